Source: an optimization exercise on an open RTL-to-GDS flow (aim: small area and a short achievable clock period). Production flows keep margins and buffers that such runs may drop. RTL that was checked went through simulation tests only; none was proved equivalent to the original. Runs are listed by start time; runs that overlapped did not see each other's results, and the first one shown may already differ from the original design. Some runs may be left out. An edit can pass the tests and still lose a function that they never use. The RTL of runs 3 to 15, 19 to 23, 30 and 31 was laid out without a check of its function. Power is estimated from default activity; no workload was simulated.

==> flow/config.mk <==
export PLATFORM = sky130hd
export DESIGN_NAME = gb_apu
export DESIGN_NICKNAME = gb_apu
export VERILOG_FILES = /design/flow/design.v
export SDC_FILE = /design/flow/constraint.sdc
export NUM_CORES = 4
export LEC_CHECK = 0
export CAP_MARGIN = 20
export CORE_MARGIN = 2
export CORE_UTILIZATION = 40
export SLEW_MARGIN = 20
==> flow/constraint.sdc <==
create_clock -name core_clock -period 11.0 [get_ports {clk}]
set_input_delay 2.2000 -clock core_clock [delete_from_list [all_inputs] [get_ports {clk}]]
set_output_delay 2.2000 -clock core_clock [all_outputs]
set_load 0.01 [all_outputs]
==> flow/design.v <==
module edgeDetector (
    input  logic clk,
    input  logic i,
    output logic o
);
    logic last_i;
    always_ff @(posedge clk) begin
        last_i <= i;
    end
    assign o = (!last_i) && i;
endmodule
module gb_apu_function_envelope (
    input logic clk,
    input logic clk_vol_env,
    input logic start,
    input logic [3:0] initial_volume,
    input logic envelope_increasing,
    input logic [2:0] num_envelope_sweeps,
    output logic [3:0] target_vol
);
    logic [2:0] enve_left;   
    logic enve_enabled;
    assign enve_enabled = (num_envelope_sweeps == 3'd0) ? 0 : 1;
    always_ff @(posedge clk) begin
        if (start) begin
            target_vol <= initial_volume;
            enve_left  <= num_envelope_sweeps;
        end else if (clk_vol_env) begin
            if (enve_left != 3'b0) enve_left <= enve_left - 1'b1;
            else begin
                if (enve_enabled) begin
                    if (envelope_increasing)
                        if (target_vol != 4'b1111) target_vol <= target_vol + 1;
                        else if (target_vol != 4'b0000) target_vol <= target_vol - 1;
                    enve_left <= num_envelope_sweeps;
                end
            end
        end
    end
endmodule
module gb_apu_function_length #(
    parameter WIDTH = 6
) (
    input logic clk,
    input logic reset,
    input logic clk_length_ctr,
    input logic start,
    input logic single,
    input logic [WIDTH-1:0] length,
    output logic enable
);
    logic [WIDTH-1:0] length_left;
    always_ff @(posedge clk) begin
        if (reset) begin
            enable <= 1'b0;
            length_left <= 0;
        end else begin
            if (start) begin
                enable <= 1'b1;
                length_left <= (length == 0) ? ({WIDTH{1'b1}}) : (length);
            end else if (clk_length_ctr) begin
                if (single) begin
                    if (length_left != {WIDTH{1'b1}}) length_left <= length_left + 1;
                    else enable <= 1'b0;
                end
            end
        end
    end
endmodule
module gb_apu_function_sweep (
    input logic clk,
    input logic clk_sweep,
    input logic trigger,
    input logic [2:0] sweep_pace,
    input logic sweep_decreasing,
    input logic [2:0] num_sweep_shifts,
    input logic [10:0] frequency,
    output logic overflow,
    output logic [10:0] shadow_frequency
);
    logic sweep_enabled;
    logic [3:0] sweep_timer;   
    logic [10:0] new_frequency;
    assign new_frequency = shadow_frequency >> num_sweep_shifts;
    always_ff @(posedge clk) begin
        if (trigger) begin
            shadow_frequency <= frequency;
            sweep_timer <= (sweep_pace == 3'b000) ? 4'b1000 : {1'b0, sweep_pace};
            sweep_enabled <= ((sweep_pace != 0) && (num_sweep_shifts != 0)) ? 1'b1 : 1'b0;
            overflow <= 1'b0;
        end else if (clk_sweep) begin
            if (sweep_timer != 4'b0000) begin
                sweep_timer <= sweep_timer - 1;
            end else begin
                sweep_timer <= (sweep_pace == 3'b000) ? 4'b1000 : {1'b0, sweep_pace};
                if (sweep_enabled) begin
                    if (sweep_decreasing) shadow_frequency <= shadow_frequency - new_frequency;
                    else begin
                        if (~overflow) {overflow, shadow_frequency} <= {1'b0, shadow_frequency} + {1'b0, new_frequency};
                    end
                end
            end
        end
    end
endmodule
module gb_apu_channel_pulse (
    input logic reset,
    input logic clk,
    input logic clk_length_ctr,
    input logic clk_vol_env,
    input logic clk_sweep,
    input logic [2:0] sweep_time,
    input logic sweep_decreasing,
    input logic [2:0] num_sweep_shifts,
    input logic [1:0] wave_duty,
    input logic [5:0] length,
    input logic [3:0] initial_volume,
    input logic envelope_increasing,
    input logic [2:0] num_envelope_sweeps,
    input logic start,
    input logic single,
    input logic [10:0] frequency,
    output logic [3:0] level,
    output logic enable
);
    logic start_posedge;
    edgeDetector start_edgeDetection (
        .clk(clk),
        .i  (start),
        .o  (start_posedge)
    );
    logic overflow;
    logic [10:0] pulse_frequency;
    gb_apu_function_sweep sweepFunction (
        .clk(clk),
        .clk_sweep(clk_sweep),
        .trigger(start_posedge),
        .sweep_pace(sweep_time),
        .sweep_decreasing(sweep_decreasing),
        .num_sweep_shifts(num_sweep_shifts),
        .frequency(frequency),
        .overflow(overflow),
        .shadow_frequency(pulse_frequency)
    );
    logic [3:0] target_vol;
    gb_apu_function_envelope envelopeFunction (
        .clk(clk),
        .clk_vol_env(clk_vol_env),
        .start(start_posedge),
        .initial_volume(initial_volume),
        .envelope_increasing(envelope_increasing),
        .num_envelope_sweeps(num_envelope_sweeps),
        .target_vol(target_vol)
    );
    logic enable_length;
    gb_apu_function_length #(6) lengthFunction (
        .clk(clk),
        .reset(reset),
        .clk_length_ctr(clk_length_ctr),
        .start(start_posedge),
        .single(single),
        .length(length),
        .enable(enable_length)
    );
    logic [ 2:0] waveIndex;
    logic [10:0] periodDivider;   
    logic [ 1:0] periodDividerClock;   
    always_ff @(posedge clk) begin
        if (start_posedge) begin
            waveIndex <= 3'b000;
            periodDivider <= frequency;
            periodDividerClock <= 2'b11;
        end else begin
            if (periodDividerClock == 2'b00) begin
                if (periodDivider == 11'd2047) begin
                    waveIndex <= waveIndex + 1;
                    periodDivider <= pulse_frequency;   
                end else periodDivider <= periodDivider + 1;
            end
            periodDividerClock <= periodDividerClock - 1;
        end
    end
    logic waveValue;
    always_comb begin
        case (wave_duty)
            2'b00:   waveValue = (waveIndex != 3'b111) ? 1'b0 : 1'b1;
            2'b01:   waveValue = (waveIndex[2:1] != 2'b11) ? 1'b0 : 1'b1;
            2'b10:   waveValue = (waveIndex[2]) ? 1'b1 : 1'b0;
            2'b11:   waveValue = (waveIndex[2:1] == 2'b00) ? 1'b0 : 1'b1;
            default: waveValue = 1'b0;
        endcase
    end
    assign enable = enable_length & ~overflow;
    assign level  = (enable & waveValue) ? target_vol : 4'b0000;
endmodule
module gb_apu_channel_custom (
    input logic reset,
    input logic clk,
    input logic clk_length_ctr,
    input logic [7:0] length,
    input logic [1:0] volume,
    input logic on,
    input logic single,
    input logic start,
    input logic [10:0] frequency,
    input logic [7:0] wave_data,
    output logic [3:0] wave_addr,
    output logic [3:0] level,
    output logic enable
);
    logic start_posedge;
    edgeDetector start_edgeDetection (
        .clk(clk),
        .i  (start),
        .o  (start_posedge)
    );
    logic [4:0] current_pointer;
    logic [3:0] current_sample;
    assign wave_addr[3:0] = current_pointer[4:1];
    assign current_sample[3:0] = (current_pointer[0]) ? (wave_data[3:0]) : (wave_data[7:4]);
    logic [11:0] divider;
    always_ff @(posedge clk) begin
        if (start_posedge) begin
            divider <= {frequency, 1'b0};   
            current_pointer <= 5'd0;
        end else begin
            if (divider == 12'd4095) begin
                if (on) current_pointer <= current_pointer + 1'b1;
                divider <= {frequency, 1'b0};
            end else divider <= divider + 1'b1;
        end
    end
    gb_apu_function_length #(8) lengthFunction (
        .clk(clk),
        .reset(reset),
        .clk_length_ctr(clk_length_ctr),
        .start(start),
        .single(single),
        .length(length),
        .enable(enable)
    );
    always_comb begin
        if (on) begin
            case (volume)
                2'b00:   level = 4'b0000;
                2'b01:   level = current_sample[3:0];
                2'b10:   level = {1'b0, current_sample[3:1]};   
                2'b11:   level = {2'b00, current_sample[3:2]};   
                default: level = 4'b0000;
            endcase
        end else begin
            level = 4'b0000;   
        end
    end
endmodule
module gb_apu_channel_noise (
    input logic reset,
    input logic clk,
    input logic clk_length_ctr,
    input logic clk_vol_env,
    input logic [5:0] length,
    input logic [3:0] initial_volume,
    input logic envelope_increasing,
    input logic [2:0] num_envelope_sweeps,
    input logic [3:0] shift_clock_freq,
    input logic counter_width,
    input logic [2:0] freq_dividing_ratio,
    input logic start,
    input logic single,
    output logic [3:0] level,
    output logic enable
);
    logic start_posedge;
    edgeDetector start_edgeDetection (
        .clk(clk),
        .i  (start),
        .o  (start_posedge)
    );
    logic [6:0] polynomialDivisor;
    always_comb begin
        if (freq_dividing_ratio == 3'b000) polynomialDivisor = 7'd8;
        else polynomialDivisor = {freq_dividing_ratio, 4'b0000};
    end
    logic [21:0] frequencyTimer;
    logic [21:0] calcFrequencyTimer;
    assign calcFrequencyTimer = ({{15{1'b0}}, polynomialDivisor} << shift_clock_freq);
    logic [14:0] lfsr;
    logic target_freq_out;
    assign target_freq_out = ~lfsr[0];
    logic [14:0] lfsr_next;
    always_comb begin
        case (counter_width)
            0: lfsr_next = {(lfsr[0] ^ lfsr[1]), lfsr[14:1]};
            1: lfsr_next = {(lfsr[0] ^ lfsr[1]), lfsr[14:8], (lfsr[0] ^ lfsr[1]), lfsr[6:1]};
            default: lfsr_next = lfsr;
        endcase
    end
    always_ff @(posedge clk) begin
        if (start_posedge) begin
            frequencyTimer <= calcFrequencyTimer;
            lfsr <= {15{1'b1}};
        end else begin
            if (frequencyTimer == 38'd0) begin
                frequencyTimer <= calcFrequencyTimer;
                lfsr <= lfsr_next;
            end else frequencyTimer <= frequencyTimer - 1;
        end
    end
    logic [3:0] target_vol;   
    gb_apu_function_envelope envelopeFunction (
        .clk(clk),
        .clk_vol_env(clk_vol_env),
        .start(start_posedge),
        .initial_volume(initial_volume),
        .envelope_increasing(envelope_increasing),
        .num_envelope_sweeps(num_envelope_sweeps),
        .target_vol(target_vol)
    );
    gb_apu_function_length #(6) lengthFunction (
        .clk(clk),
        .reset(reset),
        .clk_length_ctr(clk_length_ctr),
        .start(start_posedge),
        .single(single),
        .length(length),
        .enable(enable)
    );
    assign level = (enable & target_freq_out) ? target_vol : 4'b0000;
endmodule
module gb_apu_frameSequencer (
    input  logic clk,
    input  logic reset,
    output logic length_clk,
    output logic envelope_clk,
    output logic sweep_clk
);
    logic [15:0] div;
    always_ff @(posedge clk) begin
        if (reset) div <= 16'd0;
        else div <= div + 16'd1;
    end
    assign length_clk   = (div[13:0] == {14{1'b1}});   
    assign envelope_clk = (div[15:0] == {16{1'b1}});   
    assign sweep_clk    = (div[14:0] == {15{1'b1}});   
endmodule
module gb_apu (
    input logic clk,
    input logic reset,
    input logic [15:0] addr_i,
    input logic [7:0] data_i,
    input logic wren,
    output logic [7:0] data_o,
    output logic [15:0] left,
    output logic [15:0] right
);
    logic [7:0] regs[32];
    logic [7:0] reg_nr10, reg_nr11, reg_nr12, reg_nr13, reg_nr14;
    logic [7:0] reg_nr21, reg_nr22, reg_nr23, reg_nr24;
    logic [7:0] reg_nr30, reg_nr31, reg_nr32, reg_nr33, reg_nr34;
    logic [7:0] reg_nr41, reg_nr42, reg_nr43, reg_nr44;
    logic [7:0] reg_nr50, reg_nr51, reg_nr52;
    assign reg_nr10 = regs[00];   
    assign reg_nr11 = regs[01];   
    assign reg_nr12 = regs[02];   
    assign reg_nr13 = regs[03];   
    assign reg_nr14 = regs[04];   
    assign reg_nr21 = regs[06];   
    assign reg_nr22 = regs[07];   
    assign reg_nr23 = regs[08];   
    assign reg_nr24 = regs[09];   
    assign reg_nr30 = regs[10];   
    assign reg_nr31 = regs[11];   
    assign reg_nr32 = regs[12];   
    assign reg_nr33 = regs[13];   
    assign reg_nr34 = regs[14];   
    assign reg_nr41 = regs[16];   
    assign reg_nr42 = regs[17];   
    assign reg_nr43 = regs[18];   
    assign reg_nr44 = regs[19];   
    assign reg_nr50 = regs[20];   
    assign reg_nr51 = regs[21];   
    assign reg_nr52 = regs[22];   
    logic [ 2:0] ch1_sweep_time;
    logic        ch1_sweep_decreasing;
    logic [ 2:0] ch1_num_sweep_shifts;
    logic [ 1:0] ch1_wave_duty;
    logic [ 5:0] ch1_length;   
    logic [ 3:0] ch1_initial_volume;
    logic        ch1_envelope_increasing;
    logic [ 2:0] ch1_num_envelope_sweeps;
    logic [10:0] ch1_frequency;
    logic        ch1_start;   
    logic        ch1_single;
    assign ch1_sweep_time = reg_nr10[6:4];
    assign ch1_sweep_decreasing = reg_nr10[3];
    assign ch1_num_sweep_shifts = reg_nr10[2:0];
    assign ch1_wave_duty = reg_nr11[7:6];
    assign ch1_length = reg_nr11[5:0];
    assign ch1_initial_volume = reg_nr12[7:4];
    assign ch1_envelope_increasing = reg_nr12[3];
    assign ch1_num_envelope_sweeps = reg_nr12[2:0];
    assign ch1_frequency = {reg_nr14[2:0], reg_nr13[7:0]};
    assign ch1_single = reg_nr14[6];
    logic [ 1:0] ch2_wave_duty;
    logic [ 5:0] ch2_length;
    logic [ 3:0] ch2_initial_volume;
    logic        ch2_envelope_increasing;
    logic [ 2:0] ch2_num_envelope_sweeps;
    logic [10:0] ch2_frequency;
    logic        ch2_start;   
    logic        ch2_single;
    assign ch2_wave_duty = reg_nr21[7:6];
    assign ch2_length = reg_nr21[5:0];
    assign ch2_initial_volume = reg_nr22[7:4];
    assign ch2_envelope_increasing = reg_nr22[3];
    assign ch2_num_envelope_sweeps = reg_nr22[2:0];
    assign ch2_frequency = {reg_nr24[2:0], reg_nr23[7:0]};
    assign ch2_single = reg_nr24[6];
    logic        ch3_on;
    logic [ 7:0] ch3_length;   
    logic [ 1:0] ch3_volume;   
    logic [10:0] ch3_frequency;
    logic        ch3_start;   
    logic        ch3_single;
    assign ch3_on = reg_nr30[7];
    assign ch3_length = reg_nr31[7:0];
    assign ch3_volume = reg_nr32[6:5];
    assign ch3_frequency = {reg_nr34[2:0], reg_nr33[7:0]};
    assign ch3_single = reg_nr34[6];
    logic [5:0] ch4_length;   
    logic [3:0] ch4_initial_volume;
    logic       ch4_envelope_increasing;
    logic [2:0] ch4_num_envelope_sweeps;
    logic [3:0] ch4_shift_clock_freq;
    logic       ch4_counter_width;   
    logic [2:0] ch4_freq_dividing_ratio;
    logic       ch4_start;   
    logic       ch4_single;   
    assign ch4_length = reg_nr41[5:0];
    assign ch4_initial_volume = reg_nr42[7:4];
    assign ch4_envelope_increasing = reg_nr42[3];
    assign ch4_num_envelope_sweeps = reg_nr42[2:0];
    assign ch4_shift_clock_freq = reg_nr43[7:4];
    assign ch4_counter_width = reg_nr43[3];
    assign ch4_freq_dividing_ratio = reg_nr43[2:0];
    assign ch4_single = reg_nr44[6];   
    logic [2:0] left_output_level, right_output_level;
    logic left_ch4_enable, left_ch3_enable, left_ch2_enable, left_ch1_enable;
    logic right_ch4_enable, right_ch3_enable, right_ch2_enable, right_ch1_enable;
    logic sound_enable;   
    assign left_output_level = reg_nr50[6:4];
    assign right_output_level = reg_nr50[2:0];
    assign left_ch4_enable = reg_nr51[7];
    assign left_ch3_enable = reg_nr51[6];
    assign left_ch2_enable = reg_nr51[5];
    assign left_ch1_enable = reg_nr51[4];
    assign right_ch4_enable = reg_nr51[3];
    assign right_ch3_enable = reg_nr51[2];
    assign right_ch2_enable = reg_nr51[1];
    assign right_ch1_enable = reg_nr51[0];
    assign sound_enable = reg_nr52[7];
    logic ch4_on_flag, ch3_on_flag, ch2_on_flag, ch1_on_flag;
    logic [7:0] wave[16];
    logic [3:0] wave_addr_ext;   
    logic [3:0] wave_addr_int;   
    logic [3:0] wave_addr;
    logic [7:0] wave_data;
    always_comb begin
        wave_addr_ext = addr_i[3:0];
        wave_addr = (ch3_on) ? (wave_addr_int) : (wave_addr_ext);
        wave_data = wave[wave_addr];
    end
    logic addr_in_regs;
    logic addr_in_wave;
    assign addr_in_regs = (addr_i >= 16'hFF10 && addr_i <= 16'hFF2F);
    assign addr_in_wave = (addr_i >= 16'hFF30 && addr_i <= 16'hFF3F);
    logic [4:0] reg_addr;
    assign reg_addr = {~addr_i[4], addr_i[3:0]};
    always_comb begin
        if (addr_in_regs) begin
            if (addr_i == 16'hFF26) data_o = {sound_enable, 3'b000, ch4_on_flag, ch3_on_flag, ch2_on_flag, ch1_on_flag};
            else data_o = regs[reg_addr];
        end else if (addr_in_wave) begin
            data_o = wave[wave_addr];
        end else begin
            data_o = 8'hFF;   
        end
    end
    integer i;
    always_ff @(posedge clk) begin
        if (reset) begin
            for (i = 0; i < 32; i = i + 1) begin : resetAudioRegisters
                regs[i] <= 8'h00;
            end
        end else begin
            if (wren) begin
                if (addr_in_regs) begin
                    if ((addr_i == 16'hFF26) && (data_i[7] == 1'b0)) begin
                        for (i = 0; i < 32; i = i + 1) begin : masterResetAudio
                            regs[i] <= 8'h00;
                        end
                    end else if (sound_enable || ((addr_i == 16'hFF26) && (data_i[7] == 1'b1)))
                        regs[reg_addr] <= data_i;
                end else if (addr_in_wave) begin
                    wave[wave_addr] <= data_i;
                end
            end
            if ((wren) && (addr_i == 16'hFF14)) ch1_start <= data_i[7];
            else ch1_start <= 0;
            if ((wren) && (addr_i == 16'hFF19)) ch2_start <= data_i[7];
            else ch2_start <= 0;
            if ((wren) && (addr_i == 16'hFF1E)) ch3_start <= data_i[7];
            else ch3_start <= 0;
            if ((wren) && (addr_i == 16'hFF23)) ch4_start <= data_i[7];
            else ch4_start <= 0;
        end
    end
    logic clk_length_ctr;   
    logic clk_vol_env;   
    logic clk_sweep;   
    gb_apu_frameSequencer APUclockDivider (
        .clk(clk),
        .reset(reset),
        .length_clk(clk_length_ctr),
        .envelope_clk(clk_vol_env),
        .sweep_clk(clk_sweep)
    );
    logic [3:0] ch1;
    logic [3:0] ch2;
    logic [3:0] ch3;
    logic [3:0] ch4;
    gb_apu_channel_pulse channel_1 (
        .reset(~sound_enable),
        .clk(clk),
        .clk_length_ctr(clk_length_ctr),
        .clk_vol_env(clk_vol_env),
        .clk_sweep(clk_sweep),
        .sweep_time(ch1_sweep_time),
        .sweep_decreasing(ch1_sweep_decreasing),
        .num_sweep_shifts(ch1_num_sweep_shifts),
        .wave_duty(ch1_wave_duty),
        .length(ch1_length),
        .initial_volume(ch1_initial_volume),
        .envelope_increasing(ch1_envelope_increasing),
        .num_envelope_sweeps(ch1_num_envelope_sweeps),
        .start(ch1_start),
        .single(ch1_single),
        .frequency(ch1_frequency),
        .level(ch1),
        .enable(ch1_on_flag)
    );
    gb_apu_channel_pulse channel_2 (
        .reset(~sound_enable),
        .clk(clk),
        .clk_length_ctr(clk_length_ctr),
        .clk_vol_env(clk_vol_env),
        .clk_sweep(clk_sweep),
        .sweep_time(3'b000),
        .sweep_decreasing(1'b0),
        .num_sweep_shifts(3'b000),
        .wave_duty(ch2_wave_duty),
        .length(ch2_length),
        .initial_volume(ch2_initial_volume),
        .envelope_increasing(ch2_envelope_increasing),
        .num_envelope_sweeps(ch2_num_envelope_sweeps),
        .start(ch2_start),
        .single(ch2_single),
        .frequency(ch2_frequency),
        .level(ch2),
        .enable(ch2_on_flag)
    );
    gb_apu_channel_custom channel_3 (
        .reset(~sound_enable),
        .clk(clk),
        .clk_length_ctr(clk_length_ctr),
        .length(ch3_length),
        .volume(ch3_volume),
        .on(ch3_on),
        .single(ch3_single),
        .start(ch3_start),
        .frequency(ch3_frequency),
        .wave_addr(wave_addr_int),
        .wave_data(wave_data),
        .level(ch3),
        .enable(ch3_on_flag)
    );
    gb_apu_channel_noise channel_4 (
        .reset(~sound_enable),
        .clk(clk),
        .clk_length_ctr(clk_length_ctr),
        .clk_vol_env(clk_vol_env),
        .length(ch4_length),
        .initial_volume(ch4_initial_volume),
        .envelope_increasing(ch4_envelope_increasing),
        .num_envelope_sweeps(ch4_num_envelope_sweeps),
        .shift_clock_freq(ch4_shift_clock_freq),
        .counter_width(ch4_counter_width),
        .freq_dividing_ratio(ch4_freq_dividing_ratio),
        .start(ch4_start),
        .single(ch4_single),
        .level(ch4),
        .enable(ch4_on_flag)
    );
    logic [5:0] DAC_sum_left;
    logic [5:0] DAC_sum_right;
    always_comb begin
        DAC_sum_left  = 6'd0;
        DAC_sum_right = 6'd0;
        if (left_ch1_enable) DAC_sum_left = DAC_sum_left + {2'b00, ch1};
        if (left_ch2_enable) DAC_sum_left = DAC_sum_left + {2'b00, ch2};
        if (left_ch3_enable) DAC_sum_left = DAC_sum_left + {2'b00, ch3};
        if (left_ch4_enable) DAC_sum_left = DAC_sum_left + {2'b00, ch4};
        if (right_ch1_enable) DAC_sum_right = DAC_sum_right + {2'b00, ch1};
        if (right_ch2_enable) DAC_sum_right = DAC_sum_right + {2'b00, ch2};
        if (right_ch3_enable) DAC_sum_right = DAC_sum_right + {2'b00, ch3};
        if (right_ch4_enable) DAC_sum_right = DAC_sum_right + {2'b00, ch4};
    end
    logic [8:0] mixer_sum_left;
    logic [8:0] mixer_sum_right;
    assign mixer_sum_left = DAC_sum_left * left_output_level;
    assign mixer_sum_right = DAC_sum_right * right_output_level;
    assign left = (sound_enable) ? {1'b0, mixer_sum_left[8:0], 6'b0} : 16'b0;
    assign right = (sound_enable) ? {1'b0, mixer_sum_right[8:0], 6'b0} : 16'b0;
endmodule
==> flow/run.sh <==
#!/bin/bash
# synth_recipe.tcl (not shown) runs the flow's synth.tcl, then flattens the netlist and writes it again
# the make line also repeats each setting of config.mk as NAME=value (left out here)
make -C /OpenROAD-flow-scripts/flow DESIGN_CONFIG=/design/flow/config.mk WORK_HOME=/design/flow/orfs CLKGATE_MAP_FILE= SYNTH_SCRIPT=/design/flow/synth_recipe.tcl finish
==> results of run 1 <==
what timing repair did:
item	CTS	global route
cloned	0	0
gates resized for setup	5	29
hold buffers	0	0
setup buffers	1	3
setup endpoints to repair	6	10
pin swaps	0	8
layout make-up:
| type | instances | area, um^2 |
|---|---|---|
| antenna | 4 | 10.01 |
| clock inverter | 27 | 414.1 |
| multi-input combinational | 1823 | 13560 |
| tap | 978 | 1224 |
| timing repair buffer | 142 | 1196 |
| clock buffer | 87 | 1695 |
| fill | 6774 | 41230 |
| inverter | 84 | 315.3 |
| sequential | 573 | 16060 |
layer usage:
layer  track usage, %  share of wire (%)  vias to the layer above
met5                0              0.048                        -
met4            6.143                2.6                        6
met3            3.264                7.0                      129
met2            32.37                 47                      651
met1            26.62                 43                    10290
li1                 -                  -                     9633
final timing paths:
check | to | slack [ns]
max reg2reg | channel_1.sweepFunction.shadow_frequency[10] | 7.13
min reg2reg | channel_1.periodDividerClock[0] | 0.38
max | right[11] | 0.39
min | channel_1.periodDividerClock[0] | 0.38
cells by family (layout without fill, tap and decap cells):
family,after synthesis,count (layout),share of synthesized area [%]
AND/OR/NAND/NOR,1009,1009,17.52
flip-flops,573,573,52.70
AO/OA/AOI/OAI,408,408,7.968
buffers and inverters,231,340,3.327
multiplexers,164,164,10.12
XOR/XNOR,118,118,3.392
adder cells (fa/ha/maj),110,110,4.961
other,1,18,0.01231
power breakdown:
group          leakage (nW)  internal [mW]  switching (mW)
sequential             5.44           2.48           0.115
combinational          6.57          0.277           0.356
clock                  1.01           1.31           0.870
layout by cell type, fill, tap and decap left out, drive strengths merged, types with 20 or more instances in the layout:
cell           netlist  layout
mux2                22      22
o21ai              147     147
nand2              193     193
mux4               107     107
mux2i               35      35
and3                26      26
xor2                54      54
xnor2               64      64
a21o                27      27
ha                  92      92
dfxtp              115     115
edfxtp             458     458
o22ai               20      20
buf                 60     100
nor3                32      32
nor2               217     217
nand4               24      24
nand3               72      72
clkbuf              87      87
and2               287     287
nor2b               44      44
nand2b              32      32
inv                 84      85
a21oi              117     117
nor4                22      22
clkdlybuf4s50        0      35
sequential cells by signal, indices dropped and copies added, names as in the netlist, 4 cells and up:
signal	count
channel_4.envelopeFunction.target_vol	4
channel_1.envelopeFunction.target_vol	4
APUclockDivider.div	16
channel_1.lengthFunction.length_left	6
channel_4.lfsr	15
channel_2.lengthFunction.length_left	6
channel_2.envelopeFunction.target_vol	4
regs	256
channel_3.current_pointer	5
channel_1.sweepFunction.shadow_frequency	11
channel_3.divider	12
channel_2.sweepFunction.shadow_frequency	11
wave	128
channel_2.periodDivider	11
channel_1.periodDivider	11
channel_1.sweepFunction.sweep_timer	4
channel_3.lengthFunction.length_left	8
channel_4.lengthFunction.length_left	6
channel_4.frequencyTimer	22
cells in the mapped netlist, types with 20 or more instances:
| library cell | count |
|---|---|
| edfxtp_1 | 458 |
| buf_4 | 21 |
| mux4_2 | 87 |
| and2_1 | 287 |
| o21ai_0 | 143 |
| mux4_1 | 20 |
| mux2_2 | 22 |
| xnor2_1 | 64 |
| nand3_1 | 71 |
| buf_2 | 27 |
| a21oi_1 | 116 |
| nand4_1 | 24 |
| mux2i_1 | 35 |
| o22ai_1 | 20 |
| nor2b_1 | 44 |
| and3_1 | 26 |
| dfxtp_1 | 115 |
| nor2_1 | 210 |
| xor2_1 | 54 |
| inv_1 | 84 |
| nand2b_1 | 32 |
| nor3_1 | 32 |
| a21o_1 | 27 |
| nand2_1 | 191 |
| ha_1 | 92 |
| clkbuf_1 | 87 |
through the flow:
step	utilization [%]	hold WS [ns]
floorplan	-	0.3491
global placement	42.49	0.3571
detailed placement	42.52	0.3704
CTS	45.35	0.3838
global route	45.52	0.3979
finish	45.54	0.3833
==> impl.org, run 1 <==
** STA
- Static timing analysis puts the maximum clock frequency at 0.09426 GHz.
- Setup skew after layout :: approximately 0.018 ns
- Setup repair after global routing left no endpoint under its margin.
- In this run the tightest slew margin relative to its limit is 22.27%.
- The worst path in the final design needs a cycle of between 10 and 15 ns, including I/O delays and setup.
- The final critical path takes up 96.44% of the cycle.
- Post-route worst setup slack :: 0.3912 ns
- Final slew viol count :: 0
- At the pin with the least slew margin, the transition time is roughly 1.2 ns.
- For the final routed database, the setup TNS stands at 0 ns.
- Setup violations remaining at the end of the flow were counted as 0.
- The count of final hold-check violations was 0.

** Cells and area
- Nets :: 2822
- The area growth from synthesis to layout is 13.15%.
- Layout Cells excl Fill :: between 3000 and 4000
- Finished layout cell area :: between 30000 and 40000 um^2
- Cells with a size suffix above 1 make up 12.79% of the layout.

** Power
- Overall power after layout :: 5.402 mW
- Peak VDD IR :: 0.1227 mV
- Static Leak :: 13.02 nW
- Power density normalized to cell area :: 156.7 nW/um^2

** GRT
- Global route total overflow :: 0
- Overall routing resource usage :: between 10% and 20%
- Number of antenna violations at the first check in global routing :: 8
- First-pass GRT wire length :: 118800 um
- Maximum number of pins on one net before global-route repair :: 50
- Via count of the first global-routing pass :: 20370

** Placed design
- Detailed placement ended at an HPWL of 54650 um.
- Buffers added on ports :: 52
- Pre-CTS worst setup slack :: -0.1661 ns
- Routability congestion estimate :: 0.8472
- Placed instance count :: 3595
- Placed instance area :: 32190 um^2

** Drt
- Antenna violation net count after detailed routing :: 0
- Number of iterations in the first detailed-routing pass :: 6
- Total via count in the routed design :: 20710
- In the routed layout, each cell is associated on average with a via count of about 5.6.
- Final routed DRC violation total :: 0
- After detailed routing, the total wire length is between 70000 and 80000 um.
- Iter 0 DRT Violations :: 1628
- Dividing the detail-routed wire length by the instance count gives 20.87 um.

** Setup path
- Tracing the worst setup path back leads to its startpoint at addr_i[0].
- Count of buffering cells on the critical path with inverters included :: 8
- Worst setup path category :: primary input to output pin
- Cell mode on critical path :: buf_4
- Counting cells, the worst reg-to-reg path comes to 13.
- Slowest stage delay, CP :: 0.53 ns
- Kind of start point of the critical path :: primary input
- Data on the critical path is required at its endpoint by ~8.8 ns.
- Cell with the largest stage delay on the worst path :: clkdlybuf4s50_1
- Along the worst path, the maximum fanout reaches 19.
- Data on the critical path arrives at its endpoint at 8.41 ns.
- Cell depth of the worst setup path :: 31
- Sort of element at the end of the critical path :: output pin
- The cell family contributing the most delay on the critical path is adder cells.
- In this run the critical register-to-register path is launched from regs[0][1].

** Synth
- Synthesized area divided by synthesized cell count :: around 12 um^2
- Primary flip-flop cell chosen by synthesis mapping :: edfxtp_1
- Proportion of synthesized flip-flops having asynchronous set or reset :: 0%
- The cell area that synthesis handed to floorplanning was just over 30000 um^2.
- Distinct cell type count after synthesis :: between 70 and 80
- Post-synth EDFFs :: roughly 460
- Sorting the synthesized cells by area gives the leading types as edfxtp_1 (45%), dfxtp_1 (7.6%), mux4_2 (6.4%).
- After synthesis, flip-flops and latches occupy 52.70% of the total area.
- Top cell type by total area after synthesis :: edfxtp_1
- Share of the synthesized area in the top cell type :: about 45%
- Synthesis inferred 573 register bits.
- Number of standard cells after synthesis :: approximately 2600
- During synthesis, Yosys emitted a total of 10 warnings.

** Clock network
- Total CTS buffers :: 61
- TritonCTS built the clock tree.
- After clock tree synthesis, the clock-pin slew on the worst setup and hold paths is 0.06 ns.
- Counting along the longest clock path gives a buffer depth of 3.
- Root Buffer Master :: clkbuf_16
- CTS Sinks :: ~570
- Number of levels the H-tree was split into :: 2
- Clk Latency, worst-skew pair :: 0.65 ns

** Min path
- Along the worst hold path, the cell count comes to 1.
- The min-delay analysis places its worst path in the category flip-flop to flip-flop.
- Hold path start :: channel_1.periodDividerClock[0]

** Die
- Cell Rows :: 101
- The die is approximately 280 um tall.
- Measured along the x axis, the die boundary spans 280.0 um.
- The floorplan step defined a die boundary enclosing 78380 um^2.
- I/O pins :: 67
- Area of the core :: approximately 76000 um^2
- The initial utilization of the core area, before any placement, comes to 40.25%.

** Run
- Max capacitance violation total :: 0

** Outcome
- Run status :: finished clean
==> inputs of run 2 (changes only) <==
==> flow/design.v (replaced) <==
module gbx_len #(
    parameter W = 6
) (
    input  logic         clk,
    input  logic         rst,
    input  logic         tick,
    input  logic         start,
    input  logic         single,
    input  logic [W-1:0] length,
    output logic         en
);
    logic [W-1:0] cnt;
    logic step;
    assign step = tick & single;
    always_ff @(posedge clk) begin
        if (rst) en <= 1'b0;
        else if (start) en <= 1'b1;
        else if (step & (&cnt)) en <= 1'b0;
    end
    always_ff @(posedge clk) begin
        if (start) cnt <= length | {W{~|length}};
        else if (step) cnt <= cnt + 1'b1;
    end
endmodule
module gbx_env (
    input  logic       clk,
    input  logic       tick,
    input  logic       start,
    input  logic [3:0] init,
    input  logic       inc,
    input  logic [2:0] n,
    output logic [3:0] vol
);
    logic [2:0] cnt;
    always_ff @(posedge clk) begin
        if (start) cnt <= n;
        else if (tick) cnt <= (cnt != 3'd0) ? cnt - 1'b1 : n;
    end
    always_ff @(posedge clk) begin
        if (start) vol <= init;
        else if (tick & (cnt == 3'd0) & (n != 3'd0) & inc)
            vol <= (&vol) ? 4'd14 : vol + 1'b1;
    end
endmodule
module gbx_pulse #(
    parameter SWEEP = 1
) (
    input  logic        clk,
    input  logic        len_rst,
    input  logic        len_clk,
    input  logic        env_clk,
    input  logic        sw_clk,
    input  logic        sp,
    input  logic [ 2:0] pace,
    input  logic        dec,
    input  logic [ 2:0] nsh,
    input  logic [ 1:0] duty,
    input  logic [ 5:0] length,
    input  logic [ 3:0] init,
    input  logic        inc,
    input  logic [ 2:0] nenv,
    input  logic        single,
    input  logic [10:0] freq,
    output logic [ 3:0] level,
    output logic        on
);
    logic [10:0] shadow;
    logic        ovf;
    generate
        if (SWEEP) begin : g_sweep
            logic [3:0] stimer;
            logic sen;
            logic [10:0] delta;
            logic [3:0] reload;
            assign delta  = shadow >> nsh;
            assign reload = (pace == 3'd0) ? 4'd8 : {1'b0, pace};
            always_ff @(posedge clk) begin
                if (sp) begin
                    shadow <= freq;
                    stimer <= reload;
                    sen    <= (pace != 3'd0) && (nsh != 3'd0);
                    ovf    <= 1'b0;
                end else if (sw_clk) begin
                    if (stimer != 4'd0) stimer <= stimer - 1'b1;
                    else begin
                        stimer <= reload;
                        if (sen) begin
                            if (dec) shadow <= shadow - delta;
                            else if (~ovf) {ovf, shadow} <= {1'b0, shadow} + {1'b0, delta};
                        end
                    end
                end
            end
        end else begin : g_nosweep
            always_ff @(posedge clk) begin
                if (sp) shadow <= freq;
            end
            assign ovf = 1'b0;
        end
    endgenerate
    logic [3:0] vol;
    gbx_env envelope (
        .clk  (clk),
        .tick (env_clk),
        .start(sp),
        .init (init),
        .inc  (inc),
        .n    (nenv),
        .vol  (vol)
    );
    logic len_en;
    gbx_len #(6) len (
        .clk   (clk),
        .rst   (len_rst),
        .tick  (len_clk),
        .start (sp),
        .single(single),
        .length(length),
        .en    (len_en)
    );
    logic [ 2:0] widx;
    logic [10:0] pd;
    logic [ 1:0] pdc;
    always_ff @(posedge clk) begin
        if (sp) pdc <= 2'b11;
        else pdc <= pdc - 1'b1;
    end
    always_ff @(posedge clk) begin
        if (sp) begin
            widx <= 3'd0;
            pd   <= freq;
        end else if (pdc == 2'b00) begin
            if (&pd) begin
                widx <= widx + 1'b1;
                pd   <= shadow;
            end else pd <= pd + 1'b1;
        end
    end
    logic wv;
    always_comb begin
        case (duty)
            2'b00:   wv = &widx;
            2'b01:   wv = &widx[2:1];
            2'b10:   wv = widx[2];
            default: wv = |widx[2:1];
        endcase
    end
    assign on    = len_en & ~ovf;
    assign level = (on & wv) ? vol : 4'b0000;
endmodule
module gbx_wave (
    input  logic        clk,
    input  logic        len_rst,
    input  logic        len_clk,
    input  logic        start,
    input  logic        sp,
    input  logic [ 7:0] length,
    input  logic [ 1:0] vol,
    input  logic        on,
    input  logic        single,
    input  logic [10:0] freq,
    input  logic [ 7:0] wdata,
    output logic [ 3:0] waddr,
    output logic [ 3:0] level,
    output logic        en
);
    logic [11:0] div;
    logic [ 4:0] ptr;
    always_ff @(posedge clk) begin
        if (sp) begin
            div <= {freq, 1'b0};
            ptr <= 5'd0;
        end else if (&div) begin
            if (on) ptr <= ptr + 1'b1;
            div <= {freq, 1'b0};
        end else div <= div + 1'b1;
    end
    assign waddr = ptr[4:1];
    logic [3:0] sample;
    assign sample = ptr[0] ? wdata[3:0] : wdata[7:4];
    always_comb begin
        if (on) begin
            case (vol)
                2'b00:   level = 4'b0000;
                2'b01:   level = sample;
                2'b10:   level = {1'b0, sample[3:1]};
                default: level = {2'b00, sample[3:2]};
            endcase
        end else level = 4'b0000;
    end
    gbx_len #(8) len (
        .clk   (clk),
        .rst   (len_rst),
        .tick  (len_clk),
        .start (start),
        .single(single),
        .length(length),
        .en    (en)
    );
endmodule
module gbx_noise (
    input  logic       clk,
    input  logic       len_rst,
    input  logic       len_clk,
    input  logic       env_clk,
    input  logic       sp,
    input  logic [5:0] length,
    input  logic [3:0] init,
    input  logic       inc,
    input  logic [2:0] nenv,
    input  logic [3:0] shift,
    input  logic       width7,
    input  logic [2:0] ratio,
    input  logic       single,
    output logic [3:0] level,
    output logic       en
);
    logic [ 6:0] pdiv;
    logic [21:0] calc;
    assign pdiv = (ratio == 3'd0) ? 7'd8 : {ratio, 4'b0000};
    assign calc = {15'd0, pdiv} << shift;
    logic [21:0] ft;
    logic [14:0] lfsr;
    logic        fb;
    assign fb = lfsr[0] ^ lfsr[1];
    always_ff @(posedge clk) begin
        if (sp) begin
            ft   <= calc;
            lfsr <= {15{1'b1}};
        end else if (ft == 22'd0) begin
            ft <= calc;
            lfsr <= width7 ? {fb, lfsr[14:8], fb, lfsr[6:1]} : {fb, lfsr[14:1]};
        end else ft <= ft - 1'b1;
    end
    logic [3:0] vol;
    gbx_env envelope (
        .clk  (clk),
        .tick (env_clk),
        .start(sp),
        .init (init),
        .inc  (inc),
        .n    (nenv),
        .vol  (vol)
    );
    gbx_len #(6) len (
        .clk   (clk),
        .rst   (len_rst),
        .tick  (len_clk),
        .start (sp),
        .single(single),
        .length(length),
        .en    (en)
    );
    assign level = (en & ~lfsr[0]) ? vol : 4'b0000;
endmodule
module gb_apu (
    input  logic        clk,
    input  logic        reset,
    input  logic [15:0] addr_i,
    input  logic [ 7:0] data_i,
    input  logic        wren,
    output logic [ 7:0] data_o,
    output logic [15:0] left,
    output logic [15:0] right
);
    logic       hi_ok, in_regs, in_wave, is26;
    logic [4:0] ridx;
    assign hi_ok   = (addr_i[15:6] == 10'b1111111100);
    assign in_regs = hi_ok & (addr_i[5] ^ addr_i[4]);
    assign in_wave = hi_ok & addr_i[5] & addr_i[4];
    assign ridx    = {~addr_i[4], addr_i[3:0]};
    assign is26    = in_regs & (ridx == 5'd22);
    logic [7:0] regs[32];
    logic       se;
    assign se = regs[22][7];
    logic       clr, wr_ok;
    logic [7:0] dcol;
    assign clr   = reset | (wren & is26 & ~data_i[7]);
    assign wr_ok = wren & in_regs & (se | (is26 & data_i[7]));
    assign dcol  = data_i & {8{~clr}};
    integer i;
    always_ff @(posedge clk) begin
        for (i = 0; i < 32; i = i + 1) begin
            if (clr | (wr_ok & (ridx == i[4:0]))) regs[i] <= dcol;
        end
    end
    logic [7:0] wave[16];
    logic [3:0] wave_addr_int, wave_addr;
    logic [7:0] wave_data;
    logic       ch3_dac;
    assign ch3_dac   = regs[10][7];
    assign wave_addr = ch3_dac ? wave_addr_int : addr_i[3:0];
    assign wave_data = wave[wave_addr];
    always_ff @(posedge clk) begin
        if (~reset & wren & in_wave) wave[wave_addr] <= data_i;
    end
    logic [3:0] trig_w, start, sp;
    assign trig_w[0] = wren & data_i[7] & (addr_i == 16'hFF14);
    assign trig_w[1] = wren & data_i[7] & (addr_i == 16'hFF19);
    assign trig_w[2] = wren & data_i[7] & (addr_i == 16'hFF1E);
    assign trig_w[3] = wren & data_i[7] & (addr_i == 16'hFF23);
    always_ff @(posedge clk) begin
        if (~reset) start <= trig_w;
        sp <= reset ? 4'b0000 : (trig_w & ~start);
    end
    logic [15:0] fdiv;
    always_ff @(posedge clk) begin
        if (reset) fdiv <= 16'd0;
        else fdiv <= fdiv + 1'b1;
    end
    logic len_clk, sw_clk, env_clk;
    assign len_clk = &fdiv[13:0];
    assign sw_clk  = &fdiv[14:0];
    assign env_clk = &fdiv[15:0];
    logic [3:0] ch1, ch2, ch3, ch4;
    logic ch1_on, ch2_on, ch3_on, ch4_on;
    gbx_pulse #(1) channel_1 (
        .clk    (clk),
        .len_rst(~se),
        .len_clk(len_clk),
        .env_clk(env_clk),
        .sw_clk (sw_clk),
        .sp     (sp[0]),
        .pace   (regs[0][6:4]),
        .dec    (regs[0][3]),
        .nsh    (regs[0][2:0]),
        .duty   (regs[1][7:6]),
        .length (regs[1][5:0]),
        .init   (regs[2][7:4]),
        .inc    (regs[2][3]),
        .nenv   (regs[2][2:0]),
        .single (regs[4][6]),
        .freq   ({regs[4][2:0], regs[3]}),
        .level  (ch1),
        .on     (ch1_on)
    );
    gbx_pulse #(0) channel_2 (
        .clk    (clk),
        .len_rst(~se),
        .len_clk(len_clk),
        .env_clk(env_clk),
        .sw_clk (sw_clk),
        .sp     (sp[1]),
        .pace   (3'd0),
        .dec    (1'b0),
        .nsh    (3'd0),
        .duty   (regs[6][7:6]),
        .length (regs[6][5:0]),
        .init   (regs[7][7:4]),
        .inc    (regs[7][3]),
        .nenv   (regs[7][2:0]),
        .single (regs[9][6]),
        .freq   ({regs[9][2:0], regs[8]}),
        .level  (ch2),
        .on     (ch2_on)
    );
    gbx_wave channel_3 (
        .clk    (clk),
        .len_rst(~se),
        .len_clk(len_clk),
        .start  (start[2]),
        .sp     (sp[2]),
        .length (regs[11]),
        .vol    (regs[12][6:5]),
        .on     (ch3_dac),
        .single (regs[14][6]),
        .freq   ({regs[14][2:0], regs[13]}),
        .wdata  (wave_data),
        .waddr  (wave_addr_int),
        .level  (ch3),
        .en     (ch3_on)
    );
    gbx_noise channel_4 (
        .clk    (clk),
        .len_rst(~se),
        .len_clk(len_clk),
        .env_clk(env_clk),
        .sp     (sp[3]),
        .length (regs[16][5:0]),
        .init   (regs[17][7:4]),
        .inc    (regs[17][3]),
        .nenv   (regs[17][2:0]),
        .shift  (regs[18][7:4]),
        .width7 (regs[18][3]),
        .ratio  (regs[18][2:0]),
        .single (regs[19][6]),
        .level  (ch4),
        .en     (ch4_on)
    );
    always_comb begin
        if (in_regs) begin
            if (ridx == 5'd22) data_o = {se, 3'b000, ch4_on, ch3_on, ch2_on, ch1_on};
            else data_o = regs[ridx];
        end else if (in_wave) data_o = wave_data;
        else data_o = 8'hFF;
    end
    logic [7:0] pan;
    assign pan = regs[21];
    logic [5:0] sum_l, sum_r;
    assign sum_l = (pan[4] ? {2'b00, ch1} : 6'd0) + (pan[5] ? {2'b00, ch2} : 6'd0)
                 + (pan[6] ? {2'b00, ch3} : 6'd0) + (pan[7] ? {2'b00, ch4} : 6'd0);
    assign sum_r = (pan[0] ? {2'b00, ch1} : 6'd0) + (pan[1] ? {2'b00, ch2} : 6'd0)
                 + (pan[2] ? {2'b00, ch3} : 6'd0) + (pan[3] ? {2'b00, ch4} : 6'd0);
    logic [8:0] mix_l, mix_r;
    assign mix_l = sum_l * regs[20][6:4];
    assign mix_r = sum_r * regs[20][2:0];
    assign left  = se ? {1'b0, mix_l, 6'b0} : 16'b0;
    assign right = se ? {1'b0, mix_r, 6'b0} : 16'b0;
endmodule
==> impl.org, run 2 <==
** Die
- Area of the core :: 68350 um^2
- Once the floorplan was initialized, standard cells occupied 40.28% of the core.
- Height of the die :: 266.3 um
- 67 I/O pins were placed.
- Die outline width :: 266.3 um
- Cell Rows :: 96
- The die covers 70930 um^2.

** Setup path
- In this run the worst path has a maximum fanout of 6.
- In this run the critical register-to-register path is launched from regs[0][1].
- STA classifies the critical path startpoint as a primary input.
- The worst setup path is of the primary input to output pin kind.
- STA puts the critical path data required time at 8.80 ns.
- Data arrival time of the critical path :: 8.56 ns
- Slowest stage delay, CP :: 0.54 ns
- Sort of element at the end of the critical path :: output pin
- Cell with the largest stage delay on the worst path :: fa_1
- Capturing point of the worst reg2reg path :: channel_1.shadow[9]
- Counting cells, the worst reg-to-reg path comes to 12.
- Minimum setup slack among reg-to-reg paths :: 7.14 ns

** Clock network
- Clock tree synthesis found a total of 566 sinks.
- TritonCTS built the clock tree.
- Clk Latency, worst-skew pair :: 0.66 ns
- Root Buffer Master :: clkbuf_16
- Hold bufs inserted after CTS :: 0
- The H-tree generated during clock tree synthesis spans 2 levels.
- Total CTS buffers :: 61
- Counting along the longest clock path gives a buffer depth of 3.
- After clock tree synthesis, the clock-pin slew on the worst setup and hold paths is 0.06 ns.

** GRT
- Maximum number of pins on one net before global-route repair :: 73
- Number of antenna violations at the first check in global routing :: 2
- The number of global-route vias before repair was 18800.
- The total overflow left after global routing is 0.
- First-pass GRT wire length :: approximately 120000 um
- Global routing used 21.67% of the available tracks across all layers.

** Drt
- In this run, the number of DRC markers left after iteration 0 of detailed routing was 2419.
- Ratio of routed vias to standard cells :: 5.813
- Dividing the detail-routed wire length by the instance count gives between 20 and 25 um.
- The routed design has approximately 78000 um of wire.
- Number of iterations in the first detailed-routing pass :: 5
- Antenna violation net count after detailed routing :: 0
- Total via count in the routed design :: 19560
- Final routed DRC violation total :: 0

** STA
- For the pin with the worst max-slew slack, the measured transition is 1.178 ns.
- Final worst path period need :: 10.76 ns
- Post-route worst setup slack :: around 0.24 ns
- The final critical path takes up 97.80% of the cycle.
- Worst-case hold slack :: 0.3905 ns
- Number of failing hold endpoints at the final stage :: 0
- Worst max-slew margin expressed relative to the limit :: 21.29%
- Peak Freq :: 0.09295 GHz
- Final slew viol count :: 0
- Number of setup violations in the final report :: 0
- Setup skew after layout :: 0.05206 ns
- Setup repair after global routing left no endpoint under its margin.

** Synth
- Synthesis instantiated 75 different standard cells from the library.
- In this run the cell area of the synthesized design comes to 27530 um^2.
- Share of synthesized cell area in and, or, nand and nor gates :: 14.23%
- Most frequent cells after synthesis :: edfxtp_1 (477), nor2_1 (220), nand2_1 (181)
- After synthesis, the share of cell area in mux cells is 3.904%.
- Counting flops with a built-in enable in the synthesized netlist gives 477.
- Number of warnings printed during yosys synthesis :: 10
- Yosys instantiated no cell more often than edfxtp_1.
- Flip-flop and latch count after synthesis :: 566
- Summing the areas of all compound-gate instances in the mapped netlist gives 11.65% of the synthesized area.
- Number of standard cells after synthesis :: ~2300
- The biggest area contributor in the post-synthesis netlist is edfxtp_1.
- Of the total synthesized cell area, the portion taken by full adders, half adders and majority gates is roughly 5.5%.
- Among all flip-flop cells after synthesis, the most frequent one is edfxtp_1.
- After synthesis, the largest family of logic cells by area is simple AND/OR/NAND/NOR gates.
- Each instance of the synthesized netlist takes up on average 11.89 um^2.
- Share of synthesized area occupied by flip-flops and latches :: between 50% and 60%
- Xor/xnor share of the synthesized area :: 3.054%
- Main area contributors after synthesis :: edfxtp_1 (52%), dfxtp_1 (6.5%), ha_1 (3.5%)
- Proportion of synthesized flip-flops having asynchronous set or reset :: 0%
- Share of the synthesized area in the top cell type :: a little over half

** Placed design
- OpenSTA, run right after detailed placement, puts the worst setup slack at -0.4030 ns.
- Counting tap cells, the placed design contains a total of between 3000 and 4000 instances.
- Routability-driven placement finished with a final weighted congestion of 0.9644.
- Summed over all nets, the half-perimeter wirelength after detailed placement is approximately 55000 um.
- Buffers added on ports :: 52

** Cells and area
- The repair_antennas step left the layout with diodes totalling 0.
- Count of filler cells inserted in the layout :: between 6000 and 7000
- The net count of the finished layout is about 2600.
- Commonest cells after routing, fill and taps aside :: edfxtp_1 (477), nor2_1 (215), nand2_1 (181)
- The finished layout holds 3365 standard cells, fillers aside.
- From synthesis to final layout, the design area changed by 15.31%.
- The register with the most flip-flops in the final layout is regs.
- The library cell used most frequently in the layout, excluding fill and tap cells, is edfxtp_1.
- The post-route netlist has 12.00% of its cells at a drive strength greater than 1.
- Largest registers ranked by flip-flop count :: regs (249), wave (128), channel_4.ft (22)
- Max reg flops :: 249

** Power
- Static Leak :: approximately 11 nW
- The completed layout was analyzed and its total power is 5.040 mW.
- Power density normalized to cell area :: around 160 nW/um^2
- Peak VDD IR :: roughly 0.13 mV

** Min path
- The path class of the tightest hold or removal check is flip-flop to flip-flop.
- Hold path start :: channel_2.pdc[0]
- Worst hold endpoint :: channel_2.pdc[0]
- Along the worst hold path, the cell count comes to 1.

** Outcome
- Run status :: finished clean

** Run
- Max capacitance violation total :: 0
run 2: cell families after synthesis:
group           count (synthesis)
simple gates                  782
fa+ha+maj                     105
compound gates                489
xor+xnor                       96
other cells                     1
buf+inv                       204
flops                         566
mux                            72
run 2: stage by stage:
step	util, %	setup TNS (ns)	area, um^2
after global routing	46.44	0	31740
final	46.44	0	31740
after global placement	43.21	-1.848	29530
after floorplan	-	0	27580
after CTS	46.27	0	31620
after detailed placement	43.23	-2.502	29550
run 2: timing repair:
| action | in CTS | in global routing |
|---|---|---|
| gates resized for setup | 15 | 32 |
| setup buffers | 1 | 0 |
| setup endpoints to repair | 9 | 10 |
| pin swaps | 2 | 1 |
run 2: worst max-delay path by stage:
stage / slack, ns / start / to / depth (start not counted)
after global placement: -0.32 / addr_i[0] / right[13] / 29
final: 0.24 / addr_i[0] / left[10] / 26
after floorplan: 0.58 / addr_i[0] / left[13] / 25
after detailed placement: -0.40 / addr_i[0] / left[13] / 29
after CTS: 0.04 / addr_i[0] / left[11] / 29
after global routing: 0.006 / addr_i[0] / left[10] / 25
run 2: routing by layer:
| layer | track usage (%) | wire [um] | part of all wire [%] |
|---|---|---|---|
| met4 | 8.397 | 2995 | 3.9 |
| met1 | 29.58 | 32310 | 42 |
| met5 | 0 | 15 | 0.019 |
| met2 | 33.79 | 35440 | 46 |
| met3 | 4.649 | 6984 | 9.0 |
run 2: report_power, final:
group / internal (mW) / total, mW / switching [mW]
Clock: 1.21 / 2.10 / 0.885
Sequential: 2.44 / 2.55 / 0.108
Combinational: 0.159 / 0.394 / 0.235
run 2: cell type report:
cell class,count,area [um^2],share of cell area (%)
clock inverter,41,455.4,1.435
multi-input combinational,1558,10840,34.14
tap,882,1104,3.477
clock buffer,75,1607,5.061
sequential,566,16110,50.74
inverter,93,349.1,1.100
timing repair buffer,150,1284,4.044
run 2: critical path: cells and delay by family:
kind	cells	cell delay, ns
buf+inv	10	1.72
xor+xnor	1	0.16
compound gates	1	0.11
simple gates	5	0.51
mux	3	1.21
fa+ha+maj	6	2.64
==> inputs of run 3 (changes only) <==
==> flow/design.v (replaced) <==
module gbx_len #(
    parameter W = 6
) (
    input  logic         clk,
    input  logic         rst,
    input  logic         tick,
    input  logic         start,
    input  logic         single,
    input  logic [W-1:0] length,
    output logic         en,
    output logic         en_n
);
    logic [W-1:0] cnt;
    logic step;
    assign step = tick & single;
    always_comb begin
        if (rst) en_n = 1'b0;
        else if (start) en_n = 1'b1;
        else if (step & (&cnt)) en_n = 1'b0;
        else en_n = en;
    end
    always_ff @(posedge clk) begin
        en <= en_n;
        if (start) cnt <= length | {W{~|length}};
        else if (step) cnt <= cnt + 1'b1;
    end
endmodule
module gbx_env (
    input  logic       clk,
    input  logic       tick,
    input  logic       start,
    input  logic [3:0] init,
    input  logic       inc,
    input  logic [2:0] n,
    output logic [3:0] vol_n
);
    logic [2:0] cnt;
    logic [3:0] vol;
    always_comb begin
        if (start) vol_n = init;
        else if (tick & (cnt == 3'd0) & (n != 3'd0) & inc) vol_n = (&vol) ? 4'd14 : vol + 1'b1;
        else vol_n = vol;
    end
    always_ff @(posedge clk) begin
        vol <= vol_n;
        if (start) cnt <= n;
        else if (tick) cnt <= (cnt != 3'd0) ? cnt - 1'b1 : n;
    end
endmodule
module gbx_pulse #(
    parameter SWEEP = 1
) (
    input  logic        clk,
    input  logic        len_rst,
    input  logic        len_clk,
    input  logic        env_clk,
    input  logic        sw_clk,
    input  logic        sp,
    input  logic [ 2:0] pace,
    input  logic        dec,
    input  logic [ 2:0] nsh,
    input  logic [ 1:0] duty_n,
    input  logic [ 5:0] length,
    input  logic [ 3:0] init,
    input  logic        inc,
    input  logic [ 2:0] nenv,
    input  logic        single,
    input  logic [10:0] freq,
    output logic [ 3:0] level_n,
    output logic        on
);
    logic [10:0] shadow;
    logic        ovf, ovf_n;
    generate
        if (SWEEP) begin : g_sweep
            logic [3:0] stimer;
            logic sen;
            logic [10:0] delta;
            logic [3:0] reload;
            logic step;
            assign delta  = shadow >> nsh;
            assign reload = (pace == 3'd0) ? 4'd8 : {1'b0, pace};
            assign step   = sw_clk & (stimer == 4'd0) & sen;
            always_comb begin
                if (sp) ovf_n = 1'b0;
                else if (step & ~dec & ~ovf) ovf_n = ({1'b0, shadow} + {1'b0, delta}) > 12'd2047;
                else ovf_n = ovf;
            end
            always_ff @(posedge clk) begin
                ovf <= ovf_n;
                if (sp) begin
                    shadow <= freq;
                    stimer <= reload;
                    sen    <= (pace != 3'd0) && (nsh != 3'd0);
                end else if (sw_clk) begin
                    if (stimer != 4'd0) stimer <= stimer - 1'b1;
                    else begin
                        stimer <= reload;
                        if (sen) begin
                            if (dec) shadow <= shadow - delta;
                            else if (~ovf) shadow <= shadow + delta;
                        end
                    end
                end
            end
        end else begin : g_nosweep
            always_ff @(posedge clk) begin
                if (sp) shadow <= freq;
            end
            assign ovf   = 1'b0;
            assign ovf_n = 1'b0;
        end
    endgenerate
    logic [3:0] vol_n;
    gbx_env envelope (
        .clk  (clk),
        .tick (env_clk),
        .start(sp),
        .init (init),
        .inc  (inc),
        .n    (nenv),
        .vol_n(vol_n)
    );
    logic len_en, len_en_n;
    gbx_len #(6) len (
        .clk   (clk),
        .rst   (len_rst),
        .tick  (len_clk),
        .start (sp),
        .single(single),
        .length(length),
        .en    (len_en),
        .en_n  (len_en_n)
    );
    logic [ 2:0] widx, widx_n;
    logic [10:0] pd;
    logic [ 1:0] pdc;
    logic        wrap;
    assign wrap = (pdc == 2'b00) & (&pd);
    always_comb begin
        if (sp) widx_n = 3'd0;
        else if (wrap) widx_n = widx + 1'b1;
        else widx_n = widx;
    end
    always_ff @(posedge clk) begin
        widx <= widx_n;
        if (sp) pdc <= 2'b11;
        else pdc <= pdc - 1'b1;
        if (sp) pd <= freq;
        else if (pdc == 2'b00) pd <= (&pd) ? shadow : pd + 1'b1;
    end
    logic wv_n;
    always_comb begin
        case (duty_n)
            2'b00:   wv_n = &widx_n;
            2'b01:   wv_n = &widx_n[2:1];
            2'b10:   wv_n = widx_n[2];
            default: wv_n = |widx_n[2:1];
        endcase
    end
    assign on      = len_en & ~ovf;
    assign level_n = (len_en_n & ~ovf_n & wv_n) ? vol_n : 4'b0000;
endmodule
module gbx_wave (
    input  logic        clk,
    input  logic        len_rst,
    input  logic        len_clk,
    input  logic        start,
    input  logic        sp,
    input  logic [ 7:0] length,
    input  logic [ 1:0] vol_n,
    input  logic        on,
    input  logic        on_n,
    input  logic        single,
    input  logic [10:0] freq,
    input  logic [ 7:0] byte_n,
    output logic [ 4:0] ptr,
    output logic [ 4:0] ptr_next,
    output logic [ 3:0] level_n,
    output logic        en
);
    logic [11:0] div;
    logic        wrap;
    assign wrap = &div;
    always_comb begin
        if (sp) ptr_next = 5'd0;
        else if (wrap & on) ptr_next = ptr + 1'b1;
        else ptr_next = ptr;
    end
    always_ff @(posedge clk) begin
        ptr <= ptr_next;
        if (sp | wrap) div <= {freq, 1'b0};
        else div <= div + 1'b1;
    end
    logic [3:0] sample_n;
    assign sample_n = ptr_next[0] ? byte_n[3:0] : byte_n[7:4];
    always_comb begin
        if (on_n) begin
            case (vol_n)
                2'b00:   level_n = 4'b0000;
                2'b01:   level_n = sample_n;
                2'b10:   level_n = {1'b0, sample_n[3:1]};
                default: level_n = {2'b00, sample_n[3:2]};
            endcase
        end else level_n = 4'b0000;
    end
    logic en_n;
    gbx_len #(8) len (
        .clk   (clk),
        .rst   (len_rst),
        .tick  (len_clk),
        .start (start),
        .single(single),
        .length(length),
        .en    (en),
        .en_n  (en_n)
    );
endmodule
module gbx_noise (
    input  logic       clk,
    input  logic       len_rst,
    input  logic       len_clk,
    input  logic       env_clk,
    input  logic       sp,
    input  logic [5:0] length,
    input  logic [3:0] init,
    input  logic       inc,
    input  logic [2:0] nenv,
    input  logic [3:0] shift,
    input  logic       width7,
    input  logic [2:0] ratio,
    input  logic       single,
    output logic [3:0] level_n,
    output logic       en
);
    logic [ 6:0] pdiv;
    logic [21:0] calc;
    assign pdiv = (ratio == 3'd0) ? 7'd8 : {ratio, 4'b0000};
    assign calc = {15'd0, pdiv} << shift;
    logic [21:0] ft;
    logic [14:0] lfsr, lfsr_n;
    logic        fb, fire;
    assign fb   = lfsr[0] ^ lfsr[1];
    assign fire = (ft == 22'd0);
    always_comb begin
        if (sp) lfsr_n = {15{1'b1}};
        else if (fire) lfsr_n = width7 ? {fb, lfsr[14:8], fb, lfsr[6:1]} : {fb, lfsr[14:1]};
        else lfsr_n = lfsr;
    end
    always_ff @(posedge clk) begin
        lfsr <= lfsr_n;
        if (sp | fire) ft <= calc;
        else ft <= ft - 1'b1;
    end
    logic [3:0] vol_n;
    gbx_env envelope (
        .clk  (clk),
        .tick (env_clk),
        .start(sp),
        .init (init),
        .inc  (inc),
        .n    (nenv),
        .vol_n(vol_n)
    );
    logic en_n;
    gbx_len #(6) len (
        .clk   (clk),
        .rst   (len_rst),
        .tick  (len_clk),
        .start (sp),
        .single(single),
        .length(length),
        .en    (en),
        .en_n  (en_n)
    );
    assign level_n = (en_n & ~lfsr_n[0]) ? vol_n : 4'b0000;
endmodule
module gb_apu (
    input  logic        clk,
    input  logic        reset,
    input  logic [15:0] addr_i,
    input  logic [ 7:0] data_i,
    input  logic        wren,
    output logic [ 7:0] data_o,
    output logic [15:0] left,
    output logic [15:0] right
);
    logic       hi_ok, in_regs, in_wave, is26;
    logic [4:0] ridx;
    assign hi_ok   = (addr_i[15:6] == 10'b1111111100);
    assign in_regs = hi_ok & (addr_i[5] ^ addr_i[4]);
    assign in_wave = hi_ok & addr_i[5] & addr_i[4];
    assign ridx    = {~addr_i[4], addr_i[3:0]};
    assign is26    = in_regs & (ridx == 5'd22);
    logic [31:0][7:0] regs, regs_n;
    logic             se;
    assign se = regs[22][7];
    logic       clr, wr_ok;
    logic [7:0] dcol;
    assign clr   = reset | (wren & is26 & ~data_i[7]);
    assign wr_ok = wren & in_regs & (se | (is26 & data_i[7]));
    assign dcol  = data_i & {8{~clr}};
    integer i;
    always_comb begin
        for (i = 0; i < 32; i = i + 1) begin
            regs_n[i] = (clr | (wr_ok & (ridx == i[4:0]))) ? dcol : regs[i];
        end
    end
    always_ff @(posedge clk) regs <= regs_n;
    logic [15:0][7:0] wave;
    logic [7:0] cur_byte, byte_n;
    logic [4:0] ptr, ptr_next;
    logic [3:0] wave_waddr;
    logic       wave_we, ch3_dac;
    assign ch3_dac    = regs[10][7];
    assign wave_waddr = ch3_dac ? ptr[4:1] : addr_i[3:0];
    assign wave_we    = ~reset & wren & in_wave;
    integer k;
    always_ff @(posedge clk) begin
        for (k = 0; k < 16; k = k + 1) begin
            if (wave_we & (wave_waddr == k[3:0])) wave[k] <= data_i;
        end
    end
    assign byte_n = (wave_we && (wave_waddr == ptr_next[4:1])) ? data_i : wave[ptr_next[4:1]];
    always_ff @(posedge clk) cur_byte <= byte_n;
    logic [3:0] trig_w, start, sp;
    assign trig_w[0] = wren & data_i[7] & (addr_i == 16'hFF14);
    assign trig_w[1] = wren & data_i[7] & (addr_i == 16'hFF19);
    assign trig_w[2] = wren & data_i[7] & (addr_i == 16'hFF1E);
    assign trig_w[3] = wren & data_i[7] & (addr_i == 16'hFF23);
    always_ff @(posedge clk) begin
        if (~reset) start <= trig_w;
        sp <= reset ? 4'b0000 : (trig_w & ~start);
    end
    logic [15:0] fdiv;
    always_ff @(posedge clk) begin
        if (reset) fdiv <= 16'd0;
        else fdiv <= fdiv + 1'b1;
    end
    logic len_clk, sw_clk, env_clk;
    assign len_clk = &fdiv[13:0];
    assign sw_clk  = &fdiv[14:0];
    assign env_clk = &fdiv[15:0];
    logic [3:0] lv1_n, lv2_n, lv3_n, lv4_n;
    logic ch1_on, ch2_on, ch3_on, ch4_on;
    gbx_pulse #(1) channel_1 (
        .clk    (clk),
        .len_rst(~se),
        .len_clk(len_clk),
        .env_clk(env_clk),
        .sw_clk (sw_clk),
        .sp     (sp[0]),
        .pace   (regs[0][6:4]),
        .dec    (regs[0][3]),
        .nsh    (regs[0][2:0]),
        .duty_n (regs_n[1][7:6]),
        .length (regs[1][5:0]),
        .init   (regs[2][7:4]),
        .inc    (regs[2][3]),
        .nenv   (regs[2][2:0]),
        .single (regs[4][6]),
        .freq   ({regs[4][2:0], regs[3]}),
        .level_n(lv1_n),
        .on     (ch1_on)
    );
    gbx_pulse #(0) channel_2 (
        .clk    (clk),
        .len_rst(~se),
        .len_clk(len_clk),
        .env_clk(env_clk),
        .sw_clk (sw_clk),
        .sp     (sp[1]),
        .pace   (3'd0),
        .dec    (1'b0),
        .nsh    (3'd0),
        .duty_n (regs_n[6][7:6]),
        .length (regs[6][5:0]),
        .init   (regs[7][7:4]),
        .inc    (regs[7][3]),
        .nenv   (regs[7][2:0]),
        .single (regs[9][6]),
        .freq   ({regs[9][2:0], regs[8]}),
        .level_n(lv2_n),
        .on     (ch2_on)
    );
    gbx_wave channel_3 (
        .clk     (clk),
        .len_rst (~se),
        .len_clk (len_clk),
        .start   (start[2]),
        .sp      (sp[2]),
        .length  (regs[11]),
        .vol_n   (regs_n[12][6:5]),
        .on      (ch3_dac),
        .on_n    (regs_n[10][7]),
        .single  (regs[14][6]),
        .freq    ({regs[14][2:0], regs[13]}),
        .byte_n  (byte_n),
        .ptr     (ptr),
        .ptr_next(ptr_next),
        .level_n (lv3_n),
        .en      (ch3_on)
    );
    gbx_noise channel_4 (
        .clk    (clk),
        .len_rst(~se),
        .len_clk(len_clk),
        .env_clk(env_clk),
        .sp     (sp[3]),
        .length (regs[16][5:0]),
        .init   (regs[17][7:4]),
        .inc    (regs[17][3]),
        .nenv   (regs[17][2:0]),
        .shift  (regs[18][7:4]),
        .width7 (regs[18][3]),
        .ratio  (regs[18][2:0]),
        .single (regs[19][6]),
        .level_n(lv4_n),
        .en     (ch4_on)
    );
    always_comb begin
        if (in_regs) begin
            if (ridx == 5'd22) data_o = {se, 3'b000, ch4_on, ch3_on, ch2_on, ch1_on};
            else data_o = regs[ridx];
        end else if (in_wave) data_o = ch3_dac ? cur_byte : wave[addr_i[3:0]];
        else data_o = 8'hFF;
    end
    logic [7:0] pan_n;
    assign pan_n = regs_n[21];
    logic [5:0] sum_l, sum_r;
    always_ff @(posedge clk) begin
        sum_l <= (pan_n[4] ? {2'b00, lv1_n} : 6'd0) + (pan_n[5] ? {2'b00, lv2_n} : 6'd0)
               + (pan_n[6] ? {2'b00, lv3_n} : 6'd0) + (pan_n[7] ? {2'b00, lv4_n} : 6'd0);
        sum_r <= (pan_n[0] ? {2'b00, lv1_n} : 6'd0) + (pan_n[1] ? {2'b00, lv2_n} : 6'd0)
               + (pan_n[2] ? {2'b00, lv3_n} : 6'd0) + (pan_n[3] ? {2'b00, lv4_n} : 6'd0);
    end
    logic [2:0] vl, vr;
    assign vl = regs[20][6:4] & {3{se}};
    assign vr = regs[20][2:0] & {3{se}};
    logic [8:0] mix_l, mix_r;
    assign mix_l = (vl[0] ? {3'd0, sum_l} : 9'd0) + (vl[1] ? {2'd0, sum_l, 1'b0} : 9'd0)
                 + (vl[2] ? {1'd0, sum_l, 2'b0} : 9'd0);
    assign mix_r = (vr[0] ? {3'd0, sum_r} : 9'd0) + (vr[1] ? {2'd0, sum_r, 1'b0} : 9'd0)
                 + (vr[2] ? {1'd0, sum_r, 2'b0} : 9'd0);
    assign left  = {1'b0, mix_l, 6'b0};
    assign right = {1'b0, mix_r, 6'b0};
endmodule
==> impl.org, run 3 <==
** Synth
- Yosys attributes the largest share of cell area to edfxtp_1 (46%), mux4_2 (9.3%), dfxtp_1 (9.1%).
- The synthesized netlist devotes 4.877% of its cell area to adder and majority cells.
- The largest total area in the synthesized netlist belongs to edfxtp_1.
- The Yosys step of the flow raised 8 warnings.
- Summing the areas of all compound-gate instances in the mapped netlist gives a little under a tenth of the synthesized area.
- Post-synth EDFFs :: 457
- Post-synthesis mux area share :: 11.26%
- The synthesized netlist occupies a cell area of 30070 um^2.
- After Yosys synthesis, and, or, nand and nor cells account for 12.93% of the synthesized area.
- Of the total synthesized cell area, the portion taken by XOR and XNOR cells is 3.283%.
- In the synthesized netlist the async set-or-reset flop fraction comes to 0%.
- Synthesis produced 2449 cells.
- Averaged over all synthesized cells, the footprint is about 12 um^2.
- Flip-flop and latch count after synthesis :: 593
- Primary flip-flop cell chosen by synthesis mapping :: edfxtp_1
- For this run, the register share of the synthesized area comes to 54.70%.
- Summed over its instances, the top area cell type makes up 45.64% of the synthesized netlist area.
- Sorting the synthesized cells by how often they occur yields edfxtp_1 (457), nor2_1 (204), nand2_1 (194).
- Dominant combinational cell family by area after synthesis :: simple AND/OR/NAND/NOR gates
- In this run, distinct cell masters in the synthesized netlist total 96.
- Most common cell in the synthesized netlist :: edfxtp_1

** Cells and area
- The largest registers in the layout are regs (256), wave (128), channel_4.ft (22).
- From synthesis to final layout, the design area changed by 11.91%.
- End-of-flow core utilization :: between 40% and 50%
- The final layout contains 2628 nets.
- Finished layout cell area :: about 34000 um^2
- Max reg flops :: about 260
- Ranked by flip-flop count, first place goes to regs.
- Antenna cell count :: 0
- Most frequent standard cell in the layout excluding fill and tap cells :: edfxtp_1
- For this run, the number of standard cells in the final layout without fillers is 3521.
- Commonest cells after routing, fill and taps aside :: edfxtp_1 (457), nor2_1 (196), nand2_1 (194)
- Fraction of layout cells with a size suffix above 1 :: 13.44%

** STA
- At the pin with the least slew margin, the transition time is 1.133 ns.
- Tcrit/Tclk final :: 76.24%
- Post-Route Setup TNS :: 0 ns
- Setup skew after layout :: 0.01801 ns
- After layout, the worst setup slack is 2.614 ns.
- Final slew viol count :: 0
- Number of setup violations in the final report :: 0
- Number of failing hold endpoints at the final stage :: 0
- RSZ-0062 raised after global routing :: false
- For the finished layout, the period the worst path requires is about 8.4 ns.
- In this run the tightest slew margin relative to its limit is between 20% and 30%.
- Hold timing on the final database bottoms out at a slack of 0.3955 ns.
- Peak Freq :: 0.1192 GHz

** Setup path
- Cell with the largest stage delay on the worst path :: clkdlybuf4s50_1
- Counting both buffers and inverters, the worst setup path holds a total of 3.
- In this run the worst path has a maximum fanout of 17.
- For this run, the slowest stage of the critical path takes 0.88 ns.
- Crit-path cells :: clkdlybuf4s50_1 > clkinv_1 > ha_1 > nor4_1 > nand2_1 > nor3_1 > nand3_1 > mux2i_1 > nor3_1 > nand3_1 > fa_1 > inv_1 > fa_1 > ha_1 > fa_1 > a21o_1 > a21o_1
- Data required time of the critical path :: approximately 11 ns
- Data arrives at the worst endpoint at 8.88 ns.
- By instance count, the cell type seen most on the critical path is fa_1.
- Cell family contributing the most delay on the critical path :: simple AND/OR/NAND/NOR gates
- Worst setup path category :: primary input to flip-flop
- STA classifies the critical path startpoint as a primary input.
- Sort of element at the end of the critical path :: flip-flop

** Clock network
- For this design, the CTS-stage hold fixing added 0 buffers.
- Total setup buffers inserted after CTS :: 0
- No sink is reached through more buffers than the 3 on the longest clock path.
- The cell sitting at the root of the clock tree is a clkbuf_16.
- Total CTS buffers :: 66
- Clock-pin slew was measured on the worst setup and hold paths at around 0.060 ns.
- Clk Latency, worst-skew pair :: 0.61 ns
- The number of gates resized after CTS was 0.
- CTS Sinks :: 593
- TritonCTS clock tree :: done
- Number of levels the H-tree was split into :: 3

** Placed design
- Buffers added on ports :: 52
- Pre-CTS worst setup slack :: 2.172 ns
- Once detailed placement completed, the half-perimeter wirelength came to 57210 um.
- Placed instance area :: 31600 um^2
- Placed instance count :: 3399
- At the end of routability-driven placement, the weighted congestion stood at approximately 0.92.

** Die
- Area of the die :: 77380 um^2
- Cell Rows :: 100
- During I/O placement, the number of pins put on the boundary was 67.
- In this run the horizontal extent of the chip is approximately 280 um.
- Height of the die :: 278.2 um
- Area of the core :: 74450 um^2
- The initial utilization of the core area, before any placement, comes to between 40% and 50%.

** Drt
- Total via count in the routed design :: 20510
- Routed wire length :: 81280 um
- Antenna violation net count after detailed routing :: 0
- Average wire per cell in the routed design :: 23.09 um
- Ratio of routed vias to standard cells :: 5.825
- Final routed DRC violation total :: 0
- Number of iterations in the first detailed-routing pass :: 6
- After the first detailed-routing iteration, the DRC count stood at 1856.

** GRT
- Via count of the first global-routing pass :: 20700
- The number of antenna violations at the first check in global routing is 3.
- Global route total overflow :: 0
- Overall routing resource usage :: 20.92%
- Entering global routing, the biggest net connects 78 pins.
- First-pass GRT wire length :: 124300 um

** Power
- The worst-case IR drop observed on VDD is roughly 0.13 mV.
- Overall power after layout :: 5.122 mW
- In this run the power density over the cells is 152.2 nW/um^2.
- In this run the static leakage power is 12.14 nW.

** Outcome
- Run status :: finished clean

** Min path
- The tightest min-delay check is of the flip-flop to flip-flop type.

** Run
- Max capacitance violation total :: 0
## run 3: cell count changes in the layout (fill, tap and decap cells not counted), moves of 17 or more
cell	previous run	this run
mux4_2	27	124
a22oi_1	98	8
dfxtp_1	87	134
buf_4	94	51
a21oi_1	96	124
nand3_1	60	86
a211o_1	1	22
edfxtp_1	477	457
nor2_1	215	196
a211oi_1	4	21
## run 3: worst paths after layout
path              depth (start not counted)  slack, ns             start          endpoint
setup reg to reg                         23       4.29           regs[0]          sum_l[5]
hold / removal                            1       0.40  channel_1.pdc[0]  channel_1.pdc[0]
setup / recovery                         17       2.61         addr_i[4]          sum_l[5]
hold reg to reg                           1       0.40  channel_1.pdc[0]  channel_1.pdc[0]
## run 3: power by group
part | leakage [nW] | internal [mW] | switching [mW]
clock | 0.994 | 1.19 | 0.916
combinational | 5.81 | 0.177 | 0.238
sequential | 5.34 | 2.52 | 0.0844
total | 12.1 | 3.88 | 1.24
## run 3: final cells by class
class / count / area, um^2
Fill cell: 6605 / 40800
Timing Repair Buffer: 104 / 900.9
Tap cell: 969 / 1212
Multi-Input combinational cell: 1633 / 12670
Clock inverter: 31 / 231.5
Sequential cell: 593 / 16450
Clock buffer: 89 / 1800
Inverter: 102 / 382.9
## run 3: kinds of logic after synthesis
family	Yosys count
compound gates	444
xor+xnor	111
fa+ha+maj	101
buf+inv	236
flops	593
mux	181
other cells	1
simple gates	782
## run 3: worst reg2reg max path, cell delays in order (launching register included)
cell and delay, ns:
edfxtp_1 0.84, mux2_2 0.43, mux2i_1 0.24, nor2_1 0.07, a21oi_1 0.29, inv_1 0.08
ha_1 0.27, a21o_1 0.18, a21o_1 0.17, a21o_1 0.18, a21o_1 0.17, a21oi_1 0.13
nor2b_1 0.06, o211ai_1 0.16, a211oi_1 0.25, a31oi_1 0.69, nand3_1 0.25, fa_1 0.60
inv_1 0.06, fa_1 0.48, ha_1 0.24, fa_1 0.40, a21o_1 0.19, a21o_1 0.17
## run 3: metal layers
layer	vias up	global-route usage, %	wire (um)
met4	2	8.080	3055
met2	788	35.07	39610
met3	187	3.702	5437
li1	9292	-	-
met1	10240	27.03	33160
met5	-	0	13
==> inputs of run 4 (changes only) <==
--- a/flow/config.mk
+++ b/flow/config.mk
@@ -8,4 +8,5 @@
 export CAP_MARGIN = 20
 export CORE_MARGIN = 2
 export CORE_UTILIZATION = 40
+export SETUP_SLACK_MARGIN = 5
 export SLEW_MARGIN = 20
==> impl.org, run 4 <==
** Drt
- For this run, the detailed router's first-pass iteration total came to 5.
- The count of nets left with antenna violations once routing finished came out at 0.
- The first routing iteration left 2369 violations.
- In the routed layout, each cell is associated on average with a via count of 5.882.
- After detailed routing, the average wire length per cell comes to between 20 and 25 um.
- Total via count in the routed design :: around 21000
- Summed over all layers, the routed wires come to 87350 um.
- In the routed design, unresolved DRC markers number 0.

** Cells and area
- In the final layout, the registers with the most flip-flops are regs (256), wave (128), channel_4.ft (22).
- Commonest cells after routing, fill and taps aside :: edfxtp_1 (457), nor2_1 (196), nand2_1 (182)
- Max reg flops :: 256
- Compared with the post-synthesis result, the final layout area differs by 20.10%.
- The final layout contains 2758 nets.
- Most flops, register :: regs
- End-of-flow core utilization :: 48.50%
- Most frequent standard cell in the layout excluding fill and tap cells :: edfxtp_1
- Antenna cell count :: 0
- Finished layout cell area :: 36110 um^2
- After the flow finishes, the layout carries non-filler instances totaling 3654.
- Cells with a size suffix above 1 make up 21.82% of the layout.

** Synth
- Flip-flop and latch count after synthesis :: 593
- Number of standard cells after synthesis :: 2449
- Number of warnings printed during yosys synthesis :: 8
- Share of synthesized area occupied by flip-flops and latches :: between 50% and 60%
- In this run, distinct cell masters in the synthesized netlist total 96.
- Sorting the synthesized cells by how often they occur yields edfxtp_1 (457), nor2_1 (204), nand2_1 (194).
- In the post-synthesis netlist, the cell with the most instances is edfxtp_1.
- Post-synthesis instance area :: 30070 um^2
- The top cell type by area accounts for 45.64% of the synthesized area.
- Averaged over all synthesized cells, the footprint is 12.28 um^2.
- Post-synth EDFFs :: 457
- Top cell type by total area after synthesis :: edfxtp_1
- In the synthesized netlist the dominant register cell turns out to be edfxtp_1.
- Main area contributors after synthesis :: edfxtp_1 (46%), mux4_2 (9.3%), dfxtp_1 (9.1%)
- Proportion of synthesized flip-flops having asynchronous set or reset :: 0%

** Die
- Initial Util :: 40.39%
- Cell Rows :: 100
- Area of the die :: 77380 um^2
- Pin placement for this block handled 67 I/O pins.
- The core region is 74450 um^2.
- In this run the vertical extent of the chip is around 280 um.
- Die outline width :: around 280 um

** Clock network
- Root Buffer Master :: clkbuf_16
- Clk Latency, worst-skew pair :: around 0.62 ns
- The clock tree synthesis step divided the H-tree into 3 levels.
- TritonCTS built the clock tree.
- Clock slew at reported path FFs :: 0.06 ns
- Buffers inserted during clock tree synthesis total 67.
- Counting every sink on the clock net gives 593.
- Hold bufs inserted after CTS :: 0
- Maximum buffer depth of the clock tree :: 3

** Setup path
- Capturing point of the worst reg2reg path :: sum_l[5]
- For the worst setup path, the data arrival time is 4.30 ns.
- Source of the worst register-to-register timing path :: regs[87]
- Among all stages on the critical path, the largest delay is contributed by mux4_2.
- STA puts the critical path data required time at 8.80 ns.
- The cell family contributing the most delay on the critical path is multiplexers.
- In this run the worst path has a maximum fanout of 8.
- Sort of element at the end of the critical path :: output pin
- Crit-path cells :: buf_16 > clkbuf_16 > buf_4 > mux4_2 > mux4_2 > nor2_2 > a31oi_1 > nor2_1 > a31oi_2 > buf_2
- By startpoint and endpoint, the worst setup path is classified as primary input to output pin.
- Slowest stage delay, CP :: about 0.54 ns
- Count of buffering cells on the critical path with inverters included :: 4
- Kind of start point of the critical path :: primary input
- Across all register-to-register paths, the minimum setup slack is a little over 5 ns.
- Cells on worst reg2reg path :: 18
- Cell mode on critical path :: mux4_2

** GRT
- Maximum number of pins on one net before global-route repair :: 71
- The number of global-route vias before repair was 21230.
- GR Util met3 :: ~4.5%
- First-pass GRT wire length :: approximately 130000 um
- Global routing finished with a remaining overflow of 0.
- Overall routing resource usage :: 22.18%
- GR Util met1 :: 29.48%
- Gr busiest metal :: met2
- For met2 alone, demand over resource in global routing was 35.72%.
- The number of antenna violations at the first check in global routing is 1.

** Placed design
- Routability congestion estimate :: 0.9270
- After legalization and detailed placement, the total HPWL measured 57320 um.
- Placed instance count :: between 3000 and 4000
- Buffers placed on the I/O ports in this run total 52.
- Pre-CTS worst setup slack :: 2.892 ns
- Placed instance area :: approximately 32000 um^2

** Run
- Max capacitance violation total :: 0

** STA
- The max-slew violation count is 0.
- Tcrit/Tclk final :: 59.08%
- Worst max-slew margin expressed relative to the limit :: between 20% and 30%
- Post-Route Setup TNS :: 0 ns
- Subtracting the final worst setup slack from the clock period gives 6.499 ns.
- RSZ-0062 raised after global routing :: true
- Setup violations remaining at the end of the flow were counted as 0.
- For this run, the top clock speed supported by timing is 0.1539 GHz.
- Clock skew on the completed layout was measured at 0.03533 ns.
- Slew @ Worst Pin :: ~1.2 ns
- Post-route worst setup slack :: 4.501 ns
- The count of final hold-check violations came to 0.

** Min path
- Hold path start :: channel_2.pdc[0]
- Worst hold endpoint :: channel_2.pdc[0]
- Along the worst hold path, the cell count comes to 1.
- Kind of path behind the tightest hold check :: flip-flop to flip-flop

** Power
- Summed over all cells, the static leakage comes to 13.39 nW.
- Power density normalized to cell area :: 150.0 nW/um^2
- Peak VDD IR :: 0.1522 mV

** Outcome
- The run finished with no timing, DRC or antenna violations.
==> run 4: cell counts after synthesis <==
No cell type changed its count.
==> run 4: logic make-up after synthesis <==
logic type      count (synthesis)  share of synthesized area (%)
flops                         593                          54.70
xor+xnor                      111                          3.283
fa+ha+maj                     101                          4.877
compound gates                444                          9.497
buf+inv                       236                          3.450
simple gates                  782                          12.93
mux                           181                          11.26
other cells                     1                        0.01247
==> run 4: per-stage QoR <==
step,hold WS (ns),power (mW)
after floorplan,0.3702,2.925
after global placement,0.3784,3.054
after detailed placement,0.3829,3.067
after CTS,0.3976,5.418
after global routing,0.4224,5.576
final,0.3913,5.415
==> run 4: layout make-up <==
class                   instances  area, um^2
fillers                      6352       38340
flip-flops and latches        593       16450
multi-input cells            1635       13260
repair buffers                230        2482
clock buffers                  82        1836
well taps                     969        1212
clock inverters                42       452.9
inverters                     102       406.6
repair inverters                1       7.507
==> run 4: routing by layer <==
| layer | routed length [um] | vias up |
|---|---|---|
| met3 | 8183 | 212 |
| met1 | 34960 | 10640 |
| met5 | 0 | - |
| li1 | - | 9583 |
| met4 | 3387 | 0 |
| met2 | 40820 | 1062 |
==> run 4: how the worst max path moves through the flow <==
stage | from | end | cells past startpoint
finish | addr_i[0] | data_o[2] | 10
CTS | addr_i[0] | data_o[6] | 8
global placement | addr_i[1] | data_o[0] | 9
floorplan | addr_i[3] | sum_l[5] | 18
detailed placement | addr_i[1] | data_o[0] | 9
global route | addr_i[0] | data_o[4] | 8
==> run 4: report_power, final <==
part / internal (mW) / switching [mW]
Sequential: 2.52 / 0.0881
Combinational: 0.226 / 0.266
Clock: 1.35 / 0.965
==> run 4: worst register-to-register path, stage by stage, from the launching register on <==
cell	delay, ns
dfxtp_1	0.58
buf_4	0.36
nand4_1	0.20
or4_1	0.61
o32a_2	0.54
a311oi_1	0.62
and4b_2	0.34
nor4_2	0.26
a31oi_4	0.06
nand2_2	0.09
buf_4	0.10
nand3b_1	0.09
fa_1	0.52
inv_1	0.05
fa_1	0.45
ha_2	0.21
fa_2	0.35
a21o_1	0.16
a21o_1	0.15
==> run 4: repair_timing <==
action | CTS | global route
setup buffers | 70 | 38
gates resized for setup | 139 | 70
setup endpoints to repair | 28 | 22
pin swaps | 39 | 42
gates cloned | 14 | 5
==> inputs of run 5 (changes only) <==
--- a/flow/config.mk
+++ b/flow/config.mk
@@ -8,5 +8,5 @@
 export CAP_MARGIN = 20
 export CORE_MARGIN = 2
 export CORE_UTILIZATION = 40
-export SETUP_SLACK_MARGIN = 5
+export SETUP_SLACK_MARGIN = 4
 export SLEW_MARGIN = 20
==> impl.org, run 5 <==
** Outcome
- The run finished with no timing, DRC or antenna violations.

** Setup path
- The endpoint identified for the worst register-to-register timing path is sum_r[5].
- The worst setup path is captured at an output pin.
- Minimum setup slack among reg-to-reg paths :: 4.39 ns
- Data arrival time of the critical path :: around 4.9 ns
- Maximum fanout along the worst path :: 32
- In this run the critical register-to-register path is launched from channel_3.div[0].
- The worst setup path is of the primary input to output pin kind.
- For the worst flop-to-flop path, the logic depth is 20.
- STA puts the critical path data required time at 8.80 ns.
- STA classifies the critical path startpoint as a primary input.

** Drt
- The detailed router finished its first iteration with between 2000 and 2500 violations.
- Average wire per cell in the routed design :: 23.28 um
- For this run, design rule violations remaining after detail routing come to 0.
- The detail route stage leaves a number of antenna-violating nets equal to 0.
- Routed wire length :: 82270 um
- In the routed layout, each cell is associated on average with a via count of 5.852.
- Summing over every cut layer, the via total after detailed routing is 20680.
- Number of iterations in the first detailed-routing pass :: 6

** Placed design
- The HPWL after detailed placement is 57160 um.
- At the end of routability-driven placement, the weighted congestion stood at 0.9604.
- Buffers added on ports :: 52
- Pre-CTS worst setup slack :: 2.869 ns

** Synth
- Most frequent cells after synthesis :: edfxtp_1 (457), nor2_1 (204), nand2_1 (194)
- After synthesis, the share of flip-flops with an asynchronous set or reset is 0%.
- Distinct cell type count after synthesis :: between 90 and 100
- After synthesis the cells add up to 30070 um^2.
- After synthesis the netlist holds a flip-flop and latch count of just under 600.
- By instance count, the leading cell after synthesis is edfxtp_1.
- During synthesis, Yosys emitted a total of 8 warnings.
- In this run the biggest area consumer among cell types represents 45.64% of the synthesized area.
- The largest total area in the synthesized netlist belongs to edfxtp_1.
- After technology mapping, the gate count stands at 2449.
- Sequential cells were found to cover 54.70% of the synthesized design area.
- Post-synth EDFFs :: 457
- By area the synthesized netlist is led by edfxtp_1 (46%), mux4_2 (9.3%), dfxtp_1 (9.1%).
- Primary flip-flop cell chosen by synthesis mapping :: edfxtp_1
- Synthesized area divided by synthesized cell count :: 12.28 um^2

** GRT
- Number of antenna violations at the first check in global routing :: 3
- First-pass GRT wire length :: 124800 um
- Global route total overflow :: 0
- Global routing used 21.09% of the available tracks across all layers.
- Entering global routing, the biggest net connects 71 pins.
- The number of global-route vias before repair is 20520.

** STA
- Across the routed clock network, the largest skew measured is 0.02906 ns.
- Counting I/O delays and the setup requirement, the final critical path takes 7.115 ns.
- Setup violations remaining at the end of the flow were counted as 0.
- Tcrit/Tclk final :: 64.68%
- The count of final hold-check violations was 0.
- Final slew viol count :: 0
- Post-Route Setup TNS :: 0 ns
- Derived from the worst setup path, the maximum achievable clock frequency is ~0.14 GHz.
- Once routing completed, OpenROAD measured the worst setup slack at 3.885 ns.
- At the pin with the least slew margin, the transition time is around 1.2 ns.
- Measured against its own limit, the worst slew margin works out to 20.24%.
- Setup repair after global routing could not meet its margin everywhere.

** Die
- Area of the die :: 77380 um^2
- The floorplan step defined a core boundary enclosing 74450 um^2.
- Height of the die :: 278.2 um
- Once the floorplan was initialized, standard cells occupied between 40% and 50% of the core.
- In this run the horizontal extent of the chip is 278.2 um.
- I/O pins :: 67
- Row generation in the floorplan step produced 100 rows.

** Cells and area
- Cells fill 46.08% of the core in the end.
- The largest registers in the layout are regs (256), wave (128), channel_4.ft (22).
- Fraction of layout cells with a size suffix above 1 :: 14.70%
- 0 antenna diodes ended up in the layout.
- Multi-input combinational cell area :: 12830 um^2
- The library cell used most frequently in the layout, excluding fill and tap cells, is edfxtp_1.
- In the final design database the tool counted 2641 nets.
- Max reg flops :: 256
- Area Growth Syn to Fin :: 14.10%
- regs holds more flip-flops than any other register.
- The filler cells instantiated in the layout total 6589.
- In the final layout, flip-flops and latches occupy 16450 um^2.
- Commonest cells after routing, fill and taps aside :: edfxtp_1 (457), nor2_1 (200), nand2_1 (193)

** Min path
- Counting instances, the worst hold path has a depth of 1.
- Kind of path behind the tightest hold check :: flip-flop to flip-flop
- Worst hold endpoint :: channel_1.pdc[0]
- In this run the most critical hold path is launched from channel_1.pdc[0].

** Clock network
- CTS Sinks :: 593
- Number of levels the H-tree was split into :: 3
- Root Buffer Master :: clkbuf_16
- TritonCTS built the clock tree.
- Counting the buffers created by CTS gives 66.
- Hold repair after CTS inserted 0 buffers.
- Maximum buffer depth of the clock tree :: 3
- After clock tree synthesis, the clock-pin slew on the worst setup and hold paths is 0.06 ns.
- Clk Latency, worst-skew pair :: 0.62 ns

** Power
- In this run the static leakage power is 12.43 nW.
- Across the VDD grid, the largest voltage drop is ~0.13 mV.
- Power density normalized to cell area :: 153.2 nW/um^2
- Power comes to between 5 and 6 mW.

** Run
- Across the run, the number of max-cap violations was 0.
-- run 5: cell counts after synthesis --
Identical to the previous run, type by type.
-- run 5: critical path, stage by stage --
cell and delay, ns:
buf_16 0.15, buf_12 0.24, mux4_2 0.60, mux4_2 0.53
a211oi_2 0.45, a31oi_1 0.15, clkdlybuf4s50_1 0.53
-- run 5: final cells by class --
class	count	area share [%]
sequential	593	47.94
multi-input combinational	1633	37.39
clock buffer	87	5.438
timing repair buffer	117	3.687
tap	969	3.534
inverter	102	1.131
clock inverter	33	0.8790
-- run 5: worst max path at each step --
stage / start / end / slack [ns]
2_1_floorplan: addr_i[4] / sum_l[5] / 4.03
3_3_place_gp: addr_i[1] / data_o[0] / 2.88
3_5_place_dp: addr_i[4] / sum_l[5] / 2.87
4_1_cts: addr_i[0] / data_o[2] / 3.98
5_1_grt: addr_i[0] / data_o[7] / 3.91
6_report: addr_i[1] / data_o[0] / 3.88
-- run 5: report_power, final --
group / internal, mW / total [mW] / switching [mW]
Clock: 1.30 / 2.21 / 0.918
Combinational: 0.191 / 0.433 / 0.242
Sequential: 2.52 / 2.61 / 0.0868
-- run 5: kinds of logic after synthesis --
kind of cell | Yosys count | synth area share (%)
xor gates and xnor gates | 111 | 3.283
and+or+nand+nor | 782 | 12.93
adders and majority gates | 101 | 4.877
buffers and inverters | 236 | 3.450
muxes | 181 | 11.26
AOI/OAI and AO/OA | 444 | 9.497
other | 1 | 0.01247
DFF | 593 | 54.70
-- run 5: layer usage --
layer	GRT usage (%)	up-vias	wire, um
li1	-	9321	-
met1	27.27	10320	33040
met2	35.94	849	40270
met3	3.660	192	6094
met4	7.041	4	2847
met5	0	-	25
-- run 5: what timing repair did --
action	CTS	global route
hold endpoints to repair	0	0
resized for setup	43	27
endpoints found under the setup margin	16	16
pin swaps	2	7
setup buffers	0	10
cloned	5	0
-- run 5: per-stage QoR --
stage / hold WS [ns] / std cells / area (um^2)
2_1_floorplan: 0.3702 / 2462 / 30150
3_3_place_gp: 0.3778 / 3396 / 31590
3_5_place_dp: 0.3900 / 3397 / 31600
4_1_cts: 0.4025 / 3522 / 34120
5_1_grt: 0.4174 / 3534 / 34310
6_report: 0.3982 / 3534 / 34310
==> inputs of run 6 (changes only) <==
--- a/flow/design.v
+++ b/flow/design.v
@@ -78,12 +78,14 @@
             logic [10:0] delta;
             logic [3:0] reload;
             logic step;
+            logic [11:0] res;
             assign delta  = shadow >> nsh;
             assign reload = (pace == 3'd0) ? 4'd8 : {1'b0, pace};
             assign step   = sw_clk & (stimer == 4'd0) & sen;
+            assign res    = {1'b0, shadow} + {1'b0, delta ^ {11{dec}}} + {11'd0, dec};
             always_comb begin
                 if (sp) ovf_n = 1'b0;
-                else if (step & ~dec & ~ovf) ovf_n = ({1'b0, shadow} + {1'b0, delta}) > 12'd2047;
+                else if (step & ~dec & ~ovf) ovf_n = res[11];
                 else ovf_n = ovf;
             end
             always_ff @(posedge clk) begin
@@ -96,10 +98,7 @@
                     if (stimer != 4'd0) stimer <= stimer - 1'b1;
                     else begin
                         stimer <= reload;
-                        if (sen) begin
-                            if (dec) shadow <= shadow - delta;
-                            else if (~ovf) shadow <= shadow + delta;
-                        end
+                        if (sen & (dec | ~ovf)) shadow <= res[10:0];
                     end
                 end
             end
@@ -418,12 +417,19 @@
         .level_n(lv4_n),
         .en     (ch4_on)
     );
+    logic [47:0] rsel;
+    logic [ 7:0] rd;
+    integer m;
     always_comb begin
-        if (in_regs) begin
-            if (ridx == 5'd22) data_o = {se, 3'b000, ch4_on, ch3_on, ch2_on, ch1_on};
-            else data_o = regs[ridx];
-        end else if (in_wave) data_o = ch3_dac ? cur_byte : wave[addr_i[3:0]];
-        else data_o = 8'hFF;
+        for (m = 0; m < 48; m = m + 1) rsel[m] = hi_ok & (addr_i[5:0] == m[5:0] + 6'd16);
+        rd = 8'h00;
+        for (m = 0; m < 32; m = m + 1) begin
+            if (m == 22) rd = rd | ({8{rsel[m]}} & {se, 3'b000, ch4_on, ch3_on, ch2_on, ch1_on});
+            else rd = rd | ({8{rsel[m]}} & regs[m]);
+        end
+        for (m = 0; m < 16; m = m + 1) rd = rd | ({8{rsel[32+m] & ~ch3_dac}} & wave[m]);
+        rd = rd | ({8{in_wave & ch3_dac}} & cur_byte);
+        data_o = rd | {8{~(in_regs | in_wave)}};
     end
     logic [7:0] pan_n;
     assign pan_n = regs_n[21];
--- a/flow/config.mk
+++ b/flow/config.mk
@@ -8,5 +8,6 @@
 export CAP_MARGIN = 20
 export CORE_MARGIN = 2
 export CORE_UTILIZATION = 40
-export SETUP_SLACK_MARGIN = 4
+export CTS_BUF_LIST = sky130_fd_sc_hd__clkbuf_4
+export SETUP_SLACK_MARGIN = 5
 export SLEW_MARGIN = 20
==> impl.org, run 6 <==
** Run
- Max capacitance violation total :: 0

** Drt
- Final routed DRC violation total :: 0
- M1 WL :: 47410 um
- Iter 0 DRT Violations :: around 3200
- Routed signal wires occupy layers up through met4.
- Number of iterations in the first detailed-routing pass :: 9
- Across all layers, the routed design uses 24420 vias.
- Wire length on met2 :: 52740 um
- Met3 Routed Length :: 12760 um
- After detailed routing, the number of vias per cell comes to between 6 and 7.
- Average wire per cell in the routed design :: ~31 um
- Antenna violation net count after detailed routing :: 0
- For this block, the routed nets add up to 120600 um of wire.

** Placed design
- The count of buffers added on input and output ports is 52.
- The wire-length estimate of the detail-placed layout is 86020 um.
- Routability congestion estimate :: 1.100

** Synth
- Summing the areas of all compound-gate instances in the mapped netlist gives 15.62% of the synthesized area.
- Synthesized area divided by synthesized cell count :: 11.45 um^2
- The portion of synthesized area spent on multiplexers is 3.392%.
- Post-synthesis instance area :: 29030 um^2
- Yosys printed 8 warnings.
- For this run, asynchronously set or reset flops after synthesis account for 0%.
- Distinct cell type count after synthesis :: 100
- Main area contributors after synthesis :: edfxtp_1 (47%), dfxtp_1 (9.4%), nor2_1 (3.1%)
- Primary flip-flop cell chosen by synthesis mapping :: edfxtp_1
- Share of synthesized area occupied by flip-flops and latches :: between 50% and 60%
- Most frequent cells after synthesis :: edfxtp_1 (450), nor2_1 (241), nand2_1 (142)
- In this run the biggest area consumer among cell types represents 46.55% of the synthesized area.
- Dominant combinational cell family by area after synthesis :: compound AO/OA/AOI/OAI gates
- The synthesized design contains 586 register bits.
- Most common cell in the synthesized netlist :: edfxtp_1
- Share of synthesized cell area in and, or, nand and nor gates :: 13.72%
- The synthesized design spends more area on one cell type than any other, namely edfxtp_1.
- Number of standard cells after synthesis :: approximately 2500
- Post-synth EDFFs :: 450
- Xor/xnor share of the synthesized area :: ~3.3%
- After Yosys synthesis, full adders, half adders and majority gates account for ~4.6% of the synthesized area.

** Setup path
- Kind of start point of the critical path :: primary input
- The setup path with the least slack is of type primary input to output pin.
- Maximum fanout along the worst path :: 18
- Sort of element at the end of the critical path :: output pin
- STA puts the critical path data arrival time at 4.71 ns.
- Cells on worst reg2reg path :: 19
- STA puts the critical path data required time at 8.80 ns.

** Clock network
- TritonCTS built the clock tree.
- In this run the clock root is driven by a clkbuf_4.
- Clk Latency, worst-skew pair :: 1.06 ns
- The longest clock path from root to sink contains 3 buffers.
- Clock-pin slew was measured on the worst setup and hold paths at 0.06 ns.
- In this run, post-CTS hold repair placed 0 buffers.
- The number of clock buffers added by TritonCTS is 161.
- Number of levels the H-tree was split into :: 4
- Clock tree synthesis found a total of 586 sinks.

** STA
- Summed over all failing endpoints, the final setup total negative slack is 0 ns.
- Between clock sinks in the finished design, the worst skew comes to 0.07955 ns.
- Setup repair after global routing could not meet its margin everywhere.
- Final slew viol count :: 0
- After layout, the worst path uses 62.77% of the clock period.
- Worst max-slew margin expressed relative to the limit :: 21.40%
- For the finished layout, the period the worst path requires is roughly 6.9 ns.
- For this run, the top clock speed supported by timing is 0.1448 GHz.
- At the pin with the least slew margin, the transition time is about 1.2 ns.
- Number of failing hold endpoints at the final stage :: 0
- Number of setup violations in the final report :: 0

** Cells and area
- regs holds more flip-flops than any other register.
- The library cell used most frequently in the layout, excluding fill and tap cells, is edfxtp_1.
- Area Growth Syn to Fin :: 22.70%
- Of the cells placed in the final design, the portion with a size suffix greater than 1 is 24.99%.
- Commonest cells after routing, fill and taps aside :: edfxtp_1 (450), clkbuf_4 (230), nor2_1 (192)
- Nets :: 2920
- Count of filler cells inserted in the layout :: between 6000 and 7000
- The register with the most flip-flops in the layout has 249 of them.
- Largest registers ranked by flip-flop count :: regs (249), wave (128), channel_4.ft (22)

** Die
- The floorplan has 98 rows.
- I/O pins :: 67
- The region available for standard cell placement spans 71730 um^2.
- Once the floorplan was initialized, standard cells occupied 40.47% of the core.
- The die is ~270 um wide.
- The die covers 74750 um^2.
- Height of the die :: 273.4 um

** Outcome
- Run status :: finished clean

** GRT
- Maximum number of pins on one net before global-route repair :: 78
- The first global-routing pass estimated approximately 170000 um of wire.
- For this run, the total global-route usage over all layers was measured as 31.94%.
- Via count of the first global-routing pass :: around 24000
- The number of antenna violations at the first check in global routing came to 6.
- The total overflow left after global routing is 0.

** Min path
- The tightest min-delay check is of the flip-flop to flip-flop type.
- Counting instances, the worst hold path has a depth of 1.

** Power
- Static Leak :: 13.29 nW
- Power density normalized to cell area :: 148.6 nW/um^2
- The design draws around 5.3 mW.
- Across the VDD grid, the largest voltage drop is 0.08446 mV.
## run 6: cell count changes after synthesis, moves of 14 or more
cell / previous run / this run
a221oi_1: 9 / 75
nand2_1: 194 / 142
nand4_1: 20 / 42
a22o_1: 2 / 72
nor4_1: 14 / 29
a31oi_1: 25 / 11
a22oi_1: 8 / 47
nor2_1: 204 / 241
mux4_2: 124 / 1
mux2i_1: 40 / 86
## run 6: area by class of cell
cell class | instances | area, um^2 | area share (%)
inverters | 113 | 432.9 | 1.215
well taps | 950 | 1189 | 3.337
flip-flops and latches | 586 | 16240 | 45.59
clock inverters | 67 | 445.4 | 1.250
diodes | 5 | 12.51 | 0.03512
multi-input cells | 1730 | 13510 | 37.93
repair buffers | 211 | 2064 | 5.796
clock buffers | 230 | 1727 | 4.847
## run 6: through the flow
step | worst slack [ns] | std cells | util (%) | hold WS (ns) | cell area [um^2]
floorplan | 4.775 | 2548 | - | 0.3703 | 29640
global placement | 2.276 | 3481 | 43.30 | 0.3780 | 31060
detailed placement | 2.376 | 3481 | 43.34 | 0.3815 | 31090
CTS | 4.189 | 3859 | 48.71 | 0.3960 | 34940
global route | 4.130 | 3890 | 49.65 | 0.4046 | 35620
finish | 4.095 | 3892 | 49.66 | 0.3945 | 35620
## run 6: path summary, 6_finish.rpt
path / from / end / slack, ns
worst min register to register: channel_1.pdc[0] / channel_1.pdc[0] / 0.39
worst max-delay path: addr_i[2] / data_o[4] / 4.09
worst max register to register: regs[87] / sum_l[5] / 5.13
worst min-delay path: channel_1.pdc[0] / channel_1.pdc[0] / 0.39
## run 6: worst max-delay path, stage by stage
cell and delay (ns):
buf_6 0.15, and4bb_4 0.24, a222oi_1 0.58, nor2_1 0.15, a21oi_2 0.18, o2111ai_4 0.18, a21oi_2 0.15, nand4_1 0.15
or4_4 0.55, buf_6 0.14
## run 6: kinds of logic (layout without fill, tap and decap cells)
group | after synthesis | in the layout
DFF | 586 | 586
AOI/OAI and AO/OA | 631 | 631
buffers and inverters | 234 | 621
muxes | 96 | 96
and+or+nand+nor | 786 | 788
adders and majority gates | 90 | 90
other | 1 | 19
xor gates and xnor gates | 111 | 111
## run 6: layer usage
layer	track usage [%]	vias up
met3	8.921	417
met5	0	-
li1	-	10360
met4	17.01	0
met1	41.06	12050
met2	48.96	1592
## run 6: what timing repair did
action / CTS / global route
setup endpoints to repair: 31 / 26
resized for setup: 324 / 83
endpoints found under the hold margin: 0 / 0
cloned: 8 / 2
buffers inserted: 73 / 26
pin swaps: 70 / 46
## run 6: power by group
part / internal [mW] / leakage, nW / switching [mW]
logic: 0.192 / 6.73 / 0.299
registers: 2.53 / 5.28 / 0.163
clock network: 1.11 / 1.29 / 0.994
==> inputs of run 7 (changes only) <==
--- a/flow/config.mk
+++ b/flow/config.mk
@@ -8,6 +8,5 @@
 export CAP_MARGIN = 20
 export CORE_MARGIN = 2
 export CORE_UTILIZATION = 40
-export CTS_BUF_LIST = sky130_fd_sc_hd__clkbuf_4
 export SETUP_SLACK_MARGIN = 5
 export SLEW_MARGIN = 20
==> impl.org, run 7 <==
** Outcome
- The run finished with no timing, DRC or antenna violations.

** GRT
- Number of antenna violations at the first check in global routing :: 6
- Entering global routing, the biggest net connects 78 pins.
- Via count of the first global-routing pass :: approximately 23000
- First-pass GRT wire length :: 166300 um
- Overall routing resource usage :: 31.29%
- Global route total overflow :: 0

** Placed design
- Buffers added on ports :: 52
- Post-DP HPWL :: about 86000 um
- The congestion estimate from routability-driven global placement came to ~1.1.

** Synth
- Counting flops and latches in the post-synthesis netlist gives 586.
- Share of synthesized area occupied by flip-flops and latches :: 55.92%
- Yosys mapped a number of flops with a built-in enable equal to 450.
- Distinct cell type count after synthesis :: 100
- The synthesized netlist occupies a cell area of 29030 um^2.
- Number of warnings printed during yosys synthesis :: 8
- The most used flip-flop cell after synthesis is edfxtp_1.
- Share of the synthesized area in the top cell type :: approximately 47%
- Most frequent cells after synthesis :: edfxtp_1 (450), nor2_1 (241), nand2_1 (142)
- Proportion of synthesized flip-flops having asynchronous set or reset :: 0%
- Most common cell in the synthesized netlist :: edfxtp_1
- Synthesized area divided by synthesized cell count :: 11.45 um^2
- Counting every instance in the synthesized netlist gives 2535.
- Main area contributors after synthesis :: edfxtp_1 (47%), dfxtp_1 (9.4%), nor2_1 (3.1%)
- Summed over all instances, the cell type with the most area after synthesis is edfxtp_1.

** Cells and area
- In the final layout, the registers with the most flip-flops are regs (249), wave (128), channel_4.ft (22).
- Area Growth Syn to Fin :: 22.84%
- The net count of the finished layout is 2833.
- Cells fill between 40% and 50% of the core in the end.
- Count of filler cells inserted in the layout :: 6351
- Max reg flops :: ~250
- The post-route netlist has 20.41% of its cells at a drive strength greater than 1.
- Most flops, register :: regs
- Commonest cells after routing, fill and taps aside :: edfxtp_1 (450), nor2_1 (190), dfxtp_1 (133)
- Most frequent standard cell in the layout excluding fill and tap cells :: edfxtp_1

** Die
- Area of the core :: 71730 um^2
- The die covers 74750 um^2.
- In this run the vertical extent of the chip is 273.4 um.
- Measured along the x axis, the die boundary spans 273.4 um.
- In this run the count of I/O pins placed on the die edge is 67.
- Initial Util :: 40.47%
- Cell Rows :: 98

** Setup path
- The worst setup path is captured at an output pin.
- Minimum setup slack among reg-to-reg paths :: 4.93 ns
- The worst setup path is of the primary input to output pin kind.
- CP endpoint :: data_o[4]
- Data arrival time of the critical path :: 4.75 ns
- Along the worst path, the maximum fanout reaches 5.
- For the worst flop-to-flop path, the logic depth is 21.
- The startpoint identified for the worst register-to-register timing path is channel_3.div[0].
- Data on the critical path is required at its endpoint by roughly 9 ns.
- Capturing point of the worst reg2reg path :: sum_l[5]
- The most critical setup path has its startpoint at addr_i[2].
- STA classifies the critical path startpoint as a primary input.

** Drt
- For this run, design rule violations remaining after detail routing come to 0.
- Average wire per cell in the routed design :: about 32 um
- Iter 0 DRT Violations :: 3293
- Across all layers, the routed design uses about 24000 vias.
- Dividing the detail-routed via count by the number of cells gives roughly 6.4.
- The first TritonRoute pass finished after 5 iterations.
- Routed wire length :: 119500 um
- Antenna violation net count after detailed routing :: 0

** Power
- IR analysis of the VDD net gives a maximum drop of 0.1024 mV.
- Summed over all cells, the static leakage comes to 13.16 nW.
- For this design the ratio of total power to cell area is 155.0 nW/um^2.
- Power comes to between 5 and 6 mW.

** Clock network
- Hold bufs inserted after CTS :: 0
- Maximum buffer depth of the clock tree :: 3
- CTS Sinks :: 586
- Number of levels the H-tree was split into :: 3
- Clock tree synthesis selected as its root buffer the cell clkbuf_16.
- TritonCTS clock tree :: done
- Clock slew at reported path FFs :: 0.06 ns
- Clk Latency, worst-skew pair :: between 0.6 and 0.7 ns
- Total CTS buffers :: 67

** STA
- Static timing analysis puts the maximum clock frequency at 0.1439 GHz.
- Worst max-slew margin expressed relative to the limit :: a little over a fifth
- Setup skew after layout :: 0.02740 ns
- Final slew viol count :: 0
- Tcrit/Tclk final :: 63.16%
- The count of final hold-check violations was 0.
- At the pin with the least slew margin, the transition time is 1.179 ns.
- For the final routed database, the setup TNS stands at 0 ns.
- Number of setup violations in the final report :: 0
- The worst path needs 6.947 ns of the cycle, external delays included.
- Across all hold checks on the routed design, the worst slack comes to just under 0.4 ns.
- RSZ-0062 raised after global routing :: true

** Run
- The tool flagged a number of max-cap violations equal to 0.

** Min path
- Kind of path behind the tightest hold check :: flip-flop to flip-flop
## run 7: metrics by stage
stage	cell area, um^2	instances	setup WS (ns)
floorplan	29640	2548	4.775
global placement	31060	3481	2.276
detailed placement	31090	3481	2.376
CTS	34810	3664	4.141
global route	35660	3719	4.032
finish	35660	3720	4.053
## run 7: worst min path at each step
stage                     start                to  slack, ns  cells after the start
6_report       channel_1.pdc[0]  channel_1.pdc[0]       0.40                      1
2_1_floorplan  channel_1.pdc[0]  channel_1.pdc[0]       0.37                      1
3_3_place_gp   channel_2.pdc[0]  channel_2.pdc[0]       0.38                      1
4_1_cts        channel_1.pdc[0]  channel_1.pdc[0]       0.40                      1
5_1_grt                start[3]             sp[3]       0.42                      1
3_5_place_dp   channel_1.pdc[0]  channel_1.pdc[0]       0.38                      1
## run 7: area by class of cell
type                            instances  area (um^2)  share of cell area (%)
Clock inverter                         45        529.3                   1.484
Timing Repair Buffer                  217         2175                   6.098
Clock buffer                           76         1742                   4.884
Multi-Input combinational cell       1731        13350                   37.44
Sequential cell                       586        16240                   45.54
Inverter                              113        432.9                   1.214
Tap cell                              950         1189                   3.333
Antenna cell                            2        5.005                 0.01403
## run 7: kinds of logic (layout without fill, tap and decap cells)
family / after synthesis / count (layout) / synth area share (%)
fa+ha+maj: 90 / 90 / 4.577
flops: 586 / 586 / 55.92
other cells: 1 / 16 / 0.01292
compound gates: 631 / 631 / 15.62
mux: 96 / 96 / 3.392
simple gates: 786 / 789 / 13.72
buf+inv: 234 / 451 / 3.400
xor+xnor: 111 / 111 / 3.349
## run 7: where the power goes
| group | switching [mW] | internal [mW] |
|---|---|---|
| Sequential | 0.162 | 2.53 |
| Clock | 0.967 | 1.38 |
| Combinational | 0.294 | 0.191 |
## run 7: timing repair
action                     in CTS  in global routing
setup endpoints to repair      26                 22
gates resized for setup       286                 72
pin swaps                      55                 30
cloned                          6                  6
buffers inserted               56                 48
## run 7: worst max-delay path, cell delays in order
cell and delay, ns:
buf_16 0.12, and4bb_4 0.22, a222oi_1 0.55, nor2_1 0.16, a21oi_2 0.18, o2111ai_4 0.24
a21oi_2 0.18, nand4_1 0.15, or4_4 0.59, buf_6 0.15
## run 7: routing by layer
| metal | global-route usage (%) | vias up | routed length [um] |
|---|---|---|---|
| met5 | 0 | - | 17 |
| met4 | 15.57 | 2 | 6952 |
| met3 | 8.605 | 339 | 12770 |
| met2 | 48.01 | 1501 | 52760 |
| met1 | 40.72 | 11820 | 47040 |
| li1 | - | 10070 | - |
==> inputs of run 8 (changes only) <==
--- a/flow/design.v
+++ b/flow/design.v
@@ -417,19 +417,15 @@
         .level_n(lv4_n),
         .en     (ch4_on)
     );
-    logic [47:0] rsel;
-    logic [ 7:0] rd;
-    integer m;
+    logic [31:0][7:0] rdarr;
     always_comb begin
-        for (m = 0; m < 48; m = m + 1) rsel[m] = hi_ok & (addr_i[5:0] == m[5:0] + 6'd16);
-        rd = 8'h00;
-        for (m = 0; m < 32; m = m + 1) begin
-            if (m == 22) rd = rd | ({8{rsel[m]}} & {se, 3'b000, ch4_on, ch3_on, ch2_on, ch1_on});
-            else rd = rd | ({8{rsel[m]}} & regs[m]);
-        end
-        for (m = 0; m < 16; m = m + 1) rd = rd | ({8{rsel[32+m] & ~ch3_dac}} & wave[m]);
-        rd = rd | ({8{in_wave & ch3_dac}} & cur_byte);
-        data_o = rd | {8{~(in_regs | in_wave)}};
+        rdarr     = regs;
+        rdarr[22] = {se, 3'b000, ch4_on, ch3_on, ch2_on, ch1_on};
+    end
+    always_comb begin
+        if (in_regs) data_o = rdarr[ridx];
+        else if (in_wave) data_o = ch3_dac ? cur_byte : wave[addr_i[3:0]];
+        else data_o = 8'hFF;
     end
     logic [7:0] pan_n;
     assign pan_n = regs_n[21];
==> impl.org, run 8 <==
** STA
- The max-slew violation count is 0.
- Peak Freq :: 0.1535 GHz
- Slew @ Worst Pin :: 1.106 ns
- Setup violations remaining at the end of the flow were counted as 0.
- Number of failing hold endpoints at the final stage :: 0
- In this run the tightest slew margin relative to its limit is 26.00%.
- The worst path needs ~6.5 ns of the cycle, external delays included.
- Tcrit/Tclk final :: ~59%
- After routing, the total negative slack on setup checks comes to 0 ns.
- On the final layout, the worst clock skew is 0.01736 ns.
- RSZ-0062 raised after global routing :: true

** Outcome
- The flow ran to the end and the layout has no timing, DRC or antenna violations.

** Cells and area
- Leaving out fill and tap cells, the most frequent cells in the layout are edfxtp_1 (450), nor2_1 (173), nand2_1 (164).
- Fraction of layout cells with a size suffix above 1 :: 21.63%
- Most frequent standard cell in the layout excluding fill and tap cells :: edfxtp_1
- The net count of the finished layout is 2632.
- Most flops, register :: regs
- Largest registers ranked by flip-flop count :: regs (249), wave (128), channel_4.ft (22)
- Compared with the post-synthesis result, the final layout area differs by 19.43%.
- The number of antenna diodes in the final layout is 0.
- Max reg flops :: 249

** Setup path
- The worst setup path is launched from a primary input.
- Data arrival time of the critical path :: 4.31 ns
- Sort of element at the end of the critical path :: output pin
- Maximum fanout along the worst path :: 7
- The worst register-to-register path begins at channel_3.div[0].
- The worst setup path is of the primary input to output pin kind.
- The most critical setup path has its startpoint at addr_i[1].
- Data required time of the critical path :: around 9 ns
- Counting cells, the worst reg-to-reg path comes to 17.

** Clock network
- Root Buffer Master :: clkbuf_16
- Hold bufs inserted after CTS :: 0
- TritonCTS clock tree :: done
- Clock slew at reported path FFs :: 0.05 ns
- The longest clock path from root to sink contains 3 buffers.
- The clock reaches the later pin of the worst-skew pair after 0.62 ns.
- Number of levels the H-tree was split into :: 3
- The number of clock buffers added by TritonCTS is 66.
- CTS Sinks :: between 500 and 600

** Run
- Max capacitance violation total :: 0

** Synth
- Share of the synthesized area in the top cell type :: 45.88%
- Among all flip-flop cells after synthesis, the most frequent one is edfxtp_1.
- Distinct cell type count after synthesis :: between 90 and 100
- Top cell type by total area after synthesis :: edfxtp_1
- Among all cell types in the netlist, the one instantiated most often is edfxtp_1.
- Proportion of synthesized flip-flops having asynchronous set or reset :: 0%
- Yosys printed 8 warnings.
- The synthesized design contains 450 enable-type register cells.
- Most frequent cells after synthesis :: edfxtp_1 (450), nor2_1 (194), nand2_1 (167)
- Sequential elements use 55.12% of the synthesized area.
- Flip-flop and latch count after synthesis :: 586
- Each instance of the synthesized netlist takes up on average 12.43 um^2.
- Counting every instance in the synthesized netlist gives between 2000 and 2500.
- Post-synthesis instance area :: 29450 um^2
- Main area contributors after synthesis :: edfxtp_1 (46%), mux4_2 (9.3%), dfxtp_1 (9.2%)

** Placed design
- Post-DP HPWL :: roughly 57000 um
- Buffers added on ports :: between 50 and 60
- Routability congestion estimate :: 0.8970

** Power
- Total power for the finished layout comes to 5.273 mW.
- Static Leak :: approximately 13 nW
- IR analysis of the VDD net gives a maximum drop of 0.1387 mV.
- Power density normalized to cell area :: 149.9 nW/um^2

** GRT
- The first global-routing pass estimated 128600 um of wire.
- The total overflow left after global routing is 0.
- For this run, the total global-route usage over all layers was measured as 22.70%.
- The number of global-route vias before repair was ~20000.
- Number of antenna violations at the first check in global routing :: 0
- Entering global routing, the biggest net connects 64 pins.

** Die
- The core region is 72960 um^2.
- 67 I/O pins were placed.
- Cell Rows :: 99
- Initial Util :: 40.37%
- The die covers 75820 um^2.
- Die outline width :: 275.4 um
- Height of the die :: 275.4 um

** Drt
- Antenna violation net count after detailed routing :: 0
- Number of iterations in the first detailed-routing pass :: 5
- Iter 0 DRT Violations :: 2355
- Routed wire length :: slightly below 90000 um
- Average wire per cell in the routed design :: roughly 25 um
- Final routed DRC violation total :: 0
- Dividing the detail-routed via count by the number of cells gives 5.916.
- The final route contains 20880 vias.

** Min path
- Kind of path behind the tightest hold check :: flip-flop to flip-flop
- Counting instances, the worst hold path has a depth of 1.
- Hold path start :: channel_1.pdc[0]
-- run 8: through the flow --
stage	utilization [%]	area (um^2)	hold slack, ns	instances	worst slack, ns
floorplan	-	29810	0.3663	2382	4.173
global placement	42.67	31130	0.3733	3311	2.867
detailed placement	42.73	31170	0.3812	3313	2.803
CTS	47.33	34530	0.3937	3495	4.505
global route	48.21	35180	0.4037	3529	4.466
finish	48.21	35180	0.3916	3529	4.486
-- run 8: what timing repair did --
item	4_1_cts	5_1_grt
buffers inserted	48	31
pin swaps	35	42
gates resized for setup	178	78
cloned	12	2
setup endpoints to repair	26	23
-- run 8: layout make-up --
class,instances,area (um^2)
Clock inverter,35,380.4
Timing Repair Buffer,198,2162
Tap cell,959,1200
Clock buffer,87,1760
Inverter,107,431.7
Multi-Input combinational cell,1557,13000
Sequential cell,586,16240
Fill cell,6341,37780
-- run 8: path summary, 6_finish.rpt --
check / end / slack, ns
setup / recovery: data_o[6] / 4.49
hold / removal: channel_1.pdc[0] / 0.39
setup reg to reg: sum_r[5] / 4.80
hold reg to reg: channel_1.pdc[0] / 0.39
-- run 8: cells by family (layout without fill, tap and decap cells) --
group	count (synthesis)	count (layout)	share of synthesized area, %
fa+ha+maj	89	89	4.469
buf+inv	239	427	3.513
flops	586	586	55.12
simple gates	705	705	11.81
xor+xnor	118	118	3.573
mux	214	214	12.54
other cells	1	14	0.01273
compound gates	417	417	8.955
-- run 8: worst max-delay path, cell delays in order --
cell and delay, ns:
buf_16 0.16, buf_16 0.16, buf_8 0.11, mux4_2 0.53, mux4_2 0.58, mux2i_4 0.24, a22oi_2 0.14, buf_2 0.17
-- run 8: power by group --
part	internal [mW]	total [mW]	switching, mW
Clock	1.26	2.19	0.925
Sequential	2.50	2.59	0.0945
Combinational	0.229	0.492	0.263
-- run 8: routing by layer --
layer / vias to the layer above / global-route usage (%) / part of all wire [%]
met1: 10450 / 30.06 / 41
met4: 0 / 9.474 / 4.5
met5: - / 0 / 0
li1: 9218 / - / -
met2: 998 / 36.66 / 47
met3: 210 / 4.385 / 7.8
==> inputs of run 9 (changes only) <==
--- a/flow/config.mk
+++ b/flow/config.mk
@@ -8,5 +8,7 @@
 export CAP_MARGIN = 20
 export CORE_MARGIN = 2
 export CORE_UTILIZATION = 40
+export CTS_CLUSTER_DIAMETER = 80
+export CTS_CLUSTER_SIZE = 30
 export SETUP_SLACK_MARGIN = 5
 export SLEW_MARGIN = 20
==> impl.org, run 9 <==
** Outcome
- The flow ran to the end and the layout has no timing, DRC or antenna violations.

** Cells and area
- For this run, the number of standard cells in the final layout without fillers is 3467.
- Most flops, register :: regs
- The top cell types in the final layout, fill and taps aside, are edfxtp_1 (450), nor2_1 (170), nand2_1 (164).
- In the final design database the tool counted 2599 nets.
- Largest registers ranked by flip-flop count :: regs (249), wave (128), channel_4.ft (22)
- Max reg flops :: 249
- Leaving out fill and tap cells, the most frequent cell in the layout is edfxtp_1.
- Fraction of layout cells with a size suffix above 1 :: about 21%
- Antenna cell count :: 0
- The area growth from synthesis to layout is 16.45%.

** Synth
- The synthesized netlist devotes 8.955% of its cell area to compound gates.
- Xor/xnor share of the synthesized area :: 3.573%
- Of the total synthesized cell area, the portion taken by full adders, half adders and majority gates is about 4.5%.
- Dominant combinational cell family by area after synthesis :: multiplexers
- Number of standard cells after synthesis :: approximately 2400
- By instance count, the leading cell after synthesis is edfxtp_1.
- For this run, the leading register cell type out of synthesis is edfxtp_1.
- Proportion of synthesized flip-flops having asynchronous set or reset :: 0%
- The biggest area contributor in the post-synthesis netlist is edfxtp_1.
- By count the netlist is led by edfxtp_1 (450), nor2_1 (194), nand2_1 (167).
- The synthesized netlist contains 91 unique library cells.
- The mapped netlist covers 29450 um^2.
- Flip-flop and latch count after synthesis :: 586
- Main area contributors after synthesis :: edfxtp_1 (46%), mux4_2 (9.3%), dfxtp_1 (9.2%)
- Post-synth EDFFs :: 450
- Synthesized area divided by synthesized cell count :: 12.43 um^2
- Share of the synthesized area in the top cell type :: about 46%
- Share of synthesized cell area in and, or, nand and nor gates :: roughly an eighth
- Number of warnings printed during yosys synthesis :: 8
- Post-synthesis mux area share :: 12.54%
- Sequential cells were found to cover 55.12% of the synthesized design area.

** Clock network
- Total CTS buffers :: 34
- No sink is reached through more buffers than the 3 on the longest clock path.
- Number of levels the H-tree was split into :: 2
- Root Buffer Master :: clkbuf_16
- Clock-pin slew was measured on the worst setup and hold paths at roughly 0.10 ns.
- TritonCTS clock tree :: done
- Clk Latency, worst-skew pair :: around 0.59 ns
- For this design, the sink count on the clock tree is 586.
- In this run, post-CTS hold repair placed 0 buffers.

** Setup path
- Along the worst path, the maximum fanout reaches 7.
- The worst setup path is captured at an output pin.
- In this run the critical register-to-register path is captured at sum_r[5].
- Data on the critical path arrives at its endpoint at 4.33 ns.
- Source of the worst register-to-register timing path :: channel_3.div[0]
- STA puts the critical path data required time at a little under 9 ns.
- The worst setup path is launched from a primary input.
- The largest single stage delay on the critical path is 0.58 ns.
- The setup check on the worst reg-to-reg path leaves a slack of 4.83 ns.
- The critical path is of the primary input to output pin type.
- On the critical path, the stage with the largest delay is an instance of mux4_2.
- The critical path goes through buf_16 > buf_16 > buf_8 > mux4_2 > mux4_2 > mux2i_4 > a22oi_2 > buf_2.
- Measured in cells, the most critical reg-to-reg path has a length of 17.

** Drt
- After detailed routing, the average wire length per cell comes to 24.65 um.
- The final route contains 20600 vias.
- Routed wire length :: 85460 um
- Antenna violation net count after detailed routing :: 0
- Number of iterations in the first detailed-routing pass :: 6
- Ratio of routed vias to standard cells :: 5.942
- Final routed DRC violation total :: 0
- Iter 0 DRT Violations :: 2162

** Power
- The internal power of the cells totals 3.417 mW.
- Summed over all nets, the switching power comes to 1.190 mW.
- Clock share of power :: 33.3%
- Reg power frac :: 56.2%
- The analysis attributes to cell leakage a power of about 12 nW.
- Power density normalized to cell area :: 134.3 nW/um^2
- VDD sags by at most 0.1209 mV.
- Logic gate share of total power :: 10.6%
- Net switching is around 26% of the power.

** STA
- Setup violations remaining at the end of the flow were counted as 0.
- The final critical path takes up 59.38% of the cycle.
- Final worst path period need :: 6.532 ns
- RSZ-0062 raised after global routing :: true
- Post-Route Setup TNS :: 0 ns
- Slew @ Worst Pin :: 1.134 ns
- Derived from the worst setup path, the maximum achievable clock frequency is 0.1531 GHz.
- The max-slew violation count came to 0.
- The count of final hold-check violations is 0.
- Setup skew after layout :: 0.03592 ns
- In this run the tightest slew margin relative to its limit is 24.11%.

** GRT
- First-pass GRT wire length :: 126700 um
- Maximum number of pins on one net before global-route repair :: 64
- Global route total overflow :: 0
- Via count of the first global-routing pass :: 19990
- Overall routing resource usage :: 22.34%
- Number of antenna violations at the first check in global routing :: 0

** Die
- In this run the horizontal extent of the chip is ~280 um.
- I/O pins :: 67
- Area of the die :: 75820 um^2
- The region available for standard cell placement spans 72960 um^2.
- Height of the die :: 275.4 um
- After floorplanning, the core was divided into 99 placement rows.
- The initial utilization of the core area, before any placement, comes to 40.37%.

** Placed design
- Buffers added on ports :: 52
- Post-DP HPWL :: 56650 um
- Routability congestion estimate :: 0.8970
- After detailed placement, the design holds a cell count of between 3000 and 4000.

** Min path
- Min-Delay Path Depth :: 1
- The startpoint identified for the worst hold timing path is channel_1.pdc[0].
- Kind of path behind the tightest hold check :: flip-flop to flip-flop
- Worst hold endpoint :: channel_1.pdc[0]

** Run
- Max capacitance violation total :: 0
run 9: cell count changes in the layout (fill, tap and decap cells not counted), sizes merged:
cell and delta:
clkbuf -48, clkinv -13, inv +7, bufinv -3, dlygate4sd2 -2, buf -1
clkdlybuf4s15 -1, clkdlybuf4s50 +1, clkinvlp -1, dlymetal6s2s -1
run 9: worst max path at each step:
stage                         start         to
after floorplan           addr_i[4]   sum_r[5]
after global placement    addr_i[4]  data_o[5]
after detailed placement  addr_i[4]   sum_r[5]
after CTS                 addr_i[1]  data_o[6]
after global routing      addr_i[1]  data_o[6]
final                     addr_i[1]  data_o[6]
run 9: cell families (layout without fill, tap and decap cells):
logic type / after synthesis / after routing
AO/OA/AOI/OAI: 417 / 417
buffers and inverters: 239 / 365
XOR/XNOR: 118 / 118
flip-flops: 586 / 586
AND/OR/NAND/NOR: 705 / 705
adder cells (fa/ha/maj): 89 / 89
other: 1 / 14
multiplexers: 214 / 214
run 9: metal layers:
metal	routed length, um	share of wire [%]	up-vias	global-route usage, %
li1	-	-	9119	-
met1	34470	40	10280	29.58
met2	40140	47	991	36.15
met3	7027	8.2	209	3.976
met4	3826	4.5	0	9.716
met5	0	0	-	0
run 9: what timing repair did:
action / CTS / global route
pin swaps: 45 / 43
setup buffers: 56 / 21
gates cloned: 12 / 2
gates resized for setup: 194 / 68
setup endpoints to repair: 26 / 24
run 9: cell type report:
| class | count | area (um^2) |
|---|---|---|
| Clock inverter | 25 | 359.1 |
| Tap cell | 959 | 1200 |
| Multi-Input combinational cell | 1557 | 13000 |
| Sequential cell | 586 | 16240 |
| Fill cell | 6364 | 38660 |
| Inverter | 107 | 431.7 |
| Timing Repair Buffer | 197 | 2172 |
| Clock buffer | 36 | 900.9 |
run 9: worst max-delay path: cells and delay by family:
| family | cells | cell delay, ns |
|---|---|---|
| mux | 3 | 1.36 |
| buf+inv | 4 | 0.61 |
| compound gates | 1 | 0.14 |
run 9: power by group through the flow:
stage	Sequential [mW]	Combinational (mW)	Clock, mW
3_5_place_dp	2.64	0.406	0
3_3_place_gp	2.63	0.397	0
4_1_cts	2.59	0.466	1.56
5_1_grt	2.60	0.516	1.63
6_report	2.59	0.487	1.53
2_1_floorplan	2.59	0.295	0
run 9: stage by stage:
step	total power, mW	instance area, um^2	setup WS (ns)	hold WS, ns	utilization (%)
after floorplan	2.889	29810	4.173	0.3663	-
after global placement	3.030	31130	2.867	0.3733	42.67
after detailed placement	3.043	31170	2.803	0.3812	42.73
after CTS	4.611	33780	4.500	0.4045	46.30
after global routing	4.743	34300	4.461	0.4161	47.01
final	4.607	34300	4.468	0.4024	47.01
==> inputs of run 10 (changes only) <==
==> flow/flow/run.sh (new file) <==
#!/bin/bash
cp standard.sh standard_sh_copy.txt
cp config.mk config_mk_copy.txt
export BUFFER_PORTS_ARGS="-buffer_cell sky130_fd_sc_hd__buf_4"
bash standard.sh > standard_flow.log 2>&1
==> flow/standard.sh (new file) <==
#!/bin/bash
# synth_recipe.tcl (not shown) runs the flow's synth.tcl, then flattens the netlist and writes it again
# the make line also repeats each setting of config.mk as NAME=value (left out here)
make -C /OpenROAD-flow-scripts/flow DESIGN_CONFIG=/design/flow/config.mk WORK_HOME=/design/flow/orfs CLKGATE_MAP_FILE= SYNTH_SCRIPT=/design/flow/synth_recipe.tcl "${@:-finish}"
removed: flow/run.sh
==> impl.org, run 10 <==
** Clock network
- The longest clock path from root to sink contains 3 buffers.
- The clock reaches the later pin of the worst-skew pair after roughly 0.65 ns.
- Number of levels the H-tree was split into :: 1
- The tree built by TritonCTS fans out to about 590 sinks.
- Root Buffer Master :: clkbuf_16
- TritonCTS clock tree :: done
- After clock tree synthesis, the flow added hold-fix buffers numbering 0.
- Clock slew at reported path FFs :: roughly 0.1 ns
- The number of clock buffers added by TritonCTS is 31.

** Synth
- Counting flops with a built-in enable in the synthesized netlist gives between 400 and 500.
- Ranked by total cell area, the synthesized netlist is headed by edfxtp_1 (46%), mux4_2 (9.3%), dfxtp_1 (9.2%).
- In the synthesized netlist the async set-or-reset flop fraction comes to 0%.
- By count the netlist is led by edfxtp_1 (450), nor2_1 (194), nand2_1 (167).
- The synthesized netlist occupies a cell area of approximately 29000 um^2.
- Share of synthesized area occupied by flip-flops and latches :: 55.12%
- In the synthesized netlist, the number of instances is about 2400.
- The average instance in the mapped netlist occupies between 10 and 15 um^2.
- Primary flip-flop cell chosen by synthesis mapping :: edfxtp_1
- Share of the synthesized area in the top cell type :: 45.88%
- Among all cell types in the netlist, the one instantiated most often is edfxtp_1.
- In this run, distinct cell masters in the synthesized netlist total between 90 and 100.
- Yosys printed 8 warnings.
- edfxtp_1 takes more of the synthesized area than any other cell.
- After synthesis the netlist holds a flip-flop and latch count of 586.

** GRT
- Entering global routing, the biggest net connects 64 pins.
- Global route total overflow :: 0
- Via count of the first global-routing pass :: between 15000 and 20000
- In the global route stage, overall resource usage came out at 21.43%.
- The first global-routing pass estimated approximately 120000 um of wire.
- The number of antenna violations at the first check in global routing was 2.

** STA
- Number of setup violations in the final report :: 0
- The worst path uses 59.78% of the clock period.
- For the pin with the worst max-slew slack, the measured transition is 1.192 ns.
- Final worst path period need :: roughly 6.6 ns
- Post-Route Setup TNS :: 0 ns
- The count of final hold-check violations is 0.
- Measured against its own limit, the worst slew margin works out to 20.24%.
- Between clock sinks in the finished design, the worst skew comes to 0.04961 ns.
- The max-slew violation count came to 0.
- For this run, the top clock speed supported by timing is 0.1521 GHz.
- RSZ-0062 raised after global routing :: true

** Setup path
- STA classifies the critical path endpoint as an output pin.
- Maximum fanout along the worst path :: 28
- Slowest stage delay, CP :: 0.54 ns
- The number of cells on the worst reg-to-reg path is 20.
- Cell with the largest stage delay on the worst path :: mux4_2
- The critical path goes through buf_12 > buf_16 > buf_12 > buf_12 > buf_16 > mux4_2 > mux4_2 > mux2i_2 > a22oi_2 > buf_4.
- Cell mode on critical path :: buf_12
- Capturing point of the worst reg2reg path :: sum_l[4]
- Minimum setup slack among reg-to-reg paths :: 4.86 ns
- Kind of start point of the critical path :: primary input
- Source of the worst register-to-register timing path :: channel_3.div[0]
- Data arrival time of the critical path :: roughly 4.4 ns
- Data required time of the critical path :: 8.80 ns
- Worst setup path category :: primary input to output pin

** Die
- Area of the die :: 75820 um^2
- In this run the count of I/O pins placed on the die edge is 67.
- Measured along the x axis, the die boundary spans 275.4 um.
- The core region is 72960 um^2.
- Cell Rows :: 99
- Once the floorplan was initialized, standard cells occupied 40.37% of the core.
- In this run the vertical extent of the chip is 275.4 um.

** Cells and area
- The filler cells instantiated in the layout total 6417.
- Commonest cells after routing, fill and taps aside :: edfxtp_1 (450), nor2_1 (177), nand2_1 (166)
- The net count of the finished layout is 2545.
- In the final layout, the registers with the most flip-flops are regs (249), wave (128), channel_4.ft (22).
- The register with the most flip-flops in the layout has 249 of them.
- Most frequent standard cell in the layout excluding fill and tap cells :: edfxtp_1
- Ranked by flip-flop count, first place goes to regs.
- In the final layout, the share of cells above drive strength 1 is 18.91%.
- Antenna cell count :: 0
- Area Growth Syn to Fin :: 13.11%
- Once layout is done, the placed cells without fillers occupy 33310 um^2.

** Drt
- After detailed routing, the average wire length per cell comes to between 20 and 25 um.
- Iter 0 DRT Violations :: 2164
- The final route contains between 20000 and 25000 vias.
- The pre-antenna-repair detailed-routing pass consisted of 6 iterations.
- Final routed DRC violation total :: 0
- Ratio of routed vias to standard cells :: between 5 and 6
- The detail route stage leaves a number of antenna-violating nets equal to 0.
- Routed wire length :: ~82000 um

** Power
- Peak VDD IR :: between 0.1 and 0.15 mV
- The analysis attributes to cell leakage a power of 11.92 nW.
- Power density normalized to cell area :: 134.0 nW/um^2
- Summing internal, switching and leakage power gives around 4.5 mW.

** Min path
- Min-Delay Path Depth :: 1
- The worst hold path terminates at channel_1.pdc[0].
- Kind of path behind the tightest hold check :: flip-flop to flip-flop
- The startpoint identified for the worst hold timing path is channel_1.pdc[0].

** Placed design
- Routability congestion estimate :: 0.9144
- Placed instance area :: 31020 um^2
- The wire-length estimate of the detail-placed layout is ~56000 um.
- Buffers added on ports :: 52

** Run
- Max capacitance violation total :: 0

** Outcome
- Run status :: finished clean
run 10: cell types whose count changed in the layout (fill, tap and decap cells not counted), sizes merged, moves of 2 or more:
| cell | previous run | this run |
|---|---|---|
| buf | 156 | 141 |
| bufinv | 2 | 0 |
| clkbuf | 41 | 35 |
| clkdlybuf4s15 | 3 | 0 |
| clkdlybuf4s50 | 23 | 0 |
| clkinv | 11 | 8 |
| dlymetal6s2s | 4 | 0 |
| inv | 117 | 119 |
run 10: metrics by stage:
| stage | util, % | setup WS, ns | hold WS (ns) | std cells |
|---|---|---|---|---|
| after CTS | 45.15 | 4.465 | 0.4033 | 3395 |
| final | 45.66 | 4.424 | 0.4001 | 3413 |
| after floorplan | - | 4.173 | 0.3663 | 2382 |
| after global routing | 45.66 | 4.403 | 0.4220 | 3413 |
| after detailed placement | 42.52 | 2.966 | 0.3786 | 3312 |
| after global placement | 42.50 | 3.168 | 0.3751 | 3312 |
run 10: repair_timing:
action	4_1_cts	5_1_grt
gates cloned	11	2
buffers inserted	14	16
pin swaps	11	20
setup endpoints to repair	20	19
gates resized for setup	64	51
run 10: layout make-up:
class                      count  area [um^2]  share of cell area [%]
sequential                   586        16240                   48.74
multi-input combinational   1558        12800                   38.42
timing repair buffer         145         1529                   4.590
tap                          959         1200                   3.602
clock buffer                  35        812.0                   2.437
inverter                     107        425.4                   1.277
clock inverter                23        309.0                  0.9277
run 10: logic make-up (layout without fill, tap and decap cells):
kind of cell | after synthesis | in the layout | synth area share [%]
AND/OR/NAND/NOR | 705 | 706 | 11.81
AO/OA/AOI/OAI | 417 | 417 | 8.955
buffers and inverters | 239 | 310 | 3.513
flip-flops | 586 | 586 | 55.12
XOR/XNOR | 118 | 118 | 3.573
other | 1 | 14 | 0.01273
adder cells (fa/ha/maj) | 89 | 89 | 4.469
multiplexers | 214 | 214 | 12.54
run 10: routing by layer:
metal	routed length [um]	global-route usage, %
met1	33110	29.04
met2	39130	35.44
met3	6805	3.201
met4	3075	7.041
met5	0	0
run 10: worst max-delay path by stage:
stage,from,end,cells past startpoint,slack [ns]
after floorplan,addr_i[4],sum_r[5],19,4.17
after global placement,addr_i[1],data_o[3],8,3.17
after detailed placement,addr_i[1],sum_r[5],18,2.97
after CTS,addr_i[1],data_o[2],10,4.46
after global routing,addr_i[1],data_o[5],11,4.40
final,addr_i[1],data_o[5],10,4.42
run 10: worst max-delay path: cells and delay by family:
| kind | cells | cell delay (ns) |
|---|---|---|
| buf+inv | 6 | 0.89 |
| mux | 3 | 1.10 |
| compound gates | 1 | 0.17 |
run 10: power breakdown:
group	switching, mW	internal (mW)
combinational	0.250	0.210
clock	0.830	0.589
sequential	0.0923	2.49
total	1.17	3.29
==> inputs of run 11 (changes only) <==
==> flow/run.sh (new file) <==
#!/bin/bash
# synth_recipe.tcl (not shown) runs the flow's synth.tcl, then flattens the netlist and writes it again
# the make line also repeats each setting of config.mk as NAME=value (left out here)
make -C /OpenROAD-flow-scripts/flow DESIGN_CONFIG=/design/flow/config.mk WORK_HOME=/design/flow/orfs CLKGATE_MAP_FILE= SYNTH_SCRIPT=/design/flow/synth_recipe.tcl finish
--- a/flow/config.mk
+++ b/flow/config.mk
@@ -10,5 +10,5 @@
 export CORE_UTILIZATION = 40
 export CTS_CLUSTER_DIAMETER = 80
 export CTS_CLUSTER_SIZE = 30
-export SETUP_SLACK_MARGIN = 5
+export SETUP_SLACK_MARGIN = 4.6
 export SLEW_MARGIN = 20
removed: flow/flow/run.sh
removed: flow/standard.sh
==> impl.org, run 11 <==
** Setup path
- Sort of element at the end of the critical path :: output pin
- In this run the worst path has a maximum fanout of 6.
- STA classifies the critical path startpoint as a primary input.
- Data required time of the critical path :: just under 9 ns
- The critical path is of the primary input to output pin type.
- Data arrival time of the critical path :: 4.37 ns

** Power
- Reg power frac :: 57.6%
- The analysis attributes to net switching a power of 1.182 mW.
- Power density normalized to cell area :: 132.5 nW/um^2
- Peak VDD IR :: around 0.13 mV
- Clock share of power :: 31.6%
- Proportion of total power due to net switching :: approximately a quarter
- The analysis attributes to cell leakage a power of approximately 12 nW.
- Cell internal power was estimated by the tool at 3.299 mW.
- Overall power after layout :: between 4 and 5 mW
- Combinational cells account for 10.8% of the total power.

** Synth
- Number of standard cells after synthesis :: 2369
- After synthesis, flip-flops and latches occupy 55.12% of the total area.
- edfxtp_1 is the most common cell in the netlist.
- Synthesized area divided by synthesized cell count :: 12.43 um^2
- Post-synth EDFFs :: 450
- After synthesis, the share of flip-flops with an asynchronous set or reset is 0%.
- The cell area that synthesis handed to floorplanning was 29450 um^2.
- Synthesis instantiated 91 different standard cells from the library.
- Main area contributors after synthesis :: edfxtp_1 (46%), mux4_2 (9.3%), dfxtp_1 (9.2%)
- Top cell type by total area after synthesis :: edfxtp_1
- Counting instances in the post-synthesis netlist gives the leading cell types as edfxtp_1 (450), nor2_1 (194), nand2_1 (167).
- The Yosys step of the flow raised 8 warnings.
- Share of the synthesized area in the top cell type :: 45.88%
- For this run, the leading register cell type out of synthesis is edfxtp_1.
- After synthesis the netlist holds a flip-flop and latch count of 586.

** Die
- The die covers around 76000 um^2.
- 67 I/O pins were placed.
- Initial Util :: 40.37%
- In this run the standard cell core region covers between 70000 and 80000 um^2.
- The die is 275.4 um tall.
- Die outline width :: roughly 280 um
- Cell Rows :: between 90 and 100

** Cells and area
- Finished layout cell area :: 33810 um^2
- regs holds more flip-flops than any other register.
- In the final layout, the registers with the most flip-flops are regs (249), wave (128), channel_4.ft (22).
- Commonest cells after routing, fill and taps aside :: edfxtp_1 (450), nor2_1 (177), nand2_1 (163)
- End-of-flow core utilization :: between 40% and 50%
- Most frequent standard cell in the layout excluding fill and tap cells :: edfxtp_1
- 0 antenna diodes ended up in the layout.
- Count of filler cells inserted in the layout :: approximately 6400
- Fraction of layout cells with a size suffix above 1 :: 18.61%
- At the end of the flow, the number of nets in the layout was between 2000 and 3000.
- Excluding fillers, the count of instances in the completed layout stands at 3442.
- Max reg flops :: 249
- Area Growth Syn to Fin :: 14.80%

** GRT
- After global routing, the most crowded layer is met2.
- For met2 alone, demand over resource in global routing was 34.91%.
- Entering global routing, the biggest net connects 64 pins.
- Global routing used 29.61% of the available met1 tracks.
- Number of antenna violations at the first check in global routing :: 2
- The number of global-route vias before repair came to 19730.
- Global routing finished with a remaining overflow of 0.
- Overall routing resource usage :: around 22%
- For this run, global-route usage on met3 was measured as 3.088%.
- First-pass GRT wire length :: 123800 um

** Clock network
- Clk Latency, worst-skew pair :: 0.65 ns
- The clock passes through at most 3 buffers.
- Clock-pin slew was measured on the worst setup and hold paths at between 0.1 and 0.15 ns.
- TritonCTS clock tree :: done
- Total CTS buffers :: 31
- Root Buffer Master :: clkbuf_16
- Counting every sink on the clock net gives 586.
- Number of levels the H-tree was split into :: 1
- Hold bufs inserted after CTS :: 0

** Drt
- Once detail routing completed, the nets flagged for antenna violations numbered 0.
- Wires add up to 83530 um.
- Average wire per cell in the routed design :: 24.27 um
- Total via count in the routed design :: 20400
- The pre-antenna-repair detailed-routing pass consisted of 6 iterations.
- Dividing the detail-routed via count by the number of cells gives 5.925.
- Iter 0 DRT Violations :: 2073
- Final routed DRC violation total :: 0

** STA
- At the pin with the least slew margin, the transition time is 1.271 ns.
- Post-Route Setup TNS :: 0 ns
- Number of failing hold endpoints at the final stage :: 0
- The max-slew violation count came to 0.
- Worst-case hold slack :: around 0.41 ns
- Static timing analysis puts the maximum clock frequency at 0.1523 GHz.
- Of the available clock period, the critical path in the final layout requires about three fifths.
- Setup slack on the critical path of the routed design comes to 4.434 ns.
- Across the routed clock network, the largest skew measured is 0.03467 ns.
- Counting I/O delays and the setup requirement, the final critical path takes between 6 and 7 ns.
- Worst max-slew margin expressed relative to the limit :: 14.38%
- RSZ-0062 raised after global routing :: true
- Number of setup violations in the final report :: 0

** Placed design
- Pre-CTS worst setup slack :: 2.809 ns
- The number of placed instances, taps included, is 3313.
- At the end of routability-driven placement, the weighted congestion stood at 0.9115.
- Post-DP HPWL :: roughly 54000 um
- After detailed placement, the total cell area comes to 31150 um^2.
- In this run the tool buffered the top-level ports with 52 buffer cells.

** Min path
- Kind of path behind the tightest hold check :: flip-flop to flip-flop

** Outcome
- The run finished with no timing, DRC or antenna violations.

** Run
- Max-cap violations in this run came to 0.
run 11: worst paths after layout:
kind / cells after the start / to / slack [ns] / start
worst min-delay path: 1 / channel_2.pdc[0] / 0.41 / channel_2.pdc[0]
worst min register to register: 1 / channel_2.pdc[0] / 0.41 / channel_2.pdc[0]
worst max-delay path: 8 / data_o[2] / 4.43 / addr_i[1]
worst max register to register: 19 / sum_r[5] / 4.68 / channel_3.div[0]
run 11: final cells by class:
class | count | area, um^2 | share of cell area, %
multi-input cells | 1557 | 12840 | 37.98
well taps | 959 | 1200 | 3.549
flip-flops and latches | 586 | 16240 | 48.03
clock inverters | 22 | 311.5 | 0.9214
inverters | 107 | 425.4 | 1.258
repair buffers | 175 | 1989 | 5.884
clock buffers | 36 | 804.5 | 2.379
run 11: timing repair:
| action | CTS | global route |
|---|---|---|
| setup endpoints to repair | 18 | 17 |
| resized for setup | 143 | 59 |
| buffers inserted | 36 | 14 |
| pin swaps | 30 | 27 |
| gates cloned | 14 | 5 |
run 11: power by group through the flow:
stage                     clock [mW]  combinational (mW)  sequential [mW]
after floorplan                    0               0.289             2.59
after global placement             0               0.403             2.62
after detailed placement           0               0.410             2.63
after CTS                       1.44               0.463             2.58
after global routing            1.52               0.512             2.60
final                           1.42               0.482             2.58
run 11: metal layers:
layer  vias to the layer above  part of all wire, %
met3                       179                  7.2
li1                       9061                    -
met4                         4                  4.7
met2                       865                   47
met5                         -                0.031
met1                     10290                   42
run 11: logic make-up after synthesis:
family / after synthesis / synth area share [%]
AOI/OAI and AO/OA: 417 / 8.955
xor gates and xnor gates: 118 / 3.573
adders and majority gates: 89 / 4.469
buffers and inverters: 239 / 3.513
DFF: 586 / 55.12
muxes: 214 / 12.54
other: 1 / 0.01273
and+or+nand+nor: 705 / 11.81
run 11: worst max-delay path: stages:
cell and delay, ns:
buf_16 0.14, buf_16 0.17, buf_8 0.13, mux4_2 0.56, mux4_2 0.56, mux2i_2 0.23, a22oi_2 0.16, buf_2 0.18
==> inputs of run 12 (changes only) <==
==> flow/flow/run.sh (new file) <==
#!/bin/bash
cp standard.sh standard_sh_copy.txt
cp config.mk config_mk_copy.txt
export BUFFER_PORTS_ARGS="-buffer_cell sky130_fd_sc_hd__buf_2"
bash standard.sh > standard_flow.log 2>&1
==> flow/standard.sh (new file) <==
#!/bin/bash
# synth_recipe.tcl (not shown) runs the flow's synth.tcl, then flattens the netlist and writes it again
# the make line also repeats each setting of config.mk as NAME=value (left out here)
make -C /OpenROAD-flow-scripts/flow DESIGN_CONFIG=/design/flow/config.mk WORK_HOME=/design/flow/orfs CLKGATE_MAP_FILE= SYNTH_SCRIPT=/design/flow/synth_recipe.tcl "${@:-finish}"
--- a/flow/config.mk
+++ b/flow/config.mk
@@ -9,6 +9,6 @@
 export CORE_MARGIN = 2
 export CORE_UTILIZATION = 40
 export CTS_CLUSTER_DIAMETER = 80
-export CTS_CLUSTER_SIZE = 30
+export CTS_CLUSTER_SIZE = 20
 export SETUP_SLACK_MARGIN = 4.6
 export SLEW_MARGIN = 20
removed: flow/run.sh
==> impl.org, run 12 <==
** Setup path
- At the worst endpoint, the arrival time is 4.33 ns.
- Walking the worst path, the cells encountered are buf_16 > buf_12 > buf_4 > mux4_2 > mux4_2 > mux2i_4 > a22oi_2 > buf_2.
- In this design, the stage delay of the slowest critical-path cell is ~0.55 ns.
- STA classifies the critical path startpoint as a primary input.
- Of all nets on the critical path, the largest fanout is 8.
- Minimum setup slack among reg-to-reg paths :: 4.92 ns
- Cell mode on critical path :: mux4_2
- Counting both buffers and inverters, the worst setup path holds a total of 4.
- Worst setup path category :: primary input to output pin
- At the worst endpoint, the required time is a little under 9 ns.
- Grouping stages by cell kind, the critical path spends the most delay in multiplexers.
- Cell with the largest stage delay on the worst path :: mux4_2
- STA classifies the critical path endpoint as an output pin.

** STA
- Post-Route Setup TNS :: 0 ns
- The worst path uses 59.38% of the clock period.
- Final slew viol count :: 0
- Worst-case hold slack :: 0.4011 ns
- Clock skew on the completed layout was measured at 0.04077 ns.
- The worst pin sits at a relative slew slack of 22.71%.
- Slew @ Worst Pin :: 1.155 ns
- The count of final hold-check violations was 0.
- Peak Freq :: 0.1531 GHz
- RSZ-0062 raised after global routing :: true
- Final worst path period need :: 6.532 ns
- Setup violations remaining at the end of the flow were counted as 0.

** Clock network
- Root Buffer Master :: clkbuf_16
- Hold bufs inserted after CTS :: 0
- The clock net in this run drives a total of 586 sinks.
- In this run, CTS created clock tree buffers numbering 38.
- TritonCTS clock tree :: done
- At the later pin of the worst-skew pair, clock insertion delay measures roughly 0.6 ns.
- Number of levels the H-tree was split into :: 2
- The longest clock path from root to sink contains 3 buffers.
- Clock-pin slew was measured on the worst setup and hold paths at 0.08 ns.

** Drt
- Number of iterations in the first detailed-routing pass :: 5
- Routed wire length :: ~84000 um
- After detailed routing, the number of remaining DRC violations is 0.
- Iter 0 DRT Violations :: 1950
- The detail route stage leaves a number of antenna-violating nets equal to 0.
- Ratio of routed vias to standard cells :: 5.948
- Total via count in the routed design :: 20420
- Average wire per cell in the routed design :: 24.38 um

** Placed design
- In this run the cell area measured after placement is just over 30000 um^2.
- Routability congestion estimate :: between 0.9 and 1
- The count of buffers added on input and output ports is 52.
- Post-DP HPWL :: 55720 um

** Synth
- After synthesis, the most frequently instantiated cells are edfxtp_1 (450), nor2_1 (194), nand2_1 (167).
- Primary flip-flop cell chosen by synthesis mapping :: edfxtp_1
- Most common cell in the synthesized netlist :: edfxtp_1
- Main area contributors after synthesis :: edfxtp_1 (46%), mux4_2 (9.3%), dfxtp_1 (9.2%)
- Dividing the synthesized area by the synthesized cell count gives 12.43 um^2.
- Of all flip-flops after synthesis, the portion carrying an async set or reset was 0%.
- Share of synthesized area occupied by flip-flops and latches :: between 50% and 60%
- The top cell type by area accounts for 45.88% of the synthesized area.
- In this run, synthesis inferred 450 flip-flops with an integrated enable.
- The cell area that synthesis handed to floorplanning was 29450 um^2.
- Top cell type by total area after synthesis :: edfxtp_1
- Number of warnings printed during yosys synthesis :: 8
- Number of standard cells after synthesis :: 2369
- Distinct cell type count after synthesis :: 91
- Flip-flop and latch count after synthesis :: 586

** Power
- Peak VDD IR :: 0.1536 mV
- Dividing total power by cell area gives a power density of between 100 and 150 nW/um^2.
- For this design the static power due to leakage is 12.04 nW.

** Cells and area
- Antenna cell count :: 0
- Commonest cells after routing, fill and taps aside :: edfxtp_1 (450), nor2_1 (179), nand2_1 (166)
- Nets :: approximately 2600
- Fraction of layout cells with a size suffix above 1 :: 18.84%
- The register with the most flip-flops in the layout has 249 of them.
- End-of-flow core utilization :: a little under half
- From synthesis to final layout, the design area changed by 13.80%.
- The largest registers in the layout are regs (249), wave (128), channel_4.ft (22).
- Ranked by flip-flop count, first place goes to regs.
- After routing the design area is 33520 um^2.
- Most frequent standard cell in the layout excluding fill and tap cells :: edfxtp_1

** GRT
- The number of global-route vias before repair is 19890.
- Number of antenna violations at the first check in global routing :: 3
- For this run, the total global-route usage over all layers was measured as around 22%.
- The first global-routing pass estimated 125600 um of wire.
- Entering global routing, the biggest net connects 64 pins.
- Summed over all layers, the global routing overflow is 0.

** Outcome
- Run status :: finished clean

** Die
- Once the floorplan was initialized, standard cells occupied 40.37% of the core.
- Height of the die :: 275.4 um
- The floorplan step defined a core boundary enclosing 72960 um^2.
- In this run the count of I/O pins placed on the die edge is 67.
- The die is about 280 um wide.
- The die covers 75820 um^2.
- After floorplanning, the core was divided into 99 placement rows.

** Run
- The tool flagged a number of max-cap violations equal to 0.

** Min path
- The worst hold path belongs to the class flip-flop to flip-flop.
-- run 12: changes by cell type in the layout (fill, tap and decap cells not counted), moves of 4 or more --
cell,delta
buf_2,+36
buf_4,-14
clkbuf_1,+14
clkdlybuf4s50_1,-27
dlygate4sd2_1,-8
inv_12,-4
-- run 12: cell type report --
| class | count | area, um^2 |
|---|---|---|
| Clock buffer | 59 | 1071 |
| Clock inverter | 10 | 165.2 |
| Fill cell | 6436 | 39440 |
| Inverter | 107 | 427.9 |
| Multi-Input combinational cell | 1558 | 12800 |
| Sequential cell | 586 | 16240 |
| Tap cell | 959 | 1200 |
| Timing Repair Buffer | 154 | 1612 |
-- run 12: kinds of logic after synthesis --
logic type                 after synthesis  share of synthesized area, %
buffers and inverters                  239                         3.513
adders and majority gates               89                         4.469
DFF                                    586                         55.12
muxes                                  214                         12.54
other                                    1                       0.01273
xor gates and xnor gates               118                         3.573
and+or+nand+nor                        705                         11.81
AOI/OAI and AO/OA                      417                         8.955
-- run 12: worst paths after layout --
check,cells after the start,from,to
worst min-delay path,1,channel_2.pdc[0],channel_2.pdc[0]
worst max-delay path,8,addr_i[1],data_o[4]
worst min register to register,1,channel_2.pdc[0],channel_2.pdc[0]
worst max register to register,19,channel_3.div[0],sum_l[4]
-- run 12: metrics by stage --
step | setup WS [ns] | std cells | power, mW
3_3_place_gp | 3.314 | 3308 | 3.020
6_report | 4.468 | 3433 | 4.585
3_5_place_dp | 3.152 | 3308 | 3.035
4_1_cts | 4.531 | 3424 | 4.594
5_1_grt | 4.496 | 3433 | 4.730
2_1_floorplan | 4.173 | 2382 | 2.883
-- run 12: per-layer routing --
metal	vias to the layer above	GRT usage, %	share of wire [%]
met5	-	0	0.049
met4	6	8.279	3.6
met3	162	3.297	7.5
met2	900	36.19	48
met1	10300	29.71	41
li1	9050	-	-
-- run 12: report_power, final --
part | leakage [nW] | total, mW | switching, mW | internal, mW
Combinational | 6.17 | 0.473 | 0.257 | 0.216
Clock | 0.590 | 1.53 | 0.790 | 0.741
Sequential | 5.28 | 2.58 | 0.0886 | 2.49
-- run 12: timing repair --
item | in CTS | in global routing
gates cloned | 14 | 1
buffers inserted | 33 | 7
gates resized for setup | 97 | 30
pin swaps | 25 | 18
endpoints found under the setup margin | 18 | 16
==> inputs of run 13 (changes only) <==
--- a/flow/config.mk
+++ b/flow/config.mk
@@ -7,8 +7,8 @@
 export LEC_CHECK = 0
 export CAP_MARGIN = 20
 export CORE_MARGIN = 2
-export CORE_UTILIZATION = 40
+export CORE_UTILIZATION = 60
 export CTS_CLUSTER_DIAMETER = 80
-export CTS_CLUSTER_SIZE = 20
+export CTS_CLUSTER_SIZE = 30
 export SETUP_SLACK_MARGIN = 4.6
 export SLEW_MARGIN = 20
==> impl.org, run 13 <==
** Cells and area
- Finished layout cell area :: about 33000 um^2
- Max reg flops :: about 250
- For this run, the post-layout net count is 2546.
- Fraction of layout cells with a size suffix above 1 :: around 18%
- Count of filler cells inserted in the layout :: approximately 3600
- Commonest cells after routing, fill and taps aside :: edfxtp_1 (450), nor2_1 (184), nand2_1 (167)
- Leaving out fill and tap cells, the most frequent cell in the layout is edfxtp_1.
- The area growth from synthesis to layout is 11.08%.
- Layout Cells excl Fill :: 3120
- Most flops, register :: regs
- In the final layout, the registers with the most flip-flops are regs (249), wave (128), channel_4.ft (22).

** Placed design
- Summing all placed instances gives a cell area of between 30000 and 40000 um^2.
- Post-DP HPWL :: about 54000 um
- Routability congestion estimate :: 0.9073
- After detailed placement, the design holds a cell count of approximately 3000.
- In this run the tool buffered the top-level ports with 52 buffer cells.

** Setup path
- For the worst setup path, the data required time is 8.80 ns.
- Data on the critical path arrives at its endpoint at between 4 and 5 ns.
- The critical path goes through buf_16 > buf_4 > bufbuf_16 > mux4_2 > mux4_2 > mux2i_2 > a22oi_1 > buf_2.
- Worst setup path category :: primary input to output pin
- The critical path contains buffers and inverters numbering 4 combined.
- STA classifies the critical path endpoint as an output pin.
- On the worst path, the slowest cell contributes a delay of approximately 0.52 ns.
- The slowest stage of the critical path belongs to the cell mux4_2.
- The cell family contributing the most delay on the critical path is multiplexers.
- Kind of start point of the critical path :: primary input
- Along the worst path, the maximum fanout reaches 11.
- The most numerous cell type found on the critical path is mux4_2.

** Clock network
- Total CTS buffers :: 31
- At the later pin of the worst-skew pair, clock insertion delay measures 0.64 ns.
- Clock tree synthesis found a total of roughly 600 sinks.
- Clock tree synthesis selected as its root buffer the cell clkbuf_16.
- Hold bufs inserted after CTS :: 0
- TritonCTS clock tree :: done
- Clock slew at reported path FFs :: 0.09 ns
- Maximum buffer depth of the clock tree :: 3
- In this run the number of H-tree levels came out at 1.

** Synth
- Share of the synthesized area in the top cell type :: 45.88%
- Share of synthesized area occupied by flip-flops and latches :: a little under three fifths
- After synthesis, the most frequently instantiated cells are edfxtp_1 (450), nor2_1 (194), nand2_1 (167).
- Flip-flop and latch count after synthesis :: just under 600
- Synthesized area divided by synthesized cell count :: 12.43 um^2
- Among all cell types in the netlist, the one instantiated most often is edfxtp_1.
- Primary flip-flop cell chosen by synthesis mapping :: edfxtp_1
- Top cell type by total area after synthesis :: edfxtp_1
- Number of warnings printed during yosys synthesis :: 8
- Post-synth EDFFs :: 450
- Distinct cell type count after synthesis :: 91
- Main area contributors after synthesis :: edfxtp_1 (46%), mux4_2 (9.3%), dfxtp_1 (9.2%)
- Post-synthesis instance area :: roughly 29000 um^2
- Number of standard cells after synthesis :: 2369
- After synthesis, the share of flip-flops with an asynchronous set or reset is 0%.

** GRT
- The number of antenna violations at the first check in global routing came to 4.
- First-pass GRT wire length :: 119600 um
- Entering global routing, the biggest net connects 57 pins.
- The number of global-route vias before repair is 19360.
- Global route total overflow :: 0
- In the global route stage, overall resource usage came out at 31.55%.

** Power
- Dividing total power by cell area gives a power density of 135.3 nW/um^2.
- Internal power comes to about 3.3 mW.
- Across the VDD grid, the largest voltage drop is 0.1736 mV.
- For this design the static power due to leakage is 11.91 nW.
- Reg power frac :: 58.3%
- Proportion of total power due to net switching :: 25.93%
- The share of total power dissipated in the clock network is 31.6%.
- Net switching power of the design :: 1.148 mW
- Logic gate share of total power :: roughly 10%

** Drt
- Ratio of routed vias to standard cells :: between 6 and 7
- In this run the remaining antenna-violating nets after routing total 0.
- Final routed DRC violation total :: 0
- Total via count in the routed design :: 20290
- Dividing the detail-routed wire length by the instance count gives ~26 um.
- Iter 0 DRT Violations :: 2553
- Routed wire length :: about 80000 um
- The first detailed-routing pass ran for 6 iterations.

** Die
- Cell Rows :: 81
- Die outline width :: 225.6 um
- During I/O placement, the number of pins put on the boundary was 67.
- Area of the die :: slightly above 50000 um^2
- Height of the die :: 225.6 um
- After floorplanning, the core was sized to cover between 40000 and 50000 um^2.
- Initial Util :: 60.42%

** STA
- At the pin with the least slew margin, the transition time is 1.159 ns.
- Setup skew after layout :: roughly 0.023 ns
- The max-slew violation count was 0.
- Post-Route Setup TNS :: 0 ns
- The routed design could run at a clock period as short as 6.385 ns.
- Number of setup violations in the final report :: 0
- The worst pin sits at a relative slew slack of 22.48%.
- Static timing analysis puts the maximum clock frequency at 0.1566 GHz.
- Number of failing hold endpoints at the final stage :: 0
- Dividing the final minimum period by the clock period gives 58.04%.
- RSZ-0062 raised after global routing :: true
- Hold timing on the final database bottoms out at a slack of 0.3993 ns.

** Outcome
- Run status :: finished clean

** Run
- Across the run, the number of max-cap violations was 0.

** Min path
- The path class of the tightest hold or removal check is flip-flop to flip-flop.
==> run 13: cell counts after synthesis <==
Identical to the previous run, type by type.
==> run 13: cell type report <==
type	instances	area (um^2)	share of cell area, %
inverter	107	425.4	1.300
multi-input combinational	1558	12690	38.80
tap	664	830.8	2.539
clock inverter	23	324.1	0.9905
timing repair buffer	146	1400	4.279
antenna	1	2.502	0.007648
clock buffer	35	800.8	2.448
sequential	586	16240	49.63
==> run 13: path summary, 6_finish.rpt <==
| path | slack [ns] | endpoint | cells past startpoint | startpoint |
|---|---|---|---|---|
| setup / recovery | 4.62 | data_o[4] | 8 | addr_i[1] |
| hold / removal | 0.40 | channel_2.pdc[0] | 1 | channel_2.pdc[0] |
| setup reg to reg | 4.98 | sum_r[5] | 16 | sp[2] |
| hold reg to reg | 0.40 | channel_2.pdc[0] | 1 | channel_2.pdc[0] |
==> run 13: power groups by stage <==
stage,registers [mW],logic (mW),clock network (mW)
after floorplan,2.59,0.289,0
after global placement,2.63,0.385,0
after detailed placement,2.63,0.391,0
after CTS,2.58,0.423,1.41
after global routing,2.59,0.475,1.49
final,2.58,0.446,1.40
==> run 13: routing by layer <==
| layer | up-vias | global-route usage, % | part of all wire [%] |
|---|---|---|---|
| met5 | - | 0 | 0.027 |
| met2 | 1013 | 50.39 | 47 |
| li1 | 9012 | - | - |
| met1 | 10070 | 44.77 | 40 |
| met3 | 182 | 5.319 | 9.2 |
| met4 | 6 | 9.613 | 3.7 |
==> run 13: worst reg2reg max path, stage by stage, from the launching register on <==
cell and delay [ns]:
dfxtp_1 0.74, inv_1 0.32, nand2_1 0.57, o21a_1 0.32, buf_4 0.37, a21oi_1 0.12, a221oi_1 0.64, nor4_2 0.17
a211oi_2 0.40, nor2_1 0.15, o211ai_1 0.31, fa_1 0.50, fa_2 0.48, ha_4 0.19, fa_2 0.35, a21o_1 0.16
a21o_1 0.14
==> run 13: cell families after synthesis <==
group / share of synthesized area (%)
AND/OR/NAND/NOR: 11.81
flip-flops: 55.12
AO/OA/AOI/OAI: 8.955
buffers and inverters: 3.513
multiplexers: 12.54
XOR/XNOR: 3.573
adder cells (fa/ha/maj): 4.469
other: 0.01273
==> run 13: through the flow <==
stage / util, % / setup WS, ns / power [mW]
after CTS: 66.19 / 4.576 / 4.418
final: 67.12 / 4.615 / 4.427
after detailed placement: 62.50 / 3.240 / 3.026
after floorplan: - / 4.173 / 2.883
after global routing: 67.11 / 4.523 / 4.559
after global placement: 62.50 / 3.371 / 3.013
==> run 13: repair_timing <==
action / 4_1_cts / 5_1_grt
endpoints found under the setup margin: 18 / 16
cloned: 10 / 1
buffers inserted: 13 / 24
pin swaps: 13 / 16
resized for setup: 52 / 43
==> inputs of run 14 (changes only) <==
--- a/flow/config.mk
+++ b/flow/config.mk
@@ -7,8 +7,8 @@
 export LEC_CHECK = 0
 export CAP_MARGIN = 20
 export CORE_MARGIN = 2
-export CORE_UTILIZATION = 60
+export CORE_UTILIZATION = 75
 export CTS_CLUSTER_DIAMETER = 80
-export CTS_CLUSTER_SIZE = 30
-export SETUP_SLACK_MARGIN = 4.6
+export CTS_CLUSTER_SIZE = 20
+export SETUP_SLACK_MARGIN = 4.5
 export SLEW_MARGIN = 20
==> impl.org, run 14 <==
** Outcome
- Run status :: finished clean

** Setup path
- Data on the critical path is required at its endpoint by 8.80 ns.
- Of all nets on the critical path, the largest fanout is 25.
- Cells on worst reg2reg path :: 18
- The endpoint identified for the worst register-to-register timing path is sum_r[5].
- STA classifies the critical path startpoint as a primary input.
- The worst setup path is captured at an output pin.
- The worst setup path is of the primary input to output pin kind.
- STA puts the critical path data arrival time at 4.34 ns.
- Minimum setup slack among reg-to-reg paths :: ~4.7 ns
- The startpoint identified for the worst register-to-register timing path is regs[0].

** Synth
- Most common cell in the synthesized netlist :: edfxtp_1
- Number of standard cells after synthesis :: 2369
- Top cell type by total area after synthesis :: edfxtp_1
- Xor/xnor share of the synthesized area :: 3.573%
- In this run, distinct cell masters in the synthesized netlist total 91.
- Post-synthesis mux area share :: 12.54%
- Summing the areas of all fa, ha and maj instances in the mapped netlist gives 4.469% of the synthesized area.
- Number of warnings printed during yosys synthesis :: 8
- Post-synth EDFFs :: 450
- In the post-synthesis netlist, the biggest area contributors are edfxtp_1 (46%), mux4_2 (9.3%), dfxtp_1 (9.2%).
- Among all flip-flop cells after synthesis, the most frequent one is edfxtp_1.
- After synthesis, the most frequently instantiated cells are edfxtp_1 (450), nor2_1 (194), nand2_1 (167).
- The synthesized netlist occupies a cell area of 29450 um^2.
- After synthesis, the largest family of logic cells by area is multiplexers.
- Share of synthesized cell area in and, or, nand and nor gates :: 11.81%
- Synthesized area divided by synthesized cell count :: 12.43 um^2
- After synthesis the netlist holds a flip-flop and latch count of about 600.
- Share of synthesized area occupied by flip-flops and latches :: 55.12%
- Compound-gate portion of the synthesized area :: 8.955%
- In the synthesized netlist the async set-or-reset flop fraction comes to 0%.
- Share of the synthesized area in the top cell type :: 45.88%

** Min path
- Min-Delay Path Depth :: 1
- Worst hold endpoint :: channel_1.pdc[0]
- In this run the most critical hold path is launched from channel_1.pdc[0].
- The path class of the tightest hold or removal check is flip-flop to flip-flop.

** Cells and area
- Layout Cells excl Fill :: 2970
- The net count of the finished layout is approximately 2500.
- After routing the design area is 32250 um^2.
- The register with the most flip-flops in the layout has 249 of them.
- Commonest cells after routing, fill and taps aside :: edfxtp_1 (450), nor2_1 (185), nand2_1 (167)
- The largest registers in the layout are regs (249), wave (128), channel_4.ft (22).
- Of the cells placed in the final design, the portion with a size suffix greater than 1 is 16.80%.
- Count of filler cells inserted in the layout :: roughly 2000
- End-of-flow core utilization :: 83.26%
- The register with the most flip-flops in the final layout is regs.
- Most frequent standard cell in the layout excluding fill and tap cells :: edfxtp_1
- The repair_antennas step left the layout with diodes totalling 0.
- The area growth from synthesis to layout is 9.507%.

** Power
- Static Leak :: about 12 nW
- Overall power after layout :: 4.445 mW
- Power spread over the standard cell area amounts to 137.8 nW/um^2.
- Peak VDD IR :: 0.1459 mV

** Placed design
- Timing analysis after detailed placement gives a worst setup slack of slightly above 3 ns.
- Detailed placement ended at an HPWL of 52910 um.
- The number of placed instances, taps included, is 2865.
- Routability congestion estimate :: 0.9698
- Buffers added on ports :: 52
- The placed instances occupy a cell area of 30280 um^2.

** Run
- The tool flagged a number of max-cap violations equal to 0.

** STA
- RSZ-0062 raised after global routing :: true
- Number of setup violations in the final report :: 0
- Slew @ Worst Pin :: between 1 and 1.5 ns
- Final worst path period need :: 6.540 ns
- Post-Route Setup TNS :: 0 ns
- Tcrit/Tclk final :: 59.45%
- Peak Freq :: roughly 0.15 GHz
- Once routing completed, OpenROAD measured the worst setup slack at 4.460 ns.
- Hold timing on the final database bottoms out at a slack of 0.4014 ns.
- For the final database, setup skew stands at 0.02389 ns.
- The max-slew violation count came to 0.
- The count of final hold-check violations was 0.
- Worst max-slew margin expressed relative to the limit :: 13.69%

** GRT
- The first global-routing pass estimated 119700 um of wire.
- Global routing finished with a remaining overflow of 0.
- In the global route stage, overall resource usage came out at 39.04%.
- Maximum number of pins on one net before global-route repair :: 64
- The number of antenna violations at the first check in global routing is 2.
- Via count of the first global-routing pass :: slightly above 20000

** Die
- Initial Util :: 76.03%
- I/O pins :: 67
- Die outline width :: 202.2 um
- The core region is 38740 um^2.
- Cell Rows :: 72
- Area of the die :: 40870 um^2
- The floorplan step set the die height to slightly above 200 um.

** Clock network
- CTS Sinks :: between 500 and 600
- The H-tree was split into 2 levels.
- Root Buffer Master :: clkbuf_16
- Clock slew at reported path FFs :: 0.08 ns
- For the worst-skew pair, the clock arrives at the later sink with an insertion delay of 0.59 ns.
- No sink is reached through more buffers than the 3 on the longest clock path.
- Clock tree synthesis inserted a total of 36 buffers.
- TritonCTS clock tree :: done

** Drt
- Final routed DRC violation total :: 0
- Summing over every cut layer, the via total after detailed routing is 21280.
- Number of iterations in the first detailed-routing pass :: 6
- Routed wire length :: 81190 um
- Antenna violation net count after detailed routing :: 0
- Average wire per cell in the routed design :: 27.34 um
- Iter 0 DRT Violations :: ~3200
- Ratio of routed vias to standard cells :: approximately 7.2
run 14: cell counts after synthesis:
No cell type changed its count.
run 14: critical path: stages:
cell and delay (ns):
buf_16 0.13, buf_4 0.17, bufbuf_16 0.34, mux4_2 0.35, mux4_2 0.59, mux2i_1 0.20, a22oi_1 0.14, buf_2 0.19
run 14: area by class of cell:
| type | instances | area (um^2) | area share [%] |
|---|---|---|---|
| Clock buffer | 59 | 1018 | 3.158 |
| Sequential cell | 586 | 16240 | 50.35 |
| Timing Repair Buffer | 135 | 1251 | 3.879 |
| Multi-Input combinational cell | 1558 | 12590 | 39.02 |
| Inverter | 107 | 427.9 | 1.327 |
| Tap cell | 518 | 648.1 | 2.009 |
| Clock inverter | 7 | 83.83 | 0.2599 |
run 14: how the worst max path moves through the flow:
stage	startpoint	endpoint	slack (ns)
6_report	addr_i[1]	data_o[2]	4.46
5_1_grt	addr_i[5]	sum_l[5]	4.42
4_1_cts	addr_i[5]	sum_r[5]	4.50
3_5_place_dp	addr_i[0]	sum_r[5]	3.09
3_3_place_gp	addr_i[0]	sum_r[5]	3.23
2_1_floorplan	addr_i[4]	sum_r[5]	4.17
run 14: cell families after synthesis:
| group | after synthesis |
|---|---|
| compound gates | 417 |
| xor+xnor | 118 |
| fa+ha+maj | 89 |
| buf+inv | 239 |
| flops | 586 |
| mux | 214 |
| other cells | 1 |
| simple gates | 705 |
run 14: where the power goes:
group / total [mW] / internal (mW) / switching, mW
Sequential: 2.59 / 2.49 / 0.0966
Combinational: 0.440 / 0.197 / 0.243
Clock: 1.42 / 0.673 / 0.742
run 14: per-layer routing:
metal  vias up  global-route usage (%)  part of all wire [%]
met5         -                       0                 0.042
met4         4                   17.75                   5.7
met3       377                   8.433                    12
met2      1696                   63.94                    48
met1     10220                   50.77                    34
li1       8983                       -                     -
run 14: timing repair:
item / in CTS / in global routing
setup endpoints to repair: 18 / 16
setup buffers: 14 / 14
pin swaps: 7 / 15
hold buffers: 0 / 0
gates resized for setup: 42 / 32
gates cloned: 7 / 4
==> inputs of run 15 (changes only) <==
--- a/flow/config.mk
+++ b/flow/config.mk
@@ -5,9 +5,10 @@
 export SDC_FILE = /design/flow/constraint.sdc
 export NUM_CORES = 4
 export LEC_CHECK = 0
+export ABC_AREA = 1
 export CAP_MARGIN = 20
 export CORE_MARGIN = 2
-export CORE_UTILIZATION = 75
+export CORE_UTILIZATION = 60
 export CTS_CLUSTER_DIAMETER = 80
 export CTS_CLUSTER_SIZE = 20
 export SETUP_SLACK_MARGIN = 4.5
==> impl.org, run 15 <==
** Drt
- Summed over all layers, the routed wires come to 86170 um.
- Average wire per cell in the routed design :: 23.56 um
- Antenna violation net count after detailed routing :: 0
- After detailed routing, the number of vias per cell comes to 6.271.
- For this run, design rule violations remaining after detail routing come to 0.
- Number of iterations in the first detailed-routing pass :: 6
- For this block, the via count after detailed routing is around 23000.
- The first routing iteration left 2918 violations.

** Synth
- The synthesized design devotes to its leading area cell type 46.42% of total area.
- Primary flip-flop cell chosen by synthesis mapping :: edfxtp_1
- After synthesis, the share of flip-flops with an asynchronous set or reset is 0%.
- Synthesized area divided by synthesized cell count :: 9.814 um^2
- Sorting the synthesized cells by area gives the leading types as edfxtp_1 (46%), dfxtp_1 (9.4%), nand2_1 (6.3%).
- Yosys mapped a number of flops with a built-in enable equal to 450.
- Share of synthesized area occupied by flip-flops and latches :: between 50% and 60%
- After synthesis, the most frequently instantiated cells are nand2_1 (491), edfxtp_1 (450), inv_1 (314).
- Distinct cell type count after synthesis :: 70
- Flip-flop and latch count after synthesis :: 586
- Number of standard cells after synthesis :: 2966
- In this run the cell area of the synthesized design comes to 29110 um^2.
- Summed over all instances, the cell type with the most area after synthesis is edfxtp_1.
- Most common cell in the synthesized netlist :: nand2_1
- Number of warnings printed during yosys synthesis :: 8

** Die
- Area of the die :: a little over 50000 um^2
- The die is 224.3 um wide.
- Height of the die :: between 200 and 250 um
- In this run the count of I/O pins placed on the die edge is 67.
- Cell Rows :: 80
- The total area inside the core boundary comes to 47850 um^2.
- Initial Util :: roughly three fifths

** Placed design
- Port buffering added between 50 and 60 buffers.
- OpenSTA, run right after detailed placement, puts the worst setup slack at 3.464 ns.
- The congestion estimate from routability-driven global placement came to 0.9321.
- Detailed placement ended at an HPWL of 57260 um.
- Placed instance count :: 3561

** GRT
- Maximum number of pins on one net before global-route repair :: 48
- The first global-routing pass estimated 128500 um of wire.
- Number of antenna violations at the first check in global routing :: 1
- Global routing used 33.71% of the available tracks across all layers.
- Global route total overflow :: 0
- Via count of the first global-routing pass :: 21720

** Setup path
- Data required time of the critical path :: 8.80 ns
- Count of buffering cells on the critical path with inverters included :: 6
- STA classifies the critical path endpoint as an output pin.
- Maximum fanout along the worst path :: 46
- Minimum setup slack among reg-to-reg paths :: roughly 5.1 ns
- Data arrival time of the critical path :: roughly 4.4 ns
- In this design, the critical path's most frequently occurring cell is nand2_1.
- Slowest stage delay, CP :: roughly 0.48 ns
- Crit-path cells :: clkbuf_4 > inv_4 > nand2_4 > buf_12 > inv_12 > buf_16 > a22oi_1 > a21oi_1 > o41ai_4 > nand2_1 > o21ai_0 > nand2_1 > buf_2
- Cell with the largest stage delay on the worst path :: o41ai_4
- The kind of cell with the highest combined delay along the critical path is compound AO/OA/AOI/OAI gates.
- Worst setup path category :: primary input to output pin
- Kind of start point of the critical path :: primary input

** Cells and area
- Fill cells in the final layout number ~3800.
- The register with the most flip-flops in the layout has roughly 250 of them.
- Of the cells placed in the final design, the portion with a size suffix greater than 1 is 10.39%.
- Commonest cells after routing, fill and taps aside :: nand2_1 (489), edfxtp_1 (450), inv_1 (307)
- Counting flops per register, the top entry is regs.
- The multi-input combinational cells in the finished layout cover a total of 11290 um^2.
- Most frequent standard cell in the layout excluding fill and tap cells :: nand2_1
- Nets :: 3130
- The largest registers in the layout are regs (249), wave (128), channel_4.ft (22).
- In the final layout, flip-flops and latches occupy approximately 16000 um^2.
- After the flow finishes, the layout carries non-filler instances totaling roughly 3700.
- Compared with the post-synthesis result, the final layout area differs by 9.976%.

** Outcome
- The run finished with no timing, DRC or antenna violations.

** Min path
- Kind of path behind the tightest hold check :: flip-flop to flip-flop

** Power
- Proportion of total power due to net switching :: roughly a quarter
- Combinational logic burns about an eighth of the power.
- Clock share of power :: about a third
- Summed over all cells, the static leakage comes to about 12 nW.
- Net switching power of the design :: between 1 and 1.5 mW
- Power density normalized to cell area :: 147.1 nW/um^2
- Internal power contribution :: about 3.5 mW
- Peak VDD IR :: approximately 0.14 mV
- Reg power frac :: 55.8%

** STA
- Number of failing hold endpoints at the final stage :: 0
- Final slew viol count :: 0
- Peak Freq :: 0.1505 GHz
- After layout, the worst path uses 60.40% of the clock period.
- Across all setup checks in the final design, the least slack found is 4.356 ns.
- For the final routed database, the setup TNS stands at 0 ns.
- RSZ-0062 raised after global routing :: true
- Between clock sinks in the finished design, the worst skew comes to 0.03623 ns.
- Slew @ Worst Pin :: 1.171 ns
- Worst-case hold slack :: ~0.39 ns
- Measured against its own limit, the worst slew margin works out to a little over a fifth.
- Number of setup violations in the final report :: 0
- Final worst path period need :: 6.644 ns

** Clock network
- Hold bufs inserted after CTS :: 0
- The tree is rooted in a clkbuf_16.
- Clock-pin slew was measured on the worst setup and hold paths at approximately 0.080 ns.
- Maximum buffer depth of the clock tree :: 3
- Number of levels the H-tree was split into :: 2
- The later pin in the worst-skew pair is clocked with a latency of 0.60 ns.
- CTS Sinks :: roughly 590
- Total CTS buffers :: 37
- TritonCTS built the clock tree.

** Run
- Max-cap violations in this run came to 0.
## run 15: cell types whose count changed in the layout (fill, tap and decap cells not counted), sizes merged, moves of 29 or more
cell / change
inv: +222
and3: -36
nand2: +339
a22oi: +144
nand4: +33
mux4: -122
mux2i: -73
nand3: +180
o21ai: +95
xnor2: -47
nor3: -29
## run 15: per-layer routing
metal  share of wire, %  global-route usage [%]  wire length [um]  vias up
li1                   -                       -                 -    10470
met1                 40                   46.14             34200    10950
met2                 46                   53.72             39520     1285
met3                 10                   6.780              8765      224
met4                4.3                   12.37              3685        0
met5                  0                       0                 0        -
## run 15: path summary, 6_finish.rpt
kind | from | end | cells past startpoint
worst max-delay path | addr_i[0] | data_o[5] | 13
worst min-delay path | channel_1.pdc[0] | channel_1.pdc[0] | 1
worst max register to register | channel_3.div[0] | sum_r[3] | 22
worst min register to register | channel_1.pdc[0] | channel_1.pdc[0] | 1
## run 15: timing repair
action | CTS | global route
pin swaps | 8 | 14
cloned | 6 | 3
gates resized for setup | 62 | 40
endpoints found under the setup margin | 16 | 16
buffers inserted | 11 | 9
## run 15: logic make-up after synthesis
family	Yosys count	synth area share (%)
DFF	586	55.77
AOI/OAI and AO/OA	635	13.45
xor gates and xnor gates	86	2.588
and+or+nand+nor	1094	16.97
other	1	0.01288
buffers and inverters	473	6.624
adders and majority gates	89	4.522
muxes	2	0.06878
## run 15: power by group through the flow
stage	registers (mW)	logic [mW]	clock network (mW)
after floorplan	2.64	0.355	0
after global placement	2.67	0.490	0
after detailed placement	2.68	0.502	0
after CTS	2.63	0.532	1.53
after global routing	2.65	0.610	1.60
final	2.63	0.558	1.52
## run 15: final cells by class
| type | count | area share, % |
|---|---|---|
| repair buffers | 128 | 3.650 |
| flip-flops and latches | 586 | 50.72 |
| inverters | 340 | 4.162 |
| well taps | 615 | 2.404 |
| repair inverters | 1 | 0.02345 |
| clock buffers | 58 | 3.400 |
| clock inverters | 8 | 0.3752 |
| multi-input cells | 1920 | 35.26 |
| diodes | 1 | 0.007817 |
## run 15: metrics by stage
stage | area, um^2 | utilization [%] | power, mW
2_1_floorplan | 29160 | - | 2.997
3_3_place_gp | 29920 | 62.54 | 3.163
3_5_place_dp | 29960 | 62.61 | 3.177
4_1_cts | 31710 | 66.28 | 4.689
5_1_grt | 32010 | 66.91 | 4.857
6_report | 32010 | 66.91 | 4.708
==> inputs of run 16 (changes only) <==
--- a/flow/design.v
+++ b/flow/design.v
@@ -284,25 +284,31 @@
     output logic [15:0] left,
     output logic [15:0] right
 );
-    logic       hi_ok, in_regs, in_wave, is26;
+    logic       hi_ok, in_lo, in_hi, in_regs, in_wave, is26;
     logic [4:0] ridx;
     assign hi_ok   = (addr_i[15:6] == 10'b1111111100);
-    assign in_regs = hi_ok & (addr_i[5] ^ addr_i[4]);
+    assign in_lo   = hi_ok & ~addr_i[5] & addr_i[4];
+    assign in_hi   = hi_ok & addr_i[5] & ~addr_i[4];
+    assign in_regs = in_lo | in_hi;
     assign in_wave = hi_ok & addr_i[5] & addr_i[4];
     assign ridx    = {~addr_i[4], addr_i[3:0]};
-    assign is26    = in_regs & (ridx == 5'd22);
+    assign is26    = (addr_i == 16'hFF26);
     logic [31:0][7:0] regs, regs_n;
     logic             se;
     assign se = regs[22][7];
-    logic       clr, wr_ok;
+    logic       clr;
     logic [7:0] dcol;
-    assign clr   = reset | (wren & is26 & ~data_i[7]);
-    assign wr_ok = wren & in_regs & (se | (is26 & data_i[7]));
-    assign dcol  = data_i & {8{~clr}};
+    assign clr  = reset | (wren & is26 & ~data_i[7]);
+    assign dcol = data_i & {8{~clr}};
+    logic [31:0] wsel;
     integer i;
     always_comb begin
         for (i = 0; i < 32; i = i + 1) begin
-            regs_n[i] = (clr | (wr_ok & (ridx == i[4:0]))) ? dcol : regs[i];
+            if (i == 22) wsel[i] = wren & is26 & (se | data_i[7]);
+            else wsel[i] = wren & se & (addr_i == 16'hFF10 + i[15:0]);
+        end
+        for (i = 0; i < 32; i = i + 1) begin
+            regs_n[i] = (clr | wsel[i]) ? dcol : regs[i];
         end
     end
     always_ff @(posedge clk) regs <= regs_n;
--- a/flow/config.mk
+++ b/flow/config.mk
@@ -10,6 +10,6 @@
 export CORE_MARGIN = 2
 export CORE_UTILIZATION = 60
 export CTS_CLUSTER_DIAMETER = 80
-export CTS_CLUSTER_SIZE = 20
-export SETUP_SLACK_MARGIN = 4.5
+export CTS_CLUSTER_SIZE = 30
+export SETUP_SLACK_MARGIN = 4.6
 export SLEW_MARGIN = 20
==> impl.org, run 16 <==
** Clock network
- Clock slew at reported path FFs :: 0.08 ns
- CTS saw about 590 sinks.
- Maximum buffer depth of the clock tree :: 3
- TritonCTS built the clock tree.
- For this design, the CTS-stage hold fixing added 0 buffers.
- Number of levels the H-tree was split into :: 2
- Total CTS buffers :: 34
- The tree is rooted in a clkbuf_16.
- For the worst-skew pair, the clock arrives at the later sink with an insertion delay of 0.62 ns.

** Synth
- After synthesis, the largest area contributor takes up a little under half of total cell area.
- Distinct cell type count after synthesis :: 77
- After synthesis, the largest family of logic cells by area is simple AND/OR/NAND/NOR gates.
- For this run, the register share of the synthesized area comes to 56.18%.
- Proportion of synthesized flip-flops having asynchronous set or reset :: 0%
- Counting flops and latches in the post-synthesis netlist gives 586.
- Number of standard cells after synthesis :: 2955
- Main area contributors after synthesis :: edfxtp_1 (47%), dfxtp_1 (9.4%), nand2_1 (7.1%)
- Yosys instantiated no cell more often than nand2_1.
- Summing the areas of all fa, ha and maj instances in the mapped netlist gives 4.468% of the synthesized area.
- The synthesized design spends more area on one cell type than any other, namely edfxtp_1.
- The synthesized design contains 450 enable-type register cells.
- Number of warnings printed during yosys synthesis :: 8
- After synthesis the cells add up to 28900 um^2.
- Each instance of the synthesized netlist takes up on average 9.781 um^2.
- Measured against the total synthesized area, the mux share comes to 0.03463%.
- Of the total synthesized cell area, the portion taken by XOR and XNOR cells is 2.515%.
- Among all flip-flop cells after synthesis, the most frequent one is edfxtp_1.
- Compound-gate portion of the synthesized area :: 13.42%
- Share of synthesized cell area in and, or, nand and nor gates :: 17.00%
- Ranked by instance count, the synthesized netlist is headed by nand2_1 (549), edfxtp_1 (450), inv_1 (301).

** Cells and area
- Antenna cell count :: 0
- Finished layout cell area :: 31960 um^2
- Leaving out fill and tap cells, the most frequent cell in the layout is nand2_1.
- Ranked by flip-flop count, first place goes to regs.
- Fraction of layout cells with a size suffix above 1 :: 10.54%
- The register with the most flip-flops in the layout has ~250 of them.
- Nets :: 3134
- At the end of the flow the core is filled with cells to 67.08%.
- The library cells used most frequently in the layout, excluding fill and tap cells, are nand2_1 (548), edfxtp_1 (450), inv_1 (297).
- The largest registers in the layout are regs (249), wave (128), channel_4.ft (22).
- The count of cells in the finished layout, fillers not included, comes to 3661.
- Area Growth Syn to Fin :: 10.59%

** STA
- Number of failing hold endpoints at the final stage :: 0
- At the pin with the least slew margin, the transition time is 1.228 ns.
- Setup skew after layout :: 0.04879 ns
- Hold is met by 0.3982 ns.
- Peak Freq :: 0.1553 GHz
- Once routing completed, OpenROAD measured the worst setup slack at 4.560 ns.
- Setup violations remaining at the end of the flow were counted as 0.
- In this run the tightest slew margin relative to its limit is 17.85%.
- Final slew viol count :: 0
- RSZ-0062 raised after global routing :: true
- Post-Route Setup TNS :: 0 ns
- Of the available clock period, the critical path in the final layout requires 58.54%.
- Counting I/O delays and the setup requirement, the final critical path takes around 6.4 ns.

** Drt
- Iter 0 DRT Violations :: roughly 3200
- Before antenna repair, the detailed router went through 6 iterations.
- For this run, design rule violations remaining after detail routing come to 0.
- Antenna violation net count after detailed routing :: 0
- In the final routed layout, each cell accounts on average for about 24 um.
- Ratio of routed vias to standard cells :: around 6.3
- The routed layout has 23140 vias.
- Routed wire length :: 87050 um

** Setup path
- By instance count, the cell type seen most on the critical path is buf_12.
- The signal on the critical path passes through buf_12 > inv_8 > nor2_4 > buf_6 > buf_12 > a22oi_1 > a21oi_1 > o31ai_1 > a21oi_2 > buf_2.
- Slowest stage delay, CP :: 0.37 ns
- The worst setup path is captured at an output pin.
- STA classifies the critical path startpoint as a primary input.
- Count of buffering cells on the critical path with inverters included :: 5
- Cell family contributing the most delay on the critical path :: compound AO/OA/AOI/OAI gates
- Worst setup path category :: primary input to output pin
- For the worst setup path, the data arrival time is roughly 4.2 ns.
- Along the worst path, the maximum fanout reaches 8.
- Cell with the largest stage delay on the worst path :: nor2_4
- At the worst endpoint, the required time is approximately 8.8 ns.

** Placed design
- Summed over all nets, the half-perimeter wirelength after detailed placement is 58280 um.
- Routability congestion estimate :: 0.9353
- Buffers added on ports :: 52
- In this run, placement finished with an instance count of 3559.
- OpenSTA, run right after detailed placement, puts the worst setup slack at 3.291 ns.
- In this run the cell area measured after placement is 29750 um^2.

** GRT
- Entering global routing, the biggest net connects 68 pins.
- The first global-routing pass estimated 128700 um of wire.
- The number of antenna violations at the first check in global routing is 0.
- Global route total overflow :: 0
- The number of global-route vias before repair was 21820.
- In the global route stage, overall resource usage came out at 33.87%.

** Power
- Peak VDD IR :: around 0.16 mV
- Power spread over the standard cell area amounts to 146.9 nW/um^2.
- Static Leak :: 12.48 nW
- Total power for the finished layout comes to between 4 and 5 mW.

** Die
- Initial Util :: 60.66%
- During I/O placement, the number of pins put on the boundary was 67.
- Cell Rows :: 80
- Die outline width :: 223.5 um
- Area of the core :: 47650 um^2
- Area of the die :: 49940 um^2
- The die is 223.5 um tall.

** Run
- Max capacitance violation total :: 0

** Min path
- In this run the worst hold path is classified as flip-flop to flip-flop.

** Outcome
- Run status :: finished clean
run 16: worst paths after layout:
| kind | to | from | slack [ns] | depth (start not counted) |
|---|---|---|---|---|
| min | channel_1.pdc[0] | channel_1.pdc[0] | 0.40 | 1 |
| min reg2reg | channel_1.pdc[0] | channel_1.pdc[0] | 0.40 | 1 |
| max | data_o[7] | addr_i[0] | 4.56 | 10 |
| max reg2reg | sum_l[3] | channel_3.div[0] | 4.89 | 22 |
run 16: area by class of cell:
type	count	area (um^2)
flip-flops and latches	586	16240
fillers	3772	15680
multi-input cells	1937	11320
inverters	324	1262
repair buffers	137	1171
clock buffers	41	940.9
well taps	615	769.5
clock inverters	21	262.8
run 16: metal layers:
metal | track usage, % | wire length, um
met3 | 5.426 | 8406
met5 | 0 | 0
met1 | 46.58 | 34770
met2 | 53.37 | 39400
met4 | 15.35 | 4477
run 16: kinds of logic after synthesis:
family                     after synthesis
DFF                                    586
other                                    1
buffers and inverters                  448
AOI/OAI and AO/OA                      636
xor gates and xnor gates                83
and+or+nand+nor                       1113
muxes                                    1
adders and majority gates               87
run 16: repair_timing:
item                       4_1_cts  5_1_grt
setup endpoints to repair       18       16
buffers inserted                 8       20
gates resized for setup         51       77
gates cloned                     3        9
pin swaps                        3       21
run 16: report_power, final:
group / internal [mW] / switching (mW) / total, mW
combinational: 0.188 / 0.347 / 0.535
sequential: 2.53 / 0.113 / 2.64
clock: 0.686 / 0.832 / 1.52
==> inputs of run 17 (changes only) <==
--- a/flow/config.mk
+++ b/flow/config.mk
@@ -5,11 +5,10 @@
 export SDC_FILE = /design/flow/constraint.sdc
 export NUM_CORES = 4
 export LEC_CHECK = 0
-export ABC_AREA = 1
 export CAP_MARGIN = 20
 export CORE_MARGIN = 2
 export CORE_UTILIZATION = 60
 export CTS_CLUSTER_DIAMETER = 80
 export CTS_CLUSTER_SIZE = 30
-export SETUP_SLACK_MARGIN = 4.6
+export SETUP_SLACK_MARGIN = 4.9
 export SLEW_MARGIN = 20
==> impl.org, run 17 <==
** Die
- The die covers 50300 um^2.
- Height of the die :: about 220 um
- The floorplan has 80 rows.
- During I/O placement, the number of pins put on the boundary was 67.
- Die outline width :: 224.3 um
- The core region is 47850 um^2.
- Once the floorplan was initialized, standard cells occupied 60.84% of the core.

** Synth
- The mapped netlist covers approximately 29000 um^2.
- Post-synthesis mux area share :: 14.51%
- Adder and majority cell fraction of the synthesized area :: 4.435%
- Top cell type by total area after synthesis :: edfxtp_1
- Share of synthesized area occupied by flip-flops and latches :: 55.77%
- Number of warnings printed during yosys synthesis :: 8
- Most frequent cells after synthesis :: edfxtp_1 (450), nor2_1 (190), nand2_1 (164)
- The number of different library cells used by synthesis comes to 82.
- Summing the areas of all compound-gate instances in the mapped netlist gives 7.139% of the synthesized area.
- Main area contributors after synthesis :: edfxtp_1 (46%), mux4_2 (9.6%), dfxtp_1 (9.4%)
- The synthesized netlist devotes 3.425% of its cell area to XOR and XNOR gates.
- Post-synth EDFFs :: 450
- Share of synthesized cell area in and, or, nand and nor gates :: 11.56%
- Among all flip-flop cells after synthesis, the most frequent one is edfxtp_1.
- Proportion of synthesized flip-flops having asynchronous set or reset :: 0%
- After synthesis, the largest family of logic cells by area is multiplexers.
- Number of standard cells after synthesis :: around 2300
- Share of the synthesized area in the top cell type :: between 40% and 50%
- The average instance in the mapped netlist occupies roughly 13 um^2.
- By instance count, the leading cell after synthesis is edfxtp_1.
- After synthesis the netlist holds a flip-flop and latch count of 586.

** Clock network
- Maximum buffer depth of the clock tree :: 3
- Clock slew at reported path FFs :: around 0.090 ns
- Counting the buffers created by CTS gives 34.
- The H-tree generated during clock tree synthesis spans 2 levels.
- Hold bufs inserted after CTS :: 0
- TritonCTS clock tree :: done
- CTS Sinks :: 586
- Clk Latency, worst-skew pair :: 0.59 ns
- Root Buffer Master :: clkbuf_16

** GRT
- The number of global-route vias before repair came to 18770.
- Overall routing resource usage :: 31.57%
- Global route total overflow :: 0
- Number of antenna violations at the first check in global routing :: 0
- First-pass GRT wire length :: between 100000 and 150000 um
- Maximum number of pins on one net before global-route repair :: 63

** Cells and area
- The finished layout holds 3010 standard cells, fillers aside.
- Antenna cell count :: 0
- Commonest cells after routing, fill and taps aside :: edfxtp_1 (450), nor2_1 (187), nand2_1 (162)
- Fraction of layout cells with a size suffix above 1 :: 19.04%
- After the last flow step, the layout net total stands at 2483.
- Compared with the post-synthesis result, the final layout area differs by 12.01%.
- The register with the most flip-flops in the final layout is regs.
- Count of filler cells inserted in the layout :: 3502
- In the final layout, the registers with the most flip-flops are regs (249), wave (128), channel_4.ft (22).
- The register with the most flip-flops in the layout has about 250 of them.
- Most frequent standard cell in the layout excluding fill and tap cells :: edfxtp_1

** Power
- Power density normalized to cell area :: 139.1 nW/um^2
- Logic gate share of total power :: 9.6%
- In this run the power spent charging and discharging nets is 1.138 mW.
- Internal power contribution :: 3.398 mW
- Clock share of power :: 33.4%
- The analysis attributes to cell leakage a power of roughly 12 nW.
- Reg power frac :: 57.0%
- Net switching is 25.09% of the power.
- VDD sags by at most roughly 0.15 mV.

** Setup path
- In this run the worst path has a maximum fanout of 7.
- Sort of element at the end of the critical path :: output pin
- Data required time of the critical path :: 8.80 ns
- Data arrives at the worst endpoint at 4.17 ns.
- The critical path is of the primary input to output pin type.
- STA classifies the critical path startpoint as a primary input.

** Drt
- In the routed layout, each cell is associated on average with a via count of 6.467.
- The detail route stage leaves a number of antenna-violating nets equal to 0.
- After detailed routing, the average wire length per cell comes to 26.27 um.
- For this run, the detailed router's first-pass iteration total came to 6.
- The routed layout has 19470 vias.
- Wires add up to 79070 um.
- Final routed DRC violation total :: 0
- For this block, the initial DRC count from the detailed router was approximately 2200.

** Min path
- Kind of path behind the tightest hold check :: flip-flop to flip-flop

** Placed design
- During placement, the flow inserted port buffers numbering between 50 and 60.
- Placed instance count :: 2888
- Pre-CTS worst setup slack :: about 3.3 ns
- Routability-driven placement finished with a final weighted congestion of 0.8762.
- Detailed placement ended at an HPWL of 53930 um.

** STA
- Worst-case hold slack :: roughly 0.40 ns
- Slew @ Worst Pin :: 1.006 ns
- For this run, the top clock speed supported by timing is 0.1571 GHz.
- In the final timing run, aggregate negative setup slack is 0 ns.
- Final slew viol count :: 0
- Setup skew after layout :: 0.03246 ns
- Of the available clock period, the critical path in the final layout requires a little under 60%.
- Headroom to the max-slew limit came out at 32.71%.
- Number of setup violations in the final report :: 0
- Once routing completed, OpenROAD measured the worst setup slack at 4.633 ns.
- Setup repair after global routing could not meet its margin everywhere.
- For the finished layout, the period the worst path requires is 6.367 ns.
- The count of final hold-check violations is 0.

** Outcome
- The run finished with no timing, DRC or antenna violations.

** Run
- Max capacitance violation total :: 0
[run 17: routing by layer]
layer  GRT usage [%]  vias to the layer above  part of all wire [%]
li1                -                     8702                     -
met1           42.03                     9694                    39
met3           4.128                      189                   7.5
met5               0                        -                     0
met2           51.36                      880                    47
met4           16.53                        0                   6.0
[run 17: layout make-up]
cell class	count	area [um^2]	share of cell area (%)
sequential	586	16240	49.80
multi-input combinational	1494	12450	38.18
inverter	97	387.9	1.190
timing repair buffer	156	1519	4.658
clock buffer	41	972.2	2.981
clock inverter	21	272.8	0.8365
tap	615	769.5	2.360
[run 17: logic make-up (layout without fill, tap and decap cells)]
| kind of cell | after synthesis | in the layout |
|---|---|---|
| compound gates | 334 | 334 |
| xor+xnor | 113 | 113 |
| fa+ha+maj | 87 | 87 |
| buf+inv | 215 | 315 |
| flops | 586 | 586 |
| mux | 263 | 263 |
| other cells | 1 | 14 |
| simple gates | 683 | 683 |
[run 17: worst paths after layout]
check,start,to,slack (ns),cells past startpoint
setup reg to reg,channel_3.div[0],sum_r[5],5.03,19
hold reg to reg,channel_1.pdc[0],channel_1.pdc[0],0.40,1
hold / removal,channel_1.pdc[0],channel_1.pdc[0],0.40,1
setup / recovery,addr_i[1],data_o[7],4.63,8
[run 17: critical path, cell delays in order]
cell	delay (ns)
buf_16	0.14
buf_12	0.13
buf_16	0.15
mux4_2	0.54
mux4_2	0.46
mux2i_1	0.20
a22oi_2	0.13
buf_2	0.20
[run 17: metrics by stage]
| step | utilization [%] | cell area, um^2 | power, mW |
|---|---|---|---|
| floorplan | - | 29280 | 2.863 |
| global placement | 62.85 | 30070 | 2.995 |
| detailed placement | 62.86 | 30080 | 3.007 |
| CTS | 67.26 | 32180 | 4.535 |
| global route | 68.15 | 32610 | 4.664 |
| finish | 68.15 | 32610 | 4.536 |
[run 17: power by group through the flow]
stage / combinational, mW / clock, mW / sequential (mW)
final: 0.436 / 1.52 / 2.58
after global routing: 0.465 / 1.60 / 2.59
after CTS: 0.418 / 1.53 / 2.58
after detailed placement: 0.373 / 0 / 2.63
after global placement: 0.366 / 0 / 2.63
after floorplan: 0.275 / 0 / 2.59
[run 17: repair_timing]
action                                  in CTS  in global routing
endpoints found under the setup margin      18                 17
buffers inserted                            21                 26
cloned                                      11                  2
endpoints found under the hold margin        0                  0
pin swaps                                    6                 10
resized for setup                           76                 39
==> inputs of run 18 (changes only) <==
--- a/flow/config.mk
+++ b/flow/config.mk
@@ -10,5 +10,5 @@
 export CORE_UTILIZATION = 60
 export CTS_CLUSTER_DIAMETER = 80
 export CTS_CLUSTER_SIZE = 30
-export SETUP_SLACK_MARGIN = 4.9
+export SETUP_SLACK_MARGIN = 4.6
 export SLEW_MARGIN = 20
==> impl.org, run 18 <==
** GRT
- Maximum number of pins on one net before global-route repair :: 64
- Global-route track usage on met2 :: 50.03%
- Global route total overflow :: 0
- Number of antenna violations at the first check in global routing :: 2
- GR Util met3 :: 3.801%
- GR Util met1 :: 43.01%
- The number of global-route vias before repair is roughly 19000.
- met2 is the most crowded layer.
- First-pass GRT wire length :: 114000 um
- For this run, the total global-route usage over all layers was measured as 30.27%.

** Die
- From bottom edge to top edge, the die measures 224.3 um.
- Area of the die :: 50300 um^2
- Area of the core :: between 40000 and 50000 um^2
- Initial Util :: between 60% and 70%
- I/O pins :: 67
- Die outline width :: around 220 um
- Cell Rows :: 80

** Drt
- Final routed DRC violation total :: 0
- Once detail routing completed, the nets flagged for antenna violations numbered 0.
- Iter 0 DRT Violations :: 2045
- Average wire per cell in the routed design :: 25.37 um
- Total via count in the routed design :: 19220
- Ratio of routed vias to standard cells :: 6.431
- For this run, the detailed router's first-pass iteration total came to 5.
- The final layout contains routed wiring with a total length of between 70000 and 80000 um.

** Setup path
- Data required time of the critical path :: 8.80 ns
- The number of cells on the worst reg-to-reg path is 18.
- STA classifies the critical path startpoint as a primary input.
- The worst register-to-register path begins at channel_3.div[0].
- By startpoint and endpoint, the worst setup path is classified as primary input to output pin.
- Capturing point of the worst reg2reg path :: sum_r[5]
- Maximum fanout along the worst path :: 9
- The worst register-to-register path has a setup slack of 4.79 ns.
- Data on the critical path arrives at its endpoint at around 4.2 ns.
- Sort of element at the end of the critical path :: output pin

** Synth
- After synthesis, the largest family of logic cells by area is multiplexers.
- Compound-gate portion of the synthesized area :: between 7 and 8%
- Yosys mapped the design onto 82 distinct sky130hd cell types.
- Main area contributors after synthesis :: edfxtp_1 (46%), mux4_2 (9.6%), dfxtp_1 (9.4%)
- Number of warnings printed during yosys synthesis :: 8
- Post-synth EDFFs :: 450
- For this run, the register share of the synthesized area comes to 55.77%.
- The synthesized netlist devotes 4.435% of its cell area to adder and majority cells.
- The synthesized netlist devotes 11.56% of its cell area to simple gates.
- Counting flops with an async set or reset pin after synthesis yields a share of 0%.
- Post-synthesis instance area :: 29110 um^2
- Share of the synthesized area in the top cell type :: 46.42%
- Number of standard cells after synthesis :: approximately 2300
- By count the netlist is led by edfxtp_1 (450), nor2_1 (190), nand2_1 (164).
- Among all flip-flop cells after synthesis, the most frequent one is edfxtp_1.
- Of the post-synthesis cell area, the part taken by muxes is 14.51%.
- Flip-flop and latch count after synthesis :: ~590
- Most common cell in the synthesized netlist :: edfxtp_1
- Top cell type by total area after synthesis :: edfxtp_1
- After Yosys synthesis, XOR and XNOR cells account for 3.425% of the synthesized area.
- After synthesis, the mean cell area works out to 12.76 um^2.

** Clock network
- Clock-pin slew was measured on the worst setup and hold paths at 0.11 ns.
- Root Buffer Master :: clkbuf_16
- Number of levels the H-tree was split into :: 1
- The number of hold buffers added after CTS was 0.
- The longest clock path from root to sink contains 3 buffers.
- In this run, CTS created clock tree buffers numbering 31.
- Clock latency on the worst-skew pair, taken at its later pin, is between 0.6 and 0.7 ns.
- The clock drives around 590 sinks.
- TritonCTS built the clock tree.

** STA
- Of the available clock period, the critical path in the final layout requires 57.92%.
- Setup total negative slack on the finished layout was measured at 0 ns.
- Static timing analysis puts the maximum clock frequency at 0.1569 GHz.
- Final worst path period need :: 6.372 ns
- For the final database, setup skew stands at 0.02567 ns.
- Number of failing hold endpoints at the final stage :: 0
- RSZ-0062 raised after global routing :: true
- Number of setup violations in the final report :: 0
- On the final layout, the worst hold slack is 0.3930 ns.
- For the pin with the worst max-slew slack, the measured transition is 1.071 ns.
- The max-slew violation count was 0.
- Worst max-slew margin expressed relative to the limit :: 28.35%

** Power
- The internal power of the cells totals 3.263 mW.
- Of the total power, the share spent switching nets is 25.51%.
- Of the total power, the clock network draws between 30% and 40%.
- Peak VDD IR :: 0.2019 mV
- Combinational logic burns 9.4% of the power.
- Power density normalized to cell area :: 137.1 nW/um^2
- Static Leak :: 11.71 nW
- Reg power frac :: 58.9%
- Net switching power of the design :: between 1 and 1.5 mW
- The design draws 4.380 mW.

** Cells and area
- Counting flops per register, the top entry is regs.
- Count of filler cells inserted in the layout :: between 3000 and 4000
- Antenna cell count :: 0
- The multi-input combinational cells in the finished layout cover a total of between 10000 and 15000 um^2.
- The top cell types in the final layout, fill and taps aside, are edfxtp_1 (450), nor2_1 (187), nand2_1 (164).
- Of the cells placed in the final design, the portion with a size suffix greater than 1 is about 17%.
- Sequential cell area :: 16240 um^2
- The largest registers in the layout are regs (249), wave (128), channel_4.ft (22).
- The finished cells cover 31940 um^2.
- Most frequent standard cell in the layout excluding fill and tap cells :: edfxtp_1
- Max reg flops :: 249
- The net count of the finished layout is about 2500.
- Layout Cells excl Fill :: around 3000
- Area Growth Syn to Fin :: 9.705%

** Min path
- The path class of the tightest hold or removal check is flip-flop to flip-flop.
- In this run the most critical hold path is launched from start[0].
- The worst hold path terminates at sp[0].
- Counting instances, the worst hold path has a depth of 1.

** Outcome
- Run status :: finished clean

** Placed design
- Buffers placed on the I/O ports in this run total 52.
- Once placement completed, the tool counted placed cells totaling 2888.
- Post-DP HPWL :: 51710 um
- Routability congestion estimate :: 0.8786
- The placed instances occupy a cell area of 30030 um^2.

** Run
- Max capacitance violation total :: 0
==> run 18: cell counts after synthesis <==
No cell type changed its count.
==> run 18: cell type report <==
class	instances	area share, %
Tap cell	615	2.409
Inverter	97	1.187
Clock inverter	22	0.9833
Timing Repair Buffer	138	4.035
Multi-Input combinational cell	1494	38.02
Sequential cell	586	50.84
Clock buffer	36	2.519
==> run 18: power groups by stage <==
stage	sequential [mW]	clock, mW	combinational, mW
after floorplan	2.59	0	0.272
after global placement	2.63	0	0.362
after detailed placement	2.63	0	0.370
after CTS	2.58	1.40	0.393
final	2.58	1.39	0.411
after global routing	2.59	1.48	0.438
==> run 18: timing repair <==
item,4_1_cts,5_1_grt
pin swaps,2,1
endpoints found under the setup margin,16,15
gates cloned,7,1
setup buffers,11,22
gates resized for setup,28,24
==> run 18: worst max-delay path by stage <==
stage               from   endpoint  slack [ns]
2_1_floorplan  addr_i[1]  data_o[0]        4.60
3_3_place_gp   addr_i[0]  data_o[3]        3.49
3_5_place_dp   addr_i[1]   sum_l[5]        3.43
4_1_cts        addr_i[0]  data_o[2]        4.60
5_1_grt        addr_i[4]   sum_r[5]        4.58
6_report       addr_i[0]  data_o[2]        4.63
==> run 18: cells by family after synthesis <==
group / count (synthesis)
flip-flops: 586
adder cells (fa/ha/maj): 87
other: 1
multiplexers: 263
XOR/XNOR: 113
AO/OA/AOI/OAI: 334
buffers and inverters: 215
AND/OR/NAND/NOR: 683
==> run 18: worst max-delay path, stage by stage <==
cell and delay [ns]:
buf_16 0.14, buf_4 0.18, mux4_2 0.55, mux4_2 0.57, mux2i_1 0.21, a22oi_2 0.13
buf_2 0.18
==> run 18: per-stage QoR <==
stage / utilization (%) / setup slack [ns]
after CTS: 66.06 / 4.604
after floorplan: - / 4.603
after detailed placement: 62.75 / 3.433
after global routing: 66.75 / 4.575
final: 66.75 / 4.628
after global placement: 62.74 / 3.491
==> run 18: layer usage <==
metal  routed length, um  up-vias
met5                   0        -
met4                2193        0
met3                4622      134
met2               36630      699
met1               32350     9715
li1                    -     8667
==> inputs of run 19 (changes only) <==
--- a/flow/design.v
+++ b/flow/design.v
@@ -274,6 +274,26 @@
     );
     assign level_n = (en_n & ~lfsr_n[0]) ? vol_n : 4'b0000;
 endmodule
+module gbx_read (
+    input  logic [15:0]       addr_i,
+    input  logic [31:0][7:0]  regs,
+    input  logic [15:0][7:0]  wave,
+    input  logic [ 7:0]       cur_byte,
+    input  logic              ch3_dac,
+    output logic [ 7:0]       data_o
+);
+    logic       hi_ok, in_regs, in_wave;
+    logic [4:0] ridx;
+    assign hi_ok   = (addr_i[15:6] == 10'b1111111100);
+    assign in_regs = hi_ok & ((~addr_i[5] & addr_i[4]) | (addr_i[5] & ~addr_i[4]));
+    assign in_wave = hi_ok & addr_i[5] & addr_i[4];
+    assign ridx    = {~addr_i[4], addr_i[3:0]};
+    always_comb begin
+        if (in_regs) data_o = regs[ridx];
+        else if (in_wave) data_o = ch3_dac ? cur_byte : wave[addr_i[3:0]];
+        else data_o = 8'hFF;
+    end
+endmodule
 module gb_apu (
     input  logic        clk,
     input  logic        reset,
@@ -428,11 +448,14 @@
         rdarr     = regs;
         rdarr[22] = {se, 3'b000, ch4_on, ch3_on, ch2_on, ch1_on};
     end
-    always_comb begin
-        if (in_regs) data_o = rdarr[ridx];
-        else if (in_wave) data_o = ch3_dac ? cur_byte : wave[addr_i[3:0]];
-        else data_o = 8'hFF;
-    end
+    gbx_read read_mux (
+        .addr_i  (addr_i),
+        .regs    (rdarr),
+        .wave    (wave),
+        .cur_byte(cur_byte),
+        .ch3_dac (ch3_dac),
+        .data_o  (data_o)
+    );
     logic [7:0] pan_n;
     assign pan_n = regs_n[21];
     logic [5:0] sum_l, sum_r;
--- a/flow/config.mk
+++ b/flow/config.mk
@@ -12,3 +12,5 @@
 export CTS_CLUSTER_SIZE = 30
 export SETUP_SLACK_MARGIN = 4.6
 export SLEW_MARGIN = 20
+export SYNTH_HIERARCHICAL = 1
+export SYNTH_MINIMUM_KEEP_SIZE = 700
==> impl.org, run 19 <==
** Setup path
- The worst register-to-register path has a depth of 21.
- Sort of element at the end of the critical path :: output pin
- Kind of start point of the critical path :: primary input
- Startpoint of the most critical setup path :: addr_i[6]
- Worst setup path category :: primary input to output pin
- The startpoint identified for the worst register-to-register timing path is channel_3.div[0].
- Of all nets on the critical path, the largest fanout is 8.
- Capturing point of the worst reg2reg path :: sum_r[5]
- Data arrival time of the critical path :: 4.18 ns
- At the worst endpoint, the required time is approximately 8.8 ns.
- Across all register-to-register paths, the minimum setup slack is between 4 and 5 ns.
- The critical path ends at data_o[1].

** Power
- The worst-case IR drop observed on VDD is 0.1414 mV.
- Dividing total power by cell area gives a power density of ~140 nW/um^2.
- The analysis attributes to cell leakage a power of 12.03 nW.

** Drt
- Iter 0 DRT Violations :: about 2500
- In the routed layout, each cell is associated on average with a via count of 6.535.
- In the final routed layout, each cell accounts on average for 25.30 um.
- Routed wire length :: 82130 um
- The detailed router placed between 20000 and 25000 vias in this run.
- Number of iterations in the first detailed-routing pass :: 5
- Antenna violation net count after detailed routing :: 0
- In the routed design, unresolved DRC markers number 0.

** Cells and area
- Cells with a size suffix above 1 make up ~16% of the layout.
- The library cells used most frequently in the layout, excluding fill and tap cells, are edfxtp_1 (450), nand2_1 (206), nor2_1 (198).
- The net count of the finished layout is 2670.
- The register with the most flip-flops in the final layout is regs.
- The register with the most flip-flops in the layout has 249 of them.
- The repair_antennas step left the layout with diodes totalling 0.
- The filler cells instantiated in the layout total ~3700.
- The largest registers in the layout are regs (249), wave (128), channel_4.ft (22).
- Area Growth Syn to Fin :: 10.28%
- Most frequent standard cell in the layout excluding fill and tap cells :: edfxtp_1

** Clock network
- Clk Latency, worst-skew pair :: 0.60 ns
- Hold bufs inserted after CTS :: 0
- Maximum buffer depth of the clock tree :: 3
- The H-tree was split into 2 levels.
- Clock tree synthesis found a total of 586 sinks.
- Total CTS buffers :: 36
- Clock slew at reported path FFs :: 0.08 ns
- Clock tree synthesis selected as its root buffer the cell clkbuf_16.
- TritonCTS clock tree :: done

** Synth
- In this run, synthesis produced a sequential element count of about 590.
- Share of the synthesized area in the top cell type :: approximately 45%
- Post-synthesis mux area share :: 10.62%
- Number of warnings printed during yosys synthesis :: 15
- For this run, asynchronously set or reset flops after synthesis account for 0%.
- The synthesized netlist devotes roughly 10% of its cell area to compound gates.
- Main area contributors after synthesis :: edfxtp_1 (45%), dfxtp_1 (9.1%), mux4_2 (6.9%)
- The average instance in the mapped netlist occupies 11.93 um^2.
- Adder and majority cell fraction of the synthesized area :: around 4.3%
- Top cell type by total area after synthesis :: edfxtp_1
- Share of synthesized cell area in and, or, nand and nor gates :: roughly 14%
- Most frequent cells after synthesis :: edfxtp_1 (450), nand2_1 (206), nor2_1 (204)
- Among all cell types in the netlist, the one instantiated most often is edfxtp_1.
- Yosys mapped a number of flops with a built-in enable equal to 450.
- Xor/xnor share of the synthesized area :: 3.368%
- Of the synthesized area, sequential elements account for 54.35%.
- Distinct cell type count after synthesis :: 90
- In the synthesized netlist, the number of instances is 2504.
- Primary flip-flop cell chosen by synthesis mapping :: edfxtp_1
- Dominant combinational cell family by area after synthesis :: simple AND/OR/NAND/NOR gates
- The synthesized netlist occupies a cell area of 29870 um^2.

** STA
- Setup skew after layout :: 0.03018 ns
- Measured against its own limit, the worst slew margin works out to 26.83%.
- RSZ-0062 raised after global routing :: true
- For the pin with the worst max-slew slack, the measured transition is between 1 and 1.5 ns.
- Timing would allow up to 0.1567 GHz.
- After routing, the total negative slack on setup checks comes to 0 ns.
- Final slew viol count :: 0
- Post-route worst setup slack :: 4.618 ns
- Setup violations remaining at the end of the flow were counted as 0.
- Final hold analysis gives a worst-case slack of 0.4067 ns.
- Tcrit/Tclk final :: between 50% and 60%
- Final worst path period need :: 6.382 ns
- Number of failing hold endpoints at the final stage :: 0

** Die
- Height of the die :: 227.1 um
- Area of the core :: 49050 um^2
- Initial Util :: 60.89%
- The die covers approximately 52000 um^2.
- In this run the horizontal extent of the chip is 227.1 um.
- Cell Rows :: 81
- I/O pins :: 67

** GRT
- The number of global-route vias before repair came to 20150.
- Maximum number of pins on one net before global-route repair :: 64
- The number of antenna violations at the first check in global routing is 0.
- Global routing consumed, over all layers together, between 30% and 40% of the routing resources.
- The first global-routing pass estimated 121800 um of wire.
- The total overflow left after global routing is 0.

** Run
- Max capacitance violation total :: 0

** Placed design
- Pre-CTS worst setup slack :: approximately 2.9 ns
- Post-DP HPWL :: roughly 56000 um
- Buffers added on ports :: 52
- At the end of routability-driven placement, the weighted congestion stood at 0.9558.

** Outcome
- Run status :: finished clean

** Min path
- Kind of path behind the tightest hold check :: flip-flop to flip-flop
run 19: changes by cell type after synthesis, moves of 19 or more:
cell	before	now
a211oi_1	10	46
a21oi_1	94	127
and3_1	28	51
buf_1	29	10
mux2i_1	116	81
mux4_2	124	92
nand2_1	164	206
nand3_1	75	97
o21ai_0	95	131
run 19: power breakdown:
part	internal, mW	leakage [nW]	switching, mW
clock	0.704	0.610	0.854
sequential	2.49	5.27	0.0923
combinational	0.175	6.14	0.249
total	3.37	12.0	1.20
run 19: cell families after synthesis:
group	after synthesis
AO/OA/AOI/OAI	471
buffers and inverters	237
other	1
AND/OR/NAND/NOR	812
flip-flops	586
XOR/XNOR	114
adder cells (fa/ha/maj)	87
multiplexers	196
run 19: critical path: stages:
cell and delay [ns]:
buf_2 0.15, nand4bb_1 0.25, nor3_4 0.38, nand3_4 0.27
a2111oi_4 0.51, buf_4 0.20, nor3_1 0.06, buf_2 0.16
run 19: metrics by stage:
| step | total power, mW | util (%) | instance area (um^2) | std cells |
|---|---|---|---|---|
| 4_1_cts | 4.557 | 66.36 | 32550 | 3223 |
| 3_5_place_dp | 3.015 | 62.65 | 30730 | 3148 |
| 3_3_place_gp | 2.999 | 62.65 | 30730 | 3148 |
| 2_1_floorplan | 2.874 | - | 29960 | 2520 |
| 6_report | 4.564 | 67.15 | 32940 | 3246 |
| 5_1_grt | 4.692 | 67.15 | 32940 | 3246 |
run 19: final cells by class:
cell class                 instances  area, um^2  share of cell area [%]
timing repair buffer             130        1154                   3.502
inverter                         103       395.4                   1.200
clock buffer                      40       947.2                   2.875
sequential                       586       16240                   49.30
timing repair inverter             1       5.005                 0.01519
clock inverter                    24       312.8                  0.9496
multi-input combinational       1698       13060                   39.64
tap                              664       830.8                   2.522
run 19: layer usage:
layer  vias to the layer above  wire length [um]  track usage [%]
met1                     10460             33080            44.20
met5                         -                 0                0
met2                      1107             38050            50.43
met3                       166              8065            6.944
li1                       9477                 -                -
met4                         0              2931            10.52
run 19: timing repair:
action | in CTS | in global routing
buffers inserted | 7 | 16
pin swaps | 7 | 11
setup endpoints to repair | 19 | 15
gates cloned | 4 | 6
hold endpoints to repair | 0 | 0
resized for setup | 74 | 33
run 19: Yosys stat by module (local to each module, per instance):
module	cell area, um^2	cells inside	flops+latches	times used
gb_apu	26420	2204	586	1
gbx_read	3446	300	0	1
run 19: worst min path at each step:
stage                     slack, ns                to  cells after the start              from
after floorplan                0.37  channel_1.pdc[0]                      1  channel_1.pdc[0]
after global placement         0.37  channel_1.pdc[0]                      1  channel_1.pdc[0]
after detailed placement       0.39  channel_1.pdc[0]                      1  channel_1.pdc[0]
after CTS                      0.41  channel_1.pdc[0]                      1  channel_1.pdc[0]
after global routing           0.43  channel_1.pdc[0]                      1  channel_1.pdc[0]
final                          0.41  channel_1.pdc[0]                      1  channel_1.pdc[0]
==> inputs of run 20 (changes only) <==
--- a/flow/design.v
+++ b/flow/design.v
@@ -274,26 +274,6 @@
     );
     assign level_n = (en_n & ~lfsr_n[0]) ? vol_n : 4'b0000;
 endmodule
-module gbx_read (
-    input  logic [15:0]       addr_i,
-    input  logic [31:0][7:0]  regs,
-    input  logic [15:0][7:0]  wave,
-    input  logic [ 7:0]       cur_byte,
-    input  logic              ch3_dac,
-    output logic [ 7:0]       data_o
-);
-    logic       hi_ok, in_regs, in_wave;
-    logic [4:0] ridx;
-    assign hi_ok   = (addr_i[15:6] == 10'b1111111100);
-    assign in_regs = hi_ok & ((~addr_i[5] & addr_i[4]) | (addr_i[5] & ~addr_i[4]));
-    assign in_wave = hi_ok & addr_i[5] & addr_i[4];
-    assign ridx    = {~addr_i[4], addr_i[3:0]};
-    always_comb begin
-        if (in_regs) data_o = regs[ridx];
-        else if (in_wave) data_o = ch3_dac ? cur_byte : wave[addr_i[3:0]];
-        else data_o = 8'hFF;
-    end
-endmodule
 module gb_apu (
     input  logic        clk,
     input  logic        reset,
@@ -346,7 +326,9 @@
             if (wave_we & (wave_waddr == k[3:0])) wave[k] <= data_i;
         end
     end
-    assign byte_n = (wave_we && (wave_waddr == ptr_next[4:1])) ? data_i : wave[ptr_next[4:1]];
+    logic byte_hit;
+    assign byte_hit = wave_we & ch3_dac & (ptr[4:1] == ptr_next[4:1]);
+    assign byte_n   = byte_hit ? data_i : wave[ptr_next[4:1]];
     always_ff @(posedge clk) cur_byte <= byte_n;
     logic [3:0] trig_w, start, sp;
     assign trig_w[0] = wren & data_i[7] & (addr_i == 16'hFF14);
@@ -448,14 +430,11 @@
         rdarr     = regs;
         rdarr[22] = {se, 3'b000, ch4_on, ch3_on, ch2_on, ch1_on};
     end
-    gbx_read read_mux (
-        .addr_i  (addr_i),
-        .regs    (rdarr),
-        .wave    (wave),
-        .cur_byte(cur_byte),
-        .ch3_dac (ch3_dac),
-        .data_o  (data_o)
-    );
+    always_comb begin
+        if (in_regs) data_o = rdarr[ridx];
+        else if (in_wave) data_o = ch3_dac ? cur_byte : wave[addr_i[3:0]];
+        else data_o = 8'hFF;
+    end
     logic [7:0] pan_n;
     assign pan_n = regs_n[21];
     logic [5:0] sum_l, sum_r;
--- a/flow/config.mk
+++ b/flow/config.mk
@@ -10,7 +10,5 @@
 export CORE_UTILIZATION = 60
 export CTS_CLUSTER_DIAMETER = 80
 export CTS_CLUSTER_SIZE = 30
-export SETUP_SLACK_MARGIN = 4.6
+export SETUP_SLACK_MARGIN = 4.3
 export SLEW_MARGIN = 20
-export SYNTH_HIERARCHICAL = 1
-export SYNTH_MINIMUM_KEEP_SIZE = 700
==> impl.org, run 20 <==
** GRT
- For this run, global-route usage on met1 was measured as between 40% and 50%.
- Number of antenna violations at the first check in global routing :: 4
- Global route total overflow :: 0
- Entering global routing, the biggest net connects 64 pins.
- Overall routing resource usage :: 29.46%
- Gr busiest metal :: met2
- Global routing consumed, on the met3 layer, 4.376% of the routing resources.
- Global-route track usage on met2 :: 48.19%
- First-pass GRT wire length :: ~110000 um
- The number of global-route vias before repair came to roughly 19000.

** STA
- The worst path uses 60.75% of the clock period.
- Across the routed clock network, the largest skew measured is 0.02252 ns.
- RSZ-0062 raised after global routing :: false
- Slew @ Worst Pin :: 1.113 ns
- Final worst path period need :: approximately 6.7 ns
- Final slew viol count :: 0
- Post-route worst setup slack :: 4.318 ns
- Peak Freq :: around 0.15 GHz
- Worst max-slew margin expressed relative to the limit :: between 20% and 30%
- Number of setup violations in the final report :: 0
- In the final timing run, aggregate negative setup slack is 0 ns.
- The count of final hold-check violations is 0.

** Synth
- Yosys mapped a number of flops with a built-in enable equal to 450.
- Proportion of synthesized flip-flops having asynchronous set or reset :: 0%
- In the post-synthesis netlist, the biggest area contributors are edfxtp_1 (46%), mux4_2 (9.6%), dfxtp_1 (9.3%).
- Top cell type by total area after synthesis :: edfxtp_1
- Synthesis inferred 586 register bits.
- Most frequent cells after synthesis :: edfxtp_1 (450), nor2_1 (212), nand2_1 (201)
- Most common cell in the synthesized netlist :: edfxtp_1
- Share of synthesized area occupied by flip-flops and latches :: 55.47%
- Synthesized area divided by synthesized cell count :: between 10 and 15 um^2
- Number of warnings printed during yosys synthesis :: 8
- Post-synthesis instance area :: 29270 um^2
- Number of standard cells after synthesis :: about 2400
- Among all flip-flop cells after synthesis, the most frequent one is edfxtp_1.
- In this run the biggest area consumer among cell types represents around 46% of the synthesized area.
- Distinct cell type count after synthesis :: 84

** Drt
- Number of iterations in the first detailed-routing pass :: 5
- Once detail routing completed, the nets flagged for antenna violations numbered 0.
- Total via count in the routed design :: 19570
- For this block, the routed nets add up to ~74000 um of wire.
- Final routed DRC violation total :: 0
- Iter 0 DRT Violations :: about 2000
- Average wire per cell in the routed design :: 24.35 um
- Ratio of routed vias to standard cells :: 6.469

** Setup path
- The critical path starts at addr_i[1].
- In this run the worst path has a maximum fanout of 29.
- STA puts the critical path data arrival time at 4.48 ns.
- CP endpoint :: data_o[2]
- Cells on worst reg2reg path :: 20
- For the worst setup path, the data required time is about 8.8 ns.
- Kind of start point of the critical path :: primary input
- The worst setup path is of the primary input to output pin kind.
- Source of the worst register-to-register timing path :: regs[87]
- The worst register-to-register path ends at sum_r[5].
- Across all register-to-register paths, the minimum setup slack is between 4 and 5 ns.
- Sort of element at the end of the critical path :: output pin

** Power
- Static Leak :: approximately 11 nW
- In this run the power density over the cells is between 100 and 150 nW/um^2.
- Peak VDD IR :: between 0.15 and 0.2 mV
- Overall power after layout :: 4.324 mW

** Die
- The floorplan has 80 rows.
- The die is 224.9 um tall.
- The total area inside the core boundary comes to 47950 um^2.
- 67 I/O pins were placed.
- The die covers 50570 um^2.
- The initial utilization of the core area, before any placement, comes to between 60% and 70%.
- Die outline width :: 224.9 um

** Cells and area
- Largest registers ranked by flip-flop count :: regs (249), wave (128), channel_4.ft (22)
- 0 antenna diodes ended up in the layout.
- End-of-flow core utilization :: 65.76%
- The library cell used most frequently in the layout, excluding fill and tap cells, is edfxtp_1.
- Most flops, register :: regs
- Commonest cells after routing, fill and taps aside :: edfxtp_1 (450), nor2_1 (205), nand2_1 (201)
- At the end of the flow, the number of nets in the layout was 2500.
- The post-route netlist has roughly 15% of its cells at a drive strength greater than 1.
- Max reg flops :: 249
- Area Growth Syn to Fin :: 7.711%

** Clock network
- Counting the buffers created by CTS gives 30.
- After clock tree synthesis, the clock-pin slew on the worst setup and hold paths is approximately 0.1 ns.
- The cell sitting at the root of the clock tree is a clkbuf_16.
- Clock latency on the worst-skew pair, taken at its later pin, is roughly 0.62 ns.
- Hold bufs inserted after CTS :: 0
- Maximum buffer depth of the clock tree :: 3
- The tree built by TritonCTS fans out to 586 sinks.
- TritonCTS built the clock tree.
- CTS built an H-tree with a depth of 1.

** Run
- The tool flagged a number of max-cap violations equal to 0.

** Placed design
- Buffers placed on the I/O ports in this run total 52.
- Post-DP HPWL :: 51600 um
- The congestion estimate from routability-driven global placement came to 0.9163.
- Pre-CTS worst setup slack :: 3.292 ns

** Outcome
- Run status :: finished clean

** Min path
- The path class of the tightest hold or removal check is flip-flop to flip-flop.
## run 20: cell types whose count changed after synthesis, sizes merged, moves of 13 or more
cell    previous run  this run
mux4              94       125
a21oi            127       103
mux2i             81        57
a211oi            46        25
buf               64        46
o21ai            136       119
and3              51        35
nor2b             26        13
## run 20: cell families (layout without fill, tap and decap cells)
family	count (synthesis)	in the layout	synth area share (%)
fa+ha+maj	87	87	4.411
flops	586	586	55.47
buf+inv	234	260	3.253
other cells	1	14	0.01281
simple gates	763	763	12.73
compound gates	379	379	8.156
mux	210	210	12.64
xor+xnor	111	111	3.321
## run 20: layout make-up
cell class / instances / area [um^2]
inverters: 107 / 415.4
multi-input cells: 1564 / 12250
clock inverters: 22 / 287.8
fillers: 3554 / 16420
clock buffers: 34 / 787.0
flip-flops and latches: 586 / 16240
repair buffers: 97 / 780.7
well taps: 615 / 769.5
## run 20: routing by layer
metal / wire, um / share of wire (%)
met1: 30420 / 41
met2: 35620 / 48
met4: 2411 / 3.3
met5: 16 / 0.022
met3: 5192 / 7.0
## run 20: where the power goes
group / switching, mW / leakage, nW / internal [mW]
logic: 0.216 / 5.62 / 0.178
clock network: 0.780 / 0.518 / 0.564
registers: 0.0939 / 5.28 / 2.49
total: 1.09 / 11.4 / 3.23
## run 20: critical path, cell delays in order
cell and delay [ns]:
buf_8 0.27, buf_16 0.25, mux4_2 0.58, mux4_2 0.55, mux2i_2 0.34, a32oi_1 0.10, buf_2 0.16
## run 20: repair_timing
item | CTS | global route
setup endpoints to repair | 16 | 8
buffers inserted | 0 | 1
resized for setup | 24 | 20
pin swaps | 0 | 1
gates cloned | 3 | 0
## run 20: worst min path at each step
stage                                  end  slack (ns)  cells after the start             start
after floorplan           channel_1.pdc[0]        0.37                      1  channel_1.pdc[0]
after global placement    channel_1.pdc[0]        0.38                      1  channel_1.pdc[0]
after detailed placement  channel_1.pdc[0]        0.38                      1  channel_1.pdc[0]
after CTS                 channel_1.pdc[0]        0.40                      1  channel_1.pdc[0]
after global routing      channel_1.pdc[0]        0.42                      1  channel_1.pdc[0]
final                     channel_1.pdc[0]        0.40                      1  channel_1.pdc[0]
## run 20: metrics by stage
stage          cells  hold slack (ns)  instance area [um^2]
6_report        3025           0.4032                 31530
5_1_grt         3025           0.4187                 31530
4_1_cts         3024           0.4039                 31430
3_5_place_dp    2965           0.3777                 30150
3_3_place_gp    2965           0.3756                 30150
2_1_floorplan   2384           0.3663                 29320
==> inputs of run 21 (changes only) <==
--- a/flow/config.mk
+++ b/flow/config.mk
@@ -7,8 +7,9 @@
 export LEC_CHECK = 0
 export CAP_MARGIN = 20
 export CORE_MARGIN = 2
-export CORE_UTILIZATION = 60
+export CORE_UTILIZATION = 70
 export CTS_CLUSTER_DIAMETER = 80
 export CTS_CLUSTER_SIZE = 30
-export SETUP_SLACK_MARGIN = 4.3
+export PLACE_DENSITY = 0.75
+export SETUP_SLACK_MARGIN = 4.5
 export SLEW_MARGIN = 20
==> impl.org, run 21 <==
** Setup path
- Data arrival time of the critical path :: roughly 4.3 ns
- Slowest stage delay, CP :: slightly above 0.5 ns
- Maximum fanout along the worst path :: 23
- STA classifies the critical path startpoint as a primary input.
- Crit-path cells :: buf_16 > buf_16 > mux4_2 > mux4_2 > mux2i_1 > a32oi_1 > buf_2
- Data required time of the critical path :: around 9 ns
- Cell with the largest stage delay on the worst path :: mux4_2
- Worst setup path category :: primary input to output pin
- Count of buffering cells on the critical path with inverters included :: 3
- STA classifies the critical path endpoint as an output pin.
- Among cell families on the critical path, the largest total delay comes from multiplexers.

** STA
- RSZ-0062 raised after global routing :: false
- Summed over all failing endpoints, the final setup total negative slack is 0 ns.
- Final slew viol count :: 0
- Worst max-slew margin expressed relative to the limit :: 20.14%
- Final worst path period need :: between 6 and 7 ns
- For the pin with the worst max-slew slack, the measured transition is about 1.2 ns.
- Worst-case hold slack :: 0.4056 ns
- Derived from the worst setup path, the maximum achievable clock frequency is between 0.15 and 0.2 GHz.
- Number of failing hold endpoints at the final stage :: 0
- Setup skew after layout :: 0.02044 ns
- Tcrit/Tclk final :: 58.82%
- Setup violations remaining at the end of the flow were counted as 0.

** Drt
- For this block, the routed nets add up to 75160 um of wire.
- Average wire per cell in the routed design :: 25.51 um
- Final routed DRC violation total :: 0
- Summing over every cut layer, the via total after detailed routing is 20150.
- The first detailed-routing pass took 6 iterations.
- Antenna violation net count after detailed routing :: 0
- In this run, the number of DRC markers left after iteration 0 of detailed routing was 2681.
- Ratio of routed vias to standard cells :: 6.838

** Synth
- Of all cell types, the one taking the most synthesized area is edfxtp_1.
- Synthesized area divided by synthesized cell count :: 12.35 um^2
- Summing every instance area after synthesis gives 29270 um^2.
- Post-synth EDFFs :: 450
- Flip-flop and latch count after synthesis :: 586
- Share of the synthesized area in the top cell type :: 46.17%
- For this run, the register share of the synthesized area comes to 55.47%.
- Counting every instance in the synthesized netlist gives 2371.
- By count the netlist is led by edfxtp_1 (450), nor2_1 (212), nand2_1 (201).
- Ranked by total cell area, the synthesized netlist is headed by edfxtp_1 (46%), mux4_2 (9.6%), dfxtp_1 (9.3%).
- Among all flip-flop cells after synthesis, the most frequent one is edfxtp_1.
- Most common cell in the synthesized netlist :: edfxtp_1
- After synthesis, the share of flip-flops with an asynchronous set or reset is 0%.
- Counting distinct cell types in the post-synthesis netlist gives 84.
- The Yosys step of the flow raised 8 warnings.

** Die
- The initial utilization of the core area, before any placement, comes to 71.36%.
- The die is about 210 um wide.
- Area of the core :: 41020 um^2
- The die is approximately 210 um tall.
- The die covers 43470 um^2.
- For this design the top-level I/O count stands at between 60 and 70.
- Cell Rows :: 74

** Cells and area
- Max reg flops :: 249
- Most frequent standard cell in the layout excluding fill and tap cells :: edfxtp_1
- The post-route netlist has approximately 14% of its cells at a drive strength greater than 1.
- Most flops, register :: regs
- Area Growth Syn to Fin :: 7.327%
- Commonest cells after routing, fill and taps aside :: edfxtp_1 (450), nor2_1 (207), nand2_1 (200)
- Count of filler cells inserted in the layout :: 2613
- The largest registers in the layout are regs (249), wave (128), channel_4.ft (22).
- The repair_antennas step left the layout with diodes totalling 0.
- The final layout contains ~2500 nets.

** Clock network
- No sink is reached through more buffers than the 3 on the longest clock path.
- Clk Latency, worst-skew pair :: 0.62 ns
- In this run the number of H-tree levels came out at 1.
- TritonCTS built the clock tree.
- Total CTS buffers :: 27
- CTS placed an instance of clkbuf_16 at the clock tree root.
- For this design, the sink count on the clock tree is 586.
- Clock slew at reported path FFs :: approximately 0.10 ns

** Run
- The tool flagged a number of max-cap violations equal to 0.

** GRT
- Global route total overflow :: 0
- The first global-routing pass estimated 114600 um of wire.
- For this run, the total global-route usage over all layers was measured as 34.77%.
- Maximum number of pins on one net before global-route repair :: 64
- The number of antenna violations at the first check in global routing is 0.
- Via count of the first global-routing pass :: 19590

** Placed design
- Buffers added on ports :: 52
- Detailed placement ended at an HPWL of 50800 um.
- The congestion estimate from routability-driven global placement came to 0.9380.

** Min path
- Kind of path behind the tightest hold check :: flip-flop to flip-flop

** Power
- Dividing total power by cell area gives a power density of 135.2 nW/um^2.
- VDD sags by at most about 0.17 mV.
- Summed over all cells, the static leakage comes to 11.42 nW.

** Outcome
- Run status :: finished clean
[run 21: cell count changes in the layout (fill, tap and decap cells not counted), sizes merged]
cell,change
clkinvlp,+2
buf,+8
inv,+1
bufbuf,+1
clkinv,-13
clkbuf,+5
[run 21: cell families after synthesis]
| group | Yosys count | share of synthesized area [%] |
|---|---|---|
| xor gates and xnor gates | 111 | 3.321 |
| and+or+nand+nor | 763 | 12.73 |
| other | 1 | 0.01281 |
| buffers and inverters | 234 | 3.253 |
| AOI/OAI and AO/OA | 379 | 8.156 |
| adders and majority gates | 87 | 4.411 |
| muxes | 210 | 12.64 |
| DFF | 586 | 55.47 |
[run 21: final cells by class]
| type | instances | area, um^2 | area share, % |
|---|---|---|---|
| Timing Repair Buffer | 107 | 932.1 | 2.967 |
| Inverter | 107 | 407.9 | 1.298 |
| Sequential cell | 586 | 16240 | 51.69 |
| Clock inverter | 12 | 168.9 | 0.5377 |
| Clock buffer | 38 | 759.5 | 2.418 |
| Multi-Input combinational cell | 1564 | 12240 | 38.97 |
| Tap cell | 532 | 665.6 | 2.119 |
[run 21: where the power goes]
part / switching (mW) / internal [mW] / total (mW) / leakage [nW]
Combinational: 0.221 / 0.182 / 0.403 / 5.71
Sequential: 0.0967 / 2.49 / 2.59 / 5.28
Clock: 0.734 / 0.521 / 1.25 / 0.438
Total: 1.05 / 3.20 / 4.25 / 11.4
[run 21: repair_timing]
item                                    in CTS  in global routing
endpoints found under the hold margin        0                  0
hold buffers                                 0                  0
pin swaps                                    1                  2
gates cloned                                 5                  2
resized for setup                           27                 14
endpoints found under the setup margin      16                 13
buffers inserted                             0                  2
[run 21: worst paths after layout]
check                     endpoint  slack [ns]  cells past startpoint        startpoint
setup / recovery         data_o[6]        4.53                      7         addr_i[1]
hold / removal    channel_2.pdc[0]        0.41                      1  channel_2.pdc[0]
setup reg to reg          sum_l[5]        4.60                     16  channel_3.ptr[2]
hold reg to reg   channel_2.pdc[0]        0.41                      1  channel_2.pdc[0]
[run 21: worst register-to-register path: cells and delay by family, from the launching register on]
| kind | cells | cell delay (ns) |
|---|---|---|
| mux | 1 | 0.50 |
| simple gates | 5 | 1.87 |
| fa+ha+maj | 4 | 1.70 |
| compound gates | 6 | 1.58 |
| flops | 1 | 0.64 |
[run 21: per-layer routing]
layer | part of all wire (%) | global-route usage, % | vias up | wire, um
met5 | 0 | 0 | - | 0
met4 | 5.0 | 15.06 | 0 | 3773
met3 | 9.7 | 5.736 | 245 | 7324
met2 | 48 | 56.33 | 1179 | 36010
met1 | 37 | 47.21 | 9838 | 28050
li1 | - | - | 8884 | -
[run 21: stage by stage]
| stage | area (um^2) | instances | setup slack, ns | utilization, % | power (mW) |
|---|---|---|---|---|---|
| 2_1_floorplan | 29330 | 2384 | 4.510 | - | 2.875 |
| 3_3_place_gp | 30080 | 2887 | 3.456 | 73.33 | 2.995 |
| 3_5_place_dp | 30080 | 2887 | 3.346 | 73.33 | 3.011 |
| 4_1_cts | 31300 | 2942 | 4.511 | 76.31 | 4.237 |
| 5_1_grt | 31420 | 2946 | 4.477 | 76.59 | 4.356 |
| 6_report | 31420 | 2946 | 4.530 | 76.59 | 4.247 |
==> inputs of run 22 (changes only) <==
--- a/flow/config.mk
+++ b/flow/config.mk
@@ -11,5 +11,5 @@
 export CTS_CLUSTER_DIAMETER = 80
 export CTS_CLUSTER_SIZE = 30
 export PLACE_DENSITY = 0.75
-export SETUP_SLACK_MARGIN = 4.5
+export SETUP_SLACK_MARGIN = 4.65
 export SLEW_MARGIN = 20
==> impl.org, run 22 <==
** STA
- Worst-case hold slack :: ~0.4 ns
- Post-Route Setup TNS :: 0 ns
- Peak Freq :: 0.1558 GHz
- Tcrit/Tclk final :: 58.34%
- Worst max-slew margin expressed relative to the limit :: a little under a fifth
- Setup skew after layout :: 0.03551 ns
- For the finished layout, the period the worst path requires is 6.417 ns.
- Number of setup violations in the final report :: 0
- Number of failing hold endpoints at the final stage :: 0
- For the pin with the worst max-slew slack, the measured transition is around 1.2 ns.
- Setup repair after global routing could not meet its margin everywhere.
- Final slew viol count :: 0

** Setup path
- Count of buffering cells on the critical path with inverters included :: 3
- Along the worst path, the maximum fanout reaches 6.
- Source of the worst register-to-register timing path :: regs[87]
- Kind of start point of the critical path :: primary input
- Cells on worst reg2reg path :: 20
- Slowest stage delay, CP :: 0.53 ns
- For the worst setup path, the data arrival time is between 4 and 5 ns.
- The slowest stage of the critical path belongs to the cell mux4_2.
- Crit-path cells :: buf_16 > bufbuf_16 > mux4_2 > mux4_2 > mux2i_1 > a32oi_1 > buf_2
- Minimum setup slack among reg-to-reg paths :: about 4.8 ns
- Capturing point of the worst reg2reg path :: sum_l[5]
- Sort of element at the end of the critical path :: output pin
- Worst setup path category :: primary input to output pin
- Cell mode on critical path :: mux4_2
- On the critical path the largest part of the delay comes from multiplexers.
- STA puts the critical path data required time at 8.80 ns.

** Drt
- In the final routed layout, each cell accounts on average for 26.08 um.
- In the routed design, unresolved DRC markers number 0.
- Iter 0 DRT Violations :: between 2000 and 3000
- Once detail routing completed, the nets flagged for antenna violations numbered 0.
- Number of iterations in the first detailed-routing pass :: 6
- Total via count in the routed design :: 20590
- Ratio of routed vias to standard cells :: approximately 6.9
- The routed design has 77940 um of wire.

** Clock network
- Maximum buffer depth of the clock tree :: 3
- In this run, CTS created clock tree buffers numbering 27.
- In this run the clock root is driven by a clkbuf_16.
- TritonCTS clock tree :: done
- After clock tree synthesis, the clock-pin slew on the worst setup and hold paths is 0.10 ns.
- In this run the number of H-tree levels came out at 1.
- Hold bufs inserted after CTS :: 0
- CTS Sinks :: 586
- At the later pin of the worst-skew pair, clock insertion delay measures 0.63 ns.

** Min path
- Worst hold endpoint :: channel_1.pdc[0]
- The worst hold path belongs to the class flip-flop to flip-flop.
- Along the worst hold path, the cell count comes to 1.
- Hold path start :: channel_1.pdc[0]

** Die
- Initial Util :: 71.36%
- The floorplan step defined a die boundary enclosing 43470 um^2.
- Area of the core :: 41020 um^2
- In this run the horizontal extent of the chip is ~210 um.
- Height of the die :: 208.5 um
- I/O pins :: 67
- Cell Rows :: 74

** GRT
- Via count of the first global-routing pass :: roughly 20000
- Across every metal layer, demand over resource in global routing totals between 30% and 40%.
- After global routing the overflow that remains totals 0.
- Entering global routing, the biggest net connects 64 pins.
- The first global-routing pass estimated 116000 um of wire.
- The number of antenna violations at the first check in global routing is 1.

** Power
- Power density normalized to cell area :: 132.6 nW/um^2
- Static Leak :: 11.73 nW
- The worst-case IR drop observed on VDD is 0.1583 mV.

** Synth
- Primary flip-flop cell chosen by synthesis mapping :: edfxtp_1
- Post-synth EDFFs :: 450
- Counting instances in the post-synthesis netlist gives the leading cell types as edfxtp_1 (450), nor2_1 (212), nand2_1 (201).
- Share of the synthesized area in the top cell type :: 46.17%
- Synthesis inferred 586 register bits.
- Distinct cell type count after synthesis :: 84
- Sequential elements use 55.47% of the synthesized area.
- Top cell type by total area after synthesis :: edfxtp_1
- Counting every instance in the synthesized netlist gives between 2000 and 2500.
- Main area contributors after synthesis :: edfxtp_1 (46%), mux4_2 (9.6%), dfxtp_1 (9.3%)
- The cell area that synthesis handed to floorplanning was 29270 um^2.
- Synthesized area divided by synthesized cell count :: 12.35 um^2
- For this run, the number of Yosys warnings is 8.
- Most common cell in the synthesized netlist :: edfxtp_1
- Proportion of synthesized flip-flops having asynchronous set or reset :: 0%

** Placed design
- Detailed placement finished with a half-perimeter wire length of just over 50000 um.
- In this run the tool buffered the top-level ports with 52 buffer cells.
- Routability-driven placement finished with a final weighted congestion of 0.9559.
- After detailed placement, the design holds a cell count of 2891.

** Run
- Max capacitance violation total :: 0

** Cells and area
- Commonest cells after routing, fill and taps aside :: edfxtp_1 (450), nor2_1 (202), nand2_1 (200)
- Nets :: 2548
- The register with the most flip-flops in the layout has approximately 250 of them.
- Leaving out filler cells and counting taps, the final layout contains 2989.
- From synthesis to final layout, the design area changed by 9.421%.
- The post-route netlist has 16.66% of its cells at a drive strength greater than 1.
- For this run, the share of the core covered by cells in the final layout is between 70% and 80%.
- Counting flops per register, the top entry is regs.
- Multi-input combinational cell area :: 12340 um^2
- The largest registers in the layout are regs (249), wave (128), channel_4.ft (22).
- Most frequent standard cell in the layout excluding fill and tap cells :: edfxtp_1
- In the final layout, flip-flops and latches occupy 16240 um^2.
- Count of filler cells inserted in the layout :: 2534

** Outcome
- The run finished with no timing, DRC or antenna violations.
[run 22: cell counts after synthesis]
Identical to the previous run, type by type.
[run 22: what timing repair did]
action                                  CTS  global route
setup buffers                            13            20
pin swaps                                 2             7
gates cloned                              9             4
endpoints found under the setup margin   16            12
resized for setup                        43            26
hold endpoints to repair                  0             0
[run 22: layout make-up]
type / instances / share of cell area, %
Sequential cell: 586 / 50.70
Antenna cell: 2 / 0.01563
Multi-Input combinational cell: 1564 / 38.53
Inverter: 107 / 1.309
Clock buffer: 35 / 2.235
Tap cell: 532 / 2.078
Clock inverter: 15 / 0.5508
Timing Repair Buffer: 148 / 4.578
[run 22: metal layers]
layer	track usage, %	share of wire [%]
met5	0	0
met1	46.65	36
met4	15.50	5.1
met2	58.04	48
met3	5.842	10
[run 22: metrics by stage]
| stage | power [mW] | area (um^2) | setup WS (ns) |
|---|---|---|---|
| 2_1_floorplan | 2.876 | 29370 | 4.652 |
| 3_3_place_gp | 2.993 | 30130 | 3.468 |
| 3_5_place_dp | 3.015 | 30150 | 3.467 |
| 4_1_cts | 4.221 | 31650 | 4.649 |
| 5_1_grt | 4.355 | 32030 | 4.587 |
| 6_report | 4.247 | 32030 | 4.583 |
[run 22: worst max-delay path by stage]
stage                            to  slack [ns]       from  depth (start not counted)
after CTS                 data_o[3]        4.65  addr_i[1]                          7
after global routing       sum_r[5]        4.59   regs[87]                         20
after floorplan            sum_l[5]        4.65  addr_i[7]                         16
after global placement     sum_l[5]        3.47  addr_i[5]                         16
after detailed placement  data_o[6]        3.47  addr_i[0]                          7
final                     data_o[5]        4.58  addr_i[0]                          7
[run 22: kinds of logic (layout without fill, tap and decap cells)]
logic type,count (synthesis),in the layout,share of synthesized area [%]
and+or+nand+nor,763,763,12.73
DFF,586,586,55.47
AOI/OAI and AO/OA,379,379,8.156
buffers and inverters,234,305,3.253
muxes,210,210,12.64
xor gates and xnor gates,111,111,3.321
adders and majority gates,87,87,4.411
other,1,16,0.01281
[run 22: worst register-to-register path: stages, from the launching register on]
cell        delay, ns
dfxtp_1          0.33
buf_4            0.32
clkinvlp_4       0.30
nor4_4           0.32
buf_4            0.26
a21oi_2          0.08
buf_6            0.23
inv_12           0.27
nand2_1          0.13
a32o_1           0.29
a221o_1          0.33
nor3_4           0.37
o22ai_1          0.22
o32a_1           0.43
nor4_2           0.28
fa_1             0.50
fa_1             0.50
ha_1             0.24
fa_1             0.41
a21o_1           0.17
a21o_1           0.17
[run 22: power by group]
part           internal [mW]  switching (mW)
Combinational          0.198           0.229
Clock                  0.495           0.732
Sequential              2.49           0.101
==> inputs of run 23 (changes only) <==
--- a/flow/config.mk
+++ b/flow/config.mk
@@ -7,9 +7,8 @@
 export LEC_CHECK = 0
 export CAP_MARGIN = 20
 export CORE_MARGIN = 2
-export CORE_UTILIZATION = 70
+export CORE_UTILIZATION = 60
 export CTS_CLUSTER_DIAMETER = 80
 export CTS_CLUSTER_SIZE = 30
-export PLACE_DENSITY = 0.75
 export SETUP_SLACK_MARGIN = 4.65
 export SLEW_MARGIN = 20
==> impl.org, run 23 <==
** Outcome
- Run status :: finished clean

** Cells and area
- Area Growth Syn to Fin :: 10.51%
- Most frequent standard cell in the layout excluding fill and tap cells :: edfxtp_1
- The register with the most flip-flops in the layout has between 200 and 250 of them.
- Finished layout cell area :: 32350 um^2
- In the final layout, the share of cells above drive strength 1 is about 17%.
- In the layout the commonest cells are edfxtp_1 (450), nor2_1 (208), nand2_1 (199).
- Largest registers ranked by flip-flop count :: regs (249), wave (128), channel_4.ft (22)
- Count of filler cells inserted in the layout :: 3551
- 0 antenna diodes ended up in the layout.
- Nets :: 2547
- regs holds more flip-flops than any other register.

** Synth
- Summing every instance area after synthesis gives 29270 um^2.
- Number of standard cells after synthesis :: ~2400
- Top cell type by total area after synthesis :: edfxtp_1
- For this run, asynchronously set or reset flops after synthesis account for 0%.
- By instance count, the leading cell after synthesis is edfxtp_1.
- In this run, synthesis inferred 450 flip-flops with an integrated enable.
- The netlist uses 84 different library cells.
- Among all flip-flop cells after synthesis, the most frequent one is edfxtp_1.
- The synthesized design contains 586 register bits.
- After synthesis, flip-flops and latches occupy 55.47% of the total area.
- Yosys attributes the largest share of cell area to edfxtp_1 (46%), mux4_2 (9.6%), dfxtp_1 (9.3%).
- The top cell type by area accounts for 46.17% of the synthesized area.
- Most frequent cells after synthesis :: edfxtp_1 (450), nor2_1 (212), nand2_1 (201)
- Each instance of the synthesized netlist takes up on average 12.35 um^2.
- Number of warnings printed during yosys synthesis :: 8

** STA
- Setup violations remaining at the end of the flow were counted as 0.
- Slew @ Worst Pin :: about 1.1 ns
- Adding up every negative setup slack in the final design gives 0 ns.
- Counting I/O delays and the setup requirement, the final critical path takes 6.405 ns.
- Tcrit/Tclk final :: about three fifths
- Peak Freq :: approximately 0.16 GHz
- RSZ-0062 raised after global routing :: true
- Measured against its own limit, the worst slew margin works out to 26.58%.
- The max-slew violation count is 0.
- On the final layout, the worst clock skew is 0.02145 ns.
- Number of failing hold endpoints at the final stage :: 0

** Die
- Area of the core :: 47950 um^2
- The die is around 220 um wide.
- Height of the die :: 224.9 um
- Area of the die :: slightly above 50000 um^2
- For this design the top-level I/O count stands at 67.
- Once the floorplan was initialized, standard cells occupied 61.05% of the core.
- Cell Rows :: 80

** Power
- Summed over all cells, the static leakage comes to between 10 and 15 nW.
- Across the VDD grid, the largest voltage drop is around 0.13 mV.
- Power density normalized to cell area :: between 100 and 150 nW/um^2

** Setup path
- In this run the worst path has a maximum fanout of 7.
- The signal on the critical path passes through buf_16 > buf_4 > mux4_2 > mux4_2 > mux2i_1 > a32oi_1 > buf_2.
- For this design, the slowest cell found on the critical path is mux4_2.
- Source of the worst register-to-register timing path :: channel_3.div[0]
- STA classifies the critical path startpoint as a primary input.
- For the worst flop-to-flop path, the logic depth is 18.
- Data arrival time of the critical path :: roughly 4.2 ns
- The worst setup path is of the primary input to output pin kind.
- In this design, the stage delay of the slowest critical-path cell is 0.55 ns.
- Capturing point of the worst reg2reg path :: sum_r[5]
- STA classifies the critical path endpoint as an output pin.
- For flop-to-flop paths, the worst setup slack is 4.84 ns.
- Counting stages on the worst path, the most repeated cell is mux4_2.
- Data required time of the critical path :: about 9 ns

** Placed design
- Placed instance area :: just over 30000 um^2
- Routability congestion estimate :: 0.9346
- Post-DP HPWL :: between 50000 and 60000 um
- During placement, the flow inserted port buffers numbering 52.

** Drt
- The first TritonRoute pass finished after 6 iterations.
- Ratio of routed vias to standard cells :: between 6 and 7
- Wires add up to roughly 77000 um.
- Average wire per cell in the routed design :: between 20 and 25 um
- In the routed design, unresolved DRC markers number 0.
- Total via count in the routed design :: 19880
- Iter 0 DRT Violations :: 1936
- The count of nets left with antenna violations once routing finished came out at 0.

** Clock network
- Root Buffer Master :: clkbuf_16
- TritonCTS built the clock tree.
- At the later pin of the worst-skew pair, clock insertion delay measures 0.63 ns.
- In this run the number of H-tree levels came out at 1.
- Counting the buffers created by CTS gives 30.
- Maximum buffer depth of the clock tree :: 3
- CTS Sinks :: 586
- For this design, the CTS-stage hold fixing added 0 buffers.
- After clock tree synthesis, the clock-pin slew on the worst setup and hold paths is 0.10 ns.

** GRT
- Global route total overflow :: 0
- The first global-routing pass estimated 115100 um of wire.
- Entering global routing, the biggest net connects 64 pins.
- In the global route stage, overall resource usage came out at 30.13%.
- Number of antenna violations at the first check in global routing :: 2
- The number of global-route vias before repair came to ~19000.

** Min path
- The worst hold path begins at channel_2.pdc[0].
- Counting instances, the worst hold path has a depth of 1.
- Kind of path behind the tightest hold check :: flip-flop to flip-flop
- The path with the worst hold slack has its endpoint at channel_2.pdc[0].

** Run
- Max capacitance violation total :: 0
[run 23: cell counts after synthesis]
Identical to the previous run, type by type.
[run 23: what timing repair did]
action,in CTS,in global routing
gates cloned,8,5
buffers inserted,14,20
gates resized for setup,46,39
setup endpoints to repair,16,13
pin swaps,1,11
[run 23: cell type report]
cell class / instances / area (um^2) / share of cell area [%]
clock buffers: 36 / 825.8 / 2.553
clock inverters: 20 / 276.5 / 0.8548
inverters: 107 / 412.9 / 1.276
multi-input cells: 1565 / 12440 / 38.47
flip-flops and latches: 586 / 16240 / 50.20
well taps: 615 / 769.5 / 2.379
repair buffers: 143 / 1379 / 4.263
[run 23: cell families after synthesis]
kind of cell,count (synthesis),synth area share [%]
fa+ha+maj,87,4.411
simple gates,763,12.73
flops,586,55.47
mux,210,12.64
buf+inv,234,3.253
compound gates,379,8.156
other cells,1,0.01281
xor+xnor,111,3.321
[run 23: how the worst max path moves through the flow]
stage	slack (ns)	to	startpoint
5_1_grt	4.61	sum_r[5]	addr_i[7]
4_1_cts	4.64	sum_r[5]	addr_i[2]
2_1_floorplan	4.65	sum_l[5]	addr_i[7]
6_report	4.59	data_o[2]	addr_i[1]
3_5_place_dp	3.39	sum_r[5]	addr_i[1]
3_3_place_gp	3.51	data_o[7]	addr_i[0]
[run 23: layer usage]
layer / global-route usage [%] / wire (um) / part of all wire, % / vias to the layer above
met4: 11.90 / 3340 / 4.4 / 2
met2: 48.46 / 36570 / 48 / 885
met1: 41.84 / 31070 / 41 / 9830
met3: 4.337 / 5520 / 7.2 / 190
li1: - / - / - / 8975
met5: 0 / 13 / 0.017 / -
[run 23: per-stage QoR]
stage	hold slack, ns	util (%)	total power [mW]	setup WS (ns)	instances
finish	0.4012	67.47	4.410	4.595	3072
global route	0.4220	67.47	4.546	4.609	3072
CTS	0.4064	66.57	4.414	4.639	3047
detailed placement	0.3811	62.99	3.013	3.385	2969
global placement	0.3753	62.99	3.002	3.505	2969
floorplan	0.3663	-	2.876	4.652	2384
[run 23: power by group]
| group | internal (mW) | switching [mW] |
|---|---|---|
| sequential | 2.49 | 0.0952 |
| clock | 0.611 | 0.786 |
| combinational | 0.198 | 0.228 |
[run 23: critical path, delay by kind of cell]
family | cells | cell delay, ns
muxes | 3 | 1.40
buffers and inverters | 3 | 0.49
AOI/OAI and AO/OA | 1 | 0.10
==> inputs of run 24 (changes only) <==
--- a/flow/design.v
+++ b/flow/design.v
@@ -326,9 +326,7 @@
             if (wave_we & (wave_waddr == k[3:0])) wave[k] <= data_i;
         end
     end
-    logic byte_hit;
-    assign byte_hit = wave_we & ch3_dac & (ptr[4:1] == ptr_next[4:1]);
-    assign byte_n   = byte_hit ? data_i : wave[ptr_next[4:1]];
+    assign byte_n = (wave_we && (wave_waddr == ptr_next[4:1])) ? data_i : wave[ptr_next[4:1]];
     always_ff @(posedge clk) cur_byte <= byte_n;
     logic [3:0] trig_w, start, sp;
     assign trig_w[0] = wren & data_i[7] & (addr_i == 16'hFF14);
--- a/flow/config.mk
+++ b/flow/config.mk
@@ -10,5 +10,6 @@
 export CORE_UTILIZATION = 60
 export CTS_CLUSTER_DIAMETER = 80
 export CTS_CLUSTER_SIZE = 30
-export SETUP_SLACK_MARGIN = 4.65
+export SETUP_SLACK_MARGIN = 4.6
 export SLEW_MARGIN = 20
+export TNS_END_PERCENT = 20
==> impl.org, run 24 <==
** STA
- For the final routed database, the setup TNS stands at 0 ns.
- Tcrit/Tclk final :: roughly three fifths
- Worst max-slew margin expressed relative to the limit :: between 20% and 30%
- Number of setup violations in the final report :: 0
- The max-slew violation count came to 0.
- Post-route worst setup slack :: 4.601 ns
- Setup repair after global routing could not meet its margin everywhere.
- Peak Freq :: 0.1563 GHz
- Number of failing hold endpoints at the final stage :: 0
- Final worst path period need :: 6.399 ns
- For the final database, setup skew stands at around 0.024 ns.
- Slew @ Worst Pin :: ~1.1 ns

** Min path
- Kind of path behind the tightest hold check :: flip-flop to flip-flop
- Counting instances, the worst hold path has a depth of 1.
- In this run the most critical hold path is launched from start[0].
- The worst hold path terminates at sp[0].

** Cells and area
- Multi-input combinational cell area :: 12140 um^2
- Area Growth Syn to Fin :: 9.412%
- Commonest cells after routing, fill and taps aside :: edfxtp_1 (450), nor2_1 (187), nand2_1 (164)
- The library cell used most frequently in the layout, excluding fill and tap cells, is edfxtp_1.
- Most flops, register :: regs
- Once layout is done, the placed cells without fillers occupy 31850 um^2.
- Nets :: 2453
- Largest registers ranked by flip-flop count :: regs (249), wave (128), channel_4.ft (22)
- Max reg flops :: 249
- Summing all flip-flop and latch instances after layout gives about 16000 um^2.
- The filler cells instantiated in the layout total between 3000 and 4000.
- In the final layout, the share of cells above drive strength 1 is 16.24%.
- The repair_antennas step left the layout with diodes totalling 0.

** Synth
- The number of different library cells used by synthesis comes to 82.
- Counting flops with an async set or reset pin after synthesis yields a share of 0%.
- Share of the synthesized area in the top cell type :: 46.42%
- Synthesized area divided by synthesized cell count :: 12.76 um^2
- edfxtp_1 is the most common cell in the netlist.
- Share of synthesized area occupied by flip-flops and latches :: 55.77%
- Main area contributors after synthesis :: edfxtp_1 (46%), mux4_2 (9.6%), dfxtp_1 (9.4%)
- For this run, the number of Yosys warnings is 8.
- Primary flip-flop cell chosen by synthesis mapping :: edfxtp_1
- In the synthesized netlist, the cells that appear most often are edfxtp_1 (450), nor2_1 (190), nand2_1 (164).
- Top cell type by total area after synthesis :: edfxtp_1
- Counting every instance in the synthesized netlist gives 2282.
- Post-synth EDFFs :: 450
- Synthesis inferred 586 register bits.
- Post-synthesis instance area :: 29110 um^2

** Setup path
- STA classifies the critical path endpoint as an output pin.
- STA puts the critical path data arrival time at 4.20 ns.
- The number of cells on the worst reg-to-reg path is 18.
- Minimum setup slack among reg-to-reg paths :: 4.81 ns
- Maximum fanout along the worst path :: 15
- Source of the worst register-to-register timing path :: channel_3.div[0]
- In this run the critical register-to-register path is captured at sum_r[5].
- Slowest stage delay, CP :: 0.53 ns
- Walking the worst path, the cells encountered are buf_16 > buf_16 > buf_12 > mux4_2 > mux4_2 > mux2i_1 > a22oi_1 > buf_2.
- Cell with the largest stage delay on the worst path :: mux4_2
- Data required time of the critical path :: between 8 and 9 ns
- Worst setup path category :: primary input to output pin
- Kind of start point of the critical path :: primary input

** Die
- Die outline width :: 224.3 um
- For this configuration, the core starts out at a cell density of 60.84%.
- From bottom edge to top edge, the die measures 224.3 um.
- After floorplanning, the core was divided into 80 placement rows.
- 67 I/O pins were placed.
- Area of the core :: 47850 um^2
- Area of the die :: roughly 50000 um^2

** Power
- Static Leak :: between 10 and 15 nW
- Power density normalized to cell area :: 137.4 nW/um^2
- Peak VDD IR :: a little over 0.2 mV

** Clock network
- Buffers inserted to repair hold after CTS numbered 0.
- Root Buffer Master :: clkbuf_16
- Maximum buffer depth of the clock tree :: 3
- CTS Sinks :: 586
- Clock slew at reported path FFs :: 0.11 ns
- Number of levels the H-tree was split into :: 1
- Buffers inserted during clock tree synthesis total 31.
- TritonCTS clock tree :: done
- For the worst-skew pair, the clock arrives at the later sink with an insertion delay of 0.63 ns.

** Placed design
- The congestion estimate from routability-driven global placement came to around 0.88.
- Timing analysis after detailed placement gives a worst setup slack of 3.433 ns.
- Buffers added on ports :: 52
- Summed over all nets, the half-perimeter wirelength after detailed placement is just over 50000 um.
- Summing all placed instances gives a cell area of 30030 um^2.

** Drt
- After detailed routing, the number of remaining DRC violations is 0.
- The first TritonRoute pass finished after 5 iterations.
- The detailed router used layers up to and including met4.
- The detailed router placed 19140 vias in this run.
- After detailed routing, the average wire length per cell comes to 25.40 um.
- Summed over all nets, wire length on met3 after detailed routing comes to approximately 5300 um.
- Ratio of routed vias to standard cells :: 6.426
- Once detail routing completed, the nets flagged for antenna violations numbered 0.
- Wire length on met2 :: 36470 um
- Iter 0 DRT Violations :: 2035
- The detailed router put a total of 31690 um of wire on met1.
- Routed wire length :: between 70000 and 80000 um

** GRT
- Overall routing resource usage :: 30.27%
- After global routing the overflow that remains totals 0.
- The number of antenna violations at the first check in global routing came to 2.
- Maximum number of pins on one net before global-route repair :: 64
- First-pass GRT wire length :: 114000 um
- Via count of the first global-routing pass :: 18720

** Run
- Max capacitance violation total :: 0

** Outcome
- The flow ran to the end and the layout has no timing, DRC or antenna violations.
-- run 24: cell count changes in the layout (fill, tap and decap cells not counted), sizes merged, moves of 15 or more --
cell | before | now
nor2 | 212 | 190
nand3 | 95 | 76
o21ai | 119 | 99
nand2 | 201 | 164
mux2i | 57 | 117
a211oi | 25 | 10
-- run 24: layout make-up --
cell class	instances	share of cell area, %
repair buffers	129	3.795
inverters	97	1.190
clock inverters	22	0.9860
well taps	615	2.416
flip-flops and latches	586	50.98
multi-input cells	1494	38.11
clock buffers	36	2.526
-- run 24: critical path, delay by kind of cell --
family	cells	cell delay [ns]
multiplexers	3	1.14
buffers and inverters	4	0.68
AO/OA/AOI/OAI	1	0.15
-- run 24: worst max path at each step --
stage	start	end	depth (start not counted)
floorplan	addr_i[1]	data_o[0]	7
global placement	addr_i[0]	data_o[3]	7
detailed placement	addr_i[1]	sum_l[5]	16
CTS	addr_i[0]	data_o[2]	7
global route	addr_i[1]	data_o[7]	7
finish	addr_i[1]	data_o[3]	8
-- run 24: per-stage QoR --
stage               util, %  instances  power, mW  hold slack, ns
floorplan                 -       2295      2.861          0.3663
global placement      62.74       2887      2.988          0.3749
detailed placement    62.75       2888      3.001          0.3845
CTS                   66.06       2964      4.378          0.3920
global route          66.57       2979      4.506          0.4074
finish                66.57       2979      4.378          0.3973
-- run 24: kinds of logic after synthesis --
family / after synthesis / synth area share [%]
simple gates: 683 / 11.56
fa+ha+maj: 87 / 4.435
buf+inv: 215 / 3.155
flops: 586 / 55.77
mux: 263 / 14.51
xor+xnor: 113 / 3.425
compound gates: 334 / 7.139
other cells: 1 / 0.01288
-- run 24: power breakdown --
group	switching, mW	internal (mW)	leakage (nW)	total, mW
clock network	0.809	0.582	0.531	1.39
registers	0.0898	2.49	5.28	2.58
logic	0.219	0.188	5.86	0.407
-- run 24: per-layer routing --
layer | track usage [%] | vias to the layer above
li1 | - | 8641
met5 | 0 | -
met3 | 3.801 | 134
met4 | 8.075 | 0
met1 | 43.01 | 9596
met2 | 50.03 | 772
-- run 24: what timing repair did --
action,in CTS,in global routing
gates cloned,7,1
buffers inserted,11,13
pin swaps,2,1
resized for setup,28,23
endpoints found under the setup margin,16,15
==> inputs of run 25 (changes only) <==
--- a/flow/config.mk
+++ b/flow/config.mk
@@ -7,9 +7,9 @@
 export LEC_CHECK = 0
 export CAP_MARGIN = 20
 export CORE_MARGIN = 2
-export CORE_UTILIZATION = 60
+export CORE_UTILIZATION = 65
 export CTS_CLUSTER_DIAMETER = 80
-export CTS_CLUSTER_SIZE = 30
-export SETUP_SLACK_MARGIN = 4.6
+export CTS_CLUSTER_SIZE = 25
+export GPL_ROUTABILITY_DRIVEN = 0
+export SETUP_SLACK_MARGIN = 4.62
 export SLEW_MARGIN = 20
-export TNS_END_PERCENT = 20
==> impl.org, run 25 <==
** Outcome
- The flow ran to the end and the layout has no timing, DRC or antenna violations.

** Synth
- Main area contributors after synthesis :: edfxtp_1 (46%), mux4_2 (9.6%), dfxtp_1 (9.4%)
- Proportion of synthesized flip-flops having asynchronous set or reset :: 0%
- Ranked by instance count, the synthesized netlist is headed by edfxtp_1 (450), nor2_1 (190), nand2_1 (164).
- Number of warnings printed during yosys synthesis :: 8
- Most common cell in the synthesized netlist :: edfxtp_1
- Distinct cell type count after synthesis :: 82
- Of all cell types, the one taking the most synthesized area is edfxtp_1.
- After synthesis, the mean cell area works out to 12.76 um^2.
- Among all flip-flop cells after synthesis, the most frequent one is edfxtp_1.
- Share of the synthesized area in the top cell type :: between 40% and 50%
- Number of standard cells after synthesis :: 2282
- Share of synthesized area occupied by flip-flops and latches :: 55.77%
- Post-synthesis instance area :: around 29000 um^2
- Post-synth EDFFs :: 450
- Counting flops and latches in the post-synthesis netlist gives 586.

** Cells and area
- Layout Cells excl Fill :: 2973
- Leaving out fill and tap cells, the most frequent cell in the layout is edfxtp_1.
- Commonest cells after routing, fill and taps aside :: edfxtp_1 (450), nor2_1 (186), nand2_1 (162)
- In the final layout, flip-flops and latches occupy 16240 um^2.
- Compared with the post-synthesis result, the final layout area differs by 10.79%.
- Multi-input combinational cell area :: ~12000 um^2
- In the final design database the tool counted 2468 nets.
- After routing the design area is about 32000 um^2.
- The register with the most flip-flops in the layout has approximately 250 of them.
- End-of-flow core utilization :: between 70% and 80%
- Ranked by flip-flop count, first place goes to regs.
- Largest registers ranked by flip-flop count :: regs (249), wave (128), channel_4.ft (22)
- Cells with a size suffix above 1 make up 17.78% of the layout.
- Count of filler cells inserted in the layout :: 2909

** Drt
- Antenna violation net count after detailed routing :: 0
- In the routed design, unresolved DRC markers number 0.
- Routed wire length :: just under 80000 um
- Number of iterations in the first detailed-routing pass :: 8
- In this run, the number of DRC markers left after iteration 0 of detailed routing was 2384.
- Dividing the detail-routed via count by the number of cells gives around 6.6.
- Across all layers, the routed design uses 19550 vias.
- After detailed routing, the average wire length per cell comes to 26.30 um.

** Clock network
- In this run the number of H-tree levels came out at 2.
- TritonCTS clock tree :: done
- Hold bufs inserted after CTS :: 0
- Maximum buffer depth of the clock tree :: 3
- Root Buffer Master :: clkbuf_16
- Clock-pin slew was measured on the worst setup and hold paths at 0.09 ns.
- Clk Latency, worst-skew pair :: 0.59 ns
- For this design, the sink count on the clock tree is between 500 and 600.
- Total CTS buffers :: 34

** Setup path
- Minimum setup slack among reg-to-reg paths :: 4.74 ns
- Sort of element at the end of the critical path :: output pin
- The largest single stage delay on the critical path is 0.57 ns.
- In this run the worst path has a maximum fanout of 5.
- At the worst endpoint, the required time is 8.80 ns.
- Together, buffers and inverters on the worst path number 4.
- Kind of start point of the critical path :: primary input
- For this design, the slowest cell found on the critical path is mux4_2.
- Cell family contributing the most delay on the critical path :: multiplexers
- Data arrival time of the critical path :: 4.21 ns
- The critical path is of the primary input to output pin type.
- Walking the worst path, the cells encountered are buf_16 > buf_12 > buf_16 > mux4_2 > mux4_2 > mux2i_4 > a22oi_2 > buf_2.

** Min path
- The path class of the tightest hold or removal check is flip-flop to flip-flop.

** Die
- Die outline width :: 215.6 um
- The die covers 46500 um^2.
- Area of the core :: ~44000 um^2
- I/O pins :: 67
- In this run the core area contains 77 standard-cell rows.
- For this configuration, the core starts out at a cell density of 65.83%.
- Height of the die :: 215.6 um

** GRT
- Global route total overflow :: 0
- In the global route stage, overall resource usage came out at 33.45%.
- First-pass GRT wire length :: 115600 um
- Maximum number of pins on one net before global-route repair :: 64
- The number of antenna violations at the first check in global routing is 3.
- Via count of the first global-routing pass :: 18970

** Run
- The tool flagged a number of max-cap violations equal to 0.

** STA
- Post-Route Setup TNS :: 0 ns
- Between clock sinks in the finished design, the worst skew comes to 0.02272 ns.
- Final worst path period need :: 6.414 ns
- Setup repair after global routing could not meet its margin everywhere.
- The count of final hold-check violations was 0.
- Worst max-slew margin expressed relative to the limit :: around a quarter
- At the pin with the least slew margin, the transition time is 1.134 ns.
- Tcrit/Tclk final :: 58.31%
- Peak Freq :: 0.1559 GHz
- Final slew viol count :: 0
- Setup violations remaining at the end of the flow were counted as 0.
- Worst-case hold slack :: 0.4027 ns
- Post-route worst setup slack :: 4.586 ns

** Power
- Peak VDD IR :: 0.1757 mV
- In this run the static leakage power is 11.82 nW.
- Overall power after layout :: between 4 and 5 mW
- Power density normalized to cell area :: 139.1 nW/um^2

** Placed design
- Buffers added on ports :: 52
- Pre-CTS worst setup slack :: 3.120 ns
- Placed instance area :: 29950 um^2
- After detailed placement, the design holds a cell count of 2858.
- The wire-length estimate of the detail-placed layout is ~52000 um.
## run 25: worst paths after layout
path                           end             start  cells past startpoint
setup reg to reg          sum_r[5]  channel_3.div[0]                     18
setup / recovery         data_o[1]         addr_i[0]                      8
hold / removal    channel_1.pdc[0]  channel_1.pdc[0]                      1
hold reg to reg   channel_1.pdc[0]  channel_1.pdc[0]                      1
## run 25: area by class of cell
cell class / instances / share of cell area (%)
Sequential cell: 586 / 50.35
Tap cell: 592 / 2.297
Inverter: 97 / 1.175
Timing Repair Buffer: 141 / 4.337
Multi-Input combinational cell: 1494 / 38.20
Clock buffer: 44 / 2.979
Antenna cell: 2 / 0.01552
Clock inverter: 17 / 0.6478
## run 25: cell families (layout without fill, tap and decap cells)
group                    count (synthesis)  after routing  synth area share [%]
AND/OR/NAND/NOR                        683            683                 11.56
XOR/XNOR                               113            113                 3.425
AO/OA/AOI/OAI                          334            334                 7.139
multiplexers                           263            263                 14.51
flip-flops                             586            586                 55.77
other                                    1             16               0.01288
adder cells (fa/ha/maj)                 87             87                 4.435
buffers and inverters                  215            299                 3.155
## run 25: timing repair
item / in CTS / in global routing
setup endpoints to repair: 18 / 15
resized for setup: 65 / 26
setup buffers: 11 / 27
pin swaps: 4 / 8
gates cloned: 10 / 4
## run 25: where the power goes
group	leakage (nW)	total, mW	internal (mW)	switching, mW
logic	5.97	0.426	0.199	0.227
clock network	0.575	1.48	0.697	0.779
registers	5.28	2.59	2.49	0.0948
total	11.8	4.49	3.39	1.10
## run 25: metal layers
metal / wire, um / GRT usage [%] / vias up / part of all wire [%]
met2: 37970 / 55.18 / 1017 / 49
li1: - / - / 8682 / -
met3: 6539 / 4.989 / 215 / 8.4
met1: 29130 / 43.33 / 9629 / 37
met4: 4539 / 17.70 / 2 / 5.8
met5: 11 / 0 / - / 0.014
==> inputs of run 26 (changes only) <==
--- a/flow/config.mk
+++ b/flow/config.mk
@@ -7,9 +7,9 @@
 export LEC_CHECK = 0
 export CAP_MARGIN = 20
 export CORE_MARGIN = 2
-export CORE_UTILIZATION = 65
+export CORE_UTILIZATION = 60
 export CTS_CLUSTER_DIAMETER = 80
-export CTS_CLUSTER_SIZE = 25
-export GPL_ROUTABILITY_DRIVEN = 0
-export SETUP_SLACK_MARGIN = 4.62
+export CTS_CLUSTER_SIZE = 30
+export GPL_TIMING_DRIVEN = 0
+export SETUP_SLACK_MARGIN = 4.6
 export SLEW_MARGIN = 20
==> impl.org, run 26 <==
** Outcome
- The flow ran to the end and the layout has no timing, DRC or antenna violations.

** Synth
- After synthesis the netlist holds a flip-flop and latch count of 586.
- Dividing the synthesized area by the synthesized cell count gives 12.76 um^2.
- Distinct cell type count after synthesis :: 82
- Among all cell types in the netlist, the one instantiated most often is edfxtp_1.
- Top cell type by total area after synthesis :: edfxtp_1
- By area the synthesized netlist is led by edfxtp_1 (46%), mux4_2 (9.6%), dfxtp_1 (9.4%).
- Primary flip-flop cell chosen by synthesis mapping :: edfxtp_1
- Post-synthesis instance area :: 29110 um^2
- For this run, the number of Yosys warnings is 8.
- Post-synth EDFFs :: 450
- Proportion of synthesized flip-flops having asynchronous set or reset :: 0%
- Most frequent cells after synthesis :: edfxtp_1 (450), nor2_1 (190), nand2_1 (164)
- Share of synthesized area occupied by flip-flops and latches :: 55.77%
- After technology mapping, the gate count stands at 2282.
- The top cell type by area accounts for between 40% and 50% of the synthesized area.

** Setup path
- Data arrival time of the critical path :: 4.44 ns
- In this run the worst path has a maximum fanout of 10.
- The largest single stage delay on the critical path is 0.62 ns.
- For the worst setup path, the data required time is 8.80 ns.
- Kind of start point of the critical path :: primary input
- Crit-path cells :: buf_2 > buf_2 > clkdlybuf4s15_2 > mux4_2 > mux2i_1 > a22oi_2 > buf_2
- Worst setup path category :: primary input to output pin
- Cell with the largest stage delay on the worst path :: clkdlybuf4s15_2
- Sort of element at the end of the critical path :: output pin
- Cell mode on critical path :: buf_2

** Drt
- Number of iterations in the first detailed-routing pass :: 6
- Ratio of routed vias to standard cells :: 6.485
- After detailed routing, the average wire length per cell comes to 26.20 um.
- Wire length on met2 :: approximately 38000 um
- Routed wire length :: 80820 um
- Antenna violation net count after detailed routing :: 0
- The detailed router finished its first iteration with 2079 violations.
- M1 WL :: 32430 um
- In the detailed route, the total length drawn on met3 is approximately 7600 um.
- In the routed design, unresolved DRC markers number 0.
- For this block, the via count after detailed routing is 20010.
- The highest metal layer carrying signal wires in the routed design is met5.

** Die
- Once the floorplan was initialized, standard cells occupied approximately three fifths of the core.
- Height of the die :: 224.3 um
- In this run the count of I/O pins placed on the die edge is 67.
- The die covers 50300 um^2.
- The region available for standard cell placement spans 47850 um^2.
- The floorplan has 80 rows.
- Die outline width :: 224.3 um

** Cells and area
- Layout Cells excl Fill :: 3085
- In the layout the commonest cells are edfxtp_1 (450), nor2_1 (188), nand2_1 (163).
- The library cell used most frequently in the layout, excluding fill and tap cells, is edfxtp_1.
- The multi-input combinational cells in the finished layout cover a total of between 10000 and 15000 um^2.
- Fraction of layout cells with a size suffix above 1 :: 17.94%
- Max reg flops :: between 200 and 250
- Across the whole layout, storage elements account for 16240 um^2.
- Most flops, register :: regs
- Count of filler cells inserted in the layout :: between 3000 and 4000
- Area Growth Syn to Fin :: 12.29%
- Nets :: around 2600
- In the final layout, the registers with the most flip-flops are regs (249), wave (128), channel_4.ft (22).

** Placed design
- The number of placed instances, taps included, is just under 3000.
- Once detailed placement completed, the half-perimeter wirelength came to approximately 58000 um.
- The congestion estimate from routability-driven global placement came to about 0.94.
- Port buffering added 52 buffers.

** Power
- For this design the static power due to leakage is ~12 nW.
- Peak VDD IR :: ~0.18 mV
- Power density normalized to cell area :: 135.4 nW/um^2

** STA
- For the pin with the worst max-slew slack, the measured transition is between 1 and 1.5 ns.
- Number of setup violations in the final report :: 0
- The final critical path takes up 60.37% of the cycle.
- Setup total negative slack on the finished layout was measured at 0 ns.
- The max-slew violation count is 0.
- Counting I/O delays and the setup requirement, the final critical path takes 6.641 ns.
- Setup skew after layout :: roughly 0.025 ns
- Number of failing hold endpoints at the final stage :: 0
- For this run, the top clock speed supported by timing is 0.1506 GHz.
- Worst max-slew margin expressed relative to the limit :: 18.91%
- Setup repair after global routing could not meet its margin everywhere.

** Clock network
- In this run the clock root is driven by a clkbuf_16.
- TritonCTS built the clock tree.
- Maximum buffer depth of the clock tree :: 3
- CTS Sinks :: 586
- The later pin in the worst-skew pair is clocked with a latency of 0.64 ns.
- The number of clock buffers added by TritonCTS is 31.
- In this run the number of H-tree levels came out at 1.
- After clock tree synthesis, the clock-pin slew on the worst setup and hold paths is approximately 0.11 ns.
- After clock tree synthesis, the flow added hold-fix buffers numbering 0.

** Min path
- The path class of the tightest hold or removal check is flip-flop to flip-flop.

** GRT
- Overall routing resource usage :: between 30% and 40%
- Entering global routing, the biggest net connects 31 pins.
- The number of global-route vias before repair is 19050.
- The first global-routing pass estimated 117600 um of wire.
- Number of antenna violations at the first check in global routing :: 2
- Global route total overflow :: 0

** Run
- Across the run, the number of max-cap violations was 0.
## run 26: cell counts after synthesis
No cell type changed its count.
## run 26: power breakdown
group	switching (mW)	internal, mW
registers	0.0827	2.49
logic	0.252	0.207
clock network	0.810	0.585
total	1.14	3.28
## run 26: logic make-up after synthesis
group | synth area share [%]
flip-flops | 55.77
AO/OA/AOI/OAI | 7.139
AND/OR/NAND/NOR | 11.56
XOR/XNOR | 3.425
buffers and inverters | 3.155
adder cells (fa/ha/maj) | 4.435
multiplexers | 14.51
other | 0.01288
## run 26: final cells by class
type                       count  area share, %
antenna                        1       0.007655
buffer                       118          3.177
clock buffer                  32          2.450
clock inverter                24         0.9263
inverter                      97          1.144
multi-input combinational   1494          37.20
sequential                   586          49.67
tap                          615          2.354
timing repair buffer         118          3.077
## run 26: final timing paths
check	from	endpoint	slack, ns	depth (start not counted)
setup / recovery	addr_i[2]	data_o[1]	4.36	7
hold / removal	channel_1.pdc[0]	channel_1.pdc[0]	0.40	1
setup reg to reg	channel_3.div[0]	sum_l[5]	4.77	19
hold reg to reg	channel_1.pdc[0]	channel_1.pdc[0]	0.40	1
## run 26: worst max-delay path: cells and delay by family
family                 cells  cell delay (ns)
multiplexers               2             0.71
AO/OA/AOI/OAI              1             0.11
buffers and inverters      4             1.41
## run 26: timing repair
| item | CTS | global route |
|---|---|---|
| endpoints found under the setup margin | 17 | 19 |
| buffers inserted | 10 | 35 |
| cloned | 0 | 9 |
| pin swaps | 0 | 7 |
| resized for setup | 109 | 47 |
## run 26: metrics by stage
| step | power (mW) | utilization (%) | setup WS [ns] | hold slack [ns] | instance area [um^2] |
|---|---|---|---|---|---|
| global route | 4.543 | 68.32 | 4.376 | 0.4165 | 32690 |
| finish | 4.426 | 68.32 | 4.359 | 0.4041 | 32690 |
| floorplan | 2.861 | - | 4.603 | 0.3663 | 29190 |
| detailed placement | 3.021 | 63.36 | 2.662 | 0.3769 | 30310 |
| CTS | 4.397 | 66.86 | 4.360 | 0.4038 | 31990 |
| global placement | 3.006 | 63.15 | 2.522 | 0.3739 | 30220 |
## run 26: metal layers
layer	up-vias	track usage, %
met5	-	0
met4	2	9.571
met3	164	5.056
met2	946	51.36
met1	10020	44.44
li1	8873	-
==> inputs of run 27 (changes only) <==
--- a/flow/config.mk
+++ b/flow/config.mk
@@ -7,9 +7,8 @@
 export LEC_CHECK = 0
 export CAP_MARGIN = 20
 export CORE_MARGIN = 2
-export CORE_UTILIZATION = 60
+export CORE_UTILIZATION = 50
 export CTS_CLUSTER_DIAMETER = 80
 export CTS_CLUSTER_SIZE = 30
-export GPL_TIMING_DRIVEN = 0
 export SETUP_SLACK_MARGIN = 4.6
 export SLEW_MARGIN = 20
==> impl.org, run 27 <==
** Synth
- Flip-flop and latch count after synthesis :: 586
- The cell count after synthesis came out at 2282.
- Most frequent cells after synthesis :: edfxtp_1 (450), nor2_1 (190), nand2_1 (164)
- After synthesis, the netlist uses 82 different library cells.
- Primary flip-flop cell chosen by synthesis mapping :: edfxtp_1
- By area the synthesized netlist is led by edfxtp_1 (46%), mux4_2 (9.6%), dfxtp_1 (9.4%).
- For this run, the number of Yosys warnings is 8.
- Share of the synthesized area in the top cell type :: 46.42%
- edfxtp_1 takes more of the synthesized area than any other cell.
- Post-synthesis instance area :: between 20000 and 30000 um^2
- Share of synthesized area occupied by flip-flops and latches :: about 56%
- Synthesized area divided by synthesized cell count :: 12.76 um^2
- Of all flip-flops after synthesis, the portion carrying an async set or reset was 0%.
- Yosys instantiated no cell more often than edfxtp_1.
- Post-synth EDFFs :: 450

** Clock network
- In this run, CTS created clock tree buffers numbering 30.
- Number of levels the H-tree was split into :: 1
- Clock latency on the worst-skew pair, taken at its later pin, is 0.63 ns.
- Root Buffer Master :: clkbuf_16
- After clock tree synthesis, the clock-pin slew on the worst setup and hold paths is approximately 0.10 ns.
- CTS Sinks :: 586
- The clock passes through at most 3 buffers.
- TritonCTS built the clock tree.

** Setup path
- Worst setup path category :: primary input to output pin
- Among all stages on the critical path, the largest delay is contributed by mux4_2.
- By instance count, the cell type seen most on the critical path is mux4_2.
- Sort of element at the end of the critical path :: output pin
- Data arrival time of the critical path :: between 4 and 5 ns
- The signal on the critical path passes through buf_16 > buf_12 > mux4_2 > mux4_2 > mux2i_2 > a22oi_2 > buf_2.
- Kind of start point of the critical path :: primary input
- Data required time of the critical path :: 8.80 ns
- Slowest stage delay, CP :: 0.58 ns
- Along the worst path, the maximum fanout reaches 7.
- Cells on worst reg2reg path :: 19

** Drt
- Once detail routing completed, the nets flagged for antenna violations numbered 0.
- Ratio of routed vias to standard cells :: 6.071
- The detailed router finished its first iteration with 1856 violations.
- Average wire per cell in the routed design :: around 24 um
- Final routed DRC violation total :: 0
- Routed wire length :: 75270 um
- The first TritonRoute pass finished after 5 iterations.
- Total via count in the routed design :: ~19000

** Die
- The floorplan step defined a die boundary enclosing 60170 um^2.
- Area of the core :: 57590 um^2
- The initial utilization of the core area, before any placement, comes to a little over 50%.
- In this run the horizontal extent of the chip is 245.3 um.
- For this design the top-level I/O count stands at 67.
- Cell Rows :: 88
- From bottom edge to top edge, the die measures 245.3 um.

** STA
- Number of setup violations in the final report :: 0
- Worst-case hold slack :: 0.4033 ns
- Number of failing hold endpoints at the final stage :: 0
- Setup skew after layout :: approximately 0.027 ns
- Tcrit/Tclk final :: between 50 and 60%
- At the pin with the least slew margin, the transition time is 1.066 ns.
- RSZ-0062 raised after global routing :: true
- Subtracting the final worst setup slack from the clock period gives between 6 and 7 ns.
- Worst max-slew margin expressed relative to the limit :: 28.70%
- The max-slew violation count came to 0.
- Post-Route Setup TNS :: 0 ns
- Based on the critical path, the design can be clocked at up to ~0.16 GHz.

** Outcome
- The flow ran to the end and the layout has no timing, DRC or antenna violations.

** Cells and area
- regs holds more flip-flops than any other register.
- Nets :: 2455
- Fill cells in the final layout number 4737.
- The register with the most flip-flops in the layout has between 200 and 250 of them.
- Multi-input combinational cell area :: 12220 um^2
- In the final layout, flip-flops and latches occupy 16240 um^2.
- Largest registers ranked by flip-flop count :: regs (249), wave (128), channel_4.ft (22)
- Leaving out fill and tap cells, the most frequent cell in the layout is edfxtp_1.
- Commonest cells after routing, fill and taps aside :: edfxtp_1 (450), nor2_1 (188), nand2_1 (164)
- Fraction of layout cells with a size suffix above 1 :: 16.74%
- Relative to the synthesized area, the layout overhead comes to 10.41%.

** Power
- Power density normalized to cell area :: 136.4 nW/um^2
- The analysis attributes to cell leakage a power of 11.70 nW.
- Peak VDD IR :: 0.1287 mV
- Total power for the finished layout comes to approximately 4.4 mW.

** Run
- Max capacitance violation total :: 0

** GRT
- First-pass GRT wire length :: 112900 um
- Maximum number of pins on one net before global-route repair :: 64
- Number of antenna violations at the first check in global routing :: 2
- Global route total overflow :: 0
- Via count of the first global-routing pass :: 18680
- Global routing consumed, over all layers together, 24.83% of the routing resources.

** Placed design
- Routability-driven placement finished with a final weighted congestion of 0.8888.
- Buffers added on ports :: 52
- Post-DP HPWL :: 51010 um

** Min path
- Min-Delay Path Depth :: 1
- In this run the worst hold path is classified as flip-flop to flip-flop.
run 27: cell type report:
class	count	area share, %
flip-flops and latches	586	50.52
repair inverters	1	0.02725
repair buffers	131	3.893
clock inverters	20	0.8992
multi-input cells	1494	38.01
diodes	1	0.007785
well taps	765	2.978
clock buffers	36	2.472
inverters	97	1.195
run 27: cells by family (layout without fill, tap and decap cells):
kind of cell             after synthesis  after routing  share of synthesized area, %
XOR/XNOR                             113            113                         3.425
AND/OR/NAND/NOR                      683            683                         11.56
adder cells (fa/ha/maj)               87             87                         4.435
multiplexers                         263            263                         14.51
other                                  1             15                       0.01288
flip-flops                           586            586                         55.77
AO/OA/AOI/OAI                        334            334                         7.139
buffers and inverters                215            285                         3.155
run 27: where the power goes:
part	internal, mW	leakage [nW]	switching (mW)
registers	2.49	5.28	0.0885
logic	0.190	5.90	0.220
clock network	0.593	0.523	0.805
total	3.27	11.7	1.11
run 27: worst max-delay path: cells and delay by family:
kind,cells,cell delay (ns)
AOI/OAI and AO/OA,1,0.12
buffers and inverters,3,0.48
muxes,3,1.40
run 27: path summary, 6_finish.rpt:
kind,endpoint,start,slack (ns)
worst min register to register,channel_2.pdc[0],channel_2.pdc[0],0.40
worst min-delay path,channel_2.pdc[0],channel_2.pdc[0],0.40
worst max register to register,sum_l[5],channel_3.div[0],4.87
worst max-delay path,data_o[2],addr_i[1],4.58
run 27: what timing repair did:
action | 4_1_cts | 5_1_grt
pin swaps | 3 | 7
endpoints found under the hold margin | 0 | 0
setup endpoints to repair | 18 | 14
resized for setup | 40 | 29
buffers inserted | 12 | 17
cloned | 8 | 2
hold buffers | 0 | 0
run 27: through the flow:
step	util [%]	std cells	setup slack (ns)	cell area (um^2)
detailed placement	52.43	3035	2.987	30190
global route	55.81	3130	4.568	32140
finish	55.82	3131	4.582	32140
global placement	52.43	3035	3.152	30190
CTS	55.28	3111	4.592	31830
floorplan	-	2295	4.603	29190
run 27: routing by layer:
| metal | up-vias | GRT usage [%] | routed length (um) |
|---|---|---|---|
| met4 | 4 | 6.725 | 2479 |
| met2 | 673 | 41.46 | 36060 |
| li1 | 8653 | - | - |
| met1 | 9550 | 34.17 | 31760 |
| met5 | - | 0 | 27 |
| met3 | 128 | 3.514 | 4948 |
==> inputs of run 28 (changes only) <==
==> flow/config.mk (replaced) <==
export PLATFORM = sky130hd
export DESIGN_NAME = gb_apu
export DESIGN_NICKNAME = gb_apu
export VERILOG_FILES = /design/flow/design.v
export SDC_FILE = /design/flow/constraint.sdc
export NUM_CORES = 4
export LEC_CHECK = 0
export CAP_MARGIN = 0
export CORE_MARGIN = 2
export CORE_UTILIZATION = 60
export CTS_CLUSTER_DIAMETER = 80
export CTS_CLUSTER_SIZE = 30
export SETUP_SLACK_MARGIN = 4.6
export SLEW_MARGIN = 0
==> impl.org, run 28 <==
** Die
- Area of the core :: 47850 um^2
- The die is 224.3 um tall.
- The die covers 50300 um^2.
- I/O pins :: 67
- Die outline width :: 224.3 um
- The floorplan has 80 rows.
- Initial Util :: 60.84%

** Clock network
- TritonCTS clock tree :: done
- Root Buffer Master :: clkbuf_16
- No sink is reached through more buffers than the 3 on the longest clock path.
- Clock slew at reported path FFs :: 0.11 ns
- CTS Sinks :: 586
- Total CTS buffers :: 34
- Clock latency on the worst-skew pair, taken at its later pin, is around 0.60 ns.
- In this run the number of H-tree levels came out at 2.

** Synth
- Number of warnings printed during yosys synthesis :: 8
- Number of standard cells after synthesis :: between 2000 and 2500
- Proportion of synthesized flip-flops having asynchronous set or reset :: 0%
- Sorting the synthesized cells by area gives the leading types as edfxtp_1 (46%), mux4_2 (9.6%), dfxtp_1 (9.4%).
- In this run the cell area of the synthesized design comes to 29110 um^2.
- Post-synth EDFFs :: 450
- Among all flip-flop cells after synthesis, the most frequent one is edfxtp_1.
- In the post-synthesis netlist, the cell with the most instances is edfxtp_1.
- Yosys mapped the design onto between 80 and 90 distinct sky130hd cell types.
- The largest total area in the synthesized netlist belongs to edfxtp_1.
- Share of the synthesized area in the top cell type :: a little under half
- Flip-flop and latch count after synthesis :: between 500 and 600
- Most frequent cells after synthesis :: edfxtp_1 (450), nor2_1 (190), nand2_1 (164)
- Of the synthesized area, sequential elements account for 55.77%.
- Synthesized area divided by synthesized cell count :: 12.76 um^2

** Drt
- In this run, the number of DRC markers left after iteration 0 of detailed routing was 2137.
- The final layout contains routed wiring with a total length of 77280 um.
- For this block, the via count after detailed routing is 19370.
- Antenna violation net count after detailed routing :: 0
- In the routed design, unresolved DRC markers number 0.
- Average wire per cell in the routed design :: 25.79 um
- The first detailed-routing pass took 6 iterations.
- After detailed routing, the number of vias per cell comes to approximately 6.5.

** STA
- Tcrit/Tclk final :: between 50 and 60%
- The worst path in the final design needs a cycle of 6.406 ns, including I/O delays and setup.
- Based on the critical path, the design can be clocked at up to 0.1561 GHz.
- Post-Route Setup TNS :: 0 ns
- For the final database, setup skew stands at 0.03025 ns.
- Number of setup violations in the final report :: 0
- At the pin with the least slew margin, the transition time is 1.315 ns.
- Number of failing hold endpoints at the final stage :: 0
- Final slew viol count :: 0
- Headroom to the max-slew limit came out at 11.39%.
- RSZ-0062 raised after global routing :: true
- Worst-case hold slack :: 0.4070 ns

** Setup path
- Worst setup path category :: primary input to output pin
- Sort of element at the end of the critical path :: output pin
- For the worst setup path, the data arrival time is 4.21 ns.
- At the worst endpoint, the required time is 8.80 ns.
- Maximum fanout along the worst path :: 5
- Kind of start point of the critical path :: primary input

** Outcome
- The flow ran to the end and the layout has no timing, DRC or antenna violations.

** Cells and area
- In the final layout, the registers with the most flip-flops are regs (249), wave (128), channel_4.ft (22).
- From synthesis to final layout, the design area changed by 10.94%.
- The register with the most flip-flops in the layout has 249 of them.
- Count of filler cells inserted in the layout :: around 3400
- Antenna cell count :: 0
- Commonest cells after routing, fill and taps aside :: edfxtp_1 (450), nor2_1 (187), nand2_1 (162)
- Fraction of layout cells with a size suffix above 1 :: 17.38%
- After the flow finishes, the layout carries non-filler instances totaling 2997.
- Most frequent standard cell in the layout excluding fill and tap cells :: edfxtp_1
- The final layout contains about 2500 nets.
- Ranked by flip-flop count, first place goes to regs.

** Placed design
- Including well taps, the total number of placed cells is 2887.
- Buffers added on ports :: 52
- After legalization and detailed placement, the total HPWL measured 51840 um.
- Routability congestion estimate :: 0.8786

** GRT
- Overall routing resource usage :: 30.65%
- Number of antenna violations at the first check in global routing :: 2
- Entering global routing, the biggest net connects 64 pins.
- Global route total overflow :: 0
- First-pass GRT wire length :: 114100 um
- The number of global-route vias before repair came to approximately 19000.

** Power
- For this design the static power due to leakage is 11.88 nW.
- For this design the ratio of total power to cell area is around 140 nW/um^2.
- Logic gate share of total power :: 9.3%
- Of the total power, the clock network draws 33.8%.
- Proportion of total power due to net switching :: 25.35%
- Peak VDD IR :: 0.1576 mV
- Net switching power of the design :: 1.149 mW
- Internal power contribution :: 3.383 mW
- Reg power frac :: 56.9%

** Min path
- Kind of path behind the tightest hold check :: flip-flop to flip-flop

** Run
- Across the run, the number of max-cap violations was 0.
-- run 28: cell count changes in the layout (fill, tap and decap cells not counted), sizes merged --
| cell | before | now |
|---|---|---|
| bufinv | 1 | 0 |
| clkbuf | 38 | 50 |
| inv | 109 | 107 |
| bufbuf | 5 | 4 |
| buf | 124 | 134 |
| diode | 1 | 0 |
| clkinv | 7 | 6 |
-- run 28: critical path: stages --
cell       delay, ns
buf_16          0.12
buf_12          0.12
clkbuf_16       0.15
mux4_2          0.48
mux4_2          0.54
mux2i_1         0.15
a22oi_1         0.18
buf_2           0.24
-- run 28: stage by stage --
stage | setup slack [ns] | instance area [um^2] | utilization [%] | total power, mW
after CTS | 4.579 | 31780 | 66.43 | 4.521
final | 4.594 | 32300 | 67.50 | 4.531
after detailed placement | 3.433 | 30020 | 62.74 | 3.001
after global routing | 4.575 | 32300 | 67.50 | 4.654
after floorplan | 4.603 | 29190 | - | 2.861
after global placement | 3.491 | 30020 | 62.74 | 2.988
-- run 28: what timing repair did --
| item | in CTS | in global routing |
|---|---|---|
| hold buffers | 0 | 0 |
| resized for setup | 33 | 33 |
| cloned | 7 | 6 |
| pin swaps | 2 | 3 |
| buffers inserted | 12 | 25 |
| hold endpoints to repair | 0 | 0 |
| setup endpoints to repair | 16 | 15 |
-- run 28: worst paths after layout --
check / start / end / slack [ns] / cells past startpoint
min reg2reg: channel_2.pdc[0] / channel_2.pdc[0] / 0.41 / 1
max: addr_i[0] / data_o[7] / 4.59 / 8
min: channel_2.pdc[0] / channel_2.pdc[0] / 0.41 / 1
max reg2reg: channel_3.div[0] / sum_r[5] / 4.77 / 18
-- run 28: routing by layer --
metal | share of wire [%] | up-vias | GRT usage (%)
li1 | - | 8698 | -
met1 | 41 | 9747 | 41.68
met2 | 48 | 777 | 50.19
met3 | 8.0 | 148 | 5.722
met4 | 3.4 | 0 | 10.45
met5 | 0 | - | 0
-- run 28: area by class of cell --
type | instances | area, um^2 | share of cell area, %
repair buffers | 145 | 1443 | 4.467
well taps | 615 | 769.5 | 2.383
clock buffers | 43 | 979.7 | 3.033
clock inverters | 17 | 291.5 | 0.9026
flip-flops and latches | 586 | 16240 | 50.28
multi-input cells | 1494 | 12200 | 37.77
inverters | 97 | 376.6 | 1.166
-- run 28: logic make-up (layout without fill, tap and decap cells) --
logic type	after synthesis	in the layout	share of synthesized area, %
and+or+nand+nor	683	683	11.56
DFF	586	586	55.77
AOI/OAI and AO/OA	334	334	7.139
muxes	263	263	14.51
buffers and inverters	215	302	3.155
xor gates and xnor gates	113	113	3.425
adders and majority gates	87	87	4.435
other	1	14	0.01288
-- run 28: power groups by stage --
stage               logic (mW)  registers (mW)  clock network (mW)
finish                   0.420            2.58                1.53
global placement         0.362            2.63                   0
floorplan                0.272            2.59                   0
detailed placement       0.370            2.63                   0
global route             0.449            2.59                1.61
CTS                      0.395            2.58                1.54
==> inputs of run 29 (changes only) <==
--- a/flow/config.mk
+++ b/flow/config.mk
@@ -5,10 +5,11 @@
 export SDC_FILE = /design/flow/constraint.sdc
 export NUM_CORES = 4
 export LEC_CHECK = 0
-export CAP_MARGIN = 0
+export CAP_MARGIN = 10
 export CORE_MARGIN = 2
 export CORE_UTILIZATION = 60
 export CTS_CLUSTER_DIAMETER = 80
 export CTS_CLUSTER_SIZE = 30
 export SETUP_SLACK_MARGIN = 4.6
-export SLEW_MARGIN = 0
+export SLEW_MARGIN = 10
+export TNS_END_PERCENT = 20
==> impl.org, run 29 <==
** Drt
- The final layout contains routed wiring with a total length of 77050 um.
- The first detailed-routing pass ran for 6 iterations.
- In the final routed layout, each cell accounts on average for 25.72 um.
- Final routed DRC violation total :: 0
- Total via count in the routed design :: slightly below 20000
- Iter 0 DRT Violations :: 2153
- Dividing the detail-routed via count by the number of cells gives between 6 and 7.
- The detail route stage leaves a number of antenna-violating nets equal to 0.

** Setup path
- Cell with the largest stage delay on the worst path :: mux4_2
- Crit-path cells :: buf_16 > buf_12 > clkbuf_16 > mux4_2 > mux4_2 > mux2i_1 > a22oi_1 > buf_2
- At the worst endpoint, the arrival time is 4.21 ns.
- Data required time of the critical path :: 8.80 ns
- Cell family contributing the most delay on the critical path :: multiplexers
- Minimum setup slack among reg-to-reg paths :: 4.77 ns
- The critical path is of the primary input to output pin type.
- STA classifies the critical path endpoint as an output pin.
- The worst setup path is launched from a primary input.
- Cell mode on critical path :: mux4_2
- Slowest stage delay, CP :: 0.55 ns
- The critical path contains buffers and inverters numbering 4 combined.
- Tracing the worst setup path back leads to its startpoint at addr_i[0].
- The worst register-to-register path begins at channel_3.div[0].
- Maximum fanout along the worst path :: 5

** Die
- Area of the die :: roughly 50000 um^2
- Die outline width :: 224.3 um
- Pin placement for this block handled 67 I/O pins.
- Initial Util :: between 60% and 70%
- Height of the die :: roughly 220 um
- After floorplanning, the core was divided into 80 placement rows.
- After floorplanning, the core was sized to cover 47850 um^2.

** Synth
- Of all cell types, the one taking the most synthesized area is edfxtp_1.
- In the post-synthesis netlist, the cell with the most instances is edfxtp_1.
- Sequential cells were found to cover 55.77% of the synthesized design area.
- Distinct cell type count after synthesis :: 82
- Flip-flop and latch count after synthesis :: 586
- Main area contributors after synthesis :: edfxtp_1 (46%), mux4_2 (9.6%), dfxtp_1 (9.4%)
- Share of the synthesized area in the top cell type :: 46.42%
- The cell count after synthesis came out at 2282.
- Most frequent cells after synthesis :: edfxtp_1 (450), nor2_1 (190), nand2_1 (164)
- Primary flip-flop cell chosen by synthesis mapping :: edfxtp_1
- Post-synthesis instance area :: 29110 um^2
- Post-synth EDFFs :: 450
- A synthesized cell averages 12.76 um^2.
- After synthesis, the share of flip-flops with an asynchronous set or reset is 0%.
- Yosys printed 8 warnings.

** Cells and area
- Area Growth Syn to Fin :: 10.86%
- Antenna cell count :: 0
- End-of-flow core utilization :: 67.45%
- Layout Cells excl Fill :: 2996
- Most flops, register :: regs
- Count of filler cells inserted in the layout :: between 3000 and 4000
- The register with the most flip-flops in the layout has 249 of them.
- Largest registers ranked by flip-flop count :: regs (249), wave (128), channel_4.ft (22)
- Commonest cells after routing, fill and taps aside :: edfxtp_1 (450), nor2_1 (187), nand2_1 (162)
- Cells with a size suffix above 1 make up 17.35% of the layout.
- Leaving out fill and tap cells, the most frequent cell in the layout is edfxtp_1.
- Nets :: 2471

** Placed design
- The HPWL after detailed placement is 51840 um.
- In this run, placement finished with an instance count of 2887.
- Buffers added on ports :: 52
- Routability congestion estimate :: 0.8786

** Power
- Static Leak :: 11.86 nW
- Summing internal, switching and leakage power gives about 4.5 mW.
- Power density normalized to cell area :: about 140 nW/um^2
- IR analysis of the VDD net gives a maximum drop of 0.1570 mV.

** STA
- Post-Route Setup TNS :: 0 ns
- Static timing analysis puts the maximum clock frequency at 0.1560 GHz.
- Setup violations remaining at the end of the flow were counted as 0.
- Slew @ Worst Pin :: 1.289 ns
- The max-slew violation count was 0.
- Tcrit/Tclk final :: around three fifths
- Final worst path period need :: 6.411 ns
- Worst max-slew margin expressed relative to the limit :: roughly 14%
- Setup repair after global routing could not meet its margin everywhere.
- The count of final hold-check violations came to 0.
- Setup skew after layout :: 0.02797 ns

** Run
- The tool flagged a number of max-cap violations equal to 0.

** Clock network
- Hold bufs inserted after CTS :: 0
- After clock tree synthesis, the clock-pin slew on the worst setup and hold paths is 0.11 ns.
- At the later pin of the worst-skew pair, clock insertion delay measures around 0.60 ns.
- The longest clock path from root to sink contains 3 buffers.
- Root Buffer Master :: clkbuf_16
- CTS Sinks :: 586
- CTS built an H-tree with a depth of 2.
- TritonCTS built the clock tree.
- Total CTS buffers :: 34

** GRT
- Entering global routing, the biggest net connects 64 pins.
- Number of antenna violations at the first check in global routing :: 2
- Global routing used 30.64% of the available tracks.
- The first global-routing pass estimated 114100 um of wire.
- Global route total overflow :: 0
- The number of global-route vias before repair is 18820.

** Outcome
- The flow ran to the end and the layout has no timing, DRC or antenna violations.

** Min path
- The worst hold path begins at channel_2.pdc[0].
- The worst hold path belongs to the class flip-flop to flip-flop.
==> run 29: final cells by class <==
type / instances / area [um^2] / share of cell area [%]
tap: 615 / 769.5 / 2.384
clock buffer: 43 / 979.7 / 3.036
clock inverter: 17 / 291.5 / 0.9033
sequential: 586 / 16240 / 50.32
multi-input combinational: 1494 / 12200 / 37.80
inverter: 97 / 376.6 / 1.167
timing repair buffer: 144 / 1418 / 4.393
==> run 29: final timing paths <==
kind / endpoint / depth (start not counted)
worst min-delay path: channel_2.pdc[0] / 1
worst max-delay path: data_o[7] / 8
worst min register to register: channel_2.pdc[0] / 1
worst max register to register: sum_r[5] / 18
==> run 29: metal layers <==
layer	global-route usage, %	part of all wire (%)	up-vias
met5	0	0	-
met4	10.45	3.3	0
met3	5.722	8.5	148
met2	50.19	48	817
met1	41.65	40	9696
li1	-	-	8684
==> run 29: per-stage QoR <==
stage               hold slack, ns  instance area [um^2]  setup WS (ns)
finish                      0.4072                 32270          4.589
global route                0.4399                 32270          4.575
CTS                         0.4091                 31780          4.579
detailed placement          0.3841                 30020          3.433
global placement            0.3749                 30020          3.491
floorplan                   0.3663                 29190          4.603
==> run 29: cell families after synthesis <==
group                    after synthesis  synth area share [%]
XOR/XNOR                             113                 3.425
AND/OR/NAND/NOR                      683                 11.56
multiplexers                         263                 14.51
AO/OA/AOI/OAI                        334                 7.139
buffers and inverters                215                 3.155
other                                  1               0.01288
adder cells (fa/ha/maj)               87                 4.435
flip-flops                           586                 55.77
==> run 29: worst register-to-register path, delay by kind of cell, from the launching register on <==
kind / cells / cell delay, ns
flops: 1 / 0.37
fa+ha+maj: 5 / 1.88
mux: 4 / 1.22
simple gates: 3 / 1.00
compound gates: 5 / 1.39
buf+inv: 1 / 0.31
==> run 29: where the power goes <==
group          internal [mW]  switching, mW
registers               2.49         0.0899
clock network          0.696          0.831
logic                  0.195          0.224
==> run 29: what timing repair did <==
action / in CTS / in global routing
resized for setup: 32 / 34
setup endpoints to repair: 16 / 16
gates cloned: 7 / 5
setup buffers: 12 / 25
pin swaps: 2 / 3
==> inputs of run 30 (changes only) <==
--- a/flow/design.v
+++ b/flow/design.v
@@ -274,6 +274,26 @@
     );
     assign level_n = (en_n & ~lfsr_n[0]) ? vol_n : 4'b0000;
 endmodule
+module gbx_read (
+    input  logic [15:0]       addr_i,
+    input  logic [31:0][7:0]  regs,
+    input  logic [15:0][7:0]  wave,
+    input  logic [ 7:0]       cur_byte,
+    input  logic              ch3_dac,
+    output logic [ 7:0]       data_o
+);
+    logic       hi_ok, in_regs, in_wave;
+    logic [4:0] ridx;
+    assign hi_ok   = (addr_i[15:6] == 10'b1111111100);
+    assign in_regs = hi_ok & ((~addr_i[5] & addr_i[4]) | (addr_i[5] & ~addr_i[4]));
+    assign in_wave = hi_ok & addr_i[5] & addr_i[4];
+    assign ridx    = {~addr_i[4], addr_i[3:0]};
+    always_comb begin
+        if (in_regs) data_o = regs[ridx];
+        else if (in_wave) data_o = ch3_dac ? cur_byte : wave[addr_i[3:0]];
+        else data_o = 8'hFF;
+    end
+endmodule
 module gb_apu (
     input  logic        clk,
     input  logic        reset,
@@ -326,7 +346,9 @@
             if (wave_we & (wave_waddr == k[3:0])) wave[k] <= data_i;
         end
     end
-    assign byte_n = (wave_we && (wave_waddr == ptr_next[4:1])) ? data_i : wave[ptr_next[4:1]];
+    logic byte_hit;
+    assign byte_hit = wave_we & ch3_dac & (ptr[4:1] == ptr_next[4:1]);
+    assign byte_n   = byte_hit ? data_i : wave[ptr_next[4:1]];
     always_ff @(posedge clk) cur_byte <= byte_n;
     logic [3:0] trig_w, start, sp;
     assign trig_w[0] = wren & data_i[7] & (addr_i == 16'hFF14);
@@ -428,11 +450,14 @@
         rdarr     = regs;
         rdarr[22] = {se, 3'b000, ch4_on, ch3_on, ch2_on, ch1_on};
     end
-    always_comb begin
-        if (in_regs) data_o = rdarr[ridx];
-        else if (in_wave) data_o = ch3_dac ? cur_byte : wave[addr_i[3:0]];
-        else data_o = 8'hFF;
-    end
+    gbx_read read_mux (
+        .addr_i  (addr_i),
+        .regs    (rdarr),
+        .wave    (wave),
+        .cur_byte(cur_byte),
+        .ch3_dac (ch3_dac),
+        .data_o  (data_o)
+    );
     logic [7:0] pan_n;
     assign pan_n = regs_n[21];
     logic [5:0] sum_l, sum_r;
==> flow/config.mk (replaced) <==
export PLATFORM = sky130hd
export DESIGN_NAME = gb_apu
export DESIGN_NICKNAME = gb_apu
export VERILOG_FILES = /design/flow/design.v
export SDC_FILE = /design/flow/constraint.sdc
export NUM_CORES = 4
export LEC_CHECK = 0
export CAP_MARGIN = 20
export CORE_MARGIN = 2
export CORE_UTILIZATION = 60
export CTS_CLUSTER_DIAMETER = 80
export CTS_CLUSTER_SIZE = 30
export SETUP_SLACK_MARGIN = 4.9
export SLEW_MARGIN = 20
export SYNTH_HIERARCHICAL = 1
export SYNTH_MINIMUM_KEEP_SIZE = 700
==> impl.org, run 30 <==
** Setup path
- Count of buffering cells on the critical path with inverters included :: 4
- Cell mode on critical path :: buf_16
- The critical path is of the primary input to output pin type.
- CP endpoint :: data_o[7]
- Counting cells, the worst reg-to-reg path comes to 19.
- Sort of element at the end of the critical path :: output pin
- Cell with the largest stage delay on the worst path :: mux4_2
- Kind of start point of the critical path :: primary input
- The signal on the critical path passes through buf_16 > buf_16 > buf_8 > mux4_2 > o211a_1 > a2111oi_4 > nor3_2 > buf_2.
- The worst register-to-register path has a setup slack of around 5.1 ns.
- Startpoint of the most critical setup path :: addr_i[0]
- Cell depth of the worst setup path :: 8
- On the critical path the largest part of the delay comes from compound AO/OA/AOI/OAI gates.
- In this run the critical register-to-register path is captured at sum_l[5].
- Data required time of the critical path :: 8.80 ns
- Slowest stage delay, CP :: roughly 0.48 ns
- The worst register-to-register path begins at channel_3.div[0].
- Data on the critical path arrives at its endpoint at between 4 and 5 ns.
- Maximum fanout along the worst path :: 6

** STA
- In this run the tightest slew margin relative to its limit is 20.96%.
- Number of setup violations in the final report :: 0
- Number of failing hold endpoints at the final stage :: 0
- The max-slew violation count is 0.
- RSZ-0062 raised after global routing :: true
- Slew @ Worst Pin :: between 1 and 1.5 ns
- Between clock sinks in the finished design, the worst skew comes to 0.03569 ns.
- Final worst path period need :: 6.247 ns
- Timing would allow up to 0.1601 GHz.
- Post-Route Setup TNS :: 0 ns
- Tcrit/Tclk final :: 56.79%

** Clock network
- Root Buffer Master :: clkbuf_16
- CTS saw approximately 590 sinks.
- Counting along the longest clock path gives a buffer depth of 3.
- TritonCTS clock tree :: done
- Hold bufs inserted after CTS :: 0
- Number of levels the H-tree was split into :: 2
- Clk Latency, worst-skew pair :: 0.61 ns
- Total CTS buffers :: 35
- Clock slew at reported path FFs :: ~0.1 ns

** Synth
- edfxtp_1 is the most common cell in the netlist.
- In the post-synthesis netlist, the biggest area contributors are edfxtp_1 (46%), dfxtp_1 (9.2%), mux4_2 (6.9%).
- Post-synth EDFFs :: 450
- Share of synthesized area occupied by flip-flops and latches :: 54.69%
- Share of the synthesized area in the top cell type :: a little under half
- The synthesized netlist contains 91 unique library cells.
- In the synthesized netlist the dominant register cell turns out to be edfxtp_1.
- Number of warnings printed during yosys synthesis :: 15
- Top cell type by total area after synthesis :: edfxtp_1
- In this run, synthesis produced a sequential element count of roughly 590.
- Post-synthesis instance area :: a little under 30000 um^2
- In the synthesized netlist, the cells that appear most often are edfxtp_1 (450), nor2_1 (189), nand2_1 (187).
- Averaged over all synthesized cells, the footprint is 12.19 um^2.
- Synthesis produced 2435 cells.
- Of all flip-flops after synthesis, the portion carrying an async set or reset was 0%.

** Placed design
- Routability congestion estimate :: approximately 0.95
- The placed instances occupy a cell area of 30590 um^2.
- Once placement completed, the tool counted placed cells totaling 3091.
- Buffers added on ports :: 52
- Post-DP HPWL :: around 56000 um

** Drt
- Summed over all layers, the routed wires come to 84590 um.
- The first routing iteration left 2542 violations.
- Final routed DRC violation total :: 0
- Ratio of routed vias to standard cells :: 6.559
- Average wire per cell in the routed design :: 26.32 um
- Total via count in the routed design :: about 21000
- Antenna violation net count after detailed routing :: 0
- The first detailed-routing pass took 6 iterations.

** Min path
- The worst hold path belongs to the class flip-flop to flip-flop.

** Die
- The die is between 200 and 250 um tall.
- Die outline width :: 226.4 um
- Row generation in the floorplan step produced between 80 and 90 rows.
- The initial utilization of the core area, before any placement, comes to 60.77%.
- I/O pins :: 67
- The floorplan step defined a die boundary enclosing roughly 51000 um^2.
- Area of the core :: approximately 49000 um^2

** Cells and area
- Nets :: 2638
- The register with the most flip-flops in the layout has 249 of them.
- The repair_antennas step left the layout with diodes totalling 0.
- Fraction of layout cells with a size suffix above 1 :: about a fifth
- Compared with the post-synthesis result, the final layout area differs by 13.44%.
- Most frequent standard cell in the layout excluding fill and tap cells :: edfxtp_1
- The register with the most flip-flops in the final layout is regs.
- After the flow finishes, the layout carries non-filler instances totaling 3214.
- The largest registers in the layout are regs (249), wave (128), channel_4.ft (22).
- The library cells used most frequently in the layout, excluding fill and tap cells, are edfxtp_1 (450), nand2_1 (180), nor2_1 (176).
- With fillers left out, the area of the finished cells amounts to 33680 um^2.

** GRT
- The first global-routing pass estimated 124800 um of wire.
- Global route total overflow :: 0
- Maximum number of pins on one net before global-route repair :: 75
- The number of global-route vias before repair is between 20000 and 25000.
- Global routing consumed, over all layers together, 32.91% of the routing resources.
- The number of antenna violations at the first check in global routing is 0.

** Outcome
- The run finished with no timing, DRC or antenna violations.

** Power
- Overall power after layout :: 4.526 mW
- Static Leak :: 12.40 nW
- Power density normalized to cell area :: approximately 130 nW/um^2
- Peak VDD IR :: 0.1354 mV

** Run
- Across the run, the number of max-cap violations was 0.
run 30: how the worst min path moves through the flow:
stage,end,from,depth (start not counted),slack (ns)
finish,channel_1.pdc[0],channel_1.pdc[0],1,0.40
global route,channel_1.pdc[0],channel_1.pdc[0],1,0.41
CTS,channel_1.pdc[0],channel_1.pdc[0],1,0.41
detailed placement,channel_1.pdc[0],channel_1.pdc[0],1,0.38
global placement,channel_2.pdc[0],channel_2.pdc[0],1,0.38
floorplan,channel_1.pdc[0],channel_1.pdc[0],1,0.37
run 30: layout make-up:
| cell class | instances | area, um^2 |
|---|---|---|
| Timing Repair Buffer | 160 | 1682 |
| Multi-Input combinational cell | 1642 | 13310 |
| Clock buffer | 41 | 950.9 |
| Fill cell | 3581 | 15170 |
| Clock inverter | 22 | 289.0 |
| Tap cell | 664 | 830.8 |
| Inverter | 99 | 372.9 |
| Sequential cell | 586 | 16240 |
run 30: logic make-up after synthesis:
group | share of synthesized area [%]
and+or+nand+nor | 12.93
DFF | 54.69
AOI/OAI and AO/OA | 9.399
buffers and inverters | 3.608
muxes | 11.56
xor gates and xnor gates | 3.452
adders and majority gates | 4.349
other | 0.01263
run 30: stage by stage:
stage	hold WS, ns	worst slack (ns)	utilization [%]
detailed placement	0.3820	3.440	62.63
finish	0.4003	4.753	68.94
floorplan	0.3703	4.905	-
global route	0.4114	4.763	68.94
CTS	0.4064	4.791	67.79
global placement	0.3777	3.540	62.60
run 30: metal layers:
layer	wire, um	vias to the layer above	track usage, %
met2	38960	1174	51.16
met4	4268	0	15.96
li1	-	9296	-
met3	7964	217	4.574
met1	33400	10390	46.02
met5	0	-	0
run 30: modules after synthesis, one instance, submodules excluded:
module | times used | flops+latches | area [um^2] | cells
gbx_read | 1 | 0 | 3446 | 300
gb_apu | 1 | 586 | 26240 | 2135
run 30: power breakdown:
part	total, mW	internal (mW)	switching, mW
logic	0.436	0.193	0.244
clock network	1.52	0.710	0.813
registers	2.57	2.48	0.0832
total	4.53	3.39	1.14
run 30: repair_timing:
item / in CTS / in global routing
setup buffers: 31 / 14
hold endpoints to repair: 0 / 0
gates cloned: 11 / 3
pin swaps: 33 / 44
resized for setup: 134 / 75
endpoints found under the setup margin: 18 / 16
==> inputs of run 31 (changes only) <==
--- a/flow/config.mk
+++ b/flow/config.mk
@@ -10,7 +10,8 @@
 export CORE_UTILIZATION = 60
 export CTS_CLUSTER_DIAMETER = 80
 export CTS_CLUSTER_SIZE = 30
-export SETUP_SLACK_MARGIN = 4.9
+export SETUP_SLACK_MARGIN = 5
 export SLEW_MARGIN = 20
 export SYNTH_HIERARCHICAL = 1
 export SYNTH_MINIMUM_KEEP_SIZE = 700
+export TNS_END_PERCENT = 20
==> impl.org, run 31 <==
** Outcome
- The flow ran to the end and the layout has no timing, DRC or antenna violations.

** Drt
- After detailed routing, the met2 layer carries 39130 um of wire.
- Routed wire length :: 84460 um
- In this run the top signal layer used is met4.
- In the routed design, unresolved DRC markers number 0.
- Iter 0 DRT Violations :: between 2000 and 2500
- In this run the remaining antenna-violating nets after routing total 0.
- M1 WL :: 33820 um
- In the final routed layout, each cell accounts on average for 26.37 um.
- Across all layers, the routed design uses 21160 vias.
- Met3 Routed Length :: ~8000 um
- The pre-antenna-repair detailed-routing pass consisted of 6 iterations.
- Dividing the detail-routed via count by the number of cells gives 6.608.

** Synth
- Post-synth EDFFs :: 450
- Top cell type by total area after synthesis :: edfxtp_1
- After synthesis, the share of flip-flops with an asynchronous set or reset is 0%.
- Flip-flop and latch count after synthesis :: 586
- By instance count, the leading cell after synthesis is edfxtp_1.
- Post-synthesis instance area :: 29690 um^2
- Averaged over all synthesized cells, the footprint is 12.19 um^2.
- Share of the synthesized area in the top cell type :: a little under half
- Ranked by total cell area, the synthesized netlist is headed by edfxtp_1 (46%), dfxtp_1 (9.2%), mux4_2 (6.9%).
- Yosys mapped the design onto 91 distinct sky130hd cell types.
- The Yosys step of the flow raised 15 warnings.
- Primary flip-flop cell chosen by synthesis mapping :: edfxtp_1
- Most frequent cells after synthesis :: edfxtp_1 (450), nor2_1 (189), nand2_1 (187)
- Synthesis produced a netlist whose cell count is 2435.
- Of the synthesized area, sequential elements account for 54.69%.

** Clock network
- Clock-pin slew was measured on the worst setup and hold paths at 0.09 ns.
- CTS Sinks :: 586
- Clk Latency, worst-skew pair :: 0.60 ns
- Root Buffer Master :: clkbuf_16
- The H-tree generated during clock tree synthesis spans 2 levels.
- TritonCTS clock tree :: done
- Maximum buffer depth of the clock tree :: 3
- Total CTS buffers :: 35

** Setup path
- On the critical path, the stage with the largest delay is an instance of mux4_2.
- The endpoint identified for the worst register-to-register timing path is sum_l[5].
- The startpoint identified for the worst register-to-register timing path is channel_3.div[0].
- The most critical setup path has its endpoint at data_o[5].
- On the critical path the largest part of the delay comes from compound AO/OA/AOI/OAI gates.
- Count of buffering cells on the critical path with inverters included :: 4
- Minimum setup slack among reg-to-reg paths :: 5.20 ns
- Measured in cells, the most critical reg-to-reg path has a length of 20.
- For the worst setup path, the data arrival time is 4.04 ns.
- Kind of start point of the critical path :: primary input
- STA puts the critical path data required time at 8.80 ns.
- Cell depth of the worst setup path :: 9
- Cell mode on critical path :: buf_16
- Of all nets on the critical path, the largest fanout is 7.
- Slowest stage delay, CP :: 0.51 ns
- Startpoint of the most critical setup path :: addr_i[1]
- The worst setup path is captured at an output pin.
- The critical path goes through buf_16 > buf_12 > buf_16 > mux4_2 > o22ai_1 > nor3_2 > a2111oi_4 > a211oi_2 > buf_2.
- The critical path in this run is classified as primary input to output pin.

** Die
- The initialized floorplan defines around 80 standard-cell rows.
- The die covers 51280 um^2.
- I/O pins :: 67
- Height of the die :: 226.4 um
- The die is 226.4 um wide.
- For this configuration, the core starts out at a cell density of 60.77%.
- Area of the core :: 48850 um^2

** GRT
- Maximum number of pins on one net before global-route repair :: 75
- Number of antenna violations at the first check in global routing :: 1
- The first global-routing pass estimated 125400 um of wire.
- Overall routing resource usage :: 33.17%
- Global routing finished with a remaining overflow of 0.
- The number of global-route vias before repair is 20250.

** Cells and area
- Cells with a size suffix above 1 make up 18.20% of the layout.
- The number of antenna diodes in the final layout is 0.
- Leaving out fill and tap cells, the most frequent cell in the layout is edfxtp_1.
- The net count of the finished layout is 2627.
- The register with the most flip-flops in the layout has between 200 and 250 of them.
- The largest registers in the layout are regs (249), wave (128), channel_4.ft (22).
- Commonest cells after routing, fill and taps aside :: edfxtp_1 (450), nand2_1 (185), nor2_1 (170)
- Area Growth Syn to Fin :: 12.95%
- More flip-flops sit in one register than any other, and that register is regs.

** Placed design
- The congestion estimate from routability-driven global placement came to 0.9390.
- Detailed placement ended at an HPWL of 55600 um.
- During placement, the flow inserted port buffers numbering 52.

** STA
- Final slew viol count :: 0
- The tightest hold path in the finished design has a slack of roughly 0.4 ns.
- At the pin with the least slew margin, the transition time is 1.209 ns.
- For this run, the top clock speed supported by timing is around 0.16 GHz.
- RSZ-0062 raised after global routing :: true
- Number of failing hold endpoints at the final stage :: 0
- Setup violations remaining at the end of the flow were counted as 0.
- Post-Route Setup TNS :: 0 ns
- Worst max-slew margin expressed relative to the limit :: 19.07%
- On the final layout, the worst clock skew is 0.03043 ns.
- After layout, the worst path uses between 50% and 60% of the clock period.
- Final worst path period need :: between 6 and 7 ns

** Power
- Peak VDD IR :: between 0.1 and 0.15 mV
- Overall power after layout :: 4.568 mW
- Static Leak :: around 12 nW
- For this design the ratio of total power to cell area is ~140 nW/um^2.

** Min path
- The min-delay analysis places its worst path in the category flip-flop to flip-flop.

** Run
- Max-cap violations in this run came to 0.
==> run 31: cell counts after synthesis <==
Identical to the previous run, type by type.
==> run 31: area by class of cell <==
| type | instances | area [um^2] |
|---|---|---|
| clock buffers | 40 | 937.1 |
| clock inverters | 23 | 359.1 |
| fillers | 3593 | 15320 |
| inverters | 99 | 376.6 |
| multi-input cells | 1642 | 13220 |
| flip-flops and latches | 586 | 16240 |
| well taps | 664 | 830.8 |
| repair buffers | 149 | 1570 |
==> run 31: worst min-delay path by stage <==
| stage | slack (ns) | from | cells after the start | to |
|---|---|---|---|---|
| 2_1_floorplan | 0.37 | channel_1.pdc[0] | 1 | channel_1.pdc[0] |
| 3_3_place_gp | 0.38 | channel_2.pdc[0] | 1 | channel_2.pdc[0] |
| 3_5_place_dp | 0.38 | channel_1.pdc[0] | 1 | channel_1.pdc[0] |
| 4_1_cts | 0.40 | channel_1.pdc[0] | 1 | channel_1.pdc[0] |
| 5_1_grt | 0.43 | channel_1.pdc[0] | 1 | channel_1.pdc[0] |
| 6_report | 0.40 | channel_1.pdc[0] | 1 | channel_1.pdc[0] |
==> run 31: through the flow <==
step                cell area (um^2)  cells  setup slack [ns]  util (%)
floorplan                      29850   2451             4.987         -
global placement               30590   3087             3.285     62.61
detailed placement             30610   3088             3.164     62.65
CTS                            33220   3195             4.784     68.01
global route                   33530   3203             4.739     68.64
finish                         33530   3203             4.758     68.64
==> run 31: report_power, final <==
part	total (mW)	internal, mW	switching, mW
logic	0.424	0.185	0.239
clock network	1.58	0.738	0.839
registers	2.57	2.48	0.0830
total	4.57	3.41	1.16
==> run 31: logic make-up (layout without fill, tap and decap cells) <==
| kind of cell | Yosys count | in the layout | synth area share (%) |
|---|---|---|---|
| simple gates | 764 | 765 | 12.93 |
| xor+xnor | 117 | 117 | 3.452 |
| buf+inv | 224 | 311 | 3.608 |
| other cells | 1 | 17 | 0.01263 |
| fa+ha+maj | 87 | 87 | 4.349 |
| mux | 222 | 222 | 11.56 |
| flops | 586 | 586 | 54.69 |
| compound gates | 434 | 434 | 9.399 |
==> run 31: per-module statistics from Yosys, one instance, submodules excluded <==
module    flops+latches  copies in the design
gb_apu              586                     1
gbx_read              0                     1
==> run 31: what timing repair did <==
item	in CTS	in global routing
hold buffers	0	0
endpoints found under the setup margin	18	17
endpoints found under the hold margin	0	0
pin swaps	32	38
buffers inserted	31	7
cloned	13	1
resized for setup	125	47
==> run 31: per-layer routing <==
metal  global-route usage, %  vias up
li1                        -     9278
met1                   46.81    10530
met2                   52.16     1140
met3                   4.924      218
met4                   13.26        0
met5                       0        -

-- static timing again, ports no longer ideal --
How much do the figures lean on ideal ports? The routed layouts below were timed once more, with nothing changed but the port constraints. Step 1: set_driving_cell puts a clkbuf_16 on clk and a buf_2 on each other input, an assumption about the parent block. Step 2 also shifts input and output timing later by t, the mid clock arrival at the registers, as if the neighbouring blocks saw the same clock. a / b / c = no drivers / after step 1 / after step 2; a / b = the first two.
run | shift t [ns] | setup WS [ns] | worst data-port slew with drivers (ns) | pins driven straight from the clock port
run 1 | 0.695 | 0.391 / 0.331 / 0.331 | 0.17 | 1
run 2 | 0.703 | 0.242 / 0.224 / 0.224 | 0.08 | 1
run 3 | 0.663 | 2.614 / 2.602 / 1.940 | 0.08 | 1
run 4 | 0.667 | 4.501 / 4.298 / 4.287 | 0.22 | 1
run 5 | 0.663 | 3.885 / 3.726 / 3.638 | 0.22 | 1
run 6 | 1.078 | 4.095 / 4.032 / 4.032 | 0.06 | 1
run 7 | 0.690 | 4.053 / 3.919 / 3.919 | 0.15 | 1
run 8 | 0.675 | 4.486 / 4.170 / 3.864 | 0.39 | 1
run 9 | 0.644 | 4.468 / 4.227 / 3.968 | 0.34 | 1
run 10 | 0.701 | 4.424 / 4.275 / 3.938 | 0.23 | 1
run 11 | 0.704 | 4.434 / 4.250 / 3.795 | 0.24 | 1
run 12 | 0.660 | 4.468 / 4.236 / 3.974 | 0.31 | 1
run 13 | 0.691 | 4.615 / 4.327 / 3.871 | 0.31 | 1
run 14 | 0.633 | 4.460 / 4.225 / 3.852 | 0.24 | 1
run 15 | 0.645 | 4.356 / 4.314 / 4.124 | 0.08 | 1
run 16 | 0.649 | 4.560 / 4.482 / 4.096 | 0.09 | 1
run 17 | 0.634 | 4.633 / 4.343 / 4.245 | 0.37 | 1
run 18 | 0.683 | 4.628 / 4.388 / 4.013 | 0.25 | 1
run 19 | 0.649 | 4.618 / 4.450 / 4.061 | 0.21 | 1
run 20 | 0.668 | 4.318 / 4.227 / 3.830 | 0.17 | 1
run 21 | 0.668 | 4.530 / 4.357 / 3.950 | 0.25 | 1
run 22 | 0.672 | 4.583 / 4.419 / 4.133 | 0.22 | 1
run 23 | 0.673 | 4.595 / 4.382 / 4.123 | 0.23 | 1
run 24 | 0.683 | 4.601 / 4.359 / 4.009 | 0.25 | 1
run 25 | 0.630 | 4.586 / 4.246 / 4.087 | 0.38 | 1
run 26 | 0.690 | 4.359 / 4.252 / 4.079 | 0.12 | 1
run 27 | 0.680 | 4.582 / 4.331 / 4.036 | 0.26 | 1
run 28 | 0.641 | 4.594 / 4.267 / 4.133 | 0.34 | 1
run 29 | 0.639 | 4.589 / 4.276 / 4.146 | 0.34 | 1
run 30 | 0.649 | 4.753 / 4.554 / 4.320 | 0.20 | 1
run 31 | 0.646 | 4.758 / 4.567 / 4.110 | 0.22 | 1
After both steps every run listed still meets setup and hold. For run 13, which loses most, drivers alone change the setup slack by -0.288 ns; drivers and shift together by -0.744 ns.
